Background: an optimization exercise with open tools, aiming at small area and a short achievable clock period. Do not read the settings as production practice.
RTL that was checked went through simulation tests only; none was proved equivalent to the original.
Order is by start time. A run may have started before the one above it ended, and the first run may already hold edits.
Not every run is shown, and edits may drop behaviour that the tests do not exercise.
Function not checked in runs 3 to 5, 9, 10, 14, 15, 19, 20, 27, 28 and 39 to 47: the RTL went through the layout flow alone.

File: run.sh
#!/bin/bash
# synth_recipe.tcl (not shown) runs the flow's synth.tcl, then flattens the netlist and writes it again
# the make line also repeats each setting of config.mk as NAME=value (left out here)
make -C /OpenROAD-flow-scripts/flow DESIGN_CONFIG=/design/flow/config.mk WORK_HOME=/design/flow/orfs CLKGATE_MAP_FILE= SYNTH_SCRIPT=/design/flow/synth_recipe.tcl finish
File: config.mk
export PLATFORM = sky130hd
export DESIGN_NAME = UnaryMultiplier
export DESIGN_NICKNAME = UnaryMultiplier
export VERILOG_FILES = /design/flow/design.v
export SDC_FILE = /design/flow/constraint.sdc
export NUM_CORES = 4
export LEC_CHECK = 0
export CAP_MARGIN = 20
export CORE_MARGIN = 2
export CORE_UTILIZATION = 40
export PLACE_DENSITY = 0.6
export SLEW_MARGIN = 20
File: constraint.sdc
create_clock -name core_clock -period 8.0 [get_ports {clk}]
set_input_delay 1.6000 -clock core_clock [delete_from_list [all_inputs] [get_ports {clk}]]
set_output_delay 1.6000 -clock core_clock [all_outputs]
set_load 0.01 [all_outputs]
File: design.v
module UnaryMultiplier
#(
    parameter INPUT_WIDTH = 32,
    parameter COUNT_WIDTH = $clog2(INPUT_WIDTH + 1),
    parameter EPSILON = 8
)
(
    input logic a,
    input logic b,
    input logic [1:0] ready,
    input logic clk,
    input logic reset,
    output logic valid,
    output logic y
);
    logic [(COUNT_WIDTH - 1):0] a_ones;
    logic [(COUNT_WIDTH - 1):0] b_ones;
    logic [(COUNT_WIDTH - 1):0] y_ones;
    logic [(COUNT_WIDTH - 1):0] a_count;
    logic [(COUNT_WIDTH - 1):0] b_count;
    logic [(COUNT_WIDTH - 1):0] y_count;
    logic [(COUNT_WIDTH - 1):0] a_upper_ones;
    logic [(COUNT_WIDTH - 1):0] b_upper_ones;
    logic [(COUNT_WIDTH - 1):0] a_lower_ones;
    logic [(COUNT_WIDTH - 1):0] b_lower_ones;
    logic [COUNT_WIDTH:0] y_upper_ones;
    logic [COUNT_WIDTH:0] y_lower_ones;
    logic [COUNT_WIDTH:0] y_midpoint_ones;
    logic [COUNT_WIDTH:0] y_ones_p_epsilon;
    logic [COUNT_WIDTH:0] y_ones_m_epsilon;
    logic [COUNT_WIDTH:0] y_distance_upper;
    logic [COUNT_WIDTH:0] y_distance_lower;
    logic [2*(COUNT_WIDTH - 1):0] y_prod_upper_ones;
    logic [2*(COUNT_WIDTH - 1):0] y_prod_lower_ones;
    always_comb begin
        a_upper_ones = INPUT_WIDTH - a_count + a_ones;
        a_lower_ones = a_ones;
        b_upper_ones = INPUT_WIDTH - b_count + b_ones;
        b_lower_ones = b_ones;
        y_prod_upper_ones = a_upper_ones * b_upper_ones;
        y_prod_lower_ones = a_lower_ones * b_lower_ones;
        y_upper_ones = y_prod_upper_ones >> (COUNT_WIDTH - 2);
        y_lower_ones = y_prod_lower_ones >> (COUNT_WIDTH - 2);
        y_midpoint_ones = (INPUT_WIDTH - y_count + (y_ones << 1'b1));
        y_ones_p_epsilon = y_midpoint_ones + EPSILON >= (INPUT_WIDTH << 1'b1) ? (INPUT_WIDTH) << 1'b1 : y_midpoint_ones + EPSILON;
        y_ones_m_epsilon = EPSILON >= y_midpoint_ones ? 0 : y_midpoint_ones - EPSILON;
        y_distance_upper = y_upper_ones - y_midpoint_ones;
        y_distance_lower = y_midpoint_ones - y_lower_ones;
    end
    always_ff @(posedge clk or negedge reset) begin
        if (!reset) begin
            a_ones <= 0;
            b_ones <= 0;
            y_ones <= 0;
            a_count <= 0;
            b_count <= 0;
            y_count <= 0;
            y <= 0;
            valid <= 0;
        end else begin
            if (y_count == INPUT_WIDTH) begin
                y <= 1'b0;
                valid <= 1'b0;
            end else begin
                if (ready[0]) begin
                    a_ones <= a_ones + a;
                    a_count <= a_count + 1'b1;
                end
                if (ready[1]) begin
                    b_ones <= b_ones + b;
                    b_count <= b_count + 1'b1;
                end
                if (|a_count || |b_count) begin
                    if (y_midpoint_ones <= y_lower_ones) begin
                        y <= 1'b1;
                        y_ones <= y_ones + 1'b1;
                        valid <= 1'b1;
                        y_count <= y_count + 1'b1;
                    end else if (y_midpoint_ones >= y_upper_ones) begin
                        y <= 1'b0;
                        valid <= 1'b1;
                        y_count <= y_count + 1'b1; 
                    end else if (y_ones_m_epsilon <= y_lower_ones && y_ones_p_epsilon < y_upper_ones) begin
                        y <= 1'b1;
                        y_ones <= y_ones + 1'b1;
                        valid <= 1'b1;
                        y_count <= y_count + 1'b1;
                    end else if (y_ones_p_epsilon >= y_upper_ones && y_ones_m_epsilon > y_lower_ones) begin
                        y <= 1'b0;
                        valid <= 1'b1;
                        y_count <= y_count + 1'b1;
                    end else if (y_ones_m_epsilon <= y_lower_ones && y_ones_p_epsilon >= y_upper_ones && y_distance_lower <= y_distance_upper) begin
                        y <= 1'b1;
                        y_ones <= y_ones + 1'b1;
                        valid <= 1'b1;
                        y_count <= y_count + 1'b1;
                    end else if (y_ones_m_epsilon <= y_lower_ones && y_ones_p_epsilon >= y_upper_ones && y_distance_lower >= y_distance_upper) begin
                        y <= 1'b0;
                        valid <= 1'b1;
                        y_count <= y_count + 1'b1;
                    end else begin
                        valid <= 1'b0;
                    end
                end
            end
        end
    end
endmodule
==> results of run 1 <==
==> cells in the mapped netlist, types with 5 or more instances <==
| library cell | instances | area share, % |
|---|---|---|
| nand2_1 | 39 | 2.6 |
| nor2_1 | 40 | 2.7 |
| inv_1 | 79 | 5.3 |
| nor2b_1 | 8 | 0.90 |
| fa_1 | 37 | 13 |
| xnor2_1 | 53 | 8.3 |
| nor3_1 | 8 | 0.72 |
| o21ai_0 | 13 | 1.2 |
| a21o_1 | 12 | 1.6 |
| nand3_1 | 12 | 1.1 |
| and2_1 | 31 | 3.5 |
| a21oi_1 | 37 | 3.3 |
| nand4_1 | 18 | 2.0 |
| dfrtp_1 | 38 | 17 |
| nand2b_1 | 11 | 1.2 |
| clkbuf_1 | 5 | 0.34 |
| xor2_1 | 20 | 3.1 |
| ha_1 | 110 | 25 |
==> worst max-delay path: cells and delay by family (launching register included) <==
kind / cells / cell delay [ns]
compound gates: 8 / 1.49
xor+xnor: 3 / 0.62
flops: 1 / 0.47
mux: 1 / 0.30
simple gates: 6 / 0.87
buf+inv: 5 / 0.46
fa+ha+maj: 9 / 3.15
==> cell type report <==
type	instances	share of cell area (%)
multi-input combinational	489	71.0
sequential	38	15.7
inverter	79	4.90
tap	180	3.72
clock buffer	7	2.19
timing repair buffer	14	1.94
clock inverter	1	0.496
==> through the flow <==
stage                     util (%)  instance area, um^2  setup WS [ns]  hold WS [ns]  instances
after global routing          44.1                 6050         0.0392         0.530        808
after global placement        42.8                 5870          0.594         0.496        798
final                         44.1                 6050          0.510         0.511        808
after detailed placement      42.8                 5870          0.432         0.496        798
after CTS                     44.0                 6030          0.423         0.504        806
after floorplan                  -                 5570           1.08         0.459        614
==> repair_timing <==
| item | CTS | global route |
|---|---|---|
| hold buffers | 0 | 0 |
| resized for setup | 0 | 1 |
| buffers inserted | 0 | 2 |
| setup endpoints to repair | 0 | 5 |
==> flip-flops by register name, summed over array words and instances (netlist names) <==
name,count
a_ones,6
a_count,6
y_count,6
y,1
b_ones,6
b_count,6
valid,1
y_ones,6
==> metal layers <==
layer,up-vias,part of all wire [%],GRT usage [%]
li1,2076,-,-
met1,2021,47,21.5
met2,32,50,29.5
met3,11,2.2,2.72
met4,0,1.2,3.16
met5,-,0,0
==> worst min path at each step <==
stage	startpoint	end	slack, ns	cells after the start
after detailed placement	y_ones[4]	y_ones[4]	0.50	1
after global routing	b_count[4]	b_count[4]	0.53	1
after floorplan	y_ones[4]	y_ones[4]	0.46	1
after CTS	y_ones[4]	y_ones[4]	0.50	1
final	b_count[4]	b_count[4]	0.51	1
after global placement	b_count[4]	b_count[4]	0.50	1
==> logic make-up (layout without fill, tap and decap cells) <==
kind of cell | Yosys count | after routing
flip-flops | 38 | 38
adder cells (fa/ha/maj) | 147 | 147
XOR/XNOR | 74 | 74
AO/OA/AOI/OAI | 82 | 82
buffers and inverters | 87 | 101
AND/OR/NAND/NOR | 182 | 182
multiplexers | 4 | 4
==> flow_metrics.py, run 1 <==
metrics = {
    "floorplanning": {
        "die-area_mm2": 0.0149,
        "core_area_mm2": 0.0137,
        "start_util_pct": 40.6,
        "die_x_um": 122,
        "io_pins": 8,
        "chipHeight_um": 122,
        "fp-row-count": 43,
    },
    "clock_tree": {
        "numCtsBuffers": 5,
        "cts.reportedPaths.clkPinSlew_ns": 0.06,
        "clockBufferDepth": 2,
        "htree_levels": 2,
        "cts-root-buf": "clkbuf_16",
        "cts_tree": "yes",
        "clk-insertion-delay-late_ns": 0.28,
        "clock_sinks": 38,
    },
    "worst_setup_path": {
        "crit_path_start": "a_ones[0]",
        "ff2ff_path_depth": 32,
        "rrSetupSlack_ns": 0.51,
        "cp_slowest_stage_delay_ns": 0.50,
        "cp_slowest_cell": "fa_1",
        "startpoint_type": "flop",
        "crit_type": "flop to flop",
        "r2r_start": "a_ones[0]",
        "worstPathMaxFanout": 7,
        "path_common_cell": "ha_1",
        "arrival_ns": 7.66,
        "required_ns": 8.17,
        "endpoint": "y_ones[1]",
        "cp-end-kind": "flop",
        "r2r-end": "y_ones[1]",
    },
    "layout": {
        "fill_cells": 1366,
        "regArea_um2": 951,
        "area_growth_syn_to_layout_pct": 8.62,
        "nets": 780,
        "antennaDiodeCount": 0,
        "layout_commonest_cell": "ha_1",
        "final_cell_mix": "ha_1 (110), inv_1 (79), xnor2_1 (52)",
        "drive_gt1_share_pct": 4.14,
        "multi_input_area_mm2": 0.00430,
    },
    "timing": {
        "slew_viol_final": 0,
        "setup-tns-final_ns": 0,
        "tightestPinTransition_ns": 0.883,
        "grt_setup_unrepaired": "no",
        "min_period_over_period_pct": 93.6,
        "clock.fmax_ghz": 0.134,
        "slew_headroom_pct": 41.2,
        "skew_ns": 0.00377,
        "setup_violations": 0,
        "finalCriticalPeriod_ns": 7.49,
        "hold_viol": 0,
    },
    "grt": {
        "grt_pass1_vias": 4201,
        "antenna_found_initial": 0,
        "grt_max_degree": 39,
        "grt_usage_pct": 16.7,
        "grt_pass1_wl_um": 19700,
        "grt_overflow": 0,
    },
    "logic_synthesis": {
        "synth_top_family_by_area": "adder cells",
        "synth-simple-area-share_pct": 17.0,
        "ys_seq_area_share_pct": 17.1,
        "ys_types": 46,
        "postSynthCellCount": 614,
        "syn_area_per_cell_um2": 9.08,
        "syn_area_mm2": 0.00557,
        "synthMuxAreaShare_pct": 0.808,
        "synth_xor_area_share_pct": 11.8,
        "async_flop_share_pct": 100,
        "synth-seq-cells": 38,
        "synth_edf_count": 0,
        "ys.flop_type": "dfrtp_1",
        "yosys.area_share.adder_pct": 38.0,
        "yosysWarnings": 1,
        "synth_compound_area_share_pct": 9.43,
        "synth.net_count": 767,
    },
    "job": {
        "drv_cap": 0,
    },
    "routing": {
        "wirelength_um": 11600,
        "wl_per_cell_um": 14.4,
        "vias": 4140,
        "detailedRoute.firstIterationViolations": 132,
        "viasPerCell": 5.12,
        "remaining_drc_errors": 0,
        "drtPass1Iterations": 4,
        "ant_nets": 0,
    },
    "place": {
        "dp_hpwl_um": 9970,
        "portBuffers": 7,
        "place_congestion": 0.846,
    },
    "hold_path": {
        "hold_class": "flop to flop",
    },
    "outcome": {
        "status": "no timing/DRC/antenna violations",
    },
}
Power of run 1 is not shown: default switching activity piles up to over one toggle a cycle in this logic, so the estimate is an artifact.
==> run 2: changes to the inputs <==
==> design.v (replaced) <==
module UnaryMultiplier
#(
    parameter INPUT_WIDTH = 32,
    parameter COUNT_WIDTH = $clog2(INPUT_WIDTH + 1),
    parameter EPSILON = 8
)
(
    input logic a,
    input logic b,
    input logic [1:0] ready,
    input logic clk,
    input logic reset,
    output logic valid,
    output logic y
);
    logic [5:0] a_upper, b_upper, a_ones, b_ones, y_count;
    logic [6:0] y_mid;
    logic       started;
    logic [10:0] p_upper, p_lower;
    logic [6:0]  u, l;
    logic [7:0]  ul;
    logic        near_l, near_u, emit, bit1, done;
    always_comb begin
        p_upper = a_upper * b_upper;
        p_lower = a_ones * b_ones;
        u = p_upper[10:4];
        l = p_lower[10:4];
        ul = u + l;
        near_l = {1'b0, y_mid} <= {1'b0, l} + 8'd8;
        near_u = {1'b0, y_mid} + 8'd8 >= {1'b0, u};
        bit1 = {y_mid, 1'b0} <= ul;
        done = y_count[5];
        emit = started & (near_l | near_u);
    end
    always_ff @(posedge clk or negedge reset) begin
        if (!reset) begin
            a_upper <= 6'd32;
            b_upper <= 6'd32;
            a_ones <= 0;
            b_ones <= 0;
            y_count <= 0;
            y_mid <= 7'd32;
            started <= 1'b0;
            y <= 1'b0;
            valid <= 1'b0;
        end else if (done) begin
            valid <= 1'b0;
        end else begin
            if (ready[0]) begin
                if (a) a_ones <= a_ones + 1'b1;
                else a_upper <= a_upper - 1'b1;
            end
            if (ready[1]) begin
                if (b) b_ones <= b_ones + 1'b1;
                else b_upper <= b_upper - 1'b1;
            end
            started <= started | ready[0] | ready[1];
            valid <= emit;
            y <= bit1;
            if (emit) begin
                y_count <= y_count + 1'b1;
                y_mid <= bit1 ? y_mid + 1'b1 : y_mid - 1'b1;
            end
        end
    end
endmodule
==> flow_metrics.py, run 2 <==
metrics = {
    "layout": {
        "antennaDiodeCount": 0,
        "fill_cells": 1139,
        "final_cell_mix": "ha_1 (70), inv_1 (65), nand2_1 (40)",
        "fin_util_pct": 44.4,
        "largest_reg_flops": 7,
        "nets": 617,
        "drive_gt1_share_pct": 6.69,
        "top_register": "y_mid",
        "layout_commonest_cell": "ha_1",
        "area_growth_syn_to_layout_pct": 7.22,
        "finalInstanceArea_mm2": 0.00511,
    },
    "worst_setup_path": {
        "crit_path_start": "b_ones[2]",
        "rrSetupSlack_ns": 0.85,
        "arrival_ns": 7.37,
        "crit_type": "flop to flop",
        "worstPathMaxFanout": 9,
        "cp_slowest_cell": "fa_1",
        "required_ns": 8.21,
        "endpoint": "y_mid[6]",
        "r2r-end": "y_mid[6]",
        "startpoint_type": "flop",
        "ff2ff_path_depth": 31,
        "cp_slowest_stage_delay_ns": 0.56,
        "r2r_start": "b_ones[2]",
        "cp-end-kind": "flop",
    },
    "floorplanning": {
        "io_pins": 8,
        "die-area_mm2": 0.0128,
        "core_area_mm2": 0.0115,
        "chipHeight_um": 113,
        "die_x_um": 113,
        "start_util_pct": 41.4,
        "fp-row-count": 39,
    },
    "grt": {
        "antenna_found_initial": 0,
        "grt_pass1_wl_um": 17000,
        "grt_max_degree": 41,
        "grt_usage_pct": 16.3,
        "grt_overflow": 0,
        "grt_pass1_vias": 3645,
    },
    "routing": {
        "ant_nets": 0,
        "drtPass1Iterations": 6,
        "wirelength_um": 9290,
        "viasPerCell": 5.14,
        "remaining_drc_errors": 0,
        "wl_per_cell_um": 14.3,
        "vias": 3345,
        "detailedRoute.firstIterationViolations": 128,
    },
    "clock_tree": {
        "cts_setup_buffers": 0,
        "cts_tree": "yes",
        "htree_levels": 2,
        "clockBufferDepth": 2,
        "numCtsBuffers": 5,
        "post_cts_resized": 0,
        "cts_hold_buf": 0,
        "clock_sinks": 40,
        "cts.reportedPaths.clkPinSlew_ns": 0.06,
        "clk-insertion-delay-late_ns": 0.29,
        "cts-root-buf": "clkbuf_16",
    },
    "timing": {
        "grt_setup_unrepaired": "no",
        "slew_viol_final": 0,
        "min_period_over_period_pct": 89.4,
        "tightestPinTransition_ns": 0.922,
        "slew_headroom_pct": 38.5,
        "clock.fmax_ghz": 0.140,
        "setup_violations": 0,
        "setup-tns-final_ns": 0,
        "skew_ns": 0.00586,
        "finalCriticalPeriod_ns": 7.15,
        "hold_viol": 0,
    },
    "logic_synthesis": {
        "syn_area_per_cell_um2": 9.34,
        "synth-seq-cells": 40,
        "ys_types": 55,
        "yosysWarnings": 1,
        "synth_edf_count": 0,
        "yosys.area.top_type": "dfrtp_1",
        "async_flop_share_pct": 100,
        "synth.net_count": 620,
        "synth_top_area_share_pct": 19.4,
        "synthTopCellsByArea": "dfrtp_1 (19%), ha_1 (18%), fa_1 (14%)",
        "yosys-top-cells-count": "ha_1 (70), inv_1 (65), nand2_1 (40)",
        "yosysMostFrequentCell": "ha_1",
        "ys_seq_area_share_pct": 21.1,
        "syn_area_mm2": 0.00476,
        "ys.flop_type": "dfrtp_1",
        "postSynthCellCount": 510,
    },
    "place": {
        "dp_hpwl_um": 7360,
        "place_congestion": 0.784,
        "portBuffers": 7,
        "place_area_mm2": 0.00493,
    },
    "job": {
        "drv_cap": 0,
    },
    "hold_path": {
        "holdPathStages": 1,
        "hold_class": "flop to flop",
    },
    "outcome": {
        "status": "no timing/DRC/antenna violations",
    },
}
## run 2: critical path, delay by kind of cell, from the launching register on
family,cells,cell delay (ns)
AO/OA/AOI/OAI,7,1.26
XOR/XNOR,2,0.31
adder cells (fa/ha/maj),8,3.22
buffers and inverters,4,0.33
flip-flops,1,0.49
AND/OR/NAND/NOR,10,1.47
## run 2: cell families after synthesis
| family | share of synthesized area (%) |
|---|---|
| simple gates | 17.6 |
| fa+ha+maj | 33.1 |
| buf+inv | 6.75 |
| compound gates | 8.85 |
| xor+xnor | 10.5 |
| flops | 21.1 |
| mux | 2.18 |
## run 2: worst min-delay path by stage
stage	slack, ns	to	start
floorplan	0.44	y_count[4]	y_count[4]
global placement	0.46	y_count[4]	y_count[4]
detailed placement	0.46	y_count[4]	y_count[4]
CTS	0.47	y_count[4]	y_count[4]
global route	0.50	y_count[4]	y_count[4]
finish	0.47	y_count[4]	y_count[4]
## run 2: area by class of cell
class | instances | area, um^2 | share of cell area [%]
clock buffer | 6 | 139 | 2.72
clock inverter | 2 | 38.8 | 0.759
inverter | 65 | 244 | 4.78
multi-input combinational | 388 | 3440 | 67.3
sequential | 40 | 1000 | 19.7
tap | 143 | 179 | 3.50
timing repair buffer | 7 | 65.1 | 1.27
## run 2: through the flow
stage | hold slack, ns | setup slack [ns] | std cells
finish | 0.472 | 0.846 | 651
global route | 0.504 | 0.166 | 651
CTS | 0.471 | 0.770 | 651
detailed placement | 0.461 | 0.804 | 643
global placement | 0.461 | 0.993 | 643
floorplan | 0.442 | 1.41 | 510
## run 2: per-layer routing
metal  part of all wire [%]  wire length [um]  up-vias  GRT usage [%]
met4                    1.7               155        0           4.39
met3                    2.0               187       12           2.14
li1                       -                 -     1684              -
met5                      0                 0        -              0
met1                     49              4550     1614           21.4
met2                     47              4400       35           28.4
Power of run 2 is left out for the same reason.
==> run 3: changes to the inputs <==
==> design.v (replaced) <==
module UnaryMultiplier
#(
    parameter INPUT_WIDTH = 32,
    parameter COUNT_WIDTH = $clog2(INPUT_WIDTH + 1),
    parameter EPSILON = 8
)
(
    input logic a,
    input logic b,
    input logic [1:0] ready,
    input logic clk,
    input logic reset,
    output logic valid,
    output logic y
);
    logic [5:0]  a_upper, b_upper, a_ones, b_ones, y_count;
    logic signed [11:0] d_upper, d_lower;
    logic        started;
    logic        ea, eb, za, zb;
    logic        near_l, near_u, emit, bit1, done;
    logic signed [7:0] sum_hi;
    logic [11:0] add_l, sub_u, step;
    always_comb begin
        ea = ready[0] & a;
        za = ready[0] & ~a;
        eb = ready[1] & b;
        zb = ready[1] & ~b;
        done = y_count[5];
        near_l = d_lower >= -12'sd128;
        near_u = d_upper <= 12'sd143;
        sum_hi = d_upper[11:4] + d_lower[11:4];
        bit1 = ~sum_hi[7];
        emit = started & ~done & (near_l | near_u);
        add_l = (ea ? {6'd0, b_ones} : 12'd0) + (eb ? {6'd0, a_ones} : 12'd0) + (ea & eb);
        sub_u = (za ? {6'd0, b_upper} : 12'd0) + (zb ? {6'd0, a_upper} : 12'd0) - (za & zb);
        step = emit ? (bit1 ? 12'hff0 : 12'h010) : 12'h000;
    end
    always_ff @(posedge clk or negedge reset) begin
        if (!reset) begin
            a_upper <= 6'd32;
            b_upper <= 6'd32;
            a_ones <= 0;
            b_ones <= 0;
            y_count <= 0;
            d_lower <= -12'sd512;
            d_upper <= 12'sd512;
            started <= 1'b0;
            y <= 1'b0;
            valid <= 1'b0;
        end else begin
            if (ready[0]) begin
                if (a) a_ones <= a_ones + 1'b1;
                else a_upper <= a_upper - 1'b1;
            end
            if (ready[1]) begin
                if (b) b_ones <= b_ones + 1'b1;
                else b_upper <= b_upper - 1'b1;
            end
            started <= started | ready[0] | ready[1];
            valid <= emit;
            y <= bit1;
            if (emit) y_count <= y_count + 1'b1;
            d_lower <= d_lower + add_l + step;
            d_upper <= d_upper - sub_u + step;
        end
    end
endmodule
==> flow_metrics.py, run 3 <==
metrics = {
    "clock_tree": {
        "cts.reportedPaths.clkPinSlew_ns": 0.07,
        "post_cts_resized": 0,
        "clk-insertion-delay-late_ns": 0.34,
        "clockBufferDepth": 2,
        "cts_hold_buf": 0,
        "cts_setup_buffers": 0,
        "numCtsBuffers": 9,
        "cts-root-buf": "clkbuf_8",
        "htree_levels": 3,
        "cts_tree": "yes",
        "clock_sinks": 57,
    },
    "floorplanning": {
        "start_util_pct": 40.7,
        "io_pins": 8,
        "core_area_mm2": 0.0102,
        "chipHeight_um": 106,
        "fp-row-count": 37,
        "die_x_um": 106,
        "die-area_mm2": 0.0112,
    },
    "routing": {
        "routed-wl-met2_um": 3330,
        "detailedRoute.firstIterationViolations": 107,
        "wl_per_cell_um": 12.5,
        "ant_nets": 0,
        "routed-wl-met3_um": 142,
        "wl_met1_um": 3450,
        "drtPass1Iterations": 4,
        "remaining_drc_errors": 0,
        "viasPerCell": 4.82,
        "vias": 2692,
        "top_layer": "met4",
        "wirelength_um": 7010,
    },
    "hold_path": {
        "hold_class": "flop to flop",
    },
    "timing": {
        "finalWorstSetupSlack_ns": 1.66,
        "clock.fmax_ghz": 0.158,
        "tightestPinTransition_ns": 0.757,
        "skew_ns": 0.00702,
        "slew_headroom_pct": 49.0,
        "slew_viol_final": 0,
        "setup-tns-final_ns": 0,
        "finalCriticalPeriod_ns": 6.34,
        "hold_viol": 0,
        "min_period_over_period_pct": 79.2,
        "setup_violations": 0,
        "grt_setup_unrepaired": "no",
    },
    "logic_synthesis": {
        "syn_area_mm2": 0.00416,
        "synth-seq-cells": 57,
        "yosysWarnings": 1,
        "yosys.area.top_type": "dfrtp_1",
        "ys.flop_type": "dfrtp_1",
        "synth-simple-area-share_pct": 11.8,
        "yosys-top-cells-count": "ha_1 (61), inv_1 (58), dfrtp_1 (51)",
        "synth_xor_area_share_pct": 10.7,
        "syn_area_per_cell_um2": 10.3,
        "ys_seq_area_share_pct": 34.4,
        "synth_edf_count": 0,
        "synth.net_count": 488,
        "synth_top_family_by_area": "adder cells",
        "yosysMostFrequentCell": "ha_1",
        "postSynthCellCount": 403,
        "async_flop_share_pct": 100,
        "synthMuxAreaShare_pct": 0.812,
        "synth_top_area_share_pct": 30.7,
        "synth_compound_area_share_pct": 9.71,
        "ys_types": 45,
        "yosys.area_share.adder_pct": 27.0,
        "synthTopCellsByArea": "dfrtp_1 (31%), ha_1 (18%), fa_1 (8.7%)",
    },
    "outcome": {
        "status": "no timing/DRC/antenna violations",
    },
    "layout": {
        "finalInstanceArea_mm2": 0.00462,
        "layout_commonest_cell": "ha_1",
        "fin_util_pct": 45.2,
        "area_growth_syn_to_layout_pct": 11.0,
        "final_cell_mix": "ha_1 (61), inv_1 (58), dfrtp_1 (51)",
        "antennaDiodeCount": 0,
        "fill_cells": 951,
        "nets": 503,
        "reg_top3": "d_lower (12), d_upper (12)",
        "drive_gt1_share_pct": 8.27,
    },
    "grt": {
        "antenna_found_initial": 0,
        "grt_overflow": 0,
        "grt_pass1_vias": 2755,
        "grt_pass1_wl_um": 12500,
        "grt_max_degree": 58,
        "grt_usage_pct": 14.1,
    },
    "worst_setup_path": {
        "cp-end-kind": "flop",
        "crit_type": "primary input to flop",
        "required_ns": 8.26,
        "worstPathMaxFanout": 8,
        "arrival_ns": 6.60,
        "startpoint_type": "primary input",
    },
    "job": {
        "drv_cap": 0,
    },
    "place": {
        "dp_hpwl_um": 5410,
        "portBuffers": 7,
        "pre_cts_ws_ns": 1.31,
        "place_congestion": 0.759,
        "place_area_mm2": 0.00439,
    },
}
-- run 3: cell type report --
class | instances | area [um^2] | area share (%)
Multi-Input combinational cell | 284 | 2500 | 54.0
Inverter | 58 | 218 | 4.71
Clock buffer | 11 | 151 | 3.28
Tap cell | 136 | 170 | 3.68
Clock inverter | 5 | 77.6 | 1.68
Timing Repair Buffer | 8 | 72.6 | 1.57
Sequential cell | 57 | 1430 | 31.0
-- run 3: logic make-up after synthesis --
logic type / count (synthesis)
compound gates: 55
xor+xnor: 50
simple gates: 97
mux: 3
buf+inv: 62
fa+ha+maj: 79
flops: 57
-- run 3: per-layer routing --
layer	vias to the layer above	global-route usage, %
met4	0	4.23
met1	1293	18.6
met3	7	3.68
li1	1376	-
met2	16	22.8
met5	-	0
-- run 3: per-stage QoR --
step / hold slack, ns / std cells
floorplan: 0.438 / 403
global placement: 0.455 / 543
detailed placement: 0.455 / 543
CTS: 0.469 / 559
global route: 0.497 / 559
finish: 0.466 / 559
-- run 3: path summary, 6_finish.rpt --
path / startpoint / endpoint / slack, ns / depth (start not counted)
max in group asynchronous: reset / d_upper[5] / 6.12 / 2
min in group asynchronous: reset / y_count[2] / 1.41 / 2
min: y_count[4] / y_count[4] / 0.47 / 1
max: ready[0] / d_upper[11] / 1.66 / 20
max reg2reg: b_upper[0] / d_upper[11] / 3.58 / 18
min reg2reg: y_count[4] / y_count[4] / 0.47 / 1
-- run 3: critical path: stages --
cell	delay (ns)
clkdlybuf4s50_1	0.50
nor2b_1	0.48
nand2_1	0.12
ha_1	0.29
inv_1	0.05
ha_1	0.22
fa_1	0.40
a21o_1	0.19
a21oi_1	0.21
o21bai_1	0.08
a21oi_1	0.17
xor2_1	0.19
fa_1	0.44
ha_1	0.36
and3_1	0.18
a221oi_1	0.41
a21oi_1	0.18
a31oi_1	0.23
xnor2_1	0.15
xnor2_1	0.13
Power of run 3 is left out for the same reason.
==> run 4: changes to the inputs <==
==> design.v (replaced) <==
module UnaryMultiplier
#(
    parameter INPUT_WIDTH = 32,
    parameter COUNT_WIDTH = $clog2(INPUT_WIDTH + 1),
    parameter EPSILON = 8
)
(
    input logic a,
    input logic b,
    input logic [1:0] ready,
    input logic clk,
    input logic reset,
    output logic valid,
    output logic y
);
    logic [5:0]  a_zeros, b_zeros, a_ones, b_ones, y_count;
    logic signed [10:0] d_upper, d_lower;
    logic        ea, eb, za, zb;
    logic        near_l, near_u, emit, bit1;
    logic signed [7:0] sum_hi;
    logic [10:0] step;
    always_comb begin
        ea = ready[0] & a;
        za = ready[0] & ~a;
        eb = ready[1] & b;
        zb = ready[1] & ~b;
        near_l = d_lower >= -11'sd128;
        near_u = d_upper <= 11'sd143;
        sum_hi = {d_upper[10], d_upper[10:4]} + {d_lower[10], d_lower[10:4]};
        bit1 = ~sum_hi[7];
        emit = ~y_count[5] & (near_l | near_u);
        step = emit ? (bit1 ? 11'h7f0 : 11'h010) : 11'h000;
    end
    always_ff @(posedge clk or negedge reset) begin
        if (!reset) begin
            a_zeros <= 0;
            b_zeros <= 0;
            a_ones <= 0;
            b_ones <= 0;
            y_count <= 0;
            d_lower <= -11'sd512;
            d_upper <= 11'sd512;
            y <= 1'b0;
            valid <= 1'b0;
        end else begin
            a_ones <= a_ones + ea;
            a_zeros <= a_zeros + za;
            b_ones <= b_ones + eb;
            b_zeros <= b_zeros + zb;
            valid <= emit;
            y <= bit1;
            y_count <= y_count + emit;
            d_lower <= d_lower + (ea ? {5'd0, b_ones} : 11'd0) + (eb ? {5'd0, a_ones} : 11'd0)
                       + {10'd0, ea & eb} + step;
            d_upper <= d_upper + (za ? {5'd0, b_zeros} : 11'd0) + (zb ? {5'd0, a_zeros} : 11'd0)
                       + {10'd0, za & zb} - {5'd0, za, 5'd0} - {5'd0, zb, 5'd0} + step;
        end
    end
endmodule
==> flow_metrics.py, run 4 <==
metrics = {
    "outcome": {
        "status": "no timing/DRC/antenna violations",
    },
    "grt": {
        "grt_pass1_wl_um": 10400,
        "grt_overflow": 0,
        "grt_max_degree": 55,
        "grt_usage_pct": 13.0,
        "grt_pass1_vias": 2327,
        "antenna_found_initial": 0,
    },
    "logic_synthesis": {
        "ys_types": 34,
        "synth-seq-cells": 54,
        "synth-simple-area-share_pct": 9.41,
        "postSynthCellCount": 342,
        "ys.flop_type": "dfrtp_1",
        "synth_edf_count": 0,
        "async_flop_share_pct": 100,
        "yosysMostFrequentCell": "inv_1",
        "yosysWarnings": 1,
        "synthMuxAreaShare_pct": 0,
        "synthTopCellsByArea": "dfrtp_1 (34%), ha_1 (20%), fa_1 (11%)",
        "ys_seq_area_share_pct": 36.4,
        "synth_top_family_by_area": "adder cells",
        "syn_area_per_cell_um2": 10.9,
        "synth_xor_area_share_pct": 9.68,
        "syn_area_mm2": 0.00372,
        "synth_compound_area_share_pct": 6.29,
        "synth.net_count": 429,
        "synth_top_area_share_pct": 34.3,
        "yosys.area.top_type": "dfrtp_1",
        "yosys-top-cells-count": "inv_1 (63), ha_1 (60), dfrtp_1 (51)",
        "yosys.area_share.adder_pct": 31.5,
    },
    "clock_tree": {
        "numCtsBuffers": 5,
        "clockBufferDepth": 2,
        "htree_levels": 2,
        "clk-insertion-delay-late_ns": 0.32,
        "cts.reportedPaths.clkPinSlew_ns": 0.11,
        "cts_setup_buffers": 0,
        "post_cts_resized": 0,
        "cts_tree": "yes",
        "cts-root-buf": "clkbuf_8",
        "clock_sinks": 54,
        "cts_hold_buf": 0,
    },
    "timing": {
        "grt_setup_unrepaired": "no",
        "hold_viol": 0,
        "setup_violations": 0,
        "min_period_over_period_pct": 70.3,
        "skew_ns": 0.00953,
        "clock.fmax_ghz": 0.178,
        "setup-tns-final_ns": 0,
        "slew_viol_final": 0,
        "finalCriticalPeriod_ns": 5.63,
        "tightestPinTransition_ns": 0.787,
        "slew_headroom_pct": 46.9,
    },
    "routing": {
        "vias": 2215,
        "ant_nets": 0,
        "wl_per_cell_um": 12.2,
        "wirelength_um": 5680,
        "drtPass1Iterations": 4,
        "remaining_drc_errors": 0,
        "viasPerCell": 4.76,
        "detailedRoute.firstIterationViolations": 54,
    },
    "worst_setup_path": {
        "arrival_ns": 5.83,
        "critical_path.top_delay_family": "adder cells",
        "cp-end-kind": "flop",
        "endpoint": "d_upper[10]",
        "ff2ff_path_depth": 16,
        "required_ns": 8.20,
        "crit_path_start": "ready[1]",
        "crit_chain": "clkdlybuf4s50_1 > nor2b_1 > inv_1 > fa_1 > inv_1 > fa_1 > fa_1 > inv_1 > ha_1 > o21a_1 > o31a_1 > or4_1 > a31oi_1 > xnor3_1",
        "r2r_start": "d_upper[4]",
        "cp.depth": 14,
        "rrSetupSlack_ns": 2.62,
        "crit_type": "primary input to flop",
        "worstPathMaxFanout": 9,
        "cp_slowest_stage_delay_ns": 0.54,
        "cp_slowest_cell": "fa_1",
        "path_buf_inv": 4,
        "startpoint_type": "primary input",
        "r2r-end": "d_upper[10]",
    },
    "layout": {
        "drive_gt1_share_pct": 4.24,
        "reg_top3": "d_lower (11), d_upper (11)",
        "area_growth_syn_to_layout_pct": 7.80,
        "antennaDiodeCount": 0,
        "layout_commonest_cell": "inv_1",
        "final_cell_mix": "inv_1 (63), ha_1 (60), dfrtp_1 (51)",
        "nets": 440,
    },
    "job": {
        "drv_cap": 0,
    },
    "floorplanning": {
        "die-area_mm2": 0.0101,
        "core_area_mm2": 0.00915,
        "fp-row-count": 35,
        "start_util_pct": 40.7,
        "die_x_um": 100,
        "chipHeight_um": 100,
        "io_pins": 8,
    },
    "hold_path": {
        "hold_class": "flop to flop",
        "holdPathStages": 1,
    },
    "place": {
        "portBuffers": 7,
        "dp_hpwl_um": 4440,
        "place_congestion": 0.739,
    },
}
run 4: worst min path at each step:
stage,startpoint,endpoint,slack (ns)
floorplan,a_zeros[5],a_zeros[5],0.44
global placement,a_zeros[5],a_zeros[5],0.45
detailed placement,b_zeros[5],b_zeros[5],0.46
CTS,a_zeros[5],a_zeros[5],0.48
global route,b_zeros[5],b_zeros[5],0.49
finish,b_zeros[5],b_zeros[5],0.48
run 4: kinds of logic (layout without fill, tap and decap cells):
group / count (synthesis) / after routing
adders and majority gates: 81 / 81
buffers and inverters: 67 / 79
and+or+nand+nor: 66 / 66
DFF: 54 / 54
xor gates and xnor gates: 38 / 38
AOI/OAI and AO/OA: 36 / 36
run 4: worst reg2reg max path, stage by stage, from the launching register on:
cell and delay [ns]:
dfrtp_1 0.42, o31ai_1 0.30, nand3_1 0.12, a41oi_1 0.68
nand2_1 0.40, inv_1 0.34, fa_1 0.46, inv_1 0.08
ha_1 0.24, fa_1 0.54, inv_1 0.04, ha_1 0.33
o21a_1 0.18, o31a_1 0.12, or4_1 0.41, a31oi_1 0.26
xnor3_1 0.35
run 4: area by class of cell:
| cell class | instances | area (um^2) |
|---|---|---|
| clock inverter | 3 | 25.0 |
| timing repair buffer | 8 | 72.6 |
| inverter | 63 | 236 |
| sequential | 54 | 1360 |
| clock buffer | 5 | 68.8 |
| fill | 868 | 5140 |
| tap | 111 | 139 |
| multi-input combinational | 221 | 2120 |
run 4: routing by layer:
metal / wire, um / vias to the layer above / part of all wire, % / global-route usage (%)
li1: - / 1130 / - / -
met1: 2820 / 1064 / 50 / 17.9
met2: 2690 / 16 / 47 / 21.1
met3: 112 / 5 / 2.0 / 2.29
met4: 60 / 0 / 1.1 / 3.79
met5: 0 / - / 0 / 0
run 4: stage by stage:
stage / util (%) / setup slack, ns / hold slack, ns / cells / instance area, um^2
after floorplan: - / 2.89 / 0.437 / 342 / 3720
after global placement: 42.8 / 2.12 / 0.454 / 457 / 3920
after detailed placement: 42.8 / 2.00 / 0.460 / 457 / 3920
after CTS: 43.8 / 2.35 / 0.478 / 465 / 4010
after global routing: 43.8 / 2.07 / 0.493 / 465 / 4010
final: 43.8 / 2.37 / 0.476 / 465 / 4010
Power of run 4 is left out for the same reason.
==> run 5: changes to the inputs <==
--- a/config.mk
+++ b/config.mk
@@ -10,3 +10,4 @@
 export CORE_UTILIZATION = 40
 export PLACE_DENSITY = 0.6
+export SETUP_SLACK_MARGIN = 4
 export SLEW_MARGIN = 20
==> flow_metrics.py, run 5 <==
metrics = {
    "worst_setup_path": {
        "crit_type": "primary input to flop",
        "startpoint_type": "primary input",
        "cp_slowest_stage_delay_ns": 0.54,
        "crit_chain": "buf_6 > nor2b_4 > buf_4 > nand2_2 > fa_1 > ha_4 > fa_1 > inv_2 > ha_4 > nor2b_4 > o31a_1 > or4_1 > a31oi_1 > xnor3_1",
        "required_ns": 8.19,
        "cp_slowest_cell": "fa_1",
        "cp-end-kind": "flop",
        "arrival_ns": 4.77,
        "worstPathMaxFanout": 3,
    },
    "clock_tree": {
        "clockBufferDepth": 2,
        "clk-insertion-delay-late_ns": 0.32,
        "cts.reportedPaths.clkPinSlew_ns": 0.10,
        "htree_levels": 2,
        "cts_hold_buf": 0,
        "cts_tree": "yes",
        "clock_sinks": 54,
        "cts-root-buf": "clkbuf_8",
        "numCtsBuffers": 5,
    },
    "timing": {
        "finalWorstSetupSlack_ns": 3.42,
        "tightestPinTransition_ns": 0.708,
        "setup-tns-final_ns": 0,
        "skew_ns": 0.0114,
        "clock.fmax_ghz": 0.218,
        "setup_violations": 0,
        "hold_viol": 0,
        "grt_setup_unrepaired": "yes",
        "slew_headroom_pct": 52.8,
        "finalCriticalPeriod_ns": 4.58,
        "slew_viol_final": 0,
        "min_period_over_period_pct": 57.2,
    },
    "logic_synthesis": {
        "synth.net_count": 429,
        "synth-seq-cells": 54,
        "synth_edf_count": 0,
        "synth_top_area_share_pct": 34.3,
        "ys.flop_type": "dfrtp_1",
        "async_flop_share_pct": 100,
        "yosys-top-cells-count": "inv_1 (63), ha_1 (60), dfrtp_1 (51)",
        "ys_types": 34,
        "postSynthCellCount": 342,
        "yosysMostFrequentCell": "inv_1",
        "yosys.area.top_type": "dfrtp_1",
        "ys_seq_area_share_pct": 36.4,
        "syn_area_mm2": 0.00372,
        "yosysWarnings": 1,
        "synthTopCellsByArea": "dfrtp_1 (34%), ha_1 (20%), fa_1 (11%)",
        "syn_area_per_cell_um2": 10.9,
    },
    "grt": {
        "grt_pass1_vias": 2466,
        "grt_overflow": 0,
        "antenna_found_initial": 0,
        "grt_pass1_wl_um": 11400,
        "grt_usage_pct": 14.3,
        "grt_max_degree": 55,
    },
    "routing": {
        "vias": 2284,
        "drtPass1Iterations": 4,
        "viasPerCell": 4.68,
        "detailedRoute.firstIterationViolations": 31,
        "ant_nets": 0,
        "wl_per_cell_um": 13.0,
        "wirelength_um": 6340,
        "remaining_drc_errors": 0,
    },
    "job": {
        "drv_cap": 0,
    },
    "floorplanning": {
        "core_area_mm2": 0.00915,
        "fp-row-count": 35,
        "die-area_mm2": 0.0101,
        "start_util_pct": 40.7,
        "die_x_um": 100,
        "io_pins": 8,
        "chipHeight_um": 100,
    },
    "layout": {
        "layout_commonest_cell": "inv_1",
        "instances_no_fill": 488,
        "area_growth_syn_to_layout_pct": 19.4,
        "final_cell_mix": "inv_1 (53), dfrtp_1 (51), ha_1 (49)",
        "reg_top3": "d_lower (11), d_upper (11)",
        "antennaDiodeCount": 0,
        "nets": 463,
        "drive_gt1_share_pct": 22.8,
    },
    "place": {
        "dp_hpwl_um": 4590,
        "pre_cts_ws_ns": 2.32,
        "place_congestion": 0.758,
        "dp_cells": 457,
        "portBuffers": 7,
    },
    "outcome": {
        "status": "no timing/DRC/antenna violations",
    },
    "hold_path": {
        "hold_class": "flop to flop",
    },
}
-- run 5: final timing paths --
kind / start / cells after the start / slack [ns] / end
max: ready[0] / 14 / 3.42 / d_upper[10]
min: b_ones[5] / 1 / 0.48 / b_ones[5]
min in group asynchronous: reset / 2 / 1.42 / y_count[4]
max reg2reg: d_lower[10] / 17 / 3.64 / d_upper[10]
max in group asynchronous: reset / 2 / 6.13 / d_upper[5]
min reg2reg: b_ones[5] / 1 / 0.48 / b_ones[5]
-- run 5: through the flow --
stage	hold slack [ns]	instance area (um^2)	utilization [%]
finish	0.477	4440	48.6
global route	0.501	4440	48.6
CTS	0.482	4300	47.0
detailed placement	0.463	4010	43.8
global placement	0.461	4010	43.8
floorplan	0.445	3840	-
-- run 5: worst max-delay path, delay by kind of cell --
| family | cells | cell delay (ns) |
|---|---|---|
| xor+xnor | 1 | 0.23 |
| compound gates | 2 | 0.46 |
| simple gates | 4 | 0.75 |
| buf+inv | 3 | 0.25 |
| fa+ha+maj | 4 | 1.48 |
-- run 5: cells by family (layout without fill, tap and decap cells) --
| group | count (synthesis) | after routing | share of synthesized area [%] |
|---|---|---|---|
| AO/OA/AOI/OAI | 36 | 36 | 6.29 |
| XOR/XNOR | 38 | 38 | 9.68 |
| adder cells (fa/ha/maj) | 81 | 81 | 31.5 |
| buffers and inverters | 67 | 100 | 6.76 |
| flip-flops | 54 | 54 | 36.4 |
| AND/OR/NAND/NOR | 66 | 68 | 9.41 |
-- run 5: layer usage --
metal | GRT usage (%) | wire [um] | up-vias
met4 | 3.48 | 60 | 0
met2 | 24.3 | 3110 | 12
li1 | - | - | 1176
met5 | 0 | 0 | -
met1 | 19.3 | 3070 | 1091
met3 | 2.29 | 102 | 5
-- run 5: layout make-up --
class	instances	area, um^2
clock buffer	5	68.8
multi-input combinational	223	2350
tap	111	139
inverter	63	236
timing repair buffer	29	246
sequential	54	1360
fill	842	4710
clock inverter	3	47.5
-- run 5: timing repair --
item / 4_1_cts / 5_1_grt
setup buffers: 10 / 11
resized for setup: 44 / 12
pin swaps: 14 / 18
cloned: 2 / 0
setup endpoints to repair: 14 / 11
Power of run 5 is left out for the same reason.
==> run 6: changes to the inputs <==
==> design.v (replaced) <==
module UnaryMultiplier
#(
    parameter INPUT_WIDTH = 32,
    parameter COUNT_WIDTH = $clog2(INPUT_WIDTH + 1),
    parameter EPSILON = 8
)
(
    input logic a,
    input logic b,
    input logic [1:0] ready,
    input logic clk,
    input logic reset,
    output logic valid,
    output logic y
);
    logic [5:0]  a_zeros, b_zeros, a_ones, b_ones, y_count;
    logic [10:0] d_upper, d_lower;
    logic        ea, eb, za, zb;    
    logic        near_l, near_u, emit, bit1, done;
    logic [7:0]  sum_hi;
    logic [10:0] step;
    logic [5:0]  pl, ql;
    logic [4:0]  pu, qu;
    logic        pu5, qu5;
    logic [10:0] sl1, cl1, sl2, cl2, dl;
    logic [10:0] su1, cu1, su2, cu2, du;
    logic [5:0]  yc;
    always_comb begin
        step = {{6{valid & y}}, valid, 4'd0};
        pl = ea ? b_ones : 6'd0;
        ql = eb ? a_ones : 6'd0;
        sl1 = '0; cl1 = '0;
        for (int i = 0; i < 6; i++) begin
            sl1[i] = d_lower[i] ^ pl[i] ^ ql[i];
            cl1[i + 1] = (d_lower[i] & pl[i]) | (d_lower[i] & ql[i]) | (pl[i] & ql[i]);
        end
        for (int i = 6; i < 11; i++) sl1[i] = d_lower[i];
        sl2 = sl1; cl2 = cl1;
        cl2[4] = 1'b0;
        for (int i = 4; i < 11; i++) begin
            sl2[i] = sl1[i] ^ cl1[i] ^ step[i];
            if (i < 10) cl2[i + 1] = (sl1[i] & cl1[i]) | (sl1[i] & step[i]) | (cl1[i] & step[i]);
        end
        dl = sl2 + {cl2[10:1], ea & eb};
        pu = za ? b_zeros[4:0] : 5'd0;
        qu = zb ? a_zeros[4:0] : 5'd0;
        pu5 = za & ~b_zeros[5];
        qu5 = zb & ~a_zeros[5];
        su1 = '0; cu1 = '0;
        for (int i = 0; i < 5; i++) begin
            su1[i] = d_upper[i] ^ pu[i] ^ qu[i];
            cu1[i + 1] = (d_upper[i] & pu[i]) | (d_upper[i] & qu[i]) | (pu[i] & qu[i]);
        end
        su1[5] = d_upper[5] ^ ~pu5 ^ ~qu5;
        cu1[6] = (d_upper[5] & ~pu5) | (d_upper[5] & ~qu5) | (~pu5 & ~qu5);
        for (int i = 6; i < 11; i++) begin
            su1[i] = ~d_upper[i];
            if (i < 10) cu1[i + 1] = d_upper[i];
        end
        su2 = su1; cu2 = cu1;
        cu2[4] = 1'b0;
        for (int i = 4; i < 11; i++) begin
            su2[i] = su1[i] ^ cu1[i] ^ step[i];
            if (i < 10) cu2[i + 1] = (su1[i] & cu1[i]) | (su1[i] & step[i]) | (cu1[i] & step[i]);
        end
        du = su2 + {cu2[10:1], za & zb};
        yc = y_count + valid;
        done = yc[5];
        near_l = ~dl[10] | (&dl[9:7]);                              
        near_u = du[10] | (~|du[9:8] & (~du[7] | ~|du[6:4]));       
        sum_hi = {du[10], du[10:4]} + {dl[10], dl[10:4]};
        bit1 = ~sum_hi[7];
        emit = ~done & (near_l | near_u);
    end
    always_ff @(posedge clk or negedge reset) begin
        if (!reset) begin
            a_zeros <= 0;
            b_zeros <= 0;
            a_ones <= 0;
            b_ones <= 0;
            ea <= 1'b0;
            eb <= 1'b0;
            za <= 1'b0;
            zb <= 1'b0;
            y_count <= 0;
            d_lower <= 11'h600;    
            d_upper <= 11'h200;    
            y <= 1'b0;
            valid <= 1'b0;
        end else begin
            ea <= ready[0] & a;
            za <= ready[0] & ~a;
            eb <= ready[1] & b;
            zb <= ready[1] & ~b;
            a_ones <= a_ones + ea;
            a_zeros <= a_zeros + za;
            b_ones <= b_ones + eb;
            b_zeros <= b_zeros + zb;
            y_count <= yc;
            d_lower <= dl;
            d_upper <= du;
            valid <= emit;
            y <= bit1;
        end
    end
endmodule
--- a/config.mk
+++ b/config.mk
@@ -10,4 +10,3 @@
 export CORE_UTILIZATION = 40
 export PLACE_DENSITY = 0.6
-export SETUP_SLACK_MARGIN = 4
 export SLEW_MARGIN = 20
==> flow_metrics.py, run 6 <==
metrics = {
    "outcome": {
        "status": "no timing/DRC/antenna violations",
    },
    "clock_tree": {
        "clock_sinks": 58,
        "clockBufferDepth": 2,
        "cts.reportedPaths.clkPinSlew_ns": 0.07,
        "numCtsBuffers": 9,
        "cts_setup_buffers": 0,
        "cts_hold_buf": 0,
        "htree_levels": 3,
        "clk-insertion-delay-late_ns": 0.34,
        "post_cts_resized": 0,
        "cts-root-buf": "clkbuf_8",
        "cts_tree": "yes",
    },
    "floorplanning": {
        "start_util_pct": 40.7,
        "die-area_mm2": 0.0101,
        "fp-row-count": 35,
        "die_x_um": 100,
        "core_area_mm2": 0.00915,
        "chipHeight_um": 100,
        "io_pins": 8,
    },
    "logic_synthesis": {
        "synthTopCellsByArea": "dfrtp_1 (37%), ha_1 (12%), fa_1 (12%)",
        "ys_seq_area_share_pct": 39.1,
        "synth.net_count": 405,
        "yosysWarnings": 1,
        "synth_edf_count": 0,
        "yosysMostFrequentCell": "dfrtp_1",
        "synth-seq-cells": 58,
        "syn_area_per_cell_um2": 11.0,
        "synth_top_area_share_pct": 37.0,
        "ys.flop_type": "dfrtp_1",
        "ys_types": 43,
        "yosys-top-cells-count": "dfrtp_1 (55), inv_1 (49), ha_1 (37)",
        "syn_area_mm2": 0.00372,
        "async_flop_share_pct": 100,
        "postSynthCellCount": 339,
        "yosys.area.top_type": "dfrtp_1",
    },
    "routing": {
        "vias": 2382,
        "detailedRoute.firstIterationViolations": 66,
        "remaining_drc_errors": 0,
        "wirelength_um": 6620,
        "viasPerCell": 5.05,
        "wl_per_cell_um": 14.0,
        "ant_nets": 0,
        "drtPass1Iterations": 4,
    },
    "worst_setup_path": {
        "crit_chain": "nand2_1 > inv_1 > fa_1 > ha_1 > and3_1 > a221o_1 > nor2_1 > ha_1 > a21o_1 > a21oi_1 > nand3_1 > o21ai_0 > o21ai_0",
        "critical_path.top_delay_family": "adder cells",
        "startpoint_type": "flop",
        "required_ns": 8.22,
        "path_buf_inv": 1,
        "cp_slowest_stage_delay_ns": 0.55,
        "cp-end-kind": "flop",
        "arrival_ns": 4.18,
        "worstPathMaxFanout": 8,
        "cp_slowest_cell": "dfrtp_1",
        "crit_type": "flop to flop",
    },
    "timing": {
        "setup-tns-final_ns": 0,
        "tightestPinTransition_ns": 0.756,
        "min_period_over_period_pct": 49.5,
        "hold_viol": 0,
        "clock.fmax_ghz": 0.253,
        "finalCriticalPeriod_ns": 3.96,
        "slew_viol_final": 0,
        "setup_violations": 0,
        "grt_setup_unrepaired": "no",
        "skew_ns": 0.00759,
        "slew_headroom_pct": 49.6,
    },
    "place": {
        "dp_cells": 456,
        "portBuffers": 7,
        "place_congestion": 0.855,
        "dp_hpwl_um": 4890,
    },
    "layout": {
        "regArea_mm2": 0.00146,
        "multi_input_area_mm2": 0.00207,
        "nets": 422,
        "reg_top3": "d_lower (11), d_upper (11)",
        "layout_commonest_cell": "dfrtp_1",
        "instances_no_fill": 472,
        "fin_util_pct": 44.8,
        "antennaDiodeCount": 0,
        "area_growth_syn_to_layout_pct": 10.1,
        "drive_gt1_share_pct": 8.03,
        "final_cell_mix": "dfrtp_1 (55), inv_1 (49), ha_1 (37)",
        "fill_cells": 846,
    },
    "job": {
        "drv_cap": 0,
    },
    "grt": {
        "antenna_found_initial": 0,
        "grt_overflow": 0,
        "grt_pass1_wl_um": 11900,
        "grt_usage_pct": 15.2,
        "grt_max_degree": 59,
        "grt_pass1_vias": 2513,
    },
    "hold_path": {
        "hold_class": "flop to flop",
    },
}
==> run 6: changes by cell type in the layout (fill, tap and decap cells not counted), sizes merged, moves of 6 or more <==
cell    before  now
nand2       19   27
a211oi       1    7
ha          60   37
buf         27    2
inv         65   49
==> run 6: worst register-to-register path: cells and delay by family, from the launching register on <==
kind | cells | cell delay [ns]
adders and majority gates | 3 | 1.20
and+or+nand+nor | 4 | 0.97
AOI/OAI and AO/OA | 5 | 0.75
DFF | 1 | 0.55
buffers and inverters | 1 | 0.37
==> run 6: cell type report <==
type                       instances  share of cell area (%)
inverter                          49                    4.49
multi-input combinational        230                    50.5
timing repair buffer               8                    1.77
clock buffer                      10                    3.36
sequential                        58                    35.5
clock inverter                     6                    1.04
tap                              111                    3.39
==> run 6: logic make-up (layout without fill, tap and decap cells) <==
kind of cell | after synthesis | count (layout) | share of synthesized area, %
fa+ha+maj | 60 | 60 | 24.8
buf+inv | 51 | 73 | 5.38
xor+xnor | 42 | 42 | 9.88
simple gates | 76 | 76 | 10.1
compound gates | 52 | 52 | 10.8
flops | 58 | 58 | 39.1
==> run 6: worst paths after layout <==
path / startpoint / end / slack [ns] / depth (start not counted)
setup / recovery: valid / y / 4.04 / 13
hold / removal: y_count[0] / y_count[0] / 0.48 / 1
setup reg to reg: valid / y / 4.04 / 13
hold reg to reg: y_count[0] / y_count[0] / 0.48 / 1
max in group asynchronous: reset / d_upper[2] / 6.09 / 2
min in group asynchronous: reset / y_count[2] / 1.41 / 2
==> run 6: metal layers <==
layer	track usage [%]	part of all wire [%]	up-vias
met5	0	0	-
met2	23.7	46	17
li1	-	-	1169
met3	3.81	2.3	11
met4	5.06	1.6	0
met1	21.0	50	1185
==> run 6: per-stage QoR <==
| step | setup slack (ns) | area, um^2 | hold slack, ns |
|---|---|---|---|
| after global placement | 4.08 | 3920 | 0.455 |
| after CTS | 4.00 | 4100 | 0.479 |
| after detailed placement | 4.03 | 3920 | 0.465 |
| final | 4.04 | 4100 | 0.476 |
| after floorplan | 4.56 | 3720 | 0.439 |
| after global routing | 3.75 | 4100 | 0.494 |
Power of run 6 is left out for the same reason.
==> run 7: changes to the inputs <==
--- a/config.mk
+++ b/config.mk
@@ -10,3 +10,4 @@
 export CORE_UTILIZATION = 40
 export PLACE_DENSITY = 0.6
+export SETUP_SLACK_MARGIN = 5
 export SLEW_MARGIN = 20
==> flow_metrics.py, run 7 <==
metrics = {
    "grt": {
        "met2_usage_pct": 25.7,
        "grt_usage_pct": 16.5,
        "grt_overflow": 0,
        "grtUsageMet1_pct": 21.8,
        "grt_pass1_wl_um": 12600,
        "antenna_found_initial": 0,
        "grt_pass1_vias": 2613,
        "grt_max_degree": 59,
        "top_usage_layer": "met2",
        "met3_usage_pct": 3.40,
    },
    "layout": {
        "layout_commonest_cell": "dfrtp_1",
        "fill_cells": 860,
        "regArea_mm2": 0.00146,
        "final_cell_mix": "dfrtp_1 (50), inv_1 (48), ha_1 (33)",
        "drive_gt1_share_pct": 18.2,
        "antennaDiodeCount": 0,
        "multi_input_area_mm2": 0.00221,
        "nets": 435,
        "area_growth_syn_to_layout_pct": 16.3,
        "reg_top3": "d_lower (11), d_upper (11)",
    },
    "logic_synthesis": {
        "yosysMostFrequentCell": "dfrtp_1",
        "synth-seq-cells": 58,
        "ys.flop_type": "dfrtp_1",
        "synth.net_count": 405,
        "ys_seq_area_share_pct": 39.1,
        "postSynthCellCount": 339,
        "ys_types": 43,
        "synthTopCellsByArea": "dfrtp_1 (37%), ha_1 (12%), fa_1 (12%)",
        "yosysWarnings": 1,
        "synth_top_area_share_pct": 37.0,
        "syn_area_per_cell_um2": 11.0,
        "async_flop_share_pct": 100,
        "yosys.area.top_type": "dfrtp_1",
        "yosys-top-cells-count": "dfrtp_1 (55), inv_1 (49), ha_1 (37)",
        "synth_edf_count": 0,
        "syn_area_mm2": 0.00372,
    },
    "clock_tree": {
        "clk-insertion-delay-late_ns": 0.35,
        "clockBufferDepth": 2,
        "numCtsBuffers": 9,
        "htree_levels": 3,
        "clock_sinks": 58,
        "cts_tree": "yes",
        "cts.reportedPaths.clkPinSlew_ns": 0.07,
        "cts-root-buf": "clkbuf_8",
        "cts_hold_buf": 0,
    },
    "floorplanning": {
        "fp-row-count": 35,
        "start_util_pct": 40.7,
        "io_pins": 8,
        "die_x_um": 100,
        "core_area_mm2": 0.00915,
        "die-area_mm2": 0.0101,
        "chipHeight_um": 100,
    },
    "routing": {
        "detailedRoute.firstIterationViolations": 33,
        "vias": 2434,
        "wl_per_cell_um": 14.7,
        "viasPerCell": 5.02,
        "remaining_drc_errors": 0,
        "drtPass1Iterations": 4,
        "wirelength_um": 7140,
        "ant_nets": 0,
    },
    "worst_setup_path": {
        "cp_slowest_stage_delay_ns": 0.53,
        "arrival_ns": 3.77,
        "cp-end-kind": "flop",
        "path_buf_inv": 1,
        "cp_slowest_cell": "fa_1",
        "worstPathMaxFanout": 6,
        "crit_type": "flop to flop",
        "ff2ff_path_depth": 15,
        "startpoint_type": "flop",
        "crit_chain": "nor2b_4 > fa_1 > fa_1 > inv_2 > ha_4 > nand2_4 > a211oi_4 > a221o_1 > nor2_2 > ha_1 > a21o_1 > a21oi_2 > nand3_1 > o21ai_1 > o21ai_1",
        "cp.depth": 15,
        "critical_path.top_delay_family": "adder cells",
        "required_ns": 8.24,
    },
    "timing": {
        "skew_ns": 0.0129,
        "whs_ns": 0.476,
        "slew_viol_final": 0,
        "tightestPinTransition_ns": 0.758,
        "min_period_over_period_pct": 44.1,
        "finalCriticalPeriod_ns": 3.53,
        "grt_setup_unrepaired": "yes",
        "hold_viol": 0,
        "setup-tns-final_ns": 0,
        "slew_headroom_pct": 49.5,
        "setup_violations": 0,
        "clock.fmax_ghz": 0.283,
    },
    "job": {
        "drv_cap": 0,
    },
    "hold_path": {
        "holdPathStages": 1,
        "hold_class": "flop to flop",
    },
    "place": {
        "portBuffers": 7,
        "dp_hpwl_um": 5100,
        "place_congestion": 0.822,
    },
    "outcome": {
        "status": "no timing/DRC/antenna violations",
    },
}
-- run 7: stage by stage --
step	area, um^2	worst slack, ns	instances	util (%)
after floorplan	3810	4.67	339	-
after global placement	4000	4.23	456	43.7
after detailed placement	4000	4.28	456	43.7
after CTS	4260	4.47	478	46.6
after global routing	4330	4.25	485	47.3
final	4330	4.47	485	47.3
-- run 7: cell families (layout without fill, tap and decap cells) --
group,after synthesis,in the layout,share of synthesized area (%)
simple gates,76,76,10.1
fa+ha+maj,60,60,24.8
buf+inv,51,86,5.38
flops,58,58,39.1
xor+xnor,42,42,9.88
compound gates,52,52,10.8
-- run 7: what timing repair did --
action	in CTS	in global routing
buffers inserted	6	7
resized for setup	14	7
pin swaps	5	13
endpoints found under the setup margin	6	4
-- run 7: final cells by class --
| class | instances | share of cell area (%) |
|---|---|---|
| multi-input cells | 230 | 51.0 |
| flip-flops and latches | 58 | 33.7 |
| inverters | 49 | 4.25 |
| repair buffers | 21 | 3.90 |
| well taps | 111 | 3.21 |
| clock buffers | 9 | 2.86 |
| clock inverters | 7 | 1.07 |
-- run 7: final timing paths --
path | slack (ns) | to | start
max | 4.47 | y | za
min | 0.48 | y_count[4] | y_count[4]
max reg2reg | 4.47 | y | za
min reg2reg | 0.48 | y_count[4] | y_count[4]
max in group asynchronous | 6.05 | eb | reset
min in group asynchronous | 1.40 | y_count[2] | reset
-- run 7: metal layers --
metal / wire, um / up-vias
li1: - / 1189
met1: 3280 / 1199
met2: 3460 / 29
met3: 186 / 17
met4: 207 / 0
met5: 0 / -
-- run 7: worst reg2reg max path, delay by kind of cell, from the launching register on --
family | cells | cell delay [ns]
buffers and inverters | 1 | 0.05
AOI/OAI and AO/OA | 6 | 0.98
and+or+nand+nor | 4 | 0.32
DFF | 1 | 0.45
adders and majority gates | 4 | 1.62
Power of run 7 is left out for the same reason.
==> run 8: changes to the inputs <==
--- a/config.mk
+++ b/config.mk
@@ -8,6 +8,8 @@
 export CAP_MARGIN = 20
 export CORE_MARGIN = 2
-export CORE_UTILIZATION = 40
-export PLACE_DENSITY = 0.6
+export CORE_UTILIZATION = 65
+export GPL_TIMING_DRIVEN = 1
+export PLACE_DENSITY = 0.8
 export SETUP_SLACK_MARGIN = 5
 export SLEW_MARGIN = 20
+export TNS_END_PERCENT = 100
==> flow_metrics.py, run 8 <==
metrics = {
    "outcome": {
        "status": "no timing/DRC/antenna violations",
    },
    "layout": {
        "layout_commonest_cell": "dfrtp_1",
        "area_growth_syn_to_layout_pct": 16.2,
        "final_cell_mix": "dfrtp_1 (50), inv_1 (47), ha_1 (32)",
        "instances_no_fill": 449,
        "antennaDiodeCount": 0,
        "drive_gt1_share_pct": 19.1,
        "reg_top3": "d_lower (11), d_upper (11)",
        "finalInstanceArea_mm2": 0.00433,
        "nets": 438,
    },
    "logic_synthesis": {
        "ys_types": 43,
        "ys.flop_type": "dfrtp_1",
        "yosysMostFrequentCell": "dfrtp_1",
        "yosys.area.top_type": "dfrtp_1",
        "ys_seq_area_share_pct": 39.1,
        "async_flop_share_pct": 100,
        "postSynthCellCount": 339,
        "yosysWarnings": 1,
        "synth_top_area_share_pct": 37.0,
        "synth.net_count": 405,
        "synthTopCellsByArea": "dfrtp_1 (37%), ha_1 (12%), fa_1 (12%)",
        "syn_area_per_cell_um2": 11.0,
        "yosys-top-cells-count": "dfrtp_1 (55), inv_1 (49), ha_1 (37)",
        "synth_edf_count": 0,
        "synth-seq-cells": 58,
        "syn_area_mm2": 0.00372,
    },
    "timing": {
        "hold_viol": 0,
        "tightestPinTransition_ns": 0.743,
        "setup_violations": 0,
        "grt_setup_unrepaired": "yes",
        "setup-tns-final_ns": 0,
        "slew_headroom_pct": 50.5,
        "clock.fmax_ghz": 0.287,
        "skew_ns": 0.00573,
        "slew_viol_final": 0,
        "finalWorstSetupSlack_ns": 4.52,
        "finalCriticalPeriod_ns": 3.48,
        "min_period_over_period_pct": 43.6,
    },
    "worst_setup_path": {
        "arrival_ns": 3.72,
        "crit_path_start": "ea",
        "startpoint_type": "flop",
        "worstPathMaxFanout": 4,
        "crit_type": "flop to flop",
        "ff2ff_path_depth": 14,
        "required_ns": 8.23,
        "r2r_start": "ea",
        "endpoint": "y",
        "rrSetupSlack_ns": 4.52,
        "r2r-end": "y",
        "cp-end-kind": "flop",
    },
    "job": {
        "drv_cap": 0,
    },
    "clock_tree": {
        "cts-root-buf": "clkbuf_8",
        "clock_sinks": 58,
        "htree_levels": 3,
        "numCtsBuffers": 9,
        "clk-insertion-delay-late_ns": 0.35,
        "cts_tree": "yes",
        "clockBufferDepth": 2,
        "cts.reportedPaths.clkPinSlew_ns": 0.07,
    },
    "routing": {
        "drtPass1Iterations": 4,
        "viasPerCell": 5.60,
        "vias": 2513,
        "ant_nets": 0,
        "detailedRoute.firstIterationViolations": 67,
        "wirelength_um": 7170,
        "remaining_drc_errors": 0,
        "wl_per_cell_um": 16.0,
    },
    "grt": {
        "grt_overflow": 0,
        "antenna_found_initial": 0,
        "grt_pass1_vias": 2733,
        "grt_max_degree": 59,
        "grt_pass1_wl_um": 12600,
        "grt_usage_pct": 26.8,
    },
    "floorplanning": {
        "chipHeight_um": 79.7,
        "io_pins": 8,
        "core_area_mm2": 0.00551,
        "fp-row-count": 27,
        "start_util_pct": 67.6,
        "die_x_um": 79.7,
        "die-area_mm2": 0.00635,
    },
    "place": {
        "dp_hpwl_um": 5080,
        "place_congestion": 0.789,
        "place_area_mm2": 0.00395,
        "dp_cells": 417,
        "portBuffers": 7,
        "pre_cts_ws_ns": 4.31,
    },
    "hold_path": {
        "hold_class": "flop to flop",
    },
}
run 8: worst min-delay path by stage:
stage / start / slack [ns] / cells past startpoint / end
final: y_count[4] / 0.48 / 1 / y_count[4]
after global routing: y_count[4] / 0.49 / 1 / y_count[4]
after CTS: y_count[4] / 0.48 / 1 / y_count[4]
after detailed placement: y_count[4] / 0.46 / 1 / y_count[4]
after global placement: y_count[0] / 0.45 / 1 / y_count[0]
after floorplan: y_count[4] / 0.44 / 1 / y_count[4]
run 8: metal layers:
metal	global-route usage (%)	vias up	wire [um]
met1	33.4	1264	3220
met3	9.39	10	238
met2	44.3	41	3630
met5	0	-	0
li1	-	1198	-
met4	7.93	0	85
run 8: kinds of logic after synthesis:
kind of cell    count (synthesis)  synth area share (%)
simple gates                   76                  10.1
fa+ha+maj                      60                  24.8
flops                          58                  39.1
compound gates                 52                  10.8
buf+inv                        51                  5.38
xor+xnor                       42                  9.88
run 8: layout make-up:
| class | count | area, um^2 |
|---|---|---|
| clock inverters | 6 | 57.6 |
| repair buffers | 24 | 195 |
| well taps | 72 | 90.1 |
| multi-input cells | 230 | 2210 |
| fillers | 324 | 1180 |
| clock buffers | 10 | 128 |
| inverters | 49 | 184 |
| flip-flops and latches | 58 | 1460 |
run 8: worst max-delay path, stage by stage, from the launching register on:
cell	delay (ns)
dfrtp_2	0.40
nand2_1	0.08
fa_1	0.52
inv_1	0.06
fa_1	0.52
ha_4	0.22
and3_1	0.16
o311a_1	0.30
a221oi_2	0.31
xnor2_2	0.18
ha_1	0.28
a21oi_1	0.13
nand3_1	0.08
o21ai_0	0.07
o21ai_1	0.08
run 8: through the flow:
step                      utilization, %  hold WS (ns)
after floorplan                        -         0.439
after global placement              71.7         0.454
after detailed placement            71.7         0.463
after CTS                           77.9         0.476
after global routing                78.6         0.492
final                               78.6         0.479
run 8: repair_timing:
item | 4_1_cts | 5_1_grt
setup endpoints to repair | 5 | 4
hold buffers | 0 | 0
gates resized for setup | 18 | 4
cloned | 0 | 0
pin swaps | 15 | 2
buffers inserted | 13 | 3
Power of run 8 is left out for the same reason.
==> run 9: changes to the inputs <==
==> design.v (replaced) <==
module UnaryMultiplier
#(
    parameter INPUT_WIDTH = 32,
    parameter COUNT_WIDTH = $clog2(INPUT_WIDTH + 1),
    parameter EPSILON = 8
)
(
    input logic a,
    input logic b,
    input logic [1:0] ready,
    input logic clk,
    input logic reset,
    output logic valid,
    output logic y
);
    logic [5:0]  a_ones, b_ones, y_count;
    logic signed [5:0] a_nupper, b_nupper;  
    logic [6:0]  x_lower;                   
    logic signed [6:0] x_upper;             
    logic [10:0] d_upper, d_lower;
    logic        ea, eb, za, zb;
    logic        near_l, near_u, emit, bit1, done;
    logic [6:0]  ab_ones;
    logic signed [6:0] ab_nupper;
    logic [10:0] step, xl, xu, sl, cl, su, cu, dl, du;
    logic [5:0]  sum_hi, yc;
    always_comb begin
        ea = ready[0] & a;
        za = ready[0] & ~a;
        eb = ready[1] & b;
        zb = ready[1] & ~b;
        ab_ones = a_ones + b_ones + 7'd1;
        ab_nupper = a_nupper + b_nupper + 7'sd1;
        step = {{6{valid & y}}, valid, 4'd0};
        xl = {4'd0, x_lower};
        xu = {{4{x_upper[6]}}, x_upper};
        sl = d_lower ^ xl; cl = d_lower & xl;
        su = d_upper ^ xu; cu = d_upper & xu;
        for (int i = 4; i < 11; i++) begin
            sl[i] = d_lower[i] ^ xl[i] ^ step[i];
            cl[i] = (d_lower[i] & xl[i]) | (d_lower[i] & step[i]) | (xl[i] & step[i]);
            su[i] = d_upper[i] ^ xu[i] ^ step[i];
            cu[i] = (d_upper[i] & xu[i]) | (d_upper[i] & step[i]) | (xu[i] & step[i]);
        end
        dl = sl + {cl[9:0], 1'b0};
        du = su + {cu[9:0], 1'b0};
        yc = y_count + valid;
        done = yc[5];
        near_l = ~dl[10] | (&dl[9:7]);                              
        near_u = du[10] | (~|du[9:8] & (~du[7] | ~|du[6:4]));       
        sum_hi = {du[8], du[8:4]} + {dl[8], dl[8:4]};
        bit1 = near_l & (~near_u | ~sum_hi[5]);
        emit = ~done & (near_l | near_u);
    end
    always_ff @(posedge clk or negedge reset) begin
        if (!reset) begin
            a_ones <= 0;
            b_ones <= 0;
            a_nupper <= -6'sd32;
            b_nupper <= -6'sd32;
            x_lower <= 0;
            x_upper <= 0;
            y_count <= 0;
            d_lower <= 11'h600;    
            d_upper <= 11'h200;    
            y <= 1'b0;
            valid <= 1'b0;
        end else begin
            a_ones <= a_ones + ea;
            b_ones <= b_ones + eb;
            a_nupper <= a_nupper + za;
            b_nupper <= b_nupper + zb;
            x_lower <= ({7{ea & ~eb}} & {1'b0, b_ones}) | ({7{eb & ~ea}} & {1'b0, a_ones})
                     | ({7{ea & eb}} & ab_ones);
            x_upper <= ({7{za & ~zb}} & {b_nupper[5], b_nupper}) | ({7{zb & ~za}} & {a_nupper[5], a_nupper})
                     | ({7{za & zb}} & ab_nupper);
            y_count <= yc;
            d_lower <= dl;
            d_upper <= du;
            valid <= emit;
            y <= bit1;
        end
    end
endmodule
--- a/config.mk
+++ b/config.mk
@@ -8,8 +8,6 @@
 export CAP_MARGIN = 20
 export CORE_MARGIN = 2
-export CORE_UTILIZATION = 65
-export GPL_TIMING_DRIVEN = 1
-export PLACE_DENSITY = 0.8
+export CORE_UTILIZATION = 40
+export PLACE_DENSITY = 0.6
 export SETUP_SLACK_MARGIN = 5
 export SLEW_MARGIN = 20
-export TNS_END_PERCENT = 100
==> flow_metrics.py, run 9 <==
metrics = {
    "logic_synthesis": {
        "synth_top_area_share_pct": 37.1,
        "synth.net_count": 467,
        "postSynthCellCount": 394,
        "yosysWarnings": 1,
        "ys_seq_area_share_pct": 40.2,
        "yosys-top-cells-count": "dfrtp_1 (63), ha_1 (61), xnor2_1 (34)",
        "syn_area_mm2": 0.00424,
        "synthTopCellsByArea": "dfrtp_1 (37%), ha_1 (18%), xnor2_1 (7.0%)",
        "ys.flop_type": "dfrtp_1",
        "yosysMostFrequentCell": "dfrtp_1",
        "synth-seq-cells": 68,
        "ys_types": 53,
        "async_flop_share_pct": 100,
        "syn_area_per_cell_um2": 10.8,
        "yosys.area.top_type": "dfrtp_1",
        "synth_edf_count": 0,
    },
    "clock_tree": {
        "cts_tree": "yes",
        "cts.reportedPaths.clkPinSlew_ns": 0.07,
        "htree_levels": 3,
        "cts-root-buf": "clkbuf_8",
        "clock_sinks": 68,
        "cts_hold_buf": 0,
        "clk-insertion-delay-late_ns": 0.35,
        "clockBufferDepth": 2,
        "numCtsBuffers": 9,
    },
    "worst_setup_path": {
        "arrival_ns": 3.26,
        "startpoint_type": "flop",
        "cp-end-kind": "flop",
        "endpoint": "y",
        "r2r_start": "valid",
        "crit_type": "flop to flop",
        "required_ns": 8.22,
        "crit_path_start": "valid",
        "ff2ff_path_depth": 11,
        "worstPathMaxFanout": 7,
        "rrSetupSlack_ns": 4.97,
        "r2r-end": "y",
    },
    "place": {
        "place_congestion": 0.788,
        "portBuffers": 7,
        "dp_hpwl_um": 5190,
        "place_area_mm2": 0.00446,
    },
    "layout": {
        "reg_top3": "d_lower (11), d_upper (11)",
        "area_growth_syn_to_layout_pct": 14.7,
        "final_cell_mix": "dfrtp_1 (62), ha_1 (57), xnor2_1 (34)",
        "antennaDiodeCount": 0,
        "fin_util_pct": 47.1,
        "multi_input_area_mm2": 0.00256,
        "regArea_mm2": 0.00171,
        "fill_cells": 965,
        "nets": 490,
        "layout_commonest_cell": "dfrtp_1",
        "drive_gt1_share_pct": 14.2,
        "finalInstanceArea_mm2": 0.00487,
    },
    "timing": {
        "finalCriticalPeriod_ns": 3.03,
        "whs_ns": 0.471,
        "slew_viol_final": 0,
        "min_period_over_period_pct": 37.9,
        "skew_ns": 0.0148,
        "slew_headroom_pct": 42.6,
        "hold_viol": 0,
        "setup-tns-final_ns": 0,
        "tightestPinTransition_ns": 0.861,
        "clock.fmax_ghz": 0.330,
        "setup_violations": 0,
        "grt_setup_unrepaired": "yes",
    },
    "floorplanning": {
        "fp-row-count": 37,
        "chipHeight_um": 107,
        "io_pins": 8,
        "die_x_um": 107,
        "start_util_pct": 41.1,
        "core_area_mm2": 0.0103,
        "die-area_mm2": 0.0115,
    },
    "grt": {
        "antenna_found_initial": 0,
        "grt_pass1_wl_um": 12800,
        "grt_overflow": 0,
        "grt_max_degree": 69,
        "grt_usage_pct": 14.1,
        "grt_pass1_vias": 2738,
    },
    "routing": {
        "drtPass1Iterations": 4,
        "viasPerCell": 5.07,
        "vias": 2830,
        "ant_nets": 0,
        "wirelength_um": 7340,
        "wl_per_cell_um": 13.2,
        "detailedRoute.firstIterationViolations": 42,
        "remaining_drc_errors": 0,
    },
    "job": {
        "drv_cap": 0,
    },
    "hold_path": {
        "hold_class": "flop to flop",
    },
    "outcome": {
        "status": "no timing/DRC/antenna violations",
    },
}
## run 9: changes by cell type in the layout (fill, tap and decap cells not counted), moves of 7 or more
cell,change
a21oi_1,+11
and2_1,-8
dfrtp_1,+12
fa_1,-18
ha_1,+25
inv_1,-30
nand2_1,-7
nor2_1,+14
o21ai_0,+9
xnor2_1,+7
## run 9: worst max-delay path, cell delays in order (launching register included)
cell      delay [ns]
dfrtp_2         0.47
fa_1            0.49
ha_4            0.31
a21oi_4         0.20
nand2_1         0.11
xor2_2          0.16
ha_1            0.32
a21o_1          0.16
a41o_1          0.22
maj3_2          0.30
o21ai_1         0.12
a21boi_1        0.07
## run 9: logic make-up (layout without fill, tap and decap cells)
| group | Yosys count | in the layout | share of synthesized area, % |
|---|---|---|---|
| AND/OR/NAND/NOR | 93 | 93 | 10.8 |
| AO/OA/AOI/OAI | 86 | 86 | 14.1 |
| adder cells (fa/ha/maj) | 68 | 68 | 21.1 |
| flip-flops | 68 | 68 | 40.2 |
| XOR/XNOR | 53 | 53 | 11.1 |
| buffers and inverters | 24 | 52 | 2.21 |
| multiplexers | 2 | 2 | 0.472 |
## run 9: metrics by stage
step	instances	setup slack [ns]
4_1_cts	549	4.84
5_1_grt	558	4.87
6_report	558	4.97
2_1_floorplan	394	5.02
3_3_place_gp	531	4.53
3_5_place_dp	531	4.48
## run 9: routing by layer
layer	wire (um)	up-vias	part of all wire [%]	GRT usage, %
met5	0	-	0	0
met2	3480	18	47	22.1
met3	110	9	1.5	2.37
li1	-	1437	-	-
met1	3630	1366	49	19.4
met4	124	0	1.7	5.47
## run 9: timing repair
item                                    in CTS  in global routing
buffers inserted                             2                  9
pin swaps                                    1                 10
resized for setup                            4                 22
endpoints found under the setup margin       6                  9
## run 9: worst min-delay path by stage
| stage | start | end | slack [ns] | depth (start not counted) |
|---|---|---|---|---|
| finish | y_count[0] | y_count[0] | 0.47 | 1 |
| global placement | y_count[0] | y_count[0] | 0.46 | 1 |
| detailed placement | y_count[5] | y_count[5] | 0.46 | 1 |
| floorplan | y_count[5] | y_count[5] | 0.44 | 1 |
| CTS | y_count[5] | y_count[5] | 0.47 | 1 |
| global route | y_count[0] | y_count[0] | 0.49 | 1 |
## run 9: final cells by class
| class | instances | area share [%] |
|---|---|---|
| Clock buffer | 11 | 2.91 |
| Clock inverter | 5 | 1.29 |
| Inverter | 17 | 1.31 |
| Multi-Input combinational cell | 302 | 52.6 |
| Sequential cell | 68 | 35.1 |
| Tap cell | 136 | 3.50 |
| Timing Repair Buffer | 19 | 3.24 |
Power of run 9 is left out for the same reason.
==> run 10: changes to the inputs <==
--- a/config.mk
+++ b/config.mk
@@ -9,4 +9,7 @@
 export CORE_MARGIN = 2
 export CORE_UTILIZATION = 40
+export CTS_BUF_LIST = sky130_fd_sc_hd__clkbuf_8
+export CTS_CLUSTER_DIAMETER = 200
+export CTS_CLUSTER_SIZE = 60
 export PLACE_DENSITY = 0.6
 export SETUP_SLACK_MARGIN = 5
==> flow_metrics.py, run 10 <==
metrics = {
    "layout": {
        "antennaDiodeCount": 0,
        "nets": 490,
        "area_growth_syn_to_layout_pct": 14.7,
        "drive_gt1_share_pct": 14.2,
        "final_cell_mix": "dfrtp_1 (62), ha_1 (57), xnor2_1 (34)",
        "reg_top3": "d_lower (11), d_upper (11)",
        "layout_commonest_cell": "dfrtp_1",
        "fill_cells": 965,
    },
    "worst_setup_path": {
        "crit_type": "flop to flop",
        "cp-end-kind": "flop",
        "arrival_ns": 3.26,
        "ff2ff_path_depth": 11,
        "startpoint_type": "flop",
        "r2r-end": "y",
        "worstPathMaxFanout": 7,
        "r2r_start": "valid",
        "rrSetupSlack_ns": 4.97,
        "required_ns": 8.22,
    },
    "routing": {
        "detailedRoute.firstIterationViolations": 42,
        "routed-wl-met2_um": 3480,
        "viasPerCell": 5.07,
        "routed-wl-met3_um": 110,
        "remaining_drc_errors": 0,
        "vias": 2830,
        "wl_met1_um": 3630,
        "wl_per_cell_um": 13.2,
        "top_layer": "met4",
        "ant_nets": 0,
        "drtPass1Iterations": 4,
        "wirelength_um": 7340,
    },
    "grt": {
        "antenna_found_initial": 0,
        "grt_usage_pct": 14.1,
        "grt_overflow": 0,
        "grt_pass1_vias": 2738,
        "grt_pass1_wl_um": 12800,
        "grt_max_degree": 69,
    },
    "logic_synthesis": {
        "yosys-top-cells-count": "dfrtp_1 (63), ha_1 (61), xnor2_1 (34)",
        "ys_types": 53,
        "ys.flop_type": "dfrtp_1",
        "yosys.area.top_type": "dfrtp_1",
        "syn_area_mm2": 0.00424,
        "synth-seq-cells": 68,
        "postSynthCellCount": 394,
        "ys_seq_area_share_pct": 40.2,
        "yosysMostFrequentCell": "dfrtp_1",
        "synthTopCellsByArea": "dfrtp_1 (37%), ha_1 (18%), xnor2_1 (7.0%)",
        "synth_edf_count": 0,
        "syn_area_per_cell_um2": 10.8,
        "synth_top_area_share_pct": 37.1,
        "async_flop_share_pct": 100,
        "yosysWarnings": 1,
        "synth.net_count": 467,
    },
    "timing": {
        "grt_setup_unrepaired": "yes",
        "min_period_over_period_pct": 37.9,
        "skew_ns": 0.0150,
        "hold_viol": 0,
        "tightestPinTransition_ns": 0.861,
        "slew_viol_final": 0,
        "finalCriticalPeriod_ns": 3.03,
        "slew_headroom_pct": 42.6,
        "clock.fmax_ghz": 0.330,
        "setup_violations": 0,
        "setup-tns-final_ns": 0,
    },
    "floorplanning": {
        "core_area_mm2": 0.0103,
        "io_pins": 8,
        "die-area_mm2": 0.0115,
        "die_x_um": 107,
        "fp-row-count": 37,
        "chipHeight_um": 107,
        "start_util_pct": 41.1,
    },
    "clock_tree": {
        "clockBufferDepth": 2,
        "cts_tree": "yes",
        "clock_sinks": 68,
        "cts_hold_buf": 0,
        "cts.reportedPaths.clkPinSlew_ns": 0.07,
        "cts-root-buf": "clkbuf_8",
        "htree_levels": 3,
        "numCtsBuffers": 9,
        "clk-insertion-delay-late_ns": 0.35,
    },
    "hold_path": {
        "hold_class": "flop to flop",
        "holdPathEnd": "y_count[0]",
        "hp-start": "y_count[0]",
        "holdPathStages": 1,
    },
    "place": {
        "portBuffers": 7,
        "dp_hpwl_um": 5190,
        "place_congestion": 0.788,
    },
    "job": {
        "drv_cap": 0,
    },
    "outcome": {
        "status": "no timing/DRC/antenna violations",
    },
}
## run 10: through the flow
step / hold WS (ns) / setup slack (ns) / instances / utilization [%] / area (um^2)
after floorplan: 0.436 / 5.02 / 394 / - / 4240
after global placement: 0.456 / 4.53 / 531 / 43.2 / 4460
after detailed placement: 0.457 / 4.48 / 531 / 43.2 / 4460
after CTS: 0.472 / 4.84 / 549 / 45.4 / 4680
after global routing: 0.490 / 4.87 / 558 / 47.1 / 4870
final: 0.471 / 4.97 / 558 / 47.1 / 4870
## run 10: metal layers
layer	GRT usage, %	vias up
met5	0	-
met3	2.37	9
met2	22.1	18
met1	19.4	1366
met4	5.47	0
li1	-	1437
## run 10: repair_timing
item,in CTS,in global routing
pin swaps,1,10
resized for setup,4,22
endpoints found under the setup margin,6,9
endpoints found under the hold margin,0,0
buffers inserted,2,9
## run 10: how the worst max path moves through the flow
stage,from,end,slack [ns],cells after the start
after floorplan,valid,y,5.02,13
after global placement,ready[1],b_nupper[4],4.53,6
after detailed placement,ready[1],b_nupper[4],4.48,6
after CTS,valid,y,4.84,11
after global routing,valid,y,4.87,11
final,valid,y,4.97,11
## run 10: layout make-up
type                       count  area (um^2)  share of cell area [%]
clock buffer                  10          138                    2.83
inverter                      17         63.8                    1.31
clock inverter                 6         66.3                    1.36
sequential                    68         1710                    35.1
tap                          136          170                    3.50
timing repair buffer          19          158                    3.24
multi-input combinational    302         2560                    52.6
## run 10: cell families (layout without fill, tap and decap cells)
group	count (synthesis)	count (layout)	share of synthesized area, %
compound gates	86	86	14.1
xor+xnor	53	53	11.1
fa+ha+maj	68	68	21.1
buf+inv	24	52	2.21
flops	68	68	40.2
mux	2	2	0.472
simple gates	93	93	10.8
## run 10: worst max-delay path, cell delays in order, from the launching register on
cell,delay [ns]
dfrtp_2,0.47
fa_1,0.49
ha_4,0.31
a21oi_4,0.20
nand2_1,0.11
xor2_2,0.16
ha_1,0.32
a21o_1,0.16
a41o_1,0.22
maj3_2,0.30
o21ai_1,0.12
a21boi_1,0.07
Power of run 10 is left out for the same reason.
==> run 11: changes to the inputs <==
==> design.v (replaced) <==
module UnaryMultiplier
#(
    parameter INPUT_WIDTH = 32,
    parameter COUNT_WIDTH = $clog2(INPUT_WIDTH + 1),
    parameter EPSILON = 8
)
(
    input logic a,
    input logic b,
    input logic [1:0] ready,
    input logic clk,
    input logic reset,
    output logic valid,
    output logic y
);
    logic [5:0]  a_ones, b_ones, a_upper, b_upper, y_count;
    logic [5:0]  g_lower;    
    logic [5:0]  f_upper;    
    logic [10:0] d_upper, d_lower;
    logic        ea, eb, za, zb;
    logic        near_l, near_u, emit, bit1, done;
    logic [5:0]  ab_ones, ab_upper;
    logic [6:0]  hl, hu;
    logic [10:0] dl, du;
    logic [5:0]  yc;
    logic [3:0]  hg, hp;
    logic        c4, neg;
    always_comb begin
        ea = ready[0] & a;
        za = ready[0] & ~a;
        eb = ready[1] & b;
        zb = ready[1] & ~b;
        ab_ones = a_ones + b_ones + 6'd1;
        ab_upper = a_upper + b_upper - 6'd1;
        case ({g_lower[5:4], valid, y})
            4'b00_10: hl = 7'd1;
            4'b00_11: hl = 7'h7f;
            4'b01_10: hl = 7'd2;
            4'b01_11: hl = 7'd0;
            4'b10_10: hl = 7'd3;
            4'b10_11: hl = 7'd1;
            4'b11_10: hl = 7'd4;
            4'b11_11: hl = 7'd2;
            default:  hl = {5'd0, g_lower[5:4]};
        endcase
        dl = d_lower + {hl, g_lower[3:0]};
        case ({f_upper[5:4], valid, y})
            4'b11_10: hu = 7'h7d;
            4'b11_11: hu = 7'h7b;
            4'b10_10: hu = 7'h7e;
            4'b10_11: hu = 7'h7c;
            4'b01_10: hu = 7'h7f;
            4'b01_11: hu = 7'h7d;
            4'b00_10: hu = 7'h00;
            4'b00_11: hu = 7'h7e;
            default:  hu = {5'h1f, ~f_upper[5:4]};
        endcase
        du = d_upper + {hu, ~f_upper[3:0]} + 11'd1;
        yc = y_count + valid;
        done = yc[5];
        near_l = ~dl[10] | (&dl[9:7]);                              
        near_u = du[10] | (~|du[9:8] & (~du[7] | ~|du[6:4]));       
        hg = du[7:4] & dl[7:4];
        hp = du[7:4] ^ dl[7:4];
        c4 = hg[3] | (hp[3] & hg[2]) | (hp[3] & hp[2] & hg[1]) | (hp[3] & hp[2] & hp[1] & hg[0]);
        neg = (du[8] & dl[8]) | ((du[8] ^ dl[8]) & ~c4);
        bit1 = near_l & (~near_u | ~neg);
        emit = ~done & (near_l | near_u);
    end
    always_ff @(posedge clk or negedge reset) begin
        if (!reset) begin
            a_ones <= 0;
            b_ones <= 0;
            a_upper <= 6'd32;
            b_upper <= 6'd32;
            g_lower <= 0;
            f_upper <= 0;
            y_count <= 0;
            d_lower <= 11'h600;    
            d_upper <= 11'h200;    
            y <= 1'b0;
            valid <= 1'b0;
        end else begin
            a_ones <= a_ones + ea;
            b_ones <= b_ones + eb;
            a_upper <= a_upper - za;
            b_upper <= b_upper - zb;
            g_lower <= ({6{ea & ~eb}} & b_ones) | ({6{eb & ~ea}} & a_ones) | ({6{ea & eb}} & ab_ones);
            f_upper <= ({6{za & ~zb}} & b_upper) | ({6{zb & ~za}} & a_upper) | ({6{za & zb}} & ab_upper);
            y_count <= yc;
            d_lower <= dl;
            d_upper <= du;
            valid <= emit;
            y <= bit1;
        end
    end
endmodule
--- a/config.mk
+++ b/config.mk
@@ -9,8 +9,5 @@
 export CORE_MARGIN = 2
 export CORE_UTILIZATION = 40
-export CTS_BUF_LIST = sky130_fd_sc_hd__clkbuf_8
-export CTS_CLUSTER_DIAMETER = 200
-export CTS_CLUSTER_SIZE = 60
 export PLACE_DENSITY = 0.6
-export SETUP_SLACK_MARGIN = 5
+export SETUP_SLACK_MARGIN = 4.5
 export SLEW_MARGIN = 20
==> flow_metrics.py, run 11 <==
metrics = {
    "timing": {
        "slew_headroom_pct": 44.0,
        "grt_setup_unrepaired": "no",
        "slew_viol_final": 0,
        "setup_violations": 0,
        "finalCriticalPeriod_ns": 3.21,
        "skew_ns": 0.00918,
        "setup-tns-final_ns": 0,
        "finalWorstSetupSlack_ns": 4.79,
        "min_period_over_period_pct": 40.1,
        "tightestPinTransition_ns": 0.840,
        "hold_viol": 0,
        "clock.fmax_ghz": 0.312,
        "whs_ns": 0.470,
    },
    "layout": {
        "fill_cells": 1002,
        "nets": 478,
        "finalInstanceArea_mm2": 0.00445,
        "drive_gt1_share_pct": 7.06,
        "reg_top3": "d_lower (11), d_upper (11)",
        "final_cell_mix": "dfrtp_1 (61), ha_1 (48), inv_1 (47)",
        "regArea_mm2": 0.00166,
        "layout_commonest_cell": "dfrtp_1",
        "area_growth_syn_to_layout_pct": 9.86,
        "multi_input_area_mm2": 0.00218,
        "antennaDiodeCount": 0,
    },
    "worst_setup_path": {
        "cp-end-kind": "flop",
        "worstPathMaxFanout": 10,
        "required_ns": 8.21,
        "arrival_ns": 3.42,
        "startpoint_type": "flop",
        "crit_type": "flop to flop",
    },
    "place": {
        "dp_hpwl_um": 5190,
        "place_area_mm2": 0.00425,
        "portBuffers": 7,
        "place_congestion": 0.803,
        "pre_cts_ws_ns": 4.48,
    },
    "grt": {
        "grt_pass1_wl_um": 12700,
        "grt_max_degree": 67,
        "antenna_found_initial": 0,
        "grt_overflow": 0,
        "grt_pass1_vias": 2751,
        "grt_usage_pct": 14.4,
    },
    "logic_synthesis": {
        "yosysWarnings": 1,
        "ys.flop_type": "dfrtp_1",
        "yosys-top-cells-count": "dfrtp_1 (61), ha_1 (48), inv_1 (47)",
        "synth_top_area_share_pct": 37.7,
        "async_flop_share_pct": 100,
        "synthTopCellsByArea": "dfrtp_1 (38%), ha_1 (15%), xnor2_1 (5.4%)",
        "syn_area_per_cell_um2": 9.97,
        "postSynthCellCount": 406,
        "synth-seq-cells": 66,
        "synth.net_count": 464,
        "yosys.area.top_type": "dfrtp_1",
        "ys_types": 45,
        "synth_edf_count": 0,
        "yosysMostFrequentCell": "dfrtp_1",
        "ys_seq_area_share_pct": 41.0,
        "syn_area_mm2": 0.00405,
    },
    "floorplanning": {
        "core_area_mm2": 0.00982,
        "die-area_mm2": 0.0109,
        "chipHeight_um": 105,
        "fp-row-count": 36,
        "die_x_um": 105,
        "io_pins": 8,
        "start_util_pct": 41.2,
    },
    "clock_tree": {
        "post_cts_resized": 0,
        "cts_setup_buffers": 0,
        "numCtsBuffers": 9,
        "clockBufferDepth": 2,
        "clock_sinks": 66,
        "cts.reportedPaths.clkPinSlew_ns": 0.07,
        "cts_tree": "yes",
        "clk-insertion-delay-late_ns": 0.35,
        "htree_levels": 3,
        "cts_hold_buf": 0,
        "cts-root-buf": "clkbuf_8",
    },
    "routing": {
        "vias": 2778,
        "wirelength_um": 7080,
        "ant_nets": 0,
        "wl_per_cell_um": 12.7,
        "detailedRoute.firstIterationViolations": 106,
        "viasPerCell": 4.98,
        "drtPass1Iterations": 5,
        "remaining_drc_errors": 0,
    },
    "outcome": {
        "status": "no timing/DRC/antenna violations",
    },
    "job": {
        "drv_cap": 0,
    },
    "hold_path": {
        "hold_class": "flop to flop",
    },
}
## run 11: final cells by class
| type | count | share of cell area [%] |
|---|---|---|
| Multi-Input combinational cell | 287 | 48.9 |
| Sequential cell | 66 | 37.3 |
| Inverter | 48 | 4.05 |
| Tap cell | 133 | 3.74 |
| Clock buffer | 9 | 2.79 |
| Timing Repair Buffer | 8 | 1.63 |
| Clock inverter | 7 | 1.58 |
## run 11: per-stage QoR
stage,cells,utilization (%)
floorplan,406,-
global placement,542,43.3
detailed placement,542,43.3
CTS,558,45.3
global route,558,45.3
finish,558,45.3
## run 11: cell families after synthesis
family,after synthesis,share of synthesized area [%]
buf+inv,53,5.29
xor+xnor,49,10.8
flops,66,41.0
fa+ha+maj,53,17.1
simple gates,96,12.0
compound gates,89,13.9
## run 11: critical path, stage by stage, from the launching register on
cell and delay, ns:
dfrtp_1 0.59, or4b_2 0.72, ha_1 0.27, or4_1 0.53
o22ai_1 0.26, xnor2_1 0.17, ha_1 0.30, nand2b_1 0.05
a21oi_1 0.12, o22ai_1 0.08
## run 11: routing by layer
| metal | up-vias | share of wire, % | GRT usage, % | routed length (um) |
|---|---|---|---|---|
| li1 | 1422 | - | - | - |
| met1 | 1314 | 50 | 19.4 | 3530 |
| met2 | 35 | 46 | 22.5 | 3230 |
| met3 | 7 | 2.7 | 3.18 | 193 |
| met4 | 0 | 1.7 | 6.00 | 120 |
| met5 | - | 0 | 0 | 0 |
## run 11: path summary, 6_finish.rpt
path	start	end	slack, ns	cells past startpoint
min	y_count[5]	y_count[5]	0.47	1
max	valid	y	4.79	9
max in group asynchronous	reset	d_lower[0]	6.01	2
min in group asynchronous	reset	a_upper[4]	1.45	2
min reg2reg	y_count[5]	y_count[5]	0.47	1
max reg2reg	valid	y	4.79	9
Power of run 11 is left out for the same reason.
==> run 12: changes to the inputs <==
--- a/config.mk
+++ b/config.mk
@@ -10,4 +10,4 @@
 export CORE_UTILIZATION = 40
 export PLACE_DENSITY = 0.6
-export SETUP_SLACK_MARGIN = 4.5
+export SETUP_SLACK_MARGIN = 5
 export SLEW_MARGIN = 20
==> flow_metrics.py, run 12 <==
metrics = {
    "outcome": {
        "status": "no timing/DRC/antenna violations",
    },
    "hold_path": {
        "hold_class": "flop to flop",
    },
    "worst_setup_path": {
        "crit_chain": "clkdlybuf4s50_1",
        "required_ns": 6.40,
        "crit_type": "flop to primary output",
        "cp-end-kind": "primary output",
        "arrival_ns": 1.37,
        "worstPathMaxFanout": 9,
        "critical_path.top_delay_family": "buffers and inverters",
        "cp_slowest_cell": "clkdlybuf4s50_1",
        "startpoint_type": "flop",
        "path_buf_inv": 1,
        "cp_slowest_stage_delay_ns": 0.57,
    },
    "clock_tree": {
        "clock_sinks": 66,
        "cts-root-buf": "clkbuf_8",
        "clockBufferDepth": 2,
        "numCtsBuffers": 9,
        "cts_tree": "yes",
        "cts_hold_buf": 0,
        "clk-insertion-delay-late_ns": 0.35,
        "cts.reportedPaths.clkPinSlew_ns": 0.07,
        "htree_levels": 3,
    },
    "floorplanning": {
        "die_x_um": 105,
        "fp-row-count": 36,
        "die-area_mm2": 0.0109,
        "io_pins": 8,
        "core_area_mm2": 0.00982,
        "chipHeight_um": 105,
        "start_util_pct": 41.2,
    },
    "logic_synthesis": {
        "syn_area_mm2": 0.00405,
        "postSynthCellCount": 406,
        "synth-simple-area-share_pct": 12.0,
        "synth.net_count": 464,
        "yosys.area_share.adder_pct": 17.1,
        "yosysWarnings": 1,
        "synthTopCellsByArea": "dfrtp_1 (38%), ha_1 (15%), xnor2_1 (5.4%)",
        "synth_top_area_share_pct": 37.7,
        "ys.flop_type": "dfrtp_1",
        "synth_xor_area_share_pct": 10.8,
        "synth_compound_area_share_pct": 13.9,
        "async_flop_share_pct": 100,
        "synth-seq-cells": 66,
        "yosys.area.top_type": "dfrtp_1",
        "ys_types": 45,
        "synthMuxAreaShare_pct": 0,
        "synth_edf_count": 0,
        "ys_seq_area_share_pct": 41.0,
        "synth_top_family_by_area": "adder cells",
        "yosys-top-cells-count": "dfrtp_1 (61), ha_1 (48), inv_1 (47)",
        "syn_area_per_cell_um2": 9.97,
        "yosysMostFrequentCell": "dfrtp_1",
    },
    "timing": {
        "clock.fmax_ghz": 0.337,
        "grt_setup_unrepaired": "yes",
        "finalCriticalPeriod_ns": 2.97,
        "slew_headroom_pct": 44.3,
        "slew_viol_final": 0,
        "setup-tns-final_ns": 0,
        "min_period_over_period_pct": 37.1,
        "skew_ns": 0.00918,
        "tightestPinTransition_ns": 0.836,
        "hold_viol": 0,
        "setup_violations": 0,
    },
    "place": {
        "dp_hpwl_um": 5190,
        "portBuffers": 7,
        "place_congestion": 0.803,
    },
    "grt": {
        "grt_usage_pct": 14.5,
        "grt_max_degree": 67,
        "grt_overflow": 0,
        "grt_pass1_vias": 2763,
        "antenna_found_initial": 0,
        "grt_pass1_wl_um": 12800,
    },
    "layout": {
        "fill_cells": 992,
        "antennaDiodeCount": 0,
        "drive_gt1_share_pct": 10.1,
        "nets": 480,
        "final_cell_mix": "dfrtp_1 (59), inv_1 (46), ha_1 (46)",
        "layout_commonest_cell": "dfrtp_1",
        "reg_top3": "d_lower (11), d_upper (11)",
        "area_growth_syn_to_layout_pct": 11.2,
    },
    "routing": {
        "wl_per_cell_um": 12.8,
        "remaining_drc_errors": 0,
        "viasPerCell": 4.98,
        "drtPass1Iterations": 4,
        "wirelength_um": 7170,
        "vias": 2786,
        "detailedRoute.firstIterationViolations": 80,
        "ant_nets": 0,
    },
    "job": {
        "drv_cap": 0,
    },
}
run 12: path summary, 6_finish.rpt:
kind / startpoint / endpoint / slack, ns / depth (start not counted)
max reg2reg: y / y / 5.13 / 9
max in group asynchronous: reset / valid / 5.97 / 2
min: y_count[5] / y_count[5] / 0.47 / 1
min in group asynchronous: reset / y_count[4] / 1.44 / 2
min reg2reg: y_count[5] / y_count[5] / 0.47 / 1
max: y / y / 5.03 / 1
run 12: logic make-up after synthesis:
kind of cell               after synthesis
AOI/OAI and AO/OA                       89
xor gates and xnor gates                49
adders and majority gates               53
buffers and inverters                   53
DFF                                     66
and+or+nand+nor                         96
run 12: metal layers:
layer  share of wire (%)  vias up  GRT usage [%]  routed length (um)
met3                 2.5        8           3.18                 179
met2                  46       34           22.7                3270
met1                  50     1320           19.5                3600
met4                 1.7        0           6.00                 120
met5                   0        -              0                   0
li1                    -     1424              -                   -
run 12: cell type report:
type                       instances  area, um^2  area share, %
multi-input combinational        287        2210           49.1
sequential                        66        1660           36.9
inverter                          48         184           4.09
tap                              133         166           3.70
clock buffer                       9         124           2.75
timing repair buffer              10        87.6           1.95
clock inverter                     7        70.1           1.56
run 12: stage by stage:
step,instance area (um^2),instances,hold WS [ns],util [%],setup slack (ns)
floorplan,4050,406,0.442,-,5.09
global placement,4250,542,0.453,43.3,4.58
detailed placement,4250,542,0.460,43.3,4.48
CTS,4480,560,0.477,45.6,5.00
global route,4500,560,0.491,45.8,4.97
finish,4500,560,0.470,45.8,5.03
run 12: what timing repair did:
action / CTS / global route
setup endpoints to repair: 6 / 9
resized for setup: 5 / 8
pin swaps: 0 / 1
setup buffers: 2 / 0
cloned: 0 / 0
Power of run 12 is left out for the same reason.
==> run 13: changes to the inputs <==
==> flow/run.sh (new file) <==
#!/bin/bash
# Standard layout, with timing repair aimed at a larger setup margin.
cp standard.sh standard.sh.txt
export SETUP_SLACK_MARGIN=${MARGIN:-5.6}
bash standard.sh > standard.log 2>&1
==> standard.sh (new file) <==
#!/bin/bash
# synth_recipe.tcl (not shown) runs the flow's synth.tcl, then flattens the netlist and writes it again
# the make line also repeats each setting of config.mk as NAME=value (left out here)
make -C /OpenROAD-flow-scripts/flow DESIGN_CONFIG=/design/flow/config.mk WORK_HOME=/design/flow/orfs CLKGATE_MAP_FILE= SYNTH_SCRIPT=/design/flow/synth_recipe.tcl "${@:-finish}"
--- a/config.mk
+++ b/config.mk
@@ -10,4 +10,3 @@
 export CORE_UTILIZATION = 40
 export PLACE_DENSITY = 0.6
-export SETUP_SLACK_MARGIN = 5
 export SLEW_MARGIN = 20
removed: run.sh
==> flow_metrics.py, run 13 <==
metrics = {
    "grt": {
        "grt_max_degree": 67,
        "grt_usage_pct": 15.5,
        "grt_pass1_vias": 3036,
        "grt_overflow": 0,
        "antenna_found_initial": 0,
        "grt_pass1_wl_um": 13800,
    },
    "clock_tree": {
        "cts_hold_buf": 0,
        "clk-insertion-delay-late_ns": 0.35,
        "cts-root-buf": "clkbuf_8",
        "cts.reportedPaths.clkPinSlew_ns": 0.07,
        "clock_sinks": 66,
        "cts_tree": "yes",
        "htree_levels": 3,
        "clockBufferDepth": 2,
        "numCtsBuffers": 9,
    },
    "floorplanning": {
        "start_util_pct": 41.2,
        "die-area_mm2": 0.0109,
        "chipHeight_um": 105,
        "core_area_mm2": 0.00982,
        "io_pins": 8,
        "fp-row-count": 36,
        "die_x_um": 105,
    },
    "worst_setup_path": {
        "path_common_cell": "ha_4",
        "crit_chain": "buf_6 > or4b_4 > ha_4 > or4_4 > o22ai_4 > xnor2_4 > ha_4 > nand2b_1 > a21oi_2 > o22ai_2",
        "r2r_start": "y",
        "required_ns": 8.22,
        "rrSetupSlack_ns": 5.26,
        "cp_slowest_cell": "or4b_4",
        "r2r-end": "y",
        "startpoint_type": "flop",
        "cp_slowest_stage_delay_ns": 0.55,
        "arrival_ns": 2.96,
        "crit_type": "flop to flop",
        "cp-end-kind": "flop",
        "worstPathMaxFanout": 8,
        "ff2ff_path_depth": 10,
    },
    "place": {
        "portBuffers": 7,
        "dp_hpwl_um": 5200,
        "place_congestion": 0.791,
        "place_area_mm2": 0.00442,
    },
    "logic_synthesis": {
        "synth_top_area_share_pct": 37.7,
        "synth_edf_count": 0,
        "postSynthCellCount": 406,
        "yosys.area.top_type": "dfrtp_1",
        "yosysWarnings": 1,
        "synth.net_count": 464,
        "yosys-top-cells-count": "dfrtp_1 (61), ha_1 (48), inv_1 (47)",
        "ys_seq_area_share_pct": 41.0,
        "syn_area_per_cell_um2": 9.97,
        "async_flop_share_pct": 100,
        "ys.flop_type": "dfrtp_1",
        "synthTopCellsByArea": "dfrtp_1 (38%), ha_1 (15%), xnor2_1 (5.4%)",
        "yosysMostFrequentCell": "dfrtp_1",
        "synth-seq-cells": 66,
        "ys_types": 45,
        "syn_area_mm2": 0.00405,
    },
    "hold_path": {
        "holdPathEnd": "y_count[5]",
        "holdPathStages": 1,
        "hold_class": "flop to flop",
        "hp-start": "y_count[5]",
    },
    "layout": {
        "antennaDiodeCount": 0,
        "area_growth_syn_to_layout_pct": 27.1,
        "finalInstanceArea_mm2": 0.00514,
        "reg_top3": "d_lower (11), d_upper (11)",
        "layout_commonest_cell": "dfrtp_1",
        "fill_cells": 896,
        "drive_gt1_share_pct": 30.1,
        "nets": 512,
        "final_cell_mix": "dfrtp_1 (55), inv_1 (39), ha_1 (33)",
        "multi_input_area_mm2": 0.00259,
        "regArea_mm2": 0.00167,
    },
    "timing": {
        "hold_viol": 0,
        "skew_ns": 0.0136,
        "whs_ns": 0.474,
        "slew_headroom_pct": 43.7,
        "clock.fmax_ghz": 0.364,
        "tightestPinTransition_ns": 0.845,
        "grt_setup_unrepaired": "yes",
        "finalCriticalPeriod_ns": 2.74,
        "setup_violations": 0,
        "min_period_over_period_pct": 34.3,
        "slew_viol_final": 0,
        "setup-tns-final_ns": 0,
    },
    "routing": {
        "wirelength_um": 8060,
        "ant_nets": 0,
        "remaining_drc_errors": 0,
        "drtPass1Iterations": 6,
        "wl_per_cell_um": 13.6,
        "vias": 2998,
        "viasPerCell": 5.06,
        "detailedRoute.firstIterationViolations": 71,
    },
    "outcome": {
        "status": "no timing/DRC/antenna violations",
    },
    "job": {
        "drv_cap": 0,
    },
}
==> run 13: area by class of cell <==
class / count / area share, %
Clock buffer: 12 / 3.02
Clock inverter: 4 / 0.973
Inverter: 48 / 3.75
Multi-Input combinational cell: 287 / 50.5
Sequential cell: 66 / 32.4
Tap cell: 133 / 3.24
Timing Repair Buffer: 42 / 6.20
==> run 13: worst max-delay path by stage <==
stage	start	to	cells after the start
final	y	y	10
after global routing	g_lower[2]	y	11
after CTS	y	y	13
after detailed placement	ready[1]	b_upper[5]	6
after global placement	ready[1]	b_upper[5]	6
after floorplan	valid	y	11
==> run 13: cell families (layout without fill, tap and decap cells) <==
family	Yosys count	after routing	share of synthesized area [%]
buffers and inverters	53	106	5.29
AND/OR/NAND/NOR	96	96	12.0
flip-flops	66	66	41.0
adder cells (fa/ha/maj)	53	53	17.1
AO/OA/AOI/OAI	89	89	13.9
XOR/XNOR	49	49	10.8
==> run 13: stage by stage <==
stage,setup slack (ns),utilization (%),cells
after floorplan,5.34,-,406
after global placement,4.85,45.0,542
after detailed placement,4.81,45.0,542
after CTS,5.30,50.5,585
after global routing,5.15,52.4,592
final,5.26,52.4,592
==> run 13: routing by layer <==
metal | track usage, % | routed length [um] | part of all wire, % | vias up
met3 | 4.24 | 243 | 3.0 | 16
met2 | 25.7 | 3970 | 49 | 48
li1 | - | - | - | 1497
met4 | 6.00 | 195 | 2.4 | 0
met5 | 0 | 0 | 0 | -
met1 | 19.4 | 3650 | 45 | 1437
==> run 13: what timing repair did <==
action / in CTS / in global routing
gates resized for setup: 43 / 38
setup endpoints to repair: 39 / 21
buffers inserted: 27 / 7
pin swaps: 31 / 21
==> run 13: critical path: cells and delay by family, from the launching register on <==
family	cells	cell delay, ns
simple gates	3	1.03
fa+ha+maj	2	0.46
compound gates	3	0.44
flops	1	0.41
buf+inv	1	0.14
xor+xnor	1	0.13
Power of run 13 is left out for the same reason.
==> run 14: changes to the inputs <==
--- a/design.v
+++ b/design.v
@@ -26,4 +26,20 @@
     logic [3:0]  hg, hp;
     logic        c4, neg;
+    function automatic [10:0] add11(input [10:0] x, input [10:0] y, input cin);
+        logic [11:0] gg, pp;
+        gg = {x & y, cin};
+        pp = {x ^ y, 1'b0};
+        for (int l = 1; l < 12; l = l * 2)
+            for (int i = 2 * l - 1; i < 12; i += 2 * l) begin
+                gg[i] = gg[i] | (pp[i] & gg[i - l]);
+                pp[i] = pp[i] & pp[i - l];
+            end
+        for (int l = 4; l >= 1; l = l / 2)
+            for (int i = 3 * l - 1; i < 12; i += 2 * l) begin
+                gg[i] = gg[i] | (pp[i] & gg[i - l]);
+                pp[i] = pp[i] & pp[i - l];
+            end
+        add11 = x ^ y ^ gg[10:0];
+    endfunction
     always_comb begin
         ea = ready[0] & a;
@@ -44,5 +60,5 @@
             default:  hl = {5'd0, g_lower[5:4]};
         endcase
-        dl = d_lower + {hl, g_lower[3:0]};
+        dl = add11(d_lower, {hl, g_lower[3:0]}, 1'b0);
         case ({f_upper[5:4], valid, y})
             4'b11_10: hu = 7'h7d;
@@ -56,5 +72,5 @@
             default:  hu = {5'h1f, ~f_upper[5:4]};
         endcase
-        du = d_upper + {hu, ~f_upper[3:0]} + 11'd1;
+        du = add11(d_upper, {hu, ~f_upper[3:0]}, 1'b1);
         yc = y_count + valid;
         done = yc[5];
==> run.sh (new file) <==
#!/bin/bash
# synth_recipe.tcl (not shown) runs the flow's synth.tcl, then flattens the netlist and writes it again
# the make line also repeats each setting of config.mk as NAME=value (left out here)
make -C /OpenROAD-flow-scripts/flow DESIGN_CONFIG=/design/flow/config.mk WORK_HOME=/design/flow/orfs CLKGATE_MAP_FILE= SYNTH_SCRIPT=/design/flow/synth_recipe.tcl finish
--- a/config.mk
+++ b/config.mk
@@ -10,3 +10,4 @@
 export CORE_UTILIZATION = 40
 export PLACE_DENSITY = 0.6
+export SETUP_SLACK_MARGIN = 5
 export SLEW_MARGIN = 20
removed: flow/run.sh
removed: standard.sh
==> flow_metrics.py, run 14 <==
metrics = {
    "floorplanning": {
        "start_util_pct": 40.7,
        "die_x_um": 103,
        "die-area_mm2": 0.0107,
        "io_pins": 8,
        "fp-row-count": 36,
        "chipHeight_um": 103,
        "core_area_mm2": 0.00968,
    },
    "routing": {
        "detailedRoute.firstIterationViolations": 96,
        "wl_per_cell_um": 12.6,
        "ant_nets": 0,
        "wirelength_um": 6780,
        "remaining_drc_errors": 0,
        "viasPerCell": 4.83,
        "vias": 2607,
        "drtPass1Iterations": 4,
    },
    "logic_synthesis": {
        "ys.flop_type": "dfrtp_1",
        "synth_edf_count": 0,
        "synth_compound_area_share_pct": 10.9,
        "synthTopCellsByArea": "dfrtp_1 (39%), ha_1 (14%), fa_1 (6.1%)",
        "synth_top_area_share_pct": 38.7,
        "syn_area_per_cell_um2": 10.4,
        "ys_seq_area_share_pct": 42.1,
        "yosysMostFrequentCell": "dfrtp_1",
        "async_flop_share_pct": 100,
        "synth.net_count": 442,
        "postSynthCellCount": 379,
        "synth-simple-area-share_pct": 11.1,
        "ys_types": 43,
        "yosys.area_share.adder_pct": 20.4,
        "synthMuxAreaShare_pct": 0.254,
        "synth-seq-cells": 66,
        "synth_top_family_by_area": "adder cells",
        "yosys.area.top_type": "dfrtp_1",
        "yosys-top-cells-count": "dfrtp_1 (61), inv_1 (53), ha_1 (45)",
        "synth_xor_area_share_pct": 9.33,
        "syn_area_mm2": 0.00394,
        "yosysWarnings": 1,
    },
    "worst_setup_path": {
        "startpoint_type": "flop",
        "cp_slowest_stage_delay_ns": 0.48,
        "crit_path_start": "y",
        "r2r_start": "y",
        "crit_chain": "buf_4 > nand2_1 > o21ai_0 > and2_1 > ha_1 > a21o_1 > a211oi_1 > o21ai_0 > fa_1 > xnor2_1 > xnor2_1 > and2_1 > a31oi_1",
        "required_ns": 8.21,
        "crit_type": "flop to flop",
        "cp-end-kind": "flop",
        "cp_slowest_cell": "dfrtp_2",
        "arrival_ns": 3.19,
        "worstPathMaxFanout": 6,
    },
    "timing": {
        "setup-tns-final_ns": 0,
        "slew_viol_final": 0,
        "hold_viol": 0,
        "clock.fmax_ghz": 0.336,
        "skew_ns": 0.00898,
        "grt_setup_unrepaired": "yes",
        "finalCriticalPeriod_ns": 2.98,
        "slew_headroom_pct": 44.3,
        "tightestPinTransition_ns": 0.836,
        "setup_violations": 0,
        "min_period_over_period_pct": 37.2,
    },
    "clock_tree": {
        "cts_tree": "yes",
        "cts-root-buf": "clkbuf_8",
        "clk-insertion-delay-late_ns": 0.34,
        "clock_sinks": 66,
        "htree_levels": 3,
        "clockBufferDepth": 2,
        "cts.reportedPaths.clkPinSlew_ns": 0.08,
        "numCtsBuffers": 9,
    },
    "hold_path": {
        "hp-start": "d_lower[0]",
        "hold_class": "flop to flop",
    },
    "grt": {
        "grt_pass1_vias": 2647,
        "antenna_found_initial": 0,
        "grt_usage_pct": 14.7,
        "grt_pass1_wl_um": 12200,
        "grt_overflow": 0,
        "grt_max_degree": 67,
    },
    "layout": {
        "layout_commonest_cell": "dfrtp_1",
        "reg_top3": "d_lower (11), d_upper (11)",
        "area_growth_syn_to_layout_pct": 13.9,
        "fill_cells": 912,
        "final_cell_mix": "dfrtp_1 (59), inv_1 (52), ha_1 (45)",
        "drive_gt1_share_pct": 11.1,
        "antennaDiodeCount": 0,
        "nets": 465,
    },
    "place": {
        "portBuffers": 7,
        "place_congestion": 0.836,
        "dp_hpwl_um": 4920,
    },
    "outcome": {
        "status": "no timing/DRC/antenna violations",
    },
    "job": {
        "drv_cap": 0,
    },
}
## run 14: what timing repair did
action	4_1_cts	5_1_grt
resized for setup	4	11
pin swaps	0	3
setup endpoints to repair	6	10
hold buffers	0	0
buffers inserted	2	7
## run 14: kinds of logic after synthesis
family,count (synthesis)
muxes,1
and+or+nand+nor,86
AOI/OAI and AO/OA,67
xor gates and xnor gates,42
DFF,66
buffers and inverters,60
adders and majority gates,57
## run 14: path summary, 6_finish.rpt
path / endpoint / slack [ns] / depth (start not counted)
max reg2reg: valid / 5.02 / 13
max in group asynchronous: y / 5.98 / 2
max: valid / 5.02 / 13
min reg2reg: d_lower[0] / 0.47 / 1
min in group asynchronous: y_count[4] / 1.44 / 2
min: d_lower[0] / 0.47 / 1
## run 14: cell type report
cell class / instances / area (um^2) / area share, %
Clock inverter: 4 / 75.1 / 1.67
Inverter: 55 / 206 / 4.60
Timing Repair Buffer: 17 / 158 / 3.51
Clock buffer: 12 / 145 / 3.23
Tap cell: 133 / 166 / 3.70
Sequential cell: 66 / 1660 / 37.0
Multi-Input combinational cell: 253 / 2080 / 46.3
## run 14: metal layers
layer / global-route usage [%] / vias up / wire, um / part of all wire, %
li1: - / 1317 / - / -
met1: 19.7 / 1252 / 3470 / 51
met2: 23.4 / 25 / 3010 / 44
met3: 3.90 / 13 / 178 / 2.6
met4: 4.86 / 0 / 115 / 1.7
met5: 0 / - / 0 / 0
## run 14: worst max-delay path, delay by kind of cell (launching register included)
| kind | cells | cell delay (ns) |
|---|---|---|
| adder cells (fa/ha/maj) | 2 | 0.73 |
| AO/OA/AOI/OAI | 5 | 0.71 |
| flip-flops | 1 | 0.48 |
| AND/OR/NAND/NOR | 3 | 0.39 |
| XOR/XNOR | 2 | 0.36 |
| buffers and inverters | 1 | 0.18 |
## run 14: through the flow
step	hold WS (ns)	setup slack, ns	util (%)	cell area [um^2]	std cells
after floorplan	0.442	5.20	-	3940	379
after global placement	0.453	4.56	42.9	4150	515
after detailed placement	0.461	4.54	42.9	4150	515
after CTS	0.478	4.93	45.5	4410	533
after global routing	0.494	4.86	46.4	4490	540
final	0.471	5.02	46.4	4490	540
Power of run 14 is not shown: the default activity estimate is doubtful for this run.
==> run 15: changes to the inputs <==
--- a/design.v
+++ b/design.v
@@ -24,22 +24,8 @@
     logic [10:0] dl, du;
     logic [5:0]  yc;
-    logic [3:0]  hg, hp;
-    logic        c4, neg;
-    function automatic [10:0] add11(input [10:0] x, input [10:0] y, input cin);
-        logic [11:0] gg, pp;
-        gg = {x & y, cin};
-        pp = {x ^ y, 1'b0};
-        for (int l = 1; l < 12; l = l * 2)
-            for (int i = 2 * l - 1; i < 12; i += 2 * l) begin
-                gg[i] = gg[i] | (pp[i] & gg[i - l]);
-                pp[i] = pp[i] & pp[i - l];
-            end
-        for (int l = 4; l >= 1; l = l / 2)
-            for (int i = 3 * l - 1; i < 12; i += 2 * l) begin
-                gg[i] = gg[i] | (pp[i] & gg[i - l]);
-                pp[i] = pp[i] & pp[i - l];
-            end
-        add11 = x ^ y ^ gg[10:0];
-    endfunction
+    logic [5:0]  h_sum, hsum;    
+    logic        c4l, c4u;
+    logic [3:0]  lg, lp, ug, up;
+    logic [5:0]  hs, hc;
     always_comb begin
         ea = ready[0] & a;
@@ -60,5 +46,5 @@
             default:  hl = {5'd0, g_lower[5:4]};
         endcase
-        dl = add11(d_lower, {hl, g_lower[3:0]}, 1'b0);
+        dl = d_lower + {hl, g_lower[3:0]};
         case ({f_upper[5:4], valid, y})
             4'b11_10: hu = 7'h7d;
@@ -72,14 +58,19 @@
             default:  hu = {5'h1f, ~f_upper[5:4]};
         endcase
-        du = add11(d_upper, {hu, ~f_upper[3:0]}, 1'b1);
+        du = d_upper + {hu, ~f_upper[3:0]} + 11'd1;
         yc = y_count + valid;
         done = yc[5];
         near_l = ~dl[10] | (&dl[9:7]);                              
         near_u = du[10] | (~|du[9:8] & (~du[7] | ~|du[6:4]));       
-        hg = du[7:4] & dl[7:4];
-        hp = du[7:4] ^ dl[7:4];
-        c4 = hg[3] | (hp[3] & hg[2]) | (hp[3] & hp[2] & hg[1]) | (hp[3] & hp[2] & hp[1] & hg[0]);
-        neg = (du[8] & dl[8]) | ((du[8] ^ dl[8]) & ~c4);
-        bit1 = near_l & (~near_u | ~neg);
+        lg = d_lower[3:0] & g_lower[3:0];
+        lp = d_lower[3:0] | g_lower[3:0];
+        c4l = lg[3] | (lp[3] & lg[2]) | (lp[3] & lp[2] & lg[1]) | (lp[3] & lp[2] & lp[1] & lg[0]);
+        ug = d_upper[3:0] & ~f_upper[3:0];
+        up = d_upper[3:0] | ~f_upper[3:0];
+        c4u = ug[3] | (up[3] & ug[2]) | (up[3] & up[2] & ug[1]) | (up[3] & up[2] & up[1] & up[0]);
+        hs = h_sum ^ hl[5:0] ^ hu[5:0];
+        hc = (h_sum & hl[5:0]) | (h_sum & hu[5:0]) | (hl[5:0] & hu[5:0]);
+        hsum = hs + {hc[4:0], c4l} + {5'd0, c4u};
+        bit1 = near_l & (~near_u | ~hsum[5]);
         emit = ~done & (near_l | near_u);
     end
@@ -95,4 +86,5 @@
             d_lower <= 11'h600;    
             d_upper <= 11'h200;    
+            h_sum <= 0;
             y <= 1'b0;
             valid <= 1'b0;
@@ -107,4 +99,5 @@
             d_lower <= dl;
             d_upper <= du;
+            h_sum <= hsum;
             valid <= emit;
             y <= bit1;
==> flow_metrics.py, run 15 <==
metrics = {
    "floorplanning": {
        "fp-row-count": 39,
        "start_util_pct": 40.9,
        "core_area_mm2": 0.0114,
        "die_x_um": 112,
        "die-area_mm2": 0.0125,
        "chipHeight_um": 112,
        "io_pins": 8,
    },
    "worst_setup_path": {
        "ff2ff_path_depth": 12,
        "endpoint": "y",
        "cp_slowest_stage_delay_ns": 0.56,
        "cp_slowest_cell": "clkdlybuf4s50_1",
        "r2r_start": "y",
        "startpoint_type": "flop",
        "crit_chain": "clkdlybuf4s50_1",
        "arrival_ns": 1.32,
        "crit_path_start": "y",
        "cp-end-kind": "primary output",
        "worstPathMaxFanout": 7,
        "crit_type": "flop to primary output",
        "required_ns": 6.40,
        "r2r-end": "valid",
        "cp.depth": 1,
        "rrSetupSlack_ns": 5.13,
        "critical_path.top_delay_family": "buffers and inverters",
        "path_buf_inv": 1,
    },
    "clock_tree": {
        "htree_levels": 3,
        "cts-root-buf": "clkbuf_16",
        "cts.reportedPaths.clkPinSlew_ns": 0.05,
        "clock_sinks": 72,
        "cts_hold_buf": 0,
        "cts_tree": "yes",
        "clockBufferDepth": 2,
        "numCtsBuffers": 9,
        "clk-insertion-delay-late_ns": 0.33,
    },
    "logic_synthesis": {
        "yosysWarnings": 1,
        "synthMuxAreaShare_pct": 0,
        "ys_types": 61,
        "syn_area_per_cell_um2": 10.1,
        "yosys-top-cells-count": "dfrtp_1 (67), inv_1 (63), ha_1 (55)",
        "synth_xor_area_share_pct": 9.77,
        "synth_compound_area_share_pct": 14.3,
        "synth_edf_count": 0,
        "synth-simple-area-share_pct": 11.5,
        "syn_area_mm2": 0.00465,
        "yosys.area.top_type": "dfrtp_1",
        "yosys.area_share.adder_pct": 19.5,
        "async_flop_share_pct": 100,
        "synth-seq-cells": 72,
        "synth_top_family_by_area": "adder cells",
        "postSynthCellCount": 462,
        "synth_top_area_share_pct": 36.1,
        "ys_seq_area_share_pct": 38.9,
        "yosysMostFrequentCell": "dfrtp_1",
        "synth.net_count": 534,
        "synthTopCellsByArea": "dfrtp_1 (36%), ha_1 (15%), xnor2_1 (6.0%)",
        "ys.flop_type": "dfrtp_1",
    },
    "routing": {
        "wirelength_um": 8310,
        "vias": 3228,
        "drtPass1Iterations": 4,
        "remaining_drc_errors": 0,
        "viasPerCell": 5.12,
        "ant_nets": 0,
        "detailedRoute.firstIterationViolations": 117,
        "wl_per_cell_um": 13.2,
    },
    "layout": {
        "final_cell_mix": "dfrtp_1 (65), inv_1 (63), ha_1 (55)",
        "reg_top3": "d_lower (11), d_upper (11)",
        "area_growth_syn_to_layout_pct": 12.1,
        "antennaDiodeCount": 0,
        "fill_cells": 1080,
        "drive_gt1_share_pct": 9.84,
        "nets": 555,
        "layout_commonest_cell": "dfrtp_1",
        "instances_no_fill": 631,
    },
    "timing": {
        "slew_viol_final": 0,
        "setup-tns-final_ns": 0,
        "skew_ns": 0.00611,
        "slew_headroom_pct": 40.3,
        "grt_setup_unrepaired": "yes",
        "hold_viol": 0,
        "clock.fmax_ghz": 0.342,
        "min_period_over_period_pct": 36.5,
        "finalCriticalPeriod_ns": 2.92,
        "setup_violations": 0,
        "tightestPinTransition_ns": 0.896,
    },
    "job": {
        "drv_cap": 0,
    },
    "grt": {
        "met3_usage_pct": 4.74,
        "antenna_found_initial": 0,
        "grt_max_degree": 73,
        "met2_usage_pct": 23.5,
        "top_usage_layer": "met2",
        "grtUsageMet1_pct": 18.2,
        "grt_pass1_wl_um": 14400,
        "grt_usage_pct": 14.3,
        "grt_overflow": 0,
        "grt_pass1_vias": 3150,
    },
    "place": {
        "portBuffers": 7,
        "dp_cells": 607,
        "place_congestion": 0.883,
        "dp_hpwl_um": 6090,
    },
    "hold_path": {
        "hold_class": "flop to flop",
    },
    "outcome": {
        "status": "no timing/DRC/antenna violations",
    },
}
==> run 15: changes by cell type after synthesis, sizes merged, moves of 4 or more <==
cell    previous run  this run
and3               4         8
nor2b              2         6
xnor2             24        32
o21ai             18        23
o311ai             0         4
nor3               3         7
nor2              21        27
inv               55        63
dfrtp             61        67
ha                45        55
nand4b             4         0
a21oi             18        32
==> run 15: worst register-to-register path, stage by stage (launching register included) <==
cell,delay [ns]
dfrtp_2,0.45
buf_4,0.16
xnor2_1,0.14
nand2_1,0.10
xor2_2,0.16
buf_4,0.15
ha_1,0.31
a21o_2,0.22
a31oi_4,0.19
xor2_1,0.22
a311oi_1,0.15
or3_1,0.34
a31oi_1,0.18
==> run 15: cell type report <==
cell class / count / area, um^2 / area share, %
tap: 143 / 179 / 3.43
clock buffer: 12 / 236 / 4.54
inverter: 64 / 241 / 4.63
clock inverter: 4 / 22.5 / 0.432
timing repair buffer: 15 / 128 / 2.45
sequential: 72 / 1810 / 34.7
multi-input combinational: 321 / 2590 / 49.8
==> run 15: what timing repair did <==
action                                  4_1_cts  5_1_grt
endpoints found under the hold margin         0        0
pin swaps                                     0        1
gates resized for setup                       3        6
setup buffers                                 3        5
endpoints found under the setup margin        4       10
==> run 15: worst min-delay path by stage <==
| stage | from | slack (ns) | cells after the start | endpoint |
|---|---|---|---|---|
| detailed placement | y_count[4] | 0.46 | 1 | y_count[4] |
| CTS | y_count[4] | 0.46 | 1 | y_count[4] |
| global placement | y_count[0] | 0.45 | 1 | y_count[0] |
| finish | y_count[4] | 0.47 | 1 | y_count[4] |
| global route | y_count[4] | 0.48 | 1 | y_count[4] |
| floorplan | y_count[4] | 0.44 | 1 | y_count[4] |
==> run 15: through the flow <==
step           setup slack (ns)  instance area [um^2]  utilization (%)  hold slack [ns]
5_1_grt                    4.99                  5210             45.8            0.482
2_1_floorplan              5.18                  4650                -            0.438
6_report                   5.08                  5210             45.8            0.466
3_5_place_dp               4.64                  4860             42.7            0.456
3_3_place_gp               4.70                  4860             42.7            0.453
4_1_cts                    5.02                  5140             45.2            0.464
==> run 15: kinds of logic (layout without fill, tap and decap cells) <==
group | Yosys count | count (layout)
and+or+nand+nor | 104 | 104
AOI/OAI and AO/OA | 100 | 100
DFF | 72 | 72
buffers and inverters | 69 | 95
adders and majority gates | 66 | 66
xor gates and xnor gates | 51 | 51
==> run 15: layer usage <==
metal  part of all wire (%)  up-vias
met2                     49       58
met4                   0.42        0
met3                    3.8        2
li1                       -     1619
met1                     47     1549
met5                      0        -
Power of run 15 is not shown: default switching activity piles up to over one toggle a cycle in this logic, so the estimate is an artifact.
==> run 16: changes to the inputs <==
--- a/design.v
+++ b/design.v
@@ -24,8 +24,6 @@
     logic [10:0] dl, du;
     logic [5:0]  yc;
-    logic [5:0]  h_sum, hsum;    
-    logic        c4l, c4u;
-    logic [3:0]  lg, lp, ug, up;
-    logic [5:0]  hs, hc;
+    logic [3:0]  hg, hp;
+    logic        c4, neg;
     always_comb begin
         ea = ready[0] & a;
@@ -63,14 +61,9 @@
         near_l = ~dl[10] | (&dl[9:7]);                              
         near_u = du[10] | (~|du[9:8] & (~du[7] | ~|du[6:4]));       
-        lg = d_lower[3:0] & g_lower[3:0];
-        lp = d_lower[3:0] | g_lower[3:0];
-        c4l = lg[3] | (lp[3] & lg[2]) | (lp[3] & lp[2] & lg[1]) | (lp[3] & lp[2] & lp[1] & lg[0]);
-        ug = d_upper[3:0] & ~f_upper[3:0];
-        up = d_upper[3:0] | ~f_upper[3:0];
-        c4u = ug[3] | (up[3] & ug[2]) | (up[3] & up[2] & ug[1]) | (up[3] & up[2] & up[1] & up[0]);
-        hs = h_sum ^ hl[5:0] ^ hu[5:0];
-        hc = (h_sum & hl[5:0]) | (h_sum & hu[5:0]) | (hl[5:0] & hu[5:0]);
-        hsum = hs + {hc[4:0], c4l} + {5'd0, c4u};
-        bit1 = near_l & (~near_u | ~hsum[5]);
+        hg = du[7:4] & dl[7:4];
+        hp = du[7:4] ^ dl[7:4];
+        c4 = hg[3] | (hp[3] & hg[2]) | (hp[3] & hp[2] & hg[1]) | (hp[3] & hp[2] & hp[1] & hg[0]);
+        neg = (du[8] & dl[8]) | ((du[8] ^ dl[8]) & ~c4);
+        bit1 = near_l & (~near_u | ~neg);
         emit = ~done & (near_l | near_u);
     end
@@ -86,5 +79,4 @@
             d_lower <= 11'h600;    
             d_upper <= 11'h200;    
-            h_sum <= 0;
             y <= 1'b0;
             valid <= 1'b0;
@@ -99,5 +91,4 @@
             d_lower <= dl;
             d_upper <= du;
-            h_sum <= hsum;
             valid <= emit;
             y <= bit1;
--- a/config.mk
+++ b/config.mk
@@ -6,4 +6,5 @@
 export NUM_CORES = 4
 export LEC_CHECK = 0
+export ABC_AREA = 1
 export CAP_MARGIN = 20
 export CORE_MARGIN = 2
==> flow_metrics.py, run 16 <==
metrics = {
    "timing": {
        "grt_setup_unrepaired": "no",
        "slew_headroom_pct": 43.6,
        "finalCriticalPeriod_ns": 2.91,
        "setup-tns-final_ns": 0,
        "skew_ns": 0.0135,
        "setup_violations": 0,
        "clock.fmax_ghz": 0.343,
        "slew_viol_final": 0,
        "finalWorstSetupSlack_ns": 5.09,
        "hold_viol": 0,
        "min_period_over_period_pct": 36.4,
        "tightestPinTransition_ns": 0.846,
    },
    "outcome": {
        "status": "no timing/DRC/antenna violations",
    },
    "layout": {
        "reg_top3": "d_lower (11), d_upper (11)",
        "antennaDiodeCount": 0,
        "layout_commonest_cell": "nand2_1",
        "area_growth_syn_to_layout_pct": 9.79,
        "fin_util_pct": 45.2,
        "instances_no_fill": 673,
        "drive_gt1_share_pct": 8.75,
        "fill_cells": 1040,
        "nets": 590,
        "final_cell_mix": "nand2_1 (109), inv_1 (103), dfrtp_1 (59)",
    },
    "worst_setup_path": {
        "critical_path.top_delay_family": "buffers and inverters",
        "cp_slowest_cell": "clkdlybuf4s50_1",
        "cp.depth": 1,
        "cp_slowest_stage_delay_ns": 0.55,
        "cp-end-kind": "primary output",
        "path_buf_inv": 1,
        "startpoint_type": "flop",
        "crit_chain": "clkdlybuf4s50_1",
        "worstPathMaxFanout": 5,
        "arrival_ns": 1.31,
        "crit_type": "flop to primary output",
        "required_ns": 6.40,
        "ff2ff_path_depth": 18,
    },
    "logic_synthesis": {
        "yosysWarnings": 1,
        "synth.net_count": 571,
        "synthTopCellsByArea": "dfrtp_1 (36%), ha_1 (14%), nand2_1 (9.6%)",
        "synth-seq-cells": 66,
        "synth_top_area_share_pct": 35.9,
        "synth_edf_count": 0,
        "ys_types": 36,
        "yosysMostFrequentCell": "nand2_1",
        "yosys-top-cells-count": "nand2_1 (109), inv_1 (103), dfrtp_1 (61)",
        "ys.flop_type": "dfrtp_1",
        "postSynthCellCount": 513,
        "async_flop_share_pct": 100,
        "yosys.area.top_type": "dfrtp_1",
        "syn_area_per_cell_um2": 8.29,
        "ys_seq_area_share_pct": 39.0,
        "syn_area_mm2": 0.00425,
    },
    "job": {
        "drv_cap": 0,
    },
    "routing": {
        "vias": 3186,
        "detailedRoute.firstIterationViolations": 90,
        "ant_nets": 0,
        "drtPass1Iterations": 4,
        "viasPerCell": 4.73,
        "wl_per_cell_um": 11.7,
        "wirelength_um": 7860,
        "remaining_drc_errors": 0,
    },
    "grt": {
        "grt_pass1_vias": 3301,
        "grt_overflow": 0,
        "antenna_found_initial": 0,
        "grt_usage_pct": 15.9,
        "grt_pass1_wl_um": 14600,
        "grt_max_degree": 67,
    },
    "clock_tree": {
        "cts_tree": "yes",
        "clk-insertion-delay-late_ns": 0.35,
        "clockBufferDepth": 2,
        "cts_hold_buf": 0,
        "cts.reportedPaths.clkPinSlew_ns": 0.07,
        "cts-root-buf": "clkbuf_8",
        "clock_sinks": 66,
        "cts_setup_buffers": 0,
        "htree_levels": 3,
        "post_cts_resized": 2,
        "numCtsBuffers": 9,
    },
    "place": {
        "dp_cells": 657,
        "portBuffers": 7,
        "place_congestion": 0.805,
        "pre_cts_ws_ns": 4.87,
        "dp_hpwl_um": 6150,
    },
    "floorplanning": {
        "die-area_mm2": 0.0115,
        "die_x_um": 107,
        "chipHeight_um": 107,
        "io_pins": 8,
        "start_util_pct": 41.2,
        "fp-row-count": 37,
        "core_area_mm2": 0.0103,
    },
    "hold_path": {
        "hold_class": "flop to flop",
        "holdPathStages": 1,
    },
}
[run 16: path summary, 6_finish.rpt]
path                                  from    endpoint  slack [ns]
worst max register to register       valid           y        5.34
worst min register to register  y_count[5]  y_count[5]        0.47
worst min-delay path            y_count[5]  y_count[5]        0.47
max in group asynchronous            reset       valid        5.96
worst max-delay path                     y           y        5.09
min in group asynchronous            reset  d_upper[8]        1.42
[run 16: area by class of cell]
class / instances / area [um^2] / share of cell area (%)
Inverter: 106 / 398 / 8.52
Timing Repair Buffer: 8 / 71.3 / 1.53
Clock inverter: 4 / 27.5 / 0.589
Multi-Input combinational cell: 341 / 2200 / 47.1
Clock buffer: 12 / 145 / 3.11
Tap cell: 136 / 170 / 3.64
Sequential cell: 66 / 1660 / 35.5
[run 16: logic make-up (layout without fill, tap and decap cells)]
group                    Yosys count  after routing  synth area share [%]
adder cells (fa/ha/maj)           52             52                  16.0
flip-flops                        66             66                  39.0
XOR/XNOR                          34             34                  7.18
AND/OR/NAND/NOR                  214            214                  21.8
buffers and inverters            106            130                  9.35
AO/OA/AOI/OAI                     41             41                  6.68
[run 16: per-stage QoR]
stage	hold slack (ns)	cell area, um^2
finish	0.467	4670
global route	0.482	4670
CTS	0.468	4670
detailed placement	0.455	4500
global placement	0.454	4500
floorplan	0.436	4250
[run 16: routing by layer]
| metal | routed length [um] | up-vias | track usage, % |
|---|---|---|---|
| li1 | - | 1665 | - |
| met1 | 3830 | 1486 | 20.4 |
| met2 | 3720 | 29 | 26.6 |
| met3 | 233 | 6 | 4.44 |
| met4 | 83 | 0 | 3.80 |
| met5 | 0 | - | 0 |
Power of run 16 is left out for the same reason.
==> run 17: changes to the inputs <==
==> flow/run.sh (new file) <==
#!/bin/bash
# The standard layout, with plain buffers on the ports and timing repair
# aimed at a setup slack of SETUP_SLACK_MARGIN.
export BUFFER_PORTS_ARGS="-buffer_cell sky130_fd_sc_hd__buf_2"
export SETUP_SLACK_MARGIN=5.3
bash standard.sh > standard.log 2>&1
==> standard.sh (new file) <==
#!/bin/bash
# synth_recipe.tcl (not shown) runs the flow's synth.tcl, then flattens the netlist and writes it again
# the make line also repeats each setting of config.mk as NAME=value (left out here)
make -C /OpenROAD-flow-scripts/flow DESIGN_CONFIG=/design/flow/config.mk WORK_HOME=/design/flow/orfs CLKGATE_MAP_FILE= SYNTH_SCRIPT=/design/flow/synth_recipe.tcl "${@:-finish}"
--- a/config.mk
+++ b/config.mk
@@ -6,9 +6,7 @@
 export NUM_CORES = 4
 export LEC_CHECK = 0
-export ABC_AREA = 1
 export CAP_MARGIN = 20
 export CORE_MARGIN = 2
 export CORE_UTILIZATION = 40
 export PLACE_DENSITY = 0.6
-export SETUP_SLACK_MARGIN = 5
 export SLEW_MARGIN = 20
removed: run.sh
==> flow_metrics.py, run 17 <==
metrics = {
    "routing": {
        "wl_per_cell_um": 12.9,
        "remaining_drc_errors": 0,
        "drtPass1Iterations": 4,
        "detailedRoute.firstIterationViolations": 64,
        "ant_nets": 0,
        "viasPerCell": 4.98,
        "wirelength_um": 7430,
        "vias": 2860,
    },
    "clock_tree": {
        "cts_tree": "yes",
        "htree_levels": 3,
        "clk-insertion-delay-late_ns": 0.34,
        "clock_sinks": 66,
        "clockBufferDepth": 2,
        "cts-root-buf": "clkbuf_8",
        "numCtsBuffers": 9,
        "cts.reportedPaths.clkPinSlew_ns": 0.07,
    },
    "grt": {
        "grt_max_degree": 67,
        "met3_usage_pct": 4.12,
        "met2_usage_pct": 22.9,
        "grt_pass1_wl_um": 12800,
        "grt_usage_pct": 14.5,
        "antenna_found_initial": 0,
        "top_usage_layer": "met2",
        "grt_pass1_vias": 2784,
        "grt_overflow": 0,
        "grtUsageMet1_pct": 18.9,
    },
    "timing": {
        "slew_viol_final": 0,
        "grt_setup_unrepaired": "yes",
        "slew_headroom_pct": 43.9,
        "tightestPinTransition_ns": 0.842,
        "finalCriticalPeriod_ns": 2.66,
        "clock.fmax_ghz": 0.376,
        "min_period_over_period_pct": 33.3,
        "hold_viol": 0,
        "finalWorstSetupSlack_ns": 5.34,
        "setup_violations": 0,
        "skew_ns": 0.0122,
        "setup-tns-final_ns": 0,
    },
    "outcome": {
        "status": "no timing/DRC/antenna violations",
    },
    "job": {
        "drv_cap": 0,
    },
    "logic_synthesis": {
        "ys_seq_area_share_pct": 41.0,
        "syn_area_per_cell_um2": 9.97,
        "async_flop_share_pct": 100,
        "ys_types": 45,
        "synth_compound_area_share_pct": 13.9,
        "synth-simple-area-share_pct": 12.0,
        "synthMuxAreaShare_pct": 0,
        "synth.net_count": 464,
        "yosysMostFrequentCell": "dfrtp_1",
        "ys.flop_type": "dfrtp_1",
        "yosysWarnings": 1,
        "syn_area_mm2": 0.00405,
        "synth_top_area_share_pct": 37.7,
        "yosys.area_share.adder_pct": 17.1,
        "synth-seq-cells": 66,
        "synthTopCellsByArea": "dfrtp_1 (38%), ha_1 (15%), xnor2_1 (5.4%)",
        "synth_edf_count": 0,
        "postSynthCellCount": 406,
        "synth_xor_area_share_pct": 10.8,
        "synth_top_family_by_area": "adder cells",
        "yosys.area.top_type": "dfrtp_1",
        "yosys-top-cells-count": "dfrtp_1 (61), ha_1 (48), inv_1 (47)",
    },
    "layout": {
        "final_cell_mix": "dfrtp_1 (58), inv_1 (46), ha_1 (44)",
        "fill_cells": 969,
        "layout_commonest_cell": "dfrtp_1",
        "reg_top3": "d_lower (11), d_upper (11)",
        "regArea_mm2": 0.00166,
        "drive_gt1_share_pct": 17.0,
        "area_growth_syn_to_layout_pct": 16.3,
        "multi_input_area_mm2": 0.00232,
        "antennaDiodeCount": 0,
        "nets": 494,
    },
    "floorplanning": {
        "chipHeight_um": 105,
        "io_pins": 8,
        "start_util_pct": 41.2,
        "fp-row-count": 36,
        "core_area_mm2": 0.00982,
        "die-area_mm2": 0.0109,
        "die_x_um": 105,
    },
    "hold_path": {
        "hold_class": "flop to flop",
    },
    "worst_setup_path": {
        "cp_slowest_stage_delay_ns": 0.47,
        "worstPathMaxFanout": 6,
        "cp_slowest_cell": "dfrtp_2",
        "crit_chain": "buf_6 > buf_6",
        "cp-end-kind": "primary output",
        "startpoint_type": "flop",
        "crit_type": "flop to primary output",
        "arrival_ns": 1.06,
        "path_common_cell": "buf_6",
        "required_ns": 6.40,
    },
    "place": {
        "place_congestion": 0.817,
        "dp_hpwl_um": 5130,
        "portBuffers": 7,
        "pre_cts_ws_ns": 4.93,
    },
}
run 17: worst paths after layout:
check,startpoint,end,slack [ns],cells after the start
max,valid,valid,5.34,2
min,d_lower[0],d_lower[0],0.47,1
max reg2reg,y,y,5.35,9
min reg2reg,d_lower[0],d_lower[0],0.47,1
max in group asynchronous,reset,f_upper[4],5.96,2
min in group asynchronous,reset,y_count[3],1.44,2
run 17: final cells by class:
cell class              count  area share, %
multi-input cells         287           49.4
flip-flops and latches     66           35.3
inverters                  48           3.83
repair buffers             24           3.67
well taps                 133           3.54
clock buffers              14           3.46
clock inverters             2          0.798
run 17: logic make-up (layout without fill, tap and decap cells):
group	after synthesis	after routing
and+or+nand+nor	96	96
DFF	66	66
adders and majority gates	53	53
xor gates and xnor gates	49	49
AOI/OAI and AO/OA	89	89
buffers and inverters	53	88
run 17: timing repair:
action	in CTS	in global routing
resized for setup	8	28
pin swaps	10	18
cloned	0	0
endpoints found under the setup margin	4	5
hold buffers	0	0
buffers inserted	11	5
run 17: critical path: cells and delay by family (launching register included):
kind	cells	cell delay (ns)
flip-flops	1	0.47
buffers and inverters	2	0.26
run 17: stage by stage:
step | cell area, um^2 | utilization, % | cells | hold slack, ns
final | 4710 | 47.9 | 574 | 0.469
after global routing | 4710 | 47.9 | 574 | 0.489
after CTS | 4540 | 46.3 | 569 | 0.477
after detailed placement | 4240 | 43.1 | 542 | 0.460
after global placement | 4240 | 43.1 | 542 | 0.453
after floorplan | 4060 | - | 406 | 0.442
run 17: routing by layer:
layer  vias to the layer above  routed length, um
met3                         9                229
met5                         -                  0
met4                         0                108
met1                      1360               3620
met2                        30               3480
li1                       1461                  -
Power of run 17 is left out for the same reason.
==> run 18: changes to the inputs <==
==> flow/run.sh (replaced) <==
#!/bin/bash
# The standard layout, with plain buffers on the ports and timing repair
# aimed at a setup slack of SETUP_SLACK_MARGIN.
export BUFFER_PORTS_ARGS="-buffer_cell sky130_fd_sc_hd__buf_2"
export SETUP_SLACK_MARGIN=5.0
bash standard.sh > standard.log 2>&1
==> flow_metrics.py, run 18 <==
metrics = {
    "timing": {
        "slew_viol_final": 0,
        "tightestPinTransition_ns": 0.839,
        "hold_viol": 0,
        "slew_headroom_pct": 44.1,
        "clock.fmax_ghz": 0.357,
        "skew_ns": 0.00836,
        "finalCriticalPeriod_ns": 2.80,
        "grt_setup_unrepaired": "no",
        "setup-tns-final_ns": 0,
        "min_period_over_period_pct": 35.0,
        "whs_ns": 0.470,
        "setup_violations": 0,
    },
    "clock_tree": {
        "clockBufferDepth": 2,
        "cts_hold_buf": 0,
        "cts_tree": "yes",
        "cts-root-buf": "clkbuf_8",
        "cts.reportedPaths.clkPinSlew_ns": 0.07,
        "numCtsBuffers": 9,
        "htree_levels": 3,
        "clk-insertion-delay-late_ns": 0.34,
        "clock_sinks": 66,
    },
    "logic_synthesis": {
        "synthMuxAreaShare_pct": 0,
        "yosys.area_share.adder_pct": 17.1,
        "synth_compound_area_share_pct": 13.9,
        "async_flop_share_pct": 100,
        "yosysMostFrequentCell": "dfrtp_1",
        "postSynthCellCount": 406,
        "synth_xor_area_share_pct": 10.8,
        "ys_seq_area_share_pct": 41.0,
        "yosys-top-cells-count": "dfrtp_1 (61), ha_1 (48), inv_1 (47)",
        "synthTopCellsByArea": "dfrtp_1 (38%), ha_1 (15%), xnor2_1 (5.4%)",
        "synth_top_family_by_area": "adder cells",
        "synth.net_count": 464,
        "syn_area_mm2": 0.00405,
        "synth_top_area_share_pct": 37.7,
        "yosys.area.top_type": "dfrtp_1",
        "synth-seq-cells": 66,
        "ys_types": 45,
        "yosysWarnings": 1,
        "synth_edf_count": 0,
        "synth-simple-area-share_pct": 12.0,
        "ys.flop_type": "dfrtp_1",
        "syn_area_per_cell_um2": 9.97,
    },
    "floorplanning": {
        "core_area_mm2": 0.00982,
        "start_util_pct": 41.2,
        "chipHeight_um": 105,
        "die_x_um": 105,
        "fp-row-count": 36,
        "die-area_mm2": 0.0109,
        "io_pins": 8,
    },
    "grt": {
        "grt_pass1_wl_um": 12400,
        "grt_max_degree": 67,
        "grt_pass1_vias": 2724,
        "antenna_found_initial": 0,
        "grt_usage_pct": 14.0,
        "grt_overflow": 0,
    },
    "routing": {
        "vias": 2801,
        "wl_per_cell_um": 12.6,
        "viasPerCell": 5.00,
        "ant_nets": 0,
        "wirelength_um": 7070,
        "remaining_drc_errors": 0,
        "drtPass1Iterations": 4,
        "detailedRoute.firstIterationViolations": 90,
    },
    "worst_setup_path": {
        "crit_type": "flop to flop",
        "required_ns": 8.21,
        "crit_chain": "or4b_4 > ha_1 > or4_1 > o22ai_2 > xnor2_1 > ha_1 > nand2b_1 > a21oi_1 > o22ai_1",
        "arrival_ns": 3.01,
        "crit_path_start": "y",
        "cp_slowest_cell": "or4b_4",
        "cp_slowest_stage_delay_ns": 0.59,
        "cp-end-kind": "flop",
        "r2r_start": "y",
        "path_buf_inv": 0,
        "startpoint_type": "flop",
        "path_common_cell": "ha_1",
        "critical_path.top_delay_family": "simple AND/OR/NAND/NOR gates",
        "worstPathMaxFanout": 9,
    },
    "layout": {
        "layout_commonest_cell": "dfrtp_1",
        "drive_gt1_share_pct": 10.1,
        "area_growth_syn_to_layout_pct": 10.2,
        "nets": 480,
        "fill_cells": 980,
        "final_cell_mix": "dfrtp_1 (59), inv_1 (47), ha_1 (47)",
        "antennaDiodeCount": 0,
        "reg_top3": "d_lower (11), d_upper (11)",
        "multi_input_area_mm2": 0.00219,
        "regArea_mm2": 0.00166,
    },
    "job": {
        "drv_cap": 0,
    },
    "place": {
        "place_congestion": 0.803,
        "portBuffers": 7,
        "dp_hpwl_um": 5270,
    },
    "hold_path": {
        "hp-start": "a_upper[2]",
        "hold_class": "flop to flop",
    },
    "outcome": {
        "status": "no timing/DRC/antenna violations",
    },
}
-- run 18: cell types whose count changed in the layout (fill, tap and decap cells not counted), sizes merged --
cell    delta
clkbuf     -4
clkinv     +3
inv        +1
buf       -14
-- run 18: final timing paths --
path / to / slack (ns) / cells after the start
setup reg to reg: y / 5.20 / 9
max in group asynchronous: valid / 5.96 / 2
min in group asynchronous: y_count[1] / 1.44 / 2
hold reg to reg: a_upper[2] / 0.47 / 1
setup / recovery: y / 5.20 / 9
hold / removal: a_upper[2] / 0.47 / 1
-- run 18: metal layers --
metal	wire [um]	GRT usage, %
met1	3490	18.9
met2	3350	22.2
met3	148	3.24
met4	83	4.57
met5	0	0
-- run 18: final cells by class --
class	instances	share of cell area, %
multi-input combinational	287	49.2
clock inverter	6	1.46
tap	133	3.73
inverter	48	4.04
sequential	66	37.2
timing repair buffer	10	1.29
clock buffer	10	3.09
-- run 18: what timing repair did --
| action | 4_1_cts | 5_1_grt |
|---|---|---|
| setup buffers | 0 | 2 |
| pin swaps | 0 | 1 |
| gates cloned | 0 | 0 |
| resized for setup | 3 | 3 |
| setup endpoints to repair | 2 | 2 |
-- run 18: logic make-up (layout without fill, tap and decap cells) --
| kind of cell | after synthesis | in the layout |
|---|---|---|
| and+or+nand+nor | 96 | 96 |
| AOI/OAI and AO/OA | 89 | 89 |
| DFF | 66 | 66 |
| adders and majority gates | 53 | 53 |
| buffers and inverters | 53 | 74 |
| xor gates and xnor gates | 49 | 49 |
-- run 18: through the flow --
step	std cells	cell area, um^2	worst slack [ns]	util, %
2_1_floorplan	406	4050	5.09	-
3_3_place_gp	542	4220	4.98	43.0
3_5_place_dp	542	4220	4.94	43.0
4_1_cts	558	4430	5.05	45.2
5_1_grt	560	4460	5.00	45.4
6_report	560	4460	5.20	45.4
Power of run 18 is left out for the same reason.
==> run 19: changes to the inputs <==
--- a/design.v
+++ b/design.v
@@ -20,5 +20,7 @@
     logic        ea, eb, za, zb;
     logic        near_l, near_u, emit, bit1, done;
+    logic        up, dn;     
     logic [5:0]  ab_ones, ab_upper;
+    logic [5:0]  a_ones_inc, b_ones_inc, a_upper_dec, b_upper_dec;
     logic [6:0]  hl, hu;
     logic [10:0] dl, du;
@@ -31,31 +33,35 @@
         eb = ready[1] & b;
         zb = ready[1] & ~b;
+        a_ones_inc = a_ones + 6'd1;
+        b_ones_inc = b_ones + 6'd1;
+        a_upper_dec = a_upper - 6'd1;
+        b_upper_dec = b_upper - 6'd1;
         ab_ones = a_ones + b_ones + 6'd1;
         ab_upper = a_upper + b_upper - 6'd1;
-        case ({g_lower[5:4], valid, y})
+        case ({g_lower[5:4], dn, up})
             4'b00_10: hl = 7'd1;
-            4'b00_11: hl = 7'h7f;
+            4'b00_01: hl = 7'h7f;
             4'b01_10: hl = 7'd2;
-            4'b01_11: hl = 7'd0;
+            4'b01_01: hl = 7'd0;
             4'b10_10: hl = 7'd3;
-            4'b10_11: hl = 7'd1;
+            4'b10_01: hl = 7'd1;
             4'b11_10: hl = 7'd4;
-            4'b11_11: hl = 7'd2;
+            4'b11_01: hl = 7'd2;
             default:  hl = {5'd0, g_lower[5:4]};
         endcase
         dl = d_lower + {hl, g_lower[3:0]};
-        case ({f_upper[5:4], valid, y})
+        case ({f_upper[5:4], dn, up})
             4'b11_10: hu = 7'h7d;
-            4'b11_11: hu = 7'h7b;
+            4'b11_01: hu = 7'h7b;
             4'b10_10: hu = 7'h7e;
-            4'b10_11: hu = 7'h7c;
+            4'b10_01: hu = 7'h7c;
             4'b01_10: hu = 7'h7f;
-            4'b01_11: hu = 7'h7d;
+            4'b01_01: hu = 7'h7d;
             4'b00_10: hu = 7'h00;
-            4'b00_11: hu = 7'h7e;
+            4'b00_01: hu = 7'h7e;
             default:  hu = {5'h1f, ~f_upper[5:4]};
         endcase
         du = d_upper + {hu, ~f_upper[3:0]} + 11'd1;
-        yc = y_count + valid;
+        yc = y_count + (up | dn);
         done = yc[5];
         near_l = ~dl[10] | (&dl[9:7]);                              
@@ -81,9 +87,11 @@
             y <= 1'b0;
             valid <= 1'b0;
+            up <= 1'b0;
+            dn <= 1'b0;
         end else begin
-            a_ones <= a_ones + ea;
-            b_ones <= b_ones + eb;
-            a_upper <= a_upper - za;
-            b_upper <= b_upper - zb;
+            if (ea) a_ones <= a_ones_inc;
+            if (eb) b_ones <= b_ones_inc;
+            if (za) a_upper <= a_upper_dec;
+            if (zb) b_upper <= b_upper_dec;
             g_lower <= ({6{ea & ~eb}} & b_ones) | ({6{eb & ~ea}} & a_ones) | ({6{ea & eb}} & ab_ones);
             f_upper <= ({6{za & ~zb}} & b_upper) | ({6{zb & ~za}} & a_upper) | ({6{za & zb}} & ab_upper);
@@ -93,4 +101,6 @@
             valid <= emit;
             y <= bit1;
+            up <= emit & bit1;
+            dn <= emit & ~bit1;
         end
     end
==> flow/run.sh (replaced) <==
#!/bin/bash
# The standard layout, with plain buffers on the ports and timing repair
# aimed at a setup slack of SETUP_SLACK_MARGIN.
export BUFFER_PORTS_ARGS="-buffer_cell sky130_fd_sc_hd__buf_2"
export SETUP_SLACK_MARGIN=5.3
bash standard.sh > standard.log 2>&1
==> flow_metrics.py, run 19 <==
metrics = {
    "outcome": {
        "status": "no timing/DRC/antenna violations",
    },
    "grt": {
        "grt_max_degree": 69,
        "antenna_found_initial": 0,
        "grt_overflow": 0,
        "grt_pass1_wl_um": 13600,
        "grt_pass1_vias": 3061,
        "grt_usage_pct": 15.1,
    },
    "timing": {
        "slew_headroom_pct": 43.8,
        "min_period_over_period_pct": 40.5,
        "setup_violations": 0,
        "tightestPinTransition_ns": 0.843,
        "whs_ns": 0.472,
        "clock.fmax_ghz": 0.309,
        "skew_ns": 0.00788,
        "slew_viol_final": 0,
        "finalCriticalPeriod_ns": 3.24,
        "setup-tns-final_ns": 0,
        "grt_setup_unrepaired": "yes",
        "hold_viol": 0,
    },
    "worst_setup_path": {
        "startpoint_type": "flop",
        "cp-end-kind": "flop",
        "crit_chain": "buf_6 > ha_4 > nor3b_4 > a31o_2 > ha_4 > or2_2 > a21oi_2 > a31oi_4 > xor2_2 > ha_4 > nand2b_4 > a211oi_2 > a211o_1 > buf_6 > a21oi_4",
        "cp_slowest_stage_delay_ns": 0.41,
        "crit_type": "flop to flop",
        "critical_path.top_delay_family": "compound AO/OA/AOI/OAI gates",
        "worstPathMaxFanout": 8,
        "path_buf_inv": 2,
        "path_common_cell": "ha_4",
        "required_ns": 8.27,
        "cp_slowest_cell": "dfrtp_1",
        "arrival_ns": 3.51,
    },
    "logic_synthesis": {
        "synth.net_count": 487,
        "async_flop_share_pct": 100,
        "postSynthCellCount": 429,
        "yosys-top-cells-count": "dfrtp_1 (63), ha_1 (48), inv_1 (45)",
        "synthTopCellsByArea": "dfrtp_1 (38%), ha_1 (14%), xnor2_1 (8.0%)",
        "ys_types": 48,
        "yosysMostFrequentCell": "dfrtp_1",
        "ys_seq_area_share_pct": 41.0,
        "synth-seq-cells": 68,
        "yosys.area.top_type": "dfrtp_1",
        "syn_area_per_cell_um2": 9.71,
        "synth_edf_count": 0,
        "syn_area_mm2": 0.00417,
        "synth_top_area_share_pct": 37.8,
        "yosysWarnings": 1,
        "ys.flop_type": "dfrtp_1",
    },
    "floorplanning": {
        "start_util_pct": 40.7,
        "chipHeight_um": 106,
        "io_pins": 8,
        "die-area_mm2": 0.0112,
        "fp-row-count": 37,
        "die_x_um": 106,
        "core_area_mm2": 0.0102,
    },
    "layout": {
        "layout_commonest_cell": "dfrtp_1",
        "fin_util_pct": 49.4,
        "final_cell_mix": "dfrtp_1 (63), inv_1 (43), ha_1 (37)",
        "antennaDiodeCount": 0,
        "area_growth_syn_to_layout_pct": 21.4,
        "nets": 516,
        "finalInstanceArea_mm2": 0.00506,
        "drive_gt1_share_pct": 22.0,
        "reg_top3": "d_lower (11), d_upper (11)",
        "fill_cells": 922,
    },
    "place": {
        "place_area_mm2": 0.00438,
        "dp_hpwl_um": 5310,
        "portBuffers": 7,
        "place_congestion": 0.773,
    },
    "clock_tree": {
        "cts_tree": "yes",
        "clockBufferDepth": 2,
        "numCtsBuffers": 9,
        "clock_sinks": 68,
        "cts.reportedPaths.clkPinSlew_ns": 0.07,
        "clk-insertion-delay-late_ns": 0.35,
        "htree_levels": 3,
        "cts_hold_buf": 0,
        "cts-root-buf": "clkbuf_8",
    },
    "routing": {
        "wl_per_cell_um": 13.0,
        "vias": 3034,
        "detailedRoute.firstIterationViolations": 92,
        "remaining_drc_errors": 0,
        "ant_nets": 0,
        "viasPerCell": 5.07,
        "drtPass1Iterations": 5,
        "wirelength_um": 7760,
    },
    "hold_path": {
        "hold_class": "flop to flop",
    },
    "job": {
        "drv_cap": 0,
    },
}
[run 19: cell type report]
type	count	area, um^2	share of cell area, %
Multi-Input combinational cell	308	2630	52.0
Tap cell	136	170	3.37
Sequential cell	68	1710	33.8
Timing Repair Buffer	26	185	3.66
Clock inverter	4	48.8	0.965
Clock buffer	12	145	2.87
Inverter	45	169	3.34
[run 19: routing by layer]
layer  GRT usage (%)  vias to the layer above  wire [um]
li1                -                     1519          -
met5               0                        -          0
met4            5.92                        0        135
met3            2.82                        9        160
met2            24.7                       37       3840
met1            19.8                     1469       3630
[run 19: through the flow]
stage | setup slack [ns] | std cells
3_5_place_dp | 4.55 | 565
4_1_cts | 4.84 | 594
5_1_grt | 4.64 | 599
3_3_place_gp | 4.61 | 565
2_1_floorplan | 4.94 | 429
6_report | 4.76 | 599
[run 19: worst reg2reg max path, stage by stage, from the launching register on]
cell      delay, ns
dfrtp_1        0.41
buf_6          0.13
ha_4           0.18
nor3b_4        0.16
a31o_2         0.26
ha_4           0.23
or2_2          0.30
a21oi_2        0.17
a31oi_4        0.06
xor2_2         0.30
ha_4           0.26
nand2b_4       0.07
a211oi_2       0.04
a211o_1        0.35
buf_6          0.14
a21oi_4        0.12
[run 19: final timing paths]
kind	end	slack, ns	from	cells after the start
hold reg to reg	d_lower[0]	0.47	d_lower[0]	1
setup / recovery	y	4.76	up	15
min in group asynchronous	y_count[1]	1.42	reset	2
max in group asynchronous	b_ones[1]	6.01	reset	2
hold / removal	d_lower[0]	0.47	d_lower[0]	1
setup reg to reg	y	4.76	up	15
[run 19: logic make-up after synthesis]
| group | after synthesis | share of synthesized area, % |
|---|---|---|
| AND/OR/NAND/NOR | 111 | 13.0 |
| AO/OA/AOI/OAI | 93 | 13.9 |
| flip-flops | 68 | 41.0 |
| buffers and inverters | 53 | 4.78 |
| adder cells (fa/ha/maj) | 52 | 16.3 |
| XOR/XNOR | 51 | 10.7 |
| multiplexers | 1 | 0.240 |
[run 19: repair_timing]
action | 4_1_cts | 5_1_grt
setup endpoints to repair | 6 | 9
gates cloned | 0 | 0
setup buffers | 13 | 5
gates resized for setup | 30 | 32
pin swaps | 12 | 21
Power of run 19 is left out for the same reason.
==> run 20: changes to the inputs <==
--- a/design.v
+++ b/design.v
@@ -20,5 +20,4 @@
     logic        ea, eb, za, zb;
     logic        near_l, near_u, emit, bit1, done;
-    logic        up, dn;     
     logic [5:0]  ab_ones, ab_upper;
     logic [5:0]  a_ones_inc, b_ones_inc, a_upper_dec, b_upper_dec;
@@ -39,29 +38,29 @@
         ab_ones = a_ones + b_ones + 6'd1;
         ab_upper = a_upper + b_upper - 6'd1;
-        case ({g_lower[5:4], dn, up})
+        case ({g_lower[5:4], valid, y})
             4'b00_10: hl = 7'd1;
-            4'b00_01: hl = 7'h7f;
+            4'b00_11: hl = 7'h7f;
             4'b01_10: hl = 7'd2;
-            4'b01_01: hl = 7'd0;
+            4'b01_11: hl = 7'd0;
             4'b10_10: hl = 7'd3;
-            4'b10_01: hl = 7'd1;
+            4'b10_11: hl = 7'd1;
             4'b11_10: hl = 7'd4;
-            4'b11_01: hl = 7'd2;
+            4'b11_11: hl = 7'd2;
             default:  hl = {5'd0, g_lower[5:4]};
         endcase
         dl = d_lower + {hl, g_lower[3:0]};
-        case ({f_upper[5:4], dn, up})
+        case ({f_upper[5:4], valid, y})
             4'b11_10: hu = 7'h7d;
-            4'b11_01: hu = 7'h7b;
+            4'b11_11: hu = 7'h7b;
             4'b10_10: hu = 7'h7e;
-            4'b10_01: hu = 7'h7c;
+            4'b10_11: hu = 7'h7c;
             4'b01_10: hu = 7'h7f;
-            4'b01_01: hu = 7'h7d;
+            4'b01_11: hu = 7'h7d;
             4'b00_10: hu = 7'h00;
-            4'b00_01: hu = 7'h7e;
+            4'b00_11: hu = 7'h7e;
             default:  hu = {5'h1f, ~f_upper[5:4]};
         endcase
         du = d_upper + {hu, ~f_upper[3:0]} + 11'd1;
-        yc = y_count + (up | dn);
+        yc = y_count + valid;
         done = yc[5];
         near_l = ~dl[10] | (&dl[9:7]);                              
@@ -87,6 +86,4 @@
             y <= 1'b0;
             valid <= 1'b0;
-            up <= 1'b0;
-            dn <= 1'b0;
         end else begin
             if (ea) a_ones <= a_ones_inc;
@@ -101,6 +98,4 @@
             valid <= emit;
             y <= bit1;
-            up <= emit & bit1;
-            dn <= emit & ~bit1;
         end
     end
==> flow_metrics.py, run 20 <==
metrics = {
    "outcome": {
        "status": "no timing/DRC/antenna violations",
    },
    "timing": {
        "skew_ns": 0.00881,
        "setup_violations": 0,
        "finalWorstSetupSlack_ns": 5.00,
        "grt_setup_unrepaired": "yes",
        "hold_viol": 0,
        "slew_viol_final": 0,
        "clock.fmax_ghz": 0.334,
        "min_period_over_period_pct": 37.5,
        "tightestPinTransition_ns": 0.845,
        "setup-tns-final_ns": 0,
        "finalCriticalPeriod_ns": 3.00,
        "slew_headroom_pct": 43.7,
    },
    "routing": {
        "viasPerCell": 5.08,
        "drtPass1Iterations": 4,
        "wirelength_um": 7910,
        "ant_nets": 0,
        "detailedRoute.firstIterationViolations": 79,
        "remaining_drc_errors": 0,
        "vias": 3039,
        "wl_per_cell_um": 13.2,
    },
    "worst_setup_path": {
        "required_ns": 8.26,
        "arrival_ns": 3.26,
        "cp-end-kind": "flop",
        "critical_path.top_delay_family": "simple AND/OR/NAND/NOR gates",
        "worstPathMaxFanout": 7,
        "path_buf_inv": 1,
        "cp_slowest_stage_delay_ns": 0.56,
        "startpoint_type": "flop",
        "path_common_cell": "nor2_1",
        "crit_type": "flop to flop",
        "cp_slowest_cell": "or4b_4",
        "crit_chain": "buf_6 > or4b_4 > ha_4 > nor2_1 > nor2_1 > nand2_2 > xnor2_2 > ha_1 > nand2b_4 > a211oi_1 > or3_1 > a22oi_2",
    },
    "layout": {
        "layout_commonest_cell": "dfrtp_1",
        "reg_top3": "d_lower (11), d_upper (11)",
        "fill_cells": 937,
        "final_cell_mix": "dfrtp_1 (58), inv_1 (39), ha_1 (38)",
        "nets": 512,
        "area_growth_syn_to_layout_pct": 18.5,
        "antennaDiodeCount": 0,
        "drive_gt1_share_pct": 21.0,
    },
    "logic_synthesis": {
        "yosys.area.top_type": "dfrtp_1",
        "ys_seq_area_share_pct": 40.3,
        "synth.net_count": 478,
        "ys_types": 51,
        "synth_top_area_share_pct": 37.1,
        "syn_area_mm2": 0.00411,
        "yosys-top-cells-count": "dfrtp_1 (61), ha_1 (45), inv_1 (39)",
        "postSynthCellCount": 423,
        "yosysWarnings": 1,
        "ys.flop_type": "dfrtp_1",
        "synth-seq-cells": 66,
        "async_flop_share_pct": 100,
        "synthTopCellsByArea": "dfrtp_1 (37%), ha_1 (14%), xnor2_1 (8.1%)",
        "syn_area_per_cell_um2": 9.72,
        "synth_edf_count": 0,
        "yosysMostFrequentCell": "dfrtp_1",
    },
    "place": {
        "place_congestion": 0.785,
        "dp_hpwl_um": 5220,
        "portBuffers": 7,
        "pre_cts_ws_ns": 4.89,
    },
    "clock_tree": {
        "numCtsBuffers": 9,
        "clock_sinks": 66,
        "clockBufferDepth": 2,
        "clk-insertion-delay-late_ns": 0.35,
        "cts_hold_buf": 0,
        "cts_tree": "yes",
        "htree_levels": 3,
        "cts.reportedPaths.clkPinSlew_ns": 0.07,
        "cts-root-buf": "clkbuf_8",
    },
    "grt": {
        "grt_pass1_wl_um": 14000,
        "grt_overflow": 0,
        "grt_pass1_vias": 3029,
        "antenna_found_initial": 0,
        "grt_usage_pct": 15.6,
        "grt_max_degree": 67,
    },
    "floorplanning": {
        "die-area_mm2": 0.0111,
        "start_util_pct": 40.6,
        "chipHeight_um": 105,
        "core_area_mm2": 0.0101,
        "die_x_um": 105,
        "fp-row-count": 37,
        "io_pins": 8,
    },
    "hold_path": {
        "hold_class": "flop to flop",
    },
    "job": {
        "drv_cap": 0,
    },
}
run 20: cell count changes in the layout (fill, tap and decap cells not counted), moves of 4 or more:
cell      delta
nand3b_1     -5
inv_1        -4
buf_4        +7
ha_4         -5
nand2b_1     +4
xor2_1       +4
dfrtp_1      -5
run 20: what timing repair did:
| item | 4_1_cts | 5_1_grt |
|---|---|---|
| setup endpoints to repair | 3 | 6 |
| resized for setup | 12 | 25 |
| buffers inserted | 10 | 14 |
| pin swaps | 12 | 29 |
run 20: cells by family after synthesis:
kind of cell             share of synthesized area, %
AND/OR/NAND/NOR                                  13.9
XOR/XNOR                                         11.9
AO/OA/AOI/OAI                                    13.9
buffers and inverters                            4.38
adder cells (fa/ha/maj)                          15.6
flip-flops                                       40.3
run 20: worst paths after layout:
kind,slack [ns],startpoint,to,cells past startpoint
worst max-delay path,5.00,y,y,12
worst min-delay path,0.47,y_count[0],y_count[0],1
worst max register to register,5.00,y,y,12
worst min register to register,0.47,y_count[0],y_count[0],1
max in group asynchronous,5.96,reset,g_lower[4],2
min in group asynchronous,1.43,reset,d_upper[8],2
run 20: worst register-to-register path, stage by stage (launching register included):
cell      delay (ns)
dfrtp_2         0.46
buf_6           0.14
or4b_4          0.56
ha_4            0.30
nor2_1          0.04
nor2_1          0.16
nand2_2         0.09
xnor2_2         0.15
ha_1            0.33
nand2b_4        0.08
a211oi_1        0.05
or3_1           0.39
a22oi_2         0.17
run 20: area by class of cell:
cell class,count,area [um^2],area share [%]
sequential,66,1660,34.1
clock inverter,5,30.0,0.616
tap,136,170,3.49
timing repair buffer,32,226,4.65
clock buffer,11,141,2.90
multi-input combinational,309,2500,51.2
inverter,39,146,3.00
run 20: metrics by stage:
stage / std cells / hold slack (ns) / util [%] / area [um^2]
CTS: 584 / 0.477 / 45.7 / 4640
detailed placement: 558 / 0.460 / 42.8 / 4340
global route: 598 / 0.496 / 48.1 / 4870
finish: 598 / 0.473 / 48.1 / 4870
global placement: 558 / 0.454 / 42.8 / 4340
floorplan: 423 / 0.443 / - / 4170
run 20: per-layer routing:
metal  share of wire [%]  vias to the layer above  global-route usage [%]
li1                    -                     1516                       -
met1                  48                     1463                    21.3
met2                  47                       41                    24.2
met3                 2.5                       19                    2.60
met4                 2.2                        0                    7.52
met5                   0                        -                       0
Power of run 20 is left out for the same reason.
==> run 21: changes to the inputs <==
--- a/design.v
+++ b/design.v
@@ -21,5 +21,4 @@
     logic        near_l, near_u, emit, bit1, done;
     logic [5:0]  ab_ones, ab_upper;
-    logic [5:0]  a_ones_inc, b_ones_inc, a_upper_dec, b_upper_dec;
     logic [6:0]  hl, hu;
     logic [10:0] dl, du;
@@ -32,8 +31,4 @@
         eb = ready[1] & b;
         zb = ready[1] & ~b;
-        a_ones_inc = a_ones + 6'd1;
-        b_ones_inc = b_ones + 6'd1;
-        a_upper_dec = a_upper - 6'd1;
-        b_upper_dec = b_upper - 6'd1;
         ab_ones = a_ones + b_ones + 6'd1;
         ab_upper = a_upper + b_upper - 6'd1;
@@ -87,8 +82,8 @@
             valid <= 1'b0;
         end else begin
-            if (ea) a_ones <= a_ones_inc;
-            if (eb) b_ones <= b_ones_inc;
-            if (za) a_upper <= a_upper_dec;
-            if (zb) b_upper <= b_upper_dec;
+            a_ones <= a_ones + ea;
+            b_ones <= b_ones + eb;
+            a_upper <= a_upper - za;
+            b_upper <= b_upper - zb;
             g_lower <= ({6{ea & ~eb}} & b_ones) | ({6{eb & ~ea}} & a_ones) | ({6{ea & eb}} & ab_ones);
             f_upper <= ({6{za & ~zb}} & b_upper) | ({6{zb & ~za}} & a_upper) | ({6{za & zb}} & ab_upper);
==> flow/run.sh (replaced) <==
#!/bin/bash
# The standard layout, with plain buffers on the ports and timing repair
# aimed at a setup slack of SETUP_SLACK_MARGIN.
export BUFFER_PORTS_ARGS="-buffer_cell sky130_fd_sc_hd__buf_2"
export SETUP_SLACK_MARGIN=5.0
bash standard.sh > standard.log 2>&1
--- a/config.mk
+++ b/config.mk
@@ -9,4 +9,5 @@
 export CORE_MARGIN = 2
 export CORE_UTILIZATION = 40
+export GPL_TIMING_DRIVEN = 1
 export PLACE_DENSITY = 0.6
 export SLEW_MARGIN = 20
==> flow_metrics.py, run 21 <==
metrics = {
    "timing": {
        "clock.fmax_ghz": 0.357,
        "min_period_over_period_pct": 35.0,
        "hold_viol": 0,
        "setup_violations": 0,
        "slew_headroom_pct": 44.1,
        "skew_ns": 0.00836,
        "setup-tns-final_ns": 0,
        "slew_viol_final": 0,
        "grt_setup_unrepaired": "no",
        "finalCriticalPeriod_ns": 2.80,
        "tightestPinTransition_ns": 0.839,
    },
    "logic_synthesis": {
        "ys_types": 45,
        "async_flop_share_pct": 100,
        "synth_compound_area_share_pct": 13.9,
        "synth.net_count": 464,
        "synth_top_area_share_pct": 37.7,
        "synth_top_family_by_area": "adder cells",
        "yosys-top-cells-count": "dfrtp_1 (61), ha_1 (48), inv_1 (47)",
        "yosysMostFrequentCell": "dfrtp_1",
        "ys.flop_type": "dfrtp_1",
        "synth_edf_count": 0,
        "yosys.area.top_type": "dfrtp_1",
        "ys_seq_area_share_pct": 41.0,
        "yosys.area_share.adder_pct": 17.1,
        "synth-simple-area-share_pct": 12.0,
        "syn_area_per_cell_um2": 9.97,
        "synth_xor_area_share_pct": 10.8,
        "synthTopCellsByArea": "dfrtp_1 (38%), ha_1 (15%), xnor2_1 (5.4%)",
        "yosysWarnings": 1,
        "postSynthCellCount": 406,
        "synthMuxAreaShare_pct": 0,
        "syn_area_mm2": 0.00405,
        "synth-seq-cells": 66,
    },
    "place": {
        "place_congestion": 0.803,
        "dp_hpwl_um": 5270,
        "dp_cells": 542,
        "portBuffers": 7,
    },
    "worst_setup_path": {
        "crit_chain": "or4b_4 > ha_1 > or4_1 > o22ai_2 > xnor2_1 > ha_1 > nand2b_1 > a21oi_1 > o22ai_1",
        "r2r-end": "y",
        "path_common_cell": "ha_1",
        "crit_type": "flop to flop",
        "cp-end-kind": "flop",
        "r2r_start": "y",
        "path_buf_inv": 0,
        "required_ns": 8.21,
        "rrSetupSlack_ns": 5.20,
        "cp_slowest_cell": "or4b_4",
        "ff2ff_path_depth": 9,
        "crit_path_start": "y",
        "arrival_ns": 3.01,
        "startpoint_type": "flop",
        "critical_path.top_delay_family": "simple AND/OR/NAND/NOR gates",
        "worstPathMaxFanout": 9,
        "cp_slowest_stage_delay_ns": 0.59,
    },
    "hold_path": {
        "holdPathEnd": "a_upper[2]",
        "hold_class": "flop to flop",
        "holdPathStages": 1,
        "hp-start": "a_upper[2]",
    },
    "routing": {
        "vias": 2801,
        "drtPass1Iterations": 4,
        "wl_per_cell_um": 12.6,
        "ant_nets": 0,
        "detailedRoute.firstIterationViolations": 90,
        "wirelength_um": 7070,
        "viasPerCell": 5.00,
        "remaining_drc_errors": 0,
    },
    "clock_tree": {
        "htree_levels": 3,
        "cts_tree": "yes",
        "cts.reportedPaths.clkPinSlew_ns": 0.07,
        "numCtsBuffers": 9,
        "clock_sinks": 66,
        "clockBufferDepth": 2,
        "clk-insertion-delay-late_ns": 0.34,
        "cts-root-buf": "clkbuf_8",
    },
    "outcome": {
        "status": "no timing/DRC/antenna violations",
    },
    "layout": {
        "drive_gt1_share_pct": 10.1,
        "instances_no_fill": 560,
        "antennaDiodeCount": 0,
        "nets": 480,
        "area_growth_syn_to_layout_pct": 10.2,
        "fill_cells": 980,
        "reg_top3": "d_lower (11), d_upper (11)",
        "layout_commonest_cell": "dfrtp_1",
        "multi_input_area_mm2": 0.00219,
        "final_cell_mix": "dfrtp_1 (59), inv_1 (47), ha_1 (47)",
        "regArea_mm2": 0.00166,
    },
    "floorplanning": {
        "die-area_mm2": 0.0109,
        "fp-row-count": 36,
        "chipHeight_um": 105,
        "core_area_mm2": 0.00982,
        "io_pins": 8,
        "start_util_pct": 41.2,
        "die_x_um": 105,
    },
    "grt": {
        "grt_pass1_wl_um": 12400,
        "grt_overflow": 0,
        "antenna_found_initial": 0,
        "grt_max_degree": 67,
        "grt_usage_pct": 14.0,
        "grt_pass1_vias": 2724,
    },
    "job": {
        "drv_cap": 0,
    },
}
## run 21: changes by cell type after synthesis, sizes merged, moves of 8 or more
| cell | change |
|---|---|
| xor2 | +9 |
| nand3 | +9 |
| xnor2 | -13 |
| inv | +8 |
| nor2 | -9 |
| nand2 | -9 |
## run 21: area by class of cell
class | count | share of cell area (%)
timing repair buffer | 10 | 1.29
clock buffer | 10 | 3.09
multi-input combinational | 287 | 49.2
tap | 133 | 3.73
clock inverter | 6 | 1.46
inverter | 48 | 4.04
sequential | 66 | 37.2
## run 21: through the flow
| step | instance area, um^2 | utilization [%] | setup slack [ns] | hold WS (ns) |
|---|---|---|---|---|
| floorplan | 4050 | - | 5.09 | 0.442 |
| global placement | 4220 | 43.0 | 4.98 | 0.453 |
| detailed placement | 4220 | 43.0 | 4.94 | 0.456 |
| CTS | 4430 | 45.2 | 5.05 | 0.470 |
| global route | 4460 | 45.4 | 5.00 | 0.484 |
| finish | 4460 | 45.4 | 5.20 | 0.470 |
## run 21: kinds of logic after synthesis
kind of cell,Yosys count
xor+xnor,49
simple gates,96
compound gates,89
buf+inv,53
fa+ha+maj,53
flops,66
## run 21: worst max-delay path by stage
stage          cells after the start    endpoint
2_1_floorplan                     10           y
3_3_place_gp                       6  b_upper[5]
3_5_place_dp                       6  b_upper[5]
4_1_cts                            9           y
5_1_grt                           11           y
6_report                           9           y
## run 21: timing repair
action,in CTS,in global routing
pin swaps,0,1
hold buffers,0,0
gates cloned,0,0
gates resized for setup,3,3
setup endpoints to repair,2,2
buffers inserted,0,2
## run 21: worst reg2reg max path: cells and delay by family (launching register included)
kind,cells,cell delay [ns]
compound gates,3,0.35
xor+xnor,1,0.13
fa+ha+maj,2,0.54
flops,1,0.47
simple gates,3,1.19
## run 21: layer usage
metal	up-vias	routed length, um	global-route usage [%]
met2	29	3350	22.2
met3	7	148	3.24
met5	-	0	0
li1	1427	-	-
met1	1338	3490	18.9
met4	0	83	4.57
Power of run 21 is left out for the same reason.
==> run 22: changes to the inputs <==
==> flow/run.sh (replaced) <==
#!/bin/bash
# The standard layout, with plain buffers on the ports and timing repair
# aimed at a setup slack of SETUP_SLACK_MARGIN.
export BUFFER_PORTS_ARGS="-buffer_cell sky130_fd_sc_hd__buf_2"
export SETUP_SLACK_MARGIN=5.15
bash standard.sh > standard.log 2>&1
--- a/config.mk
+++ b/config.mk
@@ -9,5 +9,4 @@
 export CORE_MARGIN = 2
 export CORE_UTILIZATION = 40
-export GPL_TIMING_DRIVEN = 1
 export PLACE_DENSITY = 0.6
 export SLEW_MARGIN = 20
==> flow_metrics.py, run 22 <==
metrics = {
    "floorplanning": {
        "fp-row-count": 36,
        "die-area_mm2": 0.0109,
        "chipHeight_um": 105,
        "start_util_pct": 41.2,
        "io_pins": 8,
        "core_area_mm2": 0.00982,
        "die_x_um": 105,
    },
    "logic_synthesis": {
        "yosys.area_share.adder_pct": 17.1,
        "synthTopCellsByArea": "dfrtp_1 (38%), ha_1 (15%), xnor2_1 (5.4%)",
        "synth-seq-cells": 66,
        "syn_area_mm2": 0.00405,
        "syn_area_per_cell_um2": 9.97,
        "async_flop_share_pct": 100,
        "yosysWarnings": 1,
        "synth_compound_area_share_pct": 13.9,
        "postSynthCellCount": 406,
        "synthMuxAreaShare_pct": 0,
        "yosys.area.top_type": "dfrtp_1",
        "synth_edf_count": 0,
        "yosys-top-cells-count": "dfrtp_1 (61), ha_1 (48), inv_1 (47)",
        "yosysMostFrequentCell": "dfrtp_1",
        "synth_top_area_share_pct": 37.7,
        "synth.net_count": 464,
        "ys.flop_type": "dfrtp_1",
        "synth-simple-area-share_pct": 12.0,
        "synth_xor_area_share_pct": 10.8,
        "ys_seq_area_share_pct": 41.0,
        "synth_top_family_by_area": "adder cells",
        "ys_types": 45,
    },
    "place": {
        "place_congestion": 0.806,
        "pre_cts_ws_ns": 4.95,
        "dp_hpwl_um": 5270,
        "place_area_mm2": 0.00424,
        "portBuffers": 7,
    },
    "worst_setup_path": {
        "path_buf_inv": 1,
        "cp_slowest_stage_delay_ns": 0.55,
        "worstPathMaxFanout": 4,
        "cp-end-kind": "flop",
        "rrSetupSlack_ns": 5.18,
        "crit_type": "flop to flop",
        "startpoint_type": "flop",
        "crit_chain": "buf_4 > or4b_4 > ha_4 > or4_4 > o22ai_4 > xnor2_2 > ha_1 > nand2b_1 > a21oi_1 > o22ai_1",
        "critical_path.top_delay_family": "simple AND/OR/NAND/NOR gates",
        "cp_slowest_cell": "or4b_4",
        "required_ns": 8.21,
        "arrival_ns": 3.02,
    },
    "timing": {
        "clock.fmax_ghz": 0.355,
        "hold_viol": 0,
        "setup-tns-final_ns": 0,
        "slew_headroom_pct": 43.9,
        "slew_viol_final": 0,
        "skew_ns": 0.00908,
        "finalCriticalPeriod_ns": 2.82,
        "finalWorstSetupSlack_ns": 5.18,
        "tightestPinTransition_ns": 0.842,
        "min_period_over_period_pct": 35.2,
        "setup_violations": 0,
        "grt_setup_unrepaired": "yes",
    },
    "clock_tree": {
        "numCtsBuffers": 9,
        "clockBufferDepth": 2,
        "cts_tree": "yes",
        "cts.reportedPaths.clkPinSlew_ns": 0.08,
        "clk-insertion-delay-late_ns": 0.34,
        "clock_sinks": 66,
        "cts-root-buf": "clkbuf_8",
        "cts_hold_buf": 0,
        "htree_levels": 3,
    },
    "layout": {
        "finalInstanceArea_mm2": 0.00465,
        "drive_gt1_share_pct": 14.2,
        "area_growth_syn_to_layout_pct": 14.9,
        "final_cell_mix": "dfrtp_1 (58), inv_1 (47), ha_1 (46)",
        "antennaDiodeCount": 0,
        "nets": 490,
        "reg_top3": "d_lower (11), d_upper (11)",
        "layout_commonest_cell": "dfrtp_1",
    },
    "routing": {
        "detailedRoute.firstIterationViolations": 121,
        "viasPerCell": 4.99,
        "drtPass1Iterations": 4,
        "ant_nets": 0,
        "wirelength_um": 7420,
        "remaining_drc_errors": 0,
        "vias": 2845,
        "wl_per_cell_um": 13.0,
    },
    "grt": {
        "antenna_found_initial": 0,
        "grt_max_degree": 67,
        "grt_pass1_vias": 2854,
        "grt_pass1_wl_um": 13000,
        "grt_usage_pct": 14.6,
        "grt_overflow": 0,
    },
    "hold_path": {
        "hold_class": "flop to flop",
    },
    "job": {
        "drv_cap": 0,
    },
    "outcome": {
        "status": "no timing/DRC/antenna violations",
    },
}
-- run 22: changes by cell type in the layout (fill, tap and decap cells not counted), sizes merged --
cell / change
buf: +10
inv: +1
clkinv: -2
clkbuf: -1
bufinv: +2
-- run 22: repair_timing --
item                       in CTS  in global routing
setup buffers                   0                 12
gates resized for setup         2                 14
setup endpoints to repair       1                  3
hold endpoints to repair        0                  0
pin swaps                       0                 10
-- run 22: worst paths after layout --
path,cells after the start,to,from
worst max-delay path,10,y,f_upper[4]
worst min-delay path,1,y_count[5],y_count[5]
worst max register to register,10,y,f_upper[4]
worst min register to register,1,y_count[5],y_count[5]
max in group asynchronous,2,f_upper[4],reset
min in group asynchronous,2,y_count[4],reset
-- run 22: layout make-up --
type / count / area (um^2)
clock buffers: 9 / 124
inverters: 48 / 180
fillers: 948 / 5170
clock inverters: 7 / 124
well taps: 133 / 166
flip-flops and latches: 66 / 1660
repair buffers: 20 / 133
multi-input cells: 287 / 2260
-- run 22: metrics by stage --
step / std cells / hold slack, ns / util, %
detailed placement: 542 / 0.460 / 43.1
global route: 570 / 0.508 / 47.4
CTS: 558 / 0.478 / 45.7
floorplan: 406 / 0.442 / -
global placement: 542 / 0.455 / 43.1
finish: 570 / 0.475 / 47.4
-- run 22: worst reg2reg max path, cell delays in order (launching register included) --
cell and delay, ns:
dfrtp_2 0.45, buf_4 0.15, or4b_4 0.55, ha_4 0.19, or4_4 0.52, o22ai_4 0.18
xnor2_2 0.12, ha_1 0.28, nand2b_1 0.05, a21oi_1 0.13, o22ai_1 0.08
-- run 22: logic make-up (layout without fill, tap and decap cells) --
| family | Yosys count | count (layout) |
|---|---|---|
| fa+ha+maj | 53 | 53 |
| simple gates | 96 | 96 |
| xor+xnor | 49 | 49 |
| compound gates | 89 | 89 |
| buf+inv | 53 | 84 |
| flops | 66 | 66 |
-- run 22: per-layer routing --
layer | up-vias | routed length [um] | GRT usage (%)
met5 | - | 0 | 0
met4 | 0 | 61 | 3.81
met3 | 4 | 210 | 4.12
met2 | 33 | 3480 | 23.4
met1 | 1361 | 3660 | 19.6
li1 | 1447 | - | -
Power of run 22 is left out for the same reason.
==> run 23: changes to the inputs <==
==> flow/run.sh (replaced) <==
#!/bin/bash
# The standard layout, except that:
#  - synthesis maps the logic with flow/abc_speed.script (three rounds of
#    &syn2/&dch/&nf) instead of ORFS's ABC script; the rest of synthesis,
#    and so the registers, are ORFS's as run by standard.sh;
#  - the ports get plain buf_2 buffers;
#  - timing repair aims at a setup slack of SETUP_SLACK_MARGIN.
set -e
rm -rf scripts_alt
cp -r "$FLOW_HOME/scripts" scripts_alt
cp flow/abc_speed.script scripts_alt/abc_speed.script
export BUFFER_PORTS_ARGS="-buffer_cell sky130_fd_sc_hd__buf_2"
export SETUP_SLACK_MARGIN=5.0
bash standard.sh SCRIPTS_DIR="$PWD/scripts_alt" synth > synth.log 2>&1
bash standard.sh > standard.log 2>&1
==> flow/abc_speed.script (new file) <==
&get -n
&st
&syn2
&dch
&nf
&st
&syn2
&dch
&nf
&st
&syn2
&dch
&nf
&put
buffer -c
topo
stime -c
upsize -c
dnsize -c
==> flow_metrics.py, run 23 <==
metrics = {
    "outcome": {
        "status": "no timing/DRC/antenna violations",
    },
    "routing": {
        "ant_nets": 0,
        "vias": 2510,
        "remaining_drc_errors": 0,
        "drtPass1Iterations": 4,
        "viasPerCell": 4.81,
        "wirelength_um": 6400,
        "wl_per_cell_um": 12.3,
        "detailedRoute.firstIterationViolations": 96,
    },
    "place": {
        "portBuffers": 7,
        "dp_hpwl_um": 4660,
        "place_congestion": 0.862,
    },
    "logic_synthesis": {
        "yosysMostFrequentCell": "dfrtp_1",
        "async_flop_share_pct": 100,
        "synthTopCellsByArea": "dfrtp_1 (40%), ha_1 (16%), xnor2_1 (6.2%)",
        "synth_edf_count": 0,
        "syn_area_mm2": 0.00380,
        "synth.net_count": 431,
        "syn_area_per_cell_um2": 10.2,
        "ys_seq_area_share_pct": 43.6,
        "yosys.area.top_type": "dfrtp_1",
        "yosysWarnings": 1,
        "yosys-top-cells-count": "dfrtp_1 (61), ha_1 (48), inv_1 (46)",
        "ys.flop_type": "dfrtp_1",
        "postSynthCellCount": 373,
        "ys_types": 37,
        "synth_top_area_share_pct": 40.2,
        "synth-seq-cells": 66,
    },
    "timing": {
        "clock.fmax_ghz": 0.350,
        "hold_viol": 0,
        "setup_violations": 0,
        "setup-tns-final_ns": 0,
        "whs_ns": 0.472,
        "slew_headroom_pct": 44.4,
        "grt_setup_unrepaired": "no",
        "slew_viol_final": 0,
        "finalCriticalPeriod_ns": 2.86,
        "tightestPinTransition_ns": 0.834,
        "skew_ns": 0.0129,
        "min_period_over_period_pct": 35.7,
    },
    "clock_tree": {
        "cts-root-buf": "clkbuf_8",
        "cts_tree": "yes",
        "clock_sinks": 66,
        "htree_levels": 3,
        "clockBufferDepth": 2,
        "cts_setup_buffers": 0,
        "cts.reportedPaths.clkPinSlew_ns": 0.07,
        "cts_hold_buf": 0,
        "numCtsBuffers": 9,
        "clk-insertion-delay-late_ns": 0.34,
    },
    "floorplanning": {
        "die-area_mm2": 0.0103,
        "start_util_pct": 41.1,
        "die_x_um": 101,
        "core_area_mm2": 0.00924,
        "chipHeight_um": 101,
        "fp-row-count": 35,
        "io_pins": 8,
    },
    "grt": {
        "antenna_found_initial": 0,
        "grt_usage_pct": 14.3,
        "grt_pass1_wl_um": 11600,
        "grt_pass1_vias": 2542,
        "grt_max_degree": 67,
        "grt_overflow": 0,
    },
    "worst_setup_path": {
        "required_ns": 8.23,
        "startpoint_type": "flop",
        "worstPathMaxFanout": 4,
        "cp-end-kind": "flop",
        "arrival_ns": 3.08,
        "crit_type": "flop to flop",
    },
    "job": {
        "drv_cap": 0,
    },
    "layout": {
        "nets": 446,
        "final_cell_mix": "dfrtp_1 (61), ha_1 (48), inv_1 (46)",
        "fill_cells": 884,
        "drive_gt1_share_pct": 9.67,
        "area_growth_syn_to_layout_pct": 12.0,
        "fin_util_pct": 46.1,
        "reg_top3": "d_lower (11), d_upper (11)",
        "antennaDiodeCount": 0,
        "layout_commonest_cell": "dfrtp_1",
    },
    "hold_path": {
        "hold_class": "flop to flop",
    },
}
-- run 23: changes by cell type in the layout (fill, tap and decap cells not counted), sizes merged, moves of 3 or more --
cell	previous run	this run
a211oi	6	0
a21o	6	10
a21oi	25	22
a22o	5	1
a31oi	0	3
buf	20	8
clkbuf	9	12
inv	49	46
nand2b	8	3
nor2	22	19
nor4	5	1
o22ai	4	0
or4	4	0
-- run 23: per-layer routing --
| metal | vias up | share of wire, % | track usage [%] |
|---|---|---|---|
| li1 | 1278 | - | - |
| met1 | 1194 | 50 | 19.5 |
| met2 | 31 | 46 | 22.2 |
| met3 | 7 | 3.2 | 4.55 |
| met4 | 0 | 1.1 | 3.85 |
| met5 | - | 0 | 0 |
-- run 23: kinds of logic (layout without fill, tap and decap cells) --
family	after synthesis	count (layout)	share of synthesized area [%]
buffers and inverters	51	71	5.04
XOR/XNOR	49	49	11.3
adder cells (fa/ha/maj)	52	52	17.9
AO/OA/AOI/OAI	75	75	12.4
flip-flops	66	66	43.6
AND/OR/NAND/NOR	80	80	9.75
-- run 23: worst paths after layout --
path / start / end / slack, ns / cells after the start
max: f_upper[0] / y / 5.14 / 11
max reg2reg: f_upper[0] / y / 5.14 / 11
min: d_lower[0] / d_lower[0] / 0.47 / 1
min reg2reg: d_lower[0] / d_lower[0] / 0.47 / 1
min in group asynchronous: reset / d_upper[10] / 1.45 / 2
max in group asynchronous: reset / g_lower[3] / 6.01 / 2
-- run 23: final cells by class --
cell class	instances	area, um^2	share of cell area, %
Timing Repair Buffer	8	42.5	0.999
Tap cell	129	161	3.79
Multi-Input combinational cell	256	1970	46.4
Inverter	47	176	4.14
Clock buffer	12	145	3.41
Sequential cell	66	1660	38.9
Clock inverter	4	98.8	2.32
-- run 23: worst max-delay path, cell delays in order (launching register included) --
cell and delay, ns:
dfrtp_1 0.37, ha_1 0.23, fa_1 0.40, nand2b_1 0.17, a21boi_1 0.19, o21ai_0 0.13
a21oi_2 0.19, xor2_1 0.16, or3_1 0.41, a21oi_1 0.16, a31oi_1 0.13, o21ba_1 0.21
-- run 23: metrics by stage --
stage,worst slack [ns],instance area (um^2),cells
after global placement,5.10,3990,506
final,5.14,4260,522
after CTS,5.10,4230,522
after global routing,4.98,4260,522
after floorplan,5.29,3800,373
after detailed placement,5.05,3990,506
-- run 23: what timing repair did --
item	in CTS	in global routing
endpoints found under the setup margin	0	2
hold endpoints to repair	0	0
resized for setup	0	5
Power of run 23 is left out for the same reason.
==> run 24: changes to the inputs <==
--- a/flow/run.sh
+++ b/flow/run.sh
@@ -11,5 +11,5 @@
 cp flow/abc_speed.script scripts_alt/abc_speed.script
 export BUFFER_PORTS_ARGS="-buffer_cell sky130_fd_sc_hd__buf_2"
-export SETUP_SLACK_MARGIN=5.0
+export SETUP_SLACK_MARGIN=5.3
 bash standard.sh SCRIPTS_DIR="$PWD/scripts_alt" synth > synth.log 2>&1
 bash standard.sh > standard.log 2>&1
==> flow_metrics.py, run 24 <==
metrics = {
    "grt": {
        "grt_pass1_wl_um": 11400,
        "grt_overflow": 0,
        "grt_usage_pct": 14.2,
        "grt_pass1_vias": 2493,
        "grt_max_degree": 67,
        "antenna_found_initial": 0,
    },
    "timing": {
        "tightestPinTransition_ns": 0.819,
        "skew_ns": 0.0134,
        "slew_headroom_pct": 45.4,
        "setup_violations": 0,
        "finalWorstSetupSlack_ns": 5.39,
        "min_period_over_period_pct": 32.6,
        "finalCriticalPeriod_ns": 2.61,
        "clock.fmax_ghz": 0.383,
        "hold_viol": 0,
        "grt_setup_unrepaired": "yes",
        "setup-tns-final_ns": 0,
        "slew_viol_final": 0,
    },
    "layout": {
        "nets": 454,
        "area_growth_syn_to_layout_pct": 13.3,
        "regArea_mm2": 0.00166,
        "multi_input_area_mm2": 0.00203,
        "layout_commonest_cell": "dfrtp_1",
        "antennaDiodeCount": 0,
        "final_cell_mix": "dfrtp_1 (57), ha_1 (47), inv_1 (46)",
        "reg_top3": "d_lower (11), d_upper (11)",
        "drive_gt1_share_pct": 16.0,
        "fill_cells": 853,
    },
    "worst_setup_path": {
        "path_buf_inv": 1,
        "r2r_start": "f_upper[0]",
        "crit_chain": "buf_2",
        "crit_path_start": "valid",
        "arrival_ns": 1.01,
        "crit_type": "flop to primary output",
        "cp-end-kind": "primary output",
        "cp_slowest_cell": "dfrtp_2",
        "critical_path.top_delay_family": "flip-flops",
        "worstPathMaxFanout": 10,
        "startpoint_type": "flop",
        "cp_slowest_stage_delay_ns": 0.49,
        "rrSetupSlack_ns": 5.40,
        "required_ns": 6.40,
    },
    "clock_tree": {
        "cts_hold_buf": 0,
        "clock_sinks": 66,
        "clockBufferDepth": 2,
        "clk-insertion-delay-late_ns": 0.35,
        "cts.reportedPaths.clkPinSlew_ns": 0.07,
        "numCtsBuffers": 9,
        "cts-root-buf": "clkbuf_8",
        "htree_levels": 3,
        "cts_tree": "yes",
    },
    "logic_synthesis": {
        "yosys-top-cells-count": "dfrtp_1 (61), ha_1 (48), inv_1 (46)",
        "syn_area_mm2": 0.00380,
        "postSynthCellCount": 373,
        "async_flop_share_pct": 100,
        "synth-seq-cells": 66,
        "yosysMostFrequentCell": "dfrtp_1",
        "synth_edf_count": 0,
        "yosys.area.top_type": "dfrtp_1",
        "synth.net_count": 431,
        "ys_types": 37,
        "synthTopCellsByArea": "dfrtp_1 (40%), ha_1 (16%), xnor2_1 (6.2%)",
        "ys_seq_area_share_pct": 43.6,
        "synth_top_area_share_pct": 40.2,
        "ys.flop_type": "dfrtp_1",
        "yosysWarnings": 1,
        "syn_area_per_cell_um2": 10.2,
    },
    "routing": {
        "ant_nets": 0,
        "remaining_drc_errors": 0,
        "detailedRoute.firstIterationViolations": 53,
        "wl_per_cell_um": 12.3,
        "viasPerCell": 4.82,
        "wirelength_um": 6530,
        "drtPass1Iterations": 4,
        "vias": 2552,
    },
    "place": {
        "place_congestion": 0.937,
        "portBuffers": 7,
        "pre_cts_ws_ns": 5.06,
        "dp_hpwl_um": 4600,
    },
    "floorplanning": {
        "core_area_mm2": 0.00924,
        "io_pins": 8,
        "chipHeight_um": 101,
        "die-area_mm2": 0.0103,
        "start_util_pct": 41.1,
        "die_x_um": 101,
        "fp-row-count": 35,
    },
    "hold_path": {
        "hold_class": "flop to flop",
        "hp-start": "y_count[0]",
    },
    "job": {
        "drv_cap": 0,
    },
    "outcome": {
        "status": "no timing/DRC/antenna violations",
    },
}
## run 24: changes by cell type in the layout (fill, tap and decap cells not counted), sizes merged
| cell | before | now |
|---|---|---|
| clkbuf | 12 | 10 |
| buf | 8 | 16 |
| clkinv | 2 | 3 |
| clkinvlp | 0 | 2 |
| bufinv | 3 | 0 |
| inv | 46 | 48 |
## run 24: worst paths after layout
kind / to / cells past startpoint
max in group asynchronous: g_lower[4] / 2
worst min-delay path: y_count[0] / 1
worst min register to register: y_count[0] / 1
min in group asynchronous: d_upper[10] / 2
worst max register to register: y / 12
worst max-delay path: valid / 1
## run 24: repair_timing
action | in CTS | in global routing
endpoints found under the setup margin | 3 | 4
gates cloned | 0 | 0
resized for setup | 6 | 20
pin swaps | 3 | 16
setup buffers | 1 | 7
## run 24: layer usage
metal | GRT usage, % | wire (um) | part of all wire (%)
met1 | 19.1 | 3140 | 48
met2 | 22.1 | 3040 | 47
met3 | 4.14 | 224 | 3.4
met4 | 4.78 | 120 | 1.8
met5 | 0 | 0 | 0
## run 24: area by class of cell
| type | count | share of cell area, % |
|---|---|---|
| flip-flops and latches | 66 | 38.6 |
| inverters | 47 | 4.10 |
| clock buffers | 10 | 2.97 |
| repair buffers | 16 | 2.38 |
| well taps | 129 | 3.75 |
| clock inverters | 6 | 0.988 |
| multi-input cells | 256 | 47.2 |
## run 24: kinds of logic (layout without fill, tap and decap cells)
logic type	Yosys count	in the layout	share of synthesized area, %
fa+ha+maj	52	52	17.9
buf+inv	51	79	5.04
simple gates	80	80	9.75
compound gates	75	75	12.4
flops	66	66	43.6
xor+xnor	49	49	11.3
## run 24: per-stage QoR
stage          hold WS, ns  instance area, um^2  cells  util [%]
6_report             0.472                 4300    530      46.6
5_1_grt              0.481                 4300    530      46.6
4_1_cts              0.476                 4200    523      45.4
3_5_place_dp         0.460                 3990    506      43.2
3_3_place_gp         0.453                 3990    506      43.2
2_1_floorplan        0.443                 3800    373         -
Power of run 24 is left out for the same reason.
==> run 25: changes to the inputs <==
--- a/flow/run.sh
+++ b/flow/run.sh
@@ -11,5 +11,5 @@
 cp flow/abc_speed.script scripts_alt/abc_speed.script
 export BUFFER_PORTS_ARGS="-buffer_cell sky130_fd_sc_hd__buf_2"
-export SETUP_SLACK_MARGIN=5.3
+export SETUP_SLACK_MARGIN=5.7
 bash standard.sh SCRIPTS_DIR="$PWD/scripts_alt" synth > synth.log 2>&1
 bash standard.sh > standard.log 2>&1
==> flow_metrics.py, run 25 <==
metrics = {
    "outcome": {
        "status": "no timing/DRC/antenna violations",
    },
    "grt": {
        "grt_usage_pct": 15.6,
        "grt_overflow": 0,
        "top_usage_layer": "met2",
        "grt_pass1_vias": 2758,
        "met3_usage_pct": 3.73,
        "met2_usage_pct": 25.3,
        "grt_max_degree": 67,
        "grt_pass1_wl_um": 12400,
        "antenna_found_initial": 0,
        "grtUsageMet1_pct": 19.8,
    },
    "worst_setup_path": {
        "r2r-end": "y",
        "rrSetupSlack_ns": 5.36,
        "worstPathMaxFanout": 6,
        "endpoint": "y",
        "ff2ff_path_depth": 12,
        "arrival_ns": 1.08,
        "startpoint_type": "flop",
        "crit_path_start": "y",
        "required_ns": 6.40,
        "cp-end-kind": "primary output",
        "r2r_start": "f_upper[0]",
        "crit_type": "flop to primary output",
    },
    "place": {
        "place_congestion": 0.810,
        "dp_hpwl_um": 4780,
        "pre_cts_ws_ns": 5.05,
        "portBuffers": 7,
        "dp_cells": 506,
        "place_area_mm2": 0.00421,
    },
    "layout": {
        "drive_gt1_share_pct": 32.9,
        "final_cell_mix": "dfrtp_1 (56), inv_1 (40), ha_1 (35)",
        "instances_no_fill": 552,
        "layout_commonest_cell": "dfrtp_1",
        "multi_input_area_mm2": 0.00239,
        "nets": 476,
        "reg_top3": "d_lower (11), d_upper (11)",
        "antennaDiodeCount": 0,
        "finalInstanceArea_mm2": 0.00488,
        "regArea_mm2": 0.00166,
        "area_growth_syn_to_layout_pct": 28.4,
        "fill_cells": 807,
    },
    "logic_synthesis": {
        "synth.net_count": 431,
        "postSynthCellCount": 373,
        "synth_edf_count": 0,
        "syn_area_per_cell_um2": 10.2,
        "synth-seq-cells": 66,
        "yosys-top-cells-count": "dfrtp_1 (61), ha_1 (48), inv_1 (46)",
        "yosys.area.top_type": "dfrtp_1",
        "ys_types": 37,
        "synth_top_area_share_pct": 40.2,
        "ys.flop_type": "dfrtp_1",
        "synthTopCellsByArea": "dfrtp_1 (40%), ha_1 (16%), xnor2_1 (6.2%)",
        "yosysWarnings": 1,
        "syn_area_mm2": 0.00380,
        "async_flop_share_pct": 100,
        "yosysMostFrequentCell": "dfrtp_1",
        "ys_seq_area_share_pct": 43.6,
    },
    "routing": {
        "vias": 2682,
        "remaining_drc_errors": 0,
        "wirelength_um": 7090,
        "ant_nets": 0,
        "wl_per_cell_um": 12.8,
        "detailedRoute.firstIterationViolations": 89,
        "viasPerCell": 4.86,
        "drtPass1Iterations": 4,
    },
    "timing": {
        "setup-tns-final_ns": 0,
        "finalCriticalPeriod_ns": 2.68,
        "setup_violations": 0,
        "finalWorstSetupSlack_ns": 5.32,
        "tightestPinTransition_ns": 0.841,
        "min_period_over_period_pct": 33.5,
        "grt_setup_unrepaired": "yes",
        "slew_viol_final": 0,
        "slew_headroom_pct": 44.0,
        "skew_ns": 0.00722,
        "hold_viol": 0,
        "clock.fmax_ghz": 0.373,
    },
    "clock_tree": {
        "clock_sinks": 66,
        "numCtsBuffers": 9,
        "cts_hold_buf": 0,
        "clk-insertion-delay-late_ns": 0.35,
        "cts_tree": "yes",
        "clockBufferDepth": 2,
        "cts.reportedPaths.clkPinSlew_ns": 0.07,
        "htree_levels": 3,
        "cts-root-buf": "clkbuf_8",
    },
    "floorplanning": {
        "core_area_mm2": 0.00924,
        "start_util_pct": 41.1,
        "chipHeight_um": 101,
        "io_pins": 8,
        "die_x_um": 101,
        "die-area_mm2": 0.0103,
        "fp-row-count": 35,
    },
    "hold_path": {
        "hold_class": "flop to flop",
    },
    "job": {
        "drv_cap": 0,
    },
}
[run 25: metrics by stage]
step | hold slack (ns) | util (%)
after global routing | 0.496 | 52.8
final | 0.473 | 52.8
after CTS | 0.479 | 51.2
after detailed placement | 0.461 | 45.6
after floorplan | 0.443 | -
after global placement | 0.453 | 45.6
[run 25: how the worst min path moves through the flow]
stage | start | to | slack, ns | cells after the start
2_1_floorplan | d_lower[0] | d_lower[0] | 0.44 | 1
3_3_place_gp | y_count[0] | y_count[0] | 0.45 | 1
3_5_place_dp | y_count[0] | y_count[0] | 0.46 | 1
4_1_cts | y_count[0] | y_count[0] | 0.48 | 1
5_1_grt | d_lower[0] | d_lower[0] | 0.50 | 1
6_report | y_count[0] | y_count[0] | 0.47 | 1
[run 25: routing by layer]
| metal | wire [um] | vias to the layer above |
|---|---|---|
| li1 | - | 1339 |
| met1 | 3370 | 1303 |
| met2 | 3420 | 30 |
| met3 | 146 | 10 |
| met4 | 144 | 0 |
| met5 | 0 | - |
[run 25: repair_timing]
action	4_1_cts	5_1_grt
endpoints found under the setup margin	20	16
buffers inserted	20	10
gates resized for setup	43	16
pin swaps	36	17
[run 25: critical path, cell delays in order (launching register included)]
cell	delay, ns
dfrtp_2	0.47
buf_4	0.16
buf_6	0.11
[run 25: cell type report]
class	count	share of cell area [%]
multi-input cells	256	48.9
repair buffers	38	5.69
clock inverters	4	1.03
flip-flops and latches	66	34.1
clock buffers	12	3.18
inverters	47	3.82
well taps	129	3.31
[run 25: kinds of logic after synthesis]
group | after synthesis | share of synthesized area (%)
AND/OR/NAND/NOR | 80 | 9.75
XOR/XNOR | 49 | 11.3
buffers and inverters | 51 | 5.04
AO/OA/AOI/OAI | 75 | 12.4
adder cells (fa/ha/maj) | 52 | 17.9
flip-flops | 66 | 43.6
Power of run 25 is left out for the same reason.
==> run 26: changes to the inputs <==
--- a/flow/run.sh
+++ b/flow/run.sh
@@ -11,5 +11,5 @@
 cp flow/abc_speed.script scripts_alt/abc_speed.script
 export BUFFER_PORTS_ARGS="-buffer_cell sky130_fd_sc_hd__buf_2"
-export SETUP_SLACK_MARGIN=5.7
+export SETUP_SLACK_MARGIN=5.5
 bash standard.sh SCRIPTS_DIR="$PWD/scripts_alt" synth > synth.log 2>&1
 bash standard.sh > standard.log 2>&1
==> flow_metrics.py, run 26 <==
metrics = {
    "logic_synthesis": {
        "synth-seq-cells": 66,
        "yosys.area.top_type": "dfrtp_1",
        "synthTopCellsByArea": "dfrtp_1 (40%), ha_1 (16%), xnor2_1 (6.2%)",
        "syn_area_mm2": 0.00380,
        "ys_types": 37,
        "yosys-top-cells-count": "dfrtp_1 (61), ha_1 (48), inv_1 (46)",
        "ys_seq_area_share_pct": 43.6,
        "synth_top_area_share_pct": 40.2,
        "synth_edf_count": 0,
        "async_flop_share_pct": 100,
        "postSynthCellCount": 373,
        "yosysMostFrequentCell": "dfrtp_1",
        "synth.net_count": 431,
        "ys.flop_type": "dfrtp_1",
        "syn_area_per_cell_um2": 10.2,
        "yosysWarnings": 1,
    },
    "routing": {
        "remaining_drc_errors": 0,
        "ant_nets": 0,
        "drtPass1Iterations": 4,
        "wl_per_cell_um": 12.4,
        "wirelength_um": 6610,
        "vias": 2594,
        "detailedRoute.firstIterationViolations": 41,
        "viasPerCell": 4.87,
    },
    "layout": {
        "multi_input_area_mm2": 0.00216,
        "drive_gt1_share_pct": 21.8,
        "nets": 457,
        "area_growth_syn_to_layout_pct": 18.4,
        "layout_commonest_cell": "dfrtp_1",
        "fill_cells": 860,
        "finalInstanceArea_mm2": 0.00450,
        "reg_top3": "d_lower (11), d_upper (11)",
        "fin_util_pct": 48.7,
        "antennaDiodeCount": 0,
        "final_cell_mix": "dfrtp_1 (58), inv_1 (44), ha_1 (42)",
        "regArea_mm2": 0.00166,
    },
    "clock_tree": {
        "numCtsBuffers": 9,
        "cts_tree": "yes",
        "clk-insertion-delay-late_ns": 0.35,
        "cts_hold_buf": 0,
        "clockBufferDepth": 2,
        "clock_sinks": 66,
        "cts-root-buf": "clkbuf_8",
        "htree_levels": 3,
        "cts.reportedPaths.clkPinSlew_ns": 0.08,
    },
    "floorplanning": {
        "fp-row-count": 35,
        "die-area_mm2": 0.0103,
        "core_area_mm2": 0.00924,
        "chipHeight_um": 101,
        "start_util_pct": 41.1,
        "die_x_um": 101,
        "io_pins": 8,
    },
    "timing": {
        "skew_ns": 0.00635,
        "setup-tns-final_ns": 0,
        "clock.fmax_ghz": 0.382,
        "tightestPinTransition_ns": 0.843,
        "min_period_over_period_pct": 32.8,
        "finalCriticalPeriod_ns": 2.62,
        "setup_violations": 0,
        "finalWorstSetupSlack_ns": 5.38,
        "slew_headroom_pct": 43.8,
        "grt_setup_unrepaired": "yes",
        "hold_viol": 0,
        "slew_viol_final": 0,
    },
    "job": {
        "drv_cap": 0,
    },
    "grt": {
        "grt_max_degree": 67,
        "grt_overflow": 0,
        "antenna_found_initial": 0,
        "grt_usage_pct": 14.9,
        "grt_pass1_wl_um": 11900,
        "grt_pass1_vias": 2650,
    },
    "outcome": {
        "status": "no timing/DRC/antenna violations",
    },
    "place": {
        "place_congestion": 0.827,
        "place_area_mm2": 0.00409,
        "portBuffers": 7,
        "pre_cts_ws_ns": 5.08,
        "dp_hpwl_um": 4620,
    },
    "worst_setup_path": {
        "startpoint_type": "flop",
        "cp-end-kind": "flop",
        "rrSetupSlack_ns": 5.38,
        "worstPathMaxFanout": 7,
        "arrival_ns": 2.86,
        "required_ns": 8.24,
        "crit_type": "flop to flop",
    },
    "hold_path": {
        "hold_class": "flop to flop",
    },
}
[run 26: cell counts after synthesis]
No cell type changed its count.
[run 26: what timing repair did]
| action | CTS | global route |
|---|---|---|
| hold endpoints to repair | 0 | 0 |
| resized for setup | 17 | 16 |
| buffers inserted | 6 | 5 |
| pin swaps | 15 | 14 |
| setup endpoints to repair | 7 | 7 |
[run 26: layout make-up]
class,instances,share of cell area [%]
clock buffers,10,3.06
multi-input cells,256,48.1
clock inverters,6,1.45
inverters,47,4.11
well taps,129,3.59
repair buffers,19,2.78
flip-flops and latches,66,36.9
[run 26: metal layers]
layer	up-vias	track usage [%]	wire length (um)
met5	-	0	0
met4	0	5.61	100
met3	10	3.52	232
met2	33	24.3	3150
met1	1255	19.2	3130
li1	1296	-	-
[run 26: final timing paths]
check                            from    endpoint  cells past startpoint
min reg2reg                d_lower[0]  d_lower[0]                      1
min                        d_lower[0]  d_lower[0]                      1
min in group asynchronous       reset  d_upper[2]                      2
max reg2reg                         y           y                     12
max in group asynchronous       reset       valid                      2
max                                 y           y                     12
[run 26: critical path: stages, from the launching register on]
cell and delay, ns:
dfrtp_2 0.48, xor2_1 0.17, nand2_1 0.09, xnor2_1 0.13
ha_1 0.32, nor2_1 0.13, a21oi_2 0.05, a211o_1 0.28
a31o_1 0.23, a21oi_2 0.13, xor2_1 0.19, and2_1 0.17
o21ba_1 0.14
[run 26: cells by family (layout without fill, tap and decap cells)]
kind of cell | after synthesis | after routing | synth area share (%)
xor gates and xnor gates | 49 | 49 | 11.3
buffers and inverters | 51 | 82 | 5.04
DFF | 66 | 66 | 43.6
adders and majority gates | 52 | 52 | 17.9
and+or+nand+nor | 80 | 80 | 9.75
AOI/OAI and AO/OA | 75 | 75 | 12.4
[run 26: through the flow]
step / cells / hold slack (ns)
2_1_floorplan: 373 / 0.443
3_3_place_gp: 506 / 0.454
3_5_place_dp: 506 / 0.460
4_1_cts: 528 / 0.478
5_1_grt: 533 / 0.494
6_report: 533 / 0.472
Power of run 26 is left out for the same reason.
==> run 27: changes to the inputs <==
--- a/design.v
+++ b/design.v
@@ -20,4 +20,5 @@
     logic        ea, eb, za, zb;
     logic        near_l, near_u, emit, bit1, done;
+    logic        up, dn;     
     logic [5:0]  ab_ones, ab_upper;
     logic [6:0]  hl, hu;
@@ -33,29 +34,29 @@
         ab_ones = a_ones + b_ones + 6'd1;
         ab_upper = a_upper + b_upper - 6'd1;
-        case ({g_lower[5:4], valid, y})
+        case ({g_lower[5:4], dn, up})
             4'b00_10: hl = 7'd1;
-            4'b00_11: hl = 7'h7f;
+            4'b00_01: hl = 7'h7f;
             4'b01_10: hl = 7'd2;
-            4'b01_11: hl = 7'd0;
+            4'b01_01: hl = 7'd0;
             4'b10_10: hl = 7'd3;
-            4'b10_11: hl = 7'd1;
+            4'b10_01: hl = 7'd1;
             4'b11_10: hl = 7'd4;
-            4'b11_11: hl = 7'd2;
+            4'b11_01: hl = 7'd2;
             default:  hl = {5'd0, g_lower[5:4]};
         endcase
         dl = d_lower + {hl, g_lower[3:0]};
-        case ({f_upper[5:4], valid, y})
+        case ({f_upper[5:4], dn, up})
             4'b11_10: hu = 7'h7d;
-            4'b11_11: hu = 7'h7b;
+            4'b11_01: hu = 7'h7b;
             4'b10_10: hu = 7'h7e;
-            4'b10_11: hu = 7'h7c;
+            4'b10_01: hu = 7'h7c;
             4'b01_10: hu = 7'h7f;
-            4'b01_11: hu = 7'h7d;
+            4'b01_01: hu = 7'h7d;
             4'b00_10: hu = 7'h00;
-            4'b00_11: hu = 7'h7e;
+            4'b00_01: hu = 7'h7e;
             default:  hu = {5'h1f, ~f_upper[5:4]};
         endcase
         du = d_upper + {hu, ~f_upper[3:0]} + 11'd1;
-        yc = y_count + valid;
+        yc = y_count + (up | dn);
         done = yc[5];
         near_l = ~dl[10] | (&dl[9:7]);                              
@@ -81,4 +82,6 @@
             y <= 1'b0;
             valid <= 1'b0;
+            up <= 1'b0;
+            dn <= 1'b0;
         end else begin
             a_ones <= a_ones + ea;
@@ -93,4 +96,6 @@
             valid <= emit;
             y <= bit1;
+            up <= emit & bit1;
+            dn <= emit & ~bit1;
         end
     end
--- a/flow/run.sh
+++ b/flow/run.sh
@@ -11,5 +11,5 @@
 cp flow/abc_speed.script scripts_alt/abc_speed.script
 export BUFFER_PORTS_ARGS="-buffer_cell sky130_fd_sc_hd__buf_2"
-export SETUP_SLACK_MARGIN=5.5
+export SETUP_SLACK_MARGIN=5.3
 bash standard.sh SCRIPTS_DIR="$PWD/scripts_alt" synth > synth.log 2>&1
 bash standard.sh > standard.log 2>&1
==> flow_metrics.py, run 27 <==
metrics = {
    "routing": {
        "vias": 2793,
        "remaining_drc_errors": 0,
        "wirelength_um": 7340,
        "viasPerCell": 4.87,
        "ant_nets": 0,
        "detailedRoute.firstIterationViolations": 123,
        "drtPass1Iterations": 4,
        "wl_per_cell_um": 12.8,
    },
    "logic_synthesis": {
        "synth-seq-cells": 68,
        "synth_compound_area_share_pct": 14.7,
        "synthMuxAreaShare_pct": 0,
        "yosys-top-cells-count": "dfrtp_1 (63), inv_1 (60), ha_1 (51)",
        "yosysWarnings": 1,
        "synth_xor_area_share_pct": 8.31,
        "postSynthCellCount": 406,
        "synth_edf_count": 0,
        "synth_top_family_by_area": "adder cells",
        "yosysMostFrequentCell": "dfrtp_1",
        "yosys.area_share.adder_pct": 17.9,
        "synthTopCellsByArea": "dfrtp_1 (39%), ha_1 (16%), inv_1 (5.6%)",
        "syn_area_per_cell_um2": 9.86,
        "ys.flop_type": "dfrtp_1",
        "synth_top_area_share_pct": 39.4,
        "ys_seq_area_share_pct": 42.6,
        "synth-simple-area-share_pct": 10.3,
        "yosys.area.top_type": "dfrtp_1",
        "async_flop_share_pct": 100,
        "ys_types": 40,
        "synth.net_count": 467,
        "syn_area_mm2": 0.00401,
    },
    "clock_tree": {
        "cts_tree": "yes",
        "clk-insertion-delay-late_ns": 0.35,
        "htree_levels": 3,
        "cts-root-buf": "clkbuf_8",
        "cts.reportedPaths.clkPinSlew_ns": 0.07,
        "numCtsBuffers": 9,
        "clock_sinks": 68,
        "clockBufferDepth": 2,
    },
    "layout": {
        "nets": 497,
        "antennaDiodeCount": 0,
        "reg_top3": "d_lower (11), d_upper (11)",
        "layout_commonest_cell": "dfrtp_1",
        "area_growth_syn_to_layout_pct": 18.4,
        "drive_gt1_share_pct": 21.1,
        "final_cell_mix": "dfrtp_1 (62), inv_1 (57), ha_1 (47)",
        "fill_cells": 931,
    },
    "hold_path": {
        "hold_class": "flop to flop",
        "holdPathStages": 1,
        "holdPathEnd": "d_lower[0]",
        "hp-start": "d_lower[0]",
    },
    "timing": {
        "skew_ns": 0.00897,
        "setup-tns-final_ns": 0,
        "clock.fmax_ghz": 0.329,
        "finalCriticalPeriod_ns": 3.04,
        "min_period_over_period_pct": 38.0,
        "whs_ns": 0.474,
        "slew_viol_final": 0,
        "slew_headroom_pct": 41.0,
        "grt_setup_unrepaired": "yes",
        "setup_violations": 0,
        "hold_viol": 0,
        "tightestPinTransition_ns": 0.884,
    },
    "worst_setup_path": {
        "crit_type": "flop to flop",
        "worstPathMaxFanout": 6,
        "r2r_start": "up",
        "ff2ff_path_depth": 14,
        "r2r-end": "valid",
        "startpoint_type": "flop",
        "rrSetupSlack_ns": 4.96,
        "arrival_ns": 3.27,
        "required_ns": 8.23,
        "cp-end-kind": "flop",
    },
    "floorplanning": {
        "io_pins": 8,
        "die-area_mm2": 0.0108,
        "core_area_mm2": 0.00973,
        "fp-row-count": 36,
        "die_x_um": 104,
        "chipHeight_um": 104,
        "start_util_pct": 41.2,
    },
    "place": {
        "place_congestion": 0.788,
        "portBuffers": 7,
        "dp_hpwl_um": 5020,
    },
    "outcome": {
        "status": "no timing/DRC/antenna violations",
    },
    "grt": {
        "antenna_found_initial": 0,
        "grt_overflow": 0,
        "grt_max_degree": 69,
        "grt_pass1_wl_um": 12300,
        "grt_usage_pct": 14.0,
        "grt_pass1_vias": 2793,
    },
    "job": {
        "drv_cap": 0,
    },
}
## run 27: cell types whose count changed in the layout (fill, tap and decap cells not counted), moves of 4 or more
cell     before  now
nor2_1       17   22
ha_1         42   47
o21ai_1       3    8
dfrtp_1      58   62
o21ai_2       1    8
xnor2_1      23   18
inv_1        44   57
## run 27: worst max-delay path, cell delays in order (launching register included)
cell      delay, ns
dfrtp_2        0.44
inv_2          0.10
ha_4           0.19
nor2_4         0.06
xnor2_2        0.12
ha_1           0.30
a21boi_4       0.16
o21ai_2        0.17
a21boi_2       0.10
o21ai_2        0.19
a21oi_2        0.08
o21a_1         0.21
or3_4          0.37
and2_4         0.16
o31a_1         0.28
## run 27: through the flow
stage          cells  setup slack, ns  util [%]  instance area (um^2)
2_1_floorplan    406             5.23         -                  4060
3_3_place_gp     544             4.88      43.7                  4250
3_5_place_dp     544             4.84      43.7                  4250
4_1_cts          564             5.02      46.5                  4530
5_1_grt          574             4.84      48.7                  4740
6_report         574             4.96      48.7                  4740
## run 27: timing repair
| action | 4_1_cts | 5_1_grt |
|---|---|---|
| setup endpoints to repair | 5 | 8 |
| pin swaps | 5 | 27 |
| hold buffers | 0 | 0 |
| gates resized for setup | 10 | 32 |
| hold endpoints to repair | 0 | 0 |
| setup buffers | 4 | 10 |
## run 27: how the worst max path moves through the flow
stage / start / end / slack [ns] / cells after the start
after floorplan: dn / valid / 5.23 / 14
after global placement: up / dn / 4.88 / 15
after detailed placement: up / dn / 4.84 / 15
after CTS: up / dn / 5.02 / 16
after global routing: dn / dn / 4.84 / 15
final: up / valid / 4.96 / 14
## run 27: final cells by class
cell class,count,area (um^2),share of cell area [%]
clock buffer,12,145,3.06
clock inverter,4,48.8,1.03
inverter,62,234,4.93
multi-input combinational,273,2290,48.3
sequential,68,1710,36.0
tap,133,166,3.51
timing repair buffer,22,148,3.11
## run 27: cell families after synthesis
kind of cell,Yosys count
adder cells (fa/ha/maj),55
AND/OR/NAND/NOR,88
buffers and inverters,65
XOR/XNOR,38
flip-flops,68
AO/OA/AOI/OAI,92
## run 27: metal layers
layer	wire, um	track usage, %	share of wire [%]
met4	103	5.50	1.4
met3	238	3.51	3.2
met2	3650	23.9	50
met1	3350	16.9	46
met5	0	0	0
Power of run 27 is left out for the same reason.
==> run 28: changes to the inputs <==
--- a/flow/run.sh
+++ b/flow/run.sh
@@ -11,5 +11,5 @@
 cp flow/abc_speed.script scripts_alt/abc_speed.script
 export BUFFER_PORTS_ARGS="-buffer_cell sky130_fd_sc_hd__buf_2"
-export SETUP_SLACK_MARGIN=5.3
+export SETUP_SLACK_MARGIN=5.5
 bash standard.sh SCRIPTS_DIR="$PWD/scripts_alt" synth > synth.log 2>&1
 bash standard.sh > standard.log 2>&1
==> flow_metrics.py, run 28 <==
metrics = {
    "floorplanning": {
        "die_x_um": 104,
        "die-area_mm2": 0.0108,
        "fp-row-count": 36,
        "core_area_mm2": 0.00973,
        "start_util_pct": 41.2,
        "io_pins": 8,
        "chipHeight_um": 104,
    },
    "timing": {
        "slew_viol_final": 0,
        "grt_setup_unrepaired": "yes",
        "min_period_over_period_pct": 37.9,
        "clock.fmax_ghz": 0.329,
        "slew_headroom_pct": 43.5,
        "setup_violations": 0,
        "finalCriticalPeriod_ns": 3.04,
        "setup-tns-final_ns": 0,
        "hold_viol": 0,
        "tightestPinTransition_ns": 0.848,
        "skew_ns": 0.0106,
    },
    "logic_synthesis": {
        "postSynthCellCount": 406,
        "synthTopCellsByArea": "dfrtp_1 (39%), ha_1 (16%), inv_1 (5.6%)",
        "synth.net_count": 467,
        "ys_types": 40,
        "yosysWarnings": 1,
        "syn_area_per_cell_um2": 9.86,
        "ys_seq_area_share_pct": 42.6,
        "ys.flop_type": "dfrtp_1",
        "async_flop_share_pct": 100,
        "yosys-top-cells-count": "dfrtp_1 (63), inv_1 (60), ha_1 (51)",
        "synth_top_area_share_pct": 39.4,
        "synth-seq-cells": 68,
        "syn_area_mm2": 0.00401,
        "synth_edf_count": 0,
        "yosysMostFrequentCell": "dfrtp_1",
        "yosys.area.top_type": "dfrtp_1",
    },
    "routing": {
        "vias": 2798,
        "detailedRoute.firstIterationViolations": 80,
        "wirelength_um": 7110,
        "drtPass1Iterations": 4,
        "ant_nets": 0,
        "wl_per_cell_um": 12.3,
        "viasPerCell": 4.84,
        "remaining_drc_errors": 0,
    },
    "layout": {
        "nets": 501,
        "drive_gt1_share_pct": 28.5,
        "area_growth_syn_to_layout_pct": 24.8,
        "antennaDiodeCount": 0,
        "fill_cells": 876,
        "reg_top3": "d_lower (11), d_upper (11)",
        "layout_commonest_cell": "dfrtp_1",
        "final_cell_mix": "dfrtp_1 (62), inv_1 (53), ha_1 (40)",
    },
    "grt": {
        "grt_pass1_wl_um": 12400,
        "grt_pass1_vias": 2739,
        "grt_max_degree": 69,
        "antenna_found_initial": 0,
        "grt_usage_pct": 14.0,
        "grt_overflow": 0,
    },
    "clock_tree": {
        "htree_levels": 3,
        "clock_sinks": 68,
        "cts-root-buf": "clkbuf_8",
        "numCtsBuffers": 9,
        "cts.reportedPaths.clkPinSlew_ns": 0.07,
        "clockBufferDepth": 2,
        "cts_tree": "yes",
        "clk-insertion-delay-late_ns": 0.35,
    },
    "worst_setup_path": {
        "arrival_ns": 3.27,
        "startpoint_type": "flop",
        "required_ns": 8.23,
        "worstPathMaxFanout": 6,
        "crit_type": "flop to flop",
        "cp-end-kind": "flop",
        "rrSetupSlack_ns": 4.96,
    },
    "place": {
        "dp_hpwl_um": 4890,
        "place_congestion": 0.765,
        "portBuffers": 7,
    },
    "job": {
        "drv_cap": 0,
    },
    "outcome": {
        "status": "no timing/DRC/antenna violations",
    },
    "hold_path": {
        "hold_class": "flop to flop",
    },
}
## run 28: cell counts after synthesis
Identical to the previous run, type by type.
## run 28: final cells by class
| class | instances | area, um^2 | area share (%) |
|---|---|---|---|
| multi-input cells | 273 | 2460 | 49.1 |
| flip-flops and latches | 68 | 1710 | 34.2 |
| inverters | 62 | 243 | 4.86 |
| repair buffers | 26 | 185 | 3.71 |
| clock buffers | 13 | 169 | 3.38 |
| well taps | 133 | 166 | 3.33 |
| clock inverters | 3 | 68.8 | 1.38 |
## run 28: timing repair
action                                  in CTS  in global routing
pin swaps                                   14                 34
setup buffers                                8                 10
hold buffers                                 0                  0
gates cloned                                 0                  0
endpoints found under the hold margin        0                  0
resized for setup                           19                 49
endpoints found under the setup margin       8                 11
## run 28: per-stage QoR
stage	area, um^2	setup slack, ns	util (%)	hold WS, ns	std cells
3_5_place_dp	4330	4.98	44.5	0.461	544
5_1_grt	5000	4.84	51.4	0.484	578
6_report	5000	4.96	51.4	0.473	578
3_3_place_gp	4330	5.01	44.5	0.453	544
2_1_floorplan	4150	5.23	-	0.443	406
4_1_cts	4690	5.04	48.3	0.477	568
## run 28: layer usage
layer	GRT usage (%)	routed length [um]	up-vias
met3	3.63	194	9
met2	22.7	3400	26
met4	5.79	102	0
li1	-	-	1424
met1	17.9	3410	1339
met5	0	0	-
## run 28: worst paths after layout
path,start,end,cells past startpoint
min in group asynchronous,reset,d_upper[10],2
hold reg to reg,d_lower[0],d_lower[0],1
setup reg to reg,dn,valid,14
setup / recovery,dn,valid,14
hold / removal,d_lower[0],d_lower[0],1
max in group asynchronous,reset,b_upper[2],2
## run 28: kinds of logic after synthesis
kind of cell	share of synthesized area, %
xor+xnor	8.31
simple gates	10.3
flops	42.6
fa+ha+maj	17.9
compound gates	14.7
buf+inv	6.12
## run 28: worst max-delay path: stages (launching register included)
cell	delay (ns)
dfrtp_1	0.42
inv_2	0.09
ha_4	0.19
nor2_4	0.14
xnor2_2	0.13
ha_1	0.27
a21boi_4	0.15
o21ai_2	0.17
a21boi_2	0.10
o21ai_2	0.19
a21oi_2	0.08
o21a_1	0.20
or3_4	0.37
and2_4	0.17
o31a_1	0.27
Power of run 28 is left out for the same reason.
==> run 29: changes to the inputs <==
--- a/design.v
+++ b/design.v
@@ -20,5 +20,4 @@
     logic        ea, eb, za, zb;
     logic        near_l, near_u, emit, bit1, done;
-    logic        up, dn;     
     logic [5:0]  ab_ones, ab_upper;
     logic [6:0]  hl, hu;
@@ -34,29 +33,29 @@
         ab_ones = a_ones + b_ones + 6'd1;
         ab_upper = a_upper + b_upper - 6'd1;
-        case ({g_lower[5:4], dn, up})
+        case ({g_lower[5:4], valid, y})
             4'b00_10: hl = 7'd1;
-            4'b00_01: hl = 7'h7f;
+            4'b00_11: hl = 7'h7f;
             4'b01_10: hl = 7'd2;
-            4'b01_01: hl = 7'd0;
+            4'b01_11: hl = 7'd0;
             4'b10_10: hl = 7'd3;
-            4'b10_01: hl = 7'd1;
+            4'b10_11: hl = 7'd1;
             4'b11_10: hl = 7'd4;
-            4'b11_01: hl = 7'd2;
+            4'b11_11: hl = 7'd2;
             default:  hl = {5'd0, g_lower[5:4]};
         endcase
         dl = d_lower + {hl, g_lower[3:0]};
-        case ({f_upper[5:4], dn, up})
+        case ({f_upper[5:4], valid, y})
             4'b11_10: hu = 7'h7d;
-            4'b11_01: hu = 7'h7b;
+            4'b11_11: hu = 7'h7b;
             4'b10_10: hu = 7'h7e;
-            4'b10_01: hu = 7'h7c;
+            4'b10_11: hu = 7'h7c;
             4'b01_10: hu = 7'h7f;
-            4'b01_01: hu = 7'h7d;
+            4'b01_11: hu = 7'h7d;
             4'b00_10: hu = 7'h00;
-            4'b00_01: hu = 7'h7e;
+            4'b00_11: hu = 7'h7e;
             default:  hu = {5'h1f, ~f_upper[5:4]};
         endcase
         du = d_upper + {hu, ~f_upper[3:0]} + 11'd1;
-        yc = y_count + (up | dn);
+        yc = y_count + valid;
         done = yc[5];
         near_l = ~dl[10] | (&dl[9:7]);                              
@@ -82,6 +81,4 @@
             y <= 1'b0;
             valid <= 1'b0;
-            up <= 1'b0;
-            dn <= 1'b0;
         end else begin
             a_ones <= a_ones + ea;
@@ -96,6 +93,4 @@
             valid <= emit;
             y <= bit1;
-            up <= emit & bit1;
-            dn <= emit & ~bit1;
         end
     end
--- a/flow/run.sh
+++ b/flow/run.sh
@@ -11,5 +11,5 @@
 cp flow/abc_speed.script scripts_alt/abc_speed.script
 export BUFFER_PORTS_ARGS="-buffer_cell sky130_fd_sc_hd__buf_2"
-export SETUP_SLACK_MARGIN=5.5
+export SETUP_SLACK_MARGIN=5.3
 bash standard.sh SCRIPTS_DIR="$PWD/scripts_alt" synth > synth.log 2>&1
 bash standard.sh > standard.log 2>&1
==> flow/abc_speed.script (replaced) <==
&get -n
&st
&syn2
&dch
&nf
&st
&syn2
&dch
&nf
&put
buffer -c
topo
stime -c
upsize -c
dnsize -c
==> flow_metrics.py, run 29 <==
metrics = {
    "place": {
        "dp_cells": 507,
        "place_congestion": 0.806,
        "portBuffers": 7,
        "dp_hpwl_um": 4700,
    },
    "worst_setup_path": {
        "r2r_start": "y",
        "arrival_ns": 2.89,
        "startpoint_type": "flop",
        "worstPathMaxFanout": 6,
        "crit_path_start": "y",
        "cp_slowest_cell": "dfrtp_2",
        "required_ns": 8.27,
        "crit_chain": "xnor2_2 > nand2_1 > xor2_2 > ha_1 > a21o_1 > o211ai_1 > nand2_1 > xor2_2 > ha_1 > a31oi_1 > a2bb2oi_1",
        "cp-end-kind": "flop",
        "cp_slowest_stage_delay_ns": 0.47,
        "crit_type": "flop to flop",
    },
    "clock_tree": {
        "numCtsBuffers": 9,
        "clockBufferDepth": 2,
        "cts.reportedPaths.clkPinSlew_ns": 0.08,
        "clock_sinks": 66,
        "clk-insertion-delay-late_ns": 0.35,
        "cts_hold_buf": 0,
        "cts_tree": "yes",
        "htree_levels": 3,
        "cts-root-buf": "clkbuf_8",
    },
    "logic_synthesis": {
        "ys.flop_type": "dfrtp_1",
        "yosys.area.top_type": "dfrtp_1",
        "synth-seq-cells": 66,
        "synth-simple-area-share_pct": 9.74,
        "syn_area_mm2": 0.00383,
        "yosys-top-cells-count": "dfrtp_1 (61), ha_1 (48), inv_1 (45)",
        "ys_seq_area_share_pct": 43.3,
        "synthMuxAreaShare_pct": 0,
        "synth_edf_count": 0,
        "synth_top_area_share_pct": 39.9,
        "synthTopCellsByArea": "dfrtp_1 (40%), ha_1 (16%), xnor2_1 (5.7%)",
        "yosys.area_share.adder_pct": 18.0,
        "synth_top_family_by_area": "adder cells",
        "synth_xor_area_share_pct": 11.9,
        "syn_area_per_cell_um2": 10.3,
        "yosysWarnings": 1,
        "synth_compound_area_share_pct": 12.1,
        "synth.net_count": 431,
        "ys_types": 41,
        "postSynthCellCount": 373,
        "yosysMostFrequentCell": "dfrtp_1",
        "async_flop_share_pct": 100,
    },
    "layout": {
        "drive_gt1_share_pct": 17.1,
        "nets": 456,
        "layout_commonest_cell": "dfrtp_1",
        "fill_cells": 890,
        "antennaDiodeCount": 0,
        "instances_no_fill": 532,
        "final_cell_mix": "dfrtp_1 (57), ha_1 (48), inv_1 (45)",
        "fin_util_pct": 47.3,
        "reg_top3": "d_lower (11), d_upper (11)",
        "area_growth_syn_to_layout_pct": 14.8,
    },
    "floorplanning": {
        "core_area_mm2": 0.00928,
        "die-area_mm2": 0.0104,
        "die_x_um": 102,
        "io_pins": 8,
        "fp-row-count": 35,
        "start_util_pct": 41.2,
        "chipHeight_um": 102,
    },
    "hold_path": {
        "hp-start": "y_count[0]",
        "hold_class": "flop to flop",
    },
    "timing": {
        "slew_headroom_pct": 46.3,
        "tightestPinTransition_ns": 0.806,
        "finalCriticalPeriod_ns": 2.62,
        "skew_ns": 0.00512,
        "grt_setup_unrepaired": "yes",
        "clock.fmax_ghz": 0.381,
        "slew_viol_final": 0,
        "setup_violations": 0,
        "setup-tns-final_ns": 0,
        "min_period_over_period_pct": 32.8,
        "whs_ns": 0.473,
        "hold_viol": 0,
    },
    "routing": {
        "drtPass1Iterations": 4,
        "viasPerCell": 4.81,
        "remaining_drc_errors": 0,
        "detailedRoute.firstIterationViolations": 69,
        "vias": 2561,
        "ant_nets": 0,
        "wirelength_um": 6440,
        "wl_per_cell_um": 12.1,
    },
    "outcome": {
        "status": "no timing/DRC/antenna violations",
    },
    "grt": {
        "grt_max_degree": 67,
        "antenna_found_initial": 0,
        "grt_pass1_wl_um": 11700,
        "grt_pass1_vias": 2593,
        "grt_usage_pct": 14.4,
        "grt_overflow": 0,
    },
    "job": {
        "drv_cap": 0,
    },
}
==> run 29: cell types whose count changed after synthesis, sizes merged, moves of 9 or more <==
cell	change
o21ai	-9
inv	-15
xor2	+9
nor2	-14
==> run 29: path summary, 6_finish.rpt <==
kind,depth (start not counted),slack (ns),to
max,11,5.38,y
min,1,0.47,y_count[0]
max reg2reg,11,5.38,y
min reg2reg,1,0.47,y_count[0]
max in group asynchronous,2,6.00,f_upper[4]
min in group asynchronous,2,1.43,d_lower[8]
==> run 29: repair_timing <==
action	4_1_cts	5_1_grt
cloned	0	0
setup buffers	1	8
gates resized for setup	5	19
pin swaps	1	18
setup endpoints to repair	2	5
==> run 29: critical path, delay by kind of cell, from the launching register on <==
kind                     cells  cell delay [ns]
AND/OR/NAND/NOR              2             0.23
AO/OA/AOI/OAI                4             0.71
adder cells (fa/ha/maj)      2             0.61
XOR/XNOR                     3             0.52
flip-flops                   1             0.47
==> run 29: per-layer routing <==
metal  share of wire, %  track usage (%)
met1                 48             18.9
met2                 48             23.0
met3                2.5             4.65
met4                1.8             4.31
met5                  0                0
==> run 29: final cells by class <==
type,count,area (um^2),area share [%]
Clock buffer,9,124,2.82
Clock inverter,7,78.8,1.79
Inverter,47,176,4.02
Multi-Input combinational cell,257,2080,47.3
Sequential cell,66,1660,37.9
Tap cell,129,161,3.67
Timing Repair Buffer,17,110,2.51
==> run 29: metrics by stage <==
stage | cell area, um^2 | setup slack [ns]
after global placement | 4020 | 5.07
final | 4390 | 5.38
after global routing | 4390 | 5.19
after CTS | 4250 | 5.25
after floorplan | 3830 | 5.33
after detailed placement | 4020 | 5.05
==> run 29: kinds of logic after synthesis <==
kind of cell	Yosys count
AND/OR/NAND/NOR	78
AO/OA/AOI/OAI	75
flip-flops	66
adder cells (fa/ha/maj)	53
XOR/XNOR	51
buffers and inverters	50
Power of run 29 is left out for the same reason.
==> run 30: changes to the inputs <==
==> flow/abc_speed.script (replaced) <==
&get -n
&st
&syn2
&dch
&nf -p
&st
&syn2
&dch
&nf -p
&st
&syn2
&dch
&nf -p
&put
buffer -c
topo
stime -c
upsize -c
dnsize -c
==> flow_metrics.py, run 30 <==
metrics = {
    "outcome": {
        "status": "no timing/DRC/antenna violations",
    },
    "worst_setup_path": {
        "startpoint_type": "flop",
        "crit_type": "flop to flop",
        "required_ns": 8.23,
        "cp-end-kind": "flop",
        "worstPathMaxFanout": 10,
        "arrival_ns": 2.88,
    },
    "floorplanning": {
        "fp-row-count": 35,
        "core_area_mm2": 0.00924,
        "chipHeight_um": 101,
        "io_pins": 8,
        "die_x_um": 101,
        "die-area_mm2": 0.0103,
        "start_util_pct": 41.1,
    },
    "place": {
        "place_area_mm2": 0.00399,
        "place_congestion": 0.872,
        "portBuffers": 7,
        "dp_cells": 505,
        "dp_hpwl_um": 4670,
    },
    "clock_tree": {
        "cts_hold_buf": 0,
        "clock_sinks": 66,
        "numCtsBuffers": 9,
        "clk-insertion-delay-late_ns": 0.34,
        "htree_levels": 3,
        "clockBufferDepth": 2,
        "cts_tree": "yes",
        "cts.reportedPaths.clkPinSlew_ns": 0.08,
        "cts-root-buf": "clkbuf_8",
    },
    "logic_synthesis": {
        "ys.flop_type": "dfrtp_1",
        "postSynthCellCount": 372,
        "yosysMostFrequentCell": "dfrtp_1",
        "async_flop_share_pct": 100,
        "syn_area_mm2": 0.00380,
        "yosys-top-cells-count": "dfrtp_1 (61), ha_1 (48), inv_1 (45)",
        "yosysWarnings": 1,
        "yosys.area.top_type": "dfrtp_1",
        "ys_seq_area_share_pct": 43.7,
        "synth.net_count": 430,
        "synth_top_area_share_pct": 40.2,
        "synthTopCellsByArea": "dfrtp_1 (40%), ha_1 (16%), xnor2_1 (5.8%)",
        "synth-seq-cells": 66,
        "ys_types": 39,
        "synth_edf_count": 0,
        "syn_area_per_cell_um2": 10.2,
    },
    "timing": {
        "grt_setup_unrepaired": "yes",
        "min_period_over_period_pct": 33.2,
        "hold_viol": 0,
        "clock.fmax_ghz": 0.376,
        "setup_violations": 0,
        "slew_headroom_pct": 45.0,
        "slew_viol_final": 0,
        "finalCriticalPeriod_ns": 2.66,
        "skew_ns": 0.0102,
        "tightestPinTransition_ns": 0.826,
        "setup-tns-final_ns": 0,
    },
    "layout": {
        "nets": 452,
        "reg_top3": "d_lower (11), d_upper (11)",
        "area_growth_syn_to_layout_pct": 16.4,
        "fill_cells": 861,
        "instances_no_fill": 528,
        "final_cell_mix": "dfrtp_1 (58), ha_1 (46), inv_1 (45)",
        "antennaDiodeCount": 0,
        "layout_commonest_cell": "dfrtp_1",
        "drive_gt1_share_pct": 19.0,
        "finalInstanceArea_mm2": 0.00442,
    },
    "hold_path": {
        "hold_class": "flop to flop",
    },
    "routing": {
        "detailedRoute.firstIterationViolations": 49,
        "viasPerCell": 4.82,
        "remaining_drc_errors": 0,
        "drtPass1Iterations": 4,
        "wl_per_cell_um": 12.5,
        "ant_nets": 0,
        "wirelength_um": 6570,
        "vias": 2543,
    },
    "job": {
        "drv_cap": 0,
    },
    "grt": {
        "grt_pass1_wl_um": 11500,
        "grt_usage_pct": 14.2,
        "grt_pass1_vias": 2598,
        "grt_overflow": 0,
        "antenna_found_initial": 0,
        "grt_max_degree": 67,
    },
}
==> run 30: worst paths after layout <==
path	to	cells after the start	startpoint	slack, ns
max	y	10	valid	5.34
min	d_lower[0]	1	d_lower[0]	0.47
max reg2reg	y	10	valid	5.34
min reg2reg	d_lower[0]	1	d_lower[0]	0.47
max in group asynchronous	g_lower[4]	2	reset	5.97
min in group asynchronous	d_upper[10]	2	reset	1.44
==> run 30: final cells by class <==
type                    instances  area, um^2  share of cell area [%]
clock buffers                   9         124                    2.80
flip-flops and latches         66        1660                    37.6
inverters                      47         176                    3.99
well taps                     129         161                    3.65
repair buffers                 15        95.1                    2.15
multi-input cells             255        2120                    48.0
clock inverters                 7        77.6                    1.76
==> run 30: routing by layer <==
| layer | track usage (%) | vias to the layer above | part of all wire [%] |
|---|---|---|---|
| met5 | 0 | - | 0 |
| met4 | 6.65 | 0 | 1.8 |
| met3 | 2.55 | 9 | 2.3 |
| met2 | 21.9 | 25 | 46 |
| met1 | 19.4 | 1220 | 50 |
| li1 | - | 1289 | - |
==> run 30: worst max-delay path, stage by stage (launching register included) <==
cell,delay [ns]
dfrtp_2,0.51
nand2_1,0.13
nor3_4,0.27
a41o_1,0.17
ha_1,0.27
a211o_1,0.33
a31o_1,0.24
a21oi_2,0.14
xor2_1,0.19
and2_1,0.17
o21ba_1,0.14
==> run 30: per-stage QoR <==
step | hold WS, ns | worst slack [ns] | utilization (%)
2_1_floorplan | 0.443 | 5.30 | -
3_3_place_gp | 0.453 | 5.12 | 43.2
3_5_place_dp | 0.460 | 5.07 | 43.2
4_1_cts | 0.480 | 5.30 | 45.7
5_1_grt | 0.480 | 5.23 | 47.8
6_report | 0.473 | 5.34 | 47.8
==> run 30: what timing repair did <==
| action | in CTS | in global routing |
|---|---|---|
| cloned | 0 | 0 |
| endpoints found under the setup margin | 3 | 5 |
| hold endpoints to repair | 0 | 0 |
| pin swaps | 6 | 26 |
| resized for setup | 9 | 28 |
| setup buffers | 0 | 7 |
==> run 30: logic make-up (layout without fill, tap and decap cells) <==
family / count (synthesis) / count (layout) / synth area share (%)
flip-flops: 66 / 66 / 43.7
AO/OA/AOI/OAI: 76 / 76 / 12.5
AND/OR/NAND/NOR: 80 / 80 / 10.0
XOR/XNOR: 47 / 47 / 10.8
buffers and inverters: 51 / 78 / 5.04
adder cells (fa/ha/maj): 52 / 52 / 17.9
Power of run 30 is left out for the same reason.
==> run 31: changes to the inputs <==
--- a/flow/run.sh
+++ b/flow/run.sh
@@ -11,5 +11,5 @@
 cp flow/abc_speed.script scripts_alt/abc_speed.script
 export BUFFER_PORTS_ARGS="-buffer_cell sky130_fd_sc_hd__buf_2"
-export SETUP_SLACK_MARGIN=5.3
+export SETUP_SLACK_MARGIN=5.4
 bash standard.sh SCRIPTS_DIR="$PWD/scripts_alt" synth > synth.log 2>&1
 bash standard.sh > standard.log 2>&1
==> flow/abc_speed.script (replaced) <==
&get -n
&st
&syn2
&dch
&nf
&st
&syn2
&dch
&nf
&st
&syn2
&dch
&nf
&put
buffer -c
topo
stime -c
upsize -c
dnsize -c
==> flow_metrics.py, run 31 <==
metrics = {
    "outcome": {
        "status": "no timing/DRC/antenna violations",
    },
    "grt": {
        "grt_overflow": 0,
        "grt_pass1_vias": 2562,
        "top_usage_layer": "met2",
        "grtUsageMet1_pct": 18.3,
        "grt_usage_pct": 14.3,
        "met3_usage_pct": 3.73,
        "met2_usage_pct": 23.1,
        "grt_pass1_wl_um": 11500,
        "grt_max_degree": 67,
        "antenna_found_initial": 0,
    },
    "logic_synthesis": {
        "syn_area_mm2": 0.00380,
        "synthTopCellsByArea": "dfrtp_1 (40%), ha_1 (16%), xnor2_1 (6.2%)",
        "ys.flop_type": "dfrtp_1",
        "syn_area_per_cell_um2": 10.2,
        "yosys-top-cells-count": "dfrtp_1 (61), ha_1 (48), inv_1 (46)",
        "synth_edf_count": 0,
        "synth.net_count": 431,
        "synth_top_area_share_pct": 40.2,
        "async_flop_share_pct": 100,
        "yosys.area.top_type": "dfrtp_1",
        "ys_types": 37,
        "yosysMostFrequentCell": "dfrtp_1",
        "postSynthCellCount": 373,
        "yosysWarnings": 1,
        "ys_seq_area_share_pct": 43.6,
        "synth-seq-cells": 66,
    },
    "timing": {
        "hold_viol": 0,
        "tightestPinTransition_ns": 0.840,
        "clock.fmax_ghz": 0.375,
        "slew_viol_final": 0,
        "slew_headroom_pct": 44.0,
        "min_period_over_period_pct": 33.4,
        "grt_setup_unrepaired": "yes",
        "finalCriticalPeriod_ns": 2.67,
        "setup-tns-final_ns": 0,
        "skew_ns": 0.00906,
        "setup_violations": 0,
    },
    "worst_setup_path": {
        "crit_path_start": "y",
        "rrSetupSlack_ns": 5.33,
        "crit_type": "flop to flop",
        "r2r-end": "y",
        "ff2ff_path_depth": 13,
        "r2r_start": "y",
        "cp-end-kind": "flop",
        "required_ns": 8.24,
        "startpoint_type": "flop",
        "worstPathMaxFanout": 7,
        "arrival_ns": 2.91,
    },
    "place": {
        "dp_hpwl_um": 4610,
        "portBuffers": 7,
        "place_congestion": 0.798,
    },
    "floorplanning": {
        "core_area_mm2": 0.00924,
        "die_x_um": 101,
        "die-area_mm2": 0.0103,
        "start_util_pct": 41.1,
        "fp-row-count": 35,
        "io_pins": 8,
        "chipHeight_um": 101,
    },
    "hold_path": {
        "holdPathEnd": "y_count[0]",
        "hold_class": "flop to flop",
        "hp-start": "y_count[0]",
        "holdPathStages": 1,
    },
    "layout": {
        "final_cell_mix": "dfrtp_1 (58), inv_1 (44), ha_1 (43)",
        "area_growth_syn_to_layout_pct": 19.0,
        "antennaDiodeCount": 0,
        "reg_top3": "d_lower (11), d_upper (11)",
        "drive_gt1_share_pct": 22.1,
        "layout_commonest_cell": "dfrtp_1",
        "nets": 460,
    },
    "routing": {
        "ant_nets": 0,
        "wl_per_cell_um": 12.4,
        "detailedRoute.firstIterationViolations": 49,
        "remaining_drc_errors": 0,
        "viasPerCell": 4.80,
        "vias": 2575,
        "wirelength_um": 6640,
        "drtPass1Iterations": 4,
    },
    "clock_tree": {
        "numCtsBuffers": 9,
        "clock_sinks": 66,
        "cts-root-buf": "clkbuf_8",
        "cts_tree": "yes",
        "clk-insertion-delay-late_ns": 0.35,
        "clockBufferDepth": 2,
        "cts.reportedPaths.clkPinSlew_ns": 0.07,
        "htree_levels": 3,
        "cts_hold_buf": 0,
    },
    "job": {
        "drv_cap": 0,
    },
}
[run 31: layer usage]
layer,vias to the layer above,share of wire [%]
met1,1239,49
met4,0,1.7
met5,-,0
met2,20,47
li1,1306,-
met3,10,2.2
[run 31: worst max-delay path: stages, from the launching register on]
cell and delay [ns]:
dfrtp_2 0.47, xnor2_2 0.15, nand2_1 0.11, xor2_2 0.22
ha_4 0.24, nor2_4 0.09, a21oi_2 0.05, a211o_1 0.34
buf_6 0.13, a31o_4 0.23, a21oi_4 0.13, xnor2_2 0.14
a31oi_2 0.07, o21ba_1 0.19
[run 31: layout make-up]
type                            instances  area, um^2
Clock buffer                           10         138
Clock inverter                          6        66.3
Fill cell                             856        4720
Inverter                               47         178
Multi-Input combinational cell        256        2150
Sequential cell                        66        1660
Tap cell                              129         161
Timing Repair Buffer                   22         161
[run 31: worst max-delay path by stage]
| stage | to | slack [ns] | depth (start not counted) |
|---|---|---|---|
| after floorplan | a_upper[4] | 5.40 | 6 |
| after global placement | a_upper[5] | 5.11 | 7 |
| after detailed placement | b_upper[5] | 5.06 | 6 |
| after CTS | y | 5.35 | 13 |
| after global routing | y | 5.22 | 13 |
| final | y | 5.33 | 13 |
[run 31: logic make-up (layout without fill, tap and decap cells)]
kind of cell,Yosys count,in the layout,synth area share [%]
xor gates and xnor gates,49,49,11.3
adders and majority gates,52,52,17.9
buffers and inverters,51,85,5.04
and+or+nand+nor,80,80,9.75
DFF,66,66,43.6
AOI/OAI and AO/OA,75,75,12.4
[run 31: what timing repair did]
item / CTS / global route
pin swaps: 19 / 32
resized for setup: 20 / 29
setup endpoints to repair: 4 / 9
hold endpoints to repair: 0 / 0
buffers inserted: 8 / 6
gates cloned: 0 / 0
[run 31: per-stage QoR]
step	worst slack (ns)	utilization, %	hold WS (ns)	instances	cell area, um^2
2_1_floorplan	5.40	-	0.443	373	3820
3_3_place_gp	5.11	43.4	0.453	506	4010
3_5_place_dp	5.06	43.4	0.461	506	4010
4_1_cts	5.35	47.0	0.478	530	4340
5_1_grt	5.22	48.9	0.489	536	4520
6_report	5.33	48.9	0.471	536	4520
Power of run 31 is left out for the same reason.
==> run 32: changes to the inputs <==
--- a/flow/run.sh
+++ b/flow/run.sh
@@ -11,5 +11,5 @@
 cp flow/abc_speed.script scripts_alt/abc_speed.script
 export BUFFER_PORTS_ARGS="-buffer_cell sky130_fd_sc_hd__buf_2"
-export SETUP_SLACK_MARGIN=5.4
+export SETUP_SLACK_MARGIN=5.3
 bash standard.sh SCRIPTS_DIR="$PWD/scripts_alt" synth > synth.log 2>&1
 bash standard.sh > standard.log 2>&1
--- a/config.mk
+++ b/config.mk
@@ -8,5 +8,5 @@
 export CAP_MARGIN = 20
 export CORE_MARGIN = 2
-export CORE_UTILIZATION = 40
-export PLACE_DENSITY = 0.6
+export CORE_UTILIZATION = 55
+export PLACE_DENSITY = 0.75
 export SLEW_MARGIN = 20
==> flow_metrics.py, run 32 <==
metrics = {
    "grt": {
        "grt_overflow": 0,
        "grt_usage_pct": 19.6,
        "antenna_found_initial": 0,
        "grt_pass1_wl_um": 11500,
        "grt_pass1_vias": 2605,
        "grt_max_degree": 67,
    },
    "logic_synthesis": {
        "synth_compound_area_share_pct": 12.4,
        "synth_edf_count": 0,
        "synthMuxAreaShare_pct": 0,
        "synth-seq-cells": 66,
        "ys.flop_type": "dfrtp_1",
        "synth_top_area_share_pct": 40.2,
        "async_flop_share_pct": 100,
        "synthTopCellsByArea": "dfrtp_1 (40%), ha_1 (16%), xnor2_1 (6.2%)",
        "ys_types": 37,
        "synth_top_family_by_area": "adder cells",
        "syn_area_mm2": 0.00380,
        "yosys.area.top_type": "dfrtp_1",
        "syn_area_per_cell_um2": 10.2,
        "synth_xor_area_share_pct": 11.3,
        "yosys-top-cells-count": "dfrtp_1 (61), ha_1 (48), inv_1 (46)",
        "postSynthCellCount": 373,
        "ys_seq_area_share_pct": 43.6,
        "yosysWarnings": 1,
        "yosys.area_share.adder_pct": 17.9,
        "yosysMostFrequentCell": "dfrtp_1",
        "synth-simple-area-share_pct": 9.75,
        "synth.net_count": 431,
    },
    "routing": {
        "wirelength_um": 6620,
        "viasPerCell": 5.35,
        "wl_per_cell_um": 13.9,
        "vias": 2548,
        "drtPass1Iterations": 4,
        "remaining_drc_errors": 0,
        "detailedRoute.firstIterationViolations": 98,
        "ant_nets": 0,
    },
    "worst_setup_path": {
        "required_ns": 6.40,
        "cp_slowest_cell": "dfrtp_2",
        "arrival_ns": 1.03,
        "critical_path.top_delay_family": "flip-flops",
        "r2r_start": "y",
        "crit_path_start": "valid",
        "path_buf_inv": 1,
        "cp_slowest_stage_delay_ns": 0.50,
        "startpoint_type": "flop",
        "worstPathMaxFanout": 10,
        "cp-end-kind": "primary output",
        "crit_chain": "buf_2",
        "crit_type": "flop to primary output",
    },
    "place": {
        "place_area_mm2": 0.00393,
        "dp_hpwl_um": 4650,
        "portBuffers": 7,
        "place_congestion": 0.950,
    },
    "clock_tree": {
        "numCtsBuffers": 9,
        "clk-insertion-delay-late_ns": 0.35,
        "clockBufferDepth": 2,
        "cts.reportedPaths.clkPinSlew_ns": 0.08,
        "cts_hold_buf": 0,
        "htree_levels": 3,
        "cts-root-buf": "clkbuf_8",
        "cts_tree": "yes",
        "clock_sinks": 66,
    },
    "timing": {
        "finalCriticalPeriod_ns": 2.63,
        "min_period_over_period_pct": 32.9,
        "setup_violations": 0,
        "hold_viol": 0,
        "tightestPinTransition_ns": 0.811,
        "slew_viol_final": 0,
        "slew_headroom_pct": 45.9,
        "clock.fmax_ghz": 0.380,
        "grt_setup_unrepaired": "yes",
        "skew_ns": 0.00787,
        "setup-tns-final_ns": 0,
    },
    "layout": {
        "final_cell_mix": "dfrtp_1 (58), ha_1 (48), inv_1 (46)",
        "reg_top3": "d_lower (11), d_upper (11)",
        "antennaDiodeCount": 0,
        "finalInstanceArea_mm2": 0.00428,
        "fin_util_pct": 63.4,
        "drive_gt1_share_pct": 14.4,
        "fill_cells": 550,
        "layout_commonest_cell": "dfrtp_1",
        "nets": 449,
        "area_growth_syn_to_layout_pct": 12.7,
    },
    "floorplanning": {
        "die_x_um": 87.1,
        "io_pins": 8,
        "start_util_pct": 56.2,
        "core_area_mm2": 0.00676,
        "chipHeight_um": 87.1,
        "die-area_mm2": 0.00759,
        "fp-row-count": 30,
    },
    "hold_path": {
        "hp-start": "y_count[0]",
        "hold_class": "flop to flop",
    },
    "outcome": {
        "status": "no timing/DRC/antenna violations",
    },
    "job": {
        "drv_cap": 0,
    },
}
-- run 32: cell counts after synthesis --
Identical to the previous run, type by type.
-- run 32: kinds of logic after synthesis --
family,Yosys count
simple gates,80
compound gates,75
flops,66
fa+ha+maj,52
buf+inv,51
xor+xnor,49
-- run 32: final timing paths --
| kind | to | slack, ns | depth (start not counted) |
|---|---|---|---|
| min | y_count[0] | 0.47 | 1 |
| max in group asynchronous | g_lower[4] | 6.00 | 2 |
| max | valid | 5.37 | 1 |
| min reg2reg | y_count[0] | 0.47 | 1 |
| min in group asynchronous | d_lower[8] | 1.42 | 2 |
| max reg2reg | y | 5.38 | 12 |
-- run 32: timing repair --
action / CTS / global route
resized for setup: 7 / 15
gates cloned: 0 / 0
buffers inserted: 1 / 2
setup endpoints to repair: 3 / 3
pin swaps: 3 / 14
-- run 32: cell type report --
type	count	area [um^2]	area share (%)
sequential	66	1660	38.8
clock buffer	10	138	3.21
multi-input combinational	256	2030	47.4
clock inverter	6	113	2.63
timing repair buffer	11	65.1	1.52
tap	80	100	2.34
inverter	47	176	4.12
-- run 32: per-layer routing --
| metal | share of wire (%) | track usage [%] |
|---|---|---|
| met1 | 47 | 25.3 |
| met2 | 49 | 32.1 |
| met3 | 3.6 | 5.97 |
| met4 | 1.2 | 5.45 |
| met5 | 0 | 0 |
-- run 32: stage by stage --
stage / hold WS [ns] / setup WS [ns] / std cells
2_1_floorplan: 0.443 / 5.30 / 373
3_3_place_gp: 0.453 / 5.16 / 457
3_5_place_dp: 0.459 / 5.09 / 457
4_1_cts: 0.477 / 5.30 / 474
5_1_grt: 0.497 / 5.19 / 476
6_report: 0.474 / 5.37 / 476
Power of run 32 is left out for the same reason.
==> run 33: changes to the inputs <==
==> flow/abc_speed.script (replaced) <==
strash
dc2
dch -f
map -B 0.9
topo
stime -c
buffer -c
upsize -c
dnsize -c
--- a/config.mk
+++ b/config.mk
@@ -8,5 +8,5 @@
 export CAP_MARGIN = 20
 export CORE_MARGIN = 2
-export CORE_UTILIZATION = 55
-export PLACE_DENSITY = 0.75
+export CORE_UTILIZATION = 40
+export PLACE_DENSITY = 0.6
 export SLEW_MARGIN = 20
==> flow_metrics.py, run 33 <==
metrics = {
    "clock_tree": {
        "htree_levels": 3,
        "clk-insertion-delay-late_ns": 0.35,
        "cts.reportedPaths.clkPinSlew_ns": 0.07,
        "clock_sinks": 66,
        "cts-root-buf": "clkbuf_8",
        "cts_tree": "yes",
        "cts_hold_buf": 0,
        "clockBufferDepth": 2,
        "numCtsBuffers": 9,
    },
    "worst_setup_path": {
        "required_ns": 6.40,
        "critical_path.top_delay_family": "flip-flops",
        "arrival_ns": 1.07,
        "cp-end-kind": "primary output",
        "path_buf_inv": 2,
        "worstPathMaxFanout": 7,
        "cp_slowest_cell": "dfrtp_2",
        "cp_slowest_stage_delay_ns": 0.48,
        "crit_chain": "buf_6 > buf_6",
        "path_common_cell": "buf_6",
        "startpoint_type": "flop",
        "crit_type": "flop to primary output",
    },
    "timing": {
        "tightestPinTransition_ns": 0.841,
        "finalWorstSetupSlack_ns": 5.33,
        "whs_ns": 0.471,
        "hold_viol": 0,
        "slew_viol_final": 0,
        "slew_headroom_pct": 43.9,
        "clock.fmax_ghz": 0.374,
        "skew_ns": 0.0114,
        "setup-tns-final_ns": 0,
        "finalCriticalPeriod_ns": 2.67,
        "min_period_over_period_pct": 33.4,
        "setup_violations": 0,
        "grt_setup_unrepaired": "yes",
    },
    "grt": {
        "grt_usage_pct": 13.8,
        "antenna_found_initial": 0,
        "grt_max_degree": 67,
        "met2_usage_pct": 22.9,
        "grt_pass1_vias": 2922,
        "grt_pass1_wl_um": 12300,
        "grtUsageMet1_pct": 17.2,
        "top_usage_layer": "met2",
        "grt_overflow": 0,
        "met3_usage_pct": 3.63,
    },
    "routing": {
        "vias": 2827,
        "detailedRoute.firstIterationViolations": 62,
        "wl_per_cell_um": 10.8,
        "viasPerCell": 4.52,
        "drtPass1Iterations": 4,
        "ant_nets": 0,
        "wirelength_um": 6750,
        "remaining_drc_errors": 0,
    },
    "logic_synthesis": {
        "syn_area_mm2": 0.00402,
        "yosys.area.top_type": "dfrtp_1",
        "ys_types": 32,
        "synth_edf_count": 0,
        "ys.flop_type": "dfrtp_1",
        "yosys-top-cells-count": "nand2_1 (107), inv_1 (94), dfrtp_1 (61)",
        "synth_top_area_share_pct": 38.0,
        "synth.net_count": 515,
        "async_flop_share_pct": 100,
        "yosysMostFrequentCell": "nand2_1",
        "ys_seq_area_share_pct": 41.2,
        "syn_area_per_cell_um2": 8.80,
        "synth-seq-cells": 66,
        "synthTopCellsByArea": "dfrtp_1 (38%), ha_1 (15%), nand2_1 (10%)",
        "yosysWarnings": 1,
        "postSynthCellCount": 457,
    },
    "layout": {
        "antennaDiodeCount": 0,
        "drive_gt1_share_pct": 15.9,
        "area_growth_syn_to_layout_pct": 14.2,
        "reg_top3": "d_lower (11), d_upper (11)",
        "layout_commonest_cell": "nand2_1",
        "fin_util_pct": 47.0,
        "final_cell_mix": "nand2_1 (96), inv_1 (92), dfrtp_1 (60)",
        "nets": 545,
        "fill_cells": 957,
    },
    "floorplanning": {
        "start_util_pct": 41.1,
        "chipHeight_um": 104,
        "io_pins": 8,
        "fp-row-count": 36,
        "die_x_um": 104,
        "die-area_mm2": 0.0109,
        "core_area_mm2": 0.00977,
    },
    "job": {
        "drv_cap": 0,
    },
    "place": {
        "portBuffers": 7,
        "dp_hpwl_um": 5040,
        "pre_cts_ws_ns": 5.28,
        "place_congestion": 0.820,
    },
    "hold_path": {
        "hold_class": "flop to flop",
    },
    "outcome": {
        "status": "no timing/DRC/antenna violations",
    },
}
run 33: changes by cell type in the layout (fill, tap and decap cells not counted), moves of 8 or more:
cell      delta
nand2_1     +73
o221ai_1     +9
a21oi_1     -12
inv_1       +46
nand2_2     +12
a21o_1      -10
buf_4        +8
xnor2_1     -13
nand3b_1    +10
inv_2       +10
o21ai_0     -20
run 33: path summary, 6_finish.rpt:
check                      startpoint          to  slack (ns)  cells after the start
setup / recovery                valid       valid        5.33                      2
hold / removal             a_upper[2]  a_upper[2]        0.47                      1
setup reg to reg           g_lower[4]           y        5.51                     17
hold reg to reg            a_upper[2]  a_upper[2]        0.47                      1
max in group asynchronous       reset       valid        5.96                      2
min in group asynchronous       reset  d_upper[7]        1.44                      2
run 33: cells by family after synthesis:
| group | share of synthesized area, % |
|---|---|
| adders and majority gates | 16.9 |
| buffers and inverters | 11.0 |
| AOI/OAI and AO/OA | 4.92 |
| and+or+nand+nor | 18.1 |
| xor gates and xnor gates | 7.84 |
| DFF | 41.2 |
run 33: cell type report:
type	count	area (um^2)	area share [%]
Tap cell	133	166	3.63
Timing Repair Buffer	20	143	3.11
Clock buffer	11	141	3.08
Inverter	105	435	9.49
Sequential cell	66	1660	36.2
Multi-Input combinational cell	285	1990	43.3
Clock inverter	5	55.1	1.20
run 33: stage by stage:
stage	std cells	instance area (um^2)
final	625	4590
after global routing	625	4590
after CTS	613	4420
after detailed placement	597	4220
after global placement	597	4220
after floorplan	457	4020
run 33: metal layers:
layer / wire length (um) / part of all wire [%]
met5: 0 / 0
met4: 83 / 1.2
met3: 188 / 2.8
met2: 3250 / 48
met1: 3220 / 48
run 33: repair_timing:
| action | 4_1_cts | 5_1_grt |
|---|---|---|
| setup buffers | 0 | 12 |
| endpoints found under the setup margin | 2 | 2 |
| pin swaps | 0 | 24 |
| resized for setup | 1 | 26 |
Power of run 33 is left out for the same reason.
==> run 34: changes to the inputs <==
==> flow/abc_speed.script (replaced) <==
&get -n
&st
&syn2
&dch
&nf
&st
&syn2
&dch
&nf
&st
&syn2
&dch
&nf
&put
==> flow_metrics.py, run 34 <==
metrics = {
    "clock_tree": {
        "htree_levels": 3,
        "clockBufferDepth": 2,
        "cts-root-buf": "clkbuf_8",
        "cts.reportedPaths.clkPinSlew_ns": 0.07,
        "clk-insertion-delay-late_ns": 0.34,
        "numCtsBuffers": 9,
        "cts_tree": "yes",
        "clock_sinks": 66,
    },
    "logic_synthesis": {
        "yosys-top-cells-count": "dfrtp_1 (61), ha_1 (48), clkinv_1 (47)",
        "synth-seq-cells": 66,
        "yosysMostFrequentCell": "dfrtp_1",
        "ys_types": 31,
        "ys.flop_type": "dfrtp_1",
        "yosys.area.top_type": "dfrtp_1",
        "synth_top_area_share_pct": 40.5,
        "synth.net_count": 427,
        "ys_seq_area_share_pct": 44.0,
        "yosysWarnings": 1,
        "synth_edf_count": 0,
        "async_flop_share_pct": 100,
        "synthTopCellsByArea": "dfrtp_1 (40%), ha_1 (16%), xnor2_1 (6.3%)",
        "syn_area_mm2": 0.00377,
        "postSynthCellCount": 369,
        "syn_area_per_cell_um2": 10.2,
    },
    "layout": {
        "area_growth_syn_to_layout_pct": 17.1,
        "layout_commonest_cell": "dfrtp_1",
        "drive_gt1_share_pct": 18.9,
        "nets": 456,
        "final_cell_mix": "dfrtp_1 (57), ha_1 (47), clkinv_1 (45)",
        "antennaDiodeCount": 0,
        "reg_top3": "d_lower (11), d_upper (11)",
    },
    "timing": {
        "min_period_over_period_pct": 33.2,
        "skew_ns": 0.00816,
        "setup-tns-final_ns": 0,
        "tightestPinTransition_ns": 0.827,
        "slew_headroom_pct": 44.8,
        "hold_viol": 0,
        "grt_setup_unrepaired": "yes",
        "setup_violations": 0,
        "finalCriticalPeriod_ns": 2.66,
        "slew_viol_final": 0,
        "clock.fmax_ghz": 0.376,
    },
    "floorplanning": {
        "fp-row-count": 35,
        "io_pins": 8,
        "die_x_um": 101,
        "die-area_mm2": 0.0102,
        "core_area_mm2": 0.00920,
        "chipHeight_um": 101,
        "start_util_pct": 41.0,
    },
    "grt": {
        "grtUsageMet1_pct": 19.7,
        "grt_overflow": 0,
        "antenna_found_initial": 0,
        "met2_usage_pct": 22.4,
        "met3_usage_pct": 3.26,
        "grt_max_degree": 67,
        "grt_pass1_wl_um": 11700,
        "top_usage_layer": "met2",
        "grt_usage_pct": 14.5,
        "grt_pass1_vias": 2540,
    },
    "routing": {
        "viasPerCell": 4.93,
        "wirelength_um": 6680,
        "detailedRoute.firstIterationViolations": 53,
        "vias": 2535,
        "drtPass1Iterations": 5,
        "remaining_drc_errors": 0,
        "wl_per_cell_um": 13.0,
        "ant_nets": 0,
    },
    "outcome": {
        "status": "no timing/DRC/antenna violations",
    },
    "hold_path": {
        "hold_class": "flop to flop",
    },
    "place": {
        "place_congestion": 0.788,
        "dp_hpwl_um": 4620,
        "portBuffers": 7,
    },
    "worst_setup_path": {
        "crit_type": "flop to flop",
        "worstPathMaxFanout": 6,
        "startpoint_type": "flop",
        "cp-end-kind": "flop",
        "required_ns": 8.23,
        "arrival_ns": 2.89,
    },
    "job": {
        "drv_cap": 0,
    },
}
==> run 34: changes by cell type after synthesis, moves of 16 or more <==
cell      before  now
clkinv_1       0   47
o21ai_0        2   24
xnor2_1       11   27
inv_1         94    0
a21oi_1        4   22
nand2_1      107   23
==> run 34: critical path: stages, from the launching register on <==
cell,delay (ns)
dfrtp_2,0.48
buf_4,0.16
nand2_1,0.09
nor3_4,0.06
a41o_1,0.21
ha_1,0.32
a211o_1,0.32
a31o_1,0.24
a21oi_2,0.16
xor2_1,0.19
and2_4,0.17
o21ba_1,0.14
==> run 34: metal layers <==
metal | part of all wire [%] | wire (um)
met1 | 48 | 3240
met3 | 1.8 | 121
met4 | 2.1 | 138
met5 | 0 | 0
met2 | 48 | 3180
==> run 34: through the flow <==
stage | hold slack, ns | util (%) | worst slack (ns) | cell area (um^2) | instances
floorplan | 0.443 | - | 5.34 | 3770 | 369
global placement | 0.454 | 43.0 | 4.97 | 3950 | 488
detailed placement | 0.460 | 43.0 | 4.95 | 3950 | 488
CTS | 0.477 | 46.0 | 5.30 | 4230 | 506
global route | 0.477 | 48.0 | 5.14 | 4420 | 514
finish | 0.471 | 48.0 | 5.34 | 4420 | 514
==> run 34: cell families after synthesis <==
kind of cell / after synthesis / synth area share, %
compound gates: 75 / 12.1
xor+xnor: 49 / 11.4
fa+ha+maj: 52 / 18.1
buf+inv: 47 / 4.68
flops: 66 / 44.0
simple gates: 80 / 9.82
==> run 34: timing repair <==
item / 4_1_cts / 5_1_grt
setup buffers: 2 / 8
hold buffers: 0 / 0
pin swaps: 6 / 20
endpoints found under the setup margin: 2 / 12
gates resized for setup: 14 / 33
==> run 34: cell type report <==
type / instances / area [um^2]
Clock inverter: 5 / 77.6
Fill cell: 852 / 4780
Clock buffer: 11 / 141
Multi-Input combinational cell: 256 / 2090
Timing Repair Buffer: 18 / 118
Inverter: 47 / 184
Sequential cell: 66 / 1660
Tap cell: 111 / 139
==> run 34: worst paths after layout <==
path | start | endpoint | slack, ns | cells after the start
hold / removal | d_lower[0] | d_lower[0] | 0.47 | 1
setup reg to reg | y | y | 5.34 | 11
min in group asynchronous | reset | y_count[5] | 1.44 | 2
hold reg to reg | d_lower[0] | d_lower[0] | 0.47 | 1
setup / recovery | y | y | 5.34 | 11
max in group asynchronous | reset | g_lower[4] | 5.97 | 2
Power of run 34 is left out for the same reason.
==> run 35: changes to the inputs <==
--- a/flow/run.sh
+++ b/flow/run.sh
@@ -12,4 +12,5 @@
 export BUFFER_PORTS_ARGS="-buffer_cell sky130_fd_sc_hd__buf_2"
 export SETUP_SLACK_MARGIN=5.3
+export RECOVER_POWER=50
 bash standard.sh SCRIPTS_DIR="$PWD/scripts_alt" synth > synth.log 2>&1
 bash standard.sh > standard.log 2>&1
==> flow/abc_speed.script (replaced) <==
&get -n
&st
&syn2
&dch
&nf
&st
&syn2
&dch
&nf
&st
&syn2
&dch
&nf
&put
buffer -c
topo
stime -c
upsize -c
dnsize -c
==> flow_metrics.py, run 35 <==
metrics = {
    "timing": {
        "tightestPinTransition_ns": 0.820,
        "finalCriticalPeriod_ns": 2.86,
        "setup_violations": 0,
        "setup-tns-final_ns": 0,
        "min_period_over_period_pct": 35.7,
        "slew_headroom_pct": 45.3,
        "grt_setup_unrepaired": "yes",
        "skew_ns": 0.0126,
        "slew_viol_final": 0,
        "clock.fmax_ghz": 0.350,
        "hold_viol": 0,
    },
    "logic_synthesis": {
        "ys_seq_area_share_pct": 43.6,
        "synth_top_area_share_pct": 40.2,
        "yosysMostFrequentCell": "dfrtp_1",
        "ys.flop_type": "dfrtp_1",
        "syn_area_mm2": 0.00380,
        "postSynthCellCount": 373,
        "syn_area_per_cell_um2": 10.2,
        "yosysWarnings": 1,
        "synth-seq-cells": 66,
        "synth.net_count": 431,
        "synthTopCellsByArea": "dfrtp_1 (40%), ha_1 (16%), xnor2_1 (6.2%)",
        "async_flop_share_pct": 100,
        "ys_types": 37,
        "yosys-top-cells-count": "dfrtp_1 (61), ha_1 (48), inv_1 (46)",
        "yosys.area.top_type": "dfrtp_1",
        "synth_edf_count": 0,
    },
    "hold_path": {
        "hold_class": "flop to flop",
        "holdPathEnd": "d_lower[0]",
        "holdPathStages": 1,
        "hp-start": "d_lower[0]",
    },
    "layout": {
        "regArea_mm2": 0.00166,
        "nets": 454,
        "reg_top3": "d_lower (11), d_upper (11)",
        "fill_cells": 857,
        "final_cell_mix": "dfrtp_1 (58), ha_1 (48), inv_1 (46)",
        "drive_gt1_share_pct": 13.7,
        "area_growth_syn_to_layout_pct": 12.5,
        "antennaDiodeCount": 0,
        "multi_input_area_mm2": 0.00200,
        "layout_commonest_cell": "dfrtp_1",
    },
    "clock_tree": {
        "cts.reportedPaths.clkPinSlew_ns": 0.08,
        "htree_levels": 3,
        "clockBufferDepth": 2,
        "clock_sinks": 66,
        "cts-root-buf": "clkbuf_8",
        "cts_hold_buf": 0,
        "clk-insertion-delay-late_ns": 0.35,
        "cts_tree": "yes",
        "numCtsBuffers": 9,
    },
    "grt": {
        "grt_pass1_wl_um": 11400,
        "grt_pass1_vias": 2493,
        "grt_usage_pct": 14.2,
        "grt_max_degree": 67,
        "antenna_found_initial": 0,
        "grt_overflow": 0,
    },
    "outcome": {
        "status": "no timing/DRC/antenna violations",
    },
    "place": {
        "dp_hpwl_um": 4600,
        "place_congestion": 0.937,
        "portBuffers": 7,
    },
    "floorplanning": {
        "fp-row-count": 35,
        "core_area_mm2": 0.00924,
        "die_x_um": 101,
        "chipHeight_um": 101,
        "io_pins": 8,
        "start_util_pct": 41.1,
        "die-area_mm2": 0.0103,
    },
    "routing": {
        "vias": 2547,
        "drtPass1Iterations": 5,
        "wirelength_um": 6530,
        "wl_per_cell_um": 12.3,
        "viasPerCell": 4.81,
        "remaining_drc_errors": 0,
        "ant_nets": 0,
        "detailedRoute.firstIterationViolations": 52,
    },
    "worst_setup_path": {
        "ff2ff_path_depth": 11,
        "cp-end-kind": "flop",
        "r2r-end": "y",
        "arrival_ns": 3.10,
        "required_ns": 8.24,
        "crit_type": "flop to flop",
        "worstPathMaxFanout": 2,
        "startpoint_type": "flop",
        "r2r_start": "f_upper[0]",
        "rrSetupSlack_ns": 5.14,
    },
    "job": {
        "drv_cap": 0,
    },
}
## run 35: worst max path at each step
| stage | startpoint | to | slack (ns) | cells after the start |
|---|---|---|---|---|
| 2_1_floorplan | a | a_ones[5] | 5.30 | 7 |
| 3_3_place_gp | a | a_upper[4] | 5.15 | 7 |
| 3_5_place_dp | a | a_upper[4] | 5.06 | 7 |
| 4_1_cts | f_upper[0] | y | 5.25 | 11 |
| 5_1_grt | f_upper[0] | y | 4.94 | 12 |
| 6_report | f_upper[0] | y | 5.14 | 11 |
## run 35: final cells by class
class                      count  area share [%]
multi-input combinational    256            46.9
sequential                    66            38.9
inverter                      47            4.13
tap                          129            3.77
clock buffer                  10            2.98
timing repair buffer          16            2.40
clock inverter                 6           0.995
## run 35: kinds of logic (layout without fill, tap and decap cells)
| logic type | count (synthesis) | after routing | share of synthesized area [%] |
|---|---|---|---|
| AND/OR/NAND/NOR | 80 | 80 | 9.75 |
| flip-flops | 66 | 66 | 43.6 |
| adder cells (fa/ha/maj) | 52 | 52 | 17.9 |
| AO/OA/AOI/OAI | 75 | 75 | 12.4 |
| buffers and inverters | 51 | 79 | 5.04 |
| XOR/XNOR | 49 | 49 | 11.3 |
## run 35: timing repair
| item | in CTS | in global routing |
|---|---|---|
| gates resized for setup | 6 | 20 |
| buffers inserted | 1 | 7 |
| pin swaps | 3 | 16 |
| endpoints found under the setup margin | 3 | 4 |
| hold endpoints to repair | 0 | 0 |
## run 35: critical path, stage by stage, from the launching register on
cell and delay, ns:
dfrtp_1 0.38, ha_1 0.22, fa_1 0.41, nand2b_1 0.17, a21boi_0 0.22, o21ai_1 0.09
a21oi_1 0.24, xor2_1 0.15, or3_4 0.41, a21oi_2 0.14, a31oi_1 0.12, o21ba_1 0.19
## run 35: metal layers
| metal | share of wire [%] | up-vias | track usage, % |
|---|---|---|---|
| met5 | 0 | - | 0 |
| met4 | 1.7 | 0 | 4.78 |
| met3 | 3.3 | 10 | 4.14 |
| met2 | 46 | 33 | 22.1 |
| met1 | 49 | 1207 | 19.1 |
| li1 | - | 1297 | - |
## run 35: through the flow
stage | hold slack [ns] | utilization [%] | worst slack, ns | cell area [um^2] | cells
after floorplan | 0.443 | - | 5.30 | 3800 | 373
after global placement | 0.453 | 43.2 | 5.15 | 3990 | 506
after detailed placement | 0.460 | 43.2 | 5.06 | 3990 | 506
after CTS | 0.476 | 45.4 | 5.25 | 4200 | 523
after global routing | 0.481 | 46.3 | 4.94 | 4280 | 530
final | 0.473 | 46.3 | 5.14 | 4280 | 530
Power of run 35 is left out for the same reason.
==> run 36: changes to the inputs <==
--- a/flow/run.sh
+++ b/flow/run.sh
@@ -12,5 +12,5 @@
 export BUFFER_PORTS_ARGS="-buffer_cell sky130_fd_sc_hd__buf_2"
 export SETUP_SLACK_MARGIN=5.3
-export RECOVER_POWER=50
+export RECOVER_POWER=90
 bash standard.sh SCRIPTS_DIR="$PWD/scripts_alt" synth > synth.log 2>&1
 bash standard.sh > standard.log 2>&1
==> flow_metrics.py, run 36 <==
metrics = {
    "routing": {
        "viasPerCell": 4.79,
        "drtPass1Iterations": 4,
        "detailedRoute.firstIterationViolations": 51,
        "ant_nets": 0,
        "wirelength_um": 6530,
        "vias": 2540,
        "remaining_drc_errors": 0,
        "wl_per_cell_um": 12.3,
    },
    "clock_tree": {
        "cts.reportedPaths.clkPinSlew_ns": 0.07,
        "clock_sinks": 66,
        "htree_levels": 3,
        "cts-root-buf": "clkbuf_8",
        "numCtsBuffers": 9,
        "cts_tree": "yes",
        "clockBufferDepth": 2,
        "cts_hold_buf": 0,
        "clk-insertion-delay-late_ns": 0.35,
    },
    "logic_synthesis": {
        "ys_types": 37,
        "synthTopCellsByArea": "dfrtp_1 (40%), ha_1 (16%), xnor2_1 (6.2%)",
        "postSynthCellCount": 373,
        "yosys.area.top_type": "dfrtp_1",
        "syn_area_per_cell_um2": 10.2,
        "syn_area_mm2": 0.00380,
        "ys_seq_area_share_pct": 43.6,
        "yosys.area_share.adder_pct": 17.9,
        "synth_compound_area_share_pct": 12.4,
        "async_flop_share_pct": 100,
        "synthMuxAreaShare_pct": 0,
        "synth_top_area_share_pct": 40.2,
        "yosysMostFrequentCell": "dfrtp_1",
        "synth_xor_area_share_pct": 11.3,
        "synth-seq-cells": 66,
        "ys.flop_type": "dfrtp_1",
        "yosysWarnings": 1,
        "synth.net_count": 431,
        "yosys-top-cells-count": "dfrtp_1 (61), ha_1 (48), inv_1 (46)",
        "synth_edf_count": 0,
        "synth_top_family_by_area": "adder cells",
        "synth-simple-area-share_pct": 9.75,
    },
    "place": {
        "portBuffers": 7,
        "place_congestion": 0.937,
        "pre_cts_ws_ns": 5.06,
        "dp_hpwl_um": 4600,
    },
    "floorplanning": {
        "die_x_um": 101,
        "die-area_mm2": 0.0103,
        "start_util_pct": 41.1,
        "io_pins": 8,
        "chipHeight_um": 101,
        "core_area_mm2": 0.00924,
        "fp-row-count": 35,
    },
    "worst_setup_path": {
        "crit_chain": "nand2_1 > nor3_1 > a41o_1 > ha_1 > a211o_1 > a31o_1 > a21oi_2 > xor2_1 > and2_4 > o21ba_1",
        "r2r_start": "valid",
        "required_ns": 8.24,
        "rrSetupSlack_ns": 5.01,
        "cp_slowest_cell": "nor3_1",
        "arrival_ns": 3.23,
        "worstPathMaxFanout": 10,
        "crit_type": "flop to flop",
        "startpoint_type": "flop",
        "cp-end-kind": "flop",
        "crit_path_start": "valid",
        "cp_slowest_stage_delay_ns": 0.59,
    },
    "timing": {
        "tightestPinTransition_ns": 0.821,
        "slew_headroom_pct": 45.3,
        "skew_ns": 0.0141,
        "hold_viol": 0,
        "clock.fmax_ghz": 0.334,
        "finalCriticalPeriod_ns": 2.99,
        "setup-tns-final_ns": 0,
        "setup_violations": 0,
        "min_period_over_period_pct": 37.4,
        "grt_setup_unrepaired": "yes",
        "slew_viol_final": 0,
        "finalWorstSetupSlack_ns": 5.01,
    },
    "layout": {
        "antennaDiodeCount": 0,
        "nets": 454,
        "layout_commonest_cell": "dfrtp_1",
        "final_cell_mix": "dfrtp_1 (58), ha_1 (48), inv_1 (47)",
        "area_growth_syn_to_layout_pct": 11.9,
        "reg_top3": "d_lower (11), d_upper (11)",
        "drive_gt1_share_pct": 12.5,
    },
    "hold_path": {
        "hp-start": "y_count[0]",
        "hold_class": "flop to flop",
    },
    "grt": {
        "grtUsageMet1_pct": 19.1,
        "antenna_found_initial": 0,
        "grt_max_degree": 67,
        "met3_usage_pct": 4.14,
        "grt_pass1_wl_um": 11400,
        "grt_usage_pct": 14.2,
        "met2_usage_pct": 22.1,
        "top_usage_layer": "met2",
        "grt_overflow": 0,
        "grt_pass1_vias": 2493,
    },
    "outcome": {
        "status": "no timing/DRC/antenna violations",
    },
    "job": {
        "drv_cap": 0,
    },
}
## run 36: repair_timing
| action | 4_1_cts | 5_1_grt |
|---|---|---|
| gates resized for setup | 6 | 20 |
| pin swaps | 3 | 16 |
| setup buffers | 1 | 7 |
| setup endpoints to repair | 3 | 4 |
## run 36: worst paths after layout
check / end / cells past startpoint
min: y_count[0] / 1
min reg2reg: y_count[0] / 1
max in group asynchronous: g_lower[4] / 2
min in group asynchronous: b_upper[1] / 2
max reg2reg: y / 10
max: y / 10
## run 36: cell type report
| class | count | area (um^2) |
|---|---|---|
| tap | 129 | 161 |
| clock inverter | 6 | 42.5 |
| sequential | 66 | 1660 |
| fill | 857 | 4990 |
| inverter | 47 | 176 |
| multi-input combinational | 256 | 1980 |
| timing repair buffer | 16 | 101 |
| clock buffer | 10 | 128 |
## run 36: metrics by stage
stage,utilization [%],instances,hold WS (ns),area [um^2]
4_1_cts,45.4,523,0.476,4200
3_5_place_dp,43.2,506,0.460,3990
2_1_floorplan,-,373,0.443,3800
6_report,46.0,530,0.472,4250
5_1_grt,46.0,530,0.481,4250
3_3_place_gp,43.2,506,0.453,3990
## run 36: layer usage
metal	part of all wire, %	up-vias
met4	1.8	0
li1	-	1293
met1	48	1204
met3	3.5	11
met2	46	32
met5	0	-
## run 36: cell families (layout without fill, tap and decap cells)
group / count (synthesis) / after routing
flip-flops: 66 / 66
buffers and inverters: 51 / 79
XOR/XNOR: 49 / 49
AO/OA/AOI/OAI: 75 / 75
AND/OR/NAND/NOR: 80 / 80
adder cells (fa/ha/maj): 52 / 52
## run 36: critical path: cells and delay by family, from the launching register on
kind                       cells  cell delay [ns]
adders and majority gates      1             0.26
and+or+nand+nor                3             0.87
xor gates and xnor gates       1             0.19
DFF                            1             0.58
AOI/OAI and AO/OA              5             0.99
Power of run 36 is left out for the same reason.
==> run 37: changes to the inputs <==
--- a/flow/run.sh
+++ b/flow/run.sh
@@ -12,5 +12,5 @@
 export BUFFER_PORTS_ARGS="-buffer_cell sky130_fd_sc_hd__buf_2"
 export SETUP_SLACK_MARGIN=5.3
-export RECOVER_POWER=90
+export CTS_ARGS="-sink_clustering_enable -repair_clock_nets -dont_use_dummy_load"
 bash standard.sh SCRIPTS_DIR="$PWD/scripts_alt" synth > synth.log 2>&1
 bash standard.sh > standard.log 2>&1
==> flow_metrics.py, run 37 <==
metrics = {
    "outcome": {
        "status": "no timing/DRC/antenna violations",
    },
    "routing": {
        "drtPass1Iterations": 4,
        "ant_nets": 0,
        "detailedRoute.firstIterationViolations": 64,
        "wirelength_um": 6400,
        "viasPerCell": 4.81,
        "remaining_drc_errors": 0,
        "wl_per_cell_um": 12.2,
        "vias": 2518,
    },
    "clock_tree": {
        "cts_tree": "yes",
        "cts_hold_buf": 0,
        "cts.reportedPaths.clkPinSlew_ns": 0.06,
        "clockBufferDepth": 2,
        "htree_levels": 3,
        "numCtsBuffers": 9,
        "cts-root-buf": "clkbuf_8",
        "clock_sinks": 66,
        "clk-insertion-delay-late_ns": 0.35,
    },
    "layout": {
        "drive_gt1_share_pct": 14.2,
        "regArea_mm2": 0.00166,
        "antennaDiodeCount": 0,
        "layout_commonest_cell": "dfrtp_1",
        "fill_cells": 850,
        "nets": 454,
        "multi_input_area_mm2": 0.00203,
        "final_cell_mix": "dfrtp_1 (58), ha_1 (47), inv_1 (46)",
        "reg_top3": "d_lower (11), d_upper (11)",
        "area_growth_syn_to_layout_pct": 12.0,
    },
    "timing": {
        "setup-tns-final_ns": 0,
        "hold_viol": 0,
        "slew_headroom_pct": 45.1,
        "slew_viol_final": 0,
        "skew_ns": 0.0202,
        "grt_setup_unrepaired": "yes",
        "min_period_over_period_pct": 33.4,
        "setup_violations": 0,
        "tightestPinTransition_ns": 0.824,
        "finalCriticalPeriod_ns": 2.67,
        "clock.fmax_ghz": 0.374,
    },
    "job": {
        "drv_cap": 0,
    },
    "grt": {
        "grt_usage_pct": 14.2,
        "grt_pass1_wl_um": 11300,
        "grt_pass1_vias": 2472,
        "grt_max_degree": 67,
        "grt_overflow": 0,
        "antenna_found_initial": 0,
    },
    "worst_setup_path": {
        "r2r-end": "y",
        "r2r_start": "y",
        "startpoint_type": "flop",
        "rrSetupSlack_ns": 5.33,
        "ff2ff_path_depth": 13,
        "crit_type": "flop to flop",
        "worstPathMaxFanout": 6,
        "cp-end-kind": "flop",
        "required_ns": 8.23,
        "arrival_ns": 2.91,
    },
    "logic_synthesis": {
        "synth_top_area_share_pct": 40.2,
        "postSynthCellCount": 373,
        "synthTopCellsByArea": "dfrtp_1 (40%), ha_1 (16%), xnor2_1 (6.2%)",
        "async_flop_share_pct": 100,
        "yosys-top-cells-count": "dfrtp_1 (61), ha_1 (48), inv_1 (46)",
        "ys_seq_area_share_pct": 43.6,
        "ys_types": 37,
        "synth.net_count": 431,
        "yosysMostFrequentCell": "dfrtp_1",
        "yosys.area.top_type": "dfrtp_1",
        "ys.flop_type": "dfrtp_1",
        "syn_area_per_cell_um2": 10.2,
        "synth_edf_count": 0,
        "synth-seq-cells": 66,
        "syn_area_mm2": 0.00380,
        "yosysWarnings": 1,
    },
    "floorplanning": {
        "core_area_mm2": 0.00924,
        "io_pins": 8,
        "start_util_pct": 41.1,
        "die-area_mm2": 0.0103,
        "fp-row-count": 35,
        "chipHeight_um": 101,
        "die_x_um": 101,
    },
    "hold_path": {
        "hp-start": "y_count[0]",
        "holdPathEnd": "y_count[0]",
        "holdPathStages": 1,
        "hold_class": "flop to flop",
    },
    "place": {
        "portBuffers": 7,
        "place_congestion": 0.937,
        "dp_hpwl_um": 4600,
    },
}
[run 37: changes by cell type in the layout (fill, tap and decap cells not counted), sizes merged]
cell and delta:
inv -1, buf +1, clkinvlp -2, clkbuf -2, clkinv -3
[run 37: worst max-delay path, cell delays in order, from the launching register on]
cell and delay (ns):
dfrtp_2 0.46, xnor2_1 0.14, nand2_1 0.10, xor2_2 0.17
ha_1 0.27, nor2_1 0.15, a21oi_2 0.07, a211o_1 0.28
buf_4 0.13, a31o_2 0.24, a21oi_2 0.16, xnor2_2 0.14
a31oi_2 0.07, o21ba_1 0.19
[run 37: timing repair]
action                                  4_1_cts  5_1_grt
gates resized for setup                      13        9
setup buffers                                 2        6
pin swaps                                    11       14
endpoints found under the setup margin        3        3
[run 37: how the worst max path moves through the flow]
stage | from | endpoint | depth (start not counted)
global route | y | y | 13
CTS | f_upper[0] | y | 12
floorplan | a | a_ones[5] | 7
global placement | a | a_upper[4] | 7
finish | y | y | 13
detailed placement | a | a_upper[4] | 7
[run 37: kinds of logic after synthesis]
logic type	after synthesis	share of synthesized area, %
AOI/OAI and AO/OA	75	12.4
xor gates and xnor gates	49	11.3
adders and majority gates	52	17.9
buffers and inverters	51	5.04
DFF	66	43.6
and+or+nand+nor	80	9.75
[run 37: metrics by stage]
stage	hold WS, ns	worst slack, ns	cell area (um^2)	cells	util (%)
after floorplan	0.443	5.30	3800	373	-
after global placement	0.453	5.15	3990	506	43.2
after detailed placement	0.460	5.06	3990	506	43.2
after CTS	0.474	5.30	4170	517	45.1
after global routing	0.481	5.16	4260	523	46.1
final	0.470	5.33	4260	523	46.1
[run 37: layout make-up]
class | count | share of cell area (%)
Sequential cell | 66 | 39.0
Inverter | 47 | 4.14
Tap cell | 129 | 3.79
Timing Repair Buffer | 16 | 2.41
Clock buffer | 9 | 2.91
Multi-Input combinational cell | 256 | 47.7
[run 37: routing by layer]
layer	vias to the layer above	track usage, %	part of all wire, %
met2	30	21.1	45
met4	0	4.68	1.6
met5	-	0	0
met1	1192	19.3	50
li1	1285	-	-
met3	11	4.97	3.9
Power of run 37 is left out for the same reason.
==> run 38: changes to the inputs <==
--- a/flow/run.sh
+++ b/flow/run.sh
@@ -12,5 +12,5 @@
 export BUFFER_PORTS_ARGS="-buffer_cell sky130_fd_sc_hd__buf_2"
 export SETUP_SLACK_MARGIN=5.3
-export CTS_ARGS="-sink_clustering_enable -repair_clock_nets -dont_use_dummy_load"
+export CTS_ARGS="-sink_clustering_enable -repair_clock_nets -dont_use_dummy_load -root_buf sky130_fd_sc_hd__clkbuf_8 -buf_list sky130_fd_sc_hd__clkbuf_4"
 bash standard.sh SCRIPTS_DIR="$PWD/scripts_alt" synth > synth.log 2>&1
 bash standard.sh > standard.log 2>&1
==> flow_metrics.py, run 38 <==
metrics = {
    "hold_path": {
        "hold_class": "flop to flop",
    },
    "layout": {
        "finalInstanceArea_mm2": 0.00426,
        "nets": 454,
        "reg_top3": "d_lower (11), d_upper (11)",
        "antennaDiodeCount": 0,
        "area_growth_syn_to_layout_pct": 12.0,
        "drive_gt1_share_pct": 14.2,
        "fill_cells": 850,
        "final_cell_mix": "dfrtp_1 (58), ha_1 (47), inv_1 (46)",
        "instances_no_fill": 523,
        "multi_input_area_mm2": 0.00203,
        "layout_commonest_cell": "dfrtp_1",
        "regArea_mm2": 0.00166,
    },
    "routing": {
        "viasPerCell": 4.81,
        "wirelength_um": 6400,
        "vias": 2518,
        "drtPass1Iterations": 4,
        "ant_nets": 0,
        "wl_per_cell_um": 12.2,
        "remaining_drc_errors": 0,
        "detailedRoute.firstIterationViolations": 64,
    },
    "logic_synthesis": {
        "synthTopCellsByArea": "dfrtp_1 (40%), ha_1 (16%), xnor2_1 (6.2%)",
        "syn_area_per_cell_um2": 10.2,
        "async_flop_share_pct": 100,
        "ys_seq_area_share_pct": 43.6,
        "syn_area_mm2": 0.00380,
        "ys.flop_type": "dfrtp_1",
        "ys_types": 37,
        "yosys.area.top_type": "dfrtp_1",
        "yosysMostFrequentCell": "dfrtp_1",
        "yosys-top-cells-count": "dfrtp_1 (61), ha_1 (48), inv_1 (46)",
        "synth_edf_count": 0,
        "yosysWarnings": 1,
        "synth-seq-cells": 66,
        "synth_top_area_share_pct": 40.2,
        "synth.net_count": 431,
        "postSynthCellCount": 373,
    },
    "floorplanning": {
        "core_area_mm2": 0.00924,
        "die_x_um": 101,
        "io_pins": 8,
        "die-area_mm2": 0.0103,
        "chipHeight_um": 101,
        "fp-row-count": 35,
        "start_util_pct": 41.1,
    },
    "grt": {
        "met2_usage_pct": 21.1,
        "met3_usage_pct": 4.97,
        "grt_pass1_vias": 2472,
        "grt_max_degree": 67,
        "grt_pass1_wl_um": 11300,
        "antenna_found_initial": 0,
        "top_usage_layer": "met2",
        "grt_overflow": 0,
        "grt_usage_pct": 14.2,
        "grtUsageMet1_pct": 19.3,
    },
    "clock_tree": {
        "clockBufferDepth": 2,
        "clock_sinks": 66,
        "numCtsBuffers": 9,
        "htree_levels": 3,
        "clk-insertion-delay-late_ns": 0.35,
        "cts_hold_buf": 0,
        "cts.reportedPaths.clkPinSlew_ns": 0.06,
        "cts_tree": "yes",
        "cts-root-buf": "clkbuf_8",
    },
    "worst_setup_path": {
        "arrival_ns": 2.91,
        "crit_path_start": "y",
        "rrSetupSlack_ns": 5.33,
        "endpoint": "y",
        "ff2ff_path_depth": 13,
        "crit_type": "flop to flop",
        "r2r_start": "y",
        "cp-end-kind": "flop",
        "required_ns": 8.23,
        "worstPathMaxFanout": 6,
        "r2r-end": "y",
        "startpoint_type": "flop",
    },
    "timing": {
        "whs_ns": 0.470,
        "hold_viol": 0,
        "skew_ns": 0.0202,
        "grt_setup_unrepaired": "yes",
        "finalCriticalPeriod_ns": 2.67,
        "min_period_over_period_pct": 33.4,
        "slew_viol_final": 0,
        "setup-tns-final_ns": 0,
        "setup_violations": 0,
        "tightestPinTransition_ns": 0.824,
        "slew_headroom_pct": 45.1,
        "clock.fmax_ghz": 0.374,
    },
    "outcome": {
        "status": "no timing/DRC/antenna violations",
    },
    "job": {
        "drv_cap": 0,
    },
    "place": {
        "dp_cells": 506,
        "place_area_mm2": 0.00399,
        "portBuffers": 7,
        "place_congestion": 0.937,
        "dp_hpwl_um": 4600,
    },
}
run 38: critical path, stage by stage, from the launching register on:
cell	delay (ns)
dfrtp_2	0.46
xnor2_1	0.14
nand2_1	0.10
xor2_2	0.17
ha_1	0.27
nor2_1	0.15
a21oi_2	0.07
a211o_1	0.28
buf_4	0.13
a31o_2	0.24
a21oi_2	0.16
xnor2_2	0.14
a31oi_2	0.07
o21ba_1	0.19
run 38: layer usage:
metal	vias to the layer above	wire length [um]	share of wire, %
met5	-	0	0
met4	0	102	1.6
met3	11	251	3.9
met2	30	2870	45
met1	1192	3170	50
li1	1285	-	-
run 38: cell families after synthesis:
kind of cell    count (synthesis)  share of synthesized area [%]
compound gates                 75                           12.4
xor+xnor                       49                           11.3
buf+inv                        51                           5.04
simple gates                   80                           9.75
fa+ha+maj                      52                           17.9
flops                          66                           43.6
run 38: stage by stage:
| stage | setup slack (ns) | utilization [%] |
|---|---|---|
| 2_1_floorplan | 5.30 | - |
| 3_3_place_gp | 5.15 | 43.2 |
| 3_5_place_dp | 5.06 | 43.2 |
| 4_1_cts | 5.30 | 45.1 |
| 5_1_grt | 5.16 | 46.1 |
| 6_report | 5.33 | 46.1 |
run 38: worst min path at each step:
stage	start	end	slack, ns	cells after the start
floorplan	d_lower[0]	d_lower[0]	0.44	1
global placement	y_count[0]	y_count[0]	0.45	1
detailed placement	y_count[0]	y_count[0]	0.46	1
CTS	y_count[0]	y_count[0]	0.47	1
global route	d_lower[0]	d_lower[0]	0.48	1
finish	y_count[0]	y_count[0]	0.47	1
run 38: final cells by class:
type	count	share of cell area [%]
clock buffer	9	2.91
inverter	47	4.14
multi-input combinational	256	47.7
sequential	66	39.0
tap	129	3.79
timing repair buffer	16	2.41
run 38: what timing repair did:
item | in CTS | in global routing
endpoints found under the setup margin | 3 | 3
setup buffers | 2 | 6
resized for setup | 13 | 9
pin swaps | 11 | 14
endpoints found under the hold margin | 0 | 0
Power of run 38 is left out for the same reason.
==> run 39: changes to the inputs <==
--- a/design.v
+++ b/design.v
@@ -20,4 +20,5 @@
     logic        ea, eb, za, zb;
     logic        near_l, near_u, emit, bit1, done;
+    logic        up;         
     logic [5:0]  ab_ones, ab_upper;
     logic [6:0]  hl, hu;
@@ -33,5 +34,5 @@
         ab_ones = a_ones + b_ones + 6'd1;
         ab_upper = a_upper + b_upper - 6'd1;
-        case ({g_lower[5:4], valid, y})
+        case ({g_lower[5:4], valid, up})
             4'b00_10: hl = 7'd1;
             4'b00_11: hl = 7'h7f;
@@ -45,5 +46,5 @@
         endcase
         dl = d_lower + {hl, g_lower[3:0]};
-        case ({f_upper[5:4], valid, y})
+        case ({f_upper[5:4], valid, up})
             4'b11_10: hu = 7'h7d;
             4'b11_11: hu = 7'h7b;
@@ -81,4 +82,5 @@
             y <= 1'b0;
             valid <= 1'b0;
+            up <= 1'b0;
         end else begin
             a_ones <= a_ones + ea;
@@ -93,4 +95,5 @@
             valid <= emit;
             y <= bit1;
+            up <= emit & bit1;
         end
     end
--- a/flow/run.sh
+++ b/flow/run.sh
@@ -12,5 +12,4 @@
 export BUFFER_PORTS_ARGS="-buffer_cell sky130_fd_sc_hd__buf_2"
 export SETUP_SLACK_MARGIN=5.3
-export CTS_ARGS="-sink_clustering_enable -repair_clock_nets -dont_use_dummy_load -root_buf sky130_fd_sc_hd__clkbuf_8 -buf_list sky130_fd_sc_hd__clkbuf_4"
 bash standard.sh SCRIPTS_DIR="$PWD/scripts_alt" synth > synth.log 2>&1
 bash standard.sh > standard.log 2>&1
==> flow_metrics.py, run 39 <==
metrics = {
    "outcome": {
        "status": "no timing/DRC/antenna violations",
    },
    "place": {
        "portBuffers": 7,
        "dp_cells": 519,
        "place_congestion": 0.843,
        "dp_hpwl_um": 4780,
        "pre_cts_ws_ns": 5.03,
    },
    "clock_tree": {
        "cts-root-buf": "clkbuf_8",
        "cts_tree": "yes",
        "htree_levels": 3,
        "numCtsBuffers": 9,
        "clockBufferDepth": 2,
        "cts.reportedPaths.clkPinSlew_ns": 0.07,
        "clk-insertion-delay-late_ns": 0.34,
        "clock_sinks": 67,
    },
    "worst_setup_path": {
        "worstPathMaxFanout": 4,
        "required_ns": 8.24,
        "ff2ff_path_depth": 13,
        "startpoint_type": "flop",
        "cp-end-kind": "flop",
        "critical_path.top_delay_family": "simple AND/OR/NAND/NOR gates",
        "rrSetupSlack_ns": 5.18,
        "cp.depth": 13,
        "path_common_cell": "buf_4",
        "crit_chain": "xnor2_1 > nand2_1 > xor2_2 > buf_4 > ha_1 > o21a_1 > buf_4 > nor2_2 > xnor2_2 > or3_4 > a31oi_4 > a211oi_1 > a21oi_1",
        "path_buf_inv": 2,
        "arrival_ns": 3.05,
        "crit_path_start": "up",
        "endpoint": "valid",
        "r2r_start": "up",
        "cp_slowest_stage_delay_ns": 0.46,
        "cp_slowest_cell": "dfrtp_2",
        "crit_type": "flop to flop",
        "r2r-end": "valid",
    },
    "grt": {
        "grt_max_degree": 68,
        "grt_pass1_vias": 2648,
        "grt_overflow": 0,
        "grt_usage_pct": 14.7,
        "antenna_found_initial": 0,
        "grt_pass1_wl_um": 12100,
    },
    "logic_synthesis": {
        "syn_area_per_cell_um2": 10.2,
        "synth.net_count": 440,
        "yosys.area.top_type": "dfrtp_1",
        "ys_types": 47,
        "yosysWarnings": 1,
        "syn_area_mm2": 0.00390,
        "async_flop_share_pct": 100,
        "yosysMostFrequentCell": "dfrtp_1",
        "ys_seq_area_share_pct": 43.2,
        "synth-seq-cells": 67,
        "synth_edf_count": 0,
        "ys.flop_type": "dfrtp_1",
        "yosys-top-cells-count": "dfrtp_1 (62), inv_1 (53), ha_1 (48)",
        "synth_top_area_share_pct": 39.8,
        "postSynthCellCount": 382,
        "synthTopCellsByArea": "dfrtp_1 (40%), ha_1 (15%), xnor2_1 (5.2%)",
    },
    "layout": {
        "antennaDiodeCount": 0,
        "nets": 468,
        "layout_commonest_cell": "dfrtp_1",
        "instances_no_fill": 548,
        "final_cell_mix": "dfrtp_1 (60), inv_1 (52), ha_1 (41)",
        "area_growth_syn_to_layout_pct": 19.3,
        "reg_top3": "d_lower (11), d_upper (11)",
        "drive_gt1_share_pct": 23.6,
    },
    "timing": {
        "finalCriticalPeriod_ns": 2.82,
        "skew_ns": 0.00591,
        "slew_viol_final": 0,
        "setup-tns-final_ns": 0,
        "finalWorstSetupSlack_ns": 5.18,
        "slew_headroom_pct": 43.4,
        "hold_viol": 0,
        "tightestPinTransition_ns": 0.848,
        "setup_violations": 0,
        "clock.fmax_ghz": 0.355,
        "grt_setup_unrepaired": "yes",
        "min_period_over_period_pct": 35.2,
    },
    "hold_path": {
        "hold_class": "flop to flop",
        "holdPathStages": 1,
    },
    "routing": {
        "detailedRoute.firstIterationViolations": 82,
        "vias": 2642,
        "routed-wl-met2_um": 3450,
        "routed-wl-met3_um": 205,
        "drtPass1Iterations": 4,
        "remaining_drc_errors": 0,
        "ant_nets": 0,
        "viasPerCell": 4.82,
        "wirelength_um": 6930,
        "wl_met1_um": 3180,
        "wl_per_cell_um": 12.6,
        "top_layer": "met4",
    },
    "floorplanning": {
        "fp-row-count": 36,
        "start_util_pct": 40.6,
        "chipHeight_um": 103,
        "core_area_mm2": 0.00959,
        "io_pins": 8,
        "die_x_um": 103,
        "die-area_mm2": 0.0106,
    },
    "job": {
        "drv_cap": 0,
    },
}
-- run 39: cell count changes in the layout (fill, tap and decap cells not counted), moves of 4 or more --
| cell | change |
|---|---|
| buf_4 | +4 |
| ha_1 | -6 |
| xnor2_1 | -4 |
| ha_4 | +5 |
| inv_1 | +6 |
| a21boi_2 | +4 |
| nand2_1 | -8 |
| nor2_1 | -5 |
| o21ai_2 | +4 |
-- run 39: kinds of logic (layout without fill, tap and decap cells) --
kind of cell               count (synthesis)  count (layout)  synth area share, %
and+or+nand+nor                           80              80                 10.7
xor gates and xnor gates                  42              42                 9.44
adders and majority gates                 53              53                 17.7
buffers and inverters                     58              91                 5.62
AOI/OAI and AO/OA                         82              82                 13.4
DFF                                       67              67                 43.2
-- run 39: layout make-up --
type	count	area [um^2]
clock buffers	10	138
inverters	54	204
fillers	885	4940
repair buffers	21	153
flip-flops and latches	67	1690
clock inverters	6	63.8
well taps	133	166
multi-input cells	257	2240
-- run 39: layer usage --
layer | up-vias | GRT usage, %
met3 | 12 | 4.07
met4 | 0 | 5.03
met2 | 25 | 23.8
li1 | 1336 | -
met1 | 1269 | 19.1
met5 | - | 0
-- run 39: stage by stage --
step / util [%] / cell area [um^2] / hold WS [ns]
CTS: 46.6 / 4470 / 0.478
finish: 48.5 / 4650 / 0.474
global placement: 42.8 / 4110 / 0.453
global route: 48.5 / 4650 / 0.492
detailed placement: 42.8 / 4110 / 0.460
floorplan: - / 3920 / 0.443
-- run 39: worst min-delay path by stage --
stage | start | end
floorplan | d_lower[0] | d_lower[0]
global placement | d_lower[0] | d_lower[0]
detailed placement | y_count[0] | y_count[0]
CTS | y_count[0] | y_count[0]
global route | y_count[0] | y_count[0]
finish | y_count[0] | y_count[0]
-- run 39: timing repair --
action / CTS / global route
setup endpoints to repair: 4 / 5
cloned: 0 / 0
resized for setup: 21 / 24
pin swaps: 21 / 11
hold buffers: 0 / 0
setup buffers: 10 / 3
Power of run 39 is left out for the same reason.
==> run 40: changes to the inputs <==
--- a/design.v
+++ b/design.v
@@ -20,8 +20,6 @@
     logic        ea, eb, za, zb;
     logic        near_l, near_u, emit, bit1, done;
-    logic        up;         
     logic [5:0]  ab_ones, ab_upper;
-    logic [6:0]  hl, hu;
-    logic [10:0] dl, du;
+    logic [10:0] step, xl, xu, sl, cl, su, cu, dl, du;
     logic [5:0]  yc;
     logic [3:0]  hg, hp;
@@ -34,28 +32,14 @@
         ab_ones = a_ones + b_ones + 6'd1;
         ab_upper = a_upper + b_upper - 6'd1;
-        case ({g_lower[5:4], valid, up})
-            4'b00_10: hl = 7'd1;
-            4'b00_11: hl = 7'h7f;
-            4'b01_10: hl = 7'd2;
-            4'b01_11: hl = 7'd0;
-            4'b10_10: hl = 7'd3;
-            4'b10_11: hl = 7'd1;
-            4'b11_10: hl = 7'd4;
-            4'b11_11: hl = 7'd2;
-            default:  hl = {5'd0, g_lower[5:4]};
-        endcase
-        dl = d_lower + {hl, g_lower[3:0]};
-        case ({f_upper[5:4], valid, up})
-            4'b11_10: hu = 7'h7d;
-            4'b11_11: hu = 7'h7b;
-            4'b10_10: hu = 7'h7e;
-            4'b10_11: hu = 7'h7c;
-            4'b01_10: hu = 7'h7f;
-            4'b01_11: hu = 7'h7d;
-            4'b00_10: hu = 7'h00;
-            4'b00_11: hu = 7'h7e;
-            default:  hu = {5'h1f, ~f_upper[5:4]};
-        endcase
-        du = d_upper + {hu, ~f_upper[3:0]} + 11'd1;
+        step = {{6{valid & y}}, valid, 4'd0};
+        xl = {5'd0, g_lower};
+        sl = d_lower ^ xl ^ step;
+        cl = (d_lower & xl) | (d_lower & step) | (xl & step);
+        dl = sl + {cl[9:0], 1'b0};
+        xu = {5'd0, ~f_upper};
+        step = step + 11'h7c0;
+        su = d_upper ^ xu ^ step;
+        cu = (d_upper & xu) | (d_upper & step) | (xu & step);
+        du = su + {cu[9:0], 1'b1};
         yc = y_count + valid;
         done = yc[5];
@@ -82,5 +66,4 @@
             y <= 1'b0;
             valid <= 1'b0;
-            up <= 1'b0;
         end else begin
             a_ones <= a_ones + ea;
@@ -95,5 +78,4 @@
             valid <= emit;
             y <= bit1;
-            up <= emit & bit1;
         end
     end
==> flow_metrics.py, run 40 <==
metrics = {
    "logic_synthesis": {
        "syn_area_per_cell_um2": 10.5,
        "synth_edf_count": 0,
        "ys_types": 33,
        "yosys.area.top_type": "dfrtp_1",
        "synth.net_count": 445,
        "ys.flop_type": "dfrtp_1",
        "yosysWarnings": 1,
        "syn_area_mm2": 0.00393,
        "synth-seq-cells": 66,
        "yosysMostFrequentCell": "dfrtp_1",
        "async_flop_share_pct": 100,
        "synth_top_area_share_pct": 38.9,
        "synthTopCellsByArea": "dfrtp_1 (39%), ha_1 (19%), xnor2_1 (6.7%)",
        "postSynthCellCount": 373,
        "yosys-top-cells-count": "dfrtp_1 (61), ha_1 (60), inv_1 (57)",
        "ys_seq_area_share_pct": 42.2,
    },
    "layout": {
        "nets": 467,
        "area_growth_syn_to_layout_pct": 14.7,
        "drive_gt1_share_pct": 15.5,
        "layout_commonest_cell": "dfrtp_1",
        "antennaDiodeCount": 0,
        "reg_top3": "d_lower (11), d_upper (11)",
        "final_cell_mix": "dfrtp_1 (60), ha_1 (55), inv_1 (53)",
    },
    "floorplanning": {
        "fp-row-count": 36,
        "chipHeight_um": 103,
        "core_area_mm2": 0.00964,
        "io_pins": 8,
        "die-area_mm2": 0.0106,
        "die_x_um": 103,
        "start_util_pct": 40.7,
    },
    "routing": {
        "top_layer": "met4",
        "wirelength_um": 6470,
        "wl_per_cell_um": 12.1,
        "detailedRoute.firstIterationViolations": 48,
        "wl_met1_um": 3090,
        "viasPerCell": 4.73,
        "vias": 2521,
        "routed-wl-met2_um": 3110,
        "routed-wl-met3_um": 198,
        "drtPass1Iterations": 4,
        "remaining_drc_errors": 0,
        "ant_nets": 0,
    },
    "timing": {
        "min_period_over_period_pct": 35.1,
        "slew_headroom_pct": 43.7,
        "setup_violations": 0,
        "tightestPinTransition_ns": 0.845,
        "hold_viol": 0,
        "slew_viol_final": 0,
        "setup-tns-final_ns": 0,
        "grt_setup_unrepaired": "yes",
        "skew_ns": 0.00924,
        "clock.fmax_ghz": 0.356,
        "finalCriticalPeriod_ns": 2.81,
    },
    "clock_tree": {
        "cts-root-buf": "clkbuf_8",
        "clockBufferDepth": 2,
        "cts_hold_buf": 0,
        "numCtsBuffers": 9,
        "clock_sinks": 66,
        "cts_tree": "yes",
        "cts.reportedPaths.clkPinSlew_ns": 0.07,
        "htree_levels": 3,
        "clk-insertion-delay-late_ns": 0.34,
    },
    "job": {
        "drv_cap": 0,
    },
    "worst_setup_path": {
        "startpoint_type": "flop",
        "arrival_ns": 3.04,
        "required_ns": 8.23,
        "cp_slowest_cell": "fa_1",
        "worstPathMaxFanout": 5,
        "crit_type": "flop to flop",
        "cp-end-kind": "flop",
        "cp_slowest_stage_delay_ns": 0.61,
        "crit_chain": "fa_1 > ha_4 > inv_1 > nor2_2 > o21a_1 > nor2_1 > ha_1 > a31oi_1 > nor2_1 > o211ai_1 > a31oi_1 > o21ba_1",
    },
    "place": {
        "portBuffers": 7,
        "dp_hpwl_um": 4690,
        "place_congestion": 0.763,
    },
    "outcome": {
        "status": "no timing/DRC/antenna violations",
    },
    "grt": {
        "grt_usage_pct": 14.2,
        "antenna_found_initial": 0,
        "grt_max_degree": 67,
        "grt_overflow": 0,
        "grt_pass1_wl_um": 11800,
        "grt_pass1_vias": 2633,
    },
    "hold_path": {
        "hold_class": "flop to flop",
    },
}
==> run 40: cell count changes after synthesis, moves of 4 or more <==
cell,delta
ha_1,+12
xnor2_1,+7
o21ai_0,-5
o21bai_1,+5
a21o_1,+4
and3_1,-4
inv_1,+4
nor3_1,-4
nor3b_1,-4
==> run 40: final cells by class <==
cell class | instances | area, um^2
Fill cell | 926 | 5130
Clock inverter | 2 | 35.0
Multi-Input combinational cell | 247 | 2170
Timing Repair Buffer | 14 | 91.3
Inverter | 57 | 214
Sequential cell | 66 | 1660
Clock buffer | 14 | 173
Tap cell | 133 | 166
==> run 40: final timing paths <==
check / start / cells past startpoint / slack, ns / to
hold / removal: d_lower[0] / 1 / 0.47 / d_lower[0]
setup reg to reg: valid / 12 / 5.19 / y
min in group asynchronous: reset / 2 / 1.43 / a_ones[0]
hold reg to reg: d_lower[0] / 1 / 0.47 / d_lower[0]
setup / recovery: valid / 12 / 5.19 / y
max in group asynchronous: reset / 2 / 5.94 / valid
==> run 40: per-layer routing <==
layer,vias up,global-route usage [%]
li1,1283,-
met1,1204,18.0
met2,28,24.1
met3,6,3.86
met4,0,3.95
met5,-,0
==> run 40: kinds of logic after synthesis <==
kind of cell	after synthesis	synth area share (%)
AO/OA/AOI/OAI	75	12.5
XOR/XNOR	47	10.5
adder cells (fa/ha/maj)	66	22.2
buffers and inverters	60	5.74
flip-flops	66	42.2
AND/OR/NAND/NOR	59	6.92
==> run 40: timing repair <==
item                       CTS  global route
setup endpoints to repair    2             7
buffers inserted             5             1
pin swaps                   17             8
resized for setup           10            11
==> run 40: metrics by stage <==
stage / utilization (%) / cells / cell area [um^2] / setup WS, ns / hold WS, ns
after floorplan: - / 373 / 3940 / 5.29 / 0.443
after global placement: 42.9 / 511 / 4140 / 4.99 / 0.453
after detailed placement: 42.9 / 511 / 4140 / 4.98 / 0.460
after CTS: 46.3 / 532 / 4460 / 5.14 / 0.477
after global routing: 46.7 / 533 / 4500 / 4.99 / 0.508
final: 46.7 / 533 / 4500 / 5.19 / 0.471
==> run 40: critical path: cells and delay by family (launching register included) <==
| kind | cells | cell delay [ns] |
|---|---|---|
| adders and majority gates | 3 | 1.08 |
| AOI/OAI and AO/OA | 5 | 0.80 |
| DFF | 1 | 0.47 |
| and+or+nand+nor | 3 | 0.26 |
| buffers and inverters | 1 | 0.08 |
Power of run 40 is left out for the same reason.
==> run 41: changes to the inputs <==
==> design.v: back to that of run 20 <==
==> flow_metrics.py, run 41 <==
metrics = {
    "outcome": {
        "status": "no timing/DRC/antenna violations",
    },
    "timing": {
        "clock.fmax_ghz": 0.366,
        "finalCriticalPeriod_ns": 2.73,
        "grt_setup_unrepaired": "yes",
        "min_period_over_period_pct": 34.1,
        "tightestPinTransition_ns": 0.821,
        "hold_viol": 0,
        "slew_headroom_pct": 45.3,
        "skew_ns": 0.00996,
        "setup-tns-final_ns": 0,
        "setup_violations": 0,
        "slew_viol_final": 0,
    },
    "grt": {
        "grt_max_degree": 67,
        "antenna_found_initial": 0,
        "grt_overflow": 0,
        "grt_pass1_vias": 2784,
        "grt_usage_pct": 14.8,
        "grt_pass1_wl_um": 12200,
    },
    "hold_path": {
        "hold_class": "flop to flop",
        "holdPathStages": 1,
    },
    "worst_setup_path": {
        "worstPathMaxFanout": 9,
        "ff2ff_path_depth": 14,
        "arrival_ns": 1.13,
        "required_ns": 6.40,
        "startpoint_type": "flop",
        "cp-end-kind": "primary output",
        "crit_type": "flop to primary output",
    },
    "logic_synthesis": {
        "ys_seq_area_share_pct": 42.4,
        "ys_types": 40,
        "synth_top_area_share_pct": 39.1,
        "ys.flop_type": "dfrtp_1",
        "syn_area_per_cell_um2": 9.97,
        "async_flop_share_pct": 100,
        "postSynthCellCount": 392,
        "yosys.area.top_type": "dfrtp_1",
        "yosysMostFrequentCell": "dfrtp_1",
        "yosysWarnings": 1,
        "yosys-top-cells-count": "dfrtp_1 (61), inv_1 (46), ha_1 (45)",
        "synth_edf_count": 0,
        "synth.net_count": 447,
        "synth-seq-cells": 66,
        "syn_area_mm2": 0.00391,
        "synthTopCellsByArea": "dfrtp_1 (39%), ha_1 (14%), xnor2_1 (8.1%)",
    },
    "layout": {
        "regArea_mm2": 0.00166,
        "final_cell_mix": "dfrtp_1 (58), inv_1 (46), ha_1 (41)",
        "drive_gt1_share_pct": 21.1,
        "multi_input_area_mm2": 0.00222,
        "area_growth_syn_to_layout_pct": 16.6,
        "nets": 471,
        "antennaDiodeCount": 0,
        "reg_top3": "d_lower (11), d_upper (11)",
        "layout_commonest_cell": "dfrtp_1",
        "fill_cells": 944,
    },
    "routing": {
        "ant_nets": 0,
        "wirelength_um": 6920,
        "viasPerCell": 4.79,
        "remaining_drc_errors": 0,
        "wl_per_cell_um": 12.5,
        "vias": 2654,
        "drtPass1Iterations": 4,
        "detailedRoute.firstIterationViolations": 45,
    },
    "floorplanning": {
        "core_area_mm2": 0.00964,
        "die-area_mm2": 0.0106,
        "start_util_pct": 40.6,
        "chipHeight_um": 103,
        "fp-row-count": 36,
        "io_pins": 8,
        "die_x_um": 103,
    },
    "place": {
        "portBuffers": 7,
        "dp_hpwl_um": 4880,
        "place_congestion": 0.767,
    },
    "clock_tree": {
        "htree_levels": 3,
        "numCtsBuffers": 9,
        "cts-root-buf": "clkbuf_8",
        "cts.reportedPaths.clkPinSlew_ns": 0.08,
        "cts_tree": "yes",
        "clock_sinks": 66,
        "clk-insertion-delay-late_ns": 0.34,
        "clockBufferDepth": 2,
        "cts_hold_buf": 0,
    },
    "job": {
        "drv_cap": 0,
    },
}
run 41: cell count changes in the layout (fill, tap and decap cells not counted), sizes merged, moves of 7 or more:
| cell | previous run | this run |
|---|---|---|
| ha | 60 | 45 |
| inv | 57 | 46 |
| o21ai | 22 | 31 |
| o21bai | 7 | 0 |
| nand2 | 16 | 32 |
| nor2 | 18 | 25 |
run 41: cell families after synthesis:
kind of cell	share of synthesized area, %
buffers and inverters	5.54
xor gates and xnor gates	10.5
and+or+nand+nor	11.7
AOI/OAI and AO/OA	13.3
DFF	42.4
adders and majority gates	16.5
run 41: metrics by stage:
| step | hold slack (ns) | instances | worst slack [ns] | utilization [%] | area [um^2] |
|---|---|---|---|---|---|
| 2_1_floorplan | 0.443 | 392 | 5.32 | - | 3940 |
| 3_3_place_gp | 0.454 | 527 | 4.96 | 42.7 | 4120 |
| 3_5_place_dp | 0.460 | 527 | 4.91 | 42.7 | 4120 |
| 4_1_cts | 0.476 | 545 | 5.30 | 45.2 | 4360 |
| 5_1_grt | 0.486 | 554 | 5.13 | 47.3 | 4560 |
| 6_report | 0.471 | 554 | 5.27 | 47.3 | 4560 |
run 41: per-layer routing:
metal,GRT usage [%],vias to the layer above,wire length [um],share of wire [%]
met5,0,-,0,0
met4,4.35,0,89,1.3
met3,4.68,8,208,3.0
met2,25.1,28,3450,50
met1,18.3,1263,3170,46
li1,-,1355,-,-
run 41: critical path: stages, from the launching register on:
cell	delay [ns]
dfrtp_2	0.50
buf_4	0.17
buf_2	0.13
run 41: worst paths after layout:
path	slack (ns)	start	endpoint
max	5.27	valid	valid
min	0.47	y_count[0]	y_count[0]
max reg2reg	5.34	g_lower[0]	valid
min reg2reg	0.47	y_count[0]	y_count[0]
max in group asynchronous	5.99	reset	f_upper[4]
min in group asynchronous	1.44	reset	d_upper[10]
run 41: layout make-up:
cell class,count,share of cell area [%]
clock inverters,7,1.54
well taps,133,3.65
flip-flops and latches,66,36.4
repair buffers,19,2.74
inverters,48,4.25
clock buffers,9,2.72
multi-input cells,272,48.7
run 41: what timing repair did:
action | 4_1_cts | 5_1_grt
setup endpoints to repair | 5 | 4
gates cloned | 0 | 0
pin swaps | 7 | 14
buffers inserted | 2 | 9
resized for setup | 8 | 27
Power of run 41 is not shown: the default activity estimate is doubtful for this run.
==> run 42: changes to the inputs <==
--- a/design.v
+++ b/design.v
@@ -20,6 +20,6 @@
     logic        ea, eb, za, zb;
     logic        near_l, near_u, emit, bit1, done;
+    logic        valid_n, y_n;
     logic [5:0]  ab_ones, ab_upper;
-    logic [5:0]  a_ones_inc, b_ones_inc, a_upper_dec, b_upper_dec;
     logic [6:0]  hl, hu;
     logic [10:0] dl, du;
@@ -32,11 +32,7 @@
         eb = ready[1] & b;
         zb = ready[1] & ~b;
-        a_ones_inc = a_ones + 6'd1;
-        b_ones_inc = b_ones + 6'd1;
-        a_upper_dec = a_upper - 6'd1;
-        b_upper_dec = b_upper - 6'd1;
         ab_ones = a_ones + b_ones + 6'd1;
         ab_upper = a_upper + b_upper - 6'd1;
-        case ({g_lower[5:4], valid, y})
+        case ({g_lower[5:4], ~valid_n, ~y_n})
             4'b00_10: hl = 7'd1;
             4'b00_11: hl = 7'h7f;
@@ -50,5 +46,5 @@
         endcase
         dl = d_lower + {hl, g_lower[3:0]};
-        case ({f_upper[5:4], valid, y})
+        case ({f_upper[5:4], ~valid_n, ~y_n})
             4'b11_10: hu = 7'h7d;
             4'b11_11: hu = 7'h7b;
@@ -62,5 +58,5 @@
         endcase
         du = d_upper + {hu, ~f_upper[3:0]} + 11'd1;
-        yc = y_count + valid;
+        yc = y_count + {5'd0, ~valid_n};
         done = yc[5];
         near_l = ~dl[10] | (&dl[9:7]);                              
@@ -86,9 +82,11 @@
             y <= 1'b0;
             valid <= 1'b0;
+            y_n <= 1'b1;
+            valid_n <= 1'b1;
         end else begin
-            if (ea) a_ones <= a_ones_inc;
-            if (eb) b_ones <= b_ones_inc;
-            if (za) a_upper <= a_upper_dec;
-            if (zb) b_upper <= b_upper_dec;
+            a_ones <= a_ones + ea;
+            b_ones <= b_ones + eb;
+            a_upper <= a_upper - za;
+            b_upper <= b_upper - zb;
             g_lower <= ({6{ea & ~eb}} & b_ones) | ({6{eb & ~ea}} & a_ones) | ({6{ea & eb}} & ab_ones);
             f_upper <= ({6{za & ~zb}} & b_upper) | ({6{zb & ~za}} & a_upper) | ({6{za & zb}} & ab_upper);
@@ -98,4 +96,6 @@
             valid <= emit;
             y <= bit1;
+            valid_n <= ~emit;
+            y_n <= ~bit1;
         end
     end
==> flow_metrics.py, run 42 <==
metrics = {
    "layout": {
        "nets": 463,
        "layout_commonest_cell": "dfrtp_1",
        "drive_gt1_share_pct": 17.6,
        "antennaDiodeCount": 0,
        "instances_no_fill": 543,
        "area_growth_syn_to_layout_pct": 15.0,
        "final_cell_mix": "dfrtp_1 (61), inv_1 (45), ha_1 (44)",
        "reg_top3": "d_lower (11), d_upper (11)",
    },
    "logic_synthesis": {
        "postSynthCellCount": 383,
        "syn_area_per_cell_um2": 10.3,
        "ys_seq_area_share_pct": 43.2,
        "synth-seq-cells": 68,
        "yosys.area.top_type": "dfrtp_1",
        "async_flop_share_pct": 100,
        "yosysWarnings": 1,
        "yosys-top-cells-count": "dfrtp_1 (61), ha_1 (48), inv_1 (46)",
        "ys.flop_type": "dfrtp_1",
        "synthTopCellsByArea": "dfrtp_1 (39%), ha_1 (15%), xnor2_1 (6.0%)",
        "synth.net_count": 441,
        "syn_area_mm2": 0.00396,
        "synth_top_area_share_pct": 38.6,
        "yosysMostFrequentCell": "dfrtp_1",
        "ys_types": 44,
        "synth_edf_count": 0,
    },
    "clock_tree": {
        "numCtsBuffers": 9,
        "cts-root-buf": "clkbuf_8",
        "clock_sinks": 68,
        "cts_tree": "yes",
        "cts.reportedPaths.clkPinSlew_ns": 0.07,
        "clk-insertion-delay-late_ns": 0.33,
        "clockBufferDepth": 2,
        "htree_levels": 3,
    },
    "routing": {
        "wl_met1_um": 3270,
        "detailedRoute.firstIterationViolations": 54,
        "top_layer": "met4",
        "drtPass1Iterations": 4,
        "remaining_drc_errors": 0,
        "routed-wl-met2_um": 3310,
        "vias": 2666,
        "ant_nets": 0,
        "wl_per_cell_um": 12.7,
        "routed-wl-met3_um": 197,
        "wirelength_um": 6880,
        "viasPerCell": 4.91,
    },
    "grt": {
        "grt_pass1_wl_um": 12500,
        "grt_usage_pct": 15.1,
        "grt_overflow": 0,
        "grt_pass1_vias": 2766,
        "grt_max_degree": 69,
        "antenna_found_initial": 0,
    },
    "place": {
        "portBuffers": 7,
        "place_congestion": 0.859,
        "dp_hpwl_um": 5000,
        "dp_cells": 521,
    },
    "worst_setup_path": {
        "rrSetupSlack_ns": 5.25,
        "path_common_cell": "o21a_1",
        "path_buf_inv": 0,
        "worstPathMaxFanout": 4,
        "crit_type": "flop to flop",
        "arrival_ns": 3.01,
        "cp_slowest_cell": "dfstp_2",
        "critical_path.top_delay_family": "compound AO/OA/AOI/OAI gates",
        "required_ns": 8.26,
        "crit_chain": "nand2b_4 > a21oi_2 > xnor2_1 > ha_1 > nor2_4 > a211oi_2 > o21a_1 > o21a_1 > or3_4 > a32oi_4 > a31o_1",
        "cp_slowest_stage_delay_ns": 0.60,
        "cp-end-kind": "flop",
        "startpoint_type": "flop",
    },
    "timing": {
        "clock.fmax_ghz": 0.364,
        "setup_violations": 0,
        "min_period_over_period_pct": 34.4,
        "tightestPinTransition_ns": 0.854,
        "skew_ns": 0.0103,
        "slew_viol_final": 0,
        "whs_ns": 0.474,
        "grt_setup_unrepaired": "yes",
        "hold_viol": 0,
        "setup-tns-final_ns": 0,
        "finalCriticalPeriod_ns": 2.75,
        "slew_headroom_pct": 43.1,
    },
    "floorplanning": {
        "start_util_pct": 40.8,
        "fp-row-count": 36,
        "die_x_um": 103,
        "chipHeight_um": 103,
        "die-area_mm2": 0.0107,
        "io_pins": 8,
        "core_area_mm2": 0.00968,
    },
    "job": {
        "drv_cap": 0,
    },
    "hold_path": {
        "hold_class": "flop to flop",
    },
    "outcome": {
        "status": "no timing/DRC/antenna violations",
    },
}
==> run 42: worst register-to-register path: stages (launching register included) <==
cell and delay (ns):
dfstp_2 0.60, nand2b_4 0.16, a21oi_2 0.06, xnor2_1 0.20, ha_1 0.29, nor2_4 0.11, a211oi_2 0.05, o21a_1 0.20
o21a_1 0.19, or3_4 0.38, a32oi_4 0.22, a31o_1 0.21
==> run 42: cells by family (layout without fill, tap and decap cells) <==
logic type	Yosys count	count (layout)	share of synthesized area, %
AO/OA/AOI/OAI	84	84	14.2
adder cells (fa/ha/maj)	52	52	17.2
flip-flops	68	68	43.2
AND/OR/NAND/NOR	79	79	9.81
XOR/XNOR	48	48	10.6
buffers and inverters	52	79	4.94
==> run 42: worst paths after layout <==
kind	end	cells after the start	startpoint
setup / recovery	valid_n	11	y_n
setup reg to reg	valid_n	11	y_n
hold reg to reg	d_lower[0]	1	d_lower[0]
hold / removal	d_lower[0]	1	d_lower[0]
max in group asynchronous	a_ones[2]	2	reset
min in group asynchronous	d_upper[8]	2	reset
==> run 42: area by class of cell <==
cell class / count / area, um^2
fillers: 900 / 5130
multi-input cells: 263 / 2210
clock inverters: 5 / 53.8
well taps: 133 / 166
clock buffers: 11 / 131
inverters: 49 / 189
repair buffers: 14 / 87.6
flip-flops and latches: 68 / 1710
==> run 42: layer usage <==
metal / GRT usage (%) / vias up
li1: - / 1345
met1: 19.5 / 1284
met2: 24.8 / 31
met3: 4.30 / 6
met4: 4.35 / 0
met5: 0 / -
==> run 42: through the flow <==
step           worst slack (ns)  instance area, um^2  utilization, %
2_1_floorplan              5.30                 3970               -
3_3_place_gp               5.00                 4160            43.0
3_5_place_dp               4.98                 4160            43.0
4_1_cts                    5.20                 4460            46.1
5_1_grt                    5.12                 4550            47.0
6_report                   5.25                 4550            47.0
==> run 42: timing repair <==
action                     4_1_cts  5_1_grt
hold buffers                     0        0
resized for setup               14       16
pin swaps                        4       12
setup buffers                    4        2
setup endpoints to repair        5        8
Power of run 42 is left out: the tool's default activity adds up to more than one toggle a clock period on the data nets, which glitch-free logic cannot reach.
==> run 43: changes to the inputs <==
--- a/flow/run.sh
+++ b/flow/run.sh
@@ -11,5 +11,5 @@
 cp flow/abc_speed.script scripts_alt/abc_speed.script
 export BUFFER_PORTS_ARGS="-buffer_cell sky130_fd_sc_hd__buf_2"
-export SETUP_SLACK_MARGIN=5.3
+export SETUP_SLACK_MARGIN=5.5
 bash standard.sh SCRIPTS_DIR="$PWD/scripts_alt" synth > synth.log 2>&1
 bash standard.sh > standard.log 2>&1
==> flow_metrics.py, run 43 <==
metrics = {
    "hold_path": {
        "hold_class": "flop to flop",
        "holdPathStages": 1,
    },
    "layout": {
        "area_growth_syn_to_layout_pct": 23.3,
        "layout_commonest_cell": "dfrtp_1",
        "fin_util_pct": 50.3,
        "reg_top3": "d_lower (11), d_upper (11)",
        "antennaDiodeCount": 0,
        "final_cell_mix": "dfrtp_1 (60), inv_1 (39), ha_1 (36)",
        "drive_gt1_share_pct": 27.9,
        "nets": 479,
    },
    "grt": {
        "grt_overflow": 0,
        "met3_usage_pct": 5.44,
        "met2_usage_pct": 24.2,
        "grt_max_degree": 69,
        "top_usage_layer": "met2",
        "grt_usage_pct": 14.9,
        "antenna_found_initial": 0,
        "grt_pass1_vias": 2662,
        "grtUsageMet1_pct": 18.7,
        "grt_pass1_wl_um": 12200,
    },
    "logic_synthesis": {
        "synthTopCellsByArea": "dfrtp_1 (39%), ha_1 (15%), xnor2_1 (6.0%)",
        "ys_seq_area_share_pct": 43.2,
        "syn_area_mm2": 0.00396,
        "synth-seq-cells": 68,
        "yosys.area.top_type": "dfrtp_1",
        "yosysMostFrequentCell": "dfrtp_1",
        "ys.flop_type": "dfrtp_1",
        "syn_area_per_cell_um2": 10.3,
        "synth_top_area_share_pct": 38.6,
        "postSynthCellCount": 383,
        "async_flop_share_pct": 100,
        "ys_types": 44,
        "synth_edf_count": 0,
        "yosys-top-cells-count": "dfrtp_1 (61), ha_1 (48), inv_1 (46)",
        "synth.net_count": 441,
        "yosysWarnings": 1,
    },
    "routing": {
        "wirelength_um": 7160,
        "drtPass1Iterations": 4,
        "vias": 2722,
        "ant_nets": 0,
        "detailedRoute.firstIterationViolations": 85,
        "remaining_drc_errors": 0,
        "wl_per_cell_um": 12.8,
        "viasPerCell": 4.87,
    },
    "place": {
        "pre_cts_ws_ns": 5.07,
        "dp_hpwl_um": 4980,
        "place_congestion": 0.834,
        "portBuffers": 7,
    },
    "worst_setup_path": {
        "startpoint_type": "flop",
        "worstPathMaxFanout": 4,
        "cp_slowest_cell": "dfstp_2",
        "arrival_ns": 3.00,
        "required_ns": 8.30,
        "cp_slowest_stage_delay_ns": 0.61,
        "crit_type": "flop to flop",
        "ff2ff_path_depth": 11,
        "path_common_cell": "o21a_1",
        "cp-end-kind": "flop",
        "crit_chain": "nand2b_4 > a21oi_2 > xnor2_2 > ha_1 > nor2_2 > a211oi_2 > o21a_1 > o21a_1 > or3_4 > a32oi_4 > a31o_1",
    },
    "timing": {
        "hold_viol": 0,
        "min_period_over_period_pct": 33.8,
        "clock.fmax_ghz": 0.370,
        "slew_headroom_pct": 42.4,
        "finalCriticalPeriod_ns": 2.70,
        "grt_setup_unrepaired": "yes",
        "setup-tns-final_ns": 0,
        "skew_ns": 0.00882,
        "setup_violations": 0,
        "finalWorstSetupSlack_ns": 5.30,
        "slew_viol_final": 0,
        "tightestPinTransition_ns": 0.864,
    },
    "clock_tree": {
        "clk-insertion-delay-late_ns": 0.36,
        "htree_levels": 3,
        "cts.reportedPaths.clkPinSlew_ns": 0.08,
        "cts_tree": "yes",
        "clockBufferDepth": 2,
        "numCtsBuffers": 9,
        "clock_sinks": 68,
        "cts_hold_buf": 0,
        "cts-root-buf": "clkbuf_8",
    },
    "floorplanning": {
        "chipHeight_um": 103,
        "fp-row-count": 36,
        "die-area_mm2": 0.0107,
        "core_area_mm2": 0.00968,
        "die_x_um": 103,
        "start_util_pct": 40.8,
        "io_pins": 8,
    },
    "job": {
        "drv_cap": 0,
    },
    "outcome": {
        "status": "no timing/DRC/antenna violations",
    },
}
-- run 43: final timing paths --
kind	from	end	slack, ns
hold / removal	d_lower[0]	d_lower[0]	0.47
hold reg to reg	d_lower[0]	d_lower[0]	0.47
setup / recovery	y_n	valid_n	5.30
min in group asynchronous	reset	d_upper[8]	1.40
setup reg to reg	y_n	valid_n	5.30
max in group asynchronous	reset	b_upper[2]	5.97
-- run 43: final cells by class --
type                       instances  area [um^2]
timing repair buffer              30          220
clock inverter                     7         98.8
clock buffer                       9          124
sequential                        68         1710
fill                             882         4810
multi-input combinational        263         2360
inverter                          49          190
tap                              133          166
-- run 43: per-layer routing --
metal | part of all wire (%) | vias up
met5 | 0 | -
li1 | - | 1378
met4 | 1.2 | 0
met2 | 50 | 32
met3 | 3.8 | 8
met1 | 45 | 1304
-- run 43: per-stage QoR --
| step | std cells | hold WS, ns | cell area (um^2) |
|---|---|---|---|
| final | 559 | 0.474 | 4880 |
| after global routing | 559 | 0.508 | 4880 |
| after CTS | 542 | 0.477 | 4610 |
| after detailed placement | 521 | 0.468 | 4270 |
| after global placement | 521 | 0.453 | 4270 |
| after floorplan | 383 | 0.443 | 4090 |
-- run 43: repair_timing --
action	CTS	global route
gates cloned	0	0
setup endpoints to repair	9	9
pin swaps	3	27
resized for setup	17	29
buffers inserted	5	17
-- run 43: cell families after synthesis --
| kind of cell | Yosys count | share of synthesized area (%) |
|---|---|---|
| buffers and inverters | 52 | 4.94 |
| XOR/XNOR | 48 | 10.6 |
| AND/OR/NAND/NOR | 79 | 9.81 |
| flip-flops | 68 | 43.2 |
| adder cells (fa/ha/maj) | 52 | 17.2 |
| AO/OA/AOI/OAI | 84 | 14.2 |
-- run 43: worst max-delay path: cells and delay by family (launching register included) --
kind	cells	cell delay, ns
compound gates	6	0.95
flops	1	0.61
fa+ha+maj	1	0.30
xor+xnor	1	0.14
simple gates	3	0.66
Power of run 43 is left out for the same reason.
==> run 44: changes to the inputs <==
--- a/design.v
+++ b/design.v
@@ -20,11 +20,9 @@
     logic        ea, eb, za, zb;
     logic        near_l, near_u, emit, bit1, done;
-    logic        valid_n, y_n;
     logic [5:0]  ab_ones, ab_upper;
     logic [6:0]  hl, hu;
     logic [10:0] dl, du;
     logic [5:0]  yc;
-    logic [3:0]  hg, hp;
-    logic        c4, neg;
+    logic        neg;
     always_comb begin
         ea = ready[0] & a;
@@ -34,5 +32,5 @@
         ab_ones = a_ones + b_ones + 6'd1;
         ab_upper = a_upper + b_upper - 6'd1;
-        case ({g_lower[5:4], ~valid_n, ~y_n})
+        case ({g_lower[5:4], valid, y})
             4'b00_10: hl = 7'd1;
             4'b00_11: hl = 7'h7f;
@@ -46,5 +44,5 @@
         endcase
         dl = d_lower + {hl, g_lower[3:0]};
-        case ({f_upper[5:4], ~valid_n, ~y_n})
+        case ({f_upper[5:4], valid, y})
             4'b11_10: hu = 7'h7d;
             4'b11_11: hu = 7'h7b;
@@ -58,12 +56,9 @@
         endcase
         du = d_upper + {hu, ~f_upper[3:0]} + 11'd1;
-        yc = y_count + {5'd0, ~valid_n};
+        yc = y_count + valid;
         done = yc[5];
         near_l = ~dl[10] | (&dl[9:7]);                              
         near_u = du[10] | (~|du[9:8] & (~du[7] | ~|du[6:4]));       
-        hg = du[7:4] & dl[7:4];
-        hp = du[7:4] ^ dl[7:4];
-        c4 = hg[3] | (hp[3] & hg[2]) | (hp[3] & hp[2] & hg[1]) | (hp[3] & hp[2] & hp[1] & hg[0]);
-        neg = (du[8] & dl[8]) | ((du[8] ^ dl[8]) & ~c4);
+        neg = dl[8] & (du[8] | (du[7:4] <= ~dl[7:4]));
         bit1 = near_l & (~near_u | ~neg);
         emit = ~done & (near_l | near_u);
@@ -82,6 +77,4 @@
             y <= 1'b0;
             valid <= 1'b0;
-            y_n <= 1'b1;
-            valid_n <= 1'b1;
         end else begin
             a_ones <= a_ones + ea;
@@ -96,6 +89,4 @@
             valid <= emit;
             y <= bit1;
-            valid_n <= ~emit;
-            y_n <= ~bit1;
         end
     end
--- a/flow/run.sh
+++ b/flow/run.sh
@@ -11,5 +11,5 @@
 cp flow/abc_speed.script scripts_alt/abc_speed.script
 export BUFFER_PORTS_ARGS="-buffer_cell sky130_fd_sc_hd__buf_2"
-export SETUP_SLACK_MARGIN=5.5
+export SETUP_SLACK_MARGIN=5.3
 bash standard.sh SCRIPTS_DIR="$PWD/scripts_alt" synth > synth.log 2>&1
 bash standard.sh > standard.log 2>&1
==> flow_metrics.py, run 44 <==
metrics = {
    "outcome": {
        "status": "no timing/DRC/antenna violations",
    },
    "logic_synthesis": {
        "synthTopCellsByArea": "dfrtp_1 (40%), ha_1 (15%), xnor2_1 (6.0%)",
        "synth-seq-cells": 66,
        "syn_area_mm2": 0.00383,
        "async_flop_share_pct": 100,
        "yosysWarnings": 1,
        "synth.net_count": 438,
        "ys_types": 43,
        "postSynthCellCount": 381,
        "yosys.area.top_type": "dfrtp_1",
        "ys.flop_type": "dfrtp_1",
        "synth_edf_count": 0,
        "yosysMostFrequentCell": "dfrtp_1",
        "synth_top_area_share_pct": 39.9,
        "syn_area_per_cell_um2": 10.0,
        "ys_seq_area_share_pct": 43.3,
        "yosys-top-cells-count": "dfrtp_1 (61), inv_1 (55), ha_1 (47)",
    },
    "hold_path": {
        "hp-start": "y_count[0]",
        "hold_class": "flop to flop",
        "holdPathStages": 1,
        "holdPathEnd": "y_count[0]",
    },
    "place": {
        "portBuffers": 7,
        "place_congestion": 0.817,
        "dp_cells": 514,
        "dp_hpwl_um": 4860,
        "pre_cts_ws_ns": 5.00,
    },
    "timing": {
        "tightestPinTransition_ns": 0.664,
        "hold_viol": 0,
        "setup_violations": 0,
        "slew_headroom_pct": 55.8,
        "grt_setup_unrepaired": "yes",
        "finalCriticalPeriod_ns": 2.84,
        "slew_viol_final": 0,
        "skew_ns": 0.00985,
        "clock.fmax_ghz": 0.352,
        "finalWorstSetupSlack_ns": 5.16,
        "setup-tns-final_ns": 0,
        "min_period_over_period_pct": 35.5,
    },
    "worst_setup_path": {
        "r2r-end": "y",
        "crit_chain": "ha_4 > nor2b_4 > o21ai_2 > a21boi_2 > o21ai_2 > a21boi_4 > o21a_1 > nor2_2 > xnor2_2 > ha_1 > nor3b_2 > or3_1 > a31oi_1",
        "ff2ff_path_depth": 13,
        "crit_type": "flop to flop",
        "cp_slowest_cell": "dfrtp_1",
        "cp_slowest_stage_delay_ns": 0.42,
        "worstPathMaxFanout": 3,
        "r2r_start": "d_upper[1]",
        "required_ns": 8.26,
        "path_buf_inv": 0,
        "rrSetupSlack_ns": 5.16,
        "arrival_ns": 3.10,
        "startpoint_type": "flop",
        "critical_path.top_delay_family": "compound AO/OA/AOI/OAI gates",
        "cp-end-kind": "flop",
        "path_common_cell": "o21ai_2",
    },
    "floorplanning": {
        "die-area_mm2": 0.0104,
        "io_pins": 8,
        "fp-row-count": 35,
        "start_util_pct": 41.4,
        "core_area_mm2": 0.00924,
        "die_x_um": 102,
        "chipHeight_um": 102,
    },
    "clock_tree": {
        "numCtsBuffers": 9,
        "cts.reportedPaths.clkPinSlew_ns": 0.08,
        "cts_hold_buf": 0,
        "clock_sinks": 66,
        "cts-root-buf": "clkbuf_8",
        "cts_tree": "yes",
        "clk-insertion-delay-late_ns": 0.35,
        "clockBufferDepth": 2,
        "htree_levels": 3,
    },
    "grt": {
        "grt_pass1_wl_um": 12000,
        "grt_usage_pct": 15.0,
        "grt_overflow": 0,
        "grt_pass1_vias": 2597,
        "antenna_found_initial": 0,
        "grt_max_degree": 54,
    },
    "layout": {
        "instances_no_fill": 548,
        "area_growth_syn_to_layout_pct": 18.1,
        "fin_util_pct": 48.9,
        "layout_commonest_cell": "dfrtp_1",
        "nets": 471,
        "antennaDiodeCount": 0,
        "drive_gt1_share_pct": 19.6,
        "final_cell_mix": "dfrtp_1 (58), inv_1 (54), ha_1 (46)",
        "reg_top3": "d_lower (11), d_upper (11)",
    },
    "routing": {
        "ant_nets": 0,
        "wl_per_cell_um": 12.6,
        "remaining_drc_errors": 0,
        "viasPerCell": 4.80,
        "wirelength_um": 6880,
        "drtPass1Iterations": 4,
        "vias": 2630,
        "detailedRoute.firstIterationViolations": 101,
    },
    "job": {
        "drv_cap": 0,
    },
}
[run 44: how the worst max path moves through the flow]
stage	cells past startpoint	slack (ns)	start	endpoint
finish	13	5.16	d_upper[1]	y
global route	14	5.04	f_upper[0]	y
global placement	6	5.01	a	a_upper[5]
detailed placement	7	5.00	b	b_upper[4]
floorplan	7	5.31	ready[1]	b_ones[5]
CTS	14	5.23	f_upper[1]	y
[run 44: cell type report]
cell class                      count  area (um^2)
Fill cell                         854         4720
Multi-Input combinational cell    255         2100
Sequential cell                    66         1660
Inverter                           56          210
Timing Repair Buffer               26          178
Tap cell                          129          161
Clock buffer                       10          138
Clock inverter                      6         66.3
[run 44: worst register-to-register path, cell delays in order, from the launching register on]
cell and delay (ns):
dfrtp_1 0.42, ha_4 0.24, nor2b_4 0.12, o21ai_2 0.17, a21boi_2 0.09, o21ai_2 0.22
a21boi_4 0.09, o21a_1 0.20, nor2_2 0.13, xnor2_2 0.14, ha_1 0.27, nor3b_2 0.16
or3_1 0.34, a31oi_1 0.17
[run 44: kinds of logic after synthesis]
group	count (synthesis)	synth area share (%)
and+or+nand+nor	80	10.0
AOI/OAI and AO/OA	79	12.8
DFF	66	43.3
buffers and inverters	60	5.92
adders and majority gates	51	17.5
xor gates and xnor gates	45	10.5
[run 44: metrics by stage]
step                      hold WS [ns]  instance area, um^2
after CTS                        0.478                 4350
after global placement           0.453                 4040
final                            0.469                 4520
after detailed placement         0.460                 4040
after floorplan                  0.443                 3850
after global routing             0.492                 4520
[run 44: timing repair]
action | 4_1_cts | 5_1_grt
cloned | 0 | 0
gates resized for setup | 13 | 20
pin swaps | 13 | 21
endpoints found under the setup margin | 3 | 6
setup buffers | 8 | 10
[run 44: layer usage]
metal	part of all wire [%]	up-vias	global-route usage (%)
met5	0	-	0
met4	1.8	0	6.13
met3	2.5	13	3.66
met2	48	28	23.8
met1	48	1256	19.6
li1	-	1333	-
Power of run 44 is left out for the same reason.
==> run 45: changes to the inputs <==
--- a/design.v
+++ b/design.v
@@ -16,5 +16,5 @@
     logic [5:0]  a_ones, b_ones, a_upper, b_upper, y_count;
     logic [5:0]  g_lower;    
-    logic [5:0]  f_upper;    
+    logic [5:0]  nf_upper;   
     logic [10:0] d_upper, d_lower;
     logic        ea, eb, za, zb;
@@ -24,5 +24,6 @@
     logic [10:0] dl, du;
     logic [5:0]  yc;
-    logic        neg;
+    logic [3:0]  hg, hp;
+    logic        c4, neg;
     always_comb begin
         ea = ready[0] & a;
@@ -44,21 +45,24 @@
         endcase
         dl = d_lower + {hl, g_lower[3:0]};
-        case ({f_upper[5:4], valid, y})
-            4'b11_10: hu = 7'h7d;
-            4'b11_11: hu = 7'h7b;
-            4'b10_10: hu = 7'h7e;
-            4'b10_11: hu = 7'h7c;
-            4'b01_10: hu = 7'h7f;
-            4'b01_11: hu = 7'h7d;
-            4'b00_10: hu = 7'h00;
-            4'b00_11: hu = 7'h7e;
-            default:  hu = {5'h1f, ~f_upper[5:4]};
+        case ({nf_upper[5:4], valid, y})
+            4'b00_10: hu = 7'h7d;
+            4'b00_11: hu = 7'h7b;
+            4'b01_10: hu = 7'h7e;
+            4'b01_11: hu = 7'h7c;
+            4'b10_10: hu = 7'h7f;
+            4'b10_11: hu = 7'h7d;
+            4'b11_10: hu = 7'h00;
+            4'b11_11: hu = 7'h7e;
+            default:  hu = {5'h1f, nf_upper[5:4]};
         endcase
-        du = d_upper + {hu, ~f_upper[3:0]} + 11'd1;
+        du = d_upper + {hu, nf_upper[3:0]} + 11'd1;
         yc = y_count + valid;
         done = yc[5];
         near_l = ~dl[10] | (&dl[9:7]);                              
         near_u = du[10] | (~|du[9:8] & (~du[7] | ~|du[6:4]));       
-        neg = dl[8] & (du[8] | (du[7:4] <= ~dl[7:4]));
+        hg = du[7:4] & dl[7:4];
+        hp = du[7:4] ^ dl[7:4];
+        c4 = hg[3] | (hp[3] & hg[2]) | (hp[3] & hp[2] & hg[1]) | (hp[3] & hp[2] & hp[1] & hg[0]);
+        neg = (du[8] & dl[8]) | ((du[8] ^ dl[8]) & ~c4);
         bit1 = near_l & (~near_u | ~neg);
         emit = ~done & (near_l | near_u);
@@ -71,5 +75,5 @@
             b_upper <= 6'd32;
             g_lower <= 0;
-            f_upper <= 0;
+            nf_upper <= 6'h3f;
             y_count <= 0;
             d_lower <= 11'h600;    
@@ -83,5 +87,5 @@
             b_upper <= b_upper - zb;
             g_lower <= ({6{ea & ~eb}} & b_ones) | ({6{eb & ~ea}} & a_ones) | ({6{ea & eb}} & ab_ones);
-            f_upper <= ({6{za & ~zb}} & b_upper) | ({6{zb & ~za}} & a_upper) | ({6{za & zb}} & ab_upper);
+            nf_upper <= ~(({6{za & ~zb}} & b_upper) | ({6{zb & ~za}} & a_upper) | ({6{za & zb}} & ab_upper));
             y_count <= yc;
             d_lower <= dl;
==> flow_metrics.py, run 45 <==
metrics = {
    "outcome": {
        "status": "no timing/DRC/antenna violations",
    },
    "logic_synthesis": {
        "ys.flop_type": "dfrtp_1",
        "yosys.area_share.adder_pct": 17.6,
        "yosys-top-cells-count": "dfrtp_1 (55), ha_1 (47), inv_1 (42)",
        "yosys.area.top_type": "dfrtp_1",
        "syn_area_per_cell_um2": 10.5,
        "synth_xor_area_share_pct": 12.0,
        "ys_seq_area_share_pct": 43.9,
        "yosysMostFrequentCell": "dfrtp_1",
        "synth_top_area_share_pct": 36.3,
        "ys_types": 39,
        "synth-simple-area-share_pct": 7.63,
        "synthMuxAreaShare_pct": 0,
        "synth_compound_area_share_pct": 14.2,
        "synthTopCellsByArea": "dfrtp_1 (36%), ha_1 (16%), dfstp_2 (7.6%)",
        "async_flop_share_pct": 100,
        "synth_edf_count": 0,
        "postSynthCellCount": 360,
        "synth_top_family_by_area": "adder cells",
        "synth-seq-cells": 66,
        "syn_area_mm2": 0.00379,
        "yosysWarnings": 1,
        "synth.net_count": 417,
    },
    "layout": {
        "final_cell_mix": "dfrtp_1 (53), ha_1 (45), inv_1 (41)",
        "drive_gt1_share_pct": 18.0,
        "area_growth_syn_to_layout_pct": 15.2,
        "antennaDiodeCount": 0,
        "fill_cells": 855,
        "layout_commonest_cell": "dfrtp_1",
        "instances_no_fill": 505,
        "nets": 446,
        "reg_top3": "d_lower (11), d_upper (11)",
    },
    "clock_tree": {
        "cts_tree": "yes",
        "clockBufferDepth": 2,
        "cts-root-buf": "clkbuf_8",
        "htree_levels": 3,
        "cts.reportedPaths.clkPinSlew_ns": 0.07,
        "clock_sinks": 66,
        "numCtsBuffers": 9,
        "cts_hold_buf": 0,
        "clk-insertion-delay-late_ns": 0.34,
    },
    "floorplanning": {
        "start_util_pct": 41.2,
        "core_area_mm2": 0.00920,
        "io_pins": 8,
        "fp-row-count": 35,
        "die_x_um": 101,
        "chipHeight_um": 101,
        "die-area_mm2": 0.0103,
    },
    "worst_setup_path": {
        "required_ns": 8.26,
        "r2r-end": "y",
        "cp.depth": 11,
        "crit_path_start": "nf_upper[4]",
        "crit_type": "flop to flop",
        "cp_slowest_stage_delay_ns": 0.57,
        "endpoint": "y",
        "rrSetupSlack_ns": 5.35,
        "worstPathMaxFanout": 4,
        "ff2ff_path_depth": 11,
        "arrival_ns": 2.92,
        "cp-end-kind": "flop",
        "crit_chain": "xor2_1 > ha_1 > a21o_1 > o211ai_1 > nand2_1 > xor2_2 > ha_1 > o21ai_1 > a21o_1 > a31oi_1 > a2bb2oi_1",
        "r2r_start": "nf_upper[4]",
        "cp_slowest_cell": "dfstp_2",
        "startpoint_type": "flop",
        "path_buf_inv": 0,
        "critical_path.top_delay_family": "compound AO/OA/AOI/OAI gates",
    },
    "job": {
        "drv_cap": 0,
    },
    "grt": {
        "grt_pass1_vias": 2683,
        "grt_pass1_wl_um": 11800,
        "antenna_found_initial": 0,
        "grt_overflow": 0,
        "grt_max_degree": 67,
        "grt_usage_pct": 14.6,
    },
    "timing": {
        "skew_ns": 0.00841,
        "setup_violations": 0,
        "clock.fmax_ghz": 0.377,
        "slew_viol_final": 0,
        "hold_viol": 0,
        "tightestPinTransition_ns": 0.829,
        "finalCriticalPeriod_ns": 2.65,
        "slew_headroom_pct": 44.7,
        "grt_setup_unrepaired": "yes",
        "setup-tns-final_ns": 0,
        "min_period_over_period_pct": 33.1,
    },
    "routing": {
        "drtPass1Iterations": 4,
        "detailedRoute.firstIterationViolations": 56,
        "viasPerCell": 5.04,
        "ant_nets": 0,
        "remaining_drc_errors": 0,
        "wl_per_cell_um": 13.0,
        "vias": 2544,
        "wirelength_um": 6560,
    },
    "place": {
        "dp_cells": 475,
        "place_congestion": 0.789,
        "portBuffers": 7,
        "dp_hpwl_um": 4640,
    },
    "hold_path": {
        "hold_class": "flop to flop",
    },
}
-- run 45: cell types whose count changed after synthesis, moves of 6 or more --
cell and delta:
o21ai_0 -6, dfstp_2 +6, a21oi_1 +7, xor2_1 +7, o21ai_1 -7, inv_1 -13
a21o_1 +7, dfrtp_1 -6, nor2_1 -12
-- run 45: layout make-up --
cell class / count / area [um^2] / area share [%]
Multi-Input combinational cell: 247 / 2040 / 46.6
Sequential cell: 66 / 1670 / 38.2
Inverter: 43 / 163 / 3.73
Clock buffer: 14 / 153 / 3.50
Timing Repair Buffer: 22 / 148 / 3.38
Tap cell: 111 / 139 / 3.18
Clock inverter: 2 / 60.1 / 1.38
-- run 45: logic make-up (layout without fill, tap and decap cells) --
logic type,Yosys count,count (layout)
flip-flops,66,66
XOR/XNOR,51,51
buffers and inverters,47,81
adder cells (fa/ha/maj),51,51
AND/OR/NAND/NOR,60,60
AO/OA/AOI/OAI,85,85
-- run 45: per-stage QoR --
stage	util [%]	hold slack (ns)	instance area, um^2	setup slack (ns)
after floorplan	-	0.384	3800	5.25
after global placement	43.1	0.408	3970	5.03
after detailed placement	43.1	0.411	3970	4.98
after CTS	46.2	0.421	4250	5.30
after global routing	47.5	0.437	4370	5.16
final	47.5	0.412	4370	5.35
-- run 45: repair_timing --
action                                  4_1_cts  5_1_grt
gates resized for setup                       8       11
pin swaps                                     3       15
hold endpoints to repair                      0        0
setup buffers                                 4       10
endpoints found under the setup margin        3        4
-- run 45: how the worst min path moves through the flow --
stage,startpoint,end,slack (ns),cells past startpoint
floorplan,a_upper[1],nf_upper[1],0.38,1
global placement,a_upper[1],nf_upper[1],0.41,1
global route,a_upper[1],nf_upper[1],0.44,1
CTS,a_upper[1],nf_upper[1],0.42,1
detailed placement,a_upper[1],nf_upper[1],0.41,1
finish,a_upper[1],nf_upper[1],0.41,1
-- run 45: layer usage --
layer	global-route usage [%]	vias to the layer above	part of all wire, %
li1	-	1277	-
met1	18.3	1238	48
met2	23.9	21	48
met3	4.35	8	2.2
met4	5.30	0	1.6
met5	0	-	0
Power of run 45 is left out for the same reason.
==> run 46: changes to the inputs <==
--- a/design.v
+++ b/design.v
@@ -16,5 +16,5 @@
     logic [5:0]  a_ones, b_ones, a_upper, b_upper, y_count;
     logic [5:0]  g_lower;    
-    logic [5:0]  nf_upper;   
+    logic [5:0]  f_upper;    
     logic [10:0] d_upper, d_lower;
     logic        ea, eb, za, zb;
@@ -26,4 +26,20 @@
     logic [3:0]  hg, hp;
     logic        c4, neg;
+    function automatic [10:0] add11(input [10:0] x, input [10:0] y, input cin);
+        logic [11:0] gg, pp, ng, np;
+        gg = {x & y, cin};
+        pp = {x ^ y, 1'b0};
+        for (int l = 0; l < 4; l++) begin
+            ng = gg; np = pp;
+            for (int i = 0; i < 12; i++) begin
+                if ((i >> l) & 1) begin
+                    ng[i] = gg[i] | (pp[i] & gg[((i >> l) << l) - 1]);
+                    np[i] = pp[i] & pp[((i >> l) << l) - 1];
+                end
+            end
+            gg = ng; pp = np;
+        end
+        add11 = x ^ y ^ gg[10:0];
+    endfunction
     always_comb begin
         ea = ready[0] & a;
@@ -44,17 +60,17 @@
             default:  hl = {5'd0, g_lower[5:4]};
         endcase
-        dl = d_lower + {hl, g_lower[3:0]};
-        case ({nf_upper[5:4], valid, y})
-            4'b00_10: hu = 7'h7d;
-            4'b00_11: hu = 7'h7b;
-            4'b01_10: hu = 7'h7e;
-            4'b01_11: hu = 7'h7c;
-            4'b10_10: hu = 7'h7f;
-            4'b10_11: hu = 7'h7d;
-            4'b11_10: hu = 7'h00;
-            4'b11_11: hu = 7'h7e;
-            default:  hu = {5'h1f, nf_upper[5:4]};
+        dl = add11(d_lower, {hl, g_lower[3:0]}, 1'b0);
+        case ({f_upper[5:4], valid, y})
+            4'b11_10: hu = 7'h7d;
+            4'b11_11: hu = 7'h7b;
+            4'b10_10: hu = 7'h7e;
+            4'b10_11: hu = 7'h7c;
+            4'b01_10: hu = 7'h7f;
+            4'b01_11: hu = 7'h7d;
+            4'b00_10: hu = 7'h00;
+            4'b00_11: hu = 7'h7e;
+            default:  hu = {5'h1f, ~f_upper[5:4]};
         endcase
-        du = d_upper + {hu, nf_upper[3:0]} + 11'd1;
+        du = add11(d_upper, {hu, ~f_upper[3:0]}, 1'b1);
         yc = y_count + valid;
         done = yc[5];
@@ -75,5 +91,5 @@
             b_upper <= 6'd32;
             g_lower <= 0;
-            nf_upper <= 6'h3f;
+            f_upper <= 0;
             y_count <= 0;
             d_lower <= 11'h600;    
@@ -87,5 +103,5 @@
             b_upper <= b_upper - zb;
             g_lower <= ({6{ea & ~eb}} & b_ones) | ({6{eb & ~ea}} & a_ones) | ({6{ea & eb}} & ab_ones);
-            nf_upper <= ~(({6{za & ~zb}} & b_upper) | ({6{zb & ~za}} & a_upper) | ({6{za & zb}} & ab_upper));
+            f_upper <= ({6{za & ~zb}} & b_upper) | ({6{zb & ~za}} & a_upper) | ({6{za & zb}} & ab_upper);
             y_count <= yc;
             d_lower <= dl;
==> flow_metrics.py, run 46 <==
metrics = {
    "outcome": {
        "status": "no timing/DRC/antenna violations",
    },
    "routing": {
        "remaining_drc_errors": 0,
        "detailedRoute.firstIterationViolations": 53,
        "wl_per_cell_um": 12.1,
        "drtPass1Iterations": 4,
        "viasPerCell": 4.72,
        "wirelength_um": 6270,
        "ant_nets": 0,
        "vias": 2439,
    },
    "clock_tree": {
        "clock_sinks": 66,
        "numCtsBuffers": 9,
        "cts_hold_buf": 0,
        "cts-root-buf": "clkbuf_8",
        "clk-insertion-delay-late_ns": 0.35,
        "cts_tree": "yes",
        "cts.reportedPaths.clkPinSlew_ns": 0.08,
        "clockBufferDepth": 2,
        "htree_levels": 3,
    },
    "layout": {
        "antennaDiodeCount": 0,
        "reg_top3": "d_lower (11), d_upper (11)",
        "final_cell_mix": "dfrtp_1 (59), inv_1 (53), ha_1 (47)",
        "drive_gt1_share_pct": 14.7,
        "fill_cells": 859,
        "area_growth_syn_to_layout_pct": 13.8,
        "nets": 444,
        "layout_commonest_cell": "dfrtp_1",
    },
    "place": {
        "portBuffers": 7,
        "dp_hpwl_um": 4650,
        "place_congestion": 0.758,
    },
    "logic_synthesis": {
        "yosysWarnings": 1,
        "syn_area_per_cell_um2": 10.5,
        "async_flop_share_pct": 100,
        "yosys.area.top_type": "dfrtp_1",
        "postSynthCellCount": 363,
        "yosysMostFrequentCell": "dfrtp_1",
        "ys_seq_area_share_pct": 43.5,
        "synth_top_area_share_pct": 40.1,
        "synth.net_count": 424,
        "ys.flop_type": "dfrtp_1",
        "syn_area_mm2": 0.00381,
        "ys_types": 43,
        "synthTopCellsByArea": "dfrtp_1 (40%), ha_1 (15%), inv_1 (5.2%)",
        "synth-seq-cells": 66,
        "yosys-top-cells-count": "dfrtp_1 (61), inv_1 (53), ha_1 (47)",
        "synth_edf_count": 0,
    },
    "timing": {
        "clock.fmax_ghz": 0.332,
        "finalCriticalPeriod_ns": 3.01,
        "skew_ns": 0.00852,
        "slew_viol_final": 0,
        "hold_viol": 0,
        "grt_setup_unrepaired": "yes",
        "setup-tns-final_ns": 0,
        "tightestPinTransition_ns": 0.831,
        "setup_violations": 0,
        "slew_headroom_pct": 44.6,
        "min_period_over_period_pct": 37.7,
    },
    "floorplanning": {
        "io_pins": 8,
        "die_x_um": 102,
        "chipHeight_um": 102,
        "fp-row-count": 35,
        "core_area_mm2": 0.00924,
        "die-area_mm2": 0.0103,
        "start_util_pct": 41.2,
    },
    "grt": {
        "met3_usage_pct": 4.14,
        "grt_pass1_wl_um": 11400,
        "antenna_found_initial": 0,
        "grt_overflow": 0,
        "grt_max_degree": 67,
        "grt_pass1_vias": 2553,
        "top_usage_layer": "met2",
        "grtUsageMet1_pct": 18.3,
        "met2_usage_pct": 22.9,
        "grt_usage_pct": 14.3,
    },
    "worst_setup_path": {
        "startpoint_type": "flop",
        "arrival_ns": 3.26,
        "crit_type": "flop to flop",
        "cp-end-kind": "flop",
        "worstPathMaxFanout": 3,
        "required_ns": 8.24,
    },
    "job": {
        "drv_cap": 0,
    },
    "hold_path": {
        "hold_class": "flop to flop",
    },
}
[run 46: changes by cell type after synthesis, sizes merged, moves of 6 or more]
cell / previous run / this run
dfrtp: 55 / 61
nand2: 14 / 22
dfstp: 11 / 5
a31oi: 7 / 1
a21oi: 28 / 14
inv: 42 / 53
[run 46: layout make-up]
| type | instances | area [um^2] | share of cell area (%) |
|---|---|---|---|
| Multi-Input combinational cell | 239 | 2010 | 46.2 |
| Sequential cell | 66 | 1660 | 38.3 |
| Inverter | 54 | 203 | 4.67 |
| Tap cell | 129 | 161 | 3.72 |
| Clock buffer | 10 | 138 | 3.17 |
| Clock inverter | 6 | 88.8 | 2.05 |
| Timing Repair Buffer | 13 | 80.1 | 1.85 |
[run 46: worst max-delay path, cell delays in order (launching register included)]
cell      delay [ns]
dfrtp_1         0.36
inv_1           0.05
ha_1            0.29
nor2b_4         0.12
o21a_1          0.18
o21a_1          0.18
o21ai_2         0.15
a21boi_2        0.09
o21a_1          0.18
or2_4           0.23
fa_2            0.38
xor2_4          0.18
ha_1            0.29
a31oi_1         0.07
o21a_1          0.16
[run 46: worst paths after layout]
check	from	to	slack, ns	cells past startpoint
max reg2reg	f_upper[1]	y	4.99	14
min	d_lower[0]	d_lower[0]	0.47	1
min reg2reg	d_lower[0]	d_lower[0]	0.47	1
max in group asynchronous	reset	valid	5.97	2
max	f_upper[1]	y	4.99	14
min in group asynchronous	reset	y_count[3]	1.43	2
[run 46: cell families after synthesis]
group           Yosys count  share of synthesized area, %
fa+ha+maj                56                          19.9
simple gates             73                          9.26
xor+xnor                 43                          9.88
buf+inv                  58                          5.71
flops                    66                          43.5
mux                       1                         0.263
compound gates           66                          11.5
[run 46: per-layer routing]
layer	share of wire (%)	up-vias
met4	1.7	0
met1	49	1160
li1	-	1249
met5	0	-
met2	47	22
met3	2.5	8
[run 46: what timing repair did]
item | in CTS | in global routing
buffers inserted | 4 | 1
resized for setup | 2 | 9
pin swaps | 0 | 2
setup endpoints to repair | 3 | 8
[run 46: per-stage QoR]
stage | hold WS (ns) | instances | util, % | worst slack, ns | instance area [um^2]
final | 0.473 | 517 | 46.9 | 4.99 | 4340
after global routing | 0.502 | 517 | 46.9 | 4.89 | 4340
after CTS | 0.478 | 516 | 46.5 | 4.99 | 4300
after detailed placement | 0.461 | 496 | 43.6 | 4.92 | 4030
after global placement | 0.453 | 496 | 43.6 | 4.95 | 4030
after floorplan | 0.443 | 363 | - | 5.08 | 3840
Power of run 46 is not shown: the default activity estimate is doubtful for this run.
==> run 47: changes to the inputs <==
--- a/design.v
+++ b/design.v
@@ -27,17 +27,17 @@
     logic        c4, neg;
     function automatic [10:0] add11(input [10:0] x, input [10:0] y, input cin);
-        logic [11:0] gg, pp, ng, np;
+        logic [11:0] gg, pp;
         gg = {x & y, cin};
         pp = {x ^ y, 1'b0};
-        for (int l = 0; l < 4; l++) begin
-            ng = gg; np = pp;
-            for (int i = 0; i < 12; i++) begin
-                if ((i >> l) & 1) begin
-                    ng[i] = gg[i] | (pp[i] & gg[((i >> l) << l) - 1]);
-                    np[i] = pp[i] & pp[((i >> l) << l) - 1];
-                end
+        for (int l = 1; l < 12; l = l * 2)
+            for (int i = 2 * l - 1; i < 12; i += 2 * l) begin
+                gg[i] = gg[i] | (pp[i] & gg[i - l]);
+                pp[i] = pp[i] & pp[i - l];
             end
-            gg = ng; pp = np;
-        end
+        for (int l = 4; l >= 1; l = l / 2)
+            for (int i = 3 * l - 1; i < 12; i += 2 * l) begin
+                gg[i] = gg[i] | (pp[i] & gg[i - l]);
+                pp[i] = pp[i] & pp[i - l];
+            end
         add11 = x ^ y ^ gg[10:0];
     endfunction
==> flow_metrics.py, run 47 <==
metrics = {
    "timing": {
        "finalWorstSetupSlack_ns": 5.07,
        "skew_ns": 0.0130,
        "finalCriticalPeriod_ns": 2.93,
        "tightestPinTransition_ns": 0.819,
        "min_period_over_period_pct": 36.7,
        "grt_setup_unrepaired": "yes",
        "hold_viol": 0,
        "setup_violations": 0,
        "slew_headroom_pct": 45.4,
        "slew_viol_final": 0,
        "setup-tns-final_ns": 0,
        "clock.fmax_ghz": 0.341,
    },
    "outcome": {
        "status": "no timing/DRC/antenna violations",
    },
    "grt": {
        "grt_pass1_vias": 2470,
        "grt_overflow": 0,
        "antenna_found_initial": 0,
        "grt_usage_pct": 14.3,
        "grt_max_degree": 67,
        "grt_pass1_wl_um": 11300,
    },
    "routing": {
        "detailedRoute.firstIterationViolations": 42,
        "viasPerCell": 4.84,
        "vias": 2387,
        "wirelength_um": 6350,
        "drtPass1Iterations": 4,
        "remaining_drc_errors": 0,
        "ant_nets": 0,
        "wl_per_cell_um": 12.9,
    },
    "logic_synthesis": {
        "async_flop_share_pct": 100,
        "postSynthCellCount": 345,
        "synthTopCellsByArea": "dfrtp_1 (41%), ha_1 (15%), fa_1 (6.4%)",
        "ys_types": 37,
        "synth_top_area_share_pct": 40.7,
        "syn_area_per_cell_um2": 10.9,
        "synth.net_count": 408,
        "yosys.area.top_type": "dfrtp_1",
        "yosysMostFrequentCell": "dfrtp_1",
        "yosysWarnings": 1,
        "syn_area_mm2": 0.00375,
        "yosys-top-cells-count": "dfrtp_1 (61), inv_1 (52), ha_1 (45)",
        "ys.flop_type": "dfrtp_1",
        "ys_seq_area_share_pct": 44.2,
        "synth-seq-cells": 66,
        "synth_edf_count": 0,
    },
    "worst_setup_path": {
        "cp_slowest_stage_delay_ns": 0.39,
        "cp-end-kind": "flop",
        "arrival_ns": 3.15,
        "crit_type": "flop to flop",
        "cp_slowest_cell": "dfrtp_1",
        "worstPathMaxFanout": 2,
        "required_ns": 8.22,
        "rrSetupSlack_ns": 5.07,
        "startpoint_type": "flop",
        "crit_chain": "ha_1 > a21o_1 > a21o_1 > a21o_1 > a21oi_2 > inv_2 > a31oi_4 > o21bai_1 > a21o_1 > fa_2 > xnor2_2 > xnor2_2 > a21boi_2 > a31oi_1",
        "path_common_cell": "a21o_1",
    },
    "hold_path": {
        "hold_class": "flop to flop",
    },
    "layout": {
        "area_growth_syn_to_layout_pct": 18.4,
        "instances_no_fill": 493,
        "final_cell_mix": "dfrtp_1 (56), inv_1 (48), ha_1 (41)",
        "reg_top3": "d_lower (11), d_upper (11)",
        "nets": 440,
        "antennaDiodeCount": 0,
        "drive_gt1_share_pct": 22.8,
        "layout_commonest_cell": "dfrtp_1",
    },
    "clock_tree": {
        "numCtsBuffers": 9,
        "htree_levels": 3,
        "cts.reportedPaths.clkPinSlew_ns": 0.08,
        "clockBufferDepth": 2,
        "clk-insertion-delay-late_ns": 0.36,
        "cts_hold_buf": 0,
        "cts_tree": "yes",
        "clock_sinks": 66,
        "cts-root-buf": "clkbuf_8",
    },
    "place": {
        "place_congestion": 0.761,
        "pre_cts_ws_ns": 4.83,
        "portBuffers": 7,
        "dp_hpwl_um": 4420,
        "dp_cells": 460,
    },
    "floorplanning": {
        "io_pins": 8,
        "chipHeight_um": 101,
        "start_util_pct": 41.0,
        "die_x_um": 101,
        "fp-row-count": 35,
        "die-area_mm2": 0.0102,
        "core_area_mm2": 0.00915,
    },
    "job": {
        "drv_cap": 0,
    },
}
-- run 47: changes by cell type in the layout (fill, tap and decap cells not counted), moves of 4 or more --
cell	previous run	this run
nor2_1	18	9
nand2_1	22	14
buf_4	6	16
inv_2	1	5
xnor2_2	1	6
ha_4	0	4
a21o_1	12	17
ha_1	47	41
inv_1	53	48
o21a_1	6	0
-- run 47: cell type report --
class                           count  area, um^2
Tap cell                          111         139
Timing Repair Buffer               25         178
Sequential cell                    66        1660
Clock buffer                        9         124
Inverter                           54         204
Multi-Input combinational cell    221        2060
Fill cell                         839        4710
Clock inverter                      7        77.6
-- run 47: path summary, 6_finish.rpt --
kind	from	to	depth (start not counted)
setup / recovery	d_lower[1]	valid	14
hold / removal	d_lower[0]	d_lower[0]	1
setup reg to reg	d_lower[1]	valid	14
hold reg to reg	d_lower[0]	d_lower[0]	1
max in group asynchronous	reset	valid	2
min in group asynchronous	reset	b_ones[0]	2
-- run 47: cells by family (layout without fill, tap and decap cells) --
kind of cell,after synthesis,in the layout,synth area share (%)
xor gates and xnor gates,43,43,10.0
buffers and inverters,58,95,5.83
AOI/OAI and AO/OA,68,68,11.6
DFF,66,66,44.2
adders and majority gates,57,57,21.4
and+or+nand+nor,53,53,6.97
-- run 47: through the flow --
| stage | area, um^2 | hold WS (ns) | utilization [%] |
|---|---|---|---|
| 5_1_grt | 4450 | 0.487 | 48.6 |
| 4_1_cts | 4320 | 0.478 | 47.1 |
| 6_report | 4450 | 0.473 | 48.6 |
| 2_1_floorplan | 3820 | 0.443 | - |
| 3_5_place_dp | 3980 | 0.461 | 43.5 |
| 3_3_place_gp | 3980 | 0.452 | 43.5 |
-- run 47: worst max-delay path: cells and delay by family (launching register included) --
kind	cells	cell delay, ns
compound gates	9	1.36
xor+xnor	2	0.34
fa+ha+maj	2	0.64
buf+inv	1	0.06
flops	1	0.39
-- run 47: per-layer routing --
layer	share of wire (%)	track usage, %	up-vias
li1	-	-	1201
met1	47	18.4	1155
met2	49	23.1	22
met3	2.6	4.37	9
met4	1.5	4.74	0
met5	0	0	-
-- run 47: what timing repair did --
item	CTS	global route
resized for setup	11	17
endpoints found under the setup margin	5	6
pin swaps	21	20
buffers inserted	11	6
Power of run 47 is not shown: default switching activity piles up to over one toggle a cycle in this logic, so the estimate is an artifact.
==> run 48: changes to the inputs <==
--- a/design.v
+++ b/design.v
@@ -26,20 +26,4 @@
     logic [3:0]  hg, hp;
     logic        c4, neg;
-    function automatic [10:0] add11(input [10:0] x, input [10:0] y, input cin);
-        logic [11:0] gg, pp;
-        gg = {x & y, cin};
-        pp = {x ^ y, 1'b0};
-        for (int l = 1; l < 12; l = l * 2)
-            for (int i = 2 * l - 1; i < 12; i += 2 * l) begin
-                gg[i] = gg[i] | (pp[i] & gg[i - l]);
-                pp[i] = pp[i] & pp[i - l];
-            end
-        for (int l = 4; l >= 1; l = l / 2)
-            for (int i = 3 * l - 1; i < 12; i += 2 * l) begin
-                gg[i] = gg[i] | (pp[i] & gg[i - l]);
-                pp[i] = pp[i] & pp[i - l];
-            end
-        add11 = x ^ y ^ gg[10:0];
-    endfunction
     always_comb begin
         ea = ready[0] & a;
@@ -60,5 +44,5 @@
             default:  hl = {5'd0, g_lower[5:4]};
         endcase
-        dl = add11(d_lower, {hl, g_lower[3:0]}, 1'b0);
+        dl = d_lower + {hl, g_lower[3:0]};
         case ({f_upper[5:4], valid, y})
             4'b11_10: hu = 7'h7d;
@@ -72,5 +56,5 @@
             default:  hu = {5'h1f, ~f_upper[5:4]};
         endcase
-        du = add11(d_upper, {hu, ~f_upper[3:0]}, 1'b1);
+        du = d_upper + {hu, ~f_upper[3:0]} + 11'd1;
         yc = y_count + valid;
         done = yc[5];
==> flow/run.sh (replaced) <==
#!/bin/bash
# The standard layout, except that:
#  - synthesis maps the logic with flow/abc_speed.script (three rounds of
#    &syn2/&dch/&nf) instead of ORFS's ABC script; the rest of synthesis,
#    and so the registers, are ORFS's as run by standard.sh;
#  - the ports get plain buf_1 buffers;
#  - timing repair aims at a setup slack of SETUP_SLACK_MARGIN.
set -e
rm -rf scripts_alt
cp -r "$FLOW_HOME/scripts" scripts_alt
cp flow/abc_speed.script scripts_alt/abc_speed.script
export BUFFER_PORTS_ARGS="-buffer_cell sky130_fd_sc_hd__buf_1"
export SETUP_SLACK_MARGIN=5.3
bash standard.sh SCRIPTS_DIR="$PWD/scripts_alt" synth > synth.log 2>&1
bash standard.sh > standard.log 2>&1
==> flow_metrics.py, run 48 <==
metrics = {
    "floorplanning": {
        "die-area_mm2": 0.0103,
        "chipHeight_um": 101,
        "start_util_pct": 41.1,
        "io_pins": 8,
        "die_x_um": 101,
        "core_area_mm2": 0.00924,
        "fp-row-count": 35,
    },
    "logic_synthesis": {
        "yosysMostFrequentCell": "dfrtp_1",
        "yosys.area.top_type": "dfrtp_1",
        "yosys-top-cells-count": "dfrtp_1 (61), ha_1 (48), inv_1 (46)",
        "postSynthCellCount": 373,
        "ys.flop_type": "dfrtp_1",
        "synthTopCellsByArea": "dfrtp_1 (40%), ha_1 (16%), xnor2_1 (6.2%)",
        "yosysWarnings": 1,
        "synth_top_area_share_pct": 40.2,
        "syn_area_mm2": 0.00380,
        "syn_area_per_cell_um2": 10.2,
        "ys_seq_area_share_pct": 43.6,
        "ys_types": 37,
        "async_flop_share_pct": 100,
        "synth-seq-cells": 66,
        "synth.net_count": 431,
        "synth_edf_count": 0,
    },
    "grt": {
        "grt_max_degree": 67,
        "met3_usage_pct": 3.52,
        "met2_usage_pct": 22.2,
        "grtUsageMet1_pct": 18.9,
        "grt_usage_pct": 14.1,
        "top_usage_layer": "met2",
        "grt_pass1_vias": 2516,
        "grt_pass1_wl_um": 11500,
        "grt_overflow": 0,
        "antenna_found_initial": 0,
    },
    "clock_tree": {
        "cts_tree": "yes",
        "clock_sinks": 66,
        "cts.reportedPaths.clkPinSlew_ns": 0.07,
        "cts-root-buf": "clkbuf_8",
        "numCtsBuffers": 9,
        "htree_levels": 3,
        "clockBufferDepth": 2,
        "clk-insertion-delay-late_ns": 0.34,
    },
    "layout": {
        "reg_top3": "d_lower (11), d_upper (11)",
        "layout_commonest_cell": "dfrtp_1",
        "final_cell_mix": "dfrtp_1 (58), ha_1 (47), inv_1 (46)",
        "drive_gt1_share_pct": 13.3,
        "area_growth_syn_to_layout_pct": 14.2,
        "nets": 452,
        "antennaDiodeCount": 0,
        "fill_cells": 877,
    },
    "worst_setup_path": {
        "crit_chain": "ha_2 > fa_2 > nand2b_1 > a21boi_2 > o21ai_0 > a21oi_1 > xor2_1 > or3_1 > a21oi_1 > a31oi_1 > o21ba_1",
        "r2r_start": "f_upper[0]",
        "critical_path.top_delay_family": "compound AO/OA/AOI/OAI gates",
        "startpoint_type": "flop",
        "crit_type": "flop to flop",
        "cp_slowest_cell": "or3_1",
        "required_ns": 8.23,
        "worstPathMaxFanout": 2,
        "r2r-end": "y",
        "ff2ff_path_depth": 11,
        "path_buf_inv": 0,
        "cp_slowest_stage_delay_ns": 0.39,
        "rrSetupSlack_ns": 5.30,
        "arrival_ns": 2.93,
        "crit_path_start": "f_upper[0]",
        "path_common_cell": "a21oi_1",
        "cp-end-kind": "flop",
    },
    "routing": {
        "viasPerCell": 4.78,
        "detailedRoute.firstIterationViolations": 48,
        "drtPass1Iterations": 4,
        "ant_nets": 0,
        "wirelength_um": 6330,
        "remaining_drc_errors": 0,
        "wl_per_cell_um": 12.0,
        "vias": 2522,
    },
    "timing": {
        "min_period_over_period_pct": 33.7,
        "tightestPinTransition_ns": 0.813,
        "slew_headroom_pct": 45.8,
        "slew_viol_final": 0,
        "setup_violations": 0,
        "skew_ns": 0.00693,
        "grt_setup_unrepaired": "yes",
        "setup-tns-final_ns": 0,
        "hold_viol": 0,
        "clock.fmax_ghz": 0.371,
        "finalCriticalPeriod_ns": 2.70,
    },
    "hold_path": {
        "holdPathStages": 1,
        "holdPathEnd": "d_lower[0]",
        "hp-start": "d_lower[0]",
        "hold_class": "flop to flop",
    },
    "place": {
        "place_congestion": 0.824,
        "portBuffers": 7,
        "dp_hpwl_um": 4640,
    },
    "outcome": {
        "status": "no timing/DRC/antenna violations",
    },
    "job": {
        "drv_cap": 0,
    },
}
run 48: cell count changes after synthesis, moves of 4 or more:
cell	previous run	this run
nand2_1	16	23
nor2_1	9	19
o21ai_0	19	23
a21o_1	17	10
fa_1	12	4
a21oi_1	15	19
nor3_1	2	6
inv_1	52	46
run 48: repair_timing:
item | CTS | global route
pin swaps | 4 | 14
setup buffers | 1 | 5
gates resized for setup | 9 | 11
endpoints found under the setup margin | 3 | 4
hold buffers | 0 | 0
run 48: final cells by class:
cell class,instances,area (um^2),area share [%]
multi-input cells,256,2030,46.8
flip-flops and latches,66,1660,38.3
inverters,47,176,4.07
well taps,129,161,3.72
clock buffers,12,155,3.58
repair buffers,14,80.1,1.85
clock inverters,4,73.8,1.70
run 48: metrics by stage:
stage	instance area [um^2]	utilization [%]	hold slack (ns)	cells	setup slack [ns]
after floorplan	3800	-	0.443	373	5.30
after global routing	4340	47.0	0.490	528	5.17
final	4340	47.0	0.471	528	5.30
after detailed placement	3990	43.1	0.460	506	5.07
after global placement	3990	43.1	0.453	506	5.12
after CTS	4250	46.0	0.476	523	5.32
run 48: metal layers:
| layer | part of all wire (%) | vias up |
|---|---|---|
| li1 | - | 1285 |
| met1 | 50 | 1205 |
| met2 | 46 | 24 |
| met3 | 2.6 | 8 |
| met4 | 1.5 | 0 |
| met5 | 0 | - |
run 48: logic make-up after synthesis:
| logic type | synth area share, % |
|---|---|
| simple gates | 9.75 |
| fa+ha+maj | 17.9 |
| compound gates | 12.4 |
| flops | 43.6 |
| buf+inv | 5.04 |
| xor+xnor | 11.3 |
run 48: worst max-delay path by stage:
stage / endpoint / slack (ns) / cells past startpoint
floorplan: a_ones[5] / 5.30 / 7
global placement: b_upper[5] / 5.12 / 6
detailed placement: b_upper[4] / 5.07 / 6
CTS: y / 5.32 / 11
global route: y / 5.17 / 12
finish: y / 5.30 / 11
Power of run 48 is left out for the same reason.
==> run 49: changes to the inputs <==
==> flow/run.sh (replaced) <==
#!/bin/bash
# The standard layout, except that:
#  - synthesis maps the logic with flow/abc_speed.script (three rounds of
#    &syn2/&dch/&nf) instead of ORFS's ABC script; the rest of synthesis,
#    and so the registers, are ORFS's as run by standard.sh;
#  - the ports get plain buf_4 buffers;
#  - timing repair aims at a setup slack of SETUP_SLACK_MARGIN.
set -e
rm -rf scripts_alt
cp -r "$FLOW_HOME/scripts" scripts_alt
cp flow/abc_speed.script scripts_alt/abc_speed.script
export BUFFER_PORTS_ARGS="-buffer_cell sky130_fd_sc_hd__buf_4"
export SETUP_SLACK_MARGIN=5.3
bash standard.sh SCRIPTS_DIR="$PWD/scripts_alt" synth > synth.log 2>&1
bash standard.sh > standard.log 2>&1
==> flow_metrics.py, run 49 <==
metrics = {
    "outcome": {
        "status": "no timing/DRC/antenna violations",
    },
    "logic_synthesis": {
        "yosys.area_share.adder_pct": 17.9,
        "synth_top_family_by_area": "adder cells",
        "synth-simple-area-share_pct": 9.75,
        "syn_area_mm2": 0.00380,
        "synth_compound_area_share_pct": 12.4,
        "ys_types": 37,
        "ys_seq_area_share_pct": 43.6,
        "yosys-top-cells-count": "dfrtp_1 (61), ha_1 (48), inv_1 (46)",
        "synth_xor_area_share_pct": 11.3,
        "synth-seq-cells": 66,
        "synth.net_count": 431,
        "async_flop_share_pct": 100,
        "yosysMostFrequentCell": "dfrtp_1",
        "synthTopCellsByArea": "dfrtp_1 (40%), ha_1 (16%), xnor2_1 (6.2%)",
        "synthMuxAreaShare_pct": 0,
        "yosysWarnings": 1,
        "ys.flop_type": "dfrtp_1",
        "yosys.area.top_type": "dfrtp_1",
        "syn_area_per_cell_um2": 10.2,
        "synth_edf_count": 0,
        "postSynthCellCount": 373,
        "synth_top_area_share_pct": 40.2,
    },
    "worst_setup_path": {
        "required_ns": 8.27,
        "startpoint_type": "flop",
        "arrival_ns": 2.91,
        "crit_chain": "ha_1 > fa_2 > nand2b_1 > a21boi_2 > o21ai_1 > a21oi_2 > a211o_1 > nand2_1 > xnor2_2 > ha_1 > a31oi_1 > o21ba_1",
        "cp-end-kind": "flop",
        "cp_slowest_cell": "dfrtp_1",
        "worstPathMaxFanout": 3,
        "crit_type": "flop to flop",
        "path_common_cell": "ha_1",
        "cp_slowest_stage_delay_ns": 0.37,
        "rrSetupSlack_ns": 5.37,
    },
    "timing": {
        "grt_setup_unrepaired": "yes",
        "finalWorstSetupSlack_ns": 5.37,
        "finalCriticalPeriod_ns": 2.63,
        "hold_viol": 0,
        "clock.fmax_ghz": 0.380,
        "slew_viol_final": 0,
        "slew_headroom_pct": 45.2,
        "min_period_over_period_pct": 32.9,
        "setup_violations": 0,
        "tightestPinTransition_ns": 0.822,
        "skew_ns": 0.00816,
        "setup-tns-final_ns": 0,
    },
    "clock_tree": {
        "clockBufferDepth": 2,
        "cts_hold_buf": 0,
        "numCtsBuffers": 9,
        "htree_levels": 3,
        "clk-insertion-delay-late_ns": 0.34,
        "cts_tree": "yes",
        "cts-root-buf": "clkbuf_8",
        "cts.reportedPaths.clkPinSlew_ns": 0.07,
        "clock_sinks": 66,
    },
    "grt": {
        "grt_usage_pct": 14.1,
        "grt_pass1_vias": 2546,
        "antenna_found_initial": 0,
        "grt_pass1_wl_um": 11400,
        "grt_overflow": 0,
        "grt_max_degree": 67,
    },
    "layout": {
        "antennaDiodeCount": 0,
        "drive_gt1_share_pct": 14.2,
        "layout_commonest_cell": "dfrtp_1",
        "final_cell_mix": "dfrtp_1 (58), ha_1 (48), inv_1 (46)",
        "area_growth_syn_to_layout_pct": 13.6,
        "nets": 448,
        "reg_top3": "d_lower (11), d_upper (11)",
    },
    "floorplanning": {
        "core_area_mm2": 0.00924,
        "die-area_mm2": 0.0103,
        "io_pins": 8,
        "fp-row-count": 35,
        "die_x_um": 101,
        "start_util_pct": 41.1,
        "chipHeight_um": 101,
    },
    "routing": {
        "wl_per_cell_um": 12.2,
        "wirelength_um": 6370,
        "drtPass1Iterations": 4,
        "remaining_drc_errors": 0,
        "viasPerCell": 4.73,
        "vias": 2472,
        "detailedRoute.firstIterationViolations": 53,
        "ant_nets": 0,
    },
    "place": {
        "pre_cts_ws_ns": 5.07,
        "dp_hpwl_um": 4590,
        "place_congestion": 0.876,
        "portBuffers": 7,
    },
    "job": {
        "drv_cap": 0,
    },
    "hold_path": {
        "hold_class": "flop to flop",
    },
}
## run 49: cell counts after synthesis
Identical to the previous run, type by type.
## run 49: cell families (layout without fill, tap and decap cells)
kind of cell | Yosys count | in the layout
xor+xnor | 49 | 49
simple gates | 80 | 80
buf+inv | 51 | 72
fa+ha+maj | 52 | 52
compound gates | 75 | 75
flops | 66 | 66
## run 49: final cells by class
| class | count | area [um^2] |
|---|---|---|
| clock buffers | 11 | 141 |
| clock inverters | 4 | 76.3 |
| fillers | 878 | 4920 |
| inverters | 47 | 176 |
| multi-input cells | 256 | 2030 |
| flip-flops and latches | 66 | 1660 |
| well taps | 129 | 161 |
| repair buffers | 10 | 75.1 |
## run 49: worst paths after layout
path	from	endpoint	depth (start not counted)
worst max-delay path	f_upper[0]	y	12
worst min register to register	y_count[0]	y_count[0]	1
max in group asynchronous	reset	g_lower[4]	1
worst max register to register	f_upper[0]	y	12
worst min-delay path	y_count[0]	y_count[0]	1
min in group asynchronous	reset	d_upper[7]	1
## run 49: through the flow
stage	cell area [um^2]	utilization, %	hold slack (ns)	instances
2_1_floorplan	3800	-	0.443	373
3_3_place_gp	4000	43.3	0.454	505
3_5_place_dp	4000	43.3	0.460	505
4_1_cts	4260	46.1	0.478	521
5_1_grt	4320	46.7	0.484	523
6_report	4320	46.7	0.470	523
## run 49: worst max-delay path: cells and delay by family, from the launching register on
kind | cells | cell delay (ns)
XOR/XNOR | 1 | 0.22
adder cells (fa/ha/maj) | 3 | 0.85
flip-flops | 1 | 0.37
AND/OR/NAND/NOR | 2 | 0.26
AO/OA/AOI/OAI | 6 | 0.86
## run 49: timing repair
item / CTS / global route
setup buffers: 1 / 2
setup endpoints to repair: 3 / 4
pin swaps: 4 / 13
gates resized for setup: 9 / 15
## run 49: routing by layer
| metal | track usage [%] | part of all wire, % | vias to the layer above |
|---|---|---|---|
| li1 | - | - | 1278 |
| met4 | 3.95 | 1.6 | 0 |
| met3 | 4.28 | 2.7 | 10 |
| met5 | 0 | 0 | - |
| met2 | 21.8 | 46 | 26 |
| met1 | 19.2 | 50 | 1158 |
Power of run 49 is left out for the same reason.

==> separate check: timing with driven ports <==
In the flow no input, the clock included, has a driving cell. The finished layouts below were timed again as built, in two steps. Step 1: set_driving_cell puts a clkbuf_16 on clk and a buf_2 on each other input, an assumption about the parent block. Step 2 times the ports against the registers' clock, not the clock port: input delays grow and output delays shrink by t, the midpoint of the rising clock arrivals with the driver on. Slacks: no drivers / after step 1 / after step 2; pairs: no drivers / after step 1.
run | t, ns | setup slack, ns | slew at the worst register clock pin (ns)
run 1 | 0.319 | 0.510 / 0.510 / 0.510 | 0.06 / 0.06
run 2 | 0.324 | 0.846 / 0.846 / 0.846 | 0.07 / 0.07
run 3 | 0.368 | 1.663 / 1.671 / 1.303 | 0.07 / 0.07
run 4 | 0.341 | 2.375 / 2.380 / 2.039 | 0.11 / 0.11
run 5 | 0.342 | 3.422 / 3.414 / 3.072 | 0.11 / 0.11
run 6 | 0.368 | 4.043 / 4.043 / 4.043 | 0.07 / 0.07
run 7 | 0.381 | 4.470 / 4.470 / 4.470 | 0.08 / 0.08
run 8 | 0.375 | 4.515 / 4.515 / 4.515 | 0.07 / 0.07
run 9 | 0.370 | 4.966 / 4.966 / 4.776 | 0.09 / 0.09
run 10 | 0.370 | 4.966 / 4.966 / 4.776 | 0.09 / 0.09
run 11 | 0.374 | 4.790 / 4.790 / 4.515 | 0.08 / 0.08
run 12 | 0.377 | 5.031 / 4.997 / 4.719 | 0.08 / 0.08
run 13 | 0.378 | 5.256 / 5.256 / 5.256 | 0.08 / 0.08
run 14 | 0.371 | 5.024 / 5.024 / 4.677 | 0.08 / 0.08
run 15 | 0.365 | 5.079 / 5.043 / 4.729 | 0.06 / 0.06
run 16 | 0.370 | 5.086 / 5.054 / 4.892 | 0.08 / 0.08
run 17 | 0.368 | 5.339 / 5.306 / 5.069 | 0.08 / 0.08
run 18 | 0.366 | 5.201 / 5.201 / 4.905 | 0.08 / 0.08
run 19 | 0.371 | 4.760 / 4.760 / 4.760 | 0.08 / 0.08
run 20 | 0.381 | 5.004 / 5.004 / 5.004 | 0.08 / 0.08
run 21 | 0.366 | 5.201 / 5.201 / 4.905 | 0.08 / 0.08
run 22 | 0.366 | 5.184 / 5.152 / 5.023 | 0.08 / 0.08
run 23 | 0.365 | 5.145 / 5.145 / 5.031 | 0.08 / 0.08
run 24 | 0.376 | 5.389 / 5.359 / 5.085 | 0.08 / 0.08
run 25 | 0.378 | 5.322 / 5.291 / 5.263 | 0.08 / 0.08
run 26 | 0.371 | 5.380 / 5.377 / 5.216 | 0.08 / 0.08
run 27 | 0.376 | 4.957 / 4.957 / 4.957 | 0.08 / 0.08
run 28 | 0.379 | 4.964 / 4.964 / 4.964 | 0.08 / 0.08
run 29 | 0.372 | 5.378 / 5.353 / 5.069 | 0.08 / 0.08
run 30 | 0.366 | 5.343 / 5.343 / 5.039 | 0.08 / 0.08
run 31 | 0.370 | 5.330 / 5.330 / 5.124 | 0.08 / 0.08
run 32 | 0.373 | 5.370 / 5.342 / 5.057 | 0.08 / 0.08
run 33 | 0.373 | 5.329 / 5.300 / 5.313 | 0.08 / 0.08
run 34 | 0.366 | 5.343 / 5.343 / 5.104 | 0.08 / 0.08
run 35 | 0.376 | 5.141 / 5.141 / 5.103 | 0.08 / 0.08
run 36 | 0.376 | 5.009 / 5.009 / 5.009 | 0.08 / 0.08
run 37 | 0.369 | 5.326 / 5.326 / 5.103 | 0.07 / 0.07
run 38 | 0.369 | 5.326 / 5.326 / 5.103 | 0.07 / 0.07
run 39 | 0.367 | 5.184 / 5.184 / 5.116 | 0.08 / 0.08
run 40 | 0.363 | 5.192 / 5.192 / 5.123 | 0.07 / 0.07
run 41 | 0.373 | 5.269 / 5.235 / 5.096 | 0.08 / 0.08
run 42 | 0.363 | 5.251 / 5.251 / 5.090 | 0.08 / 0.08
run 43 | 0.387 | 5.296 / 5.296 / 5.241 | 0.08 / 0.08
run 44 | 0.371 | 5.161 / 5.161 / 5.118 | 0.08 / 0.08
run 45 | 0.369 | 5.349 / 5.349 / 5.103 | 0.07 / 0.07
run 46 | 0.370 | 4.987 / 4.987 / 4.987 | 0.08 / 0.08
run 47 | 0.377 | 5.066 / 5.066 / 5.066 | 0.08 / 0.08
run 48 | 0.366 | 5.301 / 5.301 / 5.061 | 0.07 / 0.07
run 49 | 0.362 | 5.366 / 5.364 / 5.102 | 0.07 / 0.07
After both steps every run listed still meets setup and hold. For run 3, which loses most, drivers alone change the setup slack by +0.008 ns; drivers and shift together by -0.360 ns.
